What follows belongs to an exercise in optimizing a design on an open flow for small area; a production flow would make more cautious choices. At most, simulation tests tie the RTL to the original design; equivalence was not proved. Runs are listed by start time; runs that overlapped did not see each other's results, and the first one shown may already differ from the original design. Not every run is shown, and edits may drop behaviour that the tests do not exercise. For runs 2 to 4, 6, 7, 13, 19 to 23, 31, 32, 35, 36 and 40, only the layout was checked, not whether the RTL still works. Power and IR drop assume default switching activity.

===== constraint.sdc =====
create_clock -name core_clock -period 13.5 [get_ports {Clk}]
set_input_delay 2.7000 -clock core_clock [delete_from_list [all_inputs] [get_ports {Clk}]]
set_output_delay 2.7000 -clock core_clock [all_outputs]
set_load 0.01 [all_outputs]

===== config.mk =====
export PLATFORM = sky130hd
export DESIGN_NAME = ALU
export DESIGN_NICKNAME = ALU
export VERILOG_FILES = /design/flow/design.v
export SDC_FILE = /design/flow/constraint.sdc
export NUM_CORES = 4
export LEC_CHECK = 0
export CAP_MARGIN = 20
export CORE_MARGIN = 2
export CORE_UTILIZATION = 40
export SLEW_MARGIN = 20

===== run.sh =====
#!/bin/bash
# synth_recipe.tcl (not shown) runs the flow's synth.tcl, then flattens the netlist and writes it again
# the make line also repeats each setting of config.mk as NAME=value (left out here)
make -C /OpenROAD-flow-scripts/flow DESIGN_CONFIG=/design/flow/config.mk WORK_HOME=/design/flow/orfs CLKGATE_MAP_FILE= SYNTH_SCRIPT=/design/flow/synth_recipe.tcl finish

===== design.v =====
module ALU (
    input Clk,
    input Reset,
    input [7:0] operand_A, operand_B,
    input [3:0] Sel,
    output [7:0] Out,
    output [3:0] Flag);
    reg [7:0] Result;
    reg [3:0] FlagCpy;
    reg [7:0] nResult;
    reg [3:0] nFlag;
    reg [8:0] extendResult;
    reg [15:0] extendResult1;
    assign Out = Result;
    assign Flag = FlagCpy;
    always @(*)
    begin
        nResult = Result;
        nFlag = FlagCpy;
        extendResult = 9'd0;
        extendResult1 = 16'd0;
        case(Sel)
            4'h0:
                begin
                    extendResult = operand_A + operand_B;
                    if(extendResult >> 8 == 1)
                        nFlag = nFlag | 4'b0010;
                    else
                        nResult = extendResult[7:0];
                end
            4'h1:
                begin
                    if(operand_A < operand_B)
                        nFlag = nFlag | 4'b1000;
                    else
                        nResult = operand_A - operand_B;
                end
            4'h2:
                begin
                    extendResult1 = operand_A * operand_B;
                    if(extendResult1 >> 8 != 0)
                        nFlag = nFlag | 4'b0100;
                    else
                        nResult = operand_A * operand_B;
                    if(nResult == 0)
                        nFlag = nFlag | 4'b0001;
                end
            4'h3:
                begin
                    if(operand_A < operand_B)
                        nFlag = nFlag | 4'b1000;
                    else if(operand_B == 0)
                        nResult = 8'hFF;
                    else
                        nResult = operand_A / operand_B;
                    if(nResult == 0)
                        nFlag = nFlag | 4'b0001;
                end
            4'h4:
                begin
                extendResult1 = operand_A << operand_B;
                if(operand_B > 8 || (operand_A==1&&operand_B==8))
                    nFlag = nFlag | 4'b0010;
                else
                    begin
                    extendResult1 = operand_A << operand_B;
                    if(extendResult1 << 8 != 0)
                        nFlag = nFlag | 4'b0010;
                    else
                        nResult = operand_A << operand_B;
                    end
                if(nResult == 0)
                    nFlag = nFlag | 4'b0001;
                end
            4'h5:
                begin
                nResult = operand_A >> operand_B;
                if(nResult == 0)
                    nFlag = nFlag | 4'b0001;
                if(operand_B > 8 || (operand_B == 8 && operand_A==1) || (operand_B==7&&(operand_A == 2 || operand_A==3)) || operand_B==6&&(operand_A<=7&&operand_A>=4) || operand_B==5&&(operand_A<=15&&operand_A>=8) || operand_B==4&&(operand_A<=31&&operand_A>=16))
                    nFlag = nFlag | 4'b1000;
                end
            4'h6:
                begin
                nResult = operand_A & operand_B;
                if(nResult == 0)
                    nFlag = nFlag | 1;
                end
            4'h7:
                begin
                nResult = operand_A | operand_B;
                if(nResult == 0)
                    nFlag = nFlag | 1;
                end
            4'h8:
                begin
                nResult = operand_A ^ operand_B;
                if(nResult == 0)
                    nFlag = nFlag | 1;
                end
            4'h9:
                begin
                nResult = ~(operand_A ^ operand_B);
                if(nResult == 0)
                    nFlag = nFlag | 1;
                end
            4'hA:
                begin
                nResult = ~(operand_A & operand_B);
                if(nResult == 0)
                    nFlag = nFlag | 1;
                end
            4'hB:
                begin
                nResult = ~(operand_A | operand_B);
                if(nResult == 0)
                    nFlag = nFlag | 1;
                end
            default:
                nResult = 8'h00;
        endcase
    end
    always @(posedge Clk, posedge Reset)
    begin
        if(Reset) begin
            Result <= 8'h00;
            FlagCpy <= 4'b0000;
        end else begin
            Result <= nResult;
            FlagCpy <= nFlag;
        end
    end
endmodule

==> results.toml, run 1 <==
[setup_path]
path_class = "primary input to register"
arrival_ps = 12990
cp_slowest_cell = "or4b_4"
r2r-start = "Result[5]"
cp.required_ps = 13610
startpoint_type = "primary input"
max_stage_delay_ps = 540
worst_path_most_repeated_cell = "ha_1"
rrSetupSlack_ps = 11880
reg2reg_to = "FlagCpy[0]"
cp_max_fo = 5
ff2ff_path_depth = 5
endpoint_kind = "register"

[placed_design]
numPortBuffers = 33
dpl_worst_slack_ps = -326
place_congestion = 1.01
dp.cells = 1118
dp_hpwl_mm = 17.5

[clock_network]
htreeDepth = 1
cts_buffers = 3
clock_sinks = 12
cts_tree = "yes"
clk_latency_ps = 230
cts_root_buffer = "clkbuf_16"
clockBufferDepth = 2
cts.clk_slew.worst_paths_ps = 40
cts_hold_buffers = 0

[finish]
final_util = 0.471
drive_gt1_frac = 0.106
antenna_cells = 0
final_cells = 1128
layout.nets = 1074
area_growth_pct = 14.3

[sta]
setup_viol = 0
finalMaxSlewViolations = 0
tightest_slew_ps = 1100
fin_crit_ps = 12880
hold_viol_final = 0
fmax_mhz = 77.6
worst_slack_ps = 621
slew_headroom = 0.263
post-route-period-util = 0.954
fin_skew_ps = 1.73

[synthesis]
yosys.cell_types.count = 87
synth-edff-count = 0
synth_ff_type = "dfrtp_1"
synth.most_common_cell = "nor2_1"
synth_area_um2 = 6590
seq_area_frac_synth = 0.0456
ys_ff_latch = 12
yosys-top-cells-area = "ha_1, fa_1, nor2_1"
yosysWarnings = 1
synth.top_cell.area_share = 0.190
yosys.area.top_type = "ha_1"
synthCells = 881
syn_avg_cell_area_um2 = 7.47
synth_common_cells = "nor2_1, ha_1, inv_1"
synthArstFlopShare = 1.00

[grt]
grt_pass1_wl_mm = 35.8
antenna_found_initial = 0
grt_pass1_vias = 6433
grt_max_degree = 34
grt_overflow = 0
track_usage = 0.251

[route]
drc = 0
ant_nets = 0
drt_iter0_markers = 536
detail_route.wl_per_cell_um = 20.0
viasPerCell = 6.03
vias = 6806
firstDrtPassIters = 5
routed_wl_mm = 22.6

[floorplan]
fp.dieH_um = 132
die_w_um = 132
pin_count = 34
initial_core_util = 0.412
die_area_um2 = 17500
core_um2 = 16000
fp-row-count = 46

[worst_hold_path]
whs_endpoint = "FlagCpy[2]"
whs_path_depth = 1
min_from = "FlagCpy[2]"
hp-class = "register to register"

[power]
ir_drop_mv = 0.0729
powerDensity_nw_per_um2 = 84.3
p_total_mw = 0.635
p_leak_nw = 3.34

[status]
outcome = "finished clean"

[run]
cap_viol_max_count = 0
==> how the worst max path moves through the flow <==
stage,to,from
3_3_place_gp,Result[0],operand_B[0]
3_5_place_dp,Result[0],operand_B[0]
2_1_floorplan,Result[0],operand_B[0]
4_1_cts,Result[0],operand_B[0]
6_report,Result[0],operand_B[3]
5_1_grt,Result[0],operand_B[3]
==> power breakdown <==
part           leakage, nW  internal, mW  total (mW)  switching, mW
sequential           0.140        0.0407      0.0480        0.00728
clock               0.0370        0.0384      0.0515         0.0132
combinational         3.16         0.225       0.535          0.310
total                 3.34         0.304       0.635          0.331
==> stage by stage <==
step                hold slack [ps]  cell area, um^2  TNS, ps
floorplan                       501             6610        0
global placement                455             7260    -6.30
detailed placement              457             7260     -560
CTS                             467             7380        0
global route                    500             7530    -47.0
finish                          466             7530        0
==> placed cells by master, fill, tap and decap left out, types with 6 or more instances in the layout <==
cell,synthesis,final
nor2_1,115,113
ha_1,100,97
inv_1,81,80
nand2_1,56,56
a21oi_1,53,51
buf_4,0,40
fa_1,38,38
nor3_1,36,36
o21ai_0,35,34
clkdlybuf4s50_1,0,27
xnor2_1,16,16
nand2b_1,16,16
o21a_1,15,15
mux2i_1,17,14
dfrtp_1,12,12
nand4_1,12,12
a31oi_1,12,12
nor2b_1,11,11
nand3_1,11,11
mux2_2,12,11
a211oi_1,10,10
xor2_1,10,10
clkinv_1,9,9
a221o_1,9,9
o211ai_1,8,8
or3_1,8,8
o221ai_1,7,7
o22ai_1,7,7
dlymetal6s2s_1,0,6
==> worst max-delay path, delay by kind of cell <==
kind | cells | cell delay, ps
fa+ha+maj | 7 | 2070
compound gates | 19 | 3920
buf+inv | 4 | 810
mux | 4 | 1300
simple gates | 11 | 2200
==> final cells by class <==
| cell class | count | area [um^2] |
|---|---|---|
| timing repair buffer | 73 | 646 |
| tap | 216 | 270 |
| fill | 1683 | 8470 |
| clock buffer | 3 | 75.1 |
| inverter | 90 | 342 |
| sequential | 12 | 300 |
| multi-input combinational | 734 | 5900 |
==> state kept, by name (all words and copies together), names as in the netlist <==
signal	flops
Result	8
FlagCpy	4
==> routing by layer <==
layer / GRT usage / up-vias / wire, um
met5: 0 / - / 0
met4: 0.0532 / 0 / 433
met3: 0.0373 / 26 / 1670
met2: 0.388 / 268 / 9760
met1: 0.371 / 3267 / 10700
li1: - / 3245 / -
==> cells by family after synthesis <==
kind of cell | count (synthesis) | share of synthesized area
flip-flops | 12 | 0.0456
multiplexers | 33 | 0.0561
AND/OR/NAND/NOR | 306 | 0.225
AO/OA/AOI/OAI | 231 | 0.253
XOR/XNOR | 26 | 0.0346
adder cells (fa/ha/maj) | 138 | 0.306
buffers and inverters | 135 | 0.0802
==> what timing repair did <==
| item | CTS | global route |
|---|---|---|
| setup buffers | 3 | 4 |
| pin swaps | 3 | 16 |
| gates resized for setup | 6 | 22 |
| setup endpoints to repair | 2 | 2 |
==> run 2, diff against run 1 <==
==> design.v (replaced) <==
module ALU (
    input Clk,
    input Reset,
    input [7:0] operand_A, operand_B,
    input [3:0] Sel,
    output [7:0] Out,
    output [3:0] Flag);
    reg [7:0] Result;
    reg [3:0] FlagCpy;
    reg [7:0] nResult;
    reg [3:0] nFlag;
    assign Out = Result;
    assign Flag = FlagCpy;
    wire [7:0] A = operand_A;
    wire [7:0] B = operand_B;
    wire s_add = (Sel == 4'h0);
    wire s_sub = (Sel == 4'h1);
    wire s_mul = (Sel == 4'h2);
    wire s_div = (Sel == 4'h3);
    wire sub = Sel[0];               
    wire [7:0] Bx = B ^ {8{sub}};
    wire [7:0] hz;
    assign hz[0] = 1'b1;
    genvar g;
    generate
        for (g = 1; g < 8; g = g + 1) begin : g_hz
            assign hz[g] = ~|B[7:8-g];
        end
    endgenerate
    wire [7:0] X [0:8];
    wire [7:0] en;                   
    wire [7:0] co;                   
    wire [7:0] T0;                   
    assign X[8] = s_mul ? 8'h00 : A;
    generate
        for (g = 7; g >= 0; g = g - 1) begin : g_row
            wire [8-g:0] t = {1'b0, X[g+1][7:g]} + {1'b0, Bx[7-g:0]} + sub;
            assign co[g] = t[8-g];
            if (g == 0) begin : g_last
                assign T0 = t[7:0];
                assign en[0] = s_mul ? A[0] : (s_div ? co[0] : 1'b1);
                assign X[0] = en[0] ? t[7:0] : X[1];
            end else begin : g_mid
                assign en[g] = s_mul ? A[g] : (s_div & hz[g] & co[g]);
                if (g == 0)
                    assign X[g] = en[g] ? t[7:0] : X[g+1];
                else
                    assign X[g] = {en[g] ? t[7-g:0] : X[g+1][7:g], X[g+1][g-1:0]};
            end
        end
    endgenerate
    wire mul_ovf = |(A & (co | ~hz));
    wire [7:0] shr = hz[5] ? (A >> B[2:0]) : 8'h00;
    wire f5 = (B > 8) || (B == 8 && A == 1) || (B == 7 && (A == 2 || A == 3)) ||
              (B == 6 && (A <= 7 && A >= 4)) || (B == 5 && (A <= 15 && A >= 8)) ||
              (B == 4 && (A <= 31 && A >= 16));
    always @(*)
    begin
        nResult = Result;
        nFlag = FlagCpy;
        case(Sel)
            4'h0:
                if (co[0]) nFlag[1] = 1'b1;
                else nResult = X[0];
            4'h1:
                if (!co[0]) nFlag[3] = 1'b1;
                else nResult = X[0];
            4'h2:
                if (mul_ovf) nFlag[2] = 1'b1;
                else nResult = X[0];
            4'h3:
                if (en == 8'h00) nFlag[3] = 1'b1;
                else nResult = en;
            4'h4:
                if (A != 0 || B > 8) nFlag[1] = 1'b1;
                else nResult = 8'h00;
            4'h5:
                begin
                    nResult = shr;
                    if (f5) nFlag[3] = 1'b1;
                end
            4'h6: nResult = A & B;
            4'h7: nResult = A | B;
            4'h8: nResult = A ^ B;
            4'h9: nResult = ~(A ^ B);
            4'hA: nResult = ~(A & B);
            4'hB: nResult = ~(A | B);
            default: nResult = 8'h00;
        endcase
        if (Sel >= 4'h2 && Sel <= 4'hB && nResult == 8'h00)
            nFlag[0] = 1'b1;
    end
    always @(posedge Clk, posedge Reset)
    begin
        if(Reset) begin
            Result <= 8'h00;
            FlagCpy <= 4'b0000;
        end else begin
            Result <= nResult;
            FlagCpy <= nFlag;
        end
    end
endmodule
==> run 2 against run 1 <==
  * Global-route usage increased by 6.1 points
  * Routed wire length shrank 21%
  * Worst setup slack worse by 840 ps
  * The layout now fails its checks (setup timing)
  * Critical path type unchanged
  * Register-to-register slack worse by 170 ps
  * Cell area shrank 13%
  * Largest power group unchanged
  * Sequential power decreased by 8.5%
  * Highest routed layer unchanged
  * Clock-buffer cell count up 1
  * Total power decreased by 27%
==> results.toml, run 2 <==
[status]
outcome = "complete, but fails checks"
checkFailReasons = "setup timing"

[clock_network]
cts_hold_buffers = 0
clockBufferDepth = 2
clock_sinks = 12
cts_buffers = 3
cts_tree = "yes"
htreeDepth = 1
cts_root_buffer = "clkbuf_8"
clk_latency_ps = 240
cts.clk_slew.worst_paths_ps = 50

[finish]
largest_reg_flops = 8
final_util = 0.674
stdcell_area_um2 = 6590
drive_gt1_frac = 0.428
layout.cells.most_common = "buf_4"
top_register = "Result"
fillers = 835
antenna_cells = 0
final_cells = 888
area_growth_pct = 64.1
layout_common_cells = "buf_4, nor2_1, inv_1, nand2_1, ha_1"
layout.nets = 828
largestRegisters = "Result (8), FlagCpy (4)"

[setup_path]
arrival_ps = 13860
path_class = "primary input to register"
startpoint = "Sel[0]"
cp_slowest_cell = "or4b_4"
startpoint_type = "primary input"
cp.required_ps = 13640
path_buf_inv = 3
endpoint_kind = "register"
cpLargestDelayFamily = "simple AND/OR/NAND/NOR gates"
r2r-start = "Result[1]"
cp_max_fo = 6
max_stage_delay_ps = 560

[placed_design]
place_congestion = 0.969
dp_hpwl_mm = 13.2
numPortBuffers = 33
dp.cells = 842
dpl_cell_area_um2 = 5840

[sta]
finalMaxSlewViolations = 0
hold_viol_final = 0
setup_viol = 1
slew_headroom = 0.398
tightest_slew_ps = 899
fin_crit_ps = 13720
post-route-period-util = 1.02
rsz0062_at_grt = "yes"
worst_slack_ps = -217
fin_skew_ps = 1.41
fmax_mhz = 72.9

[floorplan]
pin_count = 34
die_area_um2 = 10800
die_w_um = 104
initial_core_util = 0.411
fp.dieH_um = 104
fp-row-count = 36
core_um2 = 9770

[synthesis]
seq_area_frac_synth = 0.0748
synth.top_cell.area_share = 0.134
yosys.cell_types.count = 78
synth_common_cells = "nor2_1, ha_1, inv_1"
synth_ff_type = "dfrtp_1"
ys_ff_latch = 12
yosysWarnings = 1
yosys-top-cells-area = "ha_1, dfrtp_1, mux2i_1"
synth.most_common_cell = "nor2_1"
synth-edff-count = 0
synthCells = 546
yosys.area.top_type = "ha_1"
synth_area_um2 = 4010
synthArstFlopShare = 1.00
syn_avg_cell_area_um2 = 7.35

[worst_hold_path]
min_from = "FlagCpy[0]"
hp-class = "register to register"

[power]
powerDensity_nw_per_um2 = 70.6
p_leak_nw = 2.98
ir_drop_mv = 0.0535
p_total_mw = 0.465

[grt]
grt_max_degree = 37
grt_pass1_wl_mm = 27.2
grt_pass1_vias = 5261
grt_overflow = 0
track_usage = 0.312
antenna_found_initial = 0

[route]
vias = 5253
drt_iter0_markers = 415
detail_route.wl_per_cell_um = 20.1
firstDrtPassIters = 5
drc = 0
routed_wl_mm = 17.8
ant_nets = 0
viasPerCell = 5.92

[run]
cap_viol_max_count = 0
## run 2: cell types whose count changed after synthesis, moves of 9 or more
cell	change
a21oi_1	-22
nor3_1	-18
inv_1	-38
clkbuf_1	-16
fa_1	-31
nand2_1	-14
ha_1	-57
nor2_1	-69
xor2_1	+9
nand4_1	-9
## run 2: per-stage QoR
stage	setup TNS (ps)	hold slack, ps	worst slack, ps
2_1_floorplan	-481	502	-481
3_3_place_gp	-5700	444	-1040
3_5_place_dp	-8560	444	-1330
4_1_cts	-126	481	-126
5_1_grt	-1260	485	-669
6_report	-217	478	-217
## run 2: metal layers
metal  vias to the layer above  part of all wire  global-route usage
li1                       2448                 -                   -
met1                      2478              0.40               0.391
met2                       263              0.48               0.547
met3                        64             0.071              0.0401
met4                         0             0.047               0.116
met5                         -                 0                   0
## run 2: power by group
part	internal [mW]	leakage (nW)	switching, mW
combinational	0.197	2.82	0.186
clock	0.0257	0.0288	0.0128
sequential	0.0405	0.139	0.00335
## run 2: final timing paths
kind                         endpoint  slack (ps)  depth (start not counted)
min reg2reg                FlagCpy[0]         480                          2
max in group asynchronous   Result[6]       10450                          2
max reg2reg                FlagCpy[0]       11710                          4
min                        FlagCpy[0]         480                          2
min in group asynchronous   Result[4]        2760                          2
max                        FlagCpy[0]        -220                         51
## run 2: worst reg2reg max path: stages, from the launching register on
cell     delay (ps)
dfrtp_1         380
o21a_1          120
or4b_1          480
or4_4           520
o41ai_2         190
## run 2: area by class of cell
cell class / instances / area (um^2) / share of cell area
sequential: 12 / 300 / 0.0456
tap: 133 / 166 / 0.0253
multi-input combinational: 462 / 4050 / 0.615
clock buffer: 4 / 55.1 / 0.00836
timing repair buffer: 233 / 1840 / 0.280
inverter: 44 / 168 / 0.0255
## run 2: cells by family (layout without fill, tap and decap cells)
family | Yosys count | in the layout | share of synthesized area
AND/OR/NAND/NOR | 183 | 183 | 0.240
AO/OA/AOI/OAI | 171 | 171 | 0.299
buffers and inverters | 72 | 281 | 0.0711
adder cells (fa/ha/maj) | 50 | 50 | 0.169
XOR/XNOR | 31 | 31 | 0.0677
multiplexers | 27 | 27 | 0.0783
flip-flops | 12 | 12 | 0.0748
## run 2: repair_timing
action                                  CTS  global route
endpoints found under the setup margin   10            10
pin swaps                                25            41
buffers inserted                         25            17
resized for setup                        45            65
==> run 3, diff against run 2 <==
==> design.v (replaced) <==
module ALU (
    input Clk,
    input Reset,
    input [7:0] operand_A, operand_B,
    input [3:0] Sel,
    output [7:0] Out,
    output [3:0] Flag);
    reg [7:0] Result;
    reg [3:0] FlagCpy;
    reg [7:0] nResult;
    reg [3:0] nFlag;
    assign Out = Result;
    assign Flag = FlagCpy;
    wire [7:0] A = operand_A;
    wire [7:0] B = operand_B;
    wire s_mul = (Sel == 4'h2);
    wire s_shr = (Sel == 4'h5);
    wire s_quo = (Sel == 4'h3) || s_shr;     
    wire sub = (Sel == 4'h1) || s_quo;       
    wire b_lo = ~|B[7:3];                    
    wire [7:0] Y = s_shr ? (8'h01 << B[2:0]) : B;
    wire [7:0] Yx = Y ^ {8{sub}};
    wire [7:0] hz;
    assign hz[0] = 1'b1;
    genvar g, k;
    generate
        for (g = 1; g < 8; g = g + 1) begin : g_hz
            assign hz[g] = ~|Y[7:8-g];
        end
    endgenerate
    wire [7:0] X [0:8];
    wire [7:0] en;                   
    wire [7:0] co;                   
    assign X[8] = (s_mul || (s_shr && !b_lo)) ? 8'h00 : A;
    generate
        for (g = 7; g >= 0; g = g - 1) begin : g_row
            wire [8-g:0] c;
            wire [7-g:0] t;
            assign c[0] = sub;
            for (k = 0; k <= 7 - g; k = k + 1) begin : g_bit
                wire x = X[g+1][g+k];
                wire y = Yx[k];
                assign t[k] = y ^ c[k];
                assign c[k+1] = (x & y) | (c[k] & (x ^ y));
            end
            assign co[g] = c[8-g];
            if (g == 0) begin : g_last
                assign en[0] = s_mul ? A[0] : (s_quo ? co[0] : 1'b1);
                assign X[0] = X[1] ^ ({8{en[0]}} & t);
            end else begin : g_mid
                assign en[g] = s_mul ? A[g] : (s_quo & hz[g] & co[g]);
                assign X[g] = {X[g+1][7:g] ^ ({(8-g){en[g]}} & t), X[g+1][g-1:0]};
            end
        end
    endgenerate
    wire mul_ovf = |(A & (co | ~hz));
    wire lt = A < Y;                 
    wire r0 = (Result == 8'h00);
    wire a0 = (A == 8'h00);
    wire b0 = (B == 8'h00);
    wire big = (B > 8);
    wire f5 = big || (B == 8 && A == 1) || (B == 7 && (A == 2 || A == 3)) ||
              (B == 6 && (A <= 7 && A >= 4)) || (B == 5 && (A <= 15 && A >= 8)) ||
              (B == 4 && (A <= 31 && A >= 16));
    reg t_n, t_p, t_g;
    always @(*)
    begin
        case (Sel)
            4'h6: {t_n, t_p, t_g} = 3'b001;      
            4'h7: {t_n, t_p, t_g} = 3'b011;      
            4'h8: {t_n, t_p, t_g} = 3'b010;      
            4'h9: {t_n, t_p, t_g} = 3'b101;      
            4'hA: {t_n, t_p, t_g} = 3'b110;      
            default: {t_n, t_p, t_g} = 3'b100;   
        endcase
    end
    wire [7:0] lg = ({8{t_n}} & ~(A | B)) | ({8{t_p}} & (A ^ B)) | ({8{t_g}} & (A & B));
    always @(*)
    begin
        nResult = Result;
        nFlag = FlagCpy;
        case(Sel)
            4'h0:
                if (co[0]) nFlag[1] = 1'b1;
                else nResult = X[0];
            4'h1:
                if (!co[0]) nFlag[3] = 1'b1;
                else nResult = X[0];
            4'h2:
                begin
                    if (mul_ovf) nFlag[2] = 1'b1;
                    else nResult = X[0];
                    if (a0 || b0 || (mul_ovf && r0)) nFlag[0] = 1'b1;
                end
            4'h3:
                begin
                    if (lt) nFlag[3] = 1'b1;
                    else nResult = en;
                    if (lt && r0) nFlag[0] = 1'b1;
                end
            4'h4:
                begin
                    if (!a0 || big) nFlag[1] = 1'b1;
                    else nResult = 8'h00;
                    if (r0 || (a0 && !big)) nFlag[0] = 1'b1;
                end
            4'h5:
                begin
                    nResult = en;
                    if (f5) nFlag[3] = 1'b1;
                    if (!b_lo || lt) nFlag[0] = 1'b1;
                end
            4'h6, 4'h7, 4'h8, 4'h9, 4'hA, 4'hB:
                begin
                    nResult = lg;
                    if (lg == 8'h00) nFlag[0] = 1'b1;
                end
            default: nResult = 8'h00;
        endcase
    end
    always @(posedge Clk, posedge Reset)
    begin
        if(Reset) begin
            Result <= 8'h00;
            FlagCpy <= 4'b0000;
        end else begin
            Result <= nResult;
            FlagCpy <= nFlag;
        end
    end
endmodule
--- a/config.mk
+++ b/config.mk
@@ -5,7 +5,9 @@
 export SDC_FILE = /design/flow/constraint.sdc
 export NUM_CORES = 4
 export LEC_CHECK = 0
+export ABC_AREA = 1
 export CAP_MARGIN = 20
 export CORE_MARGIN = 2
-export CORE_UTILIZATION = 40
+export CORE_UTILIZATION = 70
+export GPL_TIMING_DRIVEN = 0
 export SLEW_MARGIN = 20
==> run 3 against run 2 <==
  * The run now fails in 5_1_grt
  * Synthesized area down 3.2%
  * Synthesized cell count rose by 17%
==> results.toml, run 3 <==
[placed_design]
dpl_worst_slack_ps = -1840
dp.cells = 742
dpl_cell_area_um2 = 4310
dp_hpwl_mm = 9.10
numPortBuffers = 33
place_congestion = 1.03

[synthesis]
ys_ff_latch = 12
synth-edff-count = 0
synth.top_cell.area_share = 0.189
seq_area_frac_synth = 0.0773
synth.most_common_cell = "nand2_1"
syn_avg_cell_area_um2 = 6.10
synthArstFlopShare = 1.00
synthCells = 637
yosysWarnings = 1
yosys.cell_types.count = 56
synth_common_cells = "nand2_1, inv_1, nand3_1"
yosys.area.top_type = "nand2_1"
yosys-top-cells-area = "nand2_1, ha_1, inv_1"
synth_ff_type = "dfrtp_1"
synth_area_um2 = 3880

[status]
stop_stage = "5_1_grt"
error = "[ERROR DPL-0038] Utilization greater than 100%, impossible to legalize"
outcome = "stopped before the end"

[floorplan]
pin_count = 34
fp.dieH_um = 78.5
die_w_um = 78.5
fp-row-count = 27
initial_core_util = 0.714

[clock_network]
cts_hold_buffers = 0
clock_sinks = 12
cts_buffers = 3
htreeDepth = 1
clockBufferDepth = 2
cts_root_buffer = "clkbuf_8"

[sta]
endpoint_type = "register data pin"
grt-worst-endpoint = "Result[0]$_DFFE_PP0P_/D"

[grt]
grt_max_degree = 13
==> run 3: cell types whose count changed after synthesis, moves of 10 or more <==
cell	change
nand2_1	+154
inv_1	+49
nand3_1	+43
o21ai_0	-20
mux2i_1	-19
clkbuf_1	-17
a21oi_1	-15
nand2_2	+15
a31oi_1	-11
a211oi_1	-10
nor2b_1	-10
xnor2_1	+10
==> run 3: repair_timing <==
| item | 4_1_cts |
|---|---|
| pin swaps | 39 |
| endpoints found under the setup margin | 12 |
| gates resized for setup | 102 |
| setup buffers | 60 |
==> run 3: metrics by stage <==
stage | utilization | total power, mW | TNS (ps)
after CTS | 0.923 | 0.299 | 0
after detailed placement | 0.792 | 0.235 | -20260
after global placement | 0.792 | 0.226 | -16250
after floorplan | - | 0.185 | 0
==> run 3: worst max path at each step <==
| stage | from | endpoint | slack [ps] |
|---|---|---|---|
| floorplan | Sel[2] | Result[0] | 790 |
| global placement | Sel[0] | Result[7] | -1500 |
| detailed placement | Sel[0] | Result[6] | -1840 |
| CTS | Sel[0] | Result[0] | 10 |
==> run 3: logic make-up after synthesis <==
group           count (synthesis)  share of synthesized area
buf+inv                       100                     0.0976
fa+ha+maj                      50                      0.161
flops                          12                     0.0773
simple gates                  356                      0.416
xor+xnor                       41                      0.101
compound gates                 78                      0.147
==> run 3: power by group through the flow <==
stage | Clock [mW] | Combinational (mW) | Sequential, mW
2_1_floorplan | 0 | 0.141 | 0.0434
3_3_place_gp | 0 | 0.184 | 0.0419
3_5_place_dp | 0 | 0.193 | 0.0422
4_1_cts | 0.0389 | 0.219 | 0.0416
==> run 4, diff against run 3 <==
--- a/config.mk
+++ b/config.mk
@@ -8,6 +8,6 @@
 export ABC_AREA = 1
 export CAP_MARGIN = 20
 export CORE_MARGIN = 2
-export CORE_UTILIZATION = 70
+export CORE_UTILIZATION = 45
 export GPL_TIMING_DRIVEN = 0
 export SLEW_MARGIN = 20
==> run 4 against run 3 <==
  * Now clean on timing, DRC and antenna
  * Synthesized area unchanged
  * Synthesized cell count unchanged
==> results.toml, run 4 <==
[synthesis]
ys_ff_latch = 12
yosys.area.top_type = "nand2_1"
synth_top_family_by_area = "simple AND/OR/NAND/NOR gates"
synth_common_cells = "nand2_1, inv_1, nand3_1"
synthArstFlopShare = 1.00
synth.top_cell.area_share = 0.189
synth-simple-area-share = 0.416
synthMuxAreaShare = 0
seq_area_frac_synth = 0.0773
synth_ff_type = "dfrtp_1"
yosys-top-cells-area = "nand2_1, ha_1, inv_1"
syn_avg_cell_area_um2 = 6.10
yosys.cell_types.count = 56
synth_area_um2 = 3880
synth_xor_area_frac = 0.101
synth_compound_gate_area_share = 0.147
synthAdderAreaFrac = 0.161
yosysWarnings = 1
synth.most_common_cell = "nand2_1"
synthCells = 637
synth-edff-count = 0

[clock_network]
cts_root_buffer = "clkbuf_8"
clock_sinks = 12
cts_hold_buffers = 0
cts_buffers = 3
cts_tree = "yes"
clockBufferDepth = 2
clk_latency_ps = 240
htreeDepth = 1
cts.clk_slew.worst_paths_ps = 50

[worst_hold_path]
hp-class = "register to register"
whs_path_depth = 1

[grt]
grt_max_degree = 13
grt_pass1_wl_mm = 20.7
grt_pass1_vias = 4305
grt_overflow = 0
track_usage = 0.263
antenna_found_initial = 0

[sta]
hold-worst-slack_ps = 464
worst_slack_ps = 250
rsz0062_at_grt = "yes"
setup_viol = 0
post-route-period-util = 0.982
fmax_mhz = 75.5
fin_skew_ps = 2.04
finalMaxSlewViolations = 0
hold_viol_final = 0
slew_headroom = 0.373
tightest_slew_ps = 938
fin_crit_ps = 13250

[placed_design]
numPortBuffers = 33
dp_hpwl_mm = 9.69
dpl_cell_area_um2 = 4350
dp.cells = 775
dpl_worst_slack_ps = -2040
place_congestion = 0.935

[run]
cap_viol_max_count = 0

[finish]
drive_gt1_frac = 0.353
layout.cells.most_common = "nand2_1"
final_util = 0.685
multi_input_area_um2 = 3780
stdcell_area_um2 = 5680
layout.nets = 838
antenna_cells = 0
area_growth_pct = 46.3
largestRegisters = "Result (8), FlagCpy (4)"
top_register = "Result"
regArea_um2 = 300
final_cells = 869
largest_reg_flops = 8
fillers = 758
layout_common_cells = "nand2_1, buf_4, inv_1, nand2_2, ha_1"

[setup_path]
startpoint_type = "primary input"
ff2ff_path_depth = 5
max_stage_delay_ps = 300
endpoint_kind = "register"
cp_max_fo = 8
cp.required_ps = 13670
arrival_ps = 13430
worst_path_most_repeated_cell = "nand2_2"
cp_slowest_cell = "ha_1"
path_class = "primary input to register"

[route]
detail_route.wl_per_cell_um = 15.6
firstDrtPassIters = 5
routed_wl_mm = 13.6
vias = 4735
viasPerCell = 5.45
drt_iter0_markers = 235
drc = 0
ant_nets = 0

[power]
ir_drop_mv = 0.0280
powerDensity_nw_per_um2 = 60.9
p_leak_nw = 2.92

[status]
outcome = "finished clean"

[floorplan]
die_w_um = 96.9
fp-row-count = 33
initial_core_util = 0.468
pin_count = 34
fp.dieH_um = 96.9
core_um2 = 8300
die_area_um2 = 9390
[run 4: cell counts after synthesis]
Identical to the previous run, type by type.
[run 4: per-stage QoR]
stage / power [mW] / TNS (ps)
2_1_floorplan: 0.185 / 0
3_3_place_gp: 0.231 / -20110
3_5_place_dp: 0.236 / -22500
4_1_cts: 0.293 / 0
5_1_grt: 0.376 / -3970
6_report: 0.346 / 0
[run 4: what timing repair did]
item,CTS,global route
endpoints found under the setup margin,12,12
setup buffers,34,58
pin swaps,42,99
resized for setup,104,119
gates cloned,0,0
[run 4: final cells by class]
type | count | share of cell area
buffer | 2 | 0.00352
clock buffer | 3 | 0.00726
inverter | 97 | 0.0671
multi-input combinational | 525 | 0.665
sequential | 12 | 0.0528
tap | 105 | 0.0231
timing repair buffer | 125 | 0.181
[run 4: cells by family (layout without fill, tap and decap cells)]
| group | Yosys count | count (layout) |
|---|---|---|
| DFF | 12 | 12 |
| and+or+nand+nor | 356 | 356 |
| AOI/OAI and AO/OA | 78 | 78 |
| adders and majority gates | 50 | 50 |
| buffers and inverters | 100 | 227 |
| xor gates and xnor gates | 41 | 41 |
[run 4: final timing paths]
path | from | to | slack, ps
setup / recovery | Sel[3] | Result[4] | 250
hold / removal | FlagCpy[3] | FlagCpy[3] | 460
setup reg to reg | Result[5] | FlagCpy[0] | 11920
hold reg to reg | FlagCpy[3] | FlagCpy[3] | 460
max in group asynchronous | Reset | Result[2] | 10420
min in group asynchronous | Reset | FlagCpy[2] | 2770
[run 4: critical path, delay by kind of cell]
kind	cells	cell delay, ps
XOR/XNOR	3	470
buffers and inverters	12	1030
AND/OR/NAND/NOR	55	4910
adder cells (fa/ha/maj)	6	1640
AO/OA/AOI/OAI	17	2660
[run 4: where the power goes]
part | total [mW] | internal [mW] | leakage [nW] | switching [mW]
registers | 0.0418 | 0.0392 | 0.143 | 0.00259
clock network | 0.0318 | 0.0196 | 0.0216 | 0.0122
logic | 0.273 | 0.123 | 2.76 | 0.149
[run 4: per-layer routing]
metal | up-vias | routed length (um) | global-route usage
li1 | 2319 | - | -
met1 | 2213 | 5740 | 0.349
met2 | 165 | 6660 | 0.464
met3 | 38 | 823 | 0.0202
met4 | 0 | 347 | 0.0607
met5 | - | 0 | 0
==> run 5, diff against run 4 <==
--- a/design.v
+++ b/design.v
@@ -14,24 +14,21 @@
     wire [7:0] A = operand_A;
     wire [7:0] B = operand_B;
     wire s_mul = (Sel == 4'h2);
-    wire s_shr = (Sel == 4'h5);
-    wire s_quo = (Sel == 4'h3) || s_shr;     
-    wire sub = (Sel == 4'h1) || s_quo;       
-    wire b_lo = ~|B[7:3];                    
-    wire [7:0] Y = s_shr ? (8'h01 << B[2:0]) : B;
-    wire [7:0] Yx = Y ^ {8{sub}};
+    wire s_div = (Sel == 4'h3);
+    wire sub = Sel[0];               
+    wire [7:0] Bx = B ^ {8{sub}};
     wire [7:0] hz;
     assign hz[0] = 1'b1;
     genvar g, k;
     generate
         for (g = 1; g < 8; g = g + 1) begin : g_hz
-            assign hz[g] = ~|Y[7:8-g];
+            assign hz[g] = ~|B[7:8-g];
         end
     endgenerate
     wire [7:0] X [0:8];
     wire [7:0] en;                   
     wire [7:0] co;                   
-    assign X[8] = (s_mul || (s_shr && !b_lo)) ? 8'h00 : A;
+    assign X[8] = s_mul ? 8'h00 : A;
     generate
         for (g = 7; g >= 0; g = g - 1) begin : g_row
             wire [8-g:0] c;
@@ -39,42 +36,41 @@
             assign c[0] = sub;
             for (k = 0; k <= 7 - g; k = k + 1) begin : g_bit
                 wire x = X[g+1][g+k];
-                wire y = Yx[k];
-                assign t[k] = y ^ c[k];
+                wire y = Bx[k];
+                assign t[k] = y ^ c[k];    
                 assign c[k+1] = (x & y) | (c[k] & (x ^ y));
             end
             assign co[g] = c[8-g];
             if (g == 0) begin : g_last
-                assign en[0] = s_mul ? A[0] : (s_quo ? co[0] : 1'b1);
+                assign en[0] = s_mul ? A[0] : (s_div ? co[0] : 1'b1);
                 assign X[0] = X[1] ^ ({8{en[0]}} & t);
             end else begin : g_mid
-                assign en[g] = s_mul ? A[g] : (s_quo & hz[g] & co[g]);
+                assign en[g] = s_mul ? A[g] : (s_div & hz[g] & co[g]);
                 assign X[g] = {X[g+1][7:g] ^ ({(8-g){en[g]}} & t), X[g+1][g-1:0]};
             end
         end
     endgenerate
     wire mul_ovf = |(A & (co | ~hz));
-    wire lt = A < Y;                 
+    wire lt = A < B;
     wire r0 = (Result == 8'h00);
     wire a0 = (A == 8'h00);
     wire b0 = (B == 8'h00);
     wire big = (B > 8);
+    wire [7:0] shr = hz[5] ? (A >> B[2:0]) : 8'h00;
     wire f5 = big || (B == 8 && A == 1) || (B == 7 && (A == 2 || A == 3)) ||
               (B == 6 && (A <= 7 && A >= 4)) || (B == 5 && (A <= 15 && A >= 8)) ||
               (B == 4 && (A <= 31 && A >= 16));
-    reg t_n, t_p, t_g;
+    reg [7:0] lg;
     always @(*)
     begin
-        case (Sel)
-            4'h6: {t_n, t_p, t_g} = 3'b001;      
-            4'h7: {t_n, t_p, t_g} = 3'b011;      
-            4'h8: {t_n, t_p, t_g} = 3'b010;      
-            4'h9: {t_n, t_p, t_g} = 3'b101;      
-            4'hA: {t_n, t_p, t_g} = 3'b110;      
-            default: {t_n, t_p, t_g} = 3'b100;   
+        case (Sel[1:0])
+            2'b10: lg = A & B;       
+            2'b11: lg = A | B;       
+            2'b00: lg = A ^ B;       
+            default: lg = A ^ B;     
         endcase
     end
-    wire [7:0] lg = ({8{t_n}} & ~(A | B)) | ({8{t_p}} & (A ^ B)) | ({8{t_g}} & (A & B));
+    wire [7:0] lgo = (Sel == 4'h6 || Sel == 4'h7 || Sel == 4'h8) ? lg : ~lg;
     always @(*)
     begin
         nResult = Result;
@@ -106,14 +102,14 @@
                 end
             4'h5:
                 begin
-                    nResult = en;
+                    nResult = shr;
                     if (f5) nFlag[3] = 1'b1;
-                    if (!b_lo || lt) nFlag[0] = 1'b1;
+                    if (shr == 8'h00) nFlag[0] = 1'b1;
                 end
             4'h6, 4'h7, 4'h8, 4'h9, 4'hA, 4'hB:
                 begin
-                    nResult = lg;
-                    if (lg == 8'h00) nFlag[0] = 1'b1;
+                    nResult = lgo;
+                    if (lgo == 8'h00) nFlag[0] = 1'b1;
                 end
             default: nResult = 8'h00;
         endcase
==> run 5 against run 4 <==
  * Clock skew up 3.3 ps
  * Total power down 19%
  * Critical path depth down 1
  * Worst setup slack better by 740 ps
  * Still clean on timing, DRC and antenna
  * Cell area down 13%
  * Via count down 3.5%
  * Sequential power up 2%
  * Register-to-register slack better by 150 ps
  * Die area up 8.0%
  * Fmax up 5.9%
  * Synthesized cell count up 7.4%
  * Routed wire length down 1.2%
==> results.toml, run 5 <==
[status]
outcome = "finished clean"

[setup_path]
cp_max_fo = 10
cp.required_ps = 13670
max_stage_delay_ps = 460
worst_path_most_repeated_cell = "nand2_1"
cp_slowest_cell = "clkdlybuf4s50_1"
arrival_ps = 12690
path_class = "primary input to register"
endpoint_kind = "register"
cpLargestDelayFamily = "simple AND/OR/NAND/NOR gates"
path_buf_inv = 4
startpoint_type = "primary input"

[finish]
layout.nets = 812
largestRegisters = "Result (8), FlagCpy (4)"
top_register = "Result"
layout.cells.most_common = "nand2_1"
layout_common_cells = "nand2_1, inv_1, nand3_1, nand2_2, ha_1"
area_growth_pct = 17.9
largest_reg_flops = 8
drive_gt1_frac = 0.175
stdcell_area_um2 = 4960
antenna_cells = 0
fillers = 968

[route]
vias = 4567
drt_iter0_markers = 170
drc = 0
viasPerCell = 5.39
routed_wl_mm = 13.4
detail_route.wl_per_cell_um = 15.8
ant_nets = 0
firstDrtPassIters = 4

[grt]
grt_max_degree = 13
antenna_found_initial = 0
track_usage = 0.271
grt_pass1_vias = 4329
grt_overflow = 0
grt_pass1_wl_mm = 21.7

[worst_hold_path]
hp-class = "register to register"

[sta]
rsz0062_at_grt = "no"
slew_headroom = 0.347
setup-tns-final_ps = 0
fin_skew_ps = 5.33
setup_viol = 0
fmax_mhz = 79.9
finalMaxSlewViolations = 0
hold_viol_final = 0
fin_crit_ps = 12510
post-route-period-util = 0.927
tightest_slew_ps = 976

[power]
p_sw_frac = 0.498
p_total_mw = 0.280
pwr-share-clk = 0.111
p_comb_frac = 0.737
ir_drop_mv = 0.0371
pwr-share-seq = 0.152
powerDensity_nw_per_um2 = 56.3
power.internal_mw = 0.140
p_leak_nw = 2.65
p_sw_mw = 0.139

[placed_design]
numPortBuffers = 33
place_congestion = 0.997
dp_hpwl_mm = 11.0
dpl_cell_area_um2 = 4680

[floorplan]
die_w_um = 101
pin_count = 34
fp-row-count = 35
fp.dieH_um = 101
core_um2 = 9150
die_area_um2 = 10100
initial_core_util = 0.460

[synthesis]
synthCells = 684
synth-edff-count = 0
yosys.area.top_type = "nand2_1"
syn_avg_cell_area_um2 = 6.16
synth_common_cells = "nand2_1, inv_1, nand3_1"
synth.top_cell.area_share = 0.163
synth_area_um2 = 4210
ys_ff_latch = 12
yosysWarnings = 1
yosys-top-cells-area = "nand2_1, ha_1, inv_1"
synthArstFlopShare = 1.00
yosys.cell_types.count = 52
synth.most_common_cell = "nand2_1"
synth_ff_type = "dfrtp_1"
seq_area_frac_synth = 0.0713

[clock_network]
cts_root_buffer = "clkbuf_8"
cts_hold_buffers = 0
clockBufferDepth = 2
htreeDepth = 1
cts_buffers = 3
clk_latency_ps = 240
cts_tree = "yes"
cts.clk_slew.worst_paths_ps = 40
clock_sinks = 12

[run]
cap_viol_max_count = 0
run 5: cell types whose count changed after synthesis, sizes merged, moves of 6 or more:
cell    previous run  this run
a21o              11         1
nand2            214       242
inv               94       101
o221ai             1         7
buf                2         8
run 5: logic make-up after synthesis:
logic type,Yosys count,share of synthesized area
adder cells (fa/ha/maj),51,0.152
AND/OR/NAND/NOR,385,0.438
buffers and inverters,115,0.110
XOR/XNOR,46,0.110
AO/OA/AOI/OAI,75,0.119
flip-flops,12,0.0713
run 5: layout make-up:
type / instances / area, um^2 / area share
buffer: 12 / 86.3 / 0.0174
sequential: 12 / 300 / 0.0605
multi-input combinational: 557 / 3520 / 0.709
clock buffer: 3 / 41.3 / 0.00832
timing repair buffer: 50 / 483 / 0.0973
inverter: 103 / 393 / 0.0792
tap: 111 / 139 / 0.0280
run 5: metrics by stage:
stage | utilization | hold slack, ps | setup WS [ps] | cells
2_1_floorplan | - | 493 | 2460 | 684
3_3_place_gp | 0.511 | 451 | 305 | 828
3_5_place_dp | 0.511 | 452 | 140 | 828
4_1_cts | 0.516 | 467 | 347 | 831
5_1_grt | 0.542 | 483 | 15.5 | 848
6_report | 0.542 | 460 | 987 | 848
run 5: worst reg2reg max path: stages, from the launching register on:
cell and delay [ps]:
dfrtp_1 390, nor4_1 260, and3_1 250, inv_1 70, nor2_1 100, a21oi_1 50
nor2_1 130, a21o_1 130
run 5: power groups by stage:
| stage | registers, mW | logic [mW] | clock network, mW |
|---|---|---|---|
| 2_1_floorplan | 0.0446 | 0.141 | 0 |
| 3_3_place_gp | 0.0432 | 0.192 | 0 |
| 3_5_place_dp | 0.0432 | 0.196 | 0 |
| 4_1_cts | 0.0427 | 0.198 | 0.0323 |
| 5_1_grt | 0.0431 | 0.232 | 0.0336 |
| 6_report | 0.0426 | 0.206 | 0.0310 |
run 5: timing repair:
item                                    CTS  global route
endpoints found under the setup margin    0            12
gates resized for setup                   0            35
buffers inserted                          0            17
run 5: worst paths after layout:
check | startpoint | to | slack [ps] | cells past startpoint
max | operand_B[1] | Result[0] | 990 | 92
min | FlagCpy[1] | FlagCpy[1] | 460 | 2
max in group asynchronous | Reset | FlagCpy[1] | 10430 | 2
min reg2reg | FlagCpy[1] | FlagCpy[1] | 460 | 2
min in group asynchronous | Reset | Result[2] | 2770 | 2
max reg2reg | Result[1] | FlagCpy[0] | 12070 | 7
run 5: per-layer routing:
metal | track usage | wire length, um | up-vias
met5 | 0 | 0 | -
met4 | 0.0400 | 106 | 0
met3 | 0.0104 | 514 | 11
met2 | 0.493 | 6580 | 93
met1 | 0.361 | 6200 | 2151
li1 | - | - | 2312
==> run 6, diff against run 5 <==
==> design.v (replaced) <==
module ALU (
    input Clk,
    input Reset,
    input [7:0] operand_A, operand_B,
    input [3:0] Sel,
    output [7:0] Out,
    output [3:0] Flag);
    reg [7:0] Result;
    reg [3:0] FlagCpy;
    wire [7:0] nResult;
    reg [3:0] nFlag;
    assign Out = Result;
    assign Flag = FlagCpy;
    wire [7:0] A = operand_A;
    wire [7:0] B = operand_B;
    wire s_add = (Sel == 4'h0);
    wire s_sub = (Sel == 4'h1);
    wire s_mul = (Sel == 4'h2);
    wire s_div = (Sel == 4'h3);
    wire s_shl = (Sel == 4'h4);
    wire s_shr = (Sel == 4'h5);
    wire s_lgc = (Sel >= 4'h6) && (Sel <= 4'hB);
    wire s_quo = s_div || s_shr;             
    wire sub = s_sub || s_quo;               
    wire b_lo = ~|B[7:3];                    
    wire [7:0] Y = s_shr ? (8'h01 << B[2:0]) : B;
    wire [7:0] Yx = Y ^ {8{sub}};
    wire [7:0] hz;
    assign hz[0] = 1'b1;
    genvar g, k;
    generate
        for (g = 1; g < 8; g = g + 1) begin : g_hz
            assign hz[g] = ~|Y[7:8-g];
        end
    endgenerate
    wire [7:0] m = {8{s_mul}} & A;
    wire [7:0] qz = {8{s_quo}} & hz;
    wire [7:0] X [0:8];
    wire [7:0] q;                    
    wire [7:0] co;                   
    wire [7:0] pr0, gr0;             
    assign X[8] = (s_mul || (s_shr && !b_lo)) ? 8'h00 : A;
    generate
        for (g = 7; g >= 0; g = g - 1) begin : g_row
            wire [8-g:0] c;
            wire [7-g:0] xo;
            wire e;                  
            assign c[0] = sub;
            for (k = 0; k <= 7 - g; k = k + 1) begin : g_bit
                wire p, q2;
                if (k % 2 == 0) begin : g_even
                    ALU_pg  u_pg (.x(X[g+1][g+k]), .y(Yx[k]), .p(p), .g(q2));
                    ALU_ce  u_c  (.p(p), .g(q2), .c(c[k]), .cn(c[k+1]));
                    if (g == 0) begin : g_r0
                        assign pr0[k] = p;
                        assign gr0[k] = q2;
                    end
                end else begin : g_odd
                    ALU_pgn u_pg (.x(X[g+1][g+k]), .y(Yx[k]), .pn(p), .gn(q2));
                    ALU_co  u_c  (.pn(p), .gn(q2), .cn(c[k]), .c(c[k+1]));
                    if (g == 0) begin : g_r0
                        assign pr0[k] = ~p;
                        assign gr0[k] = ~q2;
                    end
                end
                if (g == 0 || (8 - g) % 2 == 1) begin : g_st
                    if (k % 2 == 0) begin : g_c
                        ALU_sel_tt u_s (.x(X[g+1][g+k]), .y(Yx[k]), .c(c[k]), .e(e), .xo(xo[k]));
                    end else begin : g_cn
                        ALU_sel_nt u_s (.x(X[g+1][g+k]), .y(Yx[k]), .c(c[k]), .e(e), .xo(xo[k]));
                    end
                end else begin : g_sn
                    if (k % 2 == 0) begin : g_c
                        ALU_sel_tn u_s (.x(X[g+1][g+k]), .y(Yx[k]), .c(c[k]), .e(e), .xo(xo[k]));
                    end else begin : g_cn
                        ALU_sel_nn u_s (.x(X[g+1][g+k]), .y(Yx[k]), .c(c[k]), .e(e), .xo(xo[k]));
                    end
                end
            end
            if ((8 - g) % 2 == 0) begin : g_co_t
                assign co[g] = c[8-g];
            end else begin : g_co_n
                assign co[g] = ~c[8-g];
            end
            if (g == 0) begin : g_last
                assign e = ~s_mul | A[0];
                assign q[0] = co[0];
                assign X[0] = xo;
            end else begin : g_mid
                if ((8 - g) % 2 == 0) begin : g_en_n
                    ALU_en_t u_en (.m(m[g]), .qz(qz[g]), .co(c[8-g]), .en_n(e));
                    assign q[g] = ~e;
                end else begin : g_en_t
                    ALU_en_n u_en (.mn(~m[g]), .qzn(~qz[g]), .con(c[8-g]), .en(e));
                    assign q[g] = e;
                end
                assign X[g] = {xo, X[g+1][g-1:0]};
            end
        end
    endgenerate
    wire mul_ovf = |(A & (co | ~hz));
    wire lt = A < Y;                 
    wire r0 = (Result == 8'h00);
    wire a0 = (A == 8'h00);
    wire b0 = (B == 8'h00);
    wire big = (B > 8);
    wire f5 = big || (B == 8 && A == 1) || (B == 7 && (A == 2 || A == 3)) ||
              (B == 6 && (A <= 7 && A >= 4)) || (B == 5 && (A <= 15 && A >= 8)) ||
              (B == 4 && (A <= 31 && A >= 16));
    wire hold = (s_add && co[0]) || (s_sub && !co[0]) || (s_mul && mul_ovf) ||
                (s_div && lt) || (s_shl && (!a0 || big));
    wire sX = (s_add || s_sub || s_mul) && !hold;    
    wire sQ = s_quo && !hold;                        
    reg T0, T1, T3;
    always @(*)
    begin
        case (Sel)
            4'h6: {T0, T1, T3} = 3'b001;      
            4'h7: {T0, T1, T3} = 3'b011;      
            4'h8: {T0, T1, T3} = 3'b010;      
            4'h9: {T0, T1, T3} = 3'b101;      
            4'hA: {T0, T1, T3} = 3'b110;      
            4'hB: {T0, T1, T3} = 3'b100;      
            default: {T0, T1, T3} = 3'b000;
        endcase
    end
    wire [7:0] lg;
    generate
        for (k = 0; k < 8; k = k + 1) begin : g_res
            ALU_lgb u_l (.p(pr0[k]), .g(gr0[k]), .T0(T0), .T1(T1), .T3(T3), .y(lg[k]));
            ALU_res u_r (.r(Result[k]), .x(X[0][k]), .q(q[k]), .l(lg[k]),
                         .hold(hold), .sx(sX), .sq(sQ), .y(nResult[k]));
        end
    endgenerate
    wire z = (s_mul && (a0 || b0 || (mul_ovf && r0))) ||
             (s_div && lt && r0) ||
             (s_shl && (r0 || (a0 && !big))) ||
             (s_shr && (!b_lo || lt)) ||
             (s_lgc && lg == 8'h00);
    always @(*)
    begin
        nFlag[0] = FlagCpy[0] || z;
        nFlag[1] = FlagCpy[1] || (s_add && co[0]) || (s_shl && (!a0 || big));
        nFlag[2] = FlagCpy[2] || (s_mul && mul_ovf);
        nFlag[3] = FlagCpy[3] || (s_sub && !co[0]) || (s_div && lt) || (s_shr && f5);
    end
    always @(posedge Clk, posedge Reset)
    begin
        if(Reset) begin
            Result <= 8'h00;
            FlagCpy <= 4'b0000;
        end else begin
            Result <= nResult;
            FlagCpy <= nFlag;
        end
    end
endmodule
module ALU_pg (input x, y, output p, g);
    assign p = x | y;
    assign g = x & y;
endmodule
module ALU_pgn (input x, y, output pn, gn);
    assign pn = ~(x | y);
    assign gn = ~(x & y);
endmodule
module ALU_ce (input p, g, c, output cn);
    assign cn = ~(g | (p & c));
endmodule
module ALU_co (input pn, gn, cn, output c);
    assign c = ~(gn & (pn | cn));
endmodule
module ALU_en_t (input m, qz, co, output en_n);
    assign en_n = ~(m | (qz & co));
endmodule
module ALU_en_n (input mn, qzn, con, output en);
    assign en = ~(mn & (qzn | con));
endmodule
module ALU_sel_tt (input x, y, c, e, output xo);
    assign xo = x ^ (e & (y ^ c));
endmodule
module ALU_sel_nt (input x, y, c, e, output xo);
    assign xo = x ^ (e & ~(y ^ c));
endmodule
module ALU_sel_tn (input x, y, c, e, output xo);
    assign xo = x ^ (~e & (y ^ c));
endmodule
module ALU_sel_nn (input x, y, c, e, output xo);
    assign xo = x ^ (~e & ~(y ^ c));
endmodule
module ALU_lgb (input p, g, T0, T1, T3, output y);
    assign y = g ? T3 : (p ? T1 : T0);
endmodule
module ALU_res (input r, x, q, l, hold, sx, sq, output y);
    assign y = (hold & r) | (sx & x) | (sq & q) | l;
endmodule
--- a/config.mk
+++ b/config.mk
@@ -5,9 +5,11 @@
 export SDC_FILE = /design/flow/constraint.sdc
 export NUM_CORES = 4
 export LEC_CHECK = 0
-export ABC_AREA = 1
+export ABC_AREA = 0
 export CAP_MARGIN = 20
 export CORE_MARGIN = 2
 export CORE_UTILIZATION = 45
 export GPL_TIMING_DRIVEN = 0
 export SLEW_MARGIN = 20
+export SYNTH_HIERARCHICAL = 1
+export SYNTH_MINIMUM_KEEP_SIZE = 0
==> run 6 against run 5 <==
  * Still clean on timing, DRC and antenna
  * First-iteration DRC count shrank 2.4%
  * Flip-flop and latch count unchanged
  * Combinational power is 33% higher
  * Cell count shrank 21%
  * Critical path type unchanged
  * Critical endpoint is now Result[7]
  * Largest power group unchanged
  * Highest routed layer unchanged
==> results.toml, run 6 <==
[synthesis]
synthArstFlopShare = 1.00
syn_avg_cell_area_um2 = 6.81
yosys.area.top_type = "xnor2_1"
synth.top_cell.area_share = 0.134
synthAdderAreaFrac = 0.0273
synthCells = 471
synth_common_cells = "nand2_1, xnor2_1, nor2_1"
yosys.cell_types.count = 58
synth.most_common_cell = "nand2_1"
yosys-top-cells-area = "xnor2_1, dfrtp_1, xor2_1"
ys_ff_latch = 12
synth_top_family_by_area = "simple AND/OR/NAND/NOR gates"
synth-edff-count = 0
seq_area_frac_synth = 0.0936
synthMuxAreaShare = 0.0382
synth_xor_area_frac = 0.224
synth_compound_gate_area_share = 0.242
synth-simple-area-share = 0.340
yosysWarnings = 7
synth_ff_type = "dfrtp_1"
synth_area_um2 = 3210

[finish]
top_register = "Result"
largest_reg_flops = 8
layout_common_cells = "buf_4, nand2_1, xnor2_1, nor2_1, xor2_1"
layout.nets = 607
largestRegisters = "Result (8), FlagCpy (4)"
stdcell_area_um2 = 4810
drive_gt1_frac = 0.373
area_growth_pct = 50.0
antenna_cells = 0

[power]
ir_drop_mv = 0.0300
p_leak_nw = 2.08
powerDensity_nw_per_um2 = 73.2

[route]
drc = 0
vias = 3710
routed_wl_mm = 10.6
drt_iter0_markers = 166
detail_route.wl_per_cell_um = 15.8
firstDrtPassIters = 5
viasPerCell = 5.52
ant_nets = 0

[placed_design]
place_congestion = 0.921
dpl_cell_area_um2 = 3770
numPortBuffers = 32
dp_hpwl_mm = 7.39

[clock_network]
clockBufferDepth = 2
cts.clk_slew.worst_paths_ps = 50
cts_root_buffer = "clkbuf_8"
cts_buffers = 3
clock_sinks = 12
clk_latency_ps = 230
cts_tree = "yes"
htreeDepth = 1
cts_hold_buffers = 0

[grt]
grt_pass1_wl_mm = 16.2
grt_overflow = 0
grt_pass1_vias = 3477
grt_max_degree = 24
antenna_found_initial = 0
track_usage = 0.259

[setup_path]
rrSetupSlack_ps = 11960
reg2reg_to = "FlagCpy[0]"
cp.required_ps = 13670
endpoint_kind = "register"
path_class = "primary input to register"
worst_path_most_repeated_cell = "o21ai_2"
cp_slowest_cell = "or3_4"
r2r-start = "Result[1]"
ff2ff_path_depth = 5
cp_max_fo = 8
startpoint_type = "primary input"
arrival_ps = 13250
max_stage_delay_ps = 400

[sta]
hold_viol_final = 0
post-route-period-util = 0.969
setup_viol = 0
setup-tns-final_ps = 0
fin_skew_ps = 0.959
tightest_slew_ps = 894
rsz0062_at_grt = "yes"
fmax_mhz = 76.4
fin_crit_ps = 13080
finalMaxSlewViolations = 0
slew_headroom = 0.400

[floorplan]
core_um2 = 6830
fp.dieH_um = 88.4
die_w_um = 88.4
initial_core_util = 0.470
pin_count = 34
fp-row-count = 30
die_area_um2 = 7820

[worst_hold_path]
min_from = "FlagCpy[3]"
whs_path_depth = 1
whs_endpoint = "FlagCpy[3]"
hp-class = "register to register"

[run]
cap_viol_max_count = 0

[status]
outcome = "finished clean"
==> run 6: repair_timing <==
action                                  CTS  global route
resized for setup                        42            77
pin swaps                                40            79
endpoints found under the setup margin   12            12
buffers inserted                         41            27
cloned                                    2             1
==> run 6: modules after synthesis, one instance, submodules excluded, a selection <==
| module | area [um^2] | flops+latches | cells | times used |
|---|---|---|---|---|
| ALU_lgb | 18.8 | 0 | 3 | 8 |
| ALU_sel_tn | 21.3 | 0 | 3 | 6 |
| ALU_co | 5.00 | 0 | 1 | 16 |
| ALU_res | 16.3 | 0 | 3 | 8 |
| ALU_pg | 13.8 | 0 | 2 | 20 |
| ALU_ce | 8.76 | 0 | 1 | 20 |
| ALU | 1470 | 12 | 200 | 1 |
| ALU_en_n | 5.00 | 0 | 1 | 4 |
==> run 6: kinds of logic after synthesis <==
logic type | count (synthesis)
AOI/OAI and AO/OA | 114
xor gates and xnor gates | 82
and+or+nand+nor | 216
muxes | 12
adders and majority gates | 7
buffers and inverters | 28
DFF | 12
==> run 6: metrics by stage <==
stage,power [mW],worst slack [ps],instances,utilization,hold WS [ps]
2_1_floorplan,0.203,17.9,471,-,504
4_1_cts,0.322,2.81,645,0.636,471
3_3_place_gp,0.249,-2940,599,0.550,448
6_report,0.352,416,672,0.704,463
5_1_grt,0.378,-296,672,0.704,491
3_5_place_dp,0.254,-3080,599,0.552,460
==> run 6: worst max-delay path, delay by kind of cell <==
family	cells	cell delay (ps)
AO/OA/AOI/OAI	40	6030
AND/OR/NAND/NOR	20	2650
XOR/XNOR	7	1230
buffers and inverters	3	430
multiplexers	1	190
==> run 6: worst max-delay path by stage <==
stage | from | endpoint | slack [ps]
CTS | operand_B[6] | Result[2] | 3
global placement | operand_B[6] | Result[3] | -2940
detailed placement | operand_B[6] | Result[3] | -3080
global route | operand_B[6] | Result[3] | -300
finish | operand_B[6] | Result[7] | 420
floorplan | Sel[0] | Result[0] | 20
==> run 6: final cells by class <==
type | count | area [um^2]
repair buffers | 100 | 863
multi-input cells | 433 | 3340
fillers | 564 | 2020
plain buffers | 10 | 71.3
flip-flops and latches | 12 | 300
well taps | 96 | 120
clock buffers | 3 | 41.3
inverters | 18 | 72.6
==> run 6: power breakdown <==
group	switching [mW]	leakage [nW]	internal [mW]	total, mW
clock	0.0119	0.0216	0.0196	0.0314
sequential	0.00570	0.138	0.0422	0.0479
combinational	0.141	1.92	0.132	0.273
total	0.158	2.08	0.194	0.352
==> run 6: metal layers <==
metal / part of all wire / up-vias / GRT usage
met5: 0 / - / 0
met4: 0.017 / 0 / 0.0744
met3: 0.041 / 15 / 0.0140
met2: 0.51 / 99 / 0.474
met1: 0.43 / 1759 / 0.327
li1: - / 1837 / -
==> run 7, diff against run 6 <==
--- a/design.v
+++ b/design.v
@@ -98,8 +98,25 @@
             end
         end
     endgenerate
-    wire mul_ovf = |(A & (co | ~hz));
-    wire lt = A < Y;                 
+    wire mul_ovf_e = |(A[7:1] & (co[7:1] | ~hz[7:1]));
+    wire mco = s_mul && A[0] && co[0];
+    wire mul_ovf = mul_ovf_e || mco;
+    wire [8:0] cc;
+    assign cc[0] = sub;
+    generate
+        for (k = 0; k < 8; k = k + 1) begin : g_cmp
+            wire p, q2;
+            if (k % 2 == 0) begin : g_even
+                ALU_pg  u_pg (.x(A[k]), .y(Yx[k]), .p(p), .g(q2));
+                ALU_ce  u_c  (.p(p), .g(q2), .c(cc[k]), .cn(cc[k+1]));
+            end else begin : g_odd
+                ALU_pgn u_pg (.x(A[k]), .y(Yx[k]), .pn(p), .gn(q2));
+                ALU_co  u_c  (.pn(p), .gn(q2), .cn(cc[k]), .c(cc[k+1]));
+            end
+        end
+    endgenerate
+    wire ge = cc[8];
+    wire lt = !ge;
     wire r0 = (Result == 8'h00);
     wire a0 = (A == 8'h00);
     wire b0 = (B == 8'h00);
@@ -107,10 +124,10 @@
     wire f5 = big || (B == 8 && A == 1) || (B == 7 && (A == 2 || A == 3)) ||
               (B == 6 && (A <= 7 && A >= 4)) || (B == 5 && (A <= 15 && A >= 8)) ||
               (B == 4 && (A <= 31 && A >= 16));
-    wire hold = (s_add && co[0]) || (s_sub && !co[0]) || (s_mul && mul_ovf) ||
-                (s_div && lt) || (s_shl && (!a0 || big));
-    wire sX = (s_add || s_sub || s_mul) && !hold;    
-    wire sQ = s_quo && !hold;                        
+    wire hold_e = (s_add && ge) || (s_sub && lt) || (s_mul && mul_ovf_e) ||
+                  (s_div && lt) || (s_shl && (!a0 || big));
+    wire sX = (s_add || s_sub || s_mul) && !hold_e;  
+    wire sQ = s_quo && !hold_e;                      
     reg T0, T1, T3;
     always @(*)
     begin
@@ -129,7 +146,7 @@
         for (k = 0; k < 8; k = k + 1) begin : g_res
             ALU_lgb u_l (.p(pr0[k]), .g(gr0[k]), .T0(T0), .T1(T1), .T3(T3), .y(lg[k]));
             ALU_res u_r (.r(Result[k]), .x(X[0][k]), .q(q[k]), .l(lg[k]),
-                         .hold(hold), .sx(sX), .sq(sQ), .y(nResult[k]));
+                         .hold(hold_e), .sx(sX), .sq(sQ), .mco(mco), .y(nResult[k]));
         end
     endgenerate
     wire z = (s_mul && (a0 || b0 || (mul_ovf && r0))) ||
@@ -140,9 +157,9 @@
     always @(*)
     begin
         nFlag[0] = FlagCpy[0] || z;
-        nFlag[1] = FlagCpy[1] || (s_add && co[0]) || (s_shl && (!a0 || big));
+        nFlag[1] = FlagCpy[1] || (s_add && ge) || (s_shl && (!a0 || big));
         nFlag[2] = FlagCpy[2] || (s_mul && mul_ovf);
-        nFlag[3] = FlagCpy[3] || (s_sub && !co[0]) || (s_div && lt) || (s_shr && f5);
+        nFlag[3] = FlagCpy[3] || (s_sub && lt) || (s_div && lt) || (s_shr && f5);
     end
     always @(posedge Clk, posedge Reset)
     begin
@@ -190,6 +207,6 @@
 module ALU_lgb (input p, g, T0, T1, T3, output y);
     assign y = g ? T3 : (p ? T1 : T0);
 endmodule
-module ALU_res (input r, x, q, l, hold, sx, sq, output y);
-    assign y = (hold & r) | (sx & x) | (sq & q) | l;
-endmodule
+module ALU_res (input r, x, q, l, hold, sx, sq, mco, output y);
+    assign y = mco ? r : ((hold & r) | (sx & x) | (sq & q) | l);
+endmodule
==> run 7 against run 6 <==
  * Sequential share of layout area about the same
  * Largest power group unchanged
  * Highest routed layer unchanged
  * Synthesized cell count rose by 3.4%
  * Utilization down 3.6 points
  * Total power decreased by 4.9%
  * Register-to-register slack gained 220 ps
  * Clock skew rose by 0.96 ps
  * Sequential power decreased by 5.8%
  * Clock power is 26% higher
  * Global-route usage decreased by 0.68 points
  * Worst hold slack better by 1.5 ps
  * Worst setup slack improved by 99 ps
==> results.toml, run 7 <==
[status]
outcome = "finished clean"

[power]
pwr-share-seq = 0.135
p_comb_frac = 0.747
power.internal_mw = 0.190
p_sw_mw = 0.145
p_total_mw = 0.335
powerDensity_nw_per_um2 = 69.7
pwr-share-clk = 0.119
p_sw_frac = 0.433
ir_drop_mv = 0.0267
p_leak_nw = 2.02

[synthesis]
synth.most_common_cell = "nand2_1"
seq_area_frac_synth = 0.0905
synth_area_um2 = 3320
synth.top_cell.area_share = 0.116
yosys.cell_types.count = 55
synth_ff_type = "dfrtp_1"
yosys-top-cells-area = "xnor2_1, dfrtp_1, xor2_1"
synth_common_cells = "nand2_1, nor2_1, xnor2_1"
ys_ff_latch = 12
synthCells = 487
yosysWarnings = 7
synth-edff-count = 0
yosys.area.top_type = "xnor2_1"
synthArstFlopShare = 1.00
syn_avg_cell_area_um2 = 6.81

[floorplan]
fp.dieH_um = 89.9
die_w_um = 89.9
die_area_um2 = 8070
initial_core_util = 0.462
fp-row-count = 31
core_um2 = 7180
pin_count = 34

[grt]
grt_overflow = 0
grt_pass1_wl_mm = 17.0
track_usage = 0.252
antenna_found_initial = 0
grt_pass1_vias = 3449
grt_max_degree = 24

[placed_design]
dp_hpwl_mm = 7.40
dpl_cell_area_um2 = 3900
dp.cells = 619
place_congestion = 1.01
numPortBuffers = 31
dpl_worst_slack_ps = -3030

[finish]
regArea_um2 = 300
top_register = "Result"
antenna_cells = 0
multi_input_area_um2 = 3280
drive_gt1_frac = 0.370
layout.nets = 615
stdcell_area_um2 = 4800
final_util = 0.669
layout.cells.most_common = "buf_4"
largestRegisters = "Result (8), FlagCpy (4)"
layout_common_cells = "buf_4, nand2_1, nor2_1, xnor2_1, xor2_1"
area_growth_pct = 44.7
final_cells = 691
largest_reg_flops = 8
fillers = 649

[setup_path]
startpoint_type = "primary input"
cpLargestDelayFamily = "compound AO/OA/AOI/OAI gates"
path_buf_inv = 1
worst_path_most_repeated_cell = "o21ai_2"
r2r-start = "Result[1]"
cp_max_fo = 8
reg2reg_to = "FlagCpy[0]"
startpoint = "operand_B[7]"
ff2ff_path_depth = 4
crit_cells = 65
endpoint = "FlagCpy[0]"
cp_slowest_cell = "or4_4"
rrSetupSlack_ps = 12180
arrival_ps = 13110
cp.required_ps = 13620
path_class = "primary input to register"
max_stage_delay_ps = 520
endpoint_kind = "register"

[route]
routed_wl_mm = 10.6
vias = 3769
drc = 0
drt_iter0_markers = 227
viasPerCell = 5.45
detail_route.wl_per_cell_um = 15.3
firstDrtPassIters = 5
ant_nets = 0

[sta]
slew_headroom = 0.310
setup-tns-final_ps = 0
fmax_mhz = 77.0
post-route-period-util = 0.962
fin_crit_ps = 12980
fin_skew_ps = 1.92
worst_slack_ps = 515
rsz0062_at_grt = "yes"
setup_viol = 0
hold_viol_final = 0
finalMaxSlewViolations = 0
tightest_slew_ps = 1030
hold-worst-slack_ps = 465

[worst_hold_path]
whs_path_depth = 2
hp-class = "register to register"

[run]
cap_viol_max_count = 0

[clock_network]
htreeDepth = 1
cts_tree = "yes"
cts_hold_buffers = 0
cts_root_buffer = "clkbuf_8"
cts_buffers = 3
clk_latency_ps = 240
clock_sinks = 12
cts.clk_slew.worst_paths_ps = 60
clockBufferDepth = 2
[run 7: cell types whose count changed in the layout (fill, tap and decap cells not counted), sizes merged, moves of 5 or more]
cell	previous run	this run
xnor2	51	44
a22oi	9	1
a221oi	1	10
buf	75	80
o21ai	36	57
nor3	10	5
and2	30	35
nor2	45	54
ha	7	0
[run 7: worst min-delay path by stage]
stage	slack, ps	from	endpoint
CTS	470	FlagCpy[1]	FlagCpy[1]
finish	460	FlagCpy[1]	FlagCpy[1]
global route	500	FlagCpy[2]	FlagCpy[2]
global placement	440	FlagCpy[1]	FlagCpy[1]
floorplan	500	FlagCpy[1]	FlagCpy[1]
detailed placement	450	FlagCpy[2]	FlagCpy[2]
[run 7: per-layer routing]
| layer | vias to the layer above | track usage | share of wire |
|---|---|---|---|
| li1 | 1885 | - | - |
| met1 | 1761 | 0.323 | 0.44 |
| met2 | 104 | 0.453 | 0.49 |
| met3 | 19 | 0.0243 | 0.048 |
| met4 | 0 | 0.0667 | 0.021 |
| met5 | - | 0 | 0 |
[run 7: Yosys stat by module (local to each module, per instance)]
module / cells inside / flops+latches
ALU: 192 / 12
ALU_res: 3 / 0
ALU_sel_nn: 3 / 0
ALU_sel_nt: 3 / 0
ALU_sel_tn: 3 / 0
ALU_sel_tt: 3 / 0
ALU_lgb: 3 / 0
ALU_pg: 2 / 0
ALU_ce: 1 / 0
ALU_en_t: 1 / 0
ALU_pgn: 2 / 0
ALU_co: 1 / 0
ALU_en_n: 1 / 0
[run 7: repair_timing]
action	in CTS	in global routing
pin swaps	29	54
buffers inserted	36	33
endpoints found under the setup margin	10	10
gates cloned	1	0
gates resized for setup	30	65
[run 7: area by class of cell]
class / instances / share of cell area
clock buffer: 4 / 0.0115
sequential: 12 / 0.0626
timing repair buffer: 102 / 0.179
buffer: 11 / 0.0227
tap: 99 / 0.0258
multi-input combinational: 443 / 0.683
inverter: 20 / 0.0156
[run 7: kinds of logic after synthesis]
logic type / count (synthesis) / share of synthesized area
xor+xnor: 78 / 0.206
mux: 11 / 0.0332
compound gates: 135 / 0.285
buf+inv: 33 / 0.0517
simple gates: 218 / 0.334
flops: 12 / 0.0905
[run 7: tightest hold or removal path, cell delays in order (launching register included)]
cell,delay [ps]
dfrtp_1,340
inv_1,40
o41ai_1,50
[run 7: power groups by stage]
| stage | registers [mW] | clock network (mW) | logic, mW |
|---|---|---|---|
| after floorplan | 0.0482 | 0 | 0.147 |
| after global placement | 0.0458 | 0 | 0.193 |
| after detailed placement | 0.0459 | 0 | 0.198 |
| after CTS | 0.0453 | 0.0400 | 0.220 |
| after global routing | 0.0459 | 0.0418 | 0.271 |
| final | 0.0451 | 0.0397 | 0.250 |
==> run 8, diff against run 7 <==
--- a/design.v
+++ b/design.v
@@ -36,6 +36,7 @@
     wire [7:0] m = {8{s_mul}} & A;
     wire [7:0] qz = {8{s_quo}} & hz;
     wire [7:0] X [0:8];
+    wire [7:0] xn0;
     wire [7:0] q;                    
     wire [7:0] co;                   
     wire [7:0] pr0, gr0;             
@@ -45,35 +46,61 @@
             wire [8-g:0] c;
             wire [7-g:0] xo;
             wire e;                  
+            localparam ET = (g == 0 || (8 - g) % 2 == 1);    
             assign c[0] = sub;
             for (k = 0; k <= 7 - g; k = k + 1) begin : g_bit
                 wire p, q2;
-                if (k % 2 == 0) begin : g_even
-                    ALU_pg  u_pg (.x(X[g+1][g+k]), .y(Yx[k]), .p(p), .g(q2));
-                    ALU_ce  u_c  (.p(p), .g(q2), .c(c[k]), .cn(c[k+1]));
+                if (k == 0) begin : g_k0
+                    ALU_pg  u_pg (.x(X[g+1][g]), .y(Yx[0]), .p(p), .g(q2));
+                    ALU_ce  u_c  (.p(p), .g(q2), .c(c[0]), .cn(c[1]));
                     if (g == 0) begin : g_r0
-                        assign pr0[k] = p;
-                        assign gr0[k] = q2;
-                    end
-                end else begin : g_odd
-                    ALU_pgn u_pg (.x(X[g+1][g+k]), .y(Yx[k]), .pn(p), .gn(q2));
-                    ALU_co  u_c  (.pn(p), .gn(q2), .cn(c[k]), .c(c[k+1]));
+                        assign pr0[0] = p;
+                        assign gr0[0] = q2;
+                        ALU_sel0 u_s (.x(X[1][0]), .t(Y[0]), .e(e), .xo(xo[0]));
+                    end else if (ET) begin : g_st
+                        ALU_sel0n_t u_s (.x(X[g+1][g]), .t(Y[0]), .e(e), .xn(xn0[g]));
+                    end else begin : g_sn
+                        ALU_sel0n_n u_s (.x(X[g+1][g]), .t(Y[0]), .e(e), .xn(xn0[g]));
+                    end
+                end else if (k == 1) begin : g_k1
+                    ALU_k1pre u_pre (.y(Yx[1]), .cn(c[1]), .pyn(p), .gyn(q2));
+                    ALU_co    u_c   (.pn(p), .gn(q2), .cn(xn0[g+1]), .c(c[2]));
+                    if (ET) begin : g_st
+                        ALU_sel1_t u_s (.xn(xn0[g+1]), .y(Yx[1]), .c(c[1]), .e(e), .xo(xo[1]));
+                    end else begin : g_sn
+                        ALU_sel1_n u_s (.xn(xn0[g+1]), .y(Yx[1]), .c(c[1]), .e(e), .xo(xo[1]));
+                    end
                     if (g == 0) begin : g_r0
-                        assign pr0[k] = ~p;
-                        assign gr0[k] = ~q2;
-                    end
-                end
-                if (g == 0 || (8 - g) % 2 == 1) begin : g_st
-                    if (k % 2 == 0) begin : g_c
-                        ALU_sel_tt u_s (.x(X[g+1][g+k]), .y(Yx[k]), .c(c[k]), .e(e), .xo(xo[k]));
-                    end else begin : g_cn
-                        ALU_sel_nt u_s (.x(X[g+1][g+k]), .y(Yx[k]), .c(c[k]), .e(e), .xo(xo[k]));
-                    end
-                end else begin : g_sn
-                    if (k % 2 == 0) begin : g_c
-                        ALU_sel_tn u_s (.x(X[g+1][g+k]), .y(Yx[k]), .c(c[k]), .e(e), .xo(xo[k]));
-                    end else begin : g_cn
-                        ALU_sel_nn u_s (.x(X[g+1][g+k]), .y(Yx[k]), .c(c[k]), .e(e), .xo(xo[k]));
+                        ALU_pg u_pg (.x(A[1]), .y(Yx[1]), .p(pr0[1]), .g(gr0[1]));
+                    end
+                end else begin : g_kn
+                    if (k % 2 == 0) begin : g_even
+                        ALU_pg  u_pg (.x(X[g+1][g+k]), .y(Yx[k]), .p(p), .g(q2));
+                        ALU_ce  u_c  (.p(p), .g(q2), .c(c[k]), .cn(c[k+1]));
+                        if (g == 0) begin : g_r0
+                            assign pr0[k] = p;
+                            assign gr0[k] = q2;
+                        end
+                    end else begin : g_odd
+                        ALU_pgn u_pg (.x(X[g+1][g+k]), .y(Yx[k]), .pn(p), .gn(q2));
+                        ALU_co  u_c  (.pn(p), .gn(q2), .cn(c[k]), .c(c[k+1]));
+                        if (g == 0) begin : g_r0
+                            assign pr0[k] = ~p;
+                            assign gr0[k] = ~q2;
+                        end
+                    end
+                    if (ET) begin : g_st
+                        if (k % 2 == 0) begin : g_c
+                            ALU_sel_tt u_s (.x(X[g+1][g+k]), .y(Yx[k]), .c(c[k]), .e(e), .xo(xo[k]));
+                        end else begin : g_cn
+                            ALU_sel_nt u_s (.x(X[g+1][g+k]), .y(Yx[k]), .c(c[k]), .e(e), .xo(xo[k]));
+                        end
+                    end else begin : g_sn
+                        if (k % 2 == 0) begin : g_c
+                            ALU_sel_tn u_s (.x(X[g+1][g+k]), .y(Yx[k]), .c(c[k]), .e(e), .xo(xo[k]));
+                        end else begin : g_cn
+                            ALU_sel_nn u_s (.x(X[g+1][g+k]), .y(Yx[k]), .c(c[k]), .e(e), .xo(xo[k]));
+                        end
                     end
                 end
             end
@@ -86,6 +113,7 @@
                 assign e = ~s_mul | A[0];
                 assign q[0] = co[0];
                 assign X[0] = xo;
+                assign xn0[0] = ~xo[0];
             end else begin : g_mid
                 if ((8 - g) % 2 == 0) begin : g_en_n
                     ALU_en_t u_en (.m(m[g]), .qz(qz[g]), .co(c[8-g]), .en_n(e));
@@ -94,7 +122,11 @@
                     ALU_en_n u_en (.mn(~m[g]), .qzn(~qz[g]), .con(c[8-g]), .en(e));
                     assign q[g] = e;
                 end
-                assign X[g] = {xo, X[g+1][g-1:0]};
+                if (g == 7) begin : g_top
+                    assign X[g] = {~xn0[g], X[g+1][g-1:0]};
+                end else begin : g_rest
+                    assign X[g] = {xo[7-g:1], ~xn0[g], X[g+1][g-1:0]};
+                end
             end
         end
     endgenerate
@@ -192,6 +224,25 @@
 module ALU_en_n (input mn, qzn, con, output en);
     assign en = ~(mn & (qzn | con));
 endmodule
+module ALU_sel0 (input x, t, e, output xo);
+    assign xo = x ^ (e & t);
+endmodule
+module ALU_sel0n_t (input x, t, e, output xn);
+    assign xn = ~(e ? (x ^ t) : x);
+endmodule
+module ALU_sel0n_n (input x, t, e, output xn);
+    assign xn = ~(e ? x : (x ^ t));
+endmodule
+module ALU_k1pre (input y, cn, output pyn, gyn);
+    assign pyn = ~y & cn;
+    assign gyn = ~y | cn;
+endmodule
+module ALU_sel1_t (input xn, y, c, e, output xo);
+    assign xo = ~xn ^ (e & ~(y ^ c));
+endmodule
+module ALU_sel1_n (input xn, y, c, e, output xo);
+    assign xo = ~xn ^ (~e & ~(y ^ c));
+endmodule
 module ALU_sel_tt (input x, y, c, e, output xo);
     assign xo = x ^ (e & (y ^ c));
 endmodule
==> run 8 against run 7 <==
  * Synthesized area rose by 0.87%
  * Utilization fell by 6.3 points
  * Combinational power fell by 9.2%
  * Largest cell class unchanged
  * Still clean on timing, DRC and antenna
==> results.toml, run 8 <==
[sta]
hold-worst-slack_ps = 455
finalMaxSlewViolations = 0
setup_viol = 0
post-route-period-util = 0.963
fin_skew_ps = 0.548
fin_crit_ps = 12990
slew_headroom = 0.263
worst_slack_ps = 506
fmax_mhz = 77.0
tightest_slew_ps = 1100
hold_viol_final = 0

[finish]
layout.nets = 568
stdcell_area_um2 = 4370
layout_common_cells = "nand2_1, nor2_1, xnor2_1, buf_4, clkdlybuf4s50_1"
layout.cells.most_common = "nand2_1"
area_growth_pct = 30.6
drive_gt1_frac = 0.306
antenna_cells = 0
top_register = "Result"
fillers = 690
largest_reg_flops = 8
largestRegisters = "Result (8), FlagCpy (4)"

[synthesis]
synthAdderAreaFrac = 0
synth_area_um2 = 3350
yosys.cell_types.count = 60
synthArstFlopShare = 1.00
syn_avg_cell_area_um2 = 6.91
synth_common_cells = "nand2_1, o21ai_1, xor2_1"
seq_area_frac_synth = 0.0898
synth_xor_area_frac = 0.186
synth.most_common_cell = "nand2_1"
synthCells = 484
yosysWarnings = 7
synthMuxAreaShare = 0.0269
synth_top_family_by_area = "simple AND/OR/NAND/NOR gates"
synth-edff-count = 0
synth-simple-area-share = 0.375
synth_ff_type = "dfrtp_1"
ys_ff_latch = 12
yosys-top-cells-area = "xor2_1, xnor2_1, dfrtp_1"
yosys.area.top_type = "xor2_1"
synth_compound_gate_area_share = 0.282
synth.top_cell.area_share = 0.0942

[power]
p_leak_nw = 1.66
powerDensity_nw_per_um2 = 71.2
ir_drop_mv = 0.0282
p_total_mw = 0.311

[route]
firstDrtPassIters = 5
detail_route.wl_per_cell_um = 16.2
vias = 3645
routed_wl_mm = 10.4
viasPerCell = 5.66
ant_nets = 0
drc = 0
drt_iter0_markers = 231

[setup_path]
cp_max_fo = 5
cpLargestDelayFamily = "compound AO/OA/AOI/OAI gates"
cp_slowest_cell = "or4_4"
rrSetupSlack_ps = 12010
max_stage_delay_ps = 590
endpoint_kind = "register"
worst_path_most_repeated_cell = "o21ai_2"
path_buf_inv = 2
cp.required_ps = 13610
startpoint_type = "primary input"
arrival_ps = 13100
path_class = "primary input to register"

[grt]
track_usage = 0.248
grt_pass1_vias = 3314
grt_overflow = 0
antenna_found_initial = 0
grt_max_degree = 26
grt_pass1_wl_mm = 16.6

[floorplan]
die_w_um = 90.2
fp.dieH_um = 90.2
pin_count = 34
fp-row-count = 31
die_area_um2 = 8140
core_um2 = 7210
initial_core_util = 0.464

[placed_design]
numPortBuffers = 28
place_congestion = 0.869
dp_hpwl_mm = 7.45
dpl_worst_slack_ps = -3500
dpl_cell_area_um2 = 3780

[clock_network]
cts_root_buffer = "clkbuf_8"
clk_latency_ps = 230
htreeDepth = 1
cts_tree = "yes"
clock_sinks = 12
cts.clk_slew.worst_paths_ps = 50
cts_buffers = 3
clockBufferDepth = 2
cts_hold_buffers = 0

[worst_hold_path]
hp-class = "register to register"

[run]
cap_viol_max_count = 0

[status]
outcome = "finished clean"
-- run 8: cell types whose count changed after synthesis, sizes merged, moves of 3 or more --
| cell | change |
|---|---|
| nor2 | -16 |
| nor2b | +10 |
| xnor2 | -9 |
| nand2b | +7 |
| nor4 | +4 |
| and4 | +3 |
-- run 8: Yosys stat by module (local to each module, per instance), a selection --
module	flops+latches	cell area, um^2
ALU	12	1360
ALU_pg	0	13.8
ALU_res	0	25.0
ALU_en_n	0	5.00
ALU_co	0	5.00
ALU_k1pre	0	15.0
ALU_en_t	0	8.76
ALU_sel_tt	0	21.3
ALU_sel_tn	0	21.3
ALU_ce	0	8.76
ALU_sel1_t	0	21.3
ALU_lgb	0	18.8
-- run 8: final timing paths --
kind / startpoint / end / depth (start not counted)
min: FlagCpy[1] / FlagCpy[1] / 1
min reg2reg: FlagCpy[1] / FlagCpy[1] / 1
min in group asynchronous: Reset / FlagCpy[2] / 2
max: operand_B[4] / FlagCpy[0] / 61
max in group asynchronous: Reset / Result[0] / 2
max reg2reg: Result[1] / FlagCpy[0] / 6
-- run 8: kinds of logic (layout without fill, tap and decap cells) --
| group | Yosys count | after routing |
|---|---|---|
| AOI/OAI and AO/OA | 133 | 133 |
| muxes | 9 | 9 |
| buffers and inverters | 32 | 93 |
| DFF | 12 | 12 |
| xor gates and xnor gates | 71 | 71 |
| and+or+nand+nor | 227 | 227 |
-- run 8: report_power, final --
part / total (mW) / internal [mW] / leakage, nW / switching (mW)
clock: 0.0383 / 0.0257 / 0.0288 / 0.0126
sequential: 0.0456 / 0.0416 / 0.138 / 0.00394
combinational: 0.227 / 0.102 / 1.50 / 0.125
-- run 8: through the flow --
step | utilization | std cells | setup TNS (ps)
after floorplan | - | 484 | 0
after global placement | 0.520 | 611 | -36250
after detailed placement | 0.524 | 612 | -34030
after CTS | 0.574 | 628 | 0
after global routing | 0.606 | 644 | -856
final | 0.606 | 644 | 0
-- run 8: cell type report --
cell class              instances  area (um^2)  share of cell area
clock buffers                   4         55.1              0.0126
inverters                      19         75.1              0.0172
plain buffers                  13         70.1              0.0160
multi-input cells             440         3230               0.739
flip-flops and latches         12          300              0.0687
well taps                      99          124              0.0284
repair buffers                 57          514               0.118
-- run 8: what timing repair did --
item                                    in CTS  in global routing
gates resized for setup                     40                 26
endpoints found under the hold margin        0                  0
endpoints found under the setup margin      10                 10
pin swaps                                   10                 27
setup buffers                               12                 16
-- run 8: worst register-to-register path: stages, from the launching register on --
cell,delay (ps)
dfrtp_1,400
nor4_1,310
nand2_1,160
nor4_1,260
a2111o_1,130
a211oi_1,40
o31ai_1,90
-- run 8: metal layers --
| metal | routed length [um] | vias up | GRT usage | part of all wire |
|---|---|---|---|---|
| met2 | 4880 | 135 | 0.419 | 0.47 |
| met4 | 272 | 0 | 0.0679 | 0.026 |
| li1 | - | 1791 | - | - |
| met1 | 4680 | 1694 | 0.341 | 0.45 |
| met3 | 604 | 25 | 0.0201 | 0.058 |
| met5 | 0 | - | 0 | 0 |
--- run 9: outline of the changes from run 8 ---
design.v: 263 -> 267 lines; modules unchanged: 5
  ALU: edited, 206 -> 201 lines, shown in part
  ALU_pge: new, 4 lines, not shown
  ALU_pgo: new, 4 lines, not shown
  ALU_en_t: edited, 3 -> 3 lines, not shown
  ALU_en_n: edited, 3 -> 3 lines, not shown
  ALU_sel0_t: new, 3 lines
  ALU_sel0_n: new, 3 lines, not shown
  ALU_sel0_r: new, 3 lines
  ALU_sel1_t: edited, 3 -> 3 lines, not shown
  ALU_sel1_n: edited, 3 -> 3 lines, not shown
  ALU_sel1_r: new, 3 lines, not shown
  ALU_selE_t: new, 3 lines, not shown
  ALU_selE_n: new, 3 lines, not shown
  ALU_selO_t: new, 3 lines, not shown
  ALU_selO_n: new, 3 lines, not shown
  ALU_selO_r: new, 3 lines, not shown
  ALU_late: new, 3 lines
  removed: ALU_pg, ALU_pgn, ALU_sel0, ALU_sel0n_t, ALU_sel0n_n, ALU_sel_tt, ALU_sel_nt, ALU_sel_tn, ALU_sel_nn
==> module ALU, changes in run 9, first 15 of 239 lines <==
@@ -8,7 +8,7 @@
     reg [7:0] Result;
     reg [3:0] FlagCpy;
     wire [7:0] nResult;
-    reg [3:0] nFlag;
+    wire [3:0] nFlag;
     assign Out = Result;
     assign Flag = FlagCpy;
     wire [7:0] A = operand_A;
@@ -24,7 +24,8 @@
     wire sub = s_sub || s_quo;               
     wire b_lo = ~|B[7:3];                    
     wire [7:0] Y = s_shr ? (8'h01 << B[2:0]) : B;
-    wire [7:0] Yx = Y ^ {8{sub}};
+    wire [7:0] Yx = Y ^ {8{sub}};            
==> module ALU_sel0_t as of run 9 <==
module ALU_sel0_t (input xn, t, e, output xon);
    assign xon = xn ^ (e & t);
endmodule
==> module ALU_sel0_r as of run 9 <==
module ALU_sel0_r (input xn, t, e, output xo);
    assign xo = ~xn ^ (e & t);
endmodule
==> module ALU_late as of run 9 <==
module ALU_late (input e, k, co0, output y);
    assign y = e | (k & co0);
endmodule
==> run 9 against run 8 <==
  * Clock power barely moved
  * Clock-buffer cell count stayed put
  * Cell area down 4.0%
  * Register-to-register slack got worse by 40 ps
  * Largest power group unchanged
  * Synthesized cell count is 1.7% lower
  * Total power down 6.3%
  * Non-clock buffer count is 9 lower
==> results.toml, run 9 <==
[route]
viasPerCell = 5.60
firstDrtPassIters = 5
vias = 3533
detail_route.wl_per_cell_um = 15.8
ant_nets = 0
drt_iter0_markers = 237
drc = 0
routed_wl_mm = 9.98

[synthesis]
yosys.area.top_type = "nand2_1"
synth.most_common_cell = "nand2_1"
seq_area_frac_synth = 0.0917
synth_ff_type = "dfrtp_1"
ys_ff_latch = 12
synth.top_cell.area_share = 0.112
synthCells = 476
synthArstFlopShare = 1.00
synth_area_um2 = 3270
synth_common_cells = "nand2_1, nor2_1, xnor2_1"
syn_avg_cell_area_um2 = 6.88
yosys.cell_types.count = 53
yosysWarnings = 7
synth-edff-count = 0
yosys-top-cells-area = "nand2_1, xnor2_1, dfrtp_1"

[finish]
area_growth_pct = 28.1
antenna_cells = 0
layout.nets = 555
top_register = "Result"
largestRegisters = "Result (8), FlagCpy (4)"
largest_reg_flops = 8
final_util = 0.587
drive_gt1_frac = 0.259
fillers = 711
layout.cells.most_common = "nand2_1"
layout_common_cells = "nand2_1, nor2_1, xnor2_1, clkdlybuf4s50_1, a21oi_2"

[sta]
fin_skew_ps = 4.17
hold_viol_final = 0
setup-tns-final_ps = 0
fin_crit_ps = 12810
fmax_mhz = 78.1
setup_viol = 0
tightest_slew_ps = 959
finalMaxSlewViolations = 0
post-route-period-util = 0.949
hold-worst-slack_ps = 455
slew_headroom = 0.361

[setup_path]
worst_path_most_repeated_cell = "a21oi_2"
cp_max_fo = 8
cpLargestDelayFamily = "compound AO/OA/AOI/OAI gates"
startpoint_type = "primary input"
endpoint_kind = "register"
arrival_ps = 12920
path_class = "primary input to register"
max_stage_delay_ps = 480
cp_slowest_cell = "clkdlybuf4s50_1"
path_buf_inv = 3
cp.required_ps = 13620

[clock_network]
cts_root_buffer = "clkbuf_8"
clockBufferDepth = 2
clk_latency_ps = 240
cts_tree = "yes"
clock_sinks = 12
cts_buffers = 3
cts.clk_slew.worst_paths_ps = 50
cts_hold_buffers = 0
htreeDepth = 1

[placed_design]
numPortBuffers = 30
dp_hpwl_mm = 7.38
place_congestion = 0.955

[status]
outcome = "finished clean"

[floorplan]
fp.dieH_um = 89.3
die_w_um = 89.3
pin_count = 34
core_um2 = 7140
die_area_um2 = 7970
initial_core_util = 0.459
fp-row-count = 31

[power]
p_leak_nw = 1.68
p_total_mw = 0.291
ir_drop_mv = 0.0274
powerDensity_nw_per_um2 = 69.5

[worst_hold_path]
hp-class = "register to register"

[run]
cap_viol_max_count = 0

[grt]
grt_overflow = 0
track_usage = 0.253
grt_pass1_vias = 3260
grt_pass1_wl_mm = 15.8
antenna_found_initial = 0
grt_max_degree = 25
## run 9: layout make-up
class	count	area, um^2	share of cell area
buffer	10	134	0.0319
clock buffer	4	55.1	0.0131
timing repair buffer	51	462	0.110
inverter	21	82.6	0.0197
multi-input combinational	434	3040	0.724
sequential	12	300	0.0716
tap	99	124	0.0295
## run 9: per-layer routing
| metal | track usage | up-vias | wire length, um |
|---|---|---|---|
| met2 | 0.439 | 119 | 4770 |
| met3 | 0.0277 | 12 | 575 |
| met4 | 0.0692 | 0 | 123 |
| met1 | 0.333 | 1645 | 4510 |
| met5 | 0 | - | 0 |
| li1 | - | 1757 | - |
## run 9: worst paths after layout
path,startpoint,endpoint,slack [ps],cells past startpoint
worst max-delay path,operand_B[5],Result[7],690,62
worst min-delay path,FlagCpy[1],FlagCpy[1],460,2
worst max register to register,Result[1],FlagCpy[0],11970,6
worst min register to register,FlagCpy[1],FlagCpy[1],460,2
max in group asynchronous,Reset,Result[7],10400,2
min in group asynchronous,Reset,Result[6],2780,2
## run 9: worst register-to-register path, cell delays in order (launching register included)
cell and delay [ps]:
dfrtp_1 390, nor4_1 320, nand2_1 180, a211oi_1 300
nor4_1 100, o31ai_1 80, a21o_1 110
## run 9: modules after synthesis (local to each module, per instance), a selection
| module | area, um^2 | cells inside | copies in the design | flops+latches |
|---|---|---|---|---|
| ALU_sel0_n | 30.0 | 2 | 3 | 0 |
| ALU_sel0_t | 12.5 | 2 | 4 | 0 |
| ALU_sel1_t | 21.3 | 3 | 3 | 0 |
| ALU_en_t | 15.0 | 1 | 4 | 0 |
| ALU_selE_t | 21.3 | 3 | 9 | 0 |
| ALU_ce | 8.76 | 1 | 24 | 0 |
| ALU_selO_t | 21.3 | 3 | 3 | 0 |
| ALU_pgo | 7.51 | 2 | 13 | 0 |
| ALU_res | 25.0 | 3 | 8 | 0 |
| ALU_sel1_n | 21.3 | 3 | 3 | 0 |
| ALU_selO_n | 23.8 | 3 | 3 | 0 |
| ALU_selE_n | 23.8 | 3 | 3 | 0 |
| ALU_k1pre | 15.0 | 2 | 7 | 0 |
| ALU_lgb | 18.8 | 3 | 8 | 0 |
## run 9: cell families after synthesis
logic type      count (synthesis)  share of synthesized area
compound gates                130                      0.291
xor+xnor                       70                      0.194
flops                          12                     0.0917
mux                            13                     0.0401
buf+inv                        31                     0.0650
simple gates                  220                      0.318
## run 9: stage by stage
step	setup slack (ps)	instance area (um^2)	std cells
6_report	691	4190	631
5_1_grt	-39.5	4190	631
4_1_cts	44.8	3980	620
3_5_place_dp	-2160	3720	606
3_3_place_gp	-3320	3700	605
2_1_floorplan	203	3270	476
## run 9: power breakdown
group	switching [mW]	internal (mW)
sequential	0.00389	0.0414
clock	0.0126	0.0257
combinational	0.118	0.0902
## run 9: timing repair
| action | 4_1_cts | 5_1_grt |
|---|---|---|
| cloned | 1 | 0 |
| pin swaps | 6 | 20 |
| resized for setup | 22 | 24 |
| buffers inserted | 9 | 11 |
| setup endpoints to repair | 10 | 10 |
==> run 10, diff against run 9 <==
==> flow/run.sh (new file) <==
#!/bin/bash
set -euo pipefail
export POST_SYNTH_TCL="$(pwd)/flow/downsize.tcl"
export BUFFER_PORTS_ARGS="-buffer_cell sky130_fd_sc_hd__buf_1"
export RECOVER_POWER=100
bash standard.sh > standard.log 2>&1
==> flow/downsize.tcl (new file) <==
# POST_SYNTH hook: set every combinational cell of the synthesized netlist to
# the smallest-area drive strength of the same cell (the same name up to the
# _N drive suffix), so that ABC's drive choices, made without placement or
# real loads, do not stay in the layout. The flow's own repair_design and
# repair_timing then upsize only the cells that timing, slew or load need.
set dont_use {}
if {[info exists ::env(DONT_USE_CELLS)]} { set dont_use $::env(DONT_USE_CELLS) }
proc ds_dont_use {name} {
  foreach pat $::dont_use { if {[string match $pat $name]} { return 1 } }
  return 0
}
set db [ord::get_db]
# smallest master for each base name: lowest area, then highest drive number
array set best {}
foreach lib [$db getLibs] {
  foreach m [$lib getMasters] {
    set n [$m getName]
    if {![regexp {^(sky130_fd_sc_hd__[a-z0-9]+(?:_[a-z0-9]+)*?)_([0-9]+)$} $n -> base drv]} { continue }
    if {[ds_dont_use $n]} { continue }
    set a [expr {[$m getWidth] * [$m getHeight]}]
    if {![info exists best($base)]} {
      set best($base) [list $a $drv $m]
    } else {
      lassign $best($base) ba bd bm
      if {$a < $ba || ($a == $ba && $drv > $bd)} { set best($base) [list $a $drv $m] }
    }
  }
}
set block [ord::get_db_block]
set swapped 0
foreach inst [$block getInsts] {
  set m [$inst getMaster]
  set n [$m getName]
  # registers keep the cell synthesis gave them
  if {[string match "sky130_fd_sc_hd__df*" $n] || [string match "sky130_fd_sc_hd__dl*" $n] || [string match "sky130_fd_sc_hd__sdf*" $n] || [string match "sky130_fd_sc_hd__edf*" $n]} { continue }
  if {![regexp {^(sky130_fd_sc_hd__[a-z0-9]+(?:_[a-z0-9]+)*?)_([0-9]+)$} $n -> base drv]} { continue }
  if {![info exists best($base)]} { continue }
  set bm [lindex $best($base) 2]
  if {[$bm getName] ne $n} {
    puts "downsize [$inst getName] $n -> [$bm getName]"
    $inst swapMaster $bm
    incr swapped
  }
}
puts "downsize: $swapped cells set to their smallest drive strength"
==> standard.sh (new file) <==
#!/bin/bash
# synth_recipe.tcl (not shown) runs the flow's synth.tcl, then flattens the netlist and writes it again
# the make line also repeats each setting of config.mk as NAME=value (left out here)
make -C /OpenROAD-flow-scripts/flow DESIGN_CONFIG=/design/flow/config.mk WORK_HOME=/design/flow/orfs CLKGATE_MAP_FILE= SYNTH_SCRIPT=/design/flow/synth_recipe.tcl "${@:-finish}"
removed: run.sh
==> run 10 against run 9 <==
  * The run now fails in 1_synth
==> results.toml, run 10 <==
[status]
stop_stage = "1_synth"
error = "Error: synth_odb.tcl, 7 can't read \"::dont_use\": no such variable"
outcome = "stopped before the end"

[synthesis]
yosysWarnings = 7
==> run 11, diff against run 10 <==
==> flow/run.sh (replaced) <==
#!/bin/bash
set -euo pipefail
export BUFFER_PORTS_ARGS="-buffer_cell sky130_fd_sc_hd__buf_1"
export RECOVER_POWER=100
bash standard.sh > standard.log 2>&1
removed: flow/downsize.tcl
==> run 11 against run 10 <==
  * The run now finishes clean
==> results.toml, run 11 <==
[status]
outcome = "finished clean"

[placed_design]
dpl_cell_area_um2 = 3540
dp_hpwl_mm = 7.35
numPortBuffers = 30
dp.cells = 607
place_congestion = 0.963

[synthesis]
synth-simple-area-share = 0.318
seq_area_frac_synth = 0.0917
yosys.area.top_type = "nand2_1"
synth_common_cells = "nand2_1, nor2_1, xnor2_1"
synth.most_common_cell = "nand2_1"
synth_xor_area_frac = 0.194
synthCells = 476
yosys-top-cells-area = "nand2_1, xnor2_1, dfrtp_1"
synth_area_um2 = 3270
yosysWarnings = 7
syn_avg_cell_area_um2 = 6.88
synth.top_cell.area_share = 0.112
synth_top_family_by_area = "simple AND/OR/NAND/NOR gates"
synth-edff-count = 0
synthMuxAreaShare = 0.0401
synth_ff_type = "dfrtp_1"
ys_ff_latch = 12
synthArstFlopShare = 1.00
synthAdderAreaFrac = 0
yosys.cell_types.count = 53
synth_compound_gate_area_share = 0.291

[setup_path]
cpLargestDelayFamily = "compound AO/OA/AOI/OAI gates"
ff2ff_path_depth = 6
cp.required_ps = 13610
rrSetupSlack_ps = 11990
cp_max_fo = 10
worst_path_most_repeated_cell = "a21oi_2"
cp_slowest_cell = "and4bb_4"
max_stage_delay_ps = 350
reg2reg_to = "FlagCpy[0]"
startpoint_type = "primary input"
path_buf_inv = 4
arrival_ps = 12950
endpoint_kind = "register"
path_class = "primary input to register"
r2r-start = "Result[1]"

[finish]
stdcell_area_um2 = 3900
final_cells = 625
largestRegisters = "Result (8), FlagCpy (4)"
antenna_cells = 0
layout.nets = 550
layout_common_cells = "nand2_1, nor2_1, xnor2_1, buf_1, o21ai_1"
final_util = 0.547
regArea_um2 = 300
fillers = 732
top_register = "Result"
largest_reg_flops = 8
area_growth_pct = 19.2
multi_input_area_um2 = 2980
drive_gt1_frac = 0.232
layout.cells.most_common = "nand2_1"

[clock_network]
cts_tree = "yes"
clockBufferDepth = 2
clk_latency_ps = 230
clock_sinks = 12
cts_buffers = 3
htreeDepth = 1
cts_hold_buffers = 0
cts.clk_slew.worst_paths_ps = 50
cts_root_buffer = "clkbuf_8"

[route]
viasPerCell = 5.66
ant_nets = 0
vias = 3536
drt_iter0_markers = 317
routed_wl_mm = 9.96
firstDrtPassIters = 5
drc = 0
detail_route.wl_per_cell_um = 15.9

[sta]
fin_skew_ps = 2.68
fmax_mhz = 77.9
finalMaxSlewViolations = 0
hold-worst-slack_ps = 461
hold_viol_final = 0
slew_headroom = 0.361
fin_crit_ps = 12840
post-route-period-util = 0.951
setup_viol = 0
tightest_slew_ps = 958

[floorplan]
fp-row-count = 31
initial_core_util = 0.459
pin_count = 34
fp.dieH_um = 89.3
die_area_um2 = 7970
die_w_um = 89.3
core_um2 = 7140

[power]
ir_drop_mv = 0.0259
powerDensity_nw_per_um2 = 69.3
p_leak_nw = 1.56

[run]
cap_viol_max_count = 0

[grt]
grt_overflow = 0
antenna_found_initial = 0
grt_pass1_vias = 3221
track_usage = 0.255
grt_pass1_wl_mm = 15.9
grt_max_degree = 25

[worst_hold_path]
min_from = "FlagCpy[1]"
whs_path_depth = 2
hp-class = "register to register"
whs_endpoint = "FlagCpy[1]"
-- run 11: routing by layer --
metal	share of wire	global-route usage	vias to the layer above
li1	-	-	1750
met1	0.45	0.351	1628
met2	0.46	0.416	134
met3	0.065	0.0212	24
met4	0.029	0.0882	0
met5	0	0	-
-- run 11: per-stage QoR --
step           setup TNS [ps]  power [mW]  setup slack [ps]
5_1_grt                 -21.3       0.296             -20.9
4_1_cts                     0       0.259              68.6
3_5_place_dp           -16090       0.222             -1730
6_report                    0       0.270               665
3_3_place_gp           -28940       0.217             -3010
2_1_floorplan               0       0.185               203
-- run 11: final cells by class --
| cell class | instances | share of cell area |
|---|---|---|
| Sequential cell | 12 | 0.0769 |
| Inverter | 21 | 0.0212 |
| Timing Repair Buffer | 47 | 0.0622 |
| Multi-Input combinational cell | 433 | 0.763 |
| Tap cell | 99 | 0.0317 |
| Clock buffer | 3 | 0.0106 |
| Buffer | 10 | 0.0343 |
-- run 11: modules after synthesis (local to each module, per instance), a selection --
module / flip-flops and latches / cells / copies in the design / cell area (um^2)
ALU_selE_n: 0 / 3 / 3 / 23.8
ALU_sel1_n: 0 / 3 / 3 / 21.3
ALU_en_n: 0 / 1 / 3 / 12.5
ALU_sel0_n: 0 / 2 / 3 / 30.0
ALU: 12 / 185 / 1 / 1350
ALU_pge: 0 / 2 / 25 / 7.51
ALU_sel1_r: 0 / 3 / 1 / 21.3
ALU_selE_t: 0 / 3 / 9 / 21.3
ALU_co: 0 / 1 / 20 / 5.00
ALU_lgb: 0 / 3 / 8 / 18.8
ALU_sel0_t: 0 / 2 / 4 / 12.5
ALU_selO_r: 0 / 3 / 3 / 21.3
ALU_k1pre: 0 / 2 / 7 / 15.0
ALU_sel0_r: 0 / 2 / 1 / 12.5
ALU_selO_n: 0 / 3 / 3 / 23.8
ALU_res: 0 / 3 / 8 / 25.0
-- run 11: cell families after synthesis --
family	count (synthesis)
buffers and inverters	31
muxes	13
xor gates and xnor gates	70
DFF	12
AOI/OAI and AO/OA	130
and+or+nand+nor	220
-- run 11: power by group --
group	total, mW	internal, mW	switching (mW)
clock network	0.0312	0.0195	0.0117
registers	0.0452	0.0415	0.00372
logic	0.194	0.0777	0.116
-- run 11: worst max-delay path by stage --
stage,startpoint,to,cells after the start
4_1_cts,Sel[3],Result[0],61
5_1_grt,operand_B[5],Result[7],61
3_3_place_gp,Sel[2],Result[2],60
6_report,Sel[3],Result[7],62
2_1_floorplan,Sel[1],Result[0],59
3_5_place_dp,Sel[0],Result[0],59
-- run 11: repair_timing --
item,4_1_cts,5_1_grt
setup endpoints to repair,10,10
setup buffers,5,9
pin swaps,2,10
resized for setup,15,22
-- run 11: tightest hold or removal path, stage by stage (launching register included) --
cell,delay (ps)
dfrtp_1,340
inv_1,40
o41ai_1,50
==> run 12, diff against run 11 <==
==> flow/run.sh (replaced) <==
#!/bin/bash
set -euo pipefail
export POST_SYNTH_TCL="$(pwd)/flow/downsize.tcl"
export BUFFER_PORTS_ARGS="-buffer_cell sky130_fd_sc_hd__buf_1"
export RECOVER_POWER=100
bash standard.sh > standard.log 2>&1
==> flow/downsize.tcl (new file) <==
# POST_SYNTH hook: set every combinational cell of the synthesized netlist to
# the smallest-area drive strength of the same cell (the same name up to the
# _N drive suffix), so that ABC's drive choices, made without placement or
# real loads, do not stay in the layout. The flow's own repair_design and
# repair_timing then upsize only the cells that timing, slew or load need.
set ::ds_dont_use {}
if {[info exists ::env(DONT_USE_CELLS)]} { set ::ds_dont_use $::env(DONT_USE_CELLS) }
proc ds_dont_use {name} {
  foreach pat $::ds_dont_use { if {[string match $pat $name]} { return 1 } }
  return 0
}
set db [ord::get_db]
# smallest master for each base name: lowest area, then highest drive number
array set best {}
foreach lib [$db getLibs] {
  foreach m [$lib getMasters] {
    set n [$m getName]
    if {![regexp {^(sky130_fd_sc_hd__[a-z0-9]+(?:_[a-z0-9]+)*?)_([0-9]+)$} $n -> base drv]} { continue }
    if {[ds_dont_use $n]} { continue }
    set a [expr {[$m getWidth] * [$m getHeight]}]
    if {![info exists best($base)]} {
      set best($base) [list $a $drv $m]
    } else {
      lassign $best($base) ba bd bm
      if {$a < $ba || ($a == $ba && $drv > $bd)} { set best($base) [list $a $drv $m] }
    }
  }
}
set block [ord::get_db_block]
set swapped 0
foreach inst [$block getInsts] {
  set m [$inst getMaster]
  set n [$m getName]
  # registers keep the cell synthesis gave them
  if {[string match "sky130_fd_sc_hd__df*" $n] || [string match "sky130_fd_sc_hd__dl*" $n] || [string match "sky130_fd_sc_hd__sdf*" $n] || [string match "sky130_fd_sc_hd__edf*" $n]} { continue }
  if {![regexp {^(sky130_fd_sc_hd__[a-z0-9]+(?:_[a-z0-9]+)*?)_([0-9]+)$} $n -> base drv]} { continue }
  if {![info exists best($base)]} { continue }
  set bm [lindex $best($base) 2]
  if {[$bm getName] ne $n} {
    puts "downsize [$inst getName] $n -> [$bm getName]"
    $inst swapMaster $bm
    incr swapped
  }
}
puts "downsize: $swapped cells set to their smallest drive strength"
==> run 12 against run 11 <==
  * Worst hold slack better by 11 ps
  * Register-to-register slack better by 30 ps
  * Critical endpoint unchanged
  * Synthesized cell count unchanged
  * Cell area down 6.0%
  * Utilization up 3.4 points
  * Highest routed layer unchanged
  * Critical path type unchanged
  * Global-route usage up 2.1 points
  * Clock power up 27%
  * Fmax down 0.21%
  * Sequential power about the same
  * Via count about the same
==> results.toml, run 12 <==
[status]
outcome = "finished clean"

[clock_network]
clock_sinks = 12
htreeDepth = 1
cts_buffers = 3
clk_latency_ps = 240
cts_hold_buffers = 0
clockBufferDepth = 2
cts_tree = "yes"
cts_root_buffer = "clkbuf_8"
cts.clk_slew.worst_paths_ps = 60

[sta]
hold-worst-slack_ps = 473
worst_slack_ps = 638
finalMaxSlewViolations = 0
slew_headroom = 0.273
fmax_mhz = 77.7
hold_viol_final = 0
setup_viol = 0
tightest_slew_ps = 1080
fin_crit_ps = 12860
fin_skew_ps = 3.19
post-route-period-util = 0.953

[setup_path]
cp_slowest_cell = "xnor2_1"
path_class = "primary input to register"
endpoint_kind = "register"
max_stage_delay_ps = 290
rrSetupSlack_ps = 12020
arrival_ps = 12990
worst_path_most_repeated_cell = "o21ai_2"
cp_max_fo = 10
endpoint = "Result[7]"
cp.required_ps = 13630
r2r-start = "Result[1]"
startpoint = "Sel[0]"
startpoint_type = "primary input"
reg2reg_to = "FlagCpy[0]"
ff2ff_path_depth = 6

[finish]
largestRegisters = "Result (8), FlagCpy (4)"
stdcell_area_um2 = 3670
layout_common_cells = "nand2_1, nor2_1, o21ai_1, xnor2_1, buf_1"
drive_gt1_frac = 0.207
layout.cells.most_common = "nand2_1"
regArea_um2 = 300
layout.nets = 554
multi_input_area_um2 = 2800
fillers = 647
largest_reg_flops = 8
area_growth_pct = 26.0
antenna_cells = 0
top_register = "Result"
final_cells = 608

[synthesis]
synthCells = 476
yosysWarnings = 7
syn_avg_cell_area_um2 = 6.12
synth_area_um2 = 2910

[power]
p_leak_nw = 1.45
ir_drop_mv = 0.0666
powerDensity_nw_per_um2 = 73.8

[grt]
antenna_found_initial = 0
grt_pass1_vias = 3293
track_usage = 0.275
grt_overflow = 0
grt_max_degree = 25
grt_pass1_wl_mm = 16.1

[placed_design]
dp.cells = 583
place_congestion = 0.996
numPortBuffers = 30
dp_hpwl_mm = 7.04
dpl_worst_slack_ps = -3680
dpl_cell_area_um2 = 3130

[route]
vias = 3534
firstDrtPassIters = 5
viasPerCell = 5.81
ant_nets = 0
drc = 0
routed_wl_mm = 9.88
drt_iter0_markers = 311
detail_route.wl_per_cell_um = 16.3

[run]
cap_viol_max_count = 0

[worst_hold_path]
whs_path_depth = 2
hp-class = "register to register"

[floorplan]
fp.dieH_um = 84.4
die_area_um2 = 7130
pin_count = 34
initial_core_util = 0.461
die_w_um = 84.4
fp-row-count = 29
core_um2 = 6310
-- run 12: area by class of cell --
cell class,count,area share
Tap cell,77,0.0263
Sequential cell,12,0.0818
Multi-Input combinational cell,433,0.764
Clock buffer,4,0.0150
Inverter,21,0.0222
Timing Repair Buffer,52,0.0757
Buffer,9,0.0153
-- run 12: what timing repair did --
action	in CTS	in global routing
setup buffers	7	15
endpoints found under the hold margin	0	0
resized for setup	42	28
pin swaps	9	14
endpoints found under the setup margin	10	10
-- run 12: per-layer routing --
metal  wire (um)  part of all wire  vias to the layer above  track usage
met2        4510              0.46                      120        0.438
met4         240             0.024                        0        0.102
met5           0                 0                        -            0
met3         604             0.061                       21       0.0226
li1            -                 -                     1756            -
met1        4530              0.46                     1637        0.389
-- run 12: metrics by stage --
step	TNS (ps)	util	power, mW
final	0	0.581	0.271
after global routing	-223	0.581	0.292
after CTS	0	0.543	0.254
after detailed placement	-35760	0.495	0.203
after global placement	-33120	0.494	0.200
after floorplan	0	-	0.168
-- run 12: worst min-delay path by stage --
stage                          start          to
after floorplan           FlagCpy[1]  FlagCpy[1]
after global placement    FlagCpy[1]  FlagCpy[1]
after detailed placement  FlagCpy[1]  FlagCpy[1]
after CTS                 FlagCpy[1]  FlagCpy[1]
after global routing      FlagCpy[1]  FlagCpy[1]
final                     FlagCpy[1]  FlagCpy[1]
-- run 12: worst max-delay path: cells and delay by family --
| kind | cells | cell delay [ps] |
|---|---|---|
| AOI/OAI and AO/OA | 33 | 5630 |
| buffers and inverters | 3 | 690 |
| and+or+nand+nor | 15 | 2170 |
| xor gates and xnor gates | 9 | 1750 |
-- run 12: report_power, final --
part / switching, mW / internal, mW
clock: 0.0138 / 0.0258
sequential: 0.00397 / 0.0414
combinational: 0.112 / 0.0738
total: 0.130 / 0.141
==> run 13, diff against run 12 <==
--- a/design.v
+++ b/design.v
@@ -35,54 +35,48 @@
         end
     endgenerate
     wire [7:0] qz = {8{s_quo}} & hz;         
-    wire [7:0] xs_n = ~((s_mul || (s_shr && !b_lo)) ? 8'h00 : A);
+    wire [7:0] xs = (s_mul || (s_shr && !b_lo)) ? 8'h00 : A;
+    wire subn = ~sub;
     wire [7:0] xn0;                  
     wire [7:0] X0;                   
     wire [7:0] q;                    
     wire [7:0] co;                   
-    wire [7:0] pr0, gr0;             
     generate
         for (g = 7; g >= 0; g = g - 1) begin : g_row
             wire [8-g:0] c;
             wire [7-g:0] xi, xo;
             wire e;                  
-            localparam ET = (g == 0 || (8 - g) % 2 == 1);
+            localparam COT = ((8 - g) % 2 == 0 || g == 7);
+            localparam ET = (g == 0 || !COT);
             assign c[0] = sub;
             for (k = 0; k <= 7 - g; k = k + 1) begin : g_bit
                 wire p, q2;
                 if (k == 0) begin : g_k0
-                    assign xi[0] = xs_n[g];
-                    ALU_pge u_pg (.xn(xi[0]), .yn(Yn[0]), .p(p), .g(q2));
-                    ALU_ce  u_c  (.p(p), .g(q2), .c(c[0]), .cn(c[1]));
+                    assign xi[0] = xs[g];
+                    ALU_pgo u_pg (.x(xi[0]), .y(Yx[0]), .pn(p), .gn(q2));
+                    ALU_co  u_c  (.pn(p), .gn(q2), .cn(subn), .c(c[1]));
                     if (g == 0) begin : g_r0
-                        assign pr0[0] = p;
-                        assign gr0[0] = q2;
-                        ALU_sel0_r u_s (.xn(xi[0]), .t(Y[0]), .e(e), .xo(xo[0]));
+                        ALU_sel0_r u_s (.x(xi[0]), .t(Y[0]), .e(e), .xo(xo[0]));
                     end else if (ET) begin : g_st
-                        ALU_sel0_t u_s (.xn(xi[0]), .t(Y[0]), .e(e), .xon(xo[0]));
-                    end else begin : g_sn
-                        ALU_sel0_n u_s (.xn(xi[0]), .t(Y[0]), .e(e), .xon(xo[0]));
+                        ALU_sel0_t u_s (.x(xi[0]), .t(Y[0]), .e(e), .xon(xo[0]));
+                    end else begin : g_sn
+                        ALU_sel0_n u_s (.x(xi[0]), .t(Y[0]), .e(e), .xon(xo[0]));
                     end
                 end else if (k == 1) begin : g_k1
                     assign xi[1] = xn0[g+1];
-                    ALU_k1pre u_pre (.y(Yx[1]), .cn(c[1]), .pyn(p), .gyn(q2));
-                    ALU_co    u_c   (.pn(p), .gn(q2), .cn(xi[1]), .c(c[2]));
+                    ALU_pgo u_pre (.x(Yx[1]), .y(c[1]), .pn(p), .gn(q2));
+                    ALU_co  u_c   (.pn(p), .gn(q2), .cn(xi[1]), .c(c[2]));
                     if (g == 0) begin : g_r0
-                        ALU_sel1_r u_s (.xn(xi[1]), .y(Yx[1]), .cn(c[1]), .e(e), .xo(xo[1]));
-                        ALU_pge u_pg (.xn(~A[1]), .yn(Yn[1]), .p(pr0[1]), .g(gr0[1]));
+                        ALU_sel1_r u_s (.xn(xi[1]), .y(Yx[1]), .c(c[1]), .e(e), .xo(xo[1]));
                     end else if (ET) begin : g_st
-                        ALU_sel1_t u_s (.xn(xi[1]), .y(Yx[1]), .cn(c[1]), .e(e), .xon(xo[1]));
-                    end else begin : g_sn
-                        ALU_sel1_n u_s (.xn(xi[1]), .y(Yx[1]), .cn(c[1]), .e(e), .xon(xo[1]));
+                        ALU_sel1_t u_s (.xn(xi[1]), .y(Yx[1]), .c(c[1]), .e(e), .xon(xo[1]));
+                    end else begin : g_sn
+                        ALU_sel1_n u_s (.xn(xi[1]), .y(Yx[1]), .c(c[1]), .e(e), .xon(xo[1]));
                     end
                 end else if (k % 2 == 0) begin : g_ke
                     assign xi[k] = g_row[g+1].xo[k-1];
                     ALU_pge u_pg (.xn(xi[k]), .yn(Yn[k]), .p(p), .g(q2));
                     ALU_ce  u_c  (.p(p), .g(q2), .c(c[k]), .cn(c[k+1]));
-                    if (g == 0) begin : g_r0
-                        assign pr0[k] = p;
-                        assign gr0[k] = q2;
-                    end
                     if (ET) begin : g_st
                         ALU_selE_t u_s (.xn(xi[k]), .yn(Yn[k]), .c(c[k]), .e(e), .xo(xo[k]));
                     end else begin : g_sn
@@ -93,8 +87,6 @@
                     ALU_pgo u_pg (.x(xi[k]), .y(Yx[k]), .pn(p), .gn(q2));
                     ALU_co  u_c  (.pn(p), .gn(q2), .cn(c[k]), .c(c[k+1]));
                     if (g == 0) begin : g_r0
-                        assign pr0[k] = ~p;
-                        assign gr0[k] = ~q2;
                         ALU_selO_r u_s (.x(xi[k]), .y(Yx[k]), .cn(c[k]), .e(e), .xo(xo[k]));
                     end else if (ET) begin : g_st
                         ALU_selO_t u_s (.x(xi[k]), .y(Yx[k]), .cn(c[k]), .e(e), .xon(xo[k]));
@@ -103,7 +95,7 @@
                     end
                 end
             end
-            if ((8 - g) % 2 == 0) begin : g_co_t
+            if (COT) begin : g_co_t
                 assign co[g] = c[8-g];
             end else begin : g_co_n
                 assign co[g] = ~c[8-g];
@@ -126,16 +118,16 @@
     endgenerate
     assign xn0[0] = ~X0[0];
     wire [8:0] cc;
+    wire [7:0] pa, ga;
     assign cc[0] = sub;
     generate
         for (k = 0; k < 8; k = k + 1) begin : g_cmp
-            wire p, q2;
             if (k % 2 == 0) begin : g_even
-                ALU_pge u_pg (.xn(~A[k]), .yn(Yn[k]), .p(p), .g(q2));
-                ALU_ce  u_c  (.p(p), .g(q2), .c(cc[k]), .cn(cc[k+1]));
+                ALU_pge u_pg (.xn(~A[k]), .yn(Yn[k]), .p(pa[k]), .g(ga[k]));
+                ALU_ce  u_c  (.p(pa[k]), .g(ga[k]), .c(cc[k]), .cn(cc[k+1]));
             end else begin : g_odd
-                ALU_pgo u_pg (.x(A[k]), .y(Yx[k]), .pn(p), .gn(q2));
-                ALU_co  u_c  (.pn(p), .gn(q2), .cn(cc[k]), .c(cc[k+1]));
+                ALU_pgo u_pg (.x(A[k]), .y(Yx[k]), .pn(pa[k]), .gn(ga[k]));
+                ALU_co  u_c  (.pn(pa[k]), .gn(ga[k]), .cn(cc[k]), .c(cc[k+1]));
             end
         end
     endgenerate
@@ -171,7 +163,11 @@
     wire [7:0] lg;
     generate
         for (k = 0; k < 8; k = k + 1) begin : g_res
-            ALU_lgb u_l (.p(pr0[k]), .g(gr0[k]), .T0(T0), .T1(T1), .T3(T3), .y(lg[k]));
+            if (k % 2 == 0) begin : g_e
+                ALU_lgb u_l (.p(pa[k]), .g(ga[k]), .T0(T0), .T1(T1), .T3(T3), .y(lg[k]));
+            end else begin : g_o
+                ALU_lgbn u_l (.pn(pa[k]), .gn(ga[k]), .T0(T0), .T1(T1), .T3(T3), .y(lg[k]));
+            end
             ALU_res u_r (.r(Result[k]), .x(X0[k]), .q(q[k]), .l(lg[k]),
                          .hold(hold_e), .sx(sX), .sq(sQ), .mco(mco),
                          .y(nResult[k]));
@@ -213,33 +209,29 @@
 module ALU_co (input pn, gn, cn, output c);
     assign c = ~(gn & (pn | cn));
 endmodule
-module ALU_k1pre (input y, cn, output pyn, gyn);
-    assign pyn = ~y & cn;
-    assign gyn = ~y | cn;
-endmodule
 module ALU_en_t (input s_mul, a, qzn, con, output en);
     assign en = (s_mul & a) | (~qzn & ~con);
 endmodule
 module ALU_en_n (input s_mul, a, qz, co, output en_n);
     assign en_n = ~((s_mul & a) | (qz & co));
 endmodule
-module ALU_sel0_t (input xn, t, e, output xon);
-    assign xon = xn ^ (e & t);
-endmodule
-module ALU_sel0_n (input xn, t, e, output xon);
-    assign xon = xn ^ (~e & t);
-endmodule
-module ALU_sel0_r (input xn, t, e, output xo);
-    assign xo = ~xn ^ (e & t);
-endmodule
-module ALU_sel1_t (input xn, y, cn, e, output xon);
-    assign xon = xn ^ (e & ~(y ^ cn));
-endmodule
-module ALU_sel1_n (input xn, y, cn, e, output xon);
-    assign xon = xn ^ (~e & ~(y ^ cn));
-endmodule
-module ALU_sel1_r (input xn, y, cn, e, output xo);
-    assign xo = ~xn ^ (e & ~(y ^ cn));
+module ALU_sel0_t (input x, t, e, output xon);
+    assign xon = ~(x ^ (e & t));
+endmodule
+module ALU_sel0_n (input x, t, e, output xon);
+    assign xon = ~(x ^ (~e & t));
+endmodule
+module ALU_sel0_r (input x, t, e, output xo);
+    assign xo = x ^ (e & t);
+endmodule
+module ALU_sel1_t (input xn, y, c, e, output xon);
+    assign xon = xn ^ (e & (y ^ c));
+endmodule
+module ALU_sel1_n (input xn, y, c, e, output xon);
+    assign xon = xn ^ (~e & (y ^ c));
+endmodule
+module ALU_sel1_r (input xn, y, c, e, output xo);
+    assign xo = ~xn ^ (e & (y ^ c));
 endmodule
 module ALU_selE_t (input xn, yn, c, e, output xo);
     assign xo = ~xn ^ (e & ~(yn ^ c));
@@ -259,6 +251,9 @@
 module ALU_lgb (input p, g, T0, T1, T3, output y);
     assign y = g ? T3 : (p ? T1 : T0);
 endmodule
+module ALU_lgbn (input pn, gn, T0, T1, T3, output y);
+    assign y = ~gn ? T3 : (~pn ? T1 : T0);
+endmodule
 module ALU_res (input r, x, q, l, hold, sx, sq, mco, output y);
     assign y = mco ? r : ((hold & r) | (sx & x) | (sq & q) | l);
 endmodule
==> run 13 against run 12 <==
  * Worst setup slack better by 170 ps
  * Via count up 3.1%
  * Sequential share of layout area down 0.21 points
  * Critical path type unchanged
  * Largest cell class unchanged
  * Die area up 1.2%
  * Flip-flop and latch count unchanged
  * Clock-buffer cell count unchanged
  * Highest routed layer unchanged
  * Still clean on timing, DRC and antenna
  * Non-clock buffer count up 7
  * Cell count up 0.49%
  * Clock power down 3%
==> results.toml, run 13 <==
[power]
p_total_mw = 0.286
powerDensity_nw_per_um2 = 75.9
p_leak_nw = 1.39
ir_drop_mv = 0.0789

[grt]
grt_max_degree = 24
track_usage = 0.271
grt_overflow = 0
antenna_found_initial = 0
grt_pass1_vias = 3350
grt_pass1_wl_mm = 16.2

[setup_path]
reg2reg_to = "FlagCpy[0]"
r2r-start = "Result[1]"
path_buf_inv = 6
arrival_ps = 12810
rrSetupSlack_ps = 11780
path_class = "primary input to register"
startpoint_type = "primary input"
cp_max_fo = 16
worst_path_most_repeated_cell = "o21ai_2"
cp_slowest_cell = "mux2i_1"
endpoint_kind = "register"
ff2ff_path_depth = 6
cp.required_ps = 13610
cpLargestDelayFamily = "compound AO/OA/AOI/OAI gates"
max_stage_delay_ps = 350

[finish]
final_cells = 611
layout.cells.most_common = "nand2_1"
multi_input_area_um2 = 2890
area_growth_pct = 27.8
fillers = 650
final_util = 0.593
regArea_um2 = 300
drive_gt1_frac = 0.208
largest_reg_flops = 8
top_register = "Result"
largestRegisters = "Result (8), FlagCpy (4)"
antenna_cells = 0
layout.nets = 557
layout_common_cells = "nand2_1, nor2_1, o21ai_1, buf_1, xnor2_1"

[sta]
tightest_slew_ps = 1050
finalMaxSlewViolations = 0
hold_viol_final = 0
setup_viol = 0
fin_crit_ps = 12690
fin_skew_ps = 1.44
post-route-period-util = 0.940
setup-tns-final_ps = 0
slew_headroom = 0.293
fmax_mhz = 78.8

[route]
routed_wl_mm = 10.0
vias = 3642
detail_route.wl_per_cell_um = 16.4
firstDrtPassIters = 5
drt_iter0_markers = 223
drc = 0
viasPerCell = 5.96
ant_nets = 0

[clock_network]
clk_latency_ps = 240
cts_root_buffer = "clkbuf_8"
cts.clk_slew.worst_paths_ps = 50
cts_tree = "yes"
htreeDepth = 1
cts_buffers = 3
cts_hold_buffers = 0
clockBufferDepth = 2
clock_sinks = 12

[placed_design]
dp_hpwl_mm = 7.45
dp.cells = 588
place_congestion = 0.932
numPortBuffers = 32

[worst_hold_path]
whs_path_depth = 1
min_from = "FlagCpy[1]"
whs_endpoint = "FlagCpy[1]"
hp-class = "register to register"

[floorplan]
pin_count = 34
fp.dieH_um = 84.9
die_w_um = 84.9
core_um2 = 6350
fp-row-count = 29
initial_core_util = 0.464
die_area_um2 = 7210

[synthesis]
synthCells = 476
syn_avg_cell_area_um2 = 6.19
yosysWarnings = 7
synth_area_um2 = 2950

[run]
cap_viol_max_count = 0

[status]
outcome = "finished clean"
-- run 13: through the flow --
step           hold slack (ps)  worst slack [ps]  instance area, um^2
5_1_grt                    503             -70.0                 3770
6_report                   475               805                 3770
2_1_floorplan              507              8.81                 2960
3_5_place_dp               466             -2860                 3240
4_1_cts                    478              11.6                 3580
3_3_place_gp               453             -3080                 3180
-- run 13: cell type report --
type / count / area share
Multi-Input combinational cell: 434 / 0.767
Timing Repair Buffer: 57 / 0.0850
Sequential cell: 12 / 0.0797
Tap cell: 77 / 0.0256
Inverter: 16 / 0.0159
Clock buffer: 4 / 0.0146
Buffer: 11 / 0.0120
-- run 13: timing repair --
item | CTS | global route
pin swaps | 9 | 9
endpoints found under the setup margin | 10 | 10
buffers inserted | 13 | 9
resized for setup | 36 | 27
-- run 13: worst max-delay path by stage --
stage                            start         to  slack, ps  depth (start not counted)
final                           Sel[0]  Result[7]        810                         62
after global routing            Sel[0]  Result[7]        -70                         62
after CTS                 operand_B[4]  Result[7]         10                         62
after detailed placement  operand_B[4]  Result[7]      -2860                         60
after global placement          Sel[1]  Result[0]      -3080                         58
after floorplan           operand_B[4]  Result[0]          9                         60
-- run 13: routing by layer --
metal,wire (um),GRT usage
met1,4350,0.361
met2,4810,0.475
met3,703,0.0233
met4,195,0.0635
met5,0,0
-- run 13: report_power, final --
group	switching, mW	internal [mW]
clock	0.0128	0.0257
sequential	0.00415	0.0417
combinational	0.121	0.0804
total	0.138	0.148
==> run 14, diff against run 13 <==
==> design.v: back to that of run 9 <==
--- a/config.mk
+++ b/config.mk
@@ -10,6 +10,7 @@
 export CORE_MARGIN = 2
 export CORE_UTILIZATION = 45
 export GPL_TIMING_DRIVEN = 0
+export SETUP_SLACK_MARGIN = -0.3
 export SLEW_MARGIN = 20
 export SYNTH_HIERARCHICAL = 1
 export SYNTH_MINIMUM_KEEP_SIZE = 0
==> run 14 against run 13 <==
  * Critical path depth down 2
  * Critical path type unchanged
  * Worst hold slack worse by 0.96 ps
  * Non-clock buffer count down 17
  * Combinational power shrank 11%
  * Die area is 1.2% lower
  * Cell count down 2.1%
  * Sequential power fell by 0.9%
  * Cell area fell by 4.4%
  * Still clean
  * Sequential share of layout area grew 0.36 points
  * Critical endpoint unchanged
==> results.toml, run 14 <==
[clock_network]
clock_sinks = 12
htreeDepth = 1
cts.clk_slew.worst_paths_ps = 60
cts_root_buffer = "clkbuf_8"
cts_tree = "yes"
clk_latency_ps = 240
clockBufferDepth = 2
cts_buffers = 3

[sta]
setup_viol = 0
worst_slack_ps = 410
finalMaxSlewViolations = 0
post-route-period-util = 0.970
fin_skew_ps = 4.80
hold-worst-slack_ps = 474
tightest_slew_ps = 1020
slew_headroom = 0.313
hold_viol_final = 0
setup-tns-final_ps = 0
fin_crit_ps = 13090
fmax_mhz = 76.4

[setup_path]
cpLargestDelayFamily = "compound AO/OA/AOI/OAI gates"
worst_path_most_repeated_cell = "a21oi_2"
arrival_ps = 13210
max_stage_delay_ps = 340
path_buf_inv = 1
startpoint_type = "primary input"
cp_max_fo = 9
cp_slowest_cell = "buf_1"
endpoint_kind = "register"
cp.required_ps = 13620
path_class = "primary input to register"

[placed_design]
dp.cells = 583
dpl_cell_area_um2 = 3130
dp_hpwl_mm = 7.04
numPortBuffers = 30
dpl_worst_slack_ps = -3680
place_congestion = 0.996

[floorplan]
pin_count = 34
die_w_um = 84.4
die_area_um2 = 7130
initial_core_util = 0.461
fp.dieH_um = 84.4
fp-row-count = 29
core_um2 = 6310

[finish]
layout.cells.most_common = "nand2_1"
antenna_cells = 0
stdcell_area_um2 = 3600
fillers = 653
final_cells = 598
layout.nets = 544
drive_gt1_frac = 0.190
largest_reg_flops = 8
top_register = "Result"
final_util = 0.571
area_growth_pct = 23.8
largestRegisters = "Result (8), FlagCpy (4)"
layout_common_cells = "nand2_1, nor2_1, o21ai_1, xnor2_1, buf_1"

[power]
ir_drop_mv = 0.0669
p_leak_nw = 1.40
powerDensity_nw_per_um2 = 73.6
p_total_mw = 0.265

[route]
detail_route.wl_per_cell_um = 16.3
viasPerCell = 5.90
vias = 3528
routed_wl_mm = 9.78
firstDrtPassIters = 5
drc = 0
ant_nets = 0
drt_iter0_markers = 354

[synthesis]
synth_area_um2 = 2910
synthCells = 476
syn_avg_cell_area_um2 = 6.12
yosysWarnings = 7

[grt]
grt_pass1_vias = 3209
grt_overflow = 0
track_usage = 0.274
grt_max_degree = 25
antenna_found_initial = 0
grt_pass1_wl_mm = 16.1

[worst_hold_path]
hp-class = "register to register"

[status]
outcome = "finished clean"

[run]
cap_viol_max_count = 0
-- run 14: what timing repair did --
action                     4_1_cts  5_1_grt
pin swaps                        6        9
setup endpoints to repair       10       10
buffers inserted                10        5
gates cloned                     0        0
gates resized for setup         31       36
hold buffers                     0        0
-- run 14: metal layers --
layer	up-vias	global-route usage	part of all wire
met1	1634	0.395	0.46
met4	0	0.0707	0.025
li1	1740	-	-
met3	23	0.0177	0.060
met5	-	0	0
met2	131	0.447	0.45
-- run 14: final timing paths --
kind / startpoint / endpoint / slack (ps) / cells past startpoint
worst max-delay path: Sel[1] / Result[7] / 410 / 60
worst min register to register: FlagCpy[1] / FlagCpy[1] / 470 / 2
worst min-delay path: FlagCpy[1] / FlagCpy[1] / 470 / 2
worst max register to register: Result[1] / FlagCpy[0] / 12040 / 6
max in group asynchronous: Reset / Result[1] / 10730 / 2
min in group asynchronous: Reset / FlagCpy[3] / 2440 / 2
-- run 14: worst min-delay path: cells and delay by family, from the launching register on --
kind,cells,cell delay [ps]
AOI/OAI and AO/OA,1,50
buffers and inverters,1,40
DFF,1,360
-- run 14: power by group --
group	internal, mW	switching [mW]
Clock	0.0258	0.0140
Sequential	0.0414	0.00395
Combinational	0.0704	0.110
Total	0.138	0.128
-- run 14: cell type report --
| class | count | area, um^2 | area share |
|---|---|---|---|
| Buffer | 6 | 40.0 | 0.0111 |
| Clock buffer | 4 | 55.1 | 0.0153 |
| Inverter | 21 | 83.8 | 0.0233 |
| Multi-Input combinational cell | 433 | 2800 | 0.777 |
| Sequential cell | 12 | 300 | 0.0833 |
| Tap cell | 77 | 96.3 | 0.0267 |
| Timing Repair Buffer | 45 | 228 | 0.0632 |
==> run 15, diff against run 14 <==
==> flow/run.sh (replaced) <==
#!/bin/bash
set -euo pipefail
export POST_SYNTH_TCL="$(pwd)/flow/downsize.tcl"
export BUFFER_PORTS_ARGS="-buffer_cell sky130_fd_sc_hd__buf_1"
export RECOVER_POWER=100
export SKIP_INCREMENTAL_REPAIR=1
bash standard.sh > standard.log 2>&1
--- a/config.mk
+++ b/config.mk
@@ -10,7 +10,6 @@
 export CORE_MARGIN = 2
 export CORE_UTILIZATION = 45
 export GPL_TIMING_DRIVEN = 0
-export SETUP_SLACK_MARGIN = -0.3
 export SLEW_MARGIN = 20
 export SYNTH_HIERARCHICAL = 1
 export SYNTH_MINIMUM_KEEP_SIZE = 0
==> run 15 against run 14 <==
  * The layout now fails its checks (setup timing)
  * Cell count decreased by 0.84%
  * Global-route usage increased by 0.087 points
  * Clock skew about the same
  * Die area unchanged
  * Critical endpoint unchanged
  * Highest routed layer unchanged
==> results.toml, run 15 <==
[power]
p_comb_frac = 0.668
pwr-share-seq = 0.177
p_leak_nw = 1.33
p_sw_frac = 0.482
power.internal_mw = 0.133
powerDensity_nw_per_um2 = 74.8
ir_drop_mv = 0.0674
pwr-share-clk = 0.156
p_sw_mw = 0.124

[finish]
antenna_cells = 0
layout.nets = 539
top_register = "Result"
layout_common_cells = "nand2_1, nor2_1, o21ai_1, xnor2_1, a21oi_1"
drive_gt1_frac = 0.134
stdcell_area_um2 = 3430
layout.cells.most_common = "nand2_1"
largestRegisters = "Result (8), FlagCpy (4)"
area_growth_pct = 17.8
largest_reg_flops = 8

[grt]
track_usage = 0.275
antenna_found_initial = 0
grt_pass1_wl_mm = 16.1
grt_max_degree = 25
grt_overflow = 0
grt_pass1_vias = 3293

[floorplan]
die_w_um = 84.4
fp-row-count = 29
core_um2 = 6310
fp.dieH_um = 84.4
initial_core_util = 0.461
pin_count = 34
die_area_um2 = 7130

[sta]
tightest_slew_ps = 1030
post-route-period-util = 1.02
setup_viol = 8
finalMaxSlewViolations = 0
fin_skew_ps = 4.33
fin_crit_ps = 13720
hold_viol_final = 0
hold-worst-slack_ps = 468
setup-tns-final_ps = -1370
fmax_mhz = 72.9
worst_slack_ps = -221
slew_headroom = 0.309

[worst_hold_path]
min_from = "FlagCpy[1]"
whs_path_depth = 2
hp-class = "register to register"

[placed_design]
dpl_worst_slack_ps = -3680
numPortBuffers = 30
place_congestion = 0.996
dp_hpwl_mm = 7.04
dpl_cell_area_um2 = 3130

[route]
vias = 3479
detail_route.wl_per_cell_um = 16.1
drc = 0
drt_iter0_markers = 297
viasPerCell = 5.87
firstDrtPassIters = 5
ant_nets = 0
routed_wl_mm = 9.54

[setup_path]
max_stage_delay_ps = 500
path_class = "primary input to register"
arrival_ps = 13840
endpoint_kind = "register"
r2r-start = "Result[1]"
cp.required_ps = 13620
cp_max_fo = 8
worst_path_most_repeated_cell = "o21ai_1"
startpoint_type = "primary input"
startpoint = "operand_B[5]"
cp_slowest_cell = "or3_1"
ff2ff_path_depth = 6

[clock_network]
postCtsSetupBuffers = 7
cts.clk_slew.worst_paths_ps = 60
cts_tree = "yes"
clk_latency_ps = 240
clockBufferDepth = 2
cts_resized = 42
htreeDepth = 1
clock_sinks = 12
cts_hold_buffers = 0
cts_buffers = 3
cts_root_buffer = "clkbuf_8"

[run]
cap_viol_max_count = 0

[synthesis]
syn_avg_cell_area_um2 = 6.12
synth_area_um2 = 2910
synthCells = 476
yosysWarnings = 7

[status]
outcome = "complete, but fails checks"
checkFailReasons = "setup timing"
==> run 15: power by group through the flow <==
stage          Sequential (mW)  Clock [mW]  Combinational [mW]
5_1_grt                 0.0461      0.0421               0.190
3_3_place_gp            0.0459           0               0.154
6_report                0.0454      0.0399               0.171
3_5_place_dp            0.0461           0               0.157
4_1_cts                 0.0455      0.0401               0.169
2_1_floorplan           0.0481           0               0.120
==> run 15: worst paths after layout <==
check	to	slack, ps
worst min register to register	FlagCpy[1]	470
worst min-delay path	FlagCpy[1]	470
worst max register to register	FlagCpy[0]	12030
worst max-delay path	Result[7]	-220
max in group asynchronous	Result[1]	10730
min in group asynchronous	FlagCpy[3]	2440
==> run 15: final cells by class <==
cell class | count | area, um^2
inverter | 21 | 78.8
multi-input combinational | 433 | 2680
tap | 77 | 96.3
buffer | 9 | 56.3
timing repair buffer | 37 | 165
clock buffer | 4 | 55.1
sequential | 12 | 300
fill | 666 | 2880
==> run 15: per-layer routing <==
metal,track usage,vias up,share of wire
li1,-,1736,-
met1,0.389,1596,0.46
met2,0.438,123,0.45
met3,0.0226,24,0.062
met4,0.102,0,0.026
met5,0,-,0
==> run 15: through the flow <==
stage	cells	power, mW	util
finish	593	0.257	0.543
global route	593	0.278	0.543
CTS	593	0.254	0.543
detailed placement	583	0.203	0.495
global placement	583	0.200	0.494
floorplan	476	0.168	-
==> run 15: critical path, delay by kind of cell <==
kind / cells / cell delay, ps
simple gates: 16 / 2670
buf+inv: 2 / 290
compound gates: 35 / 6590
xor+xnor: 9 / 1560
==> run 16, diff against run 15 <==
==> flow/run.sh (replaced) <==
#!/bin/bash
set -euo pipefail
export POST_SYNTH_TCL="$(pwd)/flow/downsize.tcl"
export BUFFER_PORTS_ARGS="-buffer_cell sky130_fd_sc_hd__buf_1"
export RECOVER_POWER=100
bash standard.sh > standard.log 2>&1
--- a/config.mk
+++ b/config.mk
@@ -10,6 +10,8 @@
 export CORE_MARGIN = 2
 export CORE_UTILIZATION = 45
 export GPL_TIMING_DRIVEN = 0
+export SETUP_SLACK_MARGIN = -0.3
 export SLEW_MARGIN = 20
 export SYNTH_HIERARCHICAL = 1
 export SYNTH_MINIMUM_KEEP_SIZE = 0
+export TNS_END_PERCENT = 0
==> run 16 against run 15 <==
  * Now clean on timing, DRC and antenna
  * Sequential share of layout area decreased by 0.42 points
  * Via count increased by 1.4%
  * Cell count increased by 0.84%
  * Critical endpoint unchanged
  * Die area unchanged
  * Global-route usage decreased by 0.087 points
  * Worst hold slack improved by 6.2 ps
  * Worst setup slack improved by 630 ps
  * Cell area increased by 5.1%
  * Utilization increased by 2.8 points
==> results.toml, run 16 <==
[route]
ant_nets = 0
drt_iter0_markers = 354
viasPerCell = 5.90
routed_wl_mm = 9.78
firstDrtPassIters = 5
vias = 3528
drc = 0
detail_route.wl_per_cell_um = 16.3

[sta]
hold_viol_final = 0
fin_crit_ps = 13090
setup-tns-final_ps = 0
post-route-period-util = 0.970
finalMaxSlewViolations = 0
worst_slack_ps = 410
slew_headroom = 0.313
fmax_mhz = 76.4
fin_skew_ps = 4.80
tightest_slew_ps = 1020
setup_viol = 0

[finish]
regArea_um2 = 300
area_growth_pct = 23.8
final_util = 0.571
layout.cells.most_common = "nand2_1"
fillers = 653
layout.nets = 544
top_register = "Result"
antenna_cells = 0
multi_input_area_um2 = 2800
largestRegisters = "Result (8), FlagCpy (4)"
drive_gt1_frac = 0.190
largest_reg_flops = 8
layout_common_cells = "nand2_1, nor2_1, o21ai_1, xnor2_1, buf_1"

[power]
p_sw_frac = 0.481
p_comb_frac = 0.679
p_leak_nw = 1.40
p_sw_mw = 0.128
powerDensity_nw_per_um2 = 73.6
pwr-share-clk = 0.150
ir_drop_mv = 0.0669
pwr-share-seq = 0.171
power.internal_mw = 0.138

[floorplan]
die_w_um = 84.4
initial_core_util = 0.461
core_um2 = 6310
fp-row-count = 29
fp.dieH_um = 84.4
die_area_um2 = 7130
pin_count = 34

[setup_path]
max_stage_delay_ps = 340
cp_slowest_cell = "buf_1"
cp_max_fo = 9
worst_path_most_repeated_cell = "a21oi_2"
endpoint_kind = "register"
cp.required_ps = 13620
path_class = "primary input to register"
startpoint_type = "primary input"
arrival_ps = 13210

[clock_network]
clockBufferDepth = 2
cts_tree = "yes"
clk_latency_ps = 240
cts_buffers = 3
htreeDepth = 1
cts.clk_slew.worst_paths_ps = 60
cts_root_buffer = "clkbuf_8"
clock_sinks = 12

[grt]
grt_pass1_vias = 3209
track_usage = 0.274
grt_max_degree = 25
grt_pass1_wl_mm = 16.1
grt_overflow = 0
antenna_found_initial = 0

[synthesis]
synthCells = 476
syn_avg_cell_area_um2 = 6.12
yosysWarnings = 7
synth_area_um2 = 2910

[status]
outcome = "finished clean"

[worst_hold_path]
hp-class = "register to register"

[placed_design]
numPortBuffers = 30
dpl_worst_slack_ps = -3680
dp_hpwl_mm = 7.04
place_congestion = 0.996

[run]
cap_viol_max_count = 0
-- run 16: power groups by stage --
stage / sequential (mW) / clock, mW / combinational (mW)
floorplan: 0.0481 / 0 / 0.120
global route: 0.0461 / 0.0421 / 0.199
global placement: 0.0459 / 0 / 0.154
detailed placement: 0.0461 / 0 / 0.157
finish: 0.0454 / 0.0398 / 0.180
CTS: 0.0455 / 0.0401 / 0.165
-- run 16: through the flow --
step	cells	hold WS, ps	cell area (um^2)	total power [mW]
6_report	598	474	3600	0.265
5_1_grt	598	488	3600	0.288
4_1_cts	593	475	3400	0.251
3_5_place_dp	583	461	3130	0.203
3_3_place_gp	583	452	3120	0.200
2_1_floorplan	476	494	2910	0.168
-- run 16: area by class of cell --
cell class | instances | share of cell area
plain buffers | 6 | 0.0111
clock buffers | 4 | 0.0153
inverters | 21 | 0.0233
multi-input cells | 433 | 0.777
flip-flops and latches | 12 | 0.0833
well taps | 77 | 0.0267
repair buffers | 45 | 0.0632
-- run 16: what timing repair did --
item	4_1_cts	5_1_grt
gates resized for setup	31	36
pin swaps	6	9
endpoints found under the setup margin	10	10
setup buffers	10	5
hold buffers	0	0
-- run 16: path summary, 6_finish.rpt --
path	from	endpoint	slack (ps)	cells after the start
max	Sel[1]	Result[7]	410	60
min	FlagCpy[1]	FlagCpy[1]	470	2
max reg2reg	Result[1]	FlagCpy[0]	12040	6
min reg2reg	FlagCpy[1]	FlagCpy[1]	470	2
max in group asynchronous	Reset	Result[1]	10730	2
min in group asynchronous	Reset	FlagCpy[3]	2440	2
-- run 16: metal layers --
metal	wire (um)	part of all wire	GRT usage
met5	0	0	0
met2	4430	0.45	0.447
met4	244	0.025	0.0707
met1	4520	0.46	0.395
met3	584	0.060	0.0177
-- run 16: worst max-delay path, delay by kind of cell --
family | cells | cell delay [ps]
compound gates | 35 | 6300
xor+xnor | 9 | 1500
buf+inv | 1 | 340
mux | 1 | 320
simple gates | 14 | 2030
==> run 17, diff against run 16 <==
--- a/config.mk
+++ b/config.mk
@@ -10,8 +10,7 @@
 export CORE_MARGIN = 2
 export CORE_UTILIZATION = 45
 export GPL_TIMING_DRIVEN = 0
-export SETUP_SLACK_MARGIN = -0.3
+export SETUP_SLACK_MARGIN = -0.45
 export SLEW_MARGIN = 20
 export SYNTH_HIERARCHICAL = 1
 export SYNTH_MINIMUM_KEEP_SIZE = 0
-export TNS_END_PERCENT = 0
==> run 17 against run 16 <==
  * Sequential share of layout area barely moved
  * Routed wire length shrank 0.41%
  * Critical path depth grew 1
  * Cell area down 0.42%
  * Flip-flop and latch count is the same
  * Fmax shrank 1.0%
  * Clock-buffer cell count did not move
  * Combinational power is essentially flat
  * Sequential power barely moved
  * Via count barely moved
  * Synthesized cell count unchanged
==> results.toml, run 17 <==
[floorplan]
fp.dieH_um = 84.4
core_um2 = 6310
fp-row-count = 29
pin_count = 34
initial_core_util = 0.461
die_w_um = 84.4
die_area_um2 = 7130

[sta]
tightest_slew_ps = 1030
hold-worst-slack_ps = 469
fin_skew_ps = 2.51
hold_viol_final = 0
slew_headroom = 0.305
post-route-period-util = 0.980
fin_crit_ps = 13220
fmax_mhz = 75.6
finalMaxSlewViolations = 0
setup_viol = 0

[route]
viasPerCell = 5.89
drt_iter0_markers = 299
vias = 3525
detail_route.wl_per_cell_um = 16.3
drc = 0
ant_nets = 0
firstDrtPassIters = 8
routed_wl_mm = 9.74

[clock_network]
cts_hold_buffers = 0
cts_root_buffer = "clkbuf_8"
cts_tree = "yes"
cts_buffers = 3
clockBufferDepth = 2
htreeDepth = 1
clk_latency_ps = 240
clock_sinks = 12
cts.clk_slew.worst_paths_ps = 60

[setup_path]
worst_path_most_repeated_cell = "a21oi_2"
endpoint_kind = "register"
max_stage_delay_ps = 450
startpoint_type = "primary input"
cp_slowest_cell = "or3_4"
cp.required_ps = 13620
arrival_ps = 13350
path_class = "primary input to register"
cp_max_fo = 8

[power]
p_total_mw = 0.265
powerDensity_nw_per_um2 = 73.7
p_leak_nw = 1.39
ir_drop_mv = 0.0658

[grt]
grt_pass1_vias = 3214
grt_max_degree = 25
antenna_found_initial = 0
track_usage = 0.271
grt_pass1_wl_mm = 15.9
grt_overflow = 0

[finish]
drive_gt1_frac = 0.182
area_growth_pct = 23.2
largestRegisters = "Result (8), FlagCpy (4)"
layout_common_cells = "nand2_1, nor2_1, o21ai_1, xnor2_1, buf_1"
largest_reg_flops = 8
layout.nets = 544
layout.cells.most_common = "nand2_1"
top_register = "Result"
antenna_cells = 0
final_util = 0.568

[placed_design]
dp_hpwl_mm = 7.04
numPortBuffers = 30
place_congestion = 0.996

[status]
outcome = "finished clean"

[run]
cap_viol_max_count = 0

[synthesis]
yosysWarnings = 7
synthCells = 476
syn_avg_cell_area_um2 = 6.12
synth_area_um2 = 2910

[worst_hold_path]
hp-class = "register to register"
## run 17: layout make-up
type | instances | area [um^2]
Inverter | 21 | 83.8
Multi-Input combinational cell | 433 | 2790
Fill cell | 647 | 2730
Buffer | 7 | 48.8
Clock buffer | 4 | 55.1
Sequential cell | 12 | 300
Timing Repair Buffer | 44 | 218
Tap cell | 77 | 96.3
## run 17: path summary, 6_finish.rpt
| path | startpoint | to | slack, ps | cells past startpoint |
|---|---|---|---|---|
| max | operand_B[5] | Result[7] | 280 | 61 |
| min | FlagCpy[1] | FlagCpy[1] | 470 | 2 |
| max reg2reg | Result[1] | FlagCpy[0] | 12040 | 6 |
| min reg2reg | FlagCpy[1] | FlagCpy[1] | 470 | 2 |
| max in group asynchronous | Reset | Result[3] | 10740 | 2 |
| min in group asynchronous | Reset | FlagCpy[1] | 2440 | 2 |
## run 17: critical path, delay by kind of cell
kind,cells,cell delay [ps]
compound gates,33,6110
xor+xnor,9,1640
buf+inv,2,320
simple gates,17,2530
## run 17: stage by stage
stage	setup WS [ps]	cell area, um^2	TNS (ps)	std cells
2_1_floorplan	232	2910	0	476
3_3_place_gp	-3410	3120	-33120	583
3_5_place_dp	-3680	3130	-35760	583
4_1_cts	-412	3380	-3090	592
5_1_grt	-539	3590	-4360	598
6_report	276	3590	0	598
## run 17: timing repair
item	4_1_cts	5_1_grt
pin swaps	6	6
setup buffers	7	7
resized for setup	29	38
setup endpoints to repair	10	10
## run 17: where the power goes
| part | internal, mW | switching, mW |
|---|---|---|
| registers | 0.0414 | 0.00395 |
| logic | 0.0703 | 0.110 |
| clock network | 0.0258 | 0.0137 |
## run 17: metal layers
metal / vias to the layer above / track usage / routed length [um]
li1: 1746 / - / -
met1: 1635 / 0.388 / 4490
met2: 128 / 0.443 / 4470
met3: 16 / 0.0177 / 599
met4: 0 / 0.0678 / 179
met5: - / 0 / 0
==> run 18, diff against run 17 <==
--- a/config.mk
+++ b/config.mk
@@ -9,8 +9,10 @@
 export CAP_MARGIN = 20
 export CORE_MARGIN = 2
 export CORE_UTILIZATION = 45
+export CTS_BUF_LIST = sky130_fd_sc_hd__clkbuf_4
+export CTS_CLUSTER_SIZE = 20
 export GPL_TIMING_DRIVEN = 0
-export SETUP_SLACK_MARGIN = -0.45
+export SETUP_SLACK_MARGIN = -0.3
 export SLEW_MARGIN = 20
 export SYNTH_HIERARCHICAL = 1
 export SYNTH_MINIMUM_KEEP_SIZE = 0
==> run 18 against run 17 <==
  * Still clean on timing, DRC and antenna
  * Synthesized area stayed put
  * Global-route usage is 0.22 points higher
  * Clock skew is 8.8 ps higher
  * Cell area is 0.98% lower
  * Highest routed layer unchanged
==> results.toml, run 18 <==
[route]
drc = 0
routed_wl_mm = 9.80
detail_route.wl_per_cell_um = 16.4
firstDrtPassIters = 5
vias = 3512
viasPerCell = 5.89
ant_nets = 0
drt_iter0_markers = 343

[finish]
fillers = 656
layout_common_cells = "nand2_1, nor2_1, o21ai_1, xnor2_1, buf_1"
largest_reg_flops = 8
drive_gt1_frac = 0.185
area_growth_pct = 22.0
layout.cells.most_common = "nand2_1"
final_util = 0.563
antenna_cells = 0
multi_input_area_um2 = 2790
regArea_um2 = 300
layout.nets = 542
largestRegisters = "Result (8), FlagCpy (4)"
top_register = "Result"

[power]
ir_drop_mv = 0.0511
p_leak_nw = 1.38
powerDensity_nw_per_um2 = 69.9
p_total_mw = 0.249

[setup_path]
rrSetupSlack_ps = 12050
startpoint_type = "primary input"
worst_path_most_repeated_cell = "a21oi_2"
cp_slowest_cell = "and4bb_4"
r2r-start = "Result[1]"
endpoint_kind = "register"
max_stage_delay_ps = 340
arrival_ps = 13230
ff2ff_path_depth = 6
reg2reg_to = "FlagCpy[0]"
cp_max_fo = 10
path_class = "primary input to register"
cp.required_ps = 13670

[sta]
tightest_slew_ps = 1060
hold_viol_final = 0
worst_slack_ps = 443
fmax_mhz = 76.6
setup_viol = 0
post-route-period-util = 0.967
finalMaxSlewViolations = 0
fin_skew_ps = 11.3
fin_crit_ps = 13060
slew_headroom = 0.289

[worst_hold_path]
min_from = "FlagCpy[1]"
whs_endpoint = "FlagCpy[1]"
whs_path_depth = 2
hp-class = "register to register"

[clock_network]
clock_sinks = 12
cts_buffers = 3
clk_latency_ps = 280
cts.clk_slew.worst_paths_ps = 90
clockBufferDepth = 2
cts_tree = "yes"
htreeDepth = 1
cts_root_buffer = "clkbuf_4"

[synthesis]
syn_avg_cell_area_um2 = 6.12
yosysWarnings = 7
synth_area_um2 = 2910
synthCells = 476

[grt]
antenna_found_initial = 0
use_met1 = 0.385
top_usage_layer = "met2"
use_met3 = 0.0216
grt_overflow = 0
grt_use_met2 = 0.449
grt_pass1_vias = 3239
track_usage = 0.273
grt_max_degree = 25
grt_pass1_wl_mm = 16.0

[floorplan]
die_w_um = 84.4
core_um2 = 6310
die_area_um2 = 7130
pin_count = 34
initial_core_util = 0.461
fp-row-count = 29
fp.dieH_um = 84.4

[placed_design]
numPortBuffers = 30
place_congestion = 0.996
dp_hpwl_mm = 7.04
dpl_worst_slack_ps = -3680

[run]
cap_viol_max_count = 0

[status]
outcome = "finished clean"
run 18: changes by cell type in the layout (fill, tap and decap cells not counted), sizes merged:
cell | before | now
buf | 45 | 42
clkinv | 0 | 1
run 18: how the worst max path moves through the flow:
stage	start	end	slack [ps]	cells after the start
6_report	Sel[2]	Result[7]	440	60
5_1_grt	operand_B[5]	Result[7]	-360	61
4_1_cts	operand_B[1]	Result[7]	-300	61
3_5_place_dp	Sel[2]	Result[1]	-3680	61
3_3_place_gp	Sel[2]	Result[2]	-3410	60
2_1_floorplan	Sel[2]	Result[0]	230	59
run 18: layer usage:
layer	part of all wire	vias up
li1	-	1736
met4	0.021	0
met3	0.069	20
met2	0.45	145
met1	0.46	1611
met5	0	-
run 18: where the power goes:
part	leakage [nW]	switching (mW)	total [mW]	internal, mW
sequential	0.138	0.00392	0.0452	0.0413
combinational	1.22	0.110	0.180	0.0701
clock	0.0154	0.0129	0.0236	0.0107
run 18: per-stage QoR:
step | instances | area [um^2] | hold slack (ps) | TNS [ps]
6_report | 596 | 3550 | 478 | 0
5_1_grt | 596 | 3550 | 494 | -2400
4_1_cts | 592 | 3360 | 481 | -2100
3_5_place_dp | 583 | 3130 | 461 | -35760
3_3_place_gp | 583 | 3120 | 452 | -33120
2_1_floorplan | 476 | 2910 | 494 | 0
run 18: timing repair:
action	4_1_cts	5_1_grt
resized for setup	29	39
endpoints found under the hold margin	0	0
hold buffers	0	0
endpoints found under the setup margin	10	10
setup buffers	8	5
pin swaps	6	7
run 18: worst max-delay path, delay by kind of cell:
family                 cells  cell delay [ps]
AO/OA/AOI/OAI             36             6440
AND/OR/NAND/NOR           12             1780
XOR/XNOR                   9             1550
multiplexers               1              320
buffers and inverters      2              390
run 18: cell type report:
class / count / area share
timing repair buffer: 43 / 0.0599
tap: 77 / 0.0271
clock buffer: 3 / 0.00634
inverter: 21 / 0.0229
sequential: 12 / 0.0845
clock inverter: 1 / 0.00106
multi-input combinational: 433 / 0.786
buffer: 6 / 0.0123
## Run 19: large edit since run 18, in outline
design.v: 267 -> 374 lines; modules unchanged: 12
  ALU: edited, 201 -> 206 lines, shown in part
  ALU_en_t: edited, 3 -> 3 lines, not shown
  ALU_en_n: edited, 3 -> 3 lines, not shown
  ALU_sel0_t: edited, 3 -> 3 lines, not shown
  ALU_sel0_n: edited, 3 -> 3 lines, not shown
  ALU_sel0_r: edited, 3 -> 3 lines, not shown
  ALU_sel1_t: edited, 3 -> 3 lines, not shown
  ALU_sel1_n: edited, 3 -> 3 lines, not shown
  ALU_sel1_r: edited, 3 -> 3 lines, not shown
  ALU_lgbn: new, 3 lines, not shown
  ALU_dec: new, 25 lines, not shown
  ALU_dec3: new, 3 lines, not shown
  ALU_ymux: new, 3 lines, not shown
  ALU_xor: new, 3 lines
  ALU_xnor: new, 3 lines, not shown
  ALU_and: new, 3 lines
  ALU_andn: new, 3 lines, not shown
  ALU_nor5: new, 3 lines, not shown
  ALU_kill: new, 3 lines, not shown
  ALU_ovn: new, 3 lines, not shown
  ALU_ovn_n: new, 3 lines, not shown
  ALU_nand7: new, 3 lines, not shown
  ALU_zero8: new, 3 lines, not shown
  ALU_big: new, 3 lines, not shown
  ALU_f5: new, 19 lines, not shown
  ALU_hold: new, 7 lines, not shown
  ALU_flags: new, 13 lines, not shown
  removed: ALU_k1pre
==> module ALU, changes in run 19, first 7 of 273 lines <==
@@ -13,76 +13,84 @@
     assign Flag = FlagCpy;
     wire [7:0] A = operand_A;
     wire [7:0] B = operand_B;
-    wire s_add = (Sel == 4'h0);
-    wire s_sub = (Sel == 4'h1);
-    wire s_mul = (Sel == 4'h2);
==> module ALU_xor as of run 19 <==
module ALU_xor (input a, b, output y);
    assign y = a ^ b;
endmodule
==> module ALU_and as of run 19 <==
module ALU_and (input a, b, output y);
    assign y = a & b;
endmodule
==> run 19 against run 18 <==
  * Combinational power up 4%
  * Global-route usage down 2.4 points
  * Routed wire length down 8.8%
  * Critical path type unchanged
  * Still clean on timing, DRC and antenna
==> results.toml, run 19 <==
[clock_network]
clk_latency_ps = 270
htreeDepth = 1
cts_hold_buffers = 0
clockBufferDepth = 2
clock_sinks = 12
cts_buffers = 3
cts.clk_slew.worst_paths_ps = 70
cts_root_buffer = "clkbuf_4"
cts_tree = "yes"

[route]
detail_route.wl_per_cell_um = 15.4
ant_nets = 0
drc = 0
routed_wl_mm = 8.94
firstDrtPassIters = 4
drt_iter0_markers = 238
vias = 3348
viasPerCell = 5.76

[setup_path]
cp_max_fo = 16
startpoint_type = "primary input"
cp.required_ps = 13690
rrSetupSlack_ps = 12010
endpoint_kind = "register"
arrival_ps = 13230
max_stage_delay_ps = 310
worst_path_most_repeated_cell = "o21ai_2"
cp_slowest_cell = "and2_4"
path_class = "primary input to register"

[sta]
hold_viol_final = 0
fin_skew_ps = 1.63
fin_crit_ps = 13040
fmax_mhz = 76.7
finalMaxSlewViolations = 0
slew_headroom = 0.423
setup-tns-final_ps = 0
setup_viol = 0
tightest_slew_ps = 865
post-route-period-util = 0.966

[synthesis]
syn_avg_cell_area_um2 = 6.31
yosysWarnings = 9
synthCells = 451
synth_area_um2 = 2850

[floorplan]
pin_count = 34
fp.dieH_um = 83.5
die_area_um2 = 6980
initial_core_util = 0.472
die_w_um = 83.5
fp-row-count = 28
core_um2 = 6030

[grt]
grt_pass1_vias = 3036
antenna_found_initial = 0
use_met3 = 0.0168
track_usage = 0.248
grt_overflow = 0
grt_use_met2 = 0.437
use_met1 = 0.334
top_usage_layer = "met2"
grt_max_degree = 17
grt_pass1_wl_mm = 14.5

[finish]
layout_common_cells = "nand2_1, nor2_1, o21ai_1, xnor2_1, buf_1"
antenna_cells = 0
area_growth_pct = 26.5
top_register = "Result"
layout.nets = 529
layout.cells.most_common = "nand2_1"
largestRegisters = "Result (8), FlagCpy (4)"
drive_gt1_frac = 0.217
stdcell_area_um2 = 3600
largest_reg_flops = 8

[power]
ir_drop_mv = 0.0655
powerDensity_nw_per_um2 = 71.2
p_leak_nw = 1.39

[placed_design]
numPortBuffers = 30
place_congestion = 0.872
dpl_cell_area_um2 = 3140
dp_hpwl_mm = 6.55

[worst_hold_path]
hp-class = "register to register"

[status]
outcome = "finished clean"

[run]
cap_viol_max_count = 0
-- run 19: report_power, final --
part	total (mW)	leakage, nW	switching (mW)	internal [mW]
Combinational	0.188	1.24	0.112	0.0757
Clock	0.0224	0.0154	0.0117	0.0107
Sequential	0.0461	0.135	0.00392	0.0421
-- run 19: metrics by stage --
| stage | hold slack [ps] | utilization | setup slack (ps) | instances | power, mW |
|---|---|---|---|---|---|
| after floorplan | 513 | - | -283 | 451 | 0.174 |
| after global placement | 464 | 0.507 | -3550 | 556 | 0.208 |
| after detailed placement | 468 | 0.521 | -2870 | 561 | 0.215 |
| after CTS | 491 | 0.551 | -280 | 573 | 0.242 |
| after global routing | 516 | 0.598 | -387 | 581 | 0.281 |
| final | 491 | 0.598 | 459 | 581 | 0.257 |
-- run 19: final timing paths --
check,startpoint,endpoint,depth (start not counted)
worst min register to register,FlagCpy[3],FlagCpy[3],2
max in group asynchronous,Reset,Result[2],2
worst max register to register,Result[7],FlagCpy[0],5
min in group asynchronous,Reset,FlagCpy[0],2
worst min-delay path,FlagCpy[3],FlagCpy[3],2
worst max-delay path,Sel[3],Result[2],60
-- run 19: what timing repair did --
item	CTS	global route
pin swaps	5	3
endpoints found under the setup margin	10	10
gates resized for setup	21	43
buffers inserted	8	8
hold endpoints to repair	0	0
-- run 19: cell type report --
class,instances,area [um^2]
Buffer,3,13.8
Clock buffer,3,22.5
Clock inverter,1,3.75
Fill cell,606,2420
Inverter,21,81.3
Multi-Input combinational cell,415,2800
Sequential cell,12,300
Tap cell,75,93.8
Timing Repair Buffer,51,285
-- run 19: routing by layer --
layer / wire (um) / part of all wire
met2: 4320 / 0.48
met3: 566 / 0.063
met4: 181 / 0.020
met1: 3870 / 0.43
met5: 0 / 0
-- run 19: worst max-delay path, delay by kind of cell --
| kind | cells | cell delay (ps) |
|---|---|---|
| AOI/OAI and AO/OA | 34 | 5640 |
| xor gates and xnor gates | 7 | 1380 |
| muxes | 1 | 290 |
| buffers and inverters | 4 | 770 |
| and+or+nand+nor | 14 | 2400 |
==> run 20, diff against run 19 <==
==> design.v: back to that of run 13 <==
==> run 20 against run 19 <==
  * Still clean on timing, DRC and antenna
  * Sequential share of layout area fell by 0.086 points
  * Via count rose by 6.3%
  * Cell area rose by 1.0%
  * Worst setup slack got worse by 97 ps
  * Synthesized cell count rose by 5.5%
  * First-iteration DRC count rose by 26%
  * Combinational power rose by 5%
  * Total power rose by 2.4%
  * Utilization fell by 2.5 points
  * Sequential power fell by 0.9%
  * Synthesized area rose by 3.6%
  * Global-route usage rose by 1.9 points
  * Critical endpoint is now Result[7]
  * Largest power group unchanged
==> results.toml, run 20 <==
[grt]
antenna_found_initial = 0
grt_pass1_wl_mm = 15.9
grt_overflow = 0
track_usage = 0.267
grt_max_degree = 24
grt_pass1_vias = 3269

[floorplan]
die_area_um2 = 7210
fp-row-count = 29
core_um2 = 6350
fp.dieH_um = 84.9
die_w_um = 84.9
pin_count = 34
initial_core_util = 0.464

[placed_design]
dpl_worst_slack_ps = -2800
numPortBuffers = 32
place_congestion = 0.963
dp_hpwl_mm = 7.43
dp.cells = 588

[power]
p_leak_nw = 1.31
ir_drop_mv = 0.0649
p_total_mw = 0.263
powerDensity_nw_per_um2 = 72.2

[sta]
post-route-period-util = 0.973
slew_headroom = 0.233
setup_viol = 0
setup-tns-final_ps = 0
fin_crit_ps = 13140
tightest_slew_ps = 1120
hold-worst-slack_ps = 468
hold_viol_final = 0
fmax_mhz = 76.1
fin_skew_ps = 0.732
finalMaxSlewViolations = 0
worst_slack_ps = 363

[finish]
layout.cells.most_common = "nand2_1"
area_growth_pct = 23.5
drive_gt1_frac = 0.172
fillers = 634
layout_common_cells = "nand2_1, nor2_1, o21ai_1, buf_1, xnor2_1"
largestRegisters = "Result (8), FlagCpy (4)"
top_register = "Result"
antenna_cells = 0
final_cells = 601
largest_reg_flops = 8
layout.nets = 548

[clock_network]
clockBufferDepth = 2
cts_tree = "yes"
clock_sinks = 12
cts_root_buffer = "clkbuf_4"
cts_hold_buffers = 0
clk_latency_ps = 260
cts_buffers = 3
cts.clk_slew.worst_paths_ps = 60
htreeDepth = 1

[synthesis]
syn_avg_cell_area_um2 = 6.19
synthCells = 476
yosysWarnings = 7
synth_area_um2 = 2950

[setup_path]
arrival_ps = 13280
path_class = "primary input to register"
rrSetupSlack_ps = 11810
cp.required_ps = 13650
worst_path_most_repeated_cell = "o21ai_2"
r2r-start = "Result[1]"
ff2ff_path_depth = 6
endpoint_kind = "register"
reg2reg_to = "FlagCpy[0]"
cp_slowest_cell = "clkbuf_1"
cp_max_fo = 18
startpoint_type = "primary input"
max_stage_delay_ps = 640

[route]
ant_nets = 0
firstDrtPassIters = 5
routed_wl_mm = 9.73
drt_iter0_markers = 299
drc = 0
vias = 3558
viasPerCell = 5.92
detail_route.wl_per_cell_um = 16.2

[status]
outcome = "finished clean"

[worst_hold_path]
min_from = "FlagCpy[1]"
hp-class = "register to register"
whs_endpoint = "FlagCpy[1]"
whs_path_depth = 1

[run]
cap_viol_max_count = 0
==> run 20: power by group <==
group	internal [mW]	leakage [nW]	switching, mW
registers	0.0416	0.135	0.00410
clock network	0.0103	0.0138	0.0101
logic	0.0774	1.16	0.119
total	0.129	1.31	0.133
==> run 20: metal layers <==
metal / vias to the layer above / GRT usage / wire length (um)
met5: - / 0 / 0
met4: 0 / 0.0577 / 68
met3: 6 / 0.0107 / 507
met2: 112 / 0.456 / 4720
met1: 1668 / 0.375 / 4440
li1: 1772 / - / -
==> run 20: final cells by class <==
| cell class | instances | area [um^2] | share of cell area |
|---|---|---|---|
| inverters | 16 | 60.1 | 0.0165 |
| plain buffers | 13 | 51.3 | 0.0141 |
| clock buffers | 3 | 22.5 | 0.00619 |
| well taps | 77 | 96.3 | 0.0265 |
| repair buffers | 46 | 236 | 0.0650 |
| multi-input cells | 434 | 2870 | 0.789 |
| flip-flops and latches | 12 | 300 | 0.0825 |
==> run 20: worst max-delay path by stage <==
stage	startpoint	end	slack, ps	cells after the start
finish	Sel[2]	Result[7]	360	61
global route	operand_B[4]	Result[7]	-410	62
detailed placement	operand_B[4]	Result[2]	-2800	61
global placement	Sel[1]	Result[0]	-2970	58
floorplan	Sel[0]	Result[0]	-60	59
CTS	operand_B[4]	Result[7]	-290	62
==> run 20: metrics by stage <==
stage | utilization | instance area, um^2
finish | 0.573 | 3640
global route | 0.573 | 3640
CTS | 0.546 | 3470
detailed placement | 0.510 | 3240
global placement | 0.499 | 3170
floorplan | - | 2950
==> run 20: critical path, delay by kind of cell <==
family,cells,cell delay [ps]
AO/OA/AOI/OAI,38,6340
multiplexers,1,340
XOR/XNOR,9,1780
AND/OR/NAND/NOR,10,1070
buffers and inverters,3,1010
==> run 20: repair_timing <==
item                       in CTS  in global routing
setup buffers                   7                  4
resized for setup              29                 28
gates cloned                    0                  0
setup endpoints to repair      10                 10
pin swaps                       8                  6
==> run 21, diff against run 20 <==
==> design.v (replaced) <==
module ALU (
    input Clk,
    input Reset,
    input [7:0] operand_A, operand_B,
    input [3:0] Sel,
    output [7:0] Out,
    output [3:0] Flag);
    reg [7:0] Result;
    reg [3:0] FlagCpy;
    wire [7:0] nResult;
    wire [3:0] nFlag;
    assign Out = Result;
    assign Flag = FlagCpy;
    wire [7:0] A = operand_A;
    wire [7:0] B = operand_B;
    wire s_add, s_sub, s_mul, s_div, s_shl, s_shr, s_lgc, s_quo, sub, subn;
    wire T0, T1, T3;
    ALU_dec u_dec (.Sel(Sel), .s_add(s_add), .s_sub(s_sub), .s_mul(s_mul),
                   .s_div(s_div), .s_shl(s_shl), .s_shr(s_shr), .s_lgc(s_lgc),
                   .s_quo(s_quo), .sub(sub), .subn(subn), .T0(T0), .T1(T1), .T3(T3));
    wire [7:0] dec, Yi, Yx, Yn;
    ALU_dec3 u_d3 (.b(B[2:0]), .d(dec));
    genvar g, k;
    generate
        for (k = 0; k < 8; k = k + 1) begin : g_y
            ALU_ymux u_m (.b(B[k]), .d(dec[k]), .s(s_shr), .yn(Yi[k]));
            if (k % 2 == 0) begin : g_e
                ALU_xor u_x (.a(Yi[k]), .b(sub), .y(Yn[k]));
                assign Yx[k] = ~Yn[k];
            end else begin : g_o
                ALU_xnor u_x (.a(Yi[k]), .b(sub), .y(Yx[k]));
                assign Yn[k] = ~Yx[k];
            end
        end
    endgenerate
    wire [7:0] Y = ~Yi;
    wire [7:0] hz;
    assign hz[0] = 1'b1;
    generate
        for (g = 1; g < 8; g = g + 1) begin : g_hz
            assign hz[g] = &Yi[7:8-g];
        end
    endgenerate
    wire b_lo;                               
    ALU_nor5 u_blo (.a(B[7:3]), .y(b_lo));
    wire kill;
    ALU_kill u_kl (.s_mul(s_mul), .s_shr(s_shr), .b_lo(b_lo), .kill(kill));
    wire [7:0] xs;
    generate
        for (k = 0; k < 8; k = k + 1) begin : g_xs
            ALU_andn u_x (.a(A[k]), .b(kill), .y(xs[k]));
        end
    endgenerate
    wire [7:0] X0;                   
    wire [7:0] q;                    
    wire [7:0] co;                   
    wire r7_e_n, r7_c1;
    wire r7_x0_n;
    wire r7_b0_pn, r7_b0_gn;
    ALU_pgo r7_b0_pg (.x(xs[7]), .y(Yx[0]), .pn(r7_b0_pn), .gn(r7_b0_gn));
    ALU_co  r7_b0_c (.pn(r7_b0_pn), .gn(r7_b0_gn), .cn(subn), .c(r7_c1));
    ALU_sel0_nn r7_b0_s (.x(xs[7]), .t(Y[0]), .e(r7_e_n), .xo(r7_x0_n));
    assign co[7] = r7_c1;
    ALU_en_n r7_en (.s_mul(s_mul), .a(A[7]), .s_quo(s_quo), .hz(hz[7]), .co(r7_c1), .en_n(r7_e_n));
    assign q[7] = ~r7_e_n;
    wire r6_e_n, r6_c1, r6_c2;
    wire r6_x0_n;
    wire r6_b0_pn, r6_b0_gn;
    ALU_pgo r6_b0_pg (.x(xs[6]), .y(Yx[0]), .pn(r6_b0_pn), .gn(r6_b0_gn));
    ALU_co  r6_b0_c (.pn(r6_b0_pn), .gn(r6_b0_gn), .cn(subn), .c(r6_c1));
    ALU_sel0_nn r6_b0_s (.x(xs[6]), .t(Y[0]), .e(r6_e_n), .xo(r6_x0_n));
    wire r6_x1_n;
    wire r6_b1_pn, r6_b1_gn;
    ALU_pgo r6_b1_pg (.x(Yx[1]), .y(r6_c1), .pn(r6_b1_pn), .gn(r6_b1_gn));
    ALU_co  r6_b1_c (.pn(r6_b1_pn), .gn(r6_b1_gn), .cn(r7_x0_n), .c(r6_c2));
    ALU_sel_nttnn r6_b1_s (.x(r7_x0_n), .y(Yx[1]), .c(r6_c1), .e(r6_e_n), .xo(r6_x1_n));
    assign co[6] = r6_c2;
    ALU_en_n r6_en (.s_mul(s_mul), .a(A[6]), .s_quo(s_quo), .hz(hz[6]), .co(r6_c2), .en_n(r6_e_n));
    assign q[6] = ~r6_e_n;
    wire r5_e, r5_c1, r5_c2, r5_c3_n;
    wire r5_x0_n;
    wire r5_b0_pn, r5_b0_gn;
    ALU_pgo r5_b0_pg (.x(xs[5]), .y(Yx[0]), .pn(r5_b0_pn), .gn(r5_b0_gn));
    ALU_co  r5_b0_c (.pn(r5_b0_pn), .gn(r5_b0_gn), .cn(subn), .c(r5_c1));
    ALU_sel0_tn r5_b0_s (.x(xs[5]), .t(Y[0]), .e(r5_e), .xo(r5_x0_n));
    wire r5_x1_n;
    wire r5_b1_pn, r5_b1_gn;
    ALU_pgo r5_b1_pg (.x(Yx[1]), .y(r5_c1), .pn(r5_b1_pn), .gn(r5_b1_gn));
    ALU_co  r5_b1_c (.pn(r5_b1_pn), .gn(r5_b1_gn), .cn(r6_x0_n), .c(r5_c2));
    ALU_sel_ntttn r5_b1_s (.x(r6_x0_n), .y(Yx[1]), .c(r5_c1), .e(r5_e), .xo(r5_x1_n));
    wire r5_x2;
    wire r5_b2_p, r5_b2_g;
    ALU_pge r5_b2_pg (.xn(r6_x1_n), .yn(Yn[2]), .p(r5_b2_p), .g(r5_b2_g));
    ALU_sel_nnttt r5_b2_s (.x(r6_x1_n), .y(Yn[2]), .c(r5_c2), .e(r5_e), .xo(r5_x2));
    ALU_ce  r5_b2_c (.p(r5_b2_p), .g(r5_b2_g), .c(r5_c2), .cn(r5_c3_n));
    assign co[5] = ~r5_c3_n;
    ALU_en_t r5_en (.s_mul(s_mul), .a(A[5]), .s_quo(s_quo), .hz(hz[5]), .con(r5_c3_n), .en(r5_e));
    assign q[5] = r5_e;
    wire r4_e_n, r4_c1, r4_c2, r4_c3_n, r4_c4;
    wire r4_x0_n;
    wire r4_b0_pn, r4_b0_gn;
    ALU_pgo r4_b0_pg (.x(xs[4]), .y(Yx[0]), .pn(r4_b0_pn), .gn(r4_b0_gn));
    ALU_co  r4_b0_c (.pn(r4_b0_pn), .gn(r4_b0_gn), .cn(subn), .c(r4_c1));
    ALU_sel0_nn r4_b0_s (.x(xs[4]), .t(Y[0]), .e(r4_e_n), .xo(r4_x0_n));
    wire r4_x1_n;
    wire r4_b1_pn, r4_b1_gn;
    ALU_pgo r4_b1_pg (.x(Yx[1]), .y(r4_c1), .pn(r4_b1_pn), .gn(r4_b1_gn));
    ALU_co  r4_b1_c (.pn(r4_b1_pn), .gn(r4_b1_gn), .cn(r5_x0_n), .c(r4_c2));
    ALU_sel_nttnn r4_b1_s (.x(r5_x0_n), .y(Yx[1]), .c(r4_c1), .e(r4_e_n), .xo(r4_x1_n));
    wire r4_x2;
    wire r4_b2_p, r4_b2_g;
    ALU_pge r4_b2_pg (.xn(r5_x1_n), .yn(Yn[2]), .p(r4_b2_p), .g(r4_b2_g));
    ALU_sel_nntnt r4_b2_s (.x(r5_x1_n), .y(Yn[2]), .c(r4_c2), .e(r4_e_n), .xo(r4_x2));
    ALU_ce  r4_b2_c (.p(r4_b2_p), .g(r4_b2_g), .c(r4_c2), .cn(r4_c3_n));
    wire r4_x3_n;
    wire r4_b3_pn, r4_b3_gn;
    ALU_pgo r4_b3_pg (.x(r5_x2), .y(Yx[3]), .pn(r4_b3_pn), .gn(r4_b3_gn));
    ALU_sel_ttnnn r4_b3_s (.x(r5_x2), .y(Yx[3]), .c(r4_c3_n), .e(r4_e_n), .xo(r4_x3_n));
    ALU_co  r4_b3_c (.pn(r4_b3_pn), .gn(r4_b3_gn), .cn(r4_c3_n), .c(r4_c4));
    assign co[4] = r4_c4;
    ALU_en_n r4_en (.s_mul(s_mul), .a(A[4]), .s_quo(s_quo), .hz(hz[4]), .co(r4_c4), .en_n(r4_e_n));
    assign q[4] = ~r4_e_n;
    wire r3_e, r3_c1, r3_c2, r3_c3_n, r3_c4, r3_c5_n;
    wire r3_x0_n;
    wire r3_b0_pn, r3_b0_gn;
    ALU_pgo r3_b0_pg (.x(xs[3]), .y(Yx[0]), .pn(r3_b0_pn), .gn(r3_b0_gn));
    ALU_co  r3_b0_c (.pn(r3_b0_pn), .gn(r3_b0_gn), .cn(subn), .c(r3_c1));
    ALU_sel0_tn r3_b0_s (.x(xs[3]), .t(Y[0]), .e(r3_e), .xo(r3_x0_n));
    wire r3_x1_n;
    wire r3_b1_pn, r3_b1_gn;
    ALU_pgo r3_b1_pg (.x(Yx[1]), .y(r3_c1), .pn(r3_b1_pn), .gn(r3_b1_gn));
    ALU_co  r3_b1_c (.pn(r3_b1_pn), .gn(r3_b1_gn), .cn(r4_x0_n), .c(r3_c2));
    ALU_sel_ntttn r3_b1_s (.x(r4_x0_n), .y(Yx[1]), .c(r3_c1), .e(r3_e), .xo(r3_x1_n));
    wire r3_x2;
    wire r3_b2_p, r3_b2_g;
    ALU_pge r3_b2_pg (.xn(r4_x1_n), .yn(Yn[2]), .p(r3_b2_p), .g(r3_b2_g));
    ALU_sel_nnttt r3_b2_s (.x(r4_x1_n), .y(Yn[2]), .c(r3_c2), .e(r3_e), .xo(r3_x2));
    ALU_ce  r3_b2_c (.p(r3_b2_p), .g(r3_b2_g), .c(r3_c2), .cn(r3_c3_n));
    wire r3_x3;
    wire r3_b3_pn, r3_b3_gn;
    ALU_pgo r3_b3_pg (.x(r4_x2), .y(Yx[3]), .pn(r3_b3_pn), .gn(r3_b3_gn));
    ALU_sel_ttntt r3_b3_s (.x(r4_x2), .y(Yx[3]), .c(r3_c3_n), .e(r3_e), .xo(r3_x3));
    ALU_co  r3_b3_c (.pn(r3_b3_pn), .gn(r3_b3_gn), .cn(r3_c3_n), .c(r3_c4));
    wire r3_x4_n;
    wire r3_b4_p, r3_b4_g;
    ALU_pge r3_b4_pg (.xn(r4_x3_n), .yn(Yn[4]), .p(r3_b4_p), .g(r3_b4_g));
    ALU_sel_nnttn r3_b4_s (.x(r4_x3_n), .y(Yn[4]), .c(r3_c4), .e(r3_e), .xo(r3_x4_n));
    ALU_ce  r3_b4_c (.p(r3_b4_p), .g(r3_b4_g), .c(r3_c4), .cn(r3_c5_n));
    assign co[3] = ~r3_c5_n;
    ALU_en_t r3_en (.s_mul(s_mul), .a(A[3]), .s_quo(s_quo), .hz(hz[3]), .con(r3_c5_n), .en(r3_e));
    assign q[3] = r3_e;
    wire r2_e_n, r2_c1, r2_c2, r2_c3_n, r2_c4_n, r2_c5, r2_c6;
    wire r2_x0_n;
    wire r2_b0_pn, r2_b0_gn;
    ALU_pgo r2_b0_pg (.x(xs[2]), .y(Yx[0]), .pn(r2_b0_pn), .gn(r2_b0_gn));
    ALU_co  r2_b0_c (.pn(r2_b0_pn), .gn(r2_b0_gn), .cn(subn), .c(r2_c1));
    ALU_sel0_nn r2_b0_s (.x(xs[2]), .t(Y[0]), .e(r2_e_n), .xo(r2_x0_n));
    wire r2_x1_n;
    wire r2_b1_pn, r2_b1_gn;
    ALU_pgo r2_b1_pg (.x(Yx[1]), .y(r2_c1), .pn(r2_b1_pn), .gn(r2_b1_gn));
    ALU_co  r2_b1_c (.pn(r2_b1_pn), .gn(r2_b1_gn), .cn(r3_x0_n), .c(r2_c2));
    ALU_sel_nttnn r2_b1_s (.x(r3_x0_n), .y(Yx[1]), .c(r2_c1), .e(r2_e_n), .xo(r2_x1_n));
    wire r2_x2;
    wire r2_b2_p, r2_b2_g;
    ALU_pge r2_b2_pg (.xn(r3_x1_n), .yn(Yn[2]), .p(r2_b2_p), .g(r2_b2_g));
    ALU_sel_nntnt r2_b2_s (.x(r3_x1_n), .y(Yn[2]), .c(r2_c2), .e(r2_e_n), .xo(r2_x2));
    ALU_ce  r2_b2_c (.p(r2_b2_p), .g(r2_b2_g), .c(r2_c2), .cn(r2_c3_n));
    wire r2_x3;
    wire r2_b3_pn, r2_b3_gn;
    ALU_pgo r2_b3_pg (.x(r3_x2), .y(Yx[3]), .pn(r2_b3_pn), .gn(r2_b3_gn));
    ALU_sel_ttnnt r2_b3_s (.x(r3_x2), .y(Yx[3]), .c(r2_c3_n), .e(r2_e_n), .xo(r2_x3));
    wire r2_b3_P, r2_b3_G;
    ALU_gpe r2_b3_gp (.p0(r2_b2_p), .g0(r2_b2_g), .pn1(r2_b3_pn), .gn1(r2_b3_gn), .P(r2_b3_P), .G(r2_b3_G));
    ALU_ce  r2_b3_c (.p(r2_b3_P), .g(r2_b3_G), .c(r2_c2), .cn(r2_c4_n));
    wire r2_x4_n;
    wire r2_b4_pn, r2_b4_gn;
    ALU_pgo r2_b4_pg (.x(r3_x3), .y(Yx[4]), .pn(r2_b4_pn), .gn(r2_b4_gn));
    ALU_sel_ttnnn r2_b4_s (.x(r3_x3), .y(Yx[4]), .c(r2_c4_n), .e(r2_e_n), .xo(r2_x4_n));
    ALU_co  r2_b4_c (.pn(r2_b4_pn), .gn(r2_b4_gn), .cn(r2_c4_n), .c(r2_c5));
    wire r2_x5_n;
    wire r2_b5_p, r2_b5_g;
    ALU_pge r2_b5_pg (.xn(r3_x4_n), .yn(Yn[5]), .p(r2_b5_p), .g(r2_b5_g));
    ALU_sel_nntnn r2_b5_s (.x(r3_x4_n), .y(Yn[5]), .c(r2_c5), .e(r2_e_n), .xo(r2_x5_n));
    wire r2_b5_Pn, r2_b5_Gn;
    ALU_gpo r2_b5_gp (.pn0(r2_b4_pn), .gn0(r2_b4_gn), .p1(r2_b5_p), .g1(r2_b5_g), .Pn(r2_b5_Pn), .Gn(r2_b5_Gn));
    ALU_co  r2_b5_c (.pn(r2_b5_Pn), .gn(r2_b5_Gn), .cn(r2_c4_n), .c(r2_c6));
    assign co[2] = r2_c6;
    ALU_en_n r2_en (.s_mul(s_mul), .a(A[2]), .s_quo(s_quo), .hz(hz[2]), .co(r2_c6), .en_n(r2_e_n));
    assign q[2] = ~r2_e_n;
    wire r1_e, r1_c1, r1_c2, r1_c3_n, r1_c4_n, r1_c5, r1_c6, r1_c7_n;
    wire r1_x0_n;
    wire r1_b0_pn, r1_b0_gn;
    ALU_pgo r1_b0_pg (.x(xs[1]), .y(Yx[0]), .pn(r1_b0_pn), .gn(r1_b0_gn));
    ALU_co  r1_b0_c (.pn(r1_b0_pn), .gn(r1_b0_gn), .cn(subn), .c(r1_c1));
    ALU_sel0_tn r1_b0_s (.x(xs[1]), .t(Y[0]), .e(r1_e), .xo(r1_x0_n));
    wire r1_x1_n;
    wire r1_b1_pn, r1_b1_gn;
    ALU_pgo r1_b1_pg (.x(Yx[1]), .y(r1_c1), .pn(r1_b1_pn), .gn(r1_b1_gn));
    ALU_co  r1_b1_c (.pn(r1_b1_pn), .gn(r1_b1_gn), .cn(r2_x0_n), .c(r1_c2));
    ALU_sel_ntttn r1_b1_s (.x(r2_x0_n), .y(Yx[1]), .c(r1_c1), .e(r1_e), .xo(r1_x1_n));
    wire r1_x2;
    wire r1_b2_p, r1_b2_g;
    ALU_pge r1_b2_pg (.xn(r2_x1_n), .yn(Yn[2]), .p(r1_b2_p), .g(r1_b2_g));
    ALU_sel_nnttt r1_b2_s (.x(r2_x1_n), .y(Yn[2]), .c(r1_c2), .e(r1_e), .xo(r1_x2));
    ALU_ce  r1_b2_c (.p(r1_b2_p), .g(r1_b2_g), .c(r1_c2), .cn(r1_c3_n));
    wire r1_x3;
    wire r1_b3_pn, r1_b3_gn;
    ALU_pgo r1_b3_pg (.x(r2_x2), .y(Yx[3]), .pn(r1_b3_pn), .gn(r1_b3_gn));
    ALU_sel_ttntt r1_b3_s (.x(r2_x2), .y(Yx[3]), .c(r1_c3_n), .e(r1_e), .xo(r1_x3));
    wire r1_b3_P, r1_b3_G;
    ALU_gpe r1_b3_gp (.p0(r1_b2_p), .g0(r1_b2_g), .pn1(r1_b3_pn), .gn1(r1_b3_gn), .P(r1_b3_P), .G(r1_b3_G));
    ALU_ce  r1_b3_c (.p(r1_b3_P), .g(r1_b3_G), .c(r1_c2), .cn(r1_c4_n));
    wire r1_x4_n;
    wire r1_b4_pn, r1_b4_gn;
    ALU_pgo r1_b4_pg (.x(r2_x3), .y(Yx[4]), .pn(r1_b4_pn), .gn(r1_b4_gn));
    ALU_sel_ttntn r1_b4_s (.x(r2_x3), .y(Yx[4]), .c(r1_c4_n), .e(r1_e), .xo(r1_x4_n));
    ALU_co  r1_b4_c (.pn(r1_b4_pn), .gn(r1_b4_gn), .cn(r1_c4_n), .c(r1_c5));
    wire r1_x5_n;
    wire r1_b5_p, r1_b5_g;
    ALU_pge r1_b5_pg (.xn(r2_x4_n), .yn(Yn[5]), .p(r1_b5_p), .g(r1_b5_g));
    ALU_sel_nnttn r1_b5_s (.x(r2_x4_n), .y(Yn[5]), .c(r1_c5), .e(r1_e), .xo(r1_x5_n));
    wire r1_b5_Pn, r1_b5_Gn;
    ALU_gpo r1_b5_gp (.pn0(r1_b4_pn), .gn0(r1_b4_gn), .p1(r1_b5_p), .g1(r1_b5_g), .Pn(r1_b5_Pn), .Gn(r1_b5_Gn));
    ALU_co  r1_b5_c (.pn(r1_b5_Pn), .gn(r1_b5_Gn), .cn(r1_c4_n), .c(r1_c6));
    wire r1_x6;
    wire r1_b6_p, r1_b6_g;
    ALU_pge r1_b6_pg (.xn(r2_x5_n), .yn(Yn[6]), .p(r1_b6_p), .g(r1_b6_g));
    ALU_sel_nnttt r1_b6_s (.x(r2_x5_n), .y(Yn[6]), .c(r1_c6), .e(r1_e), .xo(r1_x6));
    ALU_ce  r1_b6_c (.p(r1_b6_p), .g(r1_b6_g), .c(r1_c6), .cn(r1_c7_n));
    assign co[1] = ~r1_c7_n;
    ALU_en_t r1_en (.s_mul(s_mul), .a(A[1]), .s_quo(s_quo), .hz(hz[1]), .con(r1_c7_n), .en(r1_e));
    assign q[1] = r1_e;
    wire r0_e, r0_c1, r0_c2, r0_c3_n, r0_c4_n, r0_c5, r0_c6, r0_c7_n, r0_c8_n;
    wire r0_b0_pn, r0_b0_gn;
    ALU_pgo r0_b0_pg (.x(xs[0]), .y(Yx[0]), .pn(r0_b0_pn), .gn(r0_b0_gn));
    ALU_co  r0_b0_c (.pn(r0_b0_pn), .gn(r0_b0_gn), .cn(subn), .c(r0_c1));
    ALU_sel0_tt r0_b0_s (.x(xs[0]), .t(Y[0]), .e(r0_e), .xo(X0[0]));
    wire r0_b1_pn, r0_b1_gn;
    ALU_pgo r0_b1_pg (.x(Yx[1]), .y(r0_c1), .pn(r0_b1_pn), .gn(r0_b1_gn));
    ALU_co  r0_b1_c (.pn(r0_b1_pn), .gn(r0_b1_gn), .cn(r1_x0_n), .c(r0_c2));
    ALU_sel_ntttt r0_b1_s (.x(r1_x0_n), .y(Yx[1]), .c(r0_c1), .e(r0_e), .xo(X0[1]));
    wire r0_b2_p, r0_b2_g;
    ALU_pge r0_b2_pg (.xn(r1_x1_n), .yn(Yn[2]), .p(r0_b2_p), .g(r0_b2_g));
    ALU_sel_nnttt r0_b2_s (.x(r1_x1_n), .y(Yn[2]), .c(r0_c2), .e(r0_e), .xo(X0[2]));
    ALU_ce  r0_b2_c (.p(r0_b2_p), .g(r0_b2_g), .c(r0_c2), .cn(r0_c3_n));
    wire r0_b3_pn, r0_b3_gn;
    ALU_pgo r0_b3_pg (.x(r1_x2), .y(Yx[3]), .pn(r0_b3_pn), .gn(r0_b3_gn));
    ALU_sel_ttntt r0_b3_s (.x(r1_x2), .y(Yx[3]), .c(r0_c3_n), .e(r0_e), .xo(X0[3]));
    wire r0_b3_P, r0_b3_G;
    ALU_gpe r0_b3_gp (.p0(r0_b2_p), .g0(r0_b2_g), .pn1(r0_b3_pn), .gn1(r0_b3_gn), .P(r0_b3_P), .G(r0_b3_G));
    ALU_ce  r0_b3_c (.p(r0_b3_P), .g(r0_b3_G), .c(r0_c2), .cn(r0_c4_n));
    wire r0_b4_pn, r0_b4_gn;
    ALU_pgo r0_b4_pg (.x(r1_x3), .y(Yx[4]), .pn(r0_b4_pn), .gn(r0_b4_gn));
    ALU_sel_ttntt r0_b4_s (.x(r1_x3), .y(Yx[4]), .c(r0_c4_n), .e(r0_e), .xo(X0[4]));
    ALU_co  r0_b4_c (.pn(r0_b4_pn), .gn(r0_b4_gn), .cn(r0_c4_n), .c(r0_c5));
    wire r0_b5_p, r0_b5_g;
    ALU_pge r0_b5_pg (.xn(r1_x4_n), .yn(Yn[5]), .p(r0_b5_p), .g(r0_b5_g));
    ALU_sel_nnttt r0_b5_s (.x(r1_x4_n), .y(Yn[5]), .c(r0_c5), .e(r0_e), .xo(X0[5]));
    wire r0_b5_Pn, r0_b5_Gn;
    ALU_gpo r0_b5_gp (.pn0(r0_b4_pn), .gn0(r0_b4_gn), .p1(r0_b5_p), .g1(r0_b5_g), .Pn(r0_b5_Pn), .Gn(r0_b5_Gn));
    ALU_co  r0_b5_c (.pn(r0_b5_Pn), .gn(r0_b5_Gn), .cn(r0_c4_n), .c(r0_c6));
    wire r0_b6_p, r0_b6_g;
    ALU_pge r0_b6_pg (.xn(r1_x5_n), .yn(Yn[6]), .p(r0_b6_p), .g(r0_b6_g));
    ALU_sel_nnttt r0_b6_s (.x(r1_x5_n), .y(Yn[6]), .c(r0_c6), .e(r0_e), .xo(X0[6]));
    ALU_ce  r0_b6_c (.p(r0_b6_p), .g(r0_b6_g), .c(r0_c6), .cn(r0_c7_n));
    wire r0_b7_pn, r0_b7_gn;
    ALU_pgo r0_b7_pg (.x(r1_x6), .y(Yx[7]), .pn(r0_b7_pn), .gn(r0_b7_gn));
    ALU_sel_ttntt r0_b7_s (.x(r1_x6), .y(Yx[7]), .c(r0_c7_n), .e(r0_e), .xo(X0[7]));
    wire r0_b7_P, r0_b7_G;
    ALU_gpe r0_b7_gp (.p0(r0_b6_p), .g0(r0_b6_g), .pn1(r0_b7_pn), .gn1(r0_b7_gn), .P(r0_b7_P), .G(r0_b7_G));
    ALU_ce  r0_b7_c (.p(r0_b7_P), .g(r0_b7_G), .c(r0_c6), .cn(r0_c8_n));
    assign co[0] = ~r0_c8_n;
    assign r0_e = ~s_mul | A[0];      
    assign q[0] = co[0];
    wire [7:1] ovn;
    ALU_ovn_n r1_ov (.a(A[1]), .con(r1_c7_n), .hz(hz[1]), .ovn(ovn[1]));
    ALU_ovn   r2_ov (.a(A[2]), .co(r2_c6), .hz(hz[2]), .ovn(ovn[2]));
    ALU_ovn_n r3_ov (.a(A[3]), .con(r3_c5_n), .hz(hz[3]), .ovn(ovn[3]));
    ALU_ovn   r4_ov (.a(A[4]), .co(r4_c4), .hz(hz[4]), .ovn(ovn[4]));
    ALU_ovn_n r5_ov (.a(A[5]), .con(r5_c3_n), .hz(hz[5]), .ovn(ovn[5]));
    ALU_ovn   r6_ov (.a(A[6]), .co(r6_c2), .hz(hz[6]), .ovn(ovn[6]));
    ALU_ovn   r7_ov (.a(A[7]), .co(r7_c1), .hz(hz[7]), .ovn(ovn[7]));
    wire [8:0] cc;
    wire [7:0] pa, ga;
    assign cc[0] = sub;
    generate
        for (k = 0; k < 8; k = k + 1) begin : g_cmp
            if (k % 2 == 0) begin : g_even
                ALU_pge u_pg (.xn(~A[k]), .yn(Yn[k]), .p(pa[k]), .g(ga[k]));
                ALU_ce  u_c  (.p(pa[k]), .g(ga[k]), .c(cc[k]), .cn(cc[k+1]));
            end else begin : g_odd
                ALU_pgo u_pg (.x(A[k]), .y(Yx[k]), .pn(pa[k]), .gn(ga[k]));
                ALU_co  u_c  (.pn(pa[k]), .gn(ga[k]), .cn(cc[k]), .c(cc[k+1]));
            end
        end
    endgenerate
    wire mul_ovf_e;
    ALU_nand7 u_ov (.a(ovn), .y(mul_ovf_e));
    wire r0, a0, b0, big, f5;
    ALU_zero8 u_r0 (.a(Result), .z(r0));
    ALU_zero8 u_a0 (.a(A), .z(a0));
    ALU_zero8 u_b0 (.a(B), .z(b0));
    ALU_big u_big (.b(B), .b_lo(b_lo), .big(big));
    ALU_f5 u_f5 (.a(A), .b(B[2:0]), .b_lo(b_lo), .big(big), .f5(f5));
    wire hold_e, sX, sQ, m0, mco;
    ALU_hold u_hold (.s_add(s_add), .s_sub(s_sub), .s_mul(s_mul), .s_div(s_div),
                     .s_shl(s_shl), .s_quo(s_quo), .ge(cc[8]), .mul_ovf_e(mul_ovf_e),
                     .a0(a0), .big(big), .hold(hold_e), .sx(sX), .sq(sQ));
    ALU_and u_m0 (.a(s_mul), .b(A[0]), .y(m0));
    ALU_and u_mco (.a(m0), .b(co[0]), .y(mco));
    wire [7:0] lg;
    generate
        for (k = 0; k < 8; k = k + 1) begin : g_res
            if (k % 2 == 0) begin : g_e
                ALU_lgb u_l (.p(pa[k]), .g(ga[k]), .T0(T0), .T1(T1), .T3(T3), .y(lg[k]));
            end else begin : g_o
                ALU_lgbn u_l (.pn(pa[k]), .gn(ga[k]), .T0(T0), .T1(T1), .T3(T3), .y(lg[k]));
            end
            ALU_res u_r (.r(Result[k]), .x(X0[k]), .q(q[k]), .l(lg[k]),
                         .hold(hold_e), .sx(sX), .sq(sQ), .mco(mco),
                         .y(nResult[k]));
        end
    endgenerate
    wire lz;                         
    ALU_zero8 u_lz (.a(lg), .z(lz));
    wire f0_e, f2_e, k0;
    ALU_flags u_fl (.s_add(s_add), .s_sub(s_sub), .s_mul(s_mul), .s_div(s_div),
                    .s_shl(s_shl), .s_shr(s_shr), .s_lgc(s_lgc), .ge(cc[8]),
                    .mul_ovf_e(mul_ovf_e), .r0(r0), .a0(a0), .b0(b0), .big(big),
                    .b_lo(b_lo), .f5(f5), .lz(lz), .F(FlagCpy),
                    .f0_e(f0_e), .f1(nFlag[1]), .f2_e(f2_e), .f3(nFlag[3]));
    ALU_and u_k0 (.a(m0), .b(r0), .y(k0));
    ALU_late u_f0 (.e(f0_e), .k(k0), .co0(co[0]), .y(nFlag[0]));
    ALU_late u_f2 (.e(f2_e), .k(m0), .co0(co[0]), .y(nFlag[2]));
    always @(posedge Clk, posedge Reset)
    begin
        if(Reset) begin
            Result <= 8'h00;
            FlagCpy <= 4'b0000;
        end else begin
            Result <= nResult;
            FlagCpy <= nFlag;
        end
    end
endmodule
module ALU_pge (input xn, yn, output p, g);
    assign p = ~(xn & yn);
    assign g = ~(xn | yn);
endmodule
module ALU_pgo (input x, y, output pn, gn);
    assign pn = ~(x | y);
    assign gn = ~(x & y);
endmodule
module ALU_ce (input p, g, c, output cn);
    assign cn = ~(g | (p & c));
endmodule
module ALU_co (input pn, gn, cn, output c);
    assign c = ~(gn & (pn | cn));
endmodule
module ALU_en_t (input s_mul, a, s_quo, hz, con, output en);
    assign en = (s_mul & a) | (s_quo & hz & ~con);
endmodule
module ALU_en_n (input s_mul, a, s_quo, hz, co, output en_n);
    assign en_n = ~((s_mul & a) | (s_quo & hz & co));
endmodule
module ALU_lgb (input p, g, T0, T1, T3, output y);
    assign y = g ? T3 : (p ? T1 : T0);
endmodule
module ALU_lgbn (input pn, gn, T0, T1, T3, output y);
    assign y = ~gn ? T3 : (~pn ? T1 : T0);
endmodule
module ALU_res (input r, x, q, l, hold, sx, sq, mco, output y);
    assign y = mco ? r : ((hold & r) | (sx & x) | (sq & q) | l);
endmodule
module ALU_late (input e, k, co0, output y);
    assign y = e | (k & co0);
endmodule
module ALU_dec (input [3:0] Sel, output s_add, s_sub, s_mul, s_div, s_shl,
                s_shr, s_lgc, s_quo, sub, subn, output reg T0, T1, T3);
    assign s_add = (Sel == 4'h0);
    assign s_sub = (Sel == 4'h1);
    assign s_mul = (Sel == 4'h2);
    assign s_div = (Sel == 4'h3);
    assign s_shl = (Sel == 4'h4);
    assign s_shr = (Sel == 4'h5);
    assign s_lgc = (Sel >= 4'h6) && (Sel <= 4'hB);
    assign s_quo = s_div || s_shr;
    assign sub = s_sub || s_quo;
    assign subn = ~sub;
    always @(*)
    begin
        case (Sel)
            4'h6: {T0, T1, T3} = 3'b001;      
            4'h7: {T0, T1, T3} = 3'b011;      
            4'h8: {T0, T1, T3} = 3'b010;      
            4'h9: {T0, T1, T3} = 3'b101;      
            4'hA: {T0, T1, T3} = 3'b110;      
            4'hB: {T0, T1, T3} = 3'b100;      
            default: {T0, T1, T3} = 3'b000;
        endcase
    end
endmodule
module ALU_dec3 (input [2:0] b, output [7:0] d);
    assign d = 8'h01 << b;
endmodule
module ALU_ymux (input b, d, s, output yn);
    assign yn = ~(s ? d : b);
endmodule
module ALU_xor (input a, b, output y);
    assign y = a ^ b;
endmodule
module ALU_xnor (input a, b, output y);
    assign y = ~(a ^ b);
endmodule
module ALU_and (input a, b, output y);
    assign y = a & b;
endmodule
module ALU_andn (input a, b, output y);
    assign y = a & ~b;
endmodule
module ALU_nor5 (input [4:0] a, output y);
    assign y = ~|a;
endmodule
module ALU_kill (input s_mul, s_shr, b_lo, output kill);
    assign kill = s_mul | (s_shr & ~b_lo);
endmodule
module ALU_ovn (input a, co, hz, output ovn);
    assign ovn = ~(a & (co | ~hz));
endmodule
module ALU_ovn_n (input a, con, hz, output ovn);
    assign ovn = ~(a & (~con | ~hz));
endmodule
module ALU_nand7 (input [7:1] a, output y);
    assign y = ~&a;
endmodule
module ALU_zero8 (input [7:0] a, output z);
    assign z = ~|a;
endmodule
module ALU_big (input [7:0] b, input b_lo, output big);
    assign big = ~b_lo & (b[7:4] != 4'h0 || b[2:0] != 3'h0);
endmodule
module ALU_f5 (input [7:0] a, input [2:0] b, input b_lo, big, output f5);
    wire z5 = ~|a[7:5];
    wire l4 = a[4];
    wire l3 = ~a[4] & a[3];
    wire l2 = ~a[4] & ~a[3] & a[2];
    wire l1 = ~a[4] & ~a[3] & ~a[2] & a[1];
    wire l0 = ~a[4] & ~a[3] & ~a[2] & ~a[1] & a[0];
    reg lb;
    always @(*)
    begin
        case (b[1:0])
            2'd0: lb = l4;
            2'd1: lb = l3;
            2'd2: lb = l2;
            default: lb = l1;
        endcase
    end
    assign f5 = b_lo ? (b[2] & z5 & lb) : (big | (z5 & l0));
endmodule
module ALU_hold (input s_add, s_sub, s_mul, s_div, s_shl, s_quo, ge, mul_ovf_e,
                 a0, big, output hold, sx, sq);
    assign hold = (s_add & ge) | ((s_sub | s_div) & ~ge) | (s_mul & mul_ovf_e) |
                  (s_shl & (~a0 | big));
    assign sx = (s_add | s_sub | s_mul) & ~hold;
    assign sq = s_quo & ~hold;
endmodule
module ALU_flags (input s_add, s_sub, s_mul, s_div, s_shl, s_shr, s_lgc, ge,
                  mul_ovf_e, r0, a0, b0, big, b_lo, f5, lz, input [3:0] F,
                  output f0_e, f1, f2_e, f3);
    wire z = (s_mul & (a0 | b0 | (mul_ovf_e & r0))) |
             (s_div & ~ge & r0) |
             (s_shl & (r0 | (a0 & ~big))) |
             (s_shr & (~b_lo | ~ge)) |
             (s_lgc & lz);
    assign f0_e = F[0] | z;
    assign f1 = F[1] | (s_add & ge) | (s_shl & (~a0 | big));
    assign f2_e = F[2] | (s_mul & mul_ovf_e);
    assign f3 = F[3] | ((s_sub | s_div) & ~ge) | (s_shr & f5);
endmodule
module ALU_sel0_nn (input x, t, e, output xo);
    assign xo = ~(x ^ (~e & t));
endmodule
module ALU_sel0_tn (input x, t, e, output xo);
    assign xo = ~(x ^ (e & t));
endmodule
module ALU_sel0_tt (input x, t, e, output xo);
    assign xo = x ^ (e & t);
endmodule
module ALU_sel_nntnn (input x, y, c, e, output xo);
    assign xo = ~(~x ^ (~e & (~y ^ c)));
endmodule
module ALU_sel_nntnt (input x, y, c, e, output xo);
    assign xo = ~x ^ (~e & (~y ^ c));
endmodule
module ALU_sel_nnttn (input x, y, c, e, output xo);
    assign xo = ~(~x ^ (e & (~y ^ c)));
endmodule
module ALU_sel_nnttt (input x, y, c, e, output xo);
    assign xo = ~x ^ (e & (~y ^ c));
endmodule
module ALU_sel_nttnn (input x, y, c, e, output xo);
    assign xo = ~(~x ^ (~e & (y ^ c)));
endmodule
module ALU_sel_ntttn (input x, y, c, e, output xo);
    assign xo = ~(~x ^ (e & (y ^ c)));
endmodule
module ALU_sel_ntttt (input x, y, c, e, output xo);
    assign xo = ~x ^ (e & (y ^ c));
endmodule
module ALU_sel_ttnnn (input x, y, c, e, output xo);
    assign xo = ~(x ^ (~e & (y ^ ~c)));
endmodule
module ALU_sel_ttnnt (input x, y, c, e, output xo);
    assign xo = x ^ (~e & (y ^ ~c));
endmodule
module ALU_sel_ttntn (input x, y, c, e, output xo);
    assign xo = ~(x ^ (e & (y ^ ~c)));
endmodule
module ALU_sel_ttntt (input x, y, c, e, output xo);
    assign xo = x ^ (e & (y ^ ~c));
endmodule
module ALU_gpe (input p0, g0, pn1, gn1, output P, G);
    assign P = p0 & ~pn1;
    assign G = ~gn1 | (~pn1 & g0);
endmodule
module ALU_gpo (input pn0, gn0, p1, g1, output Pn, Gn);
    assign Pn = ~(p1 & ~pn0);
    assign Gn = ~(g1 | (p1 & ~gn0));
endmodule
==> run 21 against run 20 <==
  * Utilization is 0.47 points higher
  * Non-clock buffer count is 5 lower
  * Clock-buffer cell count stayed put
  * Cell count is 1.0% higher
  * Global-route usage is 2.0 points lower
  * Critical endpoint unchanged
  * Die area is 0.48% higher
  * Sequential share of layout area is 0.068 points lower
  * Critical path type unchanged
==> results.toml, run 21 <==
[clock_network]
cts_hold_buffers = 0
cts_tree = "yes"
clk_latency_ps = 260
cts_root_buffer = "clkbuf_4"
htreeDepth = 1
clockBufferDepth = 2
cts_buffers = 3
cts.clk_slew.worst_paths_ps = 70
clock_sinks = 12

[sta]
tightest_slew_ps = 912
hold_viol_final = 0
hold-worst-slack_ps = 488
fin_crit_ps = 12920
fmax_mhz = 77.4
fin_skew_ps = 2.71
setup-tns-final_ps = 0
post-route-period-util = 0.957
setup_viol = 0
slew_headroom = 0.390
finalMaxSlewViolations = 0

[grt]
track_usage = 0.248
grt_overflow = 0
grt_max_degree = 17
grt_pass1_wl_mm = 14.9
grt_pass1_vias = 3057
antenna_found_initial = 0

[power]
powerDensity_nw_per_um2 = 72.3
ir_drop_mv = 0.0559
p_leak_nw = 1.46

[worst_hold_path]
whs_endpoint = "FlagCpy[1]"
whs_path_depth = 1
hp-class = "register to register"
min_from = "FlagCpy[1]"

[route]
drc = 0
viasPerCell = 5.66
drt_iter0_markers = 229
firstDrtPassIters = 4
detail_route.wl_per_cell_um = 15.1
routed_wl_mm = 9.19
vias = 3438
ant_nets = 0

[setup_path]
cp_max_fo = 9
ff2ff_path_depth = 5
arrival_ps = 13070
cp_slowest_cell = "xnor2_1"
cp.required_ps = 13650
endpoint_kind = "register"
worst_path_most_repeated_cell = "o21ai_2"
startpoint_type = "primary input"
path_class = "primary input to register"
reg2reg_to = "FlagCpy[0]"
rrSetupSlack_ps = 11990
startpoint = "Sel[1]"
r2r-start = "Result[7]"
max_stage_delay_ps = 350

[floorplan]
die_w_um = 85.1
fp.dieH_um = 85.1
fp-row-count = 29
initial_core_util = 0.467
pin_count = 34
core_um2 = 6350
die_area_um2 = 7250

[finish]
largest_reg_flops = 8
layout_common_cells = "nand2_1, nor2_1, o21ai_1, xnor2_1, buf_1"
area_growth_pct = 23.9
drive_gt1_frac = 0.204
largestRegisters = "Result (8), FlagCpy (4)"
layout.cells.most_common = "nand2_1"
final_cells = 607
fillers = 624
final_util = 0.578
top_register = "Result"
antenna_cells = 0
layout.nets = 553

[synthesis]
syn_avg_cell_area_um2 = 6.24
synthCells = 475
synth_area_um2 = 2960
yosysWarnings = 9

[placed_design]
numPortBuffers = 30
place_congestion = 0.872
dp_hpwl_mm = 6.84
dp.cells = 587

[status]
outcome = "finished clean"

[run]
cap_viol_max_count = 0
[run 21: worst max-delay path, delay by kind of cell]
family | cells | cell delay (ps)
XOR/XNOR | 9 | 1750
buffers and inverters | 7 | 1210
multiplexers | 1 | 300
AND/OR/NAND/NOR | 16 | 2480
AO/OA/AOI/OAI | 26 | 4600
[run 21: how the worst max path moves through the flow]
| stage | endpoint | slack (ps) |
|---|---|---|
| 2_1_floorplan | Result[7] | 160 |
| 3_3_place_gp | Result[7] | -3070 |
| 3_5_place_dp | Result[7] | -2460 |
| 4_1_cts | Result[7] | -300 |
| 5_1_grt | Result[7] | -320 |
| 6_report | Result[7] | 580 |
[run 21: timing repair]
item	CTS	global route
setup endpoints to repair	10	10
resized for setup	9	42
setup buffers	9	7
pin swaps	3	5
[run 21: layout make-up]
| cell class | instances | area [um^2] | share of cell area |
|---|---|---|---|
| Buffer | 3 | 12.5 | 0.00341 |
| Clock buffer | 3 | 22.5 | 0.00614 |
| Clock inverter | 1 | 3.75 | 0.00102 |
| Inverter | 31 | 119 | 0.0324 |
| Multi-Input combinational cell | 429 | 2830 | 0.772 |
| Sequential cell | 12 | 300 | 0.0818 |
| Tap cell | 77 | 96.3 | 0.0263 |
| Timing Repair Buffer | 51 | 284 | 0.0774 |
[run 21: where the power goes]
group | switching (mW) | internal (mW)
sequential | 0.00424 | 0.0422
clock | 0.0112 | 0.0107
combinational | 0.119 | 0.0782
[run 21: per-stage QoR]
| step | instance area (um^2) | total power [mW] | worst slack [ps] |
|---|---|---|---|
| final | 3670 | 0.265 | 576 |
| after global routing | 3670 | 0.291 | -324 |
| after CTS | 3400 | 0.252 | -300 |
| after detailed placement | 3250 | 0.227 | -2460 |
| after global placement | 3170 | 0.219 | -3070 |
| after floorplan | 2960 | 0.184 | 159 |
[run 21: routing by layer]
metal | track usage | share of wire
met1 | 0.349 | 0.47
met2 | 0.412 | 0.48
met3 | 0.0156 | 0.038
met4 | 0.0606 | 0.016
met5 | 0 | 0
==> run 22, diff against run 21 <==
--- a/design.v
+++ b/design.v
@@ -273,8 +273,8 @@
     assign r0_e = ~s_mul | A[0];      
     assign q[0] = co[0];
     wire [7:1] ovn;
-    ALU_ovn_n r1_ov (.a(A[1]), .con(r1_c7_n), .hz(hz[1]), .ovn(ovn[1]));
-    ALU_ovn   r2_ov (.a(A[2]), .co(r2_c6), .hz(hz[2]), .ovn(ovn[2]));
+    ALU_ovh   r1_ov (.a(A[1]), .hz(hz[1]), .ovn(ovn[1]));
+    ALU_ovh   r2_ov (.a(A[2]), .hz(hz[2]), .ovn(ovn[2]));
     ALU_ovn_n r3_ov (.a(A[3]), .con(r3_c5_n), .hz(hz[3]), .ovn(ovn[3]));
     ALU_ovn   r4_ov (.a(A[4]), .co(r4_c4), .hz(hz[4]), .ovn(ovn[4]));
     ALU_ovn_n r5_ov (.a(A[5]), .con(r5_c3_n), .hz(hz[5]), .ovn(ovn[5]));
@@ -306,8 +306,11 @@
     ALU_hold u_hold (.s_add(s_add), .s_sub(s_sub), .s_mul(s_mul), .s_div(s_div),
                      .s_shl(s_shl), .s_quo(s_quo), .ge(cc[8]), .mul_ovf_e(mul_ovf_e),
                      .a0(a0), .big(big), .hold(hold_e), .sx(sX), .sq(sQ));
+    wire m1, m2;
     ALU_and u_m0 (.a(s_mul), .b(A[0]), .y(m0));
-    ALU_and u_mco (.a(m0), .b(co[0]), .y(mco));
+    ALU_and u_m1 (.a(s_mul), .b(A[1]), .y(m1));
+    ALU_and u_m2 (.a(s_mul), .b(A[2]), .y(m2));
+    ALU_mco u_mco (.m0(m0), .co0(co[0]), .m1(m1), .co1(co[1]), .m2(m2), .co2(co[2]), .mco(mco));
     wire [7:0] lg;
     generate
         for (k = 0; k < 8; k = k + 1) begin : g_res
@@ -323,15 +326,14 @@
     endgenerate
     wire lz;                         
     ALU_zero8 u_lz (.a(lg), .z(lz));
-    wire f0_e, f2_e, k0;
+    wire f0_e, f2_e;
     ALU_flags u_fl (.s_add(s_add), .s_sub(s_sub), .s_mul(s_mul), .s_div(s_div),
                     .s_shl(s_shl), .s_shr(s_shr), .s_lgc(s_lgc), .ge(cc[8]),
                     .mul_ovf_e(mul_ovf_e), .r0(r0), .a0(a0), .b0(b0), .big(big),
                     .b_lo(b_lo), .f5(f5), .lz(lz), .F(FlagCpy),
                     .f0_e(f0_e), .f1(nFlag[1]), .f2_e(f2_e), .f3(nFlag[3]));
-    ALU_and u_k0 (.a(m0), .b(r0), .y(k0));
-    ALU_late u_f0 (.e(f0_e), .k(k0), .co0(co[0]), .y(nFlag[0]));
-    ALU_late u_f2 (.e(f2_e), .k(m0), .co0(co[0]), .y(nFlag[2]));
+    ALU_late u_f0 (.e(f0_e), .k(r0), .co0(mco), .y(nFlag[0]));
+    ALU_or2 u_f2 (.a(f2_e), .b(mco), .y(nFlag[2]));
     always @(posedge Clk, posedge Reset)
     begin
         if(Reset) begin
@@ -412,6 +414,12 @@
 module ALU_xnor (input a, b, output y);
     assign y = ~(a ^ b);
 endmodule
+module ALU_mco (input m0, co0, m1, co1, m2, co2, output mco);
+    assign mco = (m0 & co0) | (m1 & co1) | (m2 & co2);
+endmodule
+module ALU_or2 (input a, b, output y);
+    assign y = a | b;
+endmodule
 module ALU_and (input a, b, output y);
     assign y = a & b;
 endmodule
@@ -520,6 +528,9 @@
 module ALU_sel_ttntt (input x, y, c, e, output xo);
     assign xo = x ^ (e & (y ^ ~c));
 endmodule
+module ALU_ovh (input a, hz, output ovn);
+    assign ovn = ~(a & ~hz);
+endmodule
 module ALU_gpe (input p0, g0, pn1, gn1, output P, G);
     assign P = p0 & ~pn1;
     assign G = ~gn1 | (~pn1 & g0);
==> run 22 against run 21 <==
  * Global-route usage about the same
  * Combinational power up 3%
  * First-iteration DRC count shrank 24%
  * Synthesized area increased by 0.34%
  * Utilization up 2.1 points
==> results.toml, run 22 <==
[worst_hold_path]
hp-class = "register to register"

[sta]
fmax_mhz = 76.7
finalMaxSlewViolations = 0
hold-worst-slack_ps = 494
setup-tns-final_ps = 0
fin_crit_ps = 13040
post-route-period-util = 0.966
setup_viol = 0
hold_viol_final = 0
slew_headroom = 0.395
fin_skew_ps = 3.67
tightest_slew_ps = 904

[clock_network]
clock_sinks = 12
cts_hold_buffers = 0
clockBufferDepth = 2
cts_root_buffer = "clkbuf_4"
clk_latency_ps = 270
cts_buffers = 3
cts.clk_slew.worst_paths_ps = 70
htreeDepth = 1
cts_tree = "yes"

[synthesis]
synth_area_um2 = 2970
synthCells = 477
yosysWarnings = 9
syn_avg_cell_area_um2 = 6.23

[finish]
area_growth_pct = 28.6
layout_common_cells = "nand2_1, nor2_1, o21ai_1, buf_1"
layout.nets = 564
largest_reg_flops = 8
top_register = "Result"
antenna_cells = 0
layout.cells.most_common = "nand2_1"
stdcell_area_um2 = 3820
final_cells = 618
drive_gt1_frac = 0.244
largestRegisters = "Result (8), FlagCpy (4)"

[route]
ant_nets = 0
detail_route.wl_per_cell_um = 14.8
firstDrtPassIters = 5
drc = 0
routed_wl_mm = 9.15
vias = 3494
viasPerCell = 5.65
drt_iter0_markers = 175

[grt]
track_usage = 0.248
grt_pass1_wl_mm = 14.9
grt_max_degree = 19
grt_overflow = 0
antenna_found_initial = 0
grt_pass1_vias = 3161

[floorplan]
die_area_um2 = 7270
fp.dieH_um = 85.3
die_w_um = 85.3
pin_count = 34
initial_core_util = 0.466
fp-row-count = 29
core_um2 = 6390

[placed_design]
dpl_cell_area_um2 = 3260
numPortBuffers = 30
dp_hpwl_mm = 6.89
dp.cells = 589
place_congestion = 0.843

[power]
ir_drop_mv = 0.0605
p_total_mw = 0.272
powerDensity_nw_per_um2 = 71.0
p_leak_nw = 1.52

[status]
outcome = "finished clean"

[setup_path]
max_stage_delay_ps = 340
startpoint_type = "primary input"
cp_max_fo = 9
arrival_ps = 13190
cp.required_ps = 13650
endpoint_kind = "register"
worst_path_most_repeated_cell = "o21ai_2"
path_class = "primary input to register"
cp_slowest_cell = "a222oi_1"

[run]
cap_viol_max_count = 0
## run 22: routing by layer
metal | GRT usage | vias up | wire length [um] | share of wire
met5 | 0 | - | 0 | 0
met4 | 0.0505 | 0 | 106 | 0.012
met3 | 0.00486 | 10 | 435 | 0.048
met2 | 0.427 | 88 | 4500 | 0.49
met1 | 0.348 | 1636 | 4110 | 0.45
li1 | - | 1760 | - | -
## run 22: layout make-up
cell class | count | area (um^2)
inverter | 32 | 123
tap | 77 | 96.3
fill | 647 | 2560
clock buffer | 3 | 22.5
timing repair buffer | 59 | 344
multi-input combinational | 430 | 2920
timing repair inverter | 1 | 5.00
clock inverter | 1 | 3.75
buffer | 3 | 12.5
sequential | 12 | 300
## run 22: power by group
part	switching [mW]	internal [mW]	total, mW
clock	0.0108	0.0107	0.0215
combinational	0.121	0.0823	0.203
sequential	0.00439	0.0425	0.0469
total	0.136	0.135	0.272
## run 22: path summary, 6_finish.rpt
kind / from / end / slack, ps / depth (start not counted)
worst max-delay path: Sel[1] / Result[6] / 460 / 61
worst min-delay path: FlagCpy[1] / FlagCpy[1] / 490 / 1
worst max register to register: Result[7] / FlagCpy[0] / 11970 / 5
worst min register to register: FlagCpy[1] / FlagCpy[1] / 490 / 1
max in group asynchronous: Reset / Result[5] / 10820 / 2
min in group asynchronous: Reset / Result[4] / 2390 / 2
## run 22: metrics by stage
step,util,setup WS (ps)
after floorplan,-,-176
after global placement,0.498,-3680
after detailed placement,0.511,-2520
after CTS,0.539,-264
after global routing,0.599,-382
final,0.599,459
## run 22: repair_timing
item	in CTS	in global routing
setup endpoints to repair	10	10
pin swaps	4	7
gates cloned	0	1
buffers inserted	11	13
resized for setup	14	54
hold endpoints to repair	0	0
## run 22: critical path, delay by kind of cell
family | cells | cell delay, ps
simple gates | 18 | 2820
mux | 1 | 300
compound gates | 26 | 4600
buf+inv | 9 | 1430
xor+xnor | 7 | 1330
==> run 23: too many edits to list; what changed since run 22 <==
design.v: 541 -> 518 lines; modules unchanged: 43
  ALU: edited, 347 -> 333 lines, not shown
  removed: ALU_sel_nntnn, ALU_sel_nnttn, ALU_sel_ttnnt
==> run 23 against run 22 <==
  * Flip-flop and latch count did not move
  * Worst hold slack got worse by 9.8 ps
  * Clock-buffer cell count did not move
  * Global-route usage rose by 0.55 points
  * Routed wire length fell by 0.40%
  * Clock power fell by 4%
  * Synthesized area fell by 3.9%
  * Critical path depth rose by 1
  * Non-clock buffer count rose by 2
  * Critical endpoint is now Result[0]
  * Highest routed layer unchanged
==> results.toml, run 23 <==
[clock_network]
cts_buffers = 3
clockBufferDepth = 2
cts_tree = "yes"
clk_latency_ps = 270
cts_hold_buffers = 0
clock_sinks = 12
cts.clk_slew.worst_paths_ps = 60
cts_root_buffer = "clkbuf_4"
htreeDepth = 1

[setup_path]
worst_path_most_repeated_cell = "o21ai_2"
r2r-start = "Result[1]"
ff2ff_path_depth = 5
max_stage_delay_ps = 440
rrSetupSlack_ps = 11970
cp.required_ps = 13650
cp_slowest_cell = "a222oi_1"
path_class = "primary input to register"
cp_max_fo = 9
endpoint = "Result[0]"
endpoint_kind = "register"
arrival_ps = 13300
startpoint = "Sel[1]"
startpoint_type = "primary input"
reg2reg_to = "FlagCpy[0]"

[finish]
final_cells = 594
top_register = "Result"
layout.nets = 541
largest_reg_flops = 8
drive_gt1_frac = 0.259
multi_input_area_um2 = 2880
regArea_um2 = 300
largestRegisters = "Result (8), FlagCpy (4)"
layout.cells.most_common = "nand2_1"
fillers = 591
area_growth_pct = 32.0
layout_common_cells = "nand2_1, nor2_1, o21ai_1, buf_1, xnor2_1"
antenna_cells = 0

[route]
firstDrtPassIters = 5
vias = 3418
ant_nets = 0
detail_route.wl_per_cell_um = 15.3
routed_wl_mm = 9.11
viasPerCell = 5.75
drc = 0
drt_iter0_markers = 162

[status]
outcome = "finished clean"

[sta]
slew_headroom = 0.325
fmax_mhz = 76.0
finalMaxSlewViolations = 0
fin_crit_ps = 13150
post-route-period-util = 0.974
setup-tns-final_ps = 0
setup_viol = 0
fin_skew_ps = 1.98
hold_viol_final = 0
tightest_slew_ps = 1010
hold-worst-slack_ps = 484

[placed_design]
numPortBuffers = 30
dp_hpwl_mm = 6.64
dp.cells = 564
place_congestion = 0.867

[floorplan]
pin_count = 34
initial_core_util = 0.458
die_area_um2 = 7000
core_um2 = 6240
fp.dieH_um = 83.7
die_w_um = 83.7
fp-row-count = 29

[power]
powerDensity_nw_per_um2 = 70.1
p_total_mw = 0.264
ir_drop_mv = 0.0572
p_leak_nw = 1.47

[synthesis]
yosysWarnings = 9
synthCells = 453
syn_avg_cell_area_um2 = 6.31
synth_area_um2 = 2860

[grt]
grt_pass1_vias = 3076
grt_max_degree = 17
grt_pass1_wl_mm = 14.8
track_usage = 0.253
grt_overflow = 0
antenna_found_initial = 0

[run]
cap_viol_max_count = 0

[worst_hold_path]
hp-class = "register to register"
run 23: layout make-up:
class / count / area share
inverter: 22 / 0.0226
multi-input combinational: 416 / 0.765
sequential: 12 / 0.0797
clock buffer: 3 / 0.00597
buffer: 3 / 0.00365
tap: 77 / 0.0256
timing repair buffer: 61 / 0.0979
run 23: power breakdown:
group / internal (mW) / switching [mW]
clock: 0.0103 / 0.0103
sequential: 0.0424 / 0.00399
combinational: 0.0803 / 0.117
run 23: worst min path at each step:
stage                from    endpoint  slack [ps]  cells past startpoint
2_1_floorplan  FlagCpy[3]  FlagCpy[3]         510                      2
4_1_cts        FlagCpy[1]  FlagCpy[1]         490                      1
3_3_place_gp   FlagCpy[3]  FlagCpy[3]         470                      2
6_report       FlagCpy[3]  FlagCpy[3]         480                      2
3_5_place_dp   FlagCpy[1]  FlagCpy[1]         470                      1
5_1_grt        FlagCpy[1]  FlagCpy[1]         500                      1
run 23: metal layers:
| layer | global-route usage | vias to the layer above | share of wire |
|---|---|---|---|
| li1 | - | 1701 | - |
| met1 | 0.334 | 1595 | 0.43 |
| met2 | 0.447 | 105 | 0.50 |
| met3 | 0.0198 | 17 | 0.056 |
| met4 | 0.0630 | 0 | 0.019 |
| met5 | 0 | - | 0 |
run 23: worst max-delay path, delay by kind of cell:
kind            cells  cell delay, ps
compound gates     35            5980
simple gates       13            1990
xor+xnor            7            1270
buf+inv             6            1000
mux                 1             290
run 23: stage by stage:
step / worst slack, ps / cell area [um^2] / utilization
4_1_cts: -291 / 3470 / 0.556
5_1_grt: -373 / 3770 / 0.604
2_1_floorplan: -213 / 2870 / -
3_3_place_gp: -3020 / 3080 / 0.493
3_5_place_dp: -2660 / 3160 / 0.507
6_report: 349 / 3770 / 0.604
run 23: repair_timing:
action / CTS / global route
hold endpoints to repair: 0 / 0
pin swaps: 8 / 11
setup buffers: 17 / 9
setup endpoints to repair: 10 / 10
gates resized for setup: 30 / 49
==> run 24, diff against run 23 <==
==> design.v: back to that of run 9 <==
==> flow/run.sh (replaced) <==
#!/bin/bash
set -euo pipefail
export POST_SYNTH_TCL="$(pwd)/flow/downsize.tcl"
export BUFFER_PORTS_ARGS="-buffer_cell sky130_fd_sc_hd__buf_1"
export RECOVER_POWER=100
export SKIP_INCREMENTAL_REPAIR=1
bash standard.sh > standard.log 2>&1
--- a/config.mk
+++ b/config.mk
@@ -12,7 +12,7 @@
 export CTS_BUF_LIST = sky130_fd_sc_hd__clkbuf_4
 export CTS_CLUSTER_SIZE = 20
 export GPL_TIMING_DRIVEN = 0
-export SETUP_SLACK_MARGIN = -0.3
+export SETUP_SLACK_MARGIN = 0.15
 export SLEW_MARGIN = 20
 export SYNTH_HIERARCHICAL = 1
 export SYNTH_MINIMUM_KEEP_SIZE = 0
==> run 24 against run 23 <==
  * Cell count is the same
  * Clock skew increased by 7.6 ps
  * The layout now fails its checks (setup timing)
  * Cell area shrank 9.6%
  * Critical path type unchanged
  * Highest routed layer unchanged
  * Flip-flop and latch count unchanged
  * Global-route usage grew 2.4 points
  * Fmax down 2.9%
  * Synthesized area rose by 1.9%
  * Worst hold slack got worse by 9.7 ps
==> results.toml, run 24 <==
[route]
drc = 0
ant_nets = 0
detail_route.wl_per_cell_um = 16.1
viasPerCell = 5.83
routed_wl_mm = 9.59
firstDrtPassIters = 5
drt_iter0_markers = 305
vias = 3465

[setup_path]
cp_slowest_cell = "clkbuf_1"
path_class = "primary input to register"
max_stage_delay_ps = 410
startpoint_type = "primary input"
cpLargestDelayFamily = "compound AO/OA/AOI/OAI gates"
cp.required_ps = 13670
arrival_ps = 13710
path_buf_inv = 3
worst_path_most_repeated_cell = "o21ai_1"
cp_max_fo = 10
endpoint_kind = "register"

[run]
cap_viol_max_count = 0

[sta]
setup_viol = 2
fin_skew_ps = 9.58
slew_headroom = 0.292
tightest_slew_ps = 1050
post-route-period-util = 1.00
finalMaxSlewViolations = 0
fmax_mhz = 73.8
worst_slack_ps = -45.7
fin_crit_ps = 13550
hold_viol_final = 0

[status]
outcome = "complete, but fails checks"
checkFailReasons = "setup timing"

[clock_network]
htreeDepth = 1
cts_tree = "yes"
cts_hold_buffers = 0
cts_resized = 43
clockBufferDepth = 2
cts_root_buffer = "clkbuf_4"
clk_latency_ps = 280
cts_buffers = 3
cts.clk_slew.worst_paths_ps = 90
clock_sinks = 12
postCtsSetupBuffers = 7

[floorplan]
initial_core_util = 0.461
fp.dieH_um = 84.4
fp-row-count = 29
die_area_um2 = 7130
pin_count = 34
core_um2 = 6310
die_w_um = 84.4

[grt]
grt_pass1_vias = 3316
grt_pass1_wl_mm = 16.3
grt_overflow = 0
track_usage = 0.277
antenna_found_initial = 0
grt_max_degree = 25

[finish]
regArea_um2 = 300
antenna_cells = 0
layout.cells.most_common = "nand2_1"
final_util = 0.540
top_register = "Result"
drive_gt1_frac = 0.133
layout.nets = 540
fillers = 679
final_cells = 594
area_growth_pct = 17.1
layout_common_cells = "nand2_1, nor2_1, o21ai_1, xnor2_1"
multi_input_area_um2 = 2680
largest_reg_flops = 8
largestRegisters = "Result (8), FlagCpy (4)"

[worst_hold_path]
hp-class = "register to register"

[power]
powerDensity_nw_per_um2 = 70.8
ir_drop_mv = 0.0516
p_leak_nw = 1.31

[synthesis]
syn_avg_cell_area_um2 = 6.12
yosysWarnings = 7
synthCells = 476
synth_area_um2 = 2910

[placed_design]
place_congestion = 0.996
numPortBuffers = 30
dp.cells = 583
dp_hpwl_mm = 7.04
==> run 24: changes by cell type in the layout (fill, tap and decap cells not counted), sizes merged, moves of 5 or more <==
cell and delta:
buf -21, and2 -5, nand2 +16, nand2b +6, xor2 -7, a21oi +15
or4 -9, o21ai -6, nor2b -6
==> run 24: worst paths after layout <==
| check | startpoint | end | slack [ps] | cells after the start |
|---|---|---|---|---|
| min in group asynchronous | Reset | FlagCpy[3] | 2390 | 2 |
| hold / removal | FlagCpy[1] | FlagCpy[1] | 470 | 2 |
| setup reg to reg | Result[1] | FlagCpy[0] | 12050 | 6 |
| setup / recovery | operand_B[2] | Result[7] | -50 | 62 |
| hold reg to reg | FlagCpy[1] | FlagCpy[1] | 470 | 2 |
| max in group asynchronous | Reset | Result[3] | 10770 | 2 |
==> run 24: through the flow <==
step / instance area (um^2) / TNS, ps / setup WS (ps) / hold slack [ps] / power, mW
after floorplan: 2910 / 0 / 232 / 494 / 0.168
after global placement: 3120 / -33120 / -3410 / 452 / 0.200
after detailed placement: 3130 / -35760 / -3680 / 461 / 0.203
after CTS: 3410 / 0 / 158 / 481 / 0.239
after global routing: 3410 / -9760 / -1100 / 494 / 0.263
final: 3410 / -65.7 / -45.7 / 474 / 0.241
==> run 24: layout make-up <==
class                           count  area share
Buffer                             10      0.0180
Clock buffer                        3     0.00661
Clock inverter                      1     0.00110
Inverter                           21      0.0231
Multi-Input combinational cell    433       0.786
Sequential cell                    12      0.0881
Tap cell                           77      0.0283
Timing Repair Buffer               37      0.0484
==> run 24: worst reg2reg max path, cell delays in order (launching register included) <==
cell and delay [ps]:
dfrtp_1 400, nor4_1 300, nand2_1 170, a211oi_1 280
nor4_1 90, o31ai_1 70, a21o_1 110
==> run 24: metal layers <==
layer	global-route usage	wire [um]	share of wire	vias up
li1	-	-	-	1730
met1	0.390	4370	0.46	1574
met2	0.443	4200	0.44	132
met3	0.0246	686	0.072	29
met4	0.101	332	0.035	0
met5	0	0	0	-
==> run 24: power breakdown <==
group          internal [mW]  switching, mW
clock                 0.0107         0.0129
combinational         0.0662          0.106
sequential            0.0413        0.00396
total                  0.118          0.123
==> run 25, diff against run 24 <==
==> flow/run.sh (replaced) <==
#!/bin/bash
set -euo pipefail
export POST_SYNTH_TCL="$(pwd)/flow/downsize.tcl"
export BUFFER_PORTS_ARGS="-buffer_cell sky130_fd_sc_hd__buf_1"
export RECOVER_POWER=100
SETUP_SLACK_MARGIN=0.5 bash standard.sh cts > standard_to_cts.log 2>&1
SETUP_SLACK_MARGIN=-0.3 bash standard.sh > standard.log 2>&1
--- a/config.mk
+++ b/config.mk
@@ -12,7 +12,6 @@
 export CTS_BUF_LIST = sky130_fd_sc_hd__clkbuf_4
 export CTS_CLUSTER_SIZE = 20
 export GPL_TIMING_DRIVEN = 0
-export SETUP_SLACK_MARGIN = 0.15
 export SLEW_MARGIN = 20
 export SYNTH_HIERARCHICAL = 1
 export SYNTH_MINIMUM_KEEP_SIZE = 0
==> run 25 against run 24 <==
  * The run now finishes clean
  * Sequential power about the same
  * Largest cell class unchanged
  * Worst hold slack gained 2.7 ps
  * Sequential share of layout area fell by 0.37 points
  * Global-route usage decreased by 0.64 points
  * Critical path depth unchanged
  * Cell area rose by 4.4%
  * Highest routed layer unchanged
==> results.toml, run 25 <==
[sta]
hold_viol_final = 0
fin_skew_ps = 8.71
tightest_slew_ps = 924
setup_viol = 0
finalMaxSlewViolations = 0
fmax_mhz = 77.5
worst_slack_ps = 600
slew_headroom = 0.384
fin_crit_ps = 12900
post-route-period-util = 0.956

[finish]
final_util = 0.564
fillers = 652
area_growth_pct = 22.3
drive_gt1_frac = 0.185
top_register = "Result"
largestRegisters = "Result (8), FlagCpy (4)"
layout.cells.most_common = "nand2_1"
layout.nets = 548
layout_common_cells = "nand2_1, nor2_1, o21ai_1, xnor2_1, buf_1"
antenna_cells = 0
largest_reg_flops = 8

[route]
routed_wl_mm = 9.66
ant_nets = 0
top_layer = "met4"
firstDrtPassIters = 5
wl_met1_mm = 4.41
detail_route.wl_per_cell_um = 16.0
vias = 3556
viasPerCell = 5.91
wl_met3_um = 585
drt_iter0_markers = 330
dr_wl_met2_mm = 4.47
drc = 0

[floorplan]
fp-row-count = 29
initial_core_util = 0.461
pin_count = 34
die_area_um2 = 7130
die_w_um = 84.4
core_um2 = 6310
fp.dieH_um = 84.4

[setup_path]
endpoint_kind = "register"
cp.required_ps = 13660
startpoint_type = "primary input"
cp_slowest_cell = "xor2_1"
arrival_ps = 13060
r2r-start = "Result[1]"
cp_max_fo = 10
startpoint = "Sel[2]"
max_stage_delay_ps = 340
worst_path_most_repeated_cell = "nand2_1"
path_class = "primary input to register"

[power]
p_leak_nw = 1.39
powerDensity_nw_per_um2 = 69.3
ir_drop_mv = 0.0738

[clock_network]
cts_root_buffer = "clkbuf_4"
cts.clk_slew.worst_paths_ps = 90
clk_latency_ps = 270
cts_tree = "yes"
clock_sinks = 12
cts_buffers = 3
htreeDepth = 1
clockBufferDepth = 2

[worst_hold_path]
min_from = "FlagCpy[1]"
hp-class = "register to register"

[placed_design]
place_congestion = 0.989
dp_hpwl_mm = 6.96
numPortBuffers = 30
dpl_worst_slack_ps = -2970

[synthesis]
syn_avg_cell_area_um2 = 6.12
synthCells = 476
yosysWarnings = 7
synth_area_um2 = 2910

[grt]
grt_pass1_vias = 3303
grt_overflow = 0
antenna_found_initial = 0
grt_pass1_wl_mm = 16.0
grt_max_degree = 25
track_usage = 0.271

[status]
outcome = "finished clean"

[run]
cap_viol_max_count = 0
run 25: routing by layer:
| layer | up-vias | GRT usage |
|---|---|---|
| met1 | 1656 | 0.365 |
| met3 | 24 | 0.0344 |
| met4 | 0 | 0.0620 |
| met5 | - | 0 |
| met2 | 130 | 0.464 |
| li1 | 1746 | - |
run 25: worst paths after layout:
kind,endpoint,slack (ps),depth (start not counted)
min reg2reg,FlagCpy[1],480,2
min,FlagCpy[1],480,2
min in group asynchronous,FlagCpy[3],2400,2
max in group asynchronous,Result[3],10760,2
max reg2reg,FlagCpy[0],12060,6
max,Result[7],600,62
run 25: report_power, final:
part / internal, mW / switching [mW]
Sequential: 0.0413 / 0.00388
Combinational: 0.0697 / 0.109
Clock: 0.0107 / 0.0123
Total: 0.122 / 0.125
run 25: area by class of cell:
cell class	instances	area, um^2	share of cell area
Buffer	10	62.6	0.0176
Clock buffer	3	22.5	0.00632
Clock inverter	1	3.75	0.00105
Inverter	21	78.8	0.0221
Multi-Input combinational cell	433	2770	0.778
Sequential cell	12	300	0.0843
Tap cell	77	96.3	0.0271
Timing Repair Buffer	45	225	0.0632
run 25: what timing repair did:
item / 4_1_cts / 5_1_grt
endpoints found under the hold margin: 0 / 0
endpoints found under the setup margin: 10 / 9
setup buffers: 10 / 5
resized for setup: 46 / 13
pin swaps: 10 / 7
hold buffers: 0 / 0
run 25: stage by stage:
stage | total power, mW | TNS (ps) | hold slack (ps) | instances | instance area (um^2)
after floorplan | 0.168 | 0 | 494 | 476 | 2920
after global placement | 0.201 | -27560 | 453 | 583 | 3130
after detailed placement | 0.204 | -28670 | 450 | 583 | 3140
after CTS | 0.240 | 0 | 473 | 597 | 3460
after global routing | 0.270 | -2280 | 485 | 602 | 3560
final | 0.247 | 0 | 477 | 602 | 3560
run 25: worst max-delay path, delay by kind of cell:
kind                   cells  cell delay, ps
XOR/XNOR                   9            1650
AND/OR/NAND/NOR           15            1910
multiplexers               1             270
buffers and inverters      5             830
AO/OA/AOI/OAI             32            5640
==> run 26, diff against run 25 <==
==> flow/run.sh (replaced) <==
#!/bin/bash
set -euo pipefail
export POST_SYNTH_TCL="$(pwd)/flow/downsize.tcl"
export BUFFER_PORTS_ARGS="-buffer_cell sky130_fd_sc_hd__buf_1"
export RECOVER_POWER=100
SETUP_SLACK_MARGIN=0.65 bash standard.sh cts > standard_to_cts.log 2>&1
SKIP_INCREMENTAL_REPAIR=1 bash standard.sh > standard.log 2>&1
==> run 26 against run 25 <==
  * Largest power group unchanged
  * Utilization fell by 0.79 points
  * Critical path type unchanged
  * Synthesized area did not move
  * Non-clock buffer count fell by 4
  * Clock skew fell by 5.4 ps
  * Sequential share of layout area rose by 0.12 points
  * Sequential power barely moved
  * Worst setup slack got worse by 110 ps
  * Via count fell by 0.82%
  * Clock power rose by 6%
  * First-iteration DRC count fell by 7.0%
  * Synthesized cell count did not move
==> results.toml, run 26 <==
[placed_design]
dp_hpwl_mm = 7.13
numPortBuffers = 30
dpl_worst_slack_ps = -2710
place_congestion = 0.981
dpl_cell_area_um2 = 3150

[finish]
layout.nets = 544
largestRegisters = "Result (8), FlagCpy (4)"
layout_common_cells = "nand2_1, nor2_1, o21ai_1, xnor2_1, buf_1"
stdcell_area_um2 = 3510
area_growth_pct = 20.6
drive_gt1_frac = 0.165
largest_reg_flops = 8
layout.cells.most_common = "nand2_1"
top_register = "Result"
antenna_cells = 0

[worst_hold_path]
whs_endpoint = "FlagCpy[1]"
whs_path_depth = 2
hp-class = "register to register"
min_from = "FlagCpy[1]"

[grt]
top_usage_layer = "met2"
use_met1 = 0.373
use_met3 = 0.0334
antenna_found_initial = 0
track_usage = 0.276
grt_max_degree = 25
grt_pass1_vias = 3367
grt_overflow = 0
grt_pass1_wl_mm = 16.2
grt_use_met2 = 0.464

[power]
powerDensity_nw_per_um2 = 70.1
ir_drop_mv = 0.0636
p_comb_frac = 0.718
power.internal_mw = 0.120
p_sw_frac = 0.511
p_leak_nw = 1.37
p_sw_mw = 0.126
pwr-share-clk = 0.099
pwr-share-seq = 0.184

[route]
vias = 3527
ant_nets = 0
routed_wl_mm = 9.75
viasPerCell = 5.90
drt_iter0_markers = 307
drc = 0
firstDrtPassIters = 5
detail_route.wl_per_cell_um = 16.3

[floorplan]
pin_count = 34
die_w_um = 84.4
core_um2 = 6310
initial_core_util = 0.461
fp.dieH_um = 84.4
die_area_um2 = 7130
fp-row-count = 29

[setup_path]
cp_slowest_cell = "and4bb_2"
ff2ff_path_depth = 6
worst_path_most_repeated_cell = "a21oi_2"
r2r-start = "Result[1]"
endpoint_kind = "register"
path_class = "primary input to register"
max_stage_delay_ps = 320
rrSetupSlack_ps = 12020
cp_max_fo = 10
startpoint_type = "primary input"
reg2reg_to = "FlagCpy[0]"
arrival_ps = 13180
cp.required_ps = 13670

[synthesis]
yosysWarnings = 7
synthCells = 476
synth_area_um2 = 2910
syn_avg_cell_area_um2 = 6.12

[clock_network]
cts_hold_buffers = 0
clockBufferDepth = 2
cts.clk_slew.worst_paths_ps = 80
cts_root_buffer = "clkbuf_4"
postCtsSetupBuffers = 11
clock_sinks = 12
cts_buffers = 3
clk_latency_ps = 280
cts_resized = 51
cts_tree = "yes"
htreeDepth = 1

[run]
cap_viol_max_count = 0

[sta]
fin_skew_ps = 3.32
hold_viol_final = 0
fin_crit_ps = 13010
finalMaxSlewViolations = 0
setup_viol = 0
worst_slack_ps = 487
fmax_mhz = 76.8
slew_headroom = 0.274
tightest_slew_ps = 1080
post-route-period-util = 0.964

[status]
outcome = "finished clean"
run 26: changes by cell type in the layout (fill, tap and decap cells not counted), sizes merged:
| cell | previous run | this run |
|---|---|---|
| clkbuf | 8 | 9 |
| buf | 49 | 44 |
run 26: layout make-up:
class / instances / area (um^2)
multi-input combinational: 433 / 2750
fill: 664 / 2800
clock inverter: 1 / 3.75
sequential: 12 / 300
clock buffer: 3 / 22.5
buffer: 10 / 61.3
tap: 77 / 96.3
timing repair buffer: 41 / 195
inverter: 21 / 78.8
run 26: per-stage QoR:
stage	setup TNS, ps	power (mW)	hold WS, ps	instances	util
finish	0	0.246	471	598	0.556
global route	-3090	0.268	515	598	0.556
CTS	0	0.245	483	598	0.556
detailed placement	-26070	0.205	462	583	0.498
global placement	-25720	0.201	452	583	0.497
floorplan	0	0.169	494	476	-
run 26: worst max path at each step:
stage                 startpoint        end  cells after the start
floorplan                 Sel[2]  Result[0]                     59
global placement          Sel[3]  Result[3]                     59
global route        operand_B[1]  Result[7]                     61
finish                    Sel[2]  Result[7]                     63
CTS                       Sel[3]  Result[7]                     63
detailed placement        Sel[3]  Result[1]                     60
run 26: per-layer routing:
layer | routed length [um] | vias up
met5 | 0 | -
met4 | 181 | 0
met3 | 668 | 21
met2 | 4500 | 136
met1 | 4390 | 1635
li1 | - | 1735
run 26: power by group through the flow:
stage,Sequential (mW),Clock [mW],Combinational [mW]
after floorplan,0.0481,0,0.121
after global placement,0.0459,0,0.155
after detailed placement,0.0461,0,0.159
after CTS,0.0453,0.0244,0.175
after global routing,0.0461,0.0260,0.195
final,0.0452,0.0243,0.177
run 26: worst max-delay path, delay by kind of cell:
family / cells / cell delay, ps
buf+inv: 4 / 700
compound gates: 37 / 6330
xor+xnor: 9 / 1480
mux: 1 / 270
simple gates: 12 / 1650
==> run 27, diff against run 26 <==
--- a/design.v
+++ b/design.v
@@ -26,15 +26,16 @@
     wire [7:0] Y = s_shr ? (8'h01 << B[2:0]) : B;
     wire [7:0] Yx = Y ^ {8{sub}};            
     wire [7:0] Yn = ~Yx;
-    wire [7:0] hz;
+    wire [7:0] hz, qz;
     assign hz[0] = 1'b1;
+    assign qz[0] = s_quo;
     genvar g, k;
     generate
         for (g = 1; g < 8; g = g + 1) begin : g_hz
-            assign hz[g] = ~|Y[7:8-g];
-        end
-    endgenerate
-    wire [7:0] qz = {8{s_quo}} & hz;         
+            assign hz[g] = ~|B[7:8-g];
+            assign qz[g] = (s_div && hz[g]) || (s_shr && B[2:0] < 8 - g);
+        end
+    endgenerate
     wire [7:0] xs_n = ~((s_mul || (s_shr && !b_lo)) ? 8'h00 : A);
     wire [7:0] xn0;                  
     wire [7:0] X0;                   
==> run 27 against run 26 <==
  * Clock-buffer cell count did not move
  * Sequential share of layout area rose by 0.077 points
  * Synthesized area fell by 1.0%
  * Fmax rose by 0.47%
  * Critical path type unchanged
  * Worst hold slack improved by 4.1 ps
  * Clock power fell by 8.6%
  * Die area fell by 0.98%
  * Flip-flop and latch count did not move
  * Global-route usage fell by 1.4 points
  * Non-clock buffer count rose by 2
  * Register-to-register slack got worse by 90 ps
  * Combinational power rose by 9%
==> results.toml, run 27 <==
[route]
viasPerCell = 5.65
vias = 3368
routed_wl_mm = 9.09
ant_nets = 0
detail_route.wl_per_cell_um = 15.3
drc = 0
drt_iter0_markers = 153
firstDrtPassIters = 5

[placed_design]
place_congestion = 0.959
numPortBuffers = 30
dp_hpwl_mm = 6.87
dpl_cell_area_um2 = 3210

[run]
cap_viol_max_count = 0

[finish]
top_register = "Result"
stdcell_area_um2 = 3480
layout_common_cells = "nand2_1, nor2_1, o21ai_1, xnor2_1, buf_1"
layout.nets = 542
layout.cells.most_common = "nand2_1"
area_growth_pct = 20.8
largest_reg_flops = 8
antenna_cells = 0
largestRegisters = "Result (8), FlagCpy (4)"
drive_gt1_frac = 0.162

[clock_network]
htreeDepth = 1
clockBufferDepth = 2
clk_latency_ps = 270
cts.clk_slew.worst_paths_ps = 70
cts_buffers = 3
cts_hold_buffers = 0
cts_resized = 33
cts_tree = "yes"
postCtsSetupBuffers = 11
clock_sinks = 12
cts_root_buffer = "clkbuf_4"

[power]
p_leak_nw = 1.33
p_total_mw = 0.261
ir_drop_mv = 0.0536
powerDensity_nw_per_um2 = 75.0

[sta]
fmax_mhz = 77.2
tightest_slew_ps = 1180
finalMaxSlewViolations = 0
slew_headroom = 0.210
hold_viol_final = 0
setup_viol = 0
fin_skew_ps = 2.79
post-route-period-util = 0.959
fin_crit_ps = 12950

[floorplan]
fp.dieH_um = 84.0
initial_core_util = 0.459
pin_count = 34
die_w_um = 84.0
core_um2 = 6280
fp-row-count = 29
die_area_um2 = 7060

[synthesis]
syn_avg_cell_area_um2 = 6.09
synthCells = 473
synth_area_um2 = 2880
yosysWarnings = 7

[grt]
grt_pass1_vias = 3173
track_usage = 0.262
grt_overflow = 0
antenna_found_initial = 0
grt_max_degree = 24
grt_pass1_wl_mm = 15.3

[setup_path]
startpoint_type = "primary input"
endpoint_kind = "register"
cp.required_ps = 13670
worst_path_most_repeated_cell = "nand2_1"
cp_slowest_cell = "a2111oi_0"
startpoint = "Sel[3]"
cp_max_fo = 10
path_class = "primary input to register"
r2r-start = "Result[2]"
arrival_ps = 13120
max_stage_delay_ps = 360

[worst_hold_path]
min_from = "FlagCpy[1]"
hp-class = "register to register"

[status]
outcome = "finished clean"
[run 27: cell count changes in the layout (fill, tap and decap cells not counted), moves of 3 or more]
cell | before | now
o21ai_1 | 41 | 44
nand2b_1 | 13 | 17
nor3_1 | 8 | 5
nand2_1 | 97 | 93
mux2i_1 | 12 | 8
xor2_1 | 24 | 27
nor2_1 | 68 | 65
a211oi_1 | 4 | 1
o22ai_1 | 1 | 4
[run 27: cell type report]
class / instances / area (um^2)
tap: 77 / 96.3
timing repair buffer: 42 / 210
clock buffer: 3 / 22.5
buffer: 11 / 45.0
multi-input combinational: 428 / 2720
sequential: 12 / 300
inverter: 22 / 82.6
fill: 657 / 2800
clock inverter: 1 / 3.75
[run 27: final timing paths]
check,cells past startpoint,slack [ps],to
max,63,550,FlagCpy[0]
min,2,480,FlagCpy[1]
max reg2reg,6,11930,FlagCpy[0]
min reg2reg,2,480,FlagCpy[1]
max in group asynchronous,2,10820,Result[7]
min in group asynchronous,2,2380,Result[6]
[run 27: metal layers]
metal	vias to the layer above	routed length [um]	global-route usage
met3	10	402	0.0129
met2	84	4450	0.467
li1	1737	-	-
met1	1537	4110	0.345
met5	-	0	0
met4	0	127	0.0601
[run 27: critical path: cells and delay by family]
family,cells,cell delay (ps)
compound gates,28,4870
simple gates,17,2040
xor+xnor,8,1910
buf+inv,9,1500
mux,1,70
[run 27: stage by stage]
stage / worst slack (ps) / hold slack [ps] / utilization / cells / setup TNS [ps]
global placement: -1750 / 468 / 0.506 / 580 / -16610
floorplan: 651 / 500 / - / 473 / 0
finish: 548 / 476 / 0.554 / 596 / 0
CTS: 669 / 486 / 0.554 / 596 / 0
global route: -335 / 507 / 0.554 / 596 / -2120
detailed placement: -1860 / 469 / 0.512 / 581 / -17660
[run 27: power breakdown]
part           switching [mW]  total, mW  internal (mW)
clock                  0.0115     0.0222         0.0107
combinational           0.116      0.193         0.0765
sequential            0.00410     0.0458         0.0417
total                   0.132      0.261          0.129
==> run 28, diff against run 27 <==
==> flow/run.sh (replaced) <==
#!/bin/bash
set -euo pipefail
export POST_SYNTH_TCL="$(pwd)/flow/downsize.tcl"
export BUFFER_PORTS_ARGS="-buffer_cell sky130_fd_sc_hd__buf_1"
export RECOVER_POWER=100
SETUP_SLACK_MARGIN=0.40 bash standard.sh cts > standard_to_cts.log 2>&1
SKIP_INCREMENTAL_REPAIR=1 bash standard.sh > standard.log 2>&1
==> run 28 against run 27 <==
  * Combinational power is essentially flat
  * Worst setup slack worse by 240 ps
  * Still clean
  * Non-clock buffer count down 3
  * Largest power group unchanged
  * Routed wire length is 0.42% higher
  * Worst hold slack got worse by 0.64 ps
  * Synthesized area stayed put
  * Sequential share of layout area is essentially flat
  * Clock power down 3%
  * Clock-buffer cell count is the same
  * Register-to-register slack about the same
  * Die area is the same
==> results.toml, run 28 <==
[status]
outcome = "finished clean"

[clock_network]
cts_root_buffer = "clkbuf_4"
htreeDepth = 1
cts_tree = "yes"
cts_hold_buffers = 0
cts_buffers = 3
clk_latency_ps = 260
clockBufferDepth = 2
clock_sinks = 12
postCtsSetupBuffers = 8
cts.clk_slew.worst_paths_ps = 70
cts_resized = 34

[power]
powerDensity_nw_per_um2 = 75.0
p_leak_nw = 1.32
ir_drop_mv = 0.0672

[finish]
layout_common_cells = "nand2_1, nor2_1, o21ai_1, xnor2_1, buf_1"
drive_gt1_frac = 0.153
layout.cells.most_common = "nand2_1"
layout.nets = 539
antenna_cells = 0
multi_input_area_um2 = 2720
top_register = "Result"
area_growth_pct = 20.2
largest_reg_flops = 8
fillers = 658
stdcell_area_um2 = 3460
regArea_um2 = 300
largestRegisters = "Result (8), FlagCpy (4)"
final_util = 0.552

[floorplan]
initial_core_util = 0.459
pin_count = 34
core_um2 = 6280
die_w_um = 84.0
fp-row-count = 29
fp.dieH_um = 84.0
die_area_um2 = 7060

[sta]
finalMaxSlewViolations = 0
setup_viol = 0
setup-tns-final_ps = 0
hold_viol_final = 0
fmax_mhz = 75.8
worst_slack_ps = 310
slew_headroom = 0.203
fin_crit_ps = 13190
post-route-period-util = 0.977
tightest_slew_ps = 1190
fin_skew_ps = 0.304

[route]
routed_wl_mm = 9.13
firstDrtPassIters = 5
drc = 0
drt_iter0_markers = 148
viasPerCell = 5.76
vias = 3415
detail_route.wl_per_cell_um = 15.4
ant_nets = 0

[placed_design]
dp_hpwl_mm = 7.00
place_congestion = 0.987
numPortBuffers = 30
dpl_cell_area_um2 = 3200
dpl_worst_slack_ps = -2220

[grt]
grt_overflow = 0
grt_max_degree = 24
track_usage = 0.265
grt_pass1_vias = 3166
grt_pass1_wl_mm = 15.4
antenna_found_initial = 0

[setup_path]
arrival_ps = 13350
startpoint_type = "primary input"
path_class = "primary input to register"
cp_max_fo = 10
cp.required_ps = 13660
max_stage_delay_ps = 360
worst_path_most_repeated_cell = "o21ai_1"
cp_slowest_cell = "a2111oi_0"
endpoint_kind = "register"

[run]
cap_viol_max_count = 0

[synthesis]
synth_area_um2 = 2880
syn_avg_cell_area_um2 = 6.09
synthCells = 473
yosysWarnings = 7

[worst_hold_path]
hp-class = "register to register"
==> run 28: cell types whose count changed in the layout (fill, tap and decap cells not counted), sizes merged <==
cell | before | now
buf | 45 | 42
==> run 28: stage by stage <==
stage	std cells	power, mW	hold slack [ps]
after detailed placement	581	0.223	468
after global placement	580	0.218	458
after floorplan	473	0.184	500
after global routing	593	0.283	524
after CTS	593	0.260	486
final	593	0.260	475
==> run 28: layout make-up <==
type                            count  share of cell area
Multi-Input combinational cell    428               0.785
Sequential cell                    12              0.0867
Timing Repair Buffer               39              0.0553
Tap cell                           77              0.0278
Inverter                           22              0.0238
Buffer                             11              0.0137
Clock buffer                        3             0.00650
Clock inverter                      1             0.00108
==> run 28: worst paths after layout <==
| kind | start | endpoint | slack [ps] | cells after the start |
|---|---|---|---|---|
| worst max-delay path | Sel[3] | FlagCpy[0] | 310 | 61 |
| worst min-delay path | FlagCpy[1] | FlagCpy[1] | 470 | 2 |
| worst max register to register | Result[2] | FlagCpy[0] | 11930 | 6 |
| worst min register to register | FlagCpy[1] | FlagCpy[1] | 470 | 2 |
| max in group asynchronous | Reset | Result[2] | 10810 | 2 |
| min in group asynchronous | Reset | FlagCpy[1] | 2390 | 2 |
==> run 28: per-layer routing <==
metal	vias to the layer above	GRT usage	share of wire
li1	1728	-	-
met1	1566	0.339	0.43
met2	107	0.468	0.49
met3	14	0.0287	0.067
met4	0	0.0718	0.016
met5	-	0	0
==> run 28: report_power, final <==
group	switching [mW]	total (mW)	internal, mW
clock network	0.0109	0.0216	0.0107
logic	0.117	0.193	0.0758
registers	0.00403	0.0457	0.0417
==> run 28: critical path: cells and delay by family <==
kind / cells / cell delay [ps]
buffers and inverters: 4 / 730
muxes: 1 / 190
and+or+nand+nor: 14 / 1980
AOI/OAI and AO/OA: 34 / 6080
xor gates and xnor gates: 8 / 1640
==> run 29, diff against run 28 <==
==> flow/run.sh (replaced) <==
#!/bin/bash
set -euo pipefail
export POST_SYNTH_TCL="$(pwd)/flow/downsize.tcl"
export BUFFER_PORTS_ARGS="-buffer_cell sky130_fd_sc_hd__buf_1"
export RECOVER_POWER=100
SETUP_SLACK_MARGIN=0.50 bash standard.sh cts > standard_to_cts.log 2>&1
SKIP_INCREMENTAL_REPAIR=1 bash standard.sh > standard.log 2>&1
==> run 29 against run 28 <==
  * Critical path type unchanged
  * Sequential power barely moved
  * Largest power group unchanged
  * Register-to-register slack improved by 80 ps
  * Clock skew rose by 1.1 ps
  * Worst setup slack improved by 89 ps
  * Worst hold slack got worse by 3.0 ps
  * Via count fell by 1.3%
  * Still clean on timing, DRC and antenna
  * Die area did not move
  * Largest cell class unchanged
  * First-iteration DRC count rose by 29%
  * Total power fell by 0.76%
  * Critical path depth rose by 3
==> results.toml, run 29 <==
[status]
outcome = "finished clean"

[finish]
drive_gt1_frac = 0.155
layout.cells.most_common = "nand2_1"
area_growth_pct = 19.9
largest_reg_flops = 8
largestRegisters = "Result (8), FlagCpy (4)"
final_cells = 593
antenna_cells = 0
top_register = "Result"
layout.nets = 540
layout_common_cells = "nand2_1, nor2_1, o21ai_1, xnor2_1, buf_1"

[setup_path]
reg2reg_to = "FlagCpy[0]"
startpoint_type = "primary input"
ff2ff_path_depth = 6
path_buf_inv = 4
r2r-start = "Result[1]"
max_stage_delay_ps = 310
cpLargestDelayFamily = "compound AO/OA/AOI/OAI gates"
rrSetupSlack_ps = 12010
arrival_ps = 13250
endpoint_kind = "register"
cp.required_ps = 13650
cp_slowest_cell = "or2_2"
path_class = "primary input to register"
cp_max_fo = 10

[route]
detail_route.wl_per_cell_um = 15.3
ant_nets = 0
viasPerCell = 5.68
firstDrtPassIters = 5
routed_wl_mm = 9.05
drc = 0
vias = 3370
drt_iter0_markers = 191

[power]
power.internal_mw = 0.127
p_sw_mw = 0.130
p_leak_nw = 1.32
pwr-share-seq = 0.177
p_comb_frac = 0.743
p_sw_frac = 0.506
pwr-share-clk = 0.080
ir_drop_mv = 0.0600
powerDensity_nw_per_um2 = 74.6
p_total_mw = 0.258

[clock_network]
cts_resized = 32
htreeDepth = 1
cts_root_buffer = "clkbuf_4"
clock_sinks = 12
clockBufferDepth = 2
clk_latency_ps = 260
cts_tree = "yes"
cts.clk_slew.worst_paths_ps = 70
postCtsSetupBuffers = 9
cts_buffers = 3
cts_hold_buffers = 0

[sta]
tightest_slew_ps = 1180
setup_viol = 0
fmax_mhz = 76.3
slew_headroom = 0.207
post-route-period-util = 0.970
hold_viol_final = 0
fin_crit_ps = 13100
setup-tns-final_ps = 0
finalMaxSlewViolations = 0
hold-worst-slack_ps = 472
fin_skew_ps = 1.44

[grt]
track_usage = 0.262
grt_max_degree = 24
grt_pass1_vias = 3181
antenna_found_initial = 0
grt_overflow = 0
grt_pass1_wl_mm = 15.3

[synthesis]
yosysWarnings = 7
syn_avg_cell_area_um2 = 6.09
synthCells = 473
synth_area_um2 = 2880

[placed_design]
numPortBuffers = 30
dp.cells = 581
dp_hpwl_mm = 6.95
place_congestion = 0.999

[floorplan]
die_w_um = 84.0
initial_core_util = 0.459
core_um2 = 6280
die_area_um2 = 7060
fp-row-count = 29
pin_count = 34
fp.dieH_um = 84.0

[worst_hold_path]
whs_endpoint = "FlagCpy[1]"
whs_path_depth = 2
hp-class = "register to register"
min_from = "FlagCpy[1]"

[run]
cap_viol_max_count = 0
run 29: per-stage QoR:
stage | util | worst slack, ps | cell area, um^2
detailed placement | 0.511 | -1980 | 3210
finish | 0.551 | 399 | 3460
floorplan | - | 563 | 2960
global route | 0.551 | -544 | 3460
global placement | 0.505 | -1890 | 3170
CTS | 0.551 | 507 | 3460
run 29: power by group through the flow:
stage	clock network, mW	registers (mW)	logic, mW
floorplan	0	0.0488	0.136
global placement	0	0.0463	0.171
detailed placement	0	0.0466	0.176
CTS	0.0219	0.0459	0.190
global route	0.0228	0.0467	0.212
finish	0.0207	0.0456	0.192
run 29: tightest hold or removal path, cell delays in order (launching register included):
cell and delay, ps:
dfrtp_1 360, inv_2 30, o31ai_1 50
run 29: how the worst max path moves through the flow:
stage          startpoint         to  slack (ps)  cells past startpoint
2_1_floorplan      Sel[3]  Result[7]         560                     63
3_3_place_gp       Sel[3]  Result[3]       -1890                     62
3_5_place_dp       Sel[3]  Result[6]       -1980                     62
4_1_cts            Sel[3]  Result[7]         510                     63
5_1_grt            Sel[3]  Result[7]        -540                     63
6_report           Sel[3]  Result[7]         400                     64
run 29: per-layer routing:
layer	global-route usage	wire (um)
met1	0.345	4070
met5	0	0
met2	0.449	4390
met3	0.0208	412
met4	0.0850	170
run 29: cell type report:
type,instances,area [um^2]
Multi-Input combinational cell,428,2720
Timing Repair Buffer,40,191
Sequential cell,12,300
Buffer,11,47.5
Tap cell,77,96.3
Fill cell,673,2820
Inverter,22,82.6
Clock buffer,3,22.5
==> run 30, diff against run 29 <==
==> flow/run.sh (replaced) <==
#!/bin/bash
set -euo pipefail
export POST_SYNTH_TCL="$(pwd)/flow/downsize.tcl"
export BUFFER_PORTS_ARGS="-buffer_cell sky130_fd_sc_hd__buf_1"
export RECOVER_POWER=100
SETUP_SLACK_MARGIN=0.5 bash standard.sh cts > standard_to_cts.log 2>&1
SKIP_INCREMENTAL_REPAIR=1 bash standard.sh > standard.log 2>&1
==> run 30 against run 29 <==
  * Synthesized area stayed put
  * Clock power barely moved
  * Cell area unchanged
  * Clock skew unchanged
  * Cell count is the same
  * Sequential power barely moved
  * Global-route usage unchanged
  * Synthesized cell count is the same
  * Utilization unchanged
  * Fmax did not move
  * Largest cell class unchanged
  * Largest power group unchanged
==> results.toml, run 30 <==
[status]
outcome = "finished clean"

[floorplan]
die_w_um = 84.0
die_area_um2 = 7060
fp-row-count = 29
pin_count = 34
initial_core_util = 0.459
fp.dieH_um = 84.0
core_um2 = 6280

[power]
p_sw_mw = 0.130
p_sw_frac = 0.506
p_comb_frac = 0.743
power.internal_mw = 0.127
pwr-share-seq = 0.177
ir_drop_mv = 0.0600
pwr-share-clk = 0.080
p_leak_nw = 1.32
powerDensity_nw_per_um2 = 74.6

[sta]
tightest_slew_ps = 1180
setup_viol = 0
fmax_mhz = 76.3
hold_viol_final = 0
post-route-period-util = 0.970
slew_headroom = 0.207
fin_skew_ps = 1.44
fin_crit_ps = 13100
finalMaxSlewViolations = 0

[setup_path]
arrival_ps = 13250
cp.required_ps = 13650
cpLargestDelayFamily = "compound AO/OA/AOI/OAI gates"
startpoint_type = "primary input"
rrSetupSlack_ps = 12010
ff2ff_path_depth = 6
cp_slowest_cell = "or2_2"
cp_max_fo = 10
path_buf_inv = 4
endpoint_kind = "register"
reg2reg_to = "FlagCpy[0]"
max_stage_delay_ps = 310
r2r-start = "Result[1]"
path_class = "primary input to register"

[finish]
largest_reg_flops = 8
antenna_cells = 0
regArea_um2 = 300
multi_input_area_um2 = 2720
area_growth_pct = 19.9
layout.nets = 540
final_util = 0.551
top_register = "Result"
largestRegisters = "Result (8), FlagCpy (4)"
drive_gt1_frac = 0.155
layout_common_cells = "nand2_1, nor2_1, o21ai_1, xnor2_1, buf_1"
layout.cells.most_common = "nand2_1"
fillers = 673
stdcell_area_um2 = 3460

[clock_network]
cts_buffers = 3
postCtsSetupBuffers = 9
cts_tree = "yes"
clock_sinks = 12
cts_root_buffer = "clkbuf_4"
htreeDepth = 1
cts_resized = 32
clk_latency_ps = 260
clockBufferDepth = 2
cts_hold_buffers = 0
cts.clk_slew.worst_paths_ps = 70

[run]
cap_viol_max_count = 0

[worst_hold_path]
min_from = "FlagCpy[1]"
whs_path_depth = 2
hp-class = "register to register"
whs_endpoint = "FlagCpy[1]"

[grt]
grt_overflow = 0
grt_max_degree = 24
antenna_found_initial = 0
grt_pass1_wl_mm = 15.3
track_usage = 0.262
grt_pass1_vias = 3181

[route]
viasPerCell = 5.68
drc = 0
routed_wl_mm = 9.05
vias = 3370
ant_nets = 0
firstDrtPassIters = 5
drt_iter0_markers = 191
detail_route.wl_per_cell_um = 15.3

[placed_design]
dp_hpwl_mm = 6.95
place_congestion = 0.999
dpl_cell_area_um2 = 3210
numPortBuffers = 30

[synthesis]
yosysWarnings = 7
synthCells = 473
synth_area_um2 = 2880
syn_avg_cell_area_um2 = 6.09
run 30: final cells by class:
cell class                      count  share of cell area
Tap cell                           77              0.0279
Timing Repair Buffer               40              0.0554
Buffer                             11              0.0138
Multi-Input combinational cell    428               0.786
Clock buffer                        3             0.00652
Inverter                           22              0.0239
Sequential cell                    12              0.0869
run 30: through the flow:
stage	worst slack, ps	instances	hold slack, ps	total power, mW	setup TNS, ps
after global routing	-544	593	505	0.281	-3830
final	399	593	472	0.258	0
after global placement	-1890	580	460	0.218	-18050
after CTS	507	593	478	0.258	0
after detailed placement	-1980	581	462	0.223	-18860
after floorplan	563	473	500	0.185	0
run 30: power by group through the flow:
stage,Sequential (mW),Clock [mW],Combinational (mW)
2_1_floorplan,0.0488,0,0.136
3_3_place_gp,0.0463,0,0.171
3_5_place_dp,0.0466,0,0.176
4_1_cts,0.0459,0.0219,0.190
5_1_grt,0.0467,0.0228,0.212
6_report,0.0456,0.0207,0.192
run 30: routing by layer:
metal | global-route usage | wire [um] | share of wire
met1 | 0.345 | 4070 | 0.45
met2 | 0.449 | 4390 | 0.49
met3 | 0.0208 | 412 | 0.046
met4 | 0.0850 | 170 | 0.019
met5 | 0 | 0 | 0
run 30: worst reg2reg max path, cell delays in order (launching register included):
cell,delay [ps]
dfrtp_1,360
nor4_1,70
nand2_1,130
nor3_1,70
a2111oi_0,390
o311ai_1,180
a21o_1,190
run 30: how the worst max path moves through the flow:
stage                 from   endpoint  slack [ps]  depth (start not counted)
detailed placement  Sel[3]  Result[6]       -1980                         62
global placement    Sel[3]  Result[3]       -1890                         62
finish              Sel[3]  Result[7]         400                         64
floorplan           Sel[3]  Result[7]         560                         63
CTS                 Sel[3]  Result[7]         510                         63
global route        Sel[3]  Result[7]        -540                         63
--- run 31: outline of the changes from run 30 ---
design.v: 268 -> 535 lines; modules unchanged: 8
  ALU: edited, 202 -> 347 lines, shown in part
  ALU_en_t: edited, 3 -> 3 lines, not shown
  ALU_lgbn: new, 3 lines, not shown
  ALU_dec: new, 25 lines, not shown
  ALU_dec3: new, 3 lines, not shown
  ALU_ymux: new, 3 lines, not shown
  ALU_xor: new, 3 lines
  ALU_xnor: new, 3 lines, not shown
  ALU_and: new, 3 lines
  ALU_andn: new, 3 lines, not shown
  ALU_nor5: new, 3 lines, not shown
  ALU_kill: new, 3 lines, not shown
  ALU_ovn: new, 3 lines, not shown
  ALU_ovn_n: new, 3 lines, not shown
  ALU_nand7: new, 3 lines, not shown
  ALU_zero8: new, 3 lines, not shown
  ALU_big: new, 3 lines, not shown
  ALU_f5: new, 19 lines, not shown
  ALU_hold: new, 7 lines, not shown
  ALU_flags: new, 13 lines, not shown
  ALU_sel0_nn: new, 3 lines, not shown
  ALU_sel0_tn: new, 3 lines, not shown
  ALU_sel0_tt: new, 3 lines, not shown
  ALU_sel_nntnn: new, 3 lines, not shown
  ALU_sel_nntnt: new, 3 lines, not shown
  ALU_sel_nnttn: new, 3 lines, not shown
  ALU_sel_nnttt: new, 3 lines, not shown
  and 10 more new or edited modules, 0 of them shown
  removed: ALU_k1pre, ALU_sel0_t, ALU_sel0_n, ALU_sel0_r, ALU_sel1_t, ALU_sel1_n, ALU_sel1_r, ALU_selE_t, ALU_selE_n, ALU_selO_t, ALU_selO_n, ALU_selO_r
==> module ALU, changes in run 31, first 7 of 484 lines <==
@@ -13,182 +13,327 @@
     assign Flag = FlagCpy;
     wire [7:0] A = operand_A;
     wire [7:0] B = operand_B;
-    wire s_add = (Sel == 4'h0);
-    wire s_sub = (Sel == 4'h1);
-    wire s_mul = (Sel == 4'h2);
==> module ALU_xor as of run 31 <==
module ALU_xor (input a, b, output y);
    assign y = a ^ b;
endmodule
==> module ALU_and as of run 31 <==
module ALU_and (input a, b, output y);
    assign y = a & b;
endmodule
==> run 31 against run 30 <==
  * Sequential share of layout area shrank 0.38 points
  * Cell area grew 4.6%
  * Routed wire length grew 3.8%
  * Non-clock buffer count shrank 2
  * Flip-flop and latch count is the same
  * Combinational power grew 5%
  * Sequential power grew 2%
  * Worst setup slack gained 140 ps
  * Utilization shrank 1.3 points
  * Synthesized cell count grew 4.9%
  * Critical endpoint unchanged
  * Largest cell class unchanged
==> results.toml, run 31 <==
[synthesis]
yosysWarnings = 9
syn_avg_cell_area_um2 = 6.21
synthCells = 496
synth_area_um2 = 3080

[floorplan]
core_um2 = 6720
initial_core_util = 0.458
fp-row-count = 30
die_area_um2 = 7520
fp.dieH_um = 86.7
pin_count = 34
die_w_um = 86.7

[sta]
hold-worst-slack_ps = 492
slew_headroom = 0.405
finalMaxSlewViolations = 0
setup_viol = 0
fin_crit_ps = 12960
fin_skew_ps = 1.00
post-route-period-util = 0.960
hold_viol_final = 0
tightest_slew_ps = 889
fmax_mhz = 77.2

[clock_network]
cts_buffers = 3
htreeDepth = 1
cts_resized = 24
postCtsSetupBuffers = 13
clk_latency_ps = 270
cts.clk_slew.worst_paths_ps = 60
cts_tree = "yes"
cts_hold_buffers = 0
cts_root_buffer = "clkbuf_4"
clock_sinks = 12
clockBufferDepth = 2

[finish]
area_growth_pct = 17.4
largest_reg_flops = 8
layout_common_cells = "nand2_1, nor2_1, o21ai_1, inv_2, xnor2_1"
largestRegisters = "Result (8), FlagCpy (4)"
layout.cells.most_common = "nand2_1"
stdcell_area_um2 = 3610
antenna_cells = 0
layout.nets = 568
final_cells = 624
fillers = 717
top_register = "Result"
drive_gt1_frac = 0.164

[power]
p_total_mw = 0.268
p_leak_nw = 1.41
powerDensity_nw_per_um2 = 74.2
ir_drop_mv = 0.0246

[setup_path]
ff2ff_path_depth = 5
max_stage_delay_ps = 570
cp_max_fo = 9
arrival_ps = 13100
worst_path_most_repeated_cell = "o21ai_1"
cp_slowest_cell = "or4_1"
cp.required_ps = 13630
path_class = "primary input to register"
endpoint_kind = "register"
startpoint_type = "primary input"

[placed_design]
dpl_cell_area_um2 = 3370
numPortBuffers = 30
dp_hpwl_mm = 7.13
dp.cells = 608
place_congestion = 0.897

[route]
routed_wl_mm = 9.39
detail_route.wl_per_cell_um = 15.1
firstDrtPassIters = 5
drt_iter0_markers = 226
ant_nets = 0
viasPerCell = 5.60
vias = 3495
drc = 0

[grt]
track_usage = 0.249
antenna_found_initial = 0
grt_pass1_wl_mm = 15.1
grt_overflow = 0
grt_pass1_vias = 3118
grt_max_degree = 24

[status]
outcome = "finished clean"

[worst_hold_path]
whs_path_depth = 1
hp-class = "register to register"

[run]
cap_viol_max_count = 0
run 31: cell count changes in the layout (fill, tap and decap cells not counted), sizes merged, moves of 7 or more:
cell	previous run	this run
inv	22	38
nand2	93	80
a21oi	38	27
nor2b	7	17
nor2	65	74
mux2i	8	16
nand2b	17	9
o21ai	56	64
or4	2	10
clkbuf	11	4
run 31: critical path: cells and delay by family:
family | cells | cell delay (ps)
xor+xnor | 9 | 1730
compound gates | 30 | 5680
simple gates | 17 | 2420
buf+inv | 4 | 540
run 31: layer usage:
| metal | vias up | global-route usage | share of wire | wire length, um |
|---|---|---|---|---|
| met3 | 12 | 0.0133 | 0.046 | 433 |
| li1 | 1811 | - | - | - |
| met4 | 0 | 0.0611 | 0.018 | 168 |
| met1 | 1593 | 0.326 | 0.46 | 4290 |
| met5 | - | 0 | 0 | 0 |
| met2 | 79 | 0.447 | 0.48 | 4500 |
run 31: area by class of cell:
type                            instances  area, um^2  share of cell area
Tap cell                               80         100              0.0277
Timing Repair Buffer                   45         238              0.0658
Buffer                                  4        16.3             0.00450
Sequential cell                        12         300              0.0831
Multi-Input combinational cell        442        2790               0.773
Clock buffer                            3        22.5             0.00623
Inverter                               38         143              0.0395
run 31: report_power, final:
group          internal, mW  switching (mW)  leakage [nW]  total (mW)
Combinational        0.0792           0.122          1.26       0.201
Clock                0.0103          0.0104        0.0138      0.0207
Sequential           0.0424         0.00405         0.135      0.0465
run 31: worst paths after layout:
kind,endpoint,slack [ps],startpoint
worst min register to register,FlagCpy[1],490,FlagCpy[1]
worst min-delay path,FlagCpy[1],490,FlagCpy[1]
worst max register to register,FlagCpy[0],12010,Result[7]
max in group asynchronous,Result[0],10800,Reset
min in group asynchronous,Result[1],2400,Reset
worst max-delay path,Result[7],540,operand_B[3]
run 31: through the flow:
| step | setup WS, ps | setup TNS (ps) | utilization |
|---|---|---|---|
| floorplan | 501 | 0 | - |
| detailed placement | -2140 | -19340 | 0.502 |
| CTS | 576 | 0 | 0.538 |
| global route | -468 | -3520 | 0.538 |
| finish | 539 | 0 | 0.538 |
| global placement | -2250 | -20600 | 0.492 |
--- run 32: outline of the changes from run 31 ---
design.v: 535 -> 512 lines; modules unchanged: 41
  ALU: edited, 347 -> 333 lines, not shown
  removed: ALU_sel_nntnn, ALU_sel_nnttn, ALU_sel_ttnnt
==> run 32 against run 31 <==
  * Fmax fell by 1.6%
  * Register-to-register slack got worse by 30 ps
  * Largest cell class unchanged
  * Sequential share of layout area rose by 0.18 points
  * Clock power rose by 2%
  * Clock-buffer cell count did not move
  * Still clean
  * Clock skew barely moved
  * Non-clock buffer count fell by 3
==> results.toml, run 32 <==
[status]
outcome = "finished clean"

[floorplan]
fp-row-count = 29
die_area_um2 = 7250
pin_count = 34
initial_core_util = 0.467
fp.dieH_um = 85.1
core_um2 = 6350
die_w_um = 85.1

[setup_path]
worst_path_most_repeated_cell = "o21ai_1"
path_class = "primary input to register"
reg2reg_to = "FlagCpy[0]"
endpoint = "Result[7]"
ff2ff_path_depth = 5
rrSetupSlack_ps = 11980
cp.required_ps = 13650
arrival_ps = 13320
r2r-start = "Result[7]"
cp_slowest_cell = "buf_1"
startpoint = "operand_B[1]"
cp_max_fo = 22
max_stage_delay_ps = 580
endpoint_kind = "register"
startpoint_type = "primary input"

[sta]
slew_headroom = 0.191
hold_viol_final = 0
setup-tns-final_ps = 0
setup_viol = 0
fin_crit_ps = 13170
worst_slack_ps = 328
fin_skew_ps = 0.741
finalMaxSlewViolations = 0
fmax_mhz = 75.9
post-route-period-util = 0.976
tightest_slew_ps = 1210

[route]
routed_wl_mm = 8.95
drt_iter0_markers = 163
firstDrtPassIters = 4
viasPerCell = 5.71
drc = 0
ant_nets = 0
vias = 3392
detail_route.wl_per_cell_um = 15.1

[finish]
layout_common_cells = "nand2_1, nor2_1, o21ai_1, buf_1"
layout.nets = 541
layout.cells.most_common = "nand2_1"
antenna_cells = 0
stdcell_area_um2 = 3540
final_util = 0.557
area_growth_pct = 19.4
largestRegisters = "Result (8), FlagCpy (4)"
top_register = "Result"
fillers = 633
drive_gt1_frac = 0.180
largest_reg_flops = 8

[grt]
grt_pass1_vias = 3252
grt_pass1_wl_mm = 15.3
grt_overflow = 0
antenna_found_initial = 0
track_usage = 0.255
grt_max_degree = 24

[synthesis]
syn_avg_cell_area_um2 = 6.28
yosysWarnings = 9
synth_area_um2 = 2960
synthCells = 472

[clock_network]
htreeDepth = 1
cts_tree = "yes"
cts_resized = 39
cts_buffers = 3
cts_root_buffer = "clkbuf_4"
postCtsSetupBuffers = 10
clock_sinks = 12
clk_latency_ps = 260
cts.clk_slew.worst_paths_ps = 70
clockBufferDepth = 2
cts_hold_buffers = 0

[run]
cap_viol_max_count = 0

[placed_design]
dpl_worst_slack_ps = -1960
place_congestion = 0.857
dpl_cell_area_um2 = 3260
numPortBuffers = 30
dp_hpwl_mm = 6.78

[worst_hold_path]
whs_path_depth = 1
hp-class = "register to register"

[power]
p_total_mw = 0.261
powerDensity_nw_per_um2 = 73.7
p_leak_nw = 1.34
ir_drop_mv = 0.0589
==> run 32: cell type report <==
type	count	area, um^2	share of cell area
buffer	4	16.3	0.00460
sequential	12	300	0.0849
tap	77	96.3	0.0272
clock buffer	3	22.5	0.00636
inverter	28	105	0.0297
timing repair buffer	42	211	0.0598
multi-input combinational	428	2790	0.787
==> run 32: worst min path at each step <==
stage | from | to | slack, ps
after floorplan | FlagCpy[3] | FlagCpy[3] | 510
after global placement | FlagCpy[3] | FlagCpy[3] | 460
after detailed placement | FlagCpy[1] | FlagCpy[1] | 470
after CTS | FlagCpy[1] | FlagCpy[1] | 490
after global routing | FlagCpy[1] | FlagCpy[1] | 540
final | FlagCpy[1] | FlagCpy[1] | 490
==> run 32: where the power goes <==
| part | leakage (nW) | switching (mW) | internal, mW |
|---|---|---|---|
| Combinational | 1.19 | 0.117 | 0.0766 |
| Sequential | 0.135 | 0.00424 | 0.0423 |
| Clock | 0.0138 | 0.0108 | 0.0103 |
| Total | 1.34 | 0.132 | 0.129 |
==> run 32: per-layer routing <==
layer / share of wire / track usage / vias up
met4: 0.014 / 0.0765 / 0
met1: 0.46 / 0.339 / 1589
li1: - / - / 1727
met3: 0.034 / 0.0117 / 10
met2: 0.50 / 0.446 / 66
met5: 0 / 0 / -
==> run 32: per-stage QoR <==
step / hold WS [ps] / std cells
6_report: 489 / 594
5_1_grt: 538 / 594
4_1_cts: 495 / 594
3_5_place_dp: 473 / 581
3_3_place_gp: 464 / 579
2_1_floorplan: 513 / 472
==> run 32: worst max-delay path: cells and delay by family <==
kind	cells	cell delay [ps]
AOI/OAI and AO/OA	36	6350
xor gates and xnor gates	10	1970
and+or+nand+nor	11	1240
buffers and inverters	2	750
muxes	1	240
==> run 33, diff against run 32 <==
==> design.v (replaced) <==
module ALU (
    input Clk,
    input Reset,
    input [7:0] operand_A, operand_B,
    input [3:0] Sel,
    output [7:0] Out,
    output [3:0] Flag);
    reg [7:0] Result;
    reg [3:0] FlagCpy;
    wire [7:0] nResult;
    wire [3:0] nFlag;
    assign Out = Result;
    assign Flag = FlagCpy;
    wire [7:0] A = operand_A;
    wire [7:0] B = operand_B;
    wire s_add = (Sel == 4'h0);
    wire s_sub = (Sel == 4'h1);
    wire s_mul = (Sel == 4'h2);
    wire s_div = (Sel == 4'h3);
    wire s_shl = (Sel == 4'h4);
    wire s_shr = (Sel == 4'h5);
    wire s_lgc = (Sel >= 4'h6) && (Sel <= 4'hB);
    wire s_quo = s_div || s_shr;             
    wire sub = s_sub || s_quo;               
    wire b_lo = ~|B[7:3];                    
    wire [7:0] Y = s_shr ? (8'h01 << B[2:0]) : B;
    wire [7:0] Yx = Y ^ {8{sub}};            
    wire [7:0] Yn = ~Yx;
    wire [7:0] hz, qz;
    assign hz[0] = 1'b1;
    assign qz[0] = s_quo;
    genvar g, k;
    generate
        for (g = 1; g < 8; g = g + 1) begin : g_hz
            assign hz[g] = ~|B[7:8-g];
            assign qz[g] = (s_div && hz[g]) || (s_shr && B[2:0] < 8 - g);
        end
    endgenerate
    wire [7:0] xs_n = ~((s_mul || (s_shr && !b_lo)) ? 8'h00 : A);
    wire [7:0] xn0;                  
    wire [7:0] X0;                   
    wire [7:0] q;                    
    wire [7:0] co;                   
    wire [7:0] pr0, gr0;             
    generate
        for (g = 7; g >= 0; g = g - 1) begin : g_row
            wire [8-g:0] c;
            wire [7-g:0] xi, xo;
            wire e;                  
            localparam ET = (g == 0 || (8 - g) % 2 == 1);
            assign c[0] = sub;
            for (k = 0; k <= 7 - g; k = k + 1) begin : g_bit
                wire p, q2;
                if (k == 0) begin : g_k0
                    assign xi[0] = xs_n[g];
                    ALU_pge u_pg (.xn(xi[0]), .yn(Yn[0]), .p(p), .g(q2));
                    ALU_ce  u_c  (.p(p), .g(q2), .c(c[0]), .cn(c[1]));
                    if (g == 0) begin : g_r0
                        assign pr0[0] = p;
                        assign gr0[0] = q2;
                        ALU_sel0_r u_s (.xn(xi[0]), .t(Y[0]), .e(e), .xo(xo[0]));
                    end else if (ET) begin : g_st
                        ALU_sel0_t u_s (.xn(xi[0]), .t(Y[0]), .e(e), .xon(xo[0]));
                    end else begin : g_sn
                        ALU_sel0_n u_s (.xn(xi[0]), .t(Y[0]), .e(e), .xon(xo[0]));
                    end
                end else if (k == 1) begin : g_k1
                    assign xi[1] = xn0[g+1];
                    ALU_k1pre u_pre (.y(Yx[1]), .cn(c[1]), .pyn(p), .gyn(q2));
                    ALU_co    u_c   (.pn(p), .gn(q2), .cn(xi[1]), .c(c[2]));
                    if (g == 0) begin : g_r0
                        ALU_sel1_r u_s (.xn(xi[1]), .y(Yx[1]), .cn(c[1]), .e(e), .xo(xo[1]));
                        ALU_pge u_pg (.xn(~A[1]), .yn(Yn[1]), .p(pr0[1]), .g(gr0[1]));
                    end else if (ET) begin : g_st
                        ALU_sel1_t u_s (.xn(xi[1]), .y(Yx[1]), .cn(c[1]), .e(e), .xon(xo[1]));
                    end else begin : g_sn
                        ALU_sel1_n u_s (.xn(xi[1]), .y(Yx[1]), .cn(c[1]), .e(e), .xon(xo[1]));
                    end
                end else if (k % 2 == 0) begin : g_ke
                    assign xi[k] = g_row[g+1].xo[k-1];
                    ALU_pge u_pg (.xn(xi[k]), .yn(Yn[k]), .p(p), .g(q2));
                    ALU_ce  u_c  (.p(p), .g(q2), .c(c[k]), .cn(c[k+1]));
                    if (g == 0) begin : g_r0
                        assign pr0[k] = p;
                        assign gr0[k] = q2;
                    end
                    if (ET) begin : g_st
                        ALU_selE_t u_s (.xn(xi[k]), .yn(Yn[k]), .c(c[k]), .e(e), .xo(xo[k]));
                    end else begin : g_sn
                        ALU_selE_n u_s (.xn(xi[k]), .yn(Yn[k]), .c(c[k]), .e(e), .xo(xo[k]));
                    end
                end else begin : g_ko
                    assign xi[k] = g_row[g+1].xo[k-1];
                    ALU_pgo u_pg (.x(xi[k]), .y(Yx[k]), .pn(p), .gn(q2));
                    ALU_co  u_c  (.pn(p), .gn(q2), .cn(c[k]), .c(c[k+1]));
                    if (g == 0) begin : g_r0
                        assign pr0[k] = ~p;
                        assign gr0[k] = ~q2;
                        ALU_selO_r u_s (.x(xi[k]), .y(Yx[k]), .cn(c[k]), .e(e), .xo(xo[k]));
                    end else if (ET) begin : g_st
                        ALU_selO_t u_s (.x(xi[k]), .y(Yx[k]), .cn(c[k]), .e(e), .xon(xo[k]));
                    end else begin : g_sn
                        ALU_selO_n u_s (.x(xi[k]), .y(Yx[k]), .cn(c[k]), .e(e), .xon(xo[k]));
                    end
                end
            end
            if ((8 - g) % 2 == 0) begin : g_co_t
                assign co[g] = c[8-g];
            end else begin : g_co_n
                assign co[g] = ~c[8-g];
            end
            if (g == 0) begin : g_last
                assign e = ~s_mul | A[0];
                assign q[0] = co[0];
                assign X0 = xo;
            end else begin : g_mid
                assign xn0[g] = xo[0];
                if (ET) begin : g_en_t
                    ALU_en_t u_en (.s_mul(s_mul), .a(A[g]), .qzn(~qz[g]), .con(c[8-g]), .en(e));
                    assign q[g] = e;
                end else begin : g_en_n
                    ALU_en_n u_en (.s_mul(s_mul), .a(A[g]), .qz(qz[g]), .co(c[8-g]), .en_n(e));
                    assign q[g] = ~e;
                end
            end
        end
    endgenerate
    assign xn0[0] = ~X0[0];
    wire mul_ovf_e = |(A[7:1] & (co[7:1] | ~hz[7:1]));
    wire m0 = s_mul && A[0];         
    wire r0 = (Result == 8'h00);
    wire a0 = (A == 8'h00);
    wire b0 = (B == 8'h00);
    wire big = (B > 8);
    wire f5 = big || (B == 8 && A == 1) || (B == 7 && (A == 2 || A == 3)) ||
              (B == 6 && (A <= 7 && A >= 4)) || (B == 5 && (A <= 15 && A >= 8)) ||
              (B == 4 && (A <= 31 && A >= 16));
    wire nq = ~|q[7:1];
    wire k1 = s_add || m0;                   
    wire k0 = s_sub || (s_div && nq);        
    wire hl;                                 
    ALU_mux u_hl (.s(co[0]), .a1(k1), .a0(k0), .y(hl));
    wire hold_e = (s_mul && mul_ovf_e) || (s_shl && (!a0 || big));
    wire sX = (s_add || s_sub || s_mul) && !hold_e;  
    wire sQ = s_quo && !hold_e;                      
    reg T0, T1, T3;
    always @(*)
    begin
        case (Sel)
            4'h6: {T0, T1, T3} = 3'b001;      
            4'h7: {T0, T1, T3} = 3'b011;      
            4'h8: {T0, T1, T3} = 3'b010;      
            4'h9: {T0, T1, T3} = 3'b101;      
            4'hA: {T0, T1, T3} = 3'b110;      
            4'hB: {T0, T1, T3} = 3'b100;      
            default: {T0, T1, T3} = 3'b000;
        endcase
    end
    wire [7:0] lg;
    generate
        for (k = 0; k < 8; k = k + 1) begin : g_res
            ALU_lgb u_l (.p(pr0[k]), .g(gr0[k]), .T0(T0), .T1(T1), .T3(T3), .y(lg[k]));
            ALU_res u_r (.r(Result[k]), .x(X0[k]), .q(q[k]), .l(lg[k]),
                         .hold(hold_e), .sx(sX), .sq(sQ), .hl(hl),
                         .y(nResult[k]));
        end
    endgenerate
    wire z_e = (s_mul && (a0 || b0 || (mul_ovf_e && r0))) ||
               (s_shl && (r0 || (a0 && !big))) ||
               (s_lgc && lg == 8'h00);
    wire f0_e = FlagCpy[0] || z_e;
    wire f1_e = FlagCpy[1] || (s_shl && (!a0 || big));
    wire f2_e = FlagCpy[2] || (s_mul && mul_ovf_e);
    wire f3_e = FlagCpy[3] || (s_shr && f5);
    ALU_late2 u_f0 (.e(f0_e), .k1(m0 && r0), .k0(nq && ((s_div && r0) || s_shr)),
                    .co0(co[0]), .y(nFlag[0]));
    ALU_late  u_f1 (.e(f1_e), .k(s_add), .co0(co[0]), .y(nFlag[1]));
    ALU_late  u_f2 (.e(f2_e), .k(m0), .co0(co[0]), .y(nFlag[2]));
    ALU_late2 u_f3 (.e(f3_e), .k1(1'b0), .k0(k0), .co0(co[0]), .y(nFlag[3]));
    always @(posedge Clk, posedge Reset)
    begin
        if(Reset) begin
            Result <= 8'h00;
            FlagCpy <= 4'b0000;
        end else begin
            Result <= nResult;
            FlagCpy <= nFlag;
        end
    end
endmodule
module ALU_pge (input xn, yn, output p, g);
    assign p = ~(xn & yn);
    assign g = ~(xn | yn);
endmodule
module ALU_pgo (input x, y, output pn, gn);
    assign pn = ~(x | y);
    assign gn = ~(x & y);
endmodule
module ALU_ce (input p, g, c, output cn);
    assign cn = ~(g | (p & c));
endmodule
module ALU_co (input pn, gn, cn, output c);
    assign c = ~(gn & (pn | cn));
endmodule
module ALU_k1pre (input y, cn, output pyn, gyn);
    assign pyn = ~y & cn;
    assign gyn = ~y | cn;
endmodule
module ALU_en_t (input s_mul, a, qzn, con, output en);
    assign en = (s_mul & a) | (~qzn & ~con);
endmodule
module ALU_en_n (input s_mul, a, qz, co, output en_n);
    assign en_n = ~((s_mul & a) | (qz & co));
endmodule
module ALU_sel0_t (input xn, t, e, output xon);
    assign xon = xn ^ (e & t);
endmodule
module ALU_sel0_n (input xn, t, e, output xon);
    assign xon = xn ^ (~e & t);
endmodule
module ALU_sel0_r (input xn, t, e, output xo);
    assign xo = ~xn ^ (e & t);
endmodule
module ALU_sel1_t (input xn, y, cn, e, output xon);
    assign xon = xn ^ (e & ~(y ^ cn));
endmodule
module ALU_sel1_n (input xn, y, cn, e, output xon);
    assign xon = xn ^ (~e & ~(y ^ cn));
endmodule
module ALU_sel1_r (input xn, y, cn, e, output xo);
    assign xo = ~xn ^ (e & ~(y ^ cn));
endmodule
module ALU_selE_t (input xn, yn, c, e, output xo);
    assign xo = ~xn ^ (e & ~(yn ^ c));
endmodule
module ALU_selE_n (input xn, yn, c, e, output xo);
    assign xo = ~xn ^ (~e & ~(yn ^ c));
endmodule
module ALU_selO_t (input x, y, cn, e, output xon);
    assign xon = ~(x ^ (e & ~(y ^ cn)));
endmodule
module ALU_selO_n (input x, y, cn, e, output xon);
    assign xon = ~(x ^ (~e & ~(y ^ cn)));
endmodule
module ALU_selO_r (input x, y, cn, e, output xo);
    assign xo = x ^ (e & ~(y ^ cn));
endmodule
module ALU_lgb (input p, g, T0, T1, T3, output y);
    assign y = g ? T3 : (p ? T1 : T0);
endmodule
module ALU_res (input r, x, q, l, hold, sx, sq, hl, output y);
    assign y = hl ? r : ((hold & r) | (sx & x) | (sq & q) | l);
endmodule
module ALU_mux (input s, a1, a0, output y);
    assign y = s ? a1 : a0;
endmodule
module ALU_late (input e, k, co0, output y);
    assign y = e | (k & co0);
endmodule
module ALU_late2 (input e, k1, k0, co0, output y);
    assign y = e | (co0 ? k1 : k0);
endmodule
==> run 33 against run 32 <==
  * Worst hold slack improved by 45 ps
  * Die area fell by 6.5%
  * Via count fell by 5.3%
  * Cell area fell by 5.7%
  * Combinational power rose by 5%
  * Critical path depth rose by 1
  * Critical path type unchanged
  * Largest power group unchanged
==> results.toml, run 33 <==
[synthesis]
synthCells = 446
yosysWarnings = 7
synth_area_um2 = 2760
syn_avg_cell_area_um2 = 6.19

[clock_network]
clock_sinks = 12
cts.clk_slew.worst_paths_ps = 80
clockBufferDepth = 2
cts_tree = "yes"
postCtsSetupBuffers = 12
clk_latency_ps = 280
cts_buffers = 3
htreeDepth = 1
cts_resized = 25
cts_root_buffer = "clkbuf_4"
cts_hold_buffers = 0

[sta]
post-route-period-util = 0.970
slew_headroom = 0.249
fin_skew_ps = 2.37
tightest_slew_ps = 1120
setup-tns-final_ps = 0
finalMaxSlewViolations = 0
fin_crit_ps = 13090
fmax_mhz = 76.4
setup_viol = 0
hold_viol_final = 0

[power]
powerDensity_nw_per_um2 = 82.4
p_leak_nw = 1.24
ir_drop_mv = 0.0603
p_total_mw = 0.275

[grt]
grt_overflow = 0
antenna_found_initial = 0
track_usage = 0.271
grt_max_degree = 22
grt_pass1_vias = 2980
grt_pass1_wl_mm = 14.5

[status]
outcome = "finished clean"

[setup_path]
endpoint_kind = "register"
max_stage_delay_ps = 480
cp_slowest_cell = "or4_1"
cpLargestDelayFamily = "compound AO/OA/AOI/OAI gates"
cp.required_ps = 13660
path_class = "primary input to register"
arrival_ps = 13250
path_buf_inv = 2
startpoint_type = "primary input"
worst_path_most_repeated_cell = "o21ai_1"
cp_max_fo = 16

[finish]
area_growth_pct = 20.9
stdcell_area_um2 = 3340
largest_reg_flops = 8
multi_input_area_um2 = 2610
fillers = 595
drive_gt1_frac = 0.134
top_register = "Result"
layout.cells.most_common = "nand2_1"
regArea_um2 = 300
largestRegisters = "Result (8), FlagCpy (4)"
antenna_cells = 0
layout.nets = 516
layout_common_cells = "nand2_1, nor2_1, o21ai_1, xnor2_1, buf_1"

[floorplan]
die_area_um2 = 6780
die_w_um = 82.3
fp.dieH_um = 82.3
core_um2 = 5920
pin_count = 34
initial_core_util = 0.466
fp-row-count = 28

[route]
vias = 3213
firstDrtPassIters = 6
drt_iter0_markers = 227
routed_wl_mm = 8.66
drc = 0
ant_nets = 0
detail_route.wl_per_cell_um = 15.3
viasPerCell = 5.66

[placed_design]
dp_hpwl_mm = 6.61
place_congestion = 0.874
dpl_cell_area_um2 = 3080
numPortBuffers = 30

[worst_hold_path]
hp-class = "register to register"

[run]
cap_viol_max_count = 0
-- run 33: path summary, 6_finish.rpt --
path | startpoint | to | slack, ps | depth (start not counted)
max in group asynchronous | Reset | FlagCpy[0] | 10800 | 2
worst max-delay path | operand_B[6] | Result[5] | 410 | 61
worst min register to register | Result[1] | Result[1] | 530 | 2
worst min-delay path | Result[1] | Result[1] | 530 | 2
min in group asynchronous | Reset | Result[1] | 2390 | 2
worst max register to register | Result[5] | FlagCpy[0] | 11890 | 7
-- run 33: area by class of cell --
cell class / count / area share
well taps: 75 / 0.0281
inverters: 15 / 0.0169
clock inverters: 1 / 0.00113
flip-flops and latches: 12 / 0.0900
repair buffers: 43 / 0.0641
multi-input cells: 410 / 0.782
clock buffers: 3 / 0.00675
plain buffers: 9 / 0.0109
-- run 33: through the flow --
| step | worst slack (ps) | cells | utilization | hold WS (ps) |
|---|---|---|---|---|
| after floorplan | 560 | 446 | - | 558 |
| after global placement | -2390 | 551 | 0.515 | 505 |
| after detailed placement | -2370 | 552 | 0.519 | 519 |
| after CTS | 504 | 568 | 0.563 | 535 |
| after global routing | -694 | 568 | 0.563 | 572 |
| final | 408 | 568 | 0.563 | 534 |
-- run 33: per-layer routing --
layer | global-route usage | wire length [um]
met1 | 0.346 | 3840
met2 | 0.466 | 4200
met3 | 0.0207 | 442
met4 | 0.113 | 181
met5 | 0 | 0
-- run 33: report_power, final --
part | switching, mW | internal (mW) | leakage (nW)
Combinational | 0.122 | 0.0801 | 1.09
Sequential | 0.00544 | 0.0436 | 0.137
Clock | 0.0127 | 0.0107 | 0.0154
Total | 0.140 | 0.134 | 1.24
-- run 33: worst min-delay path, cell delays in order, from the launching register on --
cell,delay [ps]
dfrtp_1,360
o21ai_1,70
o21ai_1,70
==> run 34, diff against run 33 <==
==> flow/run.sh (replaced) <==
#!/bin/bash
set -euo pipefail
export POST_SYNTH_TCL="$(pwd)/flow/downsize.tcl"
export BUFFER_PORTS_ARGS="-buffer_cell sky130_fd_sc_hd__buf_1"
export RECOVER_POWER=100
SETUP_SLACK_MARGIN=0.4 bash standard.sh cts > standard_to_cts.log 2>&1
SKIP_INCREMENTAL_REPAIR=1 bash standard.sh > standard.log 2>&1
==> run 34 against run 33 <==
  * Via count grew 0.87%
  * Register-to-register slack is essentially flat
  * Global-route usage grew 0.27 points
  * Synthesized cell count is the same
  * Synthesized area is the same
  * First-iteration DRC count shrank 38%
  * Sequential share of layout area shrank 0.10 points
  * Combinational power is essentially flat
  * Sequential power is essentially flat
  * Total power grew 0.71%
  * Cell count grew 0.35%
  * Clock power shrank 3%
==> results.toml, run 34 <==
[worst_hold_path]
whs_path_depth = 2
min_from = "Result[3]"
whs_endpoint = "Result[3]"
hp-class = "register to register"

[finish]
antenna_cells = 0
layout.cells.most_common = "nand2_1"
fillers = 630
top_register = "Result"
drive_gt1_frac = 0.143
layout_common_cells = "nand2_1, nor2_1, o21ai_1, xnor2_1, buf_1"
largestRegisters = "Result (8), FlagCpy (4)"
layout.nets = 518
largest_reg_flops = 8
area_growth_pct = 22.3
final_cells = 570
final_util = 0.570

[synthesis]
synthCells = 446
yosysWarnings = 7
syn_avg_cell_area_um2 = 6.19
synth_area_um2 = 2760

[power]
p_sw_mw = 0.141
pwr-share-clk = 0.082
power.internal_mw = 0.135
powerDensity_nw_per_um2 = 82.0
p_sw_frac = 0.510
ir_drop_mv = 0.0591
pwr-share-seq = 0.178
p_comb_frac = 0.740
p_leak_nw = 1.27

[placed_design]
dp_hpwl_mm = 6.62
numPortBuffers = 30
dp.cells = 552
place_congestion = 0.878
dpl_worst_slack_ps = -2680

[setup_path]
arrival_ps = 13330
cp_max_fo = 16
cp_slowest_cell = "or4_1"
endpoint_kind = "register"
reg2reg_to = "FlagCpy[0]"
startpoint = "operand_B[6]"
worst_path_most_repeated_cell = "o21ai_1"
max_stage_delay_ps = 480
r2r-start = "Result[5]"
cp.required_ps = 13660
ff2ff_path_depth = 7
path_class = "primary input to register"
startpoint_type = "primary input"
rrSetupSlack_ps = 11890

[route]
dr_wl_met2_mm = 4.11
ant_nets = 0
firstDrtPassIters = 5
detail_route.wl_per_cell_um = 15.3
top_layer = "met4"
vias = 3241
wl_met3_um = 430
routed_wl_mm = 8.73
drc = 0
wl_met1_mm = 3.94
drt_iter0_markers = 140
viasPerCell = 5.69

[sta]
slew_headroom = 0.253
fin_crit_ps = 13180
worst_slack_ps = 322
fin_skew_ps = 1.50
fmax_mhz = 75.9
tightest_slew_ps = 1110
finalMaxSlewViolations = 0
post-route-period-util = 0.976
setup_viol = 0
hold-worst-slack_ps = 543
hold_viol_final = 0

[floorplan]
initial_core_util = 0.466
fp.dieH_um = 82.3
core_um2 = 5920
die_w_um = 82.3
die_area_um2 = 6780
pin_count = 34
fp-row-count = 28

[clock_network]
cts_root_buffer = "clkbuf_4"
clock_sinks = 12
postCtsSetupBuffers = 14
cts_resized = 30
cts.clk_slew.worst_paths_ps = 80
cts_buffers = 3
clockBufferDepth = 2
cts_tree = "yes"
clk_latency_ps = 270
cts_hold_buffers = 0
htreeDepth = 1

[grt]
grt_overflow = 0
grt_pass1_wl_mm = 14.6
grt_max_degree = 22
grt_pass1_vias = 3083
track_usage = 0.273
antenna_found_initial = 0

[run]
cap_viol_max_count = 0

[status]
outcome = "finished clean"
-- run 34: cell count changes in the layout (fill, tap and decap cells not counted), sizes merged --
cell | previous run | this run
buf | 47 | 49
-- run 34: layer usage --
layer  global-route usage  vias up
met2                0.480       96
li1                     -     1646
met1                0.349     1479
met4                0.102        0
met3               0.0185       20
met5                    0        -
-- run 34: layout make-up --
type / count / area (um^2) / area share
multi-input cells: 410 / 2630 / 0.779
repair buffers: 45 / 229 / 0.0679
flip-flops and latches: 12 / 300 / 0.0890
clock inverters: 1 / 3.75 / 0.00111
well taps: 75 / 93.8 / 0.0278
inverters: 15 / 58.8 / 0.0174
plain buffers: 9 / 36.3 / 0.0108
clock buffers: 3 / 22.5 / 0.00667
-- run 34: worst max-delay path by stage --
stage                             to  slack (ps)  cells past startpoint
after floorplan            Result[0]         450                     59
after global placement     Result[4]       -2630                     59
after detailed placement   Result[6]       -2680                     59
after CTS                 FlagCpy[0]         440                     61
after global routing       Result[7]        -770                     62
final                      Result[1]         320                     61
-- run 34: critical path: cells and delay by family --
family / cells / cell delay (ps)
simple gates: 14 / 2330
buf+inv: 2 / 370
xor+xnor: 7 / 1170
compound gates: 37 / 6280
mux: 1 / 410
-- run 34: metrics by stage --
step | power [mW] | setup TNS [ps] | area [um^2]
2_1_floorplan | 0.194 | 0 | 2840
3_3_place_gp | 0.230 | -29680 | 3040
3_5_place_dp | 0.235 | -29920 | 3070
4_1_cts | 0.276 | 0 | 3370
5_1_grt | 0.303 | -7720 | 3370
6_report | 0.277 | 0 | 3370
-- run 34: power groups by stage --
stage / combinational (mW) / sequential [mW] / clock (mW)
global placement: 0.181 / 0.0494 / 0
finish: 0.205 / 0.0492 / 0.0228
floorplan: 0.141 / 0.0530 / 0
CTS: 0.203 / 0.0491 / 0.0237
global route: 0.227 / 0.0504 / 0.0253
detailed placement: 0.185 / 0.0499 / 0
==> run 35, diff against run 34 <==
--- a/design.v
+++ b/design.v
@@ -132,9 +132,18 @@
     wire a0 = (A == 8'h00);
     wire b0 = (B == 8'h00);
     wire big = (B > 8);
-    wire f5 = big || (B == 8 && A == 1) || (B == 7 && (A == 2 || A == 3)) ||
-              (B == 6 && (A <= 7 && A >= 4)) || (B == 5 && (A <= 15 && A >= 8)) ||
-              (B == 4 && (A <= 31 && A >= 16));
+    wire z5 = ~|A[7:5];
+    reg lb;                          
+    always @(*)
+    begin
+        case (B[1:0])
+            2'd0: lb = A[4];
+            2'd1: lb = A[4:3] == 2'b01;
+            2'd2: lb = A[4:2] == 3'b001;
+            default: lb = A[4:1] == 4'b0001;
+        endcase
+    end
+    wire f5 = b_lo ? (B[2] && z5 && lb) : (big || (z5 && A[4:0] == 5'b00001));
     wire nq = ~|q[7:1];
     wire k1 = s_add || m0;                   
     wire k0 = s_sub || (s_div && nq);        
==> flow/run.sh (replaced) <==
#!/bin/bash
set -euo pipefail
export POST_SYNTH_TCL="$(pwd)/flow/downsize.tcl"
export BUFFER_PORTS_ARGS="-buffer_cell sky130_fd_sc_hd__buf_1"
export RECOVER_POWER=100
SETUP_SLACK_MARGIN=0.5 bash standard.sh cts > standard_to_cts.log 2>&1
SKIP_INCREMENTAL_REPAIR=1 bash standard.sh > standard.log 2>&1
==> run 35 against run 34 <==
  * Still clean
  * Synthesized cell count decreased by 0.45%
  * Clock-buffer cell count unchanged
  * Sequential share of layout area decreased by 0.22 points
  * Sequential power decreased by 1%
  * First-iteration DRC count increased by 83%
  * Register-to-register slack got worse by 120 ps
  * Total power increased by 1.2%
  * Flip-flop and latch count unchanged
  * Clock skew increased by 1.5 ps
  * Clock power about the same
==> results.toml, run 35 <==
[route]
detail_route.wl_per_cell_um = 15.7
drc = 0
vias = 3283
firstDrtPassIters = 5
ant_nets = 0
viasPerCell = 5.75
routed_wl_mm = 8.98
drt_iter0_markers = 256

[placed_design]
dp.cells = 551
numPortBuffers = 30
dp_hpwl_mm = 6.61
place_congestion = 0.948

[synthesis]
syn_avg_cell_area_um2 = 6.34
synth_area_um2 = 2820
yosysWarnings = 7
synthCells = 444

[clock_network]
cts_root_buffer = "clkbuf_4"
clk_latency_ps = 270
htreeDepth = 1
cts_buffers = 3
clock_sinks = 12
cts.clk_slew.worst_paths_ps = 70
cts_resized = 30
clockBufferDepth = 2
cts_hold_buffers = 0
cts_tree = "yes"
postCtsSetupBuffers = 15

[finish]
final_util = 0.577
drive_gt1_frac = 0.153
largest_reg_flops = 8
top_register = "Result"
antenna_cells = 0
layout.cells.most_common = "nand2_1"
largestRegisters = "Result (8), FlagCpy (4)"
layout.nets = 523
final_cells = 571
area_growth_pct = 22.8
fillers = 615
layout_common_cells = "nand2_1, nor2_1, o21ai_1, xnor2_1, buf_1"

[status]
outcome = "finished clean"

[power]
pwr-share-clk = 0.082
power.internal_mw = 0.138
p_sw_mw = 0.142
powerDensity_nw_per_um2 = 80.9
ir_drop_mv = 0.0548
p_comb_frac = 0.745
p_leak_nw = 1.35
p_sw_frac = 0.507
p_total_mw = 0.280
pwr-share-seq = 0.173

[floorplan]
die_area_um2 = 6910
pin_count = 34
fp.dieH_um = 83.1
die_w_um = 83.1
fp-row-count = 28
core_um2 = 5990
initial_core_util = 0.470

[setup_path]
cp.required_ps = 13660
worst_path_most_repeated_cell = "o21ai_1"
max_stage_delay_ps = 410
arrival_ps = 13230
startpoint_type = "primary input"
cpLargestDelayFamily = "compound AO/OA/AOI/OAI gates"
endpoint_kind = "register"
cp_max_fo = 16
path_class = "primary input to register"
cp_slowest_cell = "mux2_4"
path_buf_inv = 4

[grt]
antenna_found_initial = 0
track_usage = 0.263
grt_pass1_wl_mm = 15.3
grt_pass1_vias = 3130
grt_overflow = 0
grt_max_degree = 17

[sta]
fin_skew_ps = 2.97
finalMaxSlewViolations = 0
hold_viol_final = 0
slew_headroom = 0.152
setup_viol = 0
fin_crit_ps = 13080
post-route-period-util = 0.969
hold-worst-slack_ps = 523
fmax_mhz = 76.5
tightest_slew_ps = 1260

[run]
cap_viol_max_count = 0

[worst_hold_path]
hp-class = "register to register"
## run 35: routing by layer
metal	track usage	vias up	wire, um
met4	0.0909	0	263
met2	0.455	100	4230
li1	-	1647	-
met5	0	-	0
met3	0.0268	26	471
met1	0.340	1510	4010
## run 35: area by class of cell
class / instances / area (um^2) / area share
clock buffers: 3 / 22.5 / 0.00651
inverters: 16 / 62.6 / 0.0181
clock inverters: 1 / 3.75 / 0.00109
well taps: 75 / 93.8 / 0.0271
flip-flops and latches: 12 / 300 / 0.0868
plain buffers: 8 / 32.5 / 0.00941
multi-input cells: 409 / 2690 / 0.779
repair buffers: 47 / 250 / 0.0724
## run 35: path summary, 6_finish.rpt
| path | from | endpoint | slack [ps] | cells after the start |
|---|---|---|---|---|
| worst min-delay path | Result[5] | Result[5] | 520 | 2 |
| max in group asynchronous | Reset | Result[1] | 10770 | 2 |
| min in group asynchronous | Reset | Result[0] | 2410 | 2 |
| worst max register to register | Result[5] | FlagCpy[0] | 11770 | 6 |
| worst max-delay path | Sel[3] | Result[6] | 420 | 60 |
| worst min register to register | Result[5] | Result[5] | 520 | 2 |
## run 35: through the flow
step / worst slack [ps] / TNS (ps) / instance area, um^2
global route: -698 / -6810 / 3460
CTS: 504 / 0 / 3460
floorplan: 523 / 0 / 2900
global placement: -2330 / -25980 / 3110
detailed placement: -2290 / -25290 / 3150
finish: 424 / 0 / 3460
## run 35: worst min-delay path: cells and delay by family (launching register included)
family,cells,cell delay [ps]
flops,1,360
compound gates,2,120
## run 35: power groups by stage
stage / Clock, mW / Sequential [mW] / Combinational (mW)
after floorplan: 0 / 0.0525 / 0.143
after global placement: 0 / 0.0490 / 0.184
after detailed placement: 0 / 0.0495 / 0.189
after CTS: 0.0237 / 0.0487 / 0.207
after global routing: 0.0253 / 0.0496 / 0.230
final: 0.0229 / 0.0485 / 0.208
==> run 36, diff against run 35 <==
--- a/design.v
+++ b/design.v
@@ -36,7 +36,8 @@
             assign qz[g] = (s_div && hz[g]) || (s_shr && B[2:0] < 8 - g);
         end
     endgenerate
-    wire [7:0] xs_n = ~((s_mul || (s_shr && !b_lo)) ? 8'h00 : A);
+    wire [7:0] xs = (s_mul || (s_shr && !b_lo)) ? 8'h00 : A;
+    wire subn = ~sub;
     wire [7:0] xn0;                  
     wire [7:0] X0;                   
     wire [7:0] q;                    
@@ -47,34 +48,35 @@
             wire [8-g:0] c;
             wire [7-g:0] xi, xo;
             wire e;                  
-            localparam ET = (g == 0 || (8 - g) % 2 == 1);
+            localparam COT = ((8 - g) % 2 == 0 || g == 7);
+            localparam ET = (g == 0 || !COT);
             assign c[0] = sub;
             for (k = 0; k <= 7 - g; k = k + 1) begin : g_bit
                 wire p, q2;
                 if (k == 0) begin : g_k0
-                    assign xi[0] = xs_n[g];
-                    ALU_pge u_pg (.xn(xi[0]), .yn(Yn[0]), .p(p), .g(q2));
-                    ALU_ce  u_c  (.p(p), .g(q2), .c(c[0]), .cn(c[1]));
-                    if (g == 0) begin : g_r0
-                        assign pr0[0] = p;
-                        assign gr0[0] = q2;
-                        ALU_sel0_r u_s (.xn(xi[0]), .t(Y[0]), .e(e), .xo(xo[0]));
+                    assign xi[0] = xs[g];
+                    ALU_pgo u_pg (.x(xi[0]), .y(Yx[0]), .pn(p), .gn(q2));
+                    ALU_co  u_c  (.pn(p), .gn(q2), .cn(subn), .c(c[1]));
+                    if (g == 0) begin : g_r0
+                        assign pr0[0] = ~p;
+                        assign gr0[0] = ~q2;
+                        ALU_sel0_r u_s (.x(xi[0]), .t(Y[0]), .e(e), .xo(xo[0]));
                     end else if (ET) begin : g_st
-                        ALU_sel0_t u_s (.xn(xi[0]), .t(Y[0]), .e(e), .xon(xo[0]));
-                    end else begin : g_sn
-                        ALU_sel0_n u_s (.xn(xi[0]), .t(Y[0]), .e(e), .xon(xo[0]));
+                        ALU_sel0_t u_s (.x(xi[0]), .t(Y[0]), .e(e), .xon(xo[0]));
+                    end else begin : g_sn
+                        ALU_sel0_n u_s (.x(xi[0]), .t(Y[0]), .e(e), .xon(xo[0]));
                     end
                 end else if (k == 1) begin : g_k1
                     assign xi[1] = xn0[g+1];
-                    ALU_k1pre u_pre (.y(Yx[1]), .cn(c[1]), .pyn(p), .gyn(q2));
-                    ALU_co    u_c   (.pn(p), .gn(q2), .cn(xi[1]), .c(c[2]));
-                    if (g == 0) begin : g_r0
-                        ALU_sel1_r u_s (.xn(xi[1]), .y(Yx[1]), .cn(c[1]), .e(e), .xo(xo[1]));
+                    ALU_pgo u_pre (.x(Yx[1]), .y(c[1]), .pn(p), .gn(q2));
+                    ALU_co  u_c   (.pn(p), .gn(q2), .cn(xi[1]), .c(c[2]));
+                    if (g == 0) begin : g_r0
+                        ALU_sel1_r u_s (.xn(xi[1]), .y(Yx[1]), .c(c[1]), .e(e), .xo(xo[1]));
                         ALU_pge u_pg (.xn(~A[1]), .yn(Yn[1]), .p(pr0[1]), .g(gr0[1]));
                     end else if (ET) begin : g_st
-                        ALU_sel1_t u_s (.xn(xi[1]), .y(Yx[1]), .cn(c[1]), .e(e), .xon(xo[1]));
-                    end else begin : g_sn
-                        ALU_sel1_n u_s (.xn(xi[1]), .y(Yx[1]), .cn(c[1]), .e(e), .xon(xo[1]));
+                        ALU_sel1_t u_s (.xn(xi[1]), .y(Yx[1]), .c(c[1]), .e(e), .xon(xo[1]));
+                    end else begin : g_sn
+                        ALU_sel1_n u_s (.xn(xi[1]), .y(Yx[1]), .c(c[1]), .e(e), .xon(xo[1]));
                     end
                 end else if (k % 2 == 0) begin : g_ke
                     assign xi[k] = g_row[g+1].xo[k-1];
@@ -104,7 +106,7 @@
                     end
                 end
             end
-            if ((8 - g) % 2 == 0) begin : g_co_t
+            if (COT) begin : g_co_t
                 assign co[g] = c[8-g];
             end else begin : g_co_n
                 assign co[g] = ~c[8-g];
@@ -132,18 +134,9 @@
     wire a0 = (A == 8'h00);
     wire b0 = (B == 8'h00);
     wire big = (B > 8);
-    wire z5 = ~|A[7:5];
-    reg lb;                          
-    always @(*)
-    begin
-        case (B[1:0])
-            2'd0: lb = A[4];
-            2'd1: lb = A[4:3] == 2'b01;
-            2'd2: lb = A[4:2] == 3'b001;
-            default: lb = A[4:1] == 4'b0001;
-        endcase
-    end
-    wire f5 = b_lo ? (B[2] && z5 && lb) : (big || (z5 && A[4:0] == 5'b00001));
+    wire f5 = big || (B == 8 && A == 1) || (B == 7 && (A == 2 || A == 3)) ||
+              (B == 6 && (A <= 7 && A >= 4)) || (B == 5 && (A <= 15 && A >= 8)) ||
+              (B == 4 && (A <= 31 && A >= 16));
     wire nq = ~|q[7:1];
     wire k1 = s_add || m0;                   
     wire k0 = s_sub || (s_div && nq);        
@@ -211,33 +204,29 @@
 module ALU_co (input pn, gn, cn, output c);
     assign c = ~(gn & (pn | cn));
 endmodule
-module ALU_k1pre (input y, cn, output pyn, gyn);
-    assign pyn = ~y & cn;
-    assign gyn = ~y | cn;
-endmodule
 module ALU_en_t (input s_mul, a, qzn, con, output en);
     assign en = (s_mul & a) | (~qzn & ~con);
 endmodule
 module ALU_en_n (input s_mul, a, qz, co, output en_n);
     assign en_n = ~((s_mul & a) | (qz & co));
 endmodule
-module ALU_sel0_t (input xn, t, e, output xon);
-    assign xon = xn ^ (e & t);
-endmodule
-module ALU_sel0_n (input xn, t, e, output xon);
-    assign xon = xn ^ (~e & t);
-endmodule
-module ALU_sel0_r (input xn, t, e, output xo);
-    assign xo = ~xn ^ (e & t);
-endmodule
-module ALU_sel1_t (input xn, y, cn, e, output xon);
-    assign xon = xn ^ (e & ~(y ^ cn));
-endmodule
-module ALU_sel1_n (input xn, y, cn, e, output xon);
-    assign xon = xn ^ (~e & ~(y ^ cn));
-endmodule
-module ALU_sel1_r (input xn, y, cn, e, output xo);
-    assign xo = ~xn ^ (e & ~(y ^ cn));
+module ALU_sel0_t (input x, t, e, output xon);
+    assign xon = ~(x ^ (e & t));
+endmodule
+module ALU_sel0_n (input x, t, e, output xon);
+    assign xon = ~(x ^ (~e & t));
+endmodule
+module ALU_sel0_r (input x, t, e, output xo);
+    assign xo = x ^ (e & t);
+endmodule
+module ALU_sel1_t (input xn, y, c, e, output xon);
+    assign xon = xn ^ (e & (y ^ c));
+endmodule
+module ALU_sel1_n (input xn, y, c, e, output xon);
+    assign xon = xn ^ (~e & (y ^ c));
+endmodule
+module ALU_sel1_r (input xn, y, c, e, output xo);
+    assign xo = ~xn ^ (e & (y ^ c));
 endmodule
 module ALU_selE_t (input xn, yn, c, e, output xo);
     assign xo = ~xn ^ (e & ~(yn ^ c));
==> run 36 against run 35 <==
  * Cell count grew 1.1%
  * Sequential share of layout area decreased by 0.069 points
  * Synthesized area down 1.5%
  * Via count grew 1.1%
  * Critical path depth rose by 2
  * Die area decreased by 1.4%
  * Non-clock buffer count up 6
  * Global-route usage grew 1.8 points
  * Worst hold slack improved by 8.9 ps
  * Sequential power up 1%
  * Utilization grew 0.80 points
  * Critical path type unchanged
==> results.toml, run 36 <==
[finish]
top_register = "Result"
largest_reg_flops = 8
layout.cells.most_common = "nand2_1"
final_cells = 577
largestRegisters = "Result (8), FlagCpy (4)"
layout_common_cells = "nand2_1, nor2_1, o21ai_1, xnor2_1, buf_1"
drive_gt1_frac = 0.177
stdcell_area_um2 = 3490
fillers = 606
area_growth_pct = 25.7
layout.nets = 525
final_util = 0.585
antenna_cells = 0

[floorplan]
initial_core_util = 0.466
fp-row-count = 28
die_area_um2 = 6810
pin_count = 34
core_um2 = 5960
die_w_um = 82.5
fp.dieH_um = 82.5

[placed_design]
dp_hpwl_mm = 6.64
dpl_cell_area_um2 = 3120
dp.cells = 553
numPortBuffers = 31
place_congestion = 0.884

[clock_network]
cts_hold_buffers = 0
htreeDepth = 1
cts.clk_slew.worst_paths_ps = 80
cts_resized = 34
cts_buffers = 3
cts_tree = "yes"
cts_root_buffer = "clkbuf_4"
clock_sinks = 12
clockBufferDepth = 2
clk_latency_ps = 270
postCtsSetupBuffers = 20

[grt]
grt_max_degree = 22
antenna_found_initial = 0
track_usage = 0.281
grt_overflow = 0
grt_pass1_vias = 3097
grt_pass1_wl_mm = 14.9

[route]
drt_iter0_markers = 179
ant_nets = 0
vias = 3318
viasPerCell = 5.75
detail_route.wl_per_cell_um = 15.6
firstDrtPassIters = 5
drc = 0
routed_wl_mm = 9.01

[sta]
post-route-period-util = 0.979
tightest_slew_ps = 1150
hold_viol_final = 0
fin_skew_ps = 5.26
setup_viol = 0
fmax_mhz = 75.6
hold-worst-slack_ps = 532
slew_headroom = 0.229
fin_crit_ps = 13220
finalMaxSlewViolations = 0

[run]
cap_viol_max_count = 0

[synthesis]
synth_area_um2 = 2770
yosysWarnings = 7
syn_avg_cell_area_um2 = 6.22
synthCells = 446

[setup_path]
arrival_ps = 13380
cp_slowest_cell = "or4_1"
cp.required_ps = 13660
max_stage_delay_ps = 480
cp_max_fo = 9
path_class = "primary input to register"
endpoint_kind = "register"
worst_path_most_repeated_cell = "a21oi_2"
startpoint_type = "primary input"

[status]
outcome = "finished clean"

[worst_hold_path]
hp-class = "register to register"

[power]
powerDensity_nw_per_um2 = 81.4
p_leak_nw = 1.31
ir_drop_mv = 0.0674
## run 36: path summary, 6_finish.rpt
| kind | start | end | slack (ps) | depth (start not counted) |
|---|---|---|---|---|
| max | operand_B[6] | Result[7] | 280 | 62 |
| min | Result[2] | Result[2] | 530 | 2 |
| max reg2reg | Result[5] | FlagCpy[0] | 12020 | 6 |
| min reg2reg | Result[2] | Result[2] | 530 | 2 |
| max in group asynchronous | Reset | FlagCpy[3] | 10780 | 2 |
| min in group asynchronous | Reset | Result[7] | 2400 | 2 |
## run 36: worst max-delay path, delay by kind of cell
kind / cells / cell delay, ps
compound gates: 35 / 6170
simple gates: 15 / 2200
xor+xnor: 9 / 1770
buf+inv: 3 / 520
## run 36: final cells by class
class,count,area (um^2),area share
Multi-Input combinational cell,404,2670,0.766
Inverter,21,78.8,0.0226
Sequential cell,12,300,0.0861
Timing Repair Buffer,52,278,0.0797
Clock buffer,3,22.5,0.00646
Buffer,9,37.5,0.0108
Tap cell,75,93.8,0.0269
Clock inverter,1,3.75,0.00108
## run 36: power breakdown
part | internal, mW | switching (mW) | total [mW]
sequential | 0.0436 | 0.00544 | 0.0490
clock | 0.0107 | 0.0120 | 0.0227
combinational | 0.0850 | 0.127 | 0.212
total | 0.139 | 0.145 | 0.284
## run 36: per-layer routing
layer / GRT usage / wire (um) / vias to the layer above
met2: 0.506 / 4400 / 96
met4: 0.0918 / 263 / 0
met1: 0.353 / 3950 / 1545
met5: 0 / 0 / -
met3: 0.0207 / 397 / 21
li1: - / - / 1656
## run 36: metrics by stage
stage	setup slack, ps	total power [mW]	setup TNS [ps]
after floorplan	506	0.195	0
after global placement	-2070	0.231	-23100
after detailed placement	-2160	0.236	-23870
after CTS	514	0.282	0
after global routing	-644	0.313	-6360
final	280	0.284	0
==> run 37, diff against run 36 <==
==> design.v: back to that of run 33 <==
--- a/config.mk
+++ b/config.mk
@@ -10,7 +10,8 @@
 export CORE_MARGIN = 2
 export CORE_UTILIZATION = 45
 export CTS_BUF_LIST = sky130_fd_sc_hd__clkbuf_4
-export CTS_CLUSTER_SIZE = 20
+export CTS_CLUSTER_DIAMETER = 200
+export CTS_CLUSTER_SIZE = 40
 export GPL_TIMING_DRIVEN = 0
 export SLEW_MARGIN = 20
 export SYNTH_HIERARCHICAL = 1
==> run 37 against run 36 <==
  * Clock skew shrank 2.9 ps
  * Register-to-register slack got worse by 130 ps
  * Utilization decreased by 2.2 points
  * Routed wire length is 3.8% lower
  * Synthesized cell count stayed put
  * Worst setup slack gained 130 ps
  * Largest power group unchanged
  * Flip-flop and latch count unchanged
  * Synthesized area shrank 0.50%
==> results.toml, run 37 <==
[clock_network]
clock_sinks = 12
cts_resized = 25
cts_hold_buffers = 0
cts_root_buffer = "clkbuf_4"
clockBufferDepth = 2
cts.clk_slew.worst_paths_ps = 80
cts_buffers = 3
cts_tree = "yes"
htreeDepth = 1
postCtsSetupBuffers = 12
clk_latency_ps = 280

[placed_design]
numPortBuffers = 30
dpl_worst_slack_ps = -2370
dp_hpwl_mm = 6.61
place_congestion = 0.874

[grt]
grt_max_degree = 22
track_usage = 0.271
grt_pass1_wl_mm = 14.5
antenna_found_initial = 0
grt_pass1_vias = 2980
grt_overflow = 0

[setup_path]
r2r-start = "Result[5]"
rrSetupSlack_ps = 11890
crit_cells = 61
cp.required_ps = 13660
cp_slowest_cell = "or4_1"
startpoint_type = "primary input"
path_class = "primary input to register"
arrival_ps = 13250
max_stage_delay_ps = 480
endpoint_kind = "register"
worst_path_most_repeated_cell = "o21ai_1"
cpLargestDelayFamily = "compound AO/OA/AOI/OAI gates"
cp_max_fo = 16
reg2reg_to = "FlagCpy[0]"
ff2ff_path_depth = 7
path_buf_inv = 2

[finish]
largestRegisters = "Result (8), FlagCpy (4)"
antenna_cells = 0
layout_common_cells = "nand2_1, nor2_1, o21ai_1, xnor2_1, buf_1"
final_util = 0.563
fillers = 595
top_register = "Result"
area_growth_pct = 20.9
largest_reg_flops = 8
drive_gt1_frac = 0.134
layout.cells.most_common = "nand2_1"
regArea_um2 = 300
multi_input_area_um2 = 2610
layout.nets = 516

[route]
vias = 3213
viasPerCell = 5.66
drt_iter0_markers = 227
drc = 0
firstDrtPassIters = 6
routed_wl_mm = 8.66
detail_route.wl_per_cell_um = 15.3
ant_nets = 0

[floorplan]
die_w_um = 82.3
pin_count = 34
fp.dieH_um = 82.3
initial_core_util = 0.466
die_area_um2 = 6780
core_um2 = 5920
fp-row-count = 28

[power]
p_total_mw = 0.275
powerDensity_nw_per_um2 = 82.4
p_leak_nw = 1.24
ir_drop_mv = 0.0603

[synthesis]
yosysWarnings = 7
syn_avg_cell_area_um2 = 6.19
synth_area_um2 = 2760
synthCells = 446

[status]
outcome = "finished clean"

[sta]
tightest_slew_ps = 1120
hold-worst-slack_ps = 534
fmax_mhz = 76.4
slew_headroom = 0.249
hold_viol_final = 0
fin_skew_ps = 2.37
setup_viol = 0
finalMaxSlewViolations = 0
fin_crit_ps = 13090
post-route-period-util = 0.970
worst_slack_ps = 408

[worst_hold_path]
whs_endpoint = "Result[1]"
hp-class = "register to register"
whs_path_depth = 2
min_from = "Result[1]"

[run]
cap_viol_max_count = 0
[run 37: cell type report]
| cell class | count | area share |
|---|---|---|
| multi-input cells | 410 | 0.782 |
| flip-flops and latches | 12 | 0.0900 |
| repair buffers | 43 | 0.0641 |
| well taps | 75 | 0.0281 |
| inverters | 15 | 0.0169 |
| plain buffers | 9 | 0.0109 |
| clock buffers | 3 | 0.00675 |
| clock inverters | 1 | 0.00113 |
[run 37: how the worst max path moves through the flow]
stage | slack (ps) | start | to
finish | 410 | operand_B[6] | Result[5]
global route | -690 | operand_B[6] | Result[7]
CTS | 500 | operand_B[6] | Result[7]
detailed placement | -2370 | Sel[0] | Result[5]
global placement | -2390 | Sel[0] | Result[4]
floorplan | 560 | Sel[0] | Result[0]
[run 37: metrics by stage]
stage               cell area [um^2]  TNS, ps  instances
finish                          3340        0        568
global placement                3050   -26670        551
floorplan                       2840        0        446
global route                    3340    -6830        568
detailed placement              3080   -26260        552
CTS                             3340        0        568
[run 37: layer usage]
metal | vias up | global-route usage | wire, um
met3 | 19 | 0.0207 | 442
met2 | 92 | 0.466 | 4200
met4 | 0 | 0.113 | 181
met5 | - | 0 | 0
li1 | 1638 | - | -
met1 | 1464 | 0.346 | 3840
[run 37: worst register-to-register path, stage by stage (launching register included)]
cell and delay, ps:
dfrtp_1 400, nor4_1 460, nand2_1 190, nor2_1 130, nor2_1 50, nor2_1 80
nor2b_1 130, a211o_1 120
[run 37: power breakdown]
part           internal (mW)  leakage, nW  total, mW  switching [mW]
clock                 0.0107       0.0154     0.0235          0.0127
combinational         0.0801         1.09      0.202           0.122
sequential            0.0436        0.137     0.0490         0.00544
==> run 38, diff against run 37 <==
==> flow/run.sh (replaced) <==
#!/bin/bash
set -euo pipefail
export POST_SYNTH_TCL="$(pwd)/flow/downsize.tcl"
export BUFFER_PORTS_ARGS="-buffer_cell sky130_fd_sc_hd__buf_1"
export RECOVER_POWER=100
SETUP_SLACK_MARGIN=0.45 bash standard.sh cts > standard_to_cts.log 2>&1
SKIP_INCREMENTAL_REPAIR=1 bash standard.sh > standard.log 2>&1
--- a/config.mk
+++ b/config.mk
@@ -10,8 +10,7 @@
 export CORE_MARGIN = 2
 export CORE_UTILIZATION = 45
 export CTS_BUF_LIST = sky130_fd_sc_hd__clkbuf_4
-export CTS_CLUSTER_DIAMETER = 200
-export CTS_CLUSTER_SIZE = 40
+export CTS_CLUSTER_SIZE = 20
 export GPL_TIMING_DRIVEN = 0
 export SLEW_MARGIN = 20
 export SYNTH_HIERARCHICAL = 1
==> run 38 against run 37 <==
  * Worst setup slack lost 50 ps
  * Worst hold slack gained 9.0 ps
  * Still clean
  * Sequential power about the same
  * Largest power group unchanged
==> results.toml, run 38 <==
[worst_hold_path]
hp-class = "register to register"

[route]
drc = 0
detail_route.wl_per_cell_um = 15.2
firstDrtPassIters = 5
routed_wl_mm = 8.70
ant_nets = 0
drt_iter0_markers = 145
vias = 3238
viasPerCell = 5.67

[finish]
area_growth_pct = 22.8
largestRegisters = "Result (8), FlagCpy (4)"
drive_gt1_frac = 0.147
layout_common_cells = "nand2_1, nor2_1, o21ai_1, xnor2_1, buf_1"
final_cells = 571
stdcell_area_um2 = 3390
top_register = "Result"
layout.nets = 519
largest_reg_flops = 8
antenna_cells = 0
final_util = 0.572
fillers = 627
layout.cells.most_common = "nand2_1"

[clock_network]
clockBufferDepth = 2
clock_sinks = 12
cts_resized = 31
cts_buffers = 3
cts_tree = "yes"
htreeDepth = 1
clk_latency_ps = 270
cts_hold_buffers = 0
cts_root_buffer = "clkbuf_4"
cts.clk_slew.worst_paths_ps = 80
postCtsSetupBuffers = 15

[grt]
antenna_found_initial = 0
grt_max_degree = 22
grt_pass1_wl_mm = 14.6
grt_pass1_vias = 3089
track_usage = 0.273
grt_overflow = 0

[status]
outcome = "finished clean"

[sta]
fin_crit_ps = 13140
worst_slack_ps = 359
fmax_mhz = 76.1
hold-worst-slack_ps = 543
slew_headroom = 0.254
setup-tns-final_ps = 0
setup_viol = 0
tightest_slew_ps = 1110
post-route-period-util = 0.973
fin_skew_ps = 1.68
hold_viol_final = 0
finalMaxSlewViolations = 0

[setup_path]
cpLargestDelayFamily = "compound AO/OA/AOI/OAI gates"
arrival_ps = 13300
startpoint_type = "primary input"
cp_max_fo = 16
cp.required_ps = 13660
max_stage_delay_ps = 480
path_buf_inv = 3
worst_path_most_repeated_cell = "o21ai_1"
path_class = "primary input to register"
endpoint_kind = "register"
cp_slowest_cell = "or4_1"

[floorplan]
core_um2 = 5920
die_area_um2 = 6780
initial_core_util = 0.466
pin_count = 34
die_w_um = 82.3
fp.dieH_um = 82.3
fp-row-count = 28

[synthesis]
synth_area_um2 = 2760
syn_avg_cell_area_um2 = 6.19
yosysWarnings = 7
synthCells = 446

[placed_design]
dpl_worst_slack_ps = -2680
dp_hpwl_mm = 6.62
place_congestion = 0.878
dp.cells = 552
numPortBuffers = 30
dpl_cell_area_um2 = 3070

[power]
p_leak_nw = 1.28
p_total_mw = 0.278
powerDensity_nw_per_um2 = 81.9
ir_drop_mv = 0.0593

[run]
cap_viol_max_count = 0
## run 38: changes by cell type in the layout (fill, tap and decap cells not counted), sizes merged
cell and change:
buf +3
## run 38: layout make-up
type                       instances  area, um^2  area share
timing repair buffer              46         236      0.0698
tap                               75        93.8      0.0277
clock buffer                       3        22.5     0.00664
multi-input combinational        410        2640       0.778
buffer                             9        36.3      0.0107
sequential                        12         300      0.0886
inverter                          15        58.8      0.0173
clock inverter                     1        3.75     0.00111
## run 38: tightest hold or removal path, stage by stage (launching register included)
cell	delay, ps
dfrtp_1	370
o21ai_1	70
o21ai_1	70
## run 38: worst paths after layout
path	from	endpoint	slack, ps	cells after the start
max	operand_B[6]	Result[1]	360	61
min	Result[3]	Result[3]	540	2
max reg2reg	Result[5]	FlagCpy[0]	11890	7
min reg2reg	Result[3]	Result[3]	540	2
max in group asynchronous	Reset	FlagCpy[0]	10780	2
min in group asynchronous	Reset	FlagCpy[2]	2400	2
## run 38: where the power goes
part	internal (mW)	leakage (nW)	switching [mW]	total (mW)
Clock	0.0107	0.0154	0.0120	0.0227
Combinational	0.0818	1.13	0.124	0.206
Sequential	0.0436	0.137	0.00560	0.0492
## run 38: routing by layer
metal,routed length (um),track usage,part of all wire
met1,3860,0.348,0.44
met2,4140,0.481,0.48
met3,482,0.0185,0.055
met4,216,0.102,0.025
met5,0,0,0
==> run 39, diff against run 38 <==
==> flow/run.sh (replaced) <==
#!/bin/bash
set -euo pipefail
export POST_SYNTH_TCL="$(pwd)/flow/downsize.tcl"
export BUFFER_PORTS_ARGS="-buffer_cell sky130_fd_sc_hd__buf_1"
export RECOVER_POWER=100
SETUP_SLACK_MARGIN=0.55 bash standard.sh cts > standard_to_cts.log 2>&1
SKIP_INCREMENTAL_REPAIR=1 bash standard.sh > standard.log 2>&1
==> run 39 against run 38 <==
  * Still clean on timing, DRC and antenna
  * Global-route usage shrank 0.081 points
  * Cell count decreased by 0.18%
  * Fmax grew 0.44%
  * Register-to-register slack about the same
  * Synthesized area unchanged
  * Sequential power about the same
  * Routed wire length rose by 1.1%
  * Die area stayed put
  * Worst setup slack gained 58 ps
  * Critical path depth is 1 higher
  * Critical path type unchanged
  * Critical endpoint is now Result[5]
  * Largest power group unchanged
==> results.toml, run 39 <==
[status]
outcome = "finished clean"

[synthesis]
syn_avg_cell_area_um2 = 6.19
synthCells = 446
yosysWarnings = 7
synth_area_um2 = 2760

[route]
viasPerCell = 5.69
routed_wl_mm = 8.79
firstDrtPassIters = 5
drt_iter0_markers = 213
vias = 3241
detail_route.wl_per_cell_um = 15.4
drc = 0
ant_nets = 0

[grt]
antenna_found_initial = 0
grt_pass1_vias = 2999
grt_max_degree = 22
track_usage = 0.273
grt_pass1_wl_mm = 14.5
grt_overflow = 0

[clock_network]
clockBufferDepth = 2
postCtsSetupBuffers = 14
cts_root_buffer = "clkbuf_4"
clock_sinks = 12
cts_tree = "yes"
clk_latency_ps = 280
cts_resized = 26
cts.clk_slew.worst_paths_ps = 80
cts_buffers = 3
htreeDepth = 1
cts_hold_buffers = 0

[setup_path]
r2r-start = "Result[5]"
max_stage_delay_ps = 480
reg2reg_to = "FlagCpy[0]"
cp.required_ps = 13660
cp_slowest_cell = "or4_1"
startpoint_type = "primary input"
path_buf_inv = 3
ff2ff_path_depth = 7
worst_path_most_repeated_cell = "o21ai_1"
cp_max_fo = 16
rrSetupSlack_ps = 11880
arrival_ps = 13240
endpoint_kind = "register"
cpLargestDelayFamily = "compound AO/OA/AOI/OAI gates"
path_class = "primary input to register"

[finish]
multi_input_area_um2 = 2620
antenna_cells = 0
layout_common_cells = "nand2_1, nor2_1, o21ai_1, xnor2_1, buf_1"
largestRegisters = "Result (8), FlagCpy (4)"
drive_gt1_frac = 0.139
layout.cells.most_common = "nand2_1"
layout.nets = 518
area_growth_pct = 21.7
top_register = "Result"
final_cells = 570
stdcell_area_um2 = 3360
largest_reg_flops = 8
regArea_um2 = 300
fillers = 592

[floorplan]
pin_count = 34
core_um2 = 5920
die_w_um = 82.3
die_area_um2 = 6780
initial_core_util = 0.466
fp.dieH_um = 82.3
fp-row-count = 28

[sta]
fin_crit_ps = 13080
setup_viol = 0
slew_headroom = 0.251
post-route-period-util = 0.969
setup-tns-final_ps = 0
fmax_mhz = 76.4
fin_skew_ps = 2.23
hold_viol_final = 0
tightest_slew_ps = 1120
finalMaxSlewViolations = 0

[power]
pwr-share-clk = 0.085
ir_drop_mv = 0.0604
pwr-share-seq = 0.177
powerDensity_nw_per_um2 = 82.2
p_leak_nw = 1.26
p_sw_mw = 0.141
p_comb_frac = 0.738
power.internal_mw = 0.135
p_sw_frac = 0.511

[run]
cap_viol_max_count = 0

[worst_hold_path]
whs_path_depth = 2
whs_endpoint = "Result[1]"
min_from = "Result[1]"
hp-class = "register to register"

[placed_design]
numPortBuffers = 30
dp_hpwl_mm = 6.61
dp.cells = 552
dpl_cell_area_um2 = 3080
place_congestion = 0.874
-- run 39: cell count changes in the layout (fill, tap and decap cells not counted) --
cell / delta
xnor2_1: +2
xnor2_2: -2
buf_4: -1
inv_4: -1
inv_2: +1
a221oi_2: -1
a221oi_1: +1
-- run 39: worst reg2reg max path: cells and delay by family, from the launching register on --
family,cells,cell delay [ps]
flip-flops,1,400
AO/OA/AOI/OAI,1,120
AND/OR/NAND/NOR,6,1040
-- run 39: how the worst max path moves through the flow --
stage	startpoint	to	slack, ps	cells past startpoint
floorplan	Sel[0]	Result[0]	560	59
global placement	Sel[0]	Result[4]	-2390	59
detailed placement	Sel[0]	Result[5]	-2370	59
CTS	operand_B[6]	Result[7]	600	63
global route	operand_B[6]	Result[7]	-580	63
finish	operand_B[6]	Result[5]	420	62
-- run 39: cell type report --
class,count,area share
multi-input cells,410,0.779
flip-flops and latches,12,0.0894
repair buffers,45,0.0682
well taps,75,0.0279
inverters,15,0.0168
plain buffers,9,0.0108
clock buffers,3,0.00671
clock inverters,1,0.00112
-- run 39: stage by stage --
stage                      util  power, mW  setup WS, ps  hold WS [ps]
final                     0.567      0.276           416           531
after CTS                 0.567      0.275           604           535
after detailed placement  0.519      0.236         -2370           519
after global routing      0.567      0.301          -575           572
after floorplan               -      0.194           560           558
after global placement    0.515      0.231         -2390           505
-- run 39: per-layer routing --
metal,track usage,routed length [um]
met5,0,0
met4,0.118,218
met3,0.0250,414
met2,0.468,4240
met1,0.346,3920
-- run 39: power groups by stage --
stage / sequential [mW] / combinational, mW / clock (mW)
CTS: 0.0492 / 0.202 / 0.0237
global placement: 0.0495 / 0.181 / 0
floorplan: 0.0530 / 0.141 / 0
finish: 0.0490 / 0.204 / 0.0234
detailed placement: 0.0500 / 0.186 / 0
global route: 0.0505 / 0.225 / 0.0250
==> run 40, diff against run 39 <==
--- a/design.v
+++ b/design.v
@@ -33,9 +33,13 @@
     generate
         for (g = 1; g < 8; g = g + 1) begin : g_hz
             assign hz[g] = ~|B[7:8-g];
-            assign qz[g] = (s_div && hz[g]) || (s_shr && B[2:0] < 8 - g);
+            if (g < 6) begin : g_q
+                assign qz[g] = (s_div && hz[g]) || (s_shr && B[2:0] < 8 - g);
+            end
         end
     endgenerate
+    ALU_qz7 u_qz7 (.s_div(s_div), .s_shr(s_shr), .b(B), .qz(qz[7]));
+    ALU_qz6 u_qz6 (.s_div(s_div), .s_shr(s_shr), .b(B), .qz(qz[6]));
     wire [7:0] xs_n = ~((s_mul || (s_shr && !b_lo)) ? 8'h00 : A);
     wire [7:0] xn0;                  
     wire [7:0] X0;                   
@@ -260,3 +264,9 @@
 module ALU_late2 (input e, k1, k0, co0, output y);
     assign y = e | (co0 ? k1 : k0);
 endmodule
+module ALU_qz7 (input s_div, s_shr, input [7:0] b, output qz);
+    assign qz = (s_div & ~|b[7:1]) | (s_shr & ~|b[2:0]);
+endmodule
+module ALU_qz6 (input s_div, s_shr, input [7:0] b, output qz);
+    assign qz = (s_div & ~|b[7:2]) | (s_shr & ~b[2] & ~b[1]);
+endmodule
==> flow/run.sh (replaced) <==
#!/bin/bash
set -euo pipefail
export POST_SYNTH_TCL="$(pwd)/flow/downsize.tcl"
export BUFFER_PORTS_ARGS="-buffer_cell sky130_fd_sc_hd__buf_1"
export RECOVER_POWER=100
SETUP_SLACK_MARGIN=0.5 bash standard.sh cts > standard_to_cts.log 2>&1
SKIP_INCREMENTAL_REPAIR=1 bash standard.sh > standard.log 2>&1
==> run 40 against run 39 <==
  * Clock skew shrank 2.1 ps
  * Highest routed layer unchanged
  * Die area rose by 1.3%
  * Clock-buffer cell count did not move
==> results.toml, run 40 <==
[setup_path]
rrSetupSlack_ps = 11790
crit_cells = 62
cp_slowest_cell = "xnor2_1"
worst_path_most_repeated_cell = "o21ai_1"
path_buf_inv = 2
reg2reg_to = "FlagCpy[0]"
max_stage_delay_ps = 350
path_class = "primary input to register"
endpoint_kind = "register"
cp.required_ps = 13660
startpoint = "Sel[3]"
ff2ff_path_depth = 6
startpoint_type = "primary input"
endpoint = "Result[7]"
cpLargestDelayFamily = "compound AO/OA/AOI/OAI gates"
arrival_ps = 13310
cp_max_fo = 10
r2r-start = "Result[5]"

[sta]
fin_skew_ps = 0.171
finalMaxSlewViolations = 0
fin_crit_ps = 13150
fmax_mhz = 76.1
tightest_slew_ps = 1100
slew_headroom = 0.260
setup-tns-final_ps = 0
setup_viol = 0
post-route-period-util = 0.974
hold_viol_final = 0

[floorplan]
fp-row-count = 28
pin_count = 34
initial_core_util = 0.470
die_area_um2 = 6860
die_w_um = 82.8
fp.dieH_um = 82.8
core_um2 = 5960

[grt]
grt_pass1_wl_mm = 15.0
antenna_found_initial = 0
grt_max_degree = 17
grt_pass1_vias = 3000
grt_overflow = 0
track_usage = 0.260

[power]
p_leak_nw = 1.36
p_comb_frac = 0.749
ir_drop_mv = 0.0727
power.internal_mw = 0.140
powerDensity_nw_per_um2 = 81.3
pwr-share-clk = 0.080
p_sw_mw = 0.145
p_sw_frac = 0.509
pwr-share-seq = 0.171

[clock_network]
postCtsSetupBuffers = 16
clk_latency_ps = 270
htreeDepth = 1
clockBufferDepth = 2
cts_tree = "yes"
cts_resized = 35
cts_hold_buffers = 0
cts_root_buffer = "clkbuf_4"
clock_sinks = 12
cts.clk_slew.worst_paths_ps = 70
cts_buffers = 3

[placed_design]
dp_hpwl_mm = 6.63
place_congestion = 0.948
numPortBuffers = 31
dpl_cell_area_um2 = 3160

[finish]
antenna_cells = 0
regArea_um2 = 300
area_growth_pct = 25.3
layout.cells.most_common = "nand2_1"
largestRegisters = "Result (8), FlagCpy (4)"
top_register = "Result"
layout.nets = 520
drive_gt1_frac = 0.181
multi_input_area_um2 = 2720
stdcell_area_um2 = 3500
layout_common_cells = "nand2_1, nor2_1, o21ai_1, xnor2_1, buf_1"
fillers = 609
final_util = 0.588
largest_reg_flops = 8

[synthesis]
synth_area_um2 = 2800
synthCells = 444
yosysWarnings = 7
syn_avg_cell_area_um2 = 6.30

[route]
drt_iter0_markers = 298
vias = 3338
firstDrtPassIters = 5
drc = 0
ant_nets = 0
routed_wl_mm = 8.94
viasPerCell = 5.84
detail_route.wl_per_cell_um = 15.6

[worst_hold_path]
hp-class = "register to register"

[status]
outcome = "finished clean"

[run]
cap_viol_max_count = 0
-- run 40: cell count changes in the layout (fill, tap and decap cells not counted), sizes merged, moves of 4 or more --
cell   delta
inv       +4
nor3      -4
nor2      -5
o21ai     -5
buf       +5
nand2     -6
or3       +4
-- run 40: metrics by stage --
step           instances  setup slack, ps  hold slack (ps)  total power, mW
2_1_floorplan        444              583              546            0.196
3_3_place_gp         550            -2000              506            0.234
3_5_place_dp         551            -2070              512            0.239
4_1_cts              572              518              529            0.283
5_1_grt              572             -742              549            0.310
6_report             572              352              525            0.285
-- run 40: power groups by stage --
stage / clock (mW) / combinational [mW] / sequential (mW)
detailed placement: 0 / 0.190 / 0.0495
finish: 0.0228 / 0.213 / 0.0487
global placement: 0 / 0.185 / 0.0492
global route: 0.0248 / 0.235 / 0.0497
CTS: 0.0231 / 0.211 / 0.0487
floorplan: 0 / 0.144 / 0.0525
-- run 40: routing by layer --
metal	part of all wire	GRT usage	wire length, um
met5	0	0	0
met4	0.012	0.0373	103
met3	0.077	0.0328	686
met2	0.47	0.433	4180
met1	0.44	0.367	3970
-- run 40: layout make-up --
class                      instances  share of cell area
sequential                        12              0.0857
clock buffer                       3             0.00643
timing repair buffer              48              0.0721
buffer                             8              0.0100
clock inverter                     1             0.00107
multi-input combinational        406               0.777
tap                               75              0.0268
inverter                          19              0.0211
-- run 40: worst register-to-register path, cell delays in order (launching register included) --
cell and delay, ps:
dfrtp_1 400, or4_1 550, nor2_1 240, a21oi_1 100
nor2_1 120, nor2b_1 140, a211o_1 100
-- run 40: worst min path at each step --
stage	from	endpoint	slack [ps]	cells after the start
after floorplan	Result[2]	Result[2]	550	2
after global placement	Result[1]	Result[1]	510	2
after detailed placement	Result[3]	Result[3]	510	2
after CTS	Result[3]	Result[3]	530	2
after global routing	Result[3]	Result[3]	550	2
final	Result[0]	Result[0]	530	2
==> run 41, diff against run 40 <==
--- a/design.v
+++ b/design.v
@@ -33,13 +33,9 @@
     generate
         for (g = 1; g < 8; g = g + 1) begin : g_hz
             assign hz[g] = ~|B[7:8-g];
-            if (g < 6) begin : g_q
-                assign qz[g] = (s_div && hz[g]) || (s_shr && B[2:0] < 8 - g);
-            end
+            assign qz[g] = (s_div && hz[g]) || (s_shr && B[2:0] < 8 - g);
         end
     endgenerate
-    ALU_qz7 u_qz7 (.s_div(s_div), .s_shr(s_shr), .b(B), .qz(qz[7]));
-    ALU_qz6 u_qz6 (.s_div(s_div), .s_shr(s_shr), .b(B), .qz(qz[6]));
     wire [7:0] xs_n = ~((s_mul || (s_shr && !b_lo)) ? 8'h00 : A);
     wire [7:0] xn0;                  
     wire [7:0] X0;                   
@@ -264,9 +260,3 @@
 module ALU_late2 (input e, k1, k0, co0, output y);
     assign y = e | (co0 ? k1 : k0);
 endmodule
-module ALU_qz7 (input s_div, s_shr, input [7:0] b, output qz);
-    assign qz = (s_div & ~|b[7:1]) | (s_shr & ~|b[2:0]);
-endmodule
-module ALU_qz6 (input s_div, s_shr, input [7:0] b, output qz);
-    assign qz = (s_div & ~|b[7:2]) | (s_shr & ~b[2] & ~b[1]);
-endmodule
==> flow/run.sh (replaced) <==
#!/bin/bash
set -euo pipefail
export POST_SYNTH_TCL="$(pwd)/flow/downsize.tcl"
export BUFFER_PORTS_ARGS="-buffer_cell sky130_fd_sc_hd__buf_1"
export RECOVER_POWER=100
export REMOVE_ABC_BUFFERS=1
SETUP_SLACK_MARGIN=0.5 bash standard.sh cts > standard_to_cts.log 2>&1
SKIP_INCREMENTAL_REPAIR=1 bash standard.sh > standard.log 2>&1
==> run 41 against run 40 <==
  * Worst setup slack gained 110 ps
  * Synthesized cell count grew 0.45%
  * Flip-flop and latch count is the same
  * Combinational power shrank 4%
  * Worst hold slack gained 6.4 ps
  * Clock skew grew 5.9 ps
  * Synthesized area shrank 1.3%
  * Global-route usage grew 1.6 points
  * Critical endpoint is now Result[5]
  * Sequential power is essentially flat
==> results.toml, run 41 <==
[clock_network]
cts_tree = "yes"
clock_sinks = 12
htreeDepth = 1
cts_resized = 39
cts_root_buffer = "clkbuf_4"
cts.clk_slew.worst_paths_ps = 70
clockBufferDepth = 2
cts_hold_buffers = 0
clk_latency_ps = 280
postCtsSetupBuffers = 13
cts_buffers = 3

[synthesis]
synthCells = 446
yosysWarnings = 7
synth_area_um2 = 2760
syn_avg_cell_area_um2 = 6.19

[sta]
slew_headroom = 0.208
worst_slack_ps = 465
hold-worst-slack_ps = 532
fin_skew_ps = 6.09
hold_viol_final = 0
fmax_mhz = 76.7
tightest_slew_ps = 1180
post-route-period-util = 0.966
setup_viol = 0
fin_crit_ps = 13030
finalMaxSlewViolations = 0

[floorplan]
die_w_um = 82.3
die_area_um2 = 6780
initial_core_util = 0.466
pin_count = 34
core_um2 = 5920
fp-row-count = 28
fp.dieH_um = 82.3

[finish]
stdcell_area_um2 = 3360
antenna_cells = 0
largestRegisters = "Result (8), FlagCpy (4)"
multi_input_area_um2 = 2620
layout.cells.most_common = "nand2_1"
top_register = "Result"
area_growth_pct = 21.6
final_cells = 567
fillers = 608
largest_reg_flops = 8
drive_gt1_frac = 0.146
layout.nets = 515
regArea_um2 = 300
layout_common_cells = "nand2_1, nor2_1, o21ai_1, xnor2_1, buf_1"

[grt]
grt_max_degree = 17
grt_pass1_wl_mm = 14.6
grt_pass1_vias = 3090
grt_overflow = 0
antenna_found_initial = 0
track_usage = 0.276

[placed_design]
place_congestion = 0.931
dpl_cell_area_um2 = 3010
numPortBuffers = 33
dp.cells = 549
dpl_worst_slack_ps = -4620
dp_hpwl_mm = 6.54

[route]
routed_wl_mm = 8.85
viasPerCell = 5.78
drt_iter0_markers = 222
drc = 0
ant_nets = 0
firstDrtPassIters = 5
vias = 3278
detail_route.wl_per_cell_um = 15.6

[setup_path]
cpLargestDelayFamily = "compound AO/OA/AOI/OAI gates"
path_class = "primary input to register"
cp_slowest_cell = "or3_1"
cp.required_ps = 13650
startpoint_type = "primary input"
worst_path_most_repeated_cell = "o21ai_1"
arrival_ps = 13180
endpoint_kind = "register"
cp_max_fo = 16
path_buf_inv = 1
max_stage_delay_ps = 510

[power]
p_leak_nw = 1.26
p_total_mw = 0.276
ir_drop_mv = 0.0527
powerDensity_nw_per_um2 = 82.3

[status]
outcome = "finished clean"

[run]
cap_viol_max_count = 0

[worst_hold_path]
hp-class = "register to register"
## run 41: cell count changes in the layout (fill, tap and decap cells not counted), moves of 5 or more
cell,delta
nand2_1,+6
o21ai_1,+7
xnor2_1,+5
nor2_1,+5
## run 41: final timing paths
| check | startpoint | endpoint | slack, ps | cells after the start |
|---|---|---|---|---|
| max | operand_B[2] | Result[5] | 470 | 58 |
| min | Result[2] | Result[2] | 530 | 2 |
| max reg2reg | Result[5] | FlagCpy[0] | 11800 | 7 |
| min reg2reg | Result[2] | Result[2] | 530 | 2 |
| min in group asynchronous | Reset | FlagCpy[1] | 2400 | 2 |
| max in group asynchronous | Reset | Result[5] | 10770 | 2 |
## run 41: routing by layer
layer | share of wire | track usage
met1 | 0.44 | 0.344
met2 | 0.47 | 0.479
met3 | 0.064 | 0.0326
met4 | 0.029 | 0.113
met5 | 0 | 0
## run 41: layout make-up
| type | count | share of cell area |
|---|---|---|
| inverters | 15 | 0.0175 |
| flip-flops and latches | 12 | 0.0895 |
| clock inverters | 1 | 0.00112 |
| multi-input cells | 411 | 0.780 |
| well taps | 75 | 0.0280 |
| repair buffers | 50 | 0.0772 |
| clock buffers | 3 | 0.00671 |
## run 41: report_power, final
| group | leakage, nW | total (mW) | internal (mW) | switching (mW) |
|---|---|---|---|---|
| clock | 0.0154 | 0.0230 | 0.0107 | 0.0123 |
| sequential | 0.137 | 0.0490 | 0.0436 | 0.00540 |
| combinational | 1.11 | 0.204 | 0.0802 | 0.124 |
## run 41: worst register-to-register path, stage by stage (launching register included)
cell	delay [ps]
dfrtp_1	400
nor4_1	510
nand2_1	190
nor2_1	130
nor2_1	60
nor2_1	110
nor2b_1	140
a211o_1	110
## run 41: metrics by stage
step	TNS (ps)	utilization
final	0	0.567
after global routing	-5180	0.567
after CTS	0	0.567
after detailed placement	-53180	0.508
after global placement	-55070	0.497
after floorplan	-4610	-
==> run 42, diff against run 41 <==
==> flow/run.sh (replaced) <==
#!/bin/bash
set -euo pipefail
export POST_SYNTH_TCL="$(pwd)/flow/downsize.tcl"
export BUFFER_PORTS_ARGS="-buffer_cell sky130_fd_sc_hd__buf_1"
export RECOVER_POWER=100
SETUP_SLACK_MARGIN=0 bash standard.sh floorplan > standard_to_floorplan.log 2>&1
SETUP_SLACK_MARGIN=0.5 bash standard.sh cts > standard_to_cts.log 2>&1
SKIP_INCREMENTAL_REPAIR=1 bash standard.sh > standard.log 2>&1
==> run 42 against run 41 <==
  * Clock skew shrank 5.5 ps
  * Synthesized cell count is the same
  * Cell area shrank 0.41%
  * Critical path depth grew 4
  * Sequential power is essentially flat
  * Utilization shrank 0.23 points
  * Critical path type unchanged
==> results.toml, run 42 <==
[status]
outcome = "finished clean"

[power]
pwr-share-seq = 0.180
p_leak_nw = 1.25
pwr-share-clk = 0.080
p_sw_mw = 0.138
p_sw_frac = 0.507
power.internal_mw = 0.134
p_comb_frac = 0.741
ir_drop_mv = 0.0616
powerDensity_nw_per_um2 = 81.5

[clock_network]
clk_latency_ps = 260
cts_hold_buffers = 0
cts_resized = 31
cts_buffers = 3
cts_root_buffer = "clkbuf_4"
postCtsSetupBuffers = 14
cts.clk_slew.worst_paths_ps = 70
clockBufferDepth = 2
cts_tree = "yes"
htreeDepth = 1
clock_sinks = 12

[route]
drc = 0
routed_wl_mm = 8.66
detail_route.wl_per_cell_um = 15.2
drt_iter0_markers = 144
ant_nets = 0
viasPerCell = 5.72
firstDrtPassIters = 5
vias = 3255

[grt]
antenna_found_initial = 0
grt_max_degree = 22
track_usage = 0.272
grt_overflow = 0
grt_pass1_vias = 3003
grt_pass1_wl_mm = 14.5

[finish]
final_util = 0.565
layout.nets = 518
drive_gt1_frac = 0.136
area_growth_pct = 21.1
largest_reg_flops = 8
largestRegisters = "Result (8), FlagCpy (4)"
layout.cells.most_common = "nand2_1"
antenna_cells = 0
fillers = 618
stdcell_area_um2 = 3340
layout_common_cells = "nand2_1, nor2_1, o21ai_1, xnor2_1, buf_1"
top_register = "Result"

[synthesis]
synthCells = 446
synth_area_um2 = 2760
yosysWarnings = 7
syn_avg_cell_area_um2 = 6.19

[setup_path]
cp_slowest_cell = "or4_1"
cp_max_fo = 8
worst_path_most_repeated_cell = "o21ai_1"
endpoint_kind = "register"
cp.required_ps = 13650
path_class = "primary input to register"
startpoint_type = "primary input"
max_stage_delay_ps = 480
arrival_ps = 13190

[floorplan]
core_um2 = 5920
fp.dieH_um = 82.3
die_area_um2 = 6780
fp-row-count = 28
die_w_um = 82.3
pin_count = 34
initial_core_util = 0.466

[sta]
slew_headroom = 0.213
fin_skew_ps = 0.569
finalMaxSlewViolations = 0
worst_slack_ps = 460
hold_viol_final = 0
setup_viol = 0
post-route-period-util = 0.966
fmax_mhz = 76.7
hold-worst-slack_ps = 539
setup-tns-final_ps = 0
tightest_slew_ps = 1170
fin_crit_ps = 13040

[placed_design]
dp_hpwl_mm = 6.56
place_congestion = 0.938
numPortBuffers = 30
dpl_worst_slack_ps = -3650
dpl_cell_area_um2 = 3040

[run]
cap_viol_max_count = 0

[worst_hold_path]
hp-class = "register to register"
[run 42: path summary, 6_finish.rpt]
kind	end	cells after the start	slack (ps)	start
worst max-delay path	Result[7]	62	460	operand_B[6]
min in group asynchronous	FlagCpy[3]	2	2420	Reset
worst min register to register	Result[5]	2	540	Result[5]
worst min-delay path	Result[5]	2	540	Result[5]
max in group asynchronous	Result[7]	2	10750	Reset
worst max register to register	FlagCpy[0]	7	11830	Result[5]
[run 42: power by group through the flow]
| stage | combinational, mW | sequential (mW) | clock [mW] |
|---|---|---|---|
| detailed placement | 0.183 | 0.0499 | 0 |
| CTS | 0.201 | 0.0492 | 0.0221 |
| global route | 0.226 | 0.0504 | 0.0257 |
| finish | 0.202 | 0.0490 | 0.0217 |
| global placement | 0.178 | 0.0495 | 0 |
| floorplan | 0.139 | 0.0530 | 0 |
[run 42: layout make-up]
cell class	instances	area, um^2	area share
Multi-Input combinational cell	410	2610	0.779
Inverter	15	56.3	0.0168
Timing Repair Buffer	45	229	0.0685
Sequential cell	12	300	0.0898
Buffer	9	36.3	0.0109
Tap cell	75	93.8	0.0281
Clock buffer	3	22.5	0.00674
[run 42: metal layers]
metal,vias to the layer above,global-route usage,wire length (um)
li1,1639,-,-
met1,1504,0.343,3810
met2,95,0.484,4200
met3,17,0.0272,477
met4,0,0.0800,170
met5,-,0,0
[run 42: worst max-delay path, delay by kind of cell]
family | cells | cell delay (ps)
xor gates and xnor gates | 9 | 1520
and+or+nand+nor | 14 | 2070
buffers and inverters | 2 | 350
AOI/OAI and AO/OA | 37 | 6510
[run 42: metrics by stage]
| stage | std cells | power (mW) |
|---|---|---|
| after floorplan | 446 | 0.192 |
| after global placement | 551 | 0.228 |
| after detailed placement | 552 | 0.233 |
| after CTS | 569 | 0.272 |
| after global routing | 569 | 0.302 |
| final | 569 | 0.272 |
==> run 43, diff against run 42 <==
==> flow/run.sh (replaced) <==
#!/bin/bash
set -euo pipefail
export POST_SYNTH_TCL="$(pwd)/flow/downsize.tcl"
export BUFFER_PORTS_ARGS="-buffer_cell sky130_fd_sc_hd__buf_1"
export RECOVER_POWER=100
export REMOVE_ABC_BUFFERS=1
SETUP_SLACK_MARGIN=0 bash standard.sh floorplan > standard_to_floorplan.log 2>&1
SETUP_SLACK_MARGIN=0.4 bash standard.sh cts > standard_to_cts.log 2>&1
SKIP_INCREMENTAL_REPAIR=1 bash standard.sh > standard.log 2>&1
==> run 43 against run 42 <==
  * Routed wire length is 2.1% higher
  * Sequential power hardly changed
  * Non-clock buffer count is 4 lower
  * Combinational power hardly changed
  * Via count is 0.92% higher
  * Flip-flop and latch count stayed put
  * Utilization hardly changed
  * Register-to-register slack worse by 20 ps
  * Worst hold slack worse by 6.8 ps
  * First-iteration DRC count is 94% higher
  * Global-route usage is 0.40 points higher
  * Critical endpoint is now Result[5]
==> results.toml, run 43 <==
[clock_network]
cts.clk_slew.worst_paths_ps = 70
clockBufferDepth = 2
cts_buffers = 3
cts_resized = 36
cts_root_buffer = "clkbuf_4"
cts_hold_buffers = 0
cts_tree = "yes"
postCtsSetupBuffers = 13
clock_sinks = 12
htreeDepth = 1
clk_latency_ps = 280

[placed_design]
dpl_cell_area_um2 = 3010
numPortBuffers = 33
place_congestion = 0.931
dp_hpwl_mm = 6.54

[finish]
fillers = 608
largestRegisters = "Result (8), FlagCpy (4)"
layout_common_cells = "nand2_1, nor2_1, o21ai_1, xnor2_1, buf_1"
multi_input_area_um2 = 2610
top_register = "Result"
area_growth_pct = 21.2
largest_reg_flops = 8
layout.nets = 515
antenna_cells = 0
stdcell_area_um2 = 3350
layout.cells.most_common = "nand2_1"
drive_gt1_frac = 0.140
regArea_um2 = 300

[route]
detail_route.wl_per_cell_um = 15.6
drc = 0
vias = 3285
ant_nets = 0
drt_iter0_markers = 280
viasPerCell = 5.79
routed_wl_mm = 8.84
firstDrtPassIters = 5

[synthesis]
syn_avg_cell_area_um2 = 6.19
yosysWarnings = 7
synthCells = 446
synth_area_um2 = 2760

[run]
cap_viol_max_count = 0

[sta]
fin_skew_ps = 6.70
setup-tns-final_ps = 0
post-route-period-util = 0.975
hold_viol_final = 0
setup_viol = 0
fin_crit_ps = 13170
finalMaxSlewViolations = 0
slew_headroom = 0.216
tightest_slew_ps = 1170
fmax_mhz = 75.9

[grt]
grt_overflow = 0
antenna_found_initial = 0
grt_use_met2 = 0.477
grt_max_degree = 17
top_usage_layer = "met2"
use_met1 = 0.345
grt_pass1_wl_mm = 14.6
track_usage = 0.276
grt_pass1_vias = 3076
use_met3 = 0.0326

[power]
pwr-share-clk = 0.084
ir_drop_mv = 0.0524
pwr-share-seq = 0.178
p_total_mw = 0.275
p_comb_frac = 0.738
p_sw_mw = 0.141
p_sw_frac = 0.513
powerDensity_nw_per_um2 = 82.2
power.internal_mw = 0.134
p_leak_nw = 1.26

[worst_hold_path]
hp-class = "register to register"

[setup_path]
max_stage_delay_ps = 570
cp_slowest_cell = "or4_4"
worst_path_most_repeated_cell = "o21ai_1"
startpoint_type = "primary input"
arrival_ps = 13320
endpoint_kind = "register"
path_class = "primary input to register"
cp.required_ps = 13650
cp_max_fo = 16

[floorplan]
fp.dieH_um = 82.3
die_w_um = 82.3
pin_count = 34
initial_core_util = 0.466
core_um2 = 5920
fp-row-count = 28
die_area_um2 = 6780

[status]
outcome = "finished clean"
## run 43: through the flow
stage               hold WS (ps)   util  instances  setup slack (ps)
floorplan                    558      -        437              -531
global placement             507  0.497        545             -4770
detailed placement           522  0.508        549             -4620
CTS                          537  0.565        567               401
global route                 570  0.565        567              -726
finish                       532  0.565        567               333
## run 43: area by class of cell
class	count	share of cell area
Clock buffer	3	0.00673
Clock inverter	1	0.00112
Inverter	15	0.0176
Multi-Input combinational cell	411	0.779
Sequential cell	12	0.0898
Tap cell	75	0.0280
Timing Repair Buffer	50	0.0774
## run 43: worst max-delay path, delay by kind of cell
kind / cells / cell delay [ps]
buffers and inverters: 1 / 150
muxes: 1 / 410
AOI/OAI and AO/OA: 38 / 6810
xor gates and xnor gates: 7 / 1140
and+or+nand+nor: 13 / 2030
## run 43: power by group through the flow
stage | logic [mW] | clock network, mW | registers, mW
2_1_floorplan | 0.136 | 0 | 0.0530
3_3_place_gp | 0.178 | 0 | 0.0496
3_5_place_dp | 0.184 | 0 | 0.0499
4_1_cts | 0.201 | 0.0240 | 0.0491
5_1_grt | 0.225 | 0.0256 | 0.0506
6_report | 0.203 | 0.0231 | 0.0490
## run 43: layer usage
| metal | wire [um] | vias to the layer above |
|---|---|---|
| met4 | 266 | 0 |
| met5 | 0 | - |
| met1 | 3910 | 1508 |
| li1 | - | 1641 |
| met3 | 527 | 23 |
| met2 | 4140 | 113 |
## run 43: path summary, 6_finish.rpt
check / from / end / slack, ps / cells after the start
min: Result[2] / Result[2] / 530 / 2
max reg2reg: Result[5] / FlagCpy[0] / 11810 / 7
max in group asynchronous: Reset / Result[5] / 10770 / 2
min reg2reg: Result[2] / Result[2] / 530 / 2
min in group asynchronous: Reset / FlagCpy[1] / 2390 / 2
max: operand_B[6] / Result[5] / 330 / 60
==> run 44, diff against run 43 <==
==> flow/run.sh (replaced) <==
#!/bin/bash
set -euo pipefail
export POST_SYNTH_TCL="$(pwd)/flow/downsize.tcl"
export BUFFER_PORTS_ARGS="-buffer_cell sky130_fd_sc_hd__buf_1"
export RECOVER_POWER=100
export REMOVE_ABC_BUFFERS=1
SETUP_SLACK_MARGIN=0.4 bash standard.sh cts > standard_to_cts.log 2>&1
SKIP_INCREMENTAL_REPAIR=1 bash standard.sh > standard.log 2>&1
==> run 44 against run 43 <==
  * Still clean
  * Sequential power about the same
  * Clock power about the same
  * Clock skew unchanged
  * Fmax unchanged
  * Utilization unchanged
  * Routed wire length unchanged
  * Critical path depth unchanged
  * Die area unchanged
  * Critical path type unchanged
  * Highest routed layer unchanged
==> results.toml, run 44 <==
[route]
vias = 3285
routed_wl_mm = 8.84
detail_route.wl_per_cell_um = 15.6
drt_iter0_markers = 280
ant_nets = 0
firstDrtPassIters = 5
drc = 0
viasPerCell = 5.79

[finish]
antenna_cells = 0
layout.nets = 515
final_util = 0.565
top_register = "Result"
layout_common_cells = "nand2_1, nor2_1, o21ai_1, xnor2_1, buf_1"
drive_gt1_frac = 0.140
final_cells = 567
layout.cells.most_common = "nand2_1"
stdcell_area_um2 = 3350
largestRegisters = "Result (8), FlagCpy (4)"
area_growth_pct = 21.2
largest_reg_flops = 8

[setup_path]
cp_max_fo = 16
cp.required_ps = 13650
arrival_ps = 13320
r2r-start = "Result[5]"
reg2reg_to = "FlagCpy[0]"
path_class = "primary input to register"
endpoint_kind = "register"
worst_path_most_repeated_cell = "o21ai_1"
rrSetupSlack_ps = 11810
max_stage_delay_ps = 570
ff2ff_path_depth = 7
cp_slowest_cell = "or4_4"
startpoint_type = "primary input"

[power]
powerDensity_nw_per_um2 = 82.2
p_leak_nw = 1.26
ir_drop_mv = 0.0524
p_total_mw = 0.275

[sta]
fmax_mhz = 75.9
setup_viol = 0
finalMaxSlewViolations = 0
tightest_slew_ps = 1170
fin_crit_ps = 13170
worst_slack_ps = 333
post-route-period-util = 0.975
setup-tns-final_ps = 0
hold_viol_final = 0
fin_skew_ps = 6.70
hold-worst-slack_ps = 532
slew_headroom = 0.216

[placed_design]
numPortBuffers = 33
dp.cells = 549
dp_hpwl_mm = 6.54
place_congestion = 0.931
dpl_cell_area_um2 = 3010
dpl_worst_slack_ps = -4620

[grt]
grt_overflow = 0
grt_pass1_vias = 3076
track_usage = 0.276
antenna_found_initial = 0
grt_pass1_wl_mm = 14.6
grt_max_degree = 17

[floorplan]
fp-row-count = 28
die_area_um2 = 6780
fp.dieH_um = 82.3
pin_count = 34
initial_core_util = 0.466
die_w_um = 82.3
core_um2 = 5920

[synthesis]
synth_area_um2 = 2760
synthCells = 446
yosysWarnings = 7
syn_avg_cell_area_um2 = 6.19

[clock_network]
cts_root_buffer = "clkbuf_4"
clk_latency_ps = 280
clock_sinks = 12
cts_buffers = 3
cts_tree = "yes"
htreeDepth = 1
cts_resized = 36
cts.clk_slew.worst_paths_ps = 70
cts_hold_buffers = 0
clockBufferDepth = 2
postCtsSetupBuffers = 13

[worst_hold_path]
whs_endpoint = "Result[2]"
hp-class = "register to register"
min_from = "Result[2]"
whs_path_depth = 2

[status]
outcome = "finished clean"

[run]
cap_viol_max_count = 0
-- run 44: how the worst max path moves through the flow --
stage | depth (start not counted) | start | to | slack [ps]
2_1_floorplan | 58 | Sel[1] | Result[0] | -530
3_3_place_gp | 58 | Sel[0] | Result[6] | -4770
3_5_place_dp | 58 | Sel[0] | Result[5] | -4620
4_1_cts | 60 | operand_B[6] | Result[5] | 400
5_1_grt | 60 | Sel[3] | Result[7] | -730
6_report | 60 | operand_B[6] | Result[5] | 330
-- run 44: layout make-up --
cell class / count / area, um^2
well taps: 75 / 93.8
multi-input cells: 411 / 2610
repair buffers: 50 / 259
flip-flops and latches: 12 / 300
inverters: 15 / 58.8
clock buffers: 3 / 22.5
clock inverters: 1 / 3.75
fillers: 608 / 2570
-- run 44: layer usage --
layer | vias up | part of all wire | GRT usage
met3 | 23 | 0.060 | 0.0326
met4 | 0 | 0.030 | 0.113
met1 | 1508 | 0.44 | 0.345
met5 | - | 0 | 0
met2 | 113 | 0.47 | 0.477
li1 | 1641 | - | -
-- run 44: power by group --
part	internal, mW	leakage, nW	total, mW	switching [mW]
combinational	0.0796	1.10	0.203	0.123
clock	0.0107	0.0154	0.0231	0.0124
sequential	0.0436	0.137	0.0490	0.00542
total	0.134	1.26	0.275	0.141
-- run 44: critical path: cells and delay by family --
kind | cells | cell delay, ps
AOI/OAI and AO/OA | 38 | 6810
xor gates and xnor gates | 7 | 1140
and+or+nand+nor | 13 | 2030
muxes | 1 | 410
buffers and inverters | 1 | 150

## port drivers added, routing unchanged
How much do the figures lean on ideal ports? The routed layouts below were timed once more, with nothing changed but the port constraints. Step 1 sets driving cells, clkbuf_16 on the clock port and buf_2 on the other inputs (assumed; they add their load-dependent delay and slew). Step 2 times the ports against the registers' clock, not the clock port: input delays grow and output delays shrink by t, the midpoint of the rising clock arrivals with the driver on. a / b / c = ideal / step 1 / step 2; a / b = the first two.
| run | t, ns | setup slack, ns | hold WS [ns] | clock arrival spread, ns | worst data-port slew with drivers (ns) |
|---|---|---|---|---|---|
| run 1 | 0.261 | 0.621 / 0.625 / 0.364 | 0.466 / 0.466 / 0.466 | 0.002 / 0.002 | 0.04 |
| run 2 | 0.260 | -0.217 / -0.234 / -0.494 | 0.478 / 0.478 / 0.478 | 0.002 / 0.002 | 0.05 |
| run 4 | 0.258 | 0.250 / 0.208 / -0.050 | 0.464 / 0.464 / 0.464 | 0.002 / 0.002 | 0.07 |
| run 5 | 0.255 | 0.987 / 0.987 / 0.732 | 0.460 / 0.460 / 0.460 | 0.006 / 0.006 | 0.03 |
| run 6 | 0.254 | 0.416 / 0.405 / 0.151 | 0.463 / 0.463 / 0.463 | 0.001 / 0.001 | 0.04 |
| run 7 | 0.262 | 0.515 / 0.509 / 0.247 | 0.465 / 0.465 / 0.465 | 0.003 / 0.002 | 0.05 |
| run 8 | 0.259 | 0.506 / 0.511 / 0.252 | 0.455 / 0.455 / 0.455 | 0.001 / 0.001 | 0.04 |
| run 9 | 0.258 | 0.691 / 0.693 / 0.436 | 0.455 / 0.455 / 0.455 | 0.004 / 0.005 | 0.04 |
| run 11 | 0.256 | 0.665 / 0.666 / 0.411 | 0.461 / 0.461 / 0.461 | 0.002 / 0.003 | 0.05 |
| run 12 | 0.262 | 0.638 / 0.635 / 0.374 | 0.473 / 0.473 / 0.473 | 0.003 / 0.003 | 0.03 |
| run 13 | 0.259 | 0.805 / 0.802 / 0.543 | 0.475 / 0.475 / 0.475 | 0.001 / 0.002 | 0.03 |
| run 14 | 0.264 | 0.410 / 0.408 / 0.145 | 0.474 / 0.474 / 0.474 | 0.005 / 0.005 | 0.03 |
| run 15 | 0.263 | -0.221 / -0.219 / -0.482 | 0.468 / 0.468 / 0.468 | 0.005 / 0.005 | 0.03 |
| run 16 | 0.264 | 0.410 / 0.408 / 0.145 | 0.474 / 0.474 / 0.474 | 0.005 / 0.005 | 0.03 |
| run 17 | 0.262 | 0.276 / 0.279 / 0.017 | 0.469 / 0.469 / 0.469 | 0.003 / 0.003 | 0.03 |
| run 18 | 0.295 | 0.443 / 0.439 / 0.144 | 0.478 / 0.478 / 0.478 | 0.012 / 0.012 | 0.03 |
| run 19 | 0.288 | 0.459 / 0.457 / 0.169 | 0.491 / 0.491 / 0.491 | 0.001 / 0.002 | 0.03 |
| run 20 | 0.279 | 0.363 / 0.361 / 0.082 | 0.468 / 0.468 / 0.468 | 0.001 / 0.000 | 0.03 |
| run 21 | 0.281 | 0.576 / 0.574 / 0.293 | 0.488 / 0.488 / 0.488 | 0.003 / 0.003 | 0.03 |
| run 22 | 0.284 | 0.459 / 0.456 / 0.172 | 0.494 / 0.494 / 0.494 | 0.003 / 0.003 | 0.03 |
| run 23 | 0.285 | 0.349 / 0.349 / 0.064 | 0.484 / 0.484 / 0.484 | 0.002 / 0.002 | 0.03 |
| run 24 | 0.292 | -0.046 / -0.046 / -0.339 | 0.474 / 0.474 / 0.474 | 0.010 / 0.009 | 0.03 |
| run 25 | 0.285 | 0.600 / 0.595 / 0.310 | 0.477 / 0.477 / 0.477 | 0.010 / 0.009 | 0.03 |
| run 26 | 0.298 | 0.487 / 0.482 / 0.184 | 0.471 / 0.471 / 0.471 | 0.003 / 0.003 | 0.03 |
| run 27 | 0.293 | 0.548 / 0.544 / 0.250 | 0.476 / 0.476 / 0.476 | 0.003 / 0.003 | 0.04 |
| run 28 | 0.282 | 0.310 / 0.306 / 0.024 | 0.475 / 0.475 / 0.475 | 0.000 / 0.000 | 0.03 |
| run 29 | 0.282 | 0.399 / 0.398 / 0.116 | 0.472 / 0.472 / 0.472 | 0.002 / 0.001 | 0.03 |
| run 30 | 0.282 | 0.399 / 0.398 / 0.116 | 0.472 / 0.472 / 0.472 | 0.002 / 0.001 | 0.03 |
| run 31 | 0.284 | 0.539 / 0.540 / 0.255 | 0.492 / 0.492 / 0.492 | 0.001 / 0.001 | 0.04 |
| run 32 | 0.281 | 0.328 / 0.320 / 0.039 | 0.489 / 0.489 / 0.489 | 0.001 / 0.001 | 0.03 |
| run 33 | 0.299 | 0.408 / 0.409 / 0.110 | 0.534 / 0.534 / 0.534 | 0.002 / 0.003 | 0.04 |
| run 34 | 0.292 | 0.322 / 0.325 / 0.033 | 0.543 / 0.543 / 0.543 | 0.002 / 0.001 | 0.03 |
| run 35 | 0.295 | 0.424 / 0.426 / 0.130 | 0.523 / 0.523 / 0.523 | 0.003 / 0.003 | 0.03 |
| run 36 | 0.290 | 0.280 / 0.281 / -0.009 | 0.532 / 0.532 / 0.532 | 0.005 / 0.006 | 0.03 |
| run 37 | 0.299 | 0.408 / 0.409 / 0.110 | 0.534 / 0.534 / 0.534 | 0.002 / 0.003 | 0.04 |
| run 38 | 0.292 | 0.359 / 0.362 / 0.069 | 0.543 / 0.543 / 0.543 | 0.002 / 0.001 | 0.03 |
| run 39 | 0.298 | 0.416 / 0.416 / 0.118 | 0.531 / 0.531 / 0.531 | 0.003 / 0.003 | 0.04 |
| run 40 | 0.293 | 0.352 / 0.351 / 0.058 | 0.525 / 0.525 / 0.525 | 0.000 / 0.000 | 0.03 |
| run 41 | 0.297 | 0.465 / 0.467 / 0.170 | 0.532 / 0.532 / 0.532 | 0.006 / 0.006 | 0.03 |
| run 42 | 0.287 | 0.460 / 0.461 / 0.174 | 0.539 / 0.539 / 0.539 | 0.001 / 0.000 | 0.03 |
| run 43 | 0.297 | 0.333 / 0.335 / 0.037 | 0.532 / 0.532 / 0.532 | 0.007 / 0.007 | 0.03 |
| run 44 | 0.297 | 0.333 / 0.335 / 0.037 | 0.532 / 0.532 / 0.532 | 0.007 / 0.007 | 0.03 |
With both steps, setup timing fails in run 4 and run 36, where it was met with ideal ports. For run 26, which loses most, drivers alone change the setup slack by -0.005 ns; drivers and shift together by -0.303 ns.
